Context: an optimization exercise on an open-source flow, tuned for small area and a short achievable clock period. The choices shown serve that exercise and are no tape-out recipe.
Where RTL was checked, it was by simulation tests only, not by an equivalence proof against the original.
The runs stand in the order in which they began. Some may have run side by side, so a run need not build on the results above it, and the first need not be the original design.
Not every run is shown, and edits may drop behaviour that the tests do not exercise.
For runs 2 to 10, 16 to 19, 32 and 33, only the layout was checked, not whether the RTL still works.
The flow treats the clock pin as an ideal source, which a real chip does not have.
Power is estimated from default activity; no workload was simulated.

<file path="flow/run.sh">
#!/bin/bash
# synth_recipe.tcl (not shown) runs the flow's synth.tcl, then flattens the netlist and writes it again
# the make line also repeats each setting of config.mk as NAME=value (left out here)
make -C /OpenROAD-flow-scripts/flow DESIGN_CONFIG=/design/flow/config.mk WORK_HOME=/design/flow/orfs CLKGATE_MAP_FILE= SYNTH_SCRIPT=/design/flow/synth_recipe.tcl finish
</file>
<file path="flow/config.mk">
export PLATFORM = sky130hd
export DESIGN_NAME = ALU
export DESIGN_NICKNAME = ALU
export VERILOG_FILES = /design/flow/design.v
export SDC_FILE = /design/flow/constraint.sdc
export NUM_CORES = 4
export LEC_CHECK = 0
export CAP_MARGIN = 20
export CORE_MARGIN = 2
export CORE_UTILIZATION = 40
export SLEW_MARGIN = 20
</file>
<file path="flow/constraint.sdc">
create_clock -name core_clock -period 5.0 [get_ports {clk}]
set_input_delay 1.0000 -clock core_clock [delete_from_list [all_inputs] [get_ports {clk}]]
set_output_delay 1.0000 -clock core_clock [all_outputs]
set_load 0.01 [all_outputs]
</file>
<file path="flow/design.v">
module ALU(
    input [31:0] rs1,
    input [31:0] rs2,
    input clk,
    input [3:0] sel,
    output reg[31:0] out
);
    always @(posedge clk) begin
        case(sel)
            4'b0000: begin
                out = rs1+rs2;
            end
            4'b0001: begin
                out = rs1-rs2;
            end
            4'b0010: begin
                if($signed(rs1)<$signed(rs2)) begin
                    out = 1;
                end
                else begin
                    out = 0;
                end
            end    
            4'b0011: begin
                if(rs1<rs2) begin
                    out = 1;
                end
                else begin
                    out = 0;
                end
            end
            4'b0100: begin
                out = rs1 & rs2;
            end
            4'b0101: begin
                out = rs1 | rs2;
            end
            4'b0110: begin
               out = rs1 ^ rs2;
            end
            4'b0111: begin
                out = rs1<<rs2[4:0];
            end
            4'b1000: begin
                out = rs1>>rs2[4:0];
            end
            4'b1001: begin
                out = $signed(rs1)>>>rs2[4:0];
            end
        endcase
    end
endmodule
</file>
==> impl_results.md, run 1 <==
- DRC violations left: 0
- RSZ-0062 raised after global routing: no
- CP Buf/Inv Count: 3
- Critical path cell sequence: clkdlybuf4s50_1 -> inv_1 -> ha_1 -> inv_1 -> fa_1 -> nor2b_2 -> o21ai_1 -> a31oi_2 -> and3_4 -> o21ai_0 -> a21oi_1 -> a21oi_1 -> o211ai_1 -> o211a_1 -> a21o_1
- GRT Max-Usage Layer: met1
- Max-slew headroom: 0.3266
- Vias in the first global route: 10.19k
- Total power: a little under 2 mW
- Number of buffers created by CTS: 5
- Post-synth EDFFs: 32
- Yosys top cell by area: ha_1
- Detailed-route via count: roughly 11k
- Filler Cell Count: 2429
- Total Routing Usage GR: 0.3369
- Crit start category: input pin
- Clock Path Buffers: 2
- Syn nets: about 1.5k
- Final ANT Viol Nets: 0
- Hold Crit Class: input pin to flip-flop
- Critical Path RT: 5.06 ns
- Hold violation total from the final report: 0
- # port buffers: 100
- GRT overflow: 0
- Slowest CP cell: clkdlybuf4s50_1
- Die outline area: ~25000 µm²
- DP HPWL: 34140 µm
- Clock transition at path regs: approximately 0.070 ns
- Worst EP arrival: 4.53 ns
- Synth Warn #: 1
- Crit-path max cell delay: around 0.52 ns
- Final setup TNS: 0 ns
- Initial Util: 0.4069
- Static Leak: 4.661 nW
- First-pass GRT wire length: 62990 µm
- Critical-path maximum fanout: 5
- FFs w/ async S/R, synth: 0
- Tmin final: 4.469 ns
- CP Capture Type: flip-flop
- Avg WL per Cell: 24.76 µm
- Post-CTS Setup Repair Bufs: 0
- Mean Syn Cell Area: 7.122 µm²
- Period utilization: 0.8939
- Post-cts sizing count: 0
- Worst Max-Slew Pin Slew: between 1 and 1.5 ns
- Status: complete, no violations
- DR vias/cell: 6.518
- Die W: 158.5 µm
- CTS root buffer: clkbuf_16
- Largest register FFs: 32
- Post-CTS Hold Buffers: 0
- Post-Syn Area: 9550 µm²
- Final Slew Violations: 0
- Proportion of layout cells with a drive suffix above 1: 0.1133
- Count of cell types in the netlist: 97
- Maximum Capacitance Violations: 0
- Post-synthesis sequential area ratio: 0.1006
- VDD IR max: 0.0001236 V
- Placer Congestion: 1.063
- Yosys top cell area share: 0.1271
- Core Region: 23470 µm²
- DRT Pass-1 Iters: 6
- Met2 Use GR: 0.4894
- CP top delay family: compound AO/OA/AOI/OAI gates
- Ant. Diodes: 0
- # rows: 56
- I/O pins: 101
- Clock sinks: 32
- Cells after Synth: 1341
- H-Tree Depth: 2
- GR met1 Demand/Resource: 0.4904
- Hold Slack: roughly 1.4 ns
- Initial DRC count: 1515
- CTS tree: built
- Max Clk Rate: 223.7 MHz
- Largest net degree at the start of global routing: 87
- Initial antenna violation count: 0
- Synth Register Bits: 32
- Setup Viol. Count Final: 0
- Critical path class: input pin to flip-flop
- Synth-to-Final Area Change: 16.09%
- Die H: 158.5 µm
- Pwr per Cell Area: 175.0 nW/µm²
- Top cells by area, synth: ha_1, edfxtp_1, a21oi_1, nor2_1, o21ai_0
- Post-layout util: 0.4723
- Final wirelength: roughly 43000 µm
- Met3 Usage GRT: 0.06968
- Top FF cell, synth: edfxtp_1
- Final nets: 1579
## final timing paths
path               start  depth (start not counted)       to
setup / recovery  rs1[0]                         15  out[30]
hold / removal    rs2[3]                          4   out[3]
## through the flow
step / instance area (µm²) / setup WS [ns] / instances
3_5_place_dp: 10950 / 0.3532 / 1723
2_1_floorplan: 9550 / 0.3532 / 1341
3_3_place_gp: 10950 / 0.4513 / 1723
4_1_cts: 11090 / 0.6559 / 1731
5_1_grt: 11090 / 0.4061 / 1731
6_report: 11090 / 0.5305 / 1731
## cells in the final DEF (no fill, tap or decap), types with 9 or more instances in the layout
cell type	synthesis	routed
a211oi_1	21	21
a21o_1	19	19
a21oi_1	124	124
a221oi_1	23	23
a22oi_1	14	14
a31oi_1	13	13
buf_4	5	66
clkdlybuf4s50_1	0	96
edfxtp_1	32	32
ha_1	97	97
inv_1	93	93
mux2_2	15	15
mux2i_1	47	47
mux4_2	13	13
nand2_1	130	130
nand2b_1	18	18
nand3_1	19	19
nand4_1	10	10
nor2_1	139	139
nor3_1	29	29
nor4_1	12	12
o2111ai_1	11	11
o211ai_1	26	26
o21ai_0	98	97
o21bai_1	11	11
o221ai_1	18	18
o22ai_1	15	15
o31ai_1	10	9
or2_2	12	12
## tightest hold or removal path, cell delays in order
cell       delay, ns
buf_2           0.12
ha_1            0.25
nand2_1         0.07
o2111ai_1       0.13
## cell type report
type                       count  area (µm²)  share of cell area
timing repair buffer         169        1536              0.1386
clock buffer                   5       125.1             0.01129
multi-input combinational   1106        7687              0.6934
inverter                      97       364.1             0.03284
clock inverter                 3       13.76            0.001241
sequential                    32       960.9             0.08667
tap                          319       399.1             0.03600
## kinds of logic after synthesis
kind of cell	after synthesis	share of synthesized area
xor+xnor	3	0.002752
fa+ha+maj	99	0.1313
buf+inv	203	0.09773
compound gates	499	0.3575
mux	75	0.09760
flops	32	0.1006
simple gates	430	0.2125
## power breakdown
part	switching, mW	leakage, nW	internal, mW
Clock	0.134	0.0710	0.181
Sequential	0.0127	0.320	0.359
Combinational	0.759	4.27	0.494
Total	0.906	4.66	1.03
## cells in the mapped netlist (11+ instances only)
cell	n
clkbuf_1	51
o211ai_1	26
buf_1	16
o21ai_0	98
nor2_1	139
a22oi_1	14
a221oi_1	23
o2111ai_1	11
mux2i_1	47
nand2_1	130
nand3_1	19
nand2b_1	18
a21o_1	19
mux4_2	13
a21oi_1	124
nor3_1	29
mux2_2	15
or2_2	12
inv_1	93
a211oi_1	21
o221ai_1	18
nor4_1	12
ha_1	97
o21bai_1	11
edfxtp_1	32
a31oi_1	13
buf_2	18
o22ai_1	15
## per-layer routing
layer,vias up,wire length [µm]
met5,-,0
met4,0,1416
met3,87,5381
met2,738,17710
met1,5314,18350
li1,5144,-
==> run 2, diff against run 1 <==
==> flow/design.v (replaced) <==
module ALU(
    input [31:0] rs1,
    input [31:0] rs2,
    input clk,
    input [3:0] sel,
    output reg [31:0] out
);
    wire sub   = ~sel[3] & ~sel[2] & (sel[1] | sel[0]);    
    wire op_as = ~sel[3] & ~sel[2] & ~sel[1];              
    wire op_slt  = (sel == 4'd2);
    wire op_sltu = (sel == 4'd3);
    wire op_and = (sel == 4'd4);
    wire op_or  = (sel == 4'd5);
    wire op_xor = (sel == 4'd6);
    wire op_sll = (sel == 4'd7);
    wire op_srx = (sel == 4'd8) | (sel == 4'd9);
    wire op_sra = (sel == 4'd9);
    wire hold   = sel[3] & (sel[2] | sel[1]);               
    wire [31:0] b = rs2 ^ {32{sub}};
    wire [31:0] p = rs1 ^ b;
    wire [31:0] g = rs1 & b;
    wire g0c = g[0] | (p[0] & sub);
    wire G0_1 = g[1] | (p[1] & g0c);
    wire G0_3 = g[3] | (p[3] & g[2]);
    wire P0_3 = p[3] & p[2];
    wire G0_5 = g[5] | (p[5] & g[4]);
    wire P0_5 = p[5] & p[4];
    wire G0_7 = g[7] | (p[7] & g[6]);
    wire P0_7 = p[7] & p[6];
    wire G0_9 = g[9] | (p[9] & g[8]);
    wire P0_9 = p[9] & p[8];
    wire G0_11 = g[11] | (p[11] & g[10]);
    wire P0_11 = p[11] & p[10];
    wire G0_13 = g[13] | (p[13] & g[12]);
    wire P0_13 = p[13] & p[12];
    wire G0_15 = g[15] | (p[15] & g[14]);
    wire P0_15 = p[15] & p[14];
    wire G0_17 = g[17] | (p[17] & g[16]);
    wire P0_17 = p[17] & p[16];
    wire G0_19 = g[19] | (p[19] & g[18]);
    wire P0_19 = p[19] & p[18];
    wire G0_21 = g[21] | (p[21] & g[20]);
    wire P0_21 = p[21] & p[20];
    wire G0_23 = g[23] | (p[23] & g[22]);
    wire P0_23 = p[23] & p[22];
    wire G0_25 = g[25] | (p[25] & g[24]);
    wire P0_25 = p[25] & p[24];
    wire G0_27 = g[27] | (p[27] & g[26]);
    wire P0_27 = p[27] & p[26];
    wire G0_29 = g[29] | (p[29] & g[28]);
    wire P0_29 = p[29] & p[28];
    wire G0_31 = g[31] | (p[31] & g[30]);
    wire P0_31 = p[31] & p[30];
    wire G1_2 = g[2] | (p[2] & G0_1);
    wire G1_3 = G0_3 | (P0_3 & G0_1);
    wire G1_6 = g[6] | (p[6] & G0_5);
    wire P1_6 = p[6] & P0_5;
    wire G1_7 = G0_7 | (P0_7 & G0_5);
    wire P1_7 = P0_7 & P0_5;
    wire G1_10 = g[10] | (p[10] & G0_9);
    wire P1_10 = p[10] & P0_9;
    wire G1_11 = G0_11 | (P0_11 & G0_9);
    wire P1_11 = P0_11 & P0_9;
    wire G1_14 = g[14] | (p[14] & G0_13);
    wire P1_14 = p[14] & P0_13;
    wire G1_15 = G0_15 | (P0_15 & G0_13);
    wire P1_15 = P0_15 & P0_13;
    wire G1_18 = g[18] | (p[18] & G0_17);
    wire P1_18 = p[18] & P0_17;
    wire G1_19 = G0_19 | (P0_19 & G0_17);
    wire P1_19 = P0_19 & P0_17;
    wire G1_22 = g[22] | (p[22] & G0_21);
    wire P1_22 = p[22] & P0_21;
    wire G1_23 = G0_23 | (P0_23 & G0_21);
    wire P1_23 = P0_23 & P0_21;
    wire G1_26 = g[26] | (p[26] & G0_25);
    wire P1_26 = p[26] & P0_25;
    wire G1_27 = G0_27 | (P0_27 & G0_25);
    wire P1_27 = P0_27 & P0_25;
    wire G1_30 = g[30] | (p[30] & G0_29);
    wire P1_30 = p[30] & P0_29;
    wire G1_31 = G0_31 | (P0_31 & G0_29);
    wire P1_31 = P0_31 & P0_29;
    wire G2_4 = g[4] | (p[4] & G1_3);
    wire G2_5 = G0_5 | (P0_5 & G1_3);
    wire G2_6 = G1_6 | (P1_6 & G1_3);
    wire G2_7 = G1_7 | (P1_7 & G1_3);
    wire G2_12 = g[12] | (p[12] & G1_11);
    wire P2_12 = p[12] & P1_11;
    wire G2_13 = G0_13 | (P0_13 & G1_11);
    wire P2_13 = P0_13 & P1_11;
    wire G2_14 = G1_14 | (P1_14 & G1_11);
    wire P2_14 = P1_14 & P1_11;
    wire G2_15 = G1_15 | (P1_15 & G1_11);
    wire P2_15 = P1_15 & P1_11;
    wire G2_20 = g[20] | (p[20] & G1_19);
    wire P2_20 = p[20] & P1_19;
    wire G2_21 = G0_21 | (P0_21 & G1_19);
    wire P2_21 = P0_21 & P1_19;
    wire G2_22 = G1_22 | (P1_22 & G1_19);
    wire P2_22 = P1_22 & P1_19;
    wire G2_23 = G1_23 | (P1_23 & G1_19);
    wire P2_23 = P1_23 & P1_19;
    wire G2_28 = g[28] | (p[28] & G1_27);
    wire P2_28 = p[28] & P1_27;
    wire G2_29 = G0_29 | (P0_29 & G1_27);
    wire P2_29 = P0_29 & P1_27;
    wire G2_30 = G1_30 | (P1_30 & G1_27);
    wire P2_30 = P1_30 & P1_27;
    wire G2_31 = G1_31 | (P1_31 & G1_27);
    wire P2_31 = P1_31 & P1_27;
    wire G3_8 = g[8] | (p[8] & G2_7);
    wire G3_9 = G0_9 | (P0_9 & G2_7);
    wire G3_10 = G1_10 | (P1_10 & G2_7);
    wire G3_11 = G1_11 | (P1_11 & G2_7);
    wire G3_12 = G2_12 | (P2_12 & G2_7);
    wire G3_13 = G2_13 | (P2_13 & G2_7);
    wire G3_14 = G2_14 | (P2_14 & G2_7);
    wire G3_15 = G2_15 | (P2_15 & G2_7);
    wire G3_24 = g[24] | (p[24] & G2_23);
    wire P3_24 = p[24] & P2_23;
    wire G3_25 = G0_25 | (P0_25 & G2_23);
    wire P3_25 = P0_25 & P2_23;
    wire G3_26 = G1_26 | (P1_26 & G2_23);
    wire P3_26 = P1_26 & P2_23;
    wire G3_27 = G1_27 | (P1_27 & G2_23);
    wire P3_27 = P1_27 & P2_23;
    wire G3_28 = G2_28 | (P2_28 & G2_23);
    wire P3_28 = P2_28 & P2_23;
    wire G3_29 = G2_29 | (P2_29 & G2_23);
    wire P3_29 = P2_29 & P2_23;
    wire G3_30 = G2_30 | (P2_30 & G2_23);
    wire P3_30 = P2_30 & P2_23;
    wire G3_31 = G2_31 | (P2_31 & G2_23);
    wire P3_31 = P2_31 & P2_23;
    wire G4_16 = g[16] | (p[16] & G3_15);
    wire G4_17 = G0_17 | (P0_17 & G3_15);
    wire G4_18 = G1_18 | (P1_18 & G3_15);
    wire G4_19 = G1_19 | (P1_19 & G3_15);
    wire G4_20 = G2_20 | (P2_20 & G3_15);
    wire G4_21 = G2_21 | (P2_21 & G3_15);
    wire G4_22 = G2_22 | (P2_22 & G3_15);
    wire G4_23 = G2_23 | (P2_23 & G3_15);
    wire G4_24 = G3_24 | (P3_24 & G3_15);
    wire G4_25 = G3_25 | (P3_25 & G3_15);
    wire G4_26 = G3_26 | (P3_26 & G3_15);
    wire G4_27 = G3_27 | (P3_27 & G3_15);
    wire G4_28 = G3_28 | (P3_28 & G3_15);
    wire G4_29 = G3_29 | (P3_29 & G3_15);
    wire G4_30 = G3_30 | (P3_30 & G3_15);
    wire G4_31 = G3_31 | (P3_31 & G3_15);
    wire [32:0] c;
    assign c[0] = sub;
    assign c[1] = g0c;
    assign c[2] = G0_1;
    assign c[3] = G1_2;
    assign c[4] = G1_3;
    assign c[5] = G2_4;
    assign c[6] = G2_5;
    assign c[7] = G2_6;
    assign c[8] = G2_7;
    assign c[9] = G3_8;
    assign c[10] = G3_9;
    assign c[11] = G3_10;
    assign c[12] = G3_11;
    assign c[13] = G3_12;
    assign c[14] = G3_13;
    assign c[15] = G3_14;
    assign c[16] = G3_15;
    assign c[17] = G4_16;
    assign c[18] = G4_17;
    assign c[19] = G4_18;
    assign c[20] = G4_19;
    assign c[21] = G4_20;
    assign c[22] = G4_21;
    assign c[23] = G4_22;
    assign c[24] = G4_23;
    assign c[25] = G4_24;
    assign c[26] = G4_25;
    assign c[27] = G4_26;
    assign c[28] = G4_27;
    assign c[29] = G4_28;
    assign c[30] = G4_29;
    assign c[31] = G4_30;
    assign c[32] = G4_31;
    wire [31:0] sum = p ^ c[31:0];
    wire cout = c[32];
    wire ltu = ~cout;
    wire lt  = (rs1[31] ^ rs2[31]) ? rs1[31] : sum[31];
    wire [31:0] x;
    genvar k;
    generate for (k = 0; k < 32; k = k + 1) begin : rev
        assign x[k] = op_sll ? rs1[31-k] : rs1[k];
    end endgenerate
    wire fill = op_sra & rs1[31];
    wire [31:0] s1 = rs2[0] ? {fill, x[31:1]} : x;
    wire [31:0] s2 = rs2[1] ? {{2{fill}}, s1[31:2]} : s1;
    wire [31:0] s3 = rs2[2] ? {{4{fill}}, s2[31:4]} : s2;
    wire [31:0] s4 = rs2[3] ? {{8{fill}}, s3[31:8]} : s3;
    wire [31:0] sh = rs2[4] ? {{16{fill}}, s4[31:16]} : s4;
    wire [31:0] shl;
    generate for (k = 0; k < 32; k = k + 1) begin : rev2
        assign shl[k] = sh[31-k];
    end endgenerate
    wire [31:0] nxt = ({32{op_as}} & sum) | ({32{op_and | op_or}} & g) | ({32{op_or | op_xor}} & p)
                    | ({32{op_srx}} & sh) | ({32{op_sll}} & shl)
                    | {31'd0, (op_slt & lt) | (op_sltu & ltu)};
    always @(posedge clk)
        if (!hold) out <= nxt;
endmodule
==> flow/flow/run.sh (new file) <==
#!/bin/bash
# Standard layout, with plain buf_1 cells as the port buffers instead of the
# resizer's default choice.
set -euo pipefail
export BUFFER_PORTS_ARGS="-buffer_cell sky130_fd_sc_hd__buf_1"
bash standard.sh finish > make_finish.log 2>&1
==> flow/standard.sh (new file) <==
#!/bin/bash
# synth_recipe.tcl (not shown) runs the flow's synth.tcl, then flattens the netlist and writes it again
# the make line also repeats each setting of config.mk as NAME=value (left out here)
make -C /OpenROAD-flow-scripts/flow DESIGN_CONFIG=/design/flow/config.mk WORK_HOME=/design/flow/orfs CLKGATE_MAP_FILE= SYNTH_SCRIPT=/design/flow/synth_recipe.tcl "${@:-finish}"
removed: flow/run.sh
==> impl_results.md, run 2 <==
- Status: complete, no violations
- DR vias/cell: 6.527
- RSZ-0062 raised after global routing: no
- Die outline area: roughly 15000 µm²
- Proportion of layout cells with a drive suffix above 1: 0.1314
- Hold Crit Class: input pin to flip-flop
- Slowest CP cell: fa_1
- Switching Fraction: 0.4012
- Met3 wire len: roughly 1800 µm
- DRC violations left: 0
- Maximum Capacitance Violations: 0
- DP HPWL: roughly 17000 µm
- Largest register FFs: 32
- Post-synthesis mux area share: 0.2729
- Yosys top cell by area: edfxtp_1
- Largest net degree at the start of global routing: 41
- Count of cell types in the netlist: 58
- Synth Register Bits: 32
- Largest family of logic cells by synthesized area: multiplexers
- Final nets: roughly 810
- H-Tree Depth: 2
- Syn nets: approximately 700
- Max Clk Rate: 232.4 MHz
- Top Metal Used: met4
- Critical-path maximum fanout: 22
- Final ANT Viol Nets: 0
- Final setup TNS: 0 ns
- Final non-filler cell total: 880
- Commonest cells after routing, fill and taps aside: buf_1, mux2i_1, o21ai_0, nand2_1, a21oi_1
- GRT overflow: 0
- VDD IR max: roughly 0.00011 V
- I/O pins: 101
- Synth Area in Compound Gates: 0.2357
- Critical Path RT: 5.03 ns
- Met2 Wirelength: 10050 µm
- Filler Cell Count: 1355
- Sw Pwr: slightly below 0.6 mW
- Initial DRC count: 655
- Die W: 123.0 µm
- Post-CTS Hold Buffers: 0
- Synth Warn #: 1
- Worst EP arrival: 4.33 ns
- Clock transition at path regs: ~0.060 ns
- Period utilization: 0.8605
- Ant. Diodes: 0
- First-pass GRT wire length: 32600 µm
- Final Slew Violations: 0
- Setup WS pre-CTS: 0.4493 ns
- Avg WL per Cell: 24.47 µm
- Post-synthesis sequential area ratio: 0.1697
- Post-CTS Setup Repair Bufs: 0
- Placer Congestion: 1.007
- Simple-gate share of the synthesized area: 0.1144
- Worst Max-Slew Pin Slew: a little under 1 ns
- Total power: 1.486 mW
- Gate power share: 0.515
- Xor/xnor share of the synthesized area: 0.07424
- DRT Pass-1 Iters: 6
- Yosys top cell area share: 0.1697
- Top FF cell, synth: edfxtp_1
- Cells after Synth: just over 600
- Post-synth EDFFs: 32
- CP top delay family: compound AO/OA/AOI/OAI gates
- Internal power: about 0.9 mW
- Post-Route M1 WL: 8608 µm
- Top-count cell post-synth: mux2i_1
- CP Buf/Inv Count: 2
- Synth cell count leaders: mux2i_1, o21ai_0, nand2_1
- Die H: 123.0 µm
- Critical path class: input pin to flip-flop
- Setup Viol. Count Final: 0
- Leading cell type in the layout, fill and taps excluded: buf_1
- Tmin final: about 4.3 ns
- Synthesized-area fraction occupied by adder cells: 0.08838
- # rows: 43
- Final wirelength: 21530 µm
- Total Routing Usage GR: 0.2881
- Pwr per Cell Area: 230.3 nW/µm²
- Setup ws final: 0.6974 ns
- Max-slew headroom: 0.3427
- Flop pwr share: 0.243
- Detailed-route via count: 5744
- Static Leak: approximately 2.5 nW
- Mean Syn Cell Area: 9.208 µm²
- Hold violation total from the final report: 0
- Critical path cell sequence: buf_1 -> o21a_2 -> buf_4 -> xor2_1 -> ha_1 -> o21ai_0 -> a211oi_1 -> a21o_1 -> a31oi_1 -> fa_1 -> a21o_1 -> a221o_1 -> a221o_1
- Initial antenna violation count: 1
- Crit start category: input pin
- Synth-to-Final Area Change: 13.90%
- Clock sinks: 32
- Number of buffers created by CTS: 5
- Top cells by area, synth: edfxtp_1, mux4_2, mux2i_1, ha_1, xor2_1
- Clock Power Share: 0.241
- Clock Path Buffers: 2
- Post-Syn Area: 5663 µm²
- # port buffers: 100
- CTS root buffer: clkbuf_16
- Post-cts sizing count: 0
- CP Capture Type: flip-flop
- Placed cell count: 871
- Initial Util: 0.4080
- FFs w/ async S/R, synth: 0
- Vias in the first global route: about 5.7k
- CTS tree: built
- Core Region: 13880 µm²
- Crit-path max cell delay: 0.44 ns
==> run 2: changes by cell type after synthesis, moves of 16 or more <==
cell and change:
o211ai_1 -16, inv_1 -81, nor3_1 -19, mux4_2 +27, nor2_1 -103, a221oi_1 -20
xor2_1 +32, ha_1 -65, clkbuf_1 -24, a21oi_1 -78, nand2_1 -82, o21ai_0 -49
==> run 2: metrics by stage <==
step	hold WS, ns	instance area [µm²]	utilization
floorplan	1.339	5663	-
global placement	1.442	6255	0.4506
detailed placement	1.437	6255	0.4506
CTS	1.331	6422	0.4627
global route	1.360	6450	0.4647
finish	1.324	6450	0.4647
==> run 2: power by group through the flow <==
stage | registers (mW) | clock network (mW) | logic (mW)
6_report | 0.362 | 0.359 | 0.765
5_1_grt | 0.366 | 0.371 | 0.832
2_1_floorplan | 0.391 | 0 | 0.487
3_3_place_gp | 0.367 | 0 | 0.735
4_1_cts | 0.363 | 0.362 | 0.750
3_5_place_dp | 0.368 | 0 | 0.746
==> run 2: path summary, 6_finish.rpt <==
check,startpoint,end,cells past startpoint
min,sel[3],out[0],3
max,sel[0],out[17],13
==> run 2: logic make-up after synthesis <==
group / count (synthesis)
AOI/OAI and AO/OA: 199
xor gates and xnor gates: 48
adders and majority gates: 37
buffers and inverters: 59
DFF: 32
muxes: 102
and+or+nand+nor: 138
==> run 2: per-layer routing <==
metal  up-vias  global-route usage
met2       326              0.4675
met5         -                   0
met4         0              0.1378
met3        55             0.05212
met1      2766              0.3713
li1       2597                   -
==> run 2: layout make-up <==
type / instances / area [µm²] / share of cell area
multi-input cells: 524 / 4477 / 0.6941
flip-flops and latches: 32 / 960.9 / 0.1490
repair buffers: 123 / 570.5 / 0.08846
well taps: 180 / 225.2 / 0.03492
clock buffers: 5 / 125.1 / 0.01940
inverters: 13 / 48.80 / 0.007565
clock inverters: 3 / 42.54 / 0.006596
==> run 2: tightest hold or removal path: cells and delay by family <==
kind            cells  cell delay [ns]
buf+inv             2             0.24
compound gates      1             0.19
==> run 3, diff against run 2 <==
==> flow/run.sh (new file) <==
#!/bin/bash
# synth_recipe.tcl (not shown) runs the flow's synth.tcl, then flattens the netlist and writes it again
# the make line also repeats each setting of config.mk as NAME=value (left out here)
make -C /OpenROAD-flow-scripts/flow DESIGN_CONFIG=/design/flow/config.mk WORK_HOME=/design/flow/orfs CLKGATE_MAP_FILE= SYNTH_SCRIPT=/design/flow/synth_recipe.tcl finish
removed: flow/flow/run.sh
removed: flow/standard.sh
==> impl_results.md, run 3 <==
- Setup Viol. Count Final: 0
- Post-cts sizing count: 0
- CTS tree: built
- Static Leak: 2.816 nW
- Avg WL per Cell: approximately 26 µm
- Placer Congestion: roughly 0.96
- Initial Util: 0.4080
- Synth-to-Final Area Change: 24.66%
- Hold Path Cell Cnt: 5
- CTS root buffer: clkbuf_16
- Die W: 123.0 µm
- Post-Syn Area: between 5000 and 6000 µm²
- CP Capture Type: flip-flop
- GRT overflow: 0
- Clock Path Buffers: 2
- Final ANT Viol Nets: 0
- DP HPWL: 17930 µm
- Cells after Synth: 615
- Worst min-delay path endpoint: out[1]
- Worst EP arrival: 4.76 ns
- # rows: 43
- Leading cell type in the layout, fill and taps excluded: clkdlybuf4s50_1
- Die outline area: 15130 µm²
- Critical-path maximum fanout: 16
- Synth Register Bits: 32
- Ant. Diodes: 0
- Mean Syn Cell Area: 9.208 µm²
- Post-synth EDFFs: 32
- Area of the multi-input gates: 4467 µm²
- FFs w/ async S/R, synth: 0
- Count of cell types in the netlist: 58
- HP Start: rs2[1]
- Hold Crit Class: input pin to flip-flop
- Die H: 123.0 µm
- Synth cell count leaders: mux2i_1, o21ai_0, nand2_1
- Initial DRC count: ~810
- Final Slew Violations: 0
- I/O pins: just over 100
- Yosys top cell area share: 0.1697
- RSZ-0062 raised after global routing: no
- Vias in the first global route: 5687
- Post-CTS Setup Repair Bufs: 0
- Largest net degree at the start of global routing: 42
- Hold Slack: 1.645 ns
- Critical Path RT: about 5 ns
- Detailed-route via count: about 6k
- DRT Pass-1 Iters: 8
- VDD IR max: 0.0001169 V
- Clock transition at path regs: about 0.05 ns
- FF+latch area: 960.9 µm²
- Number of buffers created by CTS: 5
- Tmin final: 4.763 ns
- Pwr per Cell Area: approximately 220 nW/µm²
- Synth Warn #: 1
- Period utilization: 0.9526
- DR vias/cell: roughly 6.7
- Crit start category: input pin
- # port buffers: 100
- Post-synthesis sequential area ratio: 0.1697
- Syn nets: between 700 and 800
- Final wirelength: 22760 µm
- Final nets: 813
- Top cells by area, synth: edfxtp_1, mux4_2, mux2i_1, ha_1, xor2_1
- Initial antenna violation count: 1
- Total power: 1.523 mW
- First-pass GRT wire length: about 34000 µm
- Max Clk Rate: between 200 and 250 MHz
- Filler Cell Count: 1334
- Proportion of layout cells with a drive suffix above 1: 0.1372
- Top FF cell, synth: edfxtp_1
- DRC violations left: 0
- Post-CTS Hold Buffers: 0
- Status: complete, no violations
- Commonest cells after routing, fill and taps aside: clkdlybuf4s50_1, mux2i_1, o21ai_0, nand2_1, a21oi_1
- Yosys top cell by area: edfxtp_1
- Maximum Capacitance Violations: 0
- Core Region: around 14000 µm²
- Clock sinks: 32
- Largest register FFs: 32
- Worst Max-Slew Pin Slew: 0.9826 ns
- Final setup TNS: 0 ns
- Top-count cell post-synth: mux2i_1
- Hold violation total from the final report: 0
- Total Routing Usage GR: 0.3030
- Critical path class: input pin to flip-flop
- Max-slew headroom: 0.3449
- H-Tree Depth: 2
run 3: changes by cell type in the layout (fill, tap and decap cells not counted), sizes merged:
cell / change
buf: -88
clkinvlp: -1
clkbuf: -1
clkdlybuf4s50: +98
bufinv: -1
run 3: per-layer routing:
layer / global-route usage / part of all wire / vias up
met3: 0.04751 / 0.085 / 55
met4: 0.1115 / 0.041 / 2
li1: - / - / 2609
met2: 0.5007 / 0.47 / 366
met1: 0.4009 / 0.41 / 2874
met5: 0 / 0.00057 / -
run 3: metrics by stage:
stage	instances	setup slack (ns)	util	instance area, µm²
6_report	887	0.2371	0.5086	7059
5_1_grt	887	0.00006750	0.5086	7059
4_1_cts	887	0.3037	0.5086	7059
3_5_place_dp	880	0.04621	0.4989	6925
3_3_place_gp	880	0.08493	0.4989	6925
2_1_floorplan	615	0.4662	-	5663
run 3: kinds of logic (layout without fill, tap and decap cells):
kind of cell             after synthesis  after routing  synth area share
AO/OA/AOI/OAI                        199            199            0.2358
XOR/XNOR                              48             48           0.07424
flip-flops                            32             32            0.1697
multiplexers                         102            102            0.2729
AND/OR/NAND/NOR                      138            138            0.1145
adder cells (fa/ha/maj)               37             37           0.08838
buffers and inverters                 59            151           0.04463
run 3: final cells by class:
| type | instances | area share |
|---|---|---|
| timing repair buffer | 131 | 0.1733 |
| inverter | 13 | 0.006912 |
| clock inverter | 1 | 0.0007090 |
| clock buffer | 6 | 0.01826 |
| sequential | 32 | 0.1361 |
| tap | 180 | 0.03190 |
| multi-input combinational | 524 | 0.6328 |
run 3: how the worst max path moves through the flow:
stage | start | to | slack [ns] | cells after the start
3_5_place_dp | sel[3] | out[8] | 0.05 | 12
5_1_grt | sel[3] | out[8] | 0.00007 | 12
4_1_cts | sel[3] | out[8] | 0.30 | 12
3_3_place_gp | sel[3] | out[17] | 0.08 | 13
2_1_floorplan | sel[2] | out[17] | 0.47 | 15
6_report | sel[3] | out[8] | 0.24 | 12
run 3: worst max-delay path, cell delays in order:
cell             delay (ns)
clkdlybuf4s50_1        0.42
nor2_1                 0.19
o21a_2                 0.53
xor2_1                 0.21
fa_1                   0.49
a211oi_1               0.33
o21ai_0                0.22
nor3_1                 0.28
nor2_1                 0.12
fa_1                   0.48
a222oi_1               0.33
o211ai_1               0.15
run 3: where the power goes:
part	total (mW)	switching (mW)	internal [mW]
sequential	0.364	0.0133	0.350
combinational	0.868	0.473	0.395
clock	0.292	0.111	0.181
total	1.52	0.597	0.926
==> run 4, diff against run 3 <==
==> flow/flow/run.sh (new file) <==
#!/bin/bash
# Standard layout, with plain buf_1 cells as the port buffers instead of the
# resizer's default choice.
set -euo pipefail
export BUFFER_PORTS_ARGS="-buffer_cell sky130_fd_sc_hd__buf_1"
bash standard.sh finish > make_finish.log 2>&1
==> flow/standard.sh (new file) <==
#!/bin/bash
# synth_recipe.tcl (not shown) runs the flow's synth.tcl, then flattens the netlist and writes it again
# the make line also repeats each setting of config.mk as NAME=value (left out here)
make -C /OpenROAD-flow-scripts/flow DESIGN_CONFIG=/design/flow/config.mk WORK_HOME=/design/flow/orfs CLKGATE_MAP_FILE= SYNTH_SCRIPT=/design/flow/synth_recipe.tcl "${@:-finish}"
--- a/flow/config.mk
+++ b/flow/config.mk
@@ -10,2 +10,3 @@
 export CORE_UTILIZATION = 40
+export SETUP_SLACK_MARGIN = 1.5
 export SLEW_MARGIN = 20
removed: flow/run.sh
==> impl_results.md, run 4 <==
- Setup WS pre-CTS: 0.3522 ns
- Slowest CP cell: fa_2
- Final ANT Viol Nets: 0
- DR vias/cell: 6.469
- Hold Crit Class: input pin to flip-flop
- Die W: 123.0 µm
- Cells after Synth: 615
- Core Region: approximately 14000 µm²
- Period utilization: 0.7734
- Maximum Capacitance Violations: 0
- Top-count cell post-synth: mux2i_1
- Leading cell type in the layout, fill and taps excluded: buf_1
- Critical path cell sequence: buf_6 -> o21a_4 -> buf_6 -> xor2_4 -> fa_2 -> a211oi_4 -> o211ai_1 -> buf_4 -> nand3_1 -> nand2_2 -> a21oi_4 -> buf_12 -> o211ai_1 -> xor2_1 -> a221o_1
- Hold Slack: roughly 1.4 ns
- Critical-path maximum fanout: 7
- Initial Util: 0.4080
- FFs w/ async S/R, synth: 0
- Yosys top cell area share: 0.1697
- Final nets: roughly 870
- Final Slew Violations: 0
- RSZ-0062 raised after global routing: yes
- Crit start category: input pin
- DP HPWL: approximately 16000 µm
- CP Capture Type: flip-flop
- Pwr per Cell Area: 216.6 nW/µm²
- CTS tree: built
- Die outline area: ~15000 µm²
- Syn nets: 721
- HP Start: rs1[15]
- Commonest cells after routing, fill and taps aside: buf_1, buf_4, mux2i_1
- Critical path class: input pin to flip-flop
- CP Buf/Inv Count: 4
- Max-slew headroom: 0.3099
- Largest net degree at the start of global routing: between 40 and 50
- First-pass GRT wire length: between 30000 and 40000 µm
- Status: complete, no violations
- Initial DRC count: 869
- Setup ws final: 1.133 ns
- Vias in the first global route: 5502
- Post-Syn Area: around 5700 µm²
- VDD IR max: 0.0001258 V
- Worst Max-Slew Pin Slew: just over 1 ns
- Clock transition at path regs: 0.06 ns
- Synth-to-Final Area Change: 34.56%
- Hold violation total from the final report: 0
- Post-synth EDFFs: 32
- Yosys top cell by area: edfxtp_1
- Ant. Diodes: 0
- Placer Congestion: around 0.9
- Final wirelength: between 20000 and 25000 µm
- Initial antenna violation count: 0
- Post-layout util: 0.5489
- Synth cell count leaders: mux2i_1, o21ai_0, nand2_1
- Crit path from: sel[1]
- Avg WL per Cell: around 24 µm
- Final setup TNS: 0 ns
- Worst min-delay path endpoint: out[15]
- Count of cell types in the netlist: 58
- Post-synthesis sequential area ratio: 0.1697
- # port buffers: 100
- Die H: 123.0 µm
- GRT overflow: 0
- DRT Pass-1 Iters: 6
- Largest register FFs: 32
- Hold Path Cell Cnt: 4
- Max Clk Rate: 258.6 MHz
- # rows: 43
- Setup Viol. Count Final: 0
- Top FF cell, synth: edfxtp_1
- Synth Warn #: 1
- CP top delay family: compound AO/OA/AOI/OAI gates
- Clock sinks: 32
- Synth Register Bits: 32
- I/O pins: 101
- Crit-path max cell delay: around 0.45 ns
- H-Tree Depth: 2
- Tmin final: 3.867 ns
- Static Leak: 2.976 nW
- Clock Path Buffers: 2
- Number of buffers created by CTS: 5
- Proportion of layout cells with a drive suffix above 1: 0.3009
- Worst EP arrival: 3.90 ns
- Detailed-route via count: between 6k and 7k
- DRC violations left: 0
- Mean Syn Cell Area: slightly above 9 µm²
- Top cells by area, synth: edfxtp_1, mux4_2, mux2i_1, ha_1, xor2_1
- Total Routing Usage GR: 0.2911
- CTS root buffer: clkbuf_16
- Critical Path RT: 5.04 ns
[run 4: cell counts after synthesis]
No cell type changed its count.
[run 4: power breakdown]
group          internal, mW  switching [mW]
sequential            0.350          0.0127
clock                 0.181           0.120
combinational         0.441           0.545
[run 4: per-stage QoR]
stage                     cell area (µm²)  power, mW  instances
after floorplan                      5874     0.9085        615
after global placement               6351      1.118        868
after detailed placement             6351      1.128        868
after CTS                            7107      1.540        915
after global routing                 7620      1.721        941
final                                7620      1.651        941
[run 4: cells by family after synthesis]
logic type,count (synthesis),synth area share
AO/OA/AOI/OAI,199,0.2358
AND/OR/NAND/NOR,138,0.1145
multiplexers,102,0.2729
buffers and inverters,59,0.04463
XOR/XNOR,48,0.07424
adder cells (fa/ha/maj),37,0.08838
flip-flops,32,0.1697
[run 4: layout make-up]
| type | instances | area (µm²) |
|---|---|---|
| clock buffers | 5 | 125.1 |
| clock inverters | 3 | 13.76 |
| fillers | 1257 | 6261 |
| inverters | 13 | 75.07 |
| multi-input cells | 524 | 4974 |
| flip-flops and latches | 32 | 960.9 |
| well taps | 180 | 225.2 |
| repair buffers | 184 | 1246 |
[run 4: layer usage]
| layer | vias up | GRT usage | part of all wire | wire length, µm |
|---|---|---|---|---|
| li1 | 2722 | - | - | - |
| met1 | 2963 | 0.4350 | 0.42 | 9601 |
| met2 | 357 | 0.4261 | 0.45 | 10250 |
| met3 | 45 | 0.04290 | 0.10 | 2291 |
| met4 | 0 | 0.1044 | 0.030 | 684 |
| met5 | - | 0 | 0 | 0 |
[run 4: repair_timing]
action                                  4_1_cts  5_1_grt
pin swaps                                    38       40
hold buffers                                  0        0
hold endpoints to repair                      0        0
gates resized for setup                      66       50
buffers inserted                             37       25
gates cloned                                  2        1
endpoints found under the setup margin       32       30
[run 4: worst min-delay path: cells and delay by family]
kind	cells	cell delay [ns]
compound gates	2	0.19
buf+inv	1	0.16
fa+ha+maj	1	0.20
[run 4: how the worst max path moves through the flow]
stage,endpoint,slack [ns],depth (start not counted)
floorplan,out[17],1.02,14
global placement,out[16],0.45,14
detailed placement,out[16],0.35,14
CTS,out[16],1.18,15
global route,out[8],1.02,14
finish,out[31],1.13,15
==> run 5, diff against run 4 <==
--- a/flow/config.mk
+++ b/flow/config.mk
@@ -10,3 +10,3 @@
 export CORE_UTILIZATION = 40
-export SETUP_SLACK_MARGIN = 1.5
+export SETUP_SLACK_MARGIN = 2.2
 export SLEW_MARGIN = 20
==> impl_results.md, run 5 <==
- Die H: 123.0 µm
- Post-synthesis sequential area ratio: 0.1697
- Number of buffers created by CTS: 5
- Avg WL per Cell: 24.24 µm
- Max-slew headroom: 0.2486
- Slowest CP cell: fa_2
- Detailed-route via count: 6119
- Final nets: 862
- Clock sinks: 32
- RSZ-0062 raised after global routing: yes
- CTS tree: built
- Post-Syn Area: 5663 µm²
- Maximum Capacitance Violations: 0
- Yosys top cell area share: 0.1697
- Count of cell types in the netlist: 58
- Yosys top cell by area: edfxtp_1
- H-Tree Depth: 2
- I/O pins: 101
- CP Buf/Inv Count: 4
- Hold Crit Class: input pin to flip-flop
- First-pass GRT wire length: 33490 µm
- Synth-to-Final Area Change: 35.00%
- CTS root buffer: clkbuf_16
- Crit-path max cell delay: around 0.4 ns
- Critical-path maximum fanout: 5
- Static Leak: around 3.0 nW
- Worst Max-Slew Pin Slew: 1.126 ns
- Commonest cells after routing, fill and taps aside: buf_1, buf_4, nand2_1, mux2i_1, mux4_2
- VDD IR max: 0.0001139 V
- FFs w/ async S/R, synth: 0
- Synth cell count leaders: mux2i_1, o21ai_0, nand2_1
- Setup WS pre-CTS: approximately 0.38 ns
- CP top delay family: compound AO/OA/AOI/OAI gates
- Crit path from: sel[1]
- DP HPWL: 16320 µm
- Critical path class: input pin to flip-flop
- Final Slew Violations: 0
- Status: complete, no violations
- Cells after Synth: 615
- Top FF cell, synth: edfxtp_1
- Die W: ~120 µm
- Syn nets: 721
- Initial Util: 0.4080
- Ant. Diodes: 0
- Largest net degree at the start of global routing: 42
- # rows: 43
- GRT overflow: 0
- Largest register FFs: 32
- Core Region: 13880 µm²
- Total Routing Usage GR: 0.2967
- Placed cell count: approximately 870
- Vias in the first global route: 5715
- Critical Path RT: about 5 ns
- Period utilization: 0.7795
- Synth Warn #: 1
- Mean Syn Cell Area: 9.208 µm²
- Pwr per Cell Area: around 210 nW/µm²
- Synth Register Bits: 32
- DRC violations left: 0
- Levels on crit path: 14
- Hold violation total from the final report: 0
- Setup ws final: 1.103 ns
- Top cells by area, synth: edfxtp_1, mux4_2, mux2i_1, ha_1, xor2_1
- Critical path cell sequence: buf_2 -> o21a_4 -> buf_6 -> xor2_4 -> fa_2 -> a211oi_2 -> o211ai_1 -> a21o_1 -> buf_4 -> buf_6 -> a21oi_4 -> xnor2_1 -> a222oi_1 -> o221ai_1
- Post-synth EDFFs: 32
- Filler Cell Count: 1241
- Crit start category: input pin
- Die outline area: ~15000 µm²
- Proportion of layout cells with a drive suffix above 1: 0.3042
- Clock transition at path regs: 0.06 ns
- Final setup TNS: 0 ns
- Top-count cell post-synth: mux2i_1
- Final ANT Viol Nets: 0
- Tmin final: 3.898 ns
- Final wirelength: roughly 23000 µm
- Clock Path Buffers: 2
- Worst EP arrival: just under 4 ns
- CP most frequent cell: buf_6
- DRT Pass-1 Iters: 8
- DR vias/cell: 6.537
- Initial DRC count: roughly 790
- Placer Congestion: 1.007
- Initial antenna violation count: 0
- Hold Slack: 1.301 ns
- Setup Viol. Count Final: 0
- # port buffers: 100
- CP Capture Type: flip-flop
- Max Clk Rate: 256.6 MHz
- Leading cell type in the layout, fill and taps excluded: buf_1
- Final non-filler cell total: approximately 940
- End of the critical path: out[13]
[run 5: stage by stage]
step,utilization,instance area [µm²],power [mW]
floorplan,-,5891,0.9109
global placement,0.4579,6356,1.118
detailed placement,0.4579,6356,1.128
CTS,0.5202,7221,1.523
global route,0.5507,7645,1.705
finish,0.5507,7645,1.626
[run 5: kinds of logic (layout without fill, tap and decap cells)]
logic type	Yosys count	in the layout	synth area share
adders and majority gates	37	37	0.08838
buffers and inverters	59	199	0.04463
muxes	102	102	0.2729
DFF	32	32	0.1697
and+or+nand+nor	138	138	0.1145
AOI/OAI and AO/OA	199	200	0.2358
xor gates and xnor gates	48	48	0.07424
[run 5: where the power goes]
part / leakage, nW / internal, mW / switching, mW
Clock: 0.0648 / 0.178 / 0.109
Sequential: 0.324 / 0.350 / 0.0128
Combinational: 2.58 / 0.431 / 0.545
Total: 2.97 / 0.960 / 0.667
[run 5: final cells by class]
type                       count  area (µm²)  area share
timing repair buffer         179        1177      0.1540
inverter                      13       75.07    0.009820
sequential                    32       960.9      0.1257
clock inverter                 2       7.507   0.0009820
multi-input combinational    525        5074      0.6637
tap                          180       225.2     0.02946
clock buffer                   5       125.1     0.01637
[run 5: worst min path at each step]
stage | from | endpoint | slack, ns | cells after the start
2_1_floorplan | sel[3] | out[5] | 1.33 | 2
3_3_place_gp | out[26] | out[26] | 1.44 | 1
3_5_place_dp | out[9] | out[9] | 1.44 | 1
4_1_cts | sel[2] | out[0] | 1.25 | 4
5_1_grt | sel[3] | out[0] | 1.30 | 4
6_report | sel[3] | out[0] | 1.30 | 4
[run 5: layer usage]
layer / vias up / GRT usage / wire length [µm]
met1: 2964 / 0.4209 / 9407
li1: 2711 / - / -
met3: 52 / 0.05858 / 2447
met4: 0 / 0.1001 / 711
met2: 392 / 0.4527 / 10130
met5: - / 0 / 0
[run 5: worst min-delay path, delay by kind of cell]
family / cells / cell delay, ns
AO/OA/AOI/OAI: 1 / 0.14
buffers and inverters: 1 / 0.08
AND/OR/NAND/NOR: 2 / 0.18
[run 5: repair_timing]
item,CTS,global route
setup endpoints to repair,32,32
pin swaps,40,35
hold buffers,0,0
cloned,3,0
gates resized for setup,82,54
buffers inserted,44,13
==> run 6, diff against run 5 <==
--- a/flow/design.v
+++ b/flow/design.v
@@ -1 +1,13 @@
+module alu_aoi22(input a1, input a2, input b1, input b2, output y);
+    assign y = ~((a1 & a2) | (b1 & b2));
+endmodule
+module alu_aoi222(input a1, input a2, input b1, input b2, input c1, input c2, output y);
+    assign y = ~((a1 & a2) | (b1 & b2) | (c1 & c2));
+endmodule
+module alu_nand2(input a, input b, output y);
+    assign y = ~(a & b);
+endmodule
+module alu_nand3(input a, input b, input c, output y);
+    assign y = ~(a & b & c);
+endmodule
 module ALU(
@@ -8,12 +20,15 @@
     wire sub   = ~sel[3] & ~sel[2] & (sel[1] | sel[0]);    
-    wire op_as = ~sel[3] & ~sel[2] & ~sel[1];              
-    wire op_slt  = (sel == 4'd2);
-    wire op_sltu = (sel == 4'd3);
-    wire op_and = (sel == 4'd4);
-    wire op_or  = (sel == 4'd5);
-    wire op_xor = (sel == 4'd6);
-    wire op_sll = (sel == 4'd7);
-    wire op_srx = (sel == 4'd8) | (sel == 4'd9);
-    wire op_sra = (sel == 4'd9);
-    wire hold   = sel[3] & (sel[2] | sel[1]);               
+    wire m_s   = ~sel[3] & ~sel[2] & ~sel[1];              
+    wire m_c   = ~sel[3] & ~sel[2] &  sel[1];              
+    wire m_g   = (sel == 4'd4) | (sel == 4'd5);            
+    wire m_p   = (sel == 4'd5) | (sel == 4'd6);            
+    wire m_l   = (sel == 4'd7);                            
+    wire m_r   = (sel == 4'd8) | (sel == 4'd9);            
+    wire m_h   = sel[3] & (sel[2] | sel[1]);               
+    wire fill  = (sel == 4'd9) & rs1[31];
+    wire fill_n = ~fill;
+    wire rev   = m_l;
+    wire rev_n = ~m_l;
+    wire [4:0] sa   = rs2[4:0];
+    wire [4:0] sa_n = ~rs2[4:0];
     wire [31:0] b = rs2 ^ {32{sub}};
@@ -187,24 +202,32 @@
     wire cout = c[32];
-    wire ltu = ~cout;
-    wire lt  = (rs1[31] ^ rs2[31]) ? rs1[31] : sum[31];
-    wire [31:0] x;
-    genvar k;
-    generate for (k = 0; k < 32; k = k + 1) begin : rev
-        assign x[k] = op_sll ? rs1[31-k] : rs1[k];
+    wire lt = (sel[0] | (rs1[31] == rs2[31])) ? ~cout : rs1[31];
+    wire [31:0] x_n, s1, s2_n, s3, s4_n, sh;
+    genvar i;
+    generate for (i = 0; i < 32; i = i + 1) begin : shf
+        alu_aoi22 u_rev (.a1(rev), .a2(rs1[31-i]), .b1(rev_n), .b2(rs1[i]), .y(x_n[i]));
+        alu_aoi22 u_s1 (.a1(sa[0]), .a2(i + 1 < 32 ? x_n[(i + 1) % 32] : fill_n),
+                        .b1(sa_n[0]), .b2(x_n[i]), .y(s1[i]));
+        alu_aoi22 u_s2 (.a1(sa[1]), .a2(i + 2 < 32 ? s1[(i + 2) % 32] : fill),
+                        .b1(sa_n[1]), .b2(s1[i]), .y(s2_n[i]));
+        alu_aoi22 u_s3 (.a1(sa[2]), .a2(i + 4 < 32 ? s2_n[(i + 4) % 32] : fill_n),
+                        .b1(sa_n[2]), .b2(s2_n[i]), .y(s3[i]));
+        alu_aoi22 u_s4 (.a1(sa[3]), .a2(i + 8 < 32 ? s3[(i + 8) % 32] : fill),
+                        .b1(sa_n[3]), .b2(s3[i]), .y(s4_n[i]));
+        alu_aoi22 u_s5 (.a1(sa[4]), .a2(i + 16 < 32 ? s4_n[(i + 16) % 32] : fill_n),
+                        .b1(sa_n[4]), .b2(s4_n[i]), .y(sh[i]));
     end endgenerate
-    wire fill = op_sra & rs1[31];
-    wire [31:0] s1 = rs2[0] ? {fill, x[31:1]} : x;
-    wire [31:0] s2 = rs2[1] ? {{2{fill}}, s1[31:2]} : s1;
-    wire [31:0] s3 = rs2[2] ? {{4{fill}}, s2[31:4]} : s2;
-    wire [31:0] s4 = rs2[3] ? {{8{fill}}, s3[31:8]} : s3;
-    wire [31:0] sh = rs2[4] ? {{16{fill}}, s4[31:16]} : s4;
-    wire [31:0] shl;
-    generate for (k = 0; k < 32; k = k + 1) begin : rev2
-        assign shl[k] = sh[31-k];
+    wire [31:0] ra_n, rb_n, nxt;
+    wire lt_n;
+    alu_nand2 u_lt (.a(m_c), .b(lt), .y(lt_n));
+    generate for (i = 0; i < 32; i = i + 1) begin : res
+        alu_aoi222 u_a (.a1(m_s), .a2(sum[i]), .b1(m_r), .b2(sh[i]), .c1(m_l), .c2(sh[31-i]), .y(ra_n[i]));
+        alu_aoi222 u_b (.a1(m_g), .a2(g[i]), .b1(m_p), .b2(p[i]), .c1(m_h), .c2(out[i]), .y(rb_n[i]));
+        if (i == 0) begin : b0
+            alu_nand3 u_o (.a(ra_n[i]), .b(rb_n[i]), .c(lt_n), .y(nxt[i]));
+        end else begin : bn
+            alu_nand2 u_o (.a(ra_n[i]), .b(rb_n[i]), .y(nxt[i]));
+        end
     end endgenerate
-    wire [31:0] nxt = ({32{op_as}} & sum) | ({32{op_and | op_or}} & g) | ({32{op_or | op_xor}} & p)
-                    | ({32{op_srx}} & sh) | ({32{op_sll}} & shl)
-                    | {31'd0, (op_slt & lt) | (op_sltu & ltu)};
     always @(posedge clk)
-        if (!hold) out <= nxt;
-endmodule
+        out <= nxt;
+endmodule
==> flow/flow/run.sh (replaced) <==
#!/bin/bash
# Standard layout with two changes: plain buf_1 cells as the port buffers, and
# every synthesized cell swapped for its smallest size before placement (the
# resizer sizes up again where needed).
set -euo pipefail
export BUFFER_PORTS_ARGS="-buffer_cell sky130_fd_sc_hd__buf_1"
export POST_FLOORPLAN_TCL="$PWD/flow/downsize.tcl"
bash standard.sh finish > make_finish.log 2>&1
==> flow/flow/downsize.tcl (new file) <==
# Swap every cell for the smallest cell of the same function (the same name
# without its drive-strength suffix); the resizer's repair steps that follow
# size up again where slew, capacitance or timing need it.
set dont_use [split $::env(DONT_USE_CELLS)]
set smallest [dict create]
foreach lc [get_lib_cells sky130_fd_sc_hd__*] {
  set n [get_name $lc]
  if {[lsearch -exact $dont_use $n] >= 0} { continue }
  if {![regexp {^(.+)_([0-9]+)$} $n -> fam drv]} { continue }
  set a [get_property $lc area]
  if {![dict exists $smallest $fam] || $a < [lindex [dict get $smallest $fam] 1]} {
    dict set smallest $fam [list $n $a]
  }
}
set count 0
foreach inst [get_cells *] {
  set lc [get_lib_cells -of_objects $inst]
  set n [get_name $lc]
  if {![regexp {^(.+)_([0-9]+)$} $n -> fam drv]} { continue }
  if {![dict exists $smallest $fam]} { continue }
  lassign [dict get $smallest $fam] best a
  if {$best ne $n && $a < [get_property $lc area]} {
    replace_cell $inst $best
    incr count
  }
}
puts "downsize.tcl: replaced $count cells"
--- a/flow/config.mk
+++ b/flow/config.mk
@@ -10,3 +10,3 @@
 export CORE_UTILIZATION = 40
-export SETUP_SLACK_MARGIN = 2.2
 export SLEW_MARGIN = 20
+export SYNTH_HIERARCHICAL = 1
==> impl_results.md, run 6 <==
- Detailed-route via count: 6143
- Post-synthesis sequential area ratio: 0.1104
- Number of buffers created by CTS: 5
- CP top delay family: compound AO/OA/AOI/OAI gates
- Final non-filler cell total: roughly 890
- End of the critical path: out[28]
- Ant. Diodes: 0
- Worst Max-Slew Pin Slew: 0.9022 ns
- GR met1 Demand/Resource: 0.3312
- Maximum Capacitance Violations: 0
- Clock transition at path regs: 0.05 ns
- Post-synth EDFFs: 0
- Yosys top cell by area: a22oi_2
- Commonest cells after routing, fill and taps aside: a22oi_1, buf_1, a222oi_1
- Max Clk Rate: 209.7 MHz
- Simple-gate share of the synthesized area: 0.08238
- Hold Slack: between 0.4 and 0.5 ns
- Setup WS pre-CTS: -0.2505 ns
- Initial DRC count: 1043
- Vias in the first global route: 5816
- Synth-to-Final Area Change: -1.380%
- Clock sinks: 32
- Synth Warn #: 7
- Post-synthesis mux area share: 0.003451
- Placed cell count: 882
- Crit-path max cell delay: 0.58 ns
- Crit start category: input pin
- Top-count cell post-synth: a22oi_2
- CP Buf/Inv Count: 4
- DRT Pass-1 Iters: 11
- Critical path cell sequence: buf_1 -> nor2_1 -> nor3_2 -> buf_12 -> buf_4 -> xor2_1 -> ha_1 -> a21oi_1 -> o21ai_1 -> a211oi_1 -> buf_4 -> a21oi_1 -> a21oi_1 -> xnor2_1 -> a222oi_1 -> nand2_1
- Hold Crit Class: flip-flop to flip-flop
- CP Capture Type: flip-flop
- H-Tree Depth: 2
- Setup ws final: 0.2318 ns
- Top FF cell, synth: dfxtp_1
- CP most frequent cell: a21oi_1
- Largest family of logic cells by synthesized area: compound AO/OA/AOI/OAI gates
- Core Region: about 14000 µm²
- Hold violation total from the final report: 0
- GRT overflow: 0
- Synth Area in Compound Gates: 0.6181
- Die outline area: 15480 µm²
- Die H: between 100 and 150 µm
- R2r startpoint: out[0]
- Reg2reg end: out[0]
- Max-slew headroom: 0.3971
- Period utilization: 0.9536
- Largest net degree at the start of global routing: 34
- I/O pins: 101
- Placed instance area: 5582 µm²
- Critical-path maximum fanout: 16
- Syn nets: 679
- Filler Cell Count: 1481
- # port buffers: 100
- Post-Syn Area: 5802 µm²
- Synthesized-area fraction occupied by adder cells: 0.08626
- Synth Register Bits: 32
- Mean Syn Cell Area: between 10 and 15 µm²
- Final wirelength: slightly above 20000 µm
- Proportion of layout cells with a drive suffix above 1: 0.06099
- Placer Congestion: 0.9153
- Status: complete, no violations
- FFs w/ async S/R, synth: 0
- DR vias/cell: 6.910
- Met2 Use GR: 0.4034
- Total Routing Usage GR: 0.2521
- Final nets: 811
- Area of the multi-input gates: around 4000 µm²
- Leading cell type in the layout, fill and taps excluded: a22oi_1
- Initial Util: 0.4038
- Worst EP arrival: 4.94 ns
- Critical path class: input pin to flip-flop
- Count of cell types in the netlist: 54
- Clock Path Buffers: 2
- Tmin final: 4.768 ns
- CTS tree: built
- Critical Path RT: 5.17 ns
- Final setup TNS: 0 ns
- Crit path from: sel[0]
- Die W: roughly 120 µm
- Slowest CP cell: a211oi_1
- CTS root buffer: clkbuf_16
- Setup Skew: 0 ns
- VDD IR max: 0.0001281 V
- Cells after Synth: 573
- Largest register FFs: 32
- Clock insertion delay at the later pin of the skew report: about 0.29 ns
- Static Leak: around 2.4 nW
- Final Slew Violations: 0
- Met3 Usage GRT: 0.04253
- Yosys top cell area share: 0.4141
- Synth cell count leaders: a22oi_2, a222oi_1, nand2_1
- GRT Max-Usage Layer: met2
- FF+latch area: 640.6 µm²
- Final ANT Viol Nets: 0
- # rows: 44
- DP HPWL: 15620 µm
- Setup Viol. Count Final: 0
- First-pass GRT wire length: 31640 µm
- Worst reg2reg path depth: 2
- Xor/xnor share of the synthesized area: 0.08001
- RSZ-0062 raised after global routing: no
- Pwr per Cell Area: 252.5 nW/µm²
- Initial antenna violation count: 0
- Avg WL per Cell: roughly 23 µm
- Top cells by area, synth: a22oi_2, a222oi_1, dfxtp_1, ha_1, xor2_1
- Reg2Reg Setup Slack: 4.14 ns
- DRC violations left: 0
- Levels on crit path: 16
- Final instance area: 5722 µm²
run 6: cell count changes after synthesis, moves of 25 or more:
cell,previous run,this run
a21oi_1,46,18
a222oi_1,13,64
a22oi_2,0,192
clkbuf_1,27,1
dfxtp_1,0,32
edfxtp_1,32,0
mux2i_1,55,2
mux4_2,40,0
nor2_1,36,11
o21ai_0,49,1
run 6: layout make-up:
class / instances / share of cell area
clock buffers: 6 / 0.02252
multi-input cells: 512 / 0.7015
repair buffers: 129 / 0.1058
clock inverters: 1 / 0.0008747
inverters: 25 / 0.01706
flip-flops and latches: 32 / 0.1120
well taps: 184 / 0.04024
run 6: cells by family (layout without fill, tap and decap cells):
group,count (synthesis),count (layout)
xor gates and xnor gates,53,53
adders and majority gates,37,37
and+or+nand+nor,99,99
AOI/OAI and AO/OA,321,321
DFF,32,32
muxes,2,2
buffers and inverters,29,161
run 6: worst min-delay path by stage:
| stage | from | to | slack, ns | cells past startpoint |
|---|---|---|---|---|
| final | out[28] | out[28] | 0.49 | 2 |
| after global routing | out[22] | out[22] | 0.51 | 2 |
| after CTS | out[28] | out[28] | 0.48 | 2 |
| after detailed placement | out[28] | out[28] | 0.47 | 2 |
| after global placement | out[19] | out[19] | 0.47 | 2 |
| after floorplan | out[1] | out[1] | 0.53 | 2 |
run 6: tightest hold or removal path, stage by stage (launching register included):
cell	delay, ns
dfxtp_1	0.32
a222oi_1	0.08
nand2_1	0.06
run 6: routing by layer:
metal	share of wire	vias to the layer above
met1	0.41	2929
met4	0.043	0
met5	0	-
met2	0.46	374
li1	-	2789
met3	0.094	51
run 6: per-module statistics from Yosys, one instance, submodules excluded:
module / area [µm²] / copies in the design / flip-flops and latches / cells
ALU: 2634 / 1 / 32 / 284
alu_aoi222: 10.01 / 64 / 0 / 1
alu_nand2: 3.754 / 32 / 0 / 1
alu_nand3: 5.005 / 1 / 0 / 1
alu_aoi22: 12.51 / 192 / 0 / 1
run 6: power by group:
| group | internal [mW] | switching, mW | leakage (nW) | total [mW] |
|---|---|---|---|---|
| sequential | 0.309 | 0.0299 | 0.268 | 0.339 |
| combinational | 0.312 | 0.486 | 2.03 | 0.798 |
| clock | 0.181 | 0.127 | 0.0667 | 0.308 |
run 6: through the flow:
step	total power, mW	utilization
after floorplan	0.9752	-
after global placement	1.107	0.3885
after detailed placement	1.119	0.3885
after CTS	1.433	0.3978
after global routing	1.536	0.3982
final	1.445	0.3982
run 6: repair_timing:
| item | CTS | global route |
|---|---|---|
| setup endpoints to repair | 0 | 1 |
| hold buffers | 0 | 0 |
| endpoints found under the hold margin | 0 | 0 |
| resized for setup | 0 | 1 |
| setup buffers | 0 | 0 |
==> run 7, diff against run 6 <==
--- a/flow/flow/run.sh
+++ b/flow/flow/run.sh
@@ -6,3 +6,2 @@
 export BUFFER_PORTS_ARGS="-buffer_cell sky130_fd_sc_hd__buf_1"
-export POST_FLOORPLAN_TCL="$PWD/flow/downsize.tcl"
 bash standard.sh finish > make_finish.log 2>&1
removed: flow/flow/downsize.tcl
==> impl_results.md, run 7 <==
- Status: complete, no violations
- Detailed-route via count: 6100
- Placer Congestion: 0.9090
- Max Clk Rate: between 200 and 250 MHz
- RSZ-0062 raised after global routing: no
- # port buffers: 100
- Maximum Capacitance Violations: 0
- Final non-filler cell total: between 800 and 900
- Critical path class: input pin to flip-flop
- Critical Path RT: 5.17 ns
- DRC violations left: 0
- Cells after Synth: 573
- CP Buf/Inv Count: 4
- Post-CTS Hold Buffers: 0
- Worst min-delay path endpoint: out[30]
- I/O pins: approximately 100
- DP HPWL: 15930 µm
- Syn nets: just under 700
- Clock Path Buffers: 2
- Die H: 124.4 µm
- Top cells by area, synth: a22oi_2, a222oi_1, dfxtp_1, ha_1, xor2_1
- Post-CTS Setup Repair Bufs: 0
- CTS tree: built
- Post-synth EDFFs: 0
- Pwr per Cell Area: 232.8 nW/µm²
- Core Region: 14370 µm²
- CTS root buffer: clkbuf_16
- Avg WL per Cell: 23.50 µm
- Post-Syn Area: 5802 µm²
- Placed cell count: 884
- Largest net degree at the start of global routing: 37
- Top FF cell, synth: dfxtp_1
- Initial antenna violation count: 0
- Worst Max-Slew Pin Slew: about 0.95 ns
- Initial DRC count: 785
- HP Start: out[30]
- Worst reg2reg path depth: 2
- Yosys top cell area share: 0.4141
- Setup Skew: 0 ns
- Reg2reg end: out[24]
- Final ANT Viol Nets: 0
- Count of cell types in the netlist: 54
- CP Capture Type: flip-flop
- GRT overflow: 0
- CP top delay family: compound AO/OA/AOI/OAI gates
- Crit start category: input pin
- Total Routing Usage GR: 0.2654
- Largest register FFs: 32
- Period utilization: 0.9158
- Clock insertion delay at the later pin of the skew report: roughly 0.29 ns
- Crit-path max cell delay: 0.64 ns
- Die outline area: 15480 µm²
- Commonest cells after routing, fill and taps aside: a22oi_2, buf_1, a222oi_1
- Max-slew headroom: 0.3675
- Tmin final: 4.579 ns
- Yosys top cell by area: a22oi_2
- Worst EP arrival: 4.75 ns
- Proportion of layout cells with a drive suffix above 1: 0.3635
- Reg2Reg Setup Slack: roughly 4 ns
- Static Leak: 2.449 nW
- Post-cts sizing count: 0
- Hold violation total from the final report: 0
- Die W: 124.4 µm
- Hold Crit Class: flip-flop to flip-flop
- Initial Util: 0.4038
- R2r startpoint: out[24]
- H-Tree Depth: 2
- Final nets: 813
- Top-count cell post-synth: a22oi_2
- Critical-path maximum fanout: 19
- Final wirelength: 20940 µm
- Setup Viol. Count Final: 0
- DR vias/cell: 6.846
- Final setup TNS: 0 ns
- Synth cell count leaders: a22oi_2, a222oi_1, nand2_1
- Clock sinks: 32
- Synth Warn #: 7
- FFs w/ async S/R, synth: 0
- Hold Path Cell Cnt: 2
- Synth-to-Final Area Change: 17.51%
- Ant. Diodes: 0
- Slowest CP cell: a2111o_2
- DRT Pass-1 Iters: 6
- Number of buffers created by CTS: 5
- Mean Syn Cell Area: around 10 µm²
- First-pass GRT wire length: 33480 µm
- Synth Register Bits: 32
- Final Slew Violations: 0
- Post-synthesis sequential area ratio: 0.1104
- Vias in the first global route: about 5.9k
- # rows: 44
- Hold Slack: 0.4845 ns
- Leading cell type in the layout, fill and taps excluded: a22oi_2
- Critical path cell sequence: buf_1 -> nor2_1 -> nor3_2 -> buf_12 -> xnor2_1 -> inv_1 -> fa_1 -> nor2b_1 -> o2111ai_1 -> a2111o_2 -> and2_1 -> fa_1 -> inv_1 -> a222oi_1 -> nand2_1
- VDD IR max: roughly 0.00012 V
- Clock transition at path regs: 0.06 ns
==> run 7: layout make-up <==
class	count	area, µm²
clock buffers	5	125.1
flip-flops and latches	32	640.6
repair buffers	131	626.9
inverters	25	97.59
clock inverters	2	12.51
well taps	184	230.2
fillers	1394	7551
multi-input cells	512	5085
==> run 7: logic make-up (layout without fill, tap and decap cells) <==
logic type	Yosys count	count (layout)	share of synthesized area
AOI/OAI and AO/OA	321	321	0.6181
muxes	2	2	0.003451
buffers and inverters	29	163	0.01941
DFF	32	32	0.1104
xor gates and xnor gates	53	53	0.08001
adders and majority gates	37	37	0.08626
and+or+nand+nor	99	99	0.08238
==> run 7: per-stage QoR <==
step	util	setup slack, ns	power [mW]	cell area (µm²)
after floorplan	-	0.09850	0.9752	5816
after global placement	0.4649	0.3199	1.248	6680
after detailed placement	0.4649	0.1785	1.261	6680
after CTS	0.4745	0.4727	1.586	6818
after global routing	0.4745	0.2087	1.684	6818
final	0.4745	0.4211	1.587	6818
==> run 7: how the worst max path moves through the flow <==
stage,start,endpoint,cells after the start
after floorplan,sel[1],out[28],10
after global placement,sel[0],out[16],15
after detailed placement,sel[0],out[16],15
after CTS,sel[0],out[16],15
after global routing,sel[0],out[16],15
final,sel[0],out[16],15
==> run 7: power by group <==
part	internal [mW]	switching [mW]
sequential	0.309	0.0281
clock	0.181	0.136
combinational	0.375	0.558
==> run 7: routing by layer <==
| layer | up-vias | GRT usage | wire length, µm |
|---|---|---|---|
| li1 | 2789 | - | - |
| met1 | 3043 | 0.3718 | 9408 |
| met2 | 242 | 0.4327 | 9792 |
| met3 | 26 | 0.03823 | 1375 |
| met4 | 0 | 0.05816 | 359 |
| met5 | - | 0 | 0 |
==> run 7: Yosys stat by module (local to each module, per instance) <==
module      cells inside  flip-flops and latches  cell area, µm²  copies in the design
alu_aoi222             1                       0           10.01                    64
alu_nand3              1                       0           5.005                     1
alu_nand2              1                       0           3.754                    32
alu_aoi22              1                       0           12.51                   192
ALU                  284                      32            2634                     1
==> run 7: worst reg2reg max path, stage by stage, from the launching register on <==
cell      delay (ns)
dfxtp_1         0.32
a222oi_1        0.36
nand2_1         0.11
==> run 8, diff against run 7 <==
==> flow/design.v (replaced) <==
module alu_inv(input a, output y);
    assign y = ~a;
endmodule
module alu_nand2(input a, input b, output y);
    assign y = ~(a & b);
endmodule
module alu_nor2(input a, input b, output y);
    assign y = ~(a | b);
endmodule
module alu_and2(input a, input b, output y);
    assign y = a & b;
endmodule
module alu_xor2(input a, input b, output y);
    assign y = a ^ b;
endmodule
module alu_xnor2(input a, input b, output y);
    assign y = ~(a ^ b);
endmodule
module alu_aoi21(input a1, input a2, input b1, output y);
    assign y = ~((a1 & a2) | b1);
endmodule
module alu_oai21(input a1, input a2, input b1, output y);
    assign y = ~((a1 | a2) & b1);
endmodule
module alu_aoi22(input a1, input a2, input b1, input b2, output y);
    assign y = ~((a1 & a2) | (b1 & b2));
endmodule
module alu_aoi222(input a1, input a2, input b1, input b2, input c1, input c2, output y);
    assign y = ~((a1 & a2) | (b1 & b2) | (c1 & c2));
endmodule
module alu_nand3(input a, input b, input c, output y);
    assign y = ~(a & b & c);
endmodule
module alu_maj3(input a, input b, input c, output y);
    assign y = (a & b) | (c & (a | b));
endmodule
module ALU(
    input [31:0] rs1,
    input [31:0] rs2,
    input clk,
    input [3:0] sel,
    output reg [31:0] out
);
    wire sub    = ~sel[3] & ~sel[2] & (sel[1] | sel[0]);   
    wire m_s    = ~sel[3] & ~sel[2] & ~sel[1];             
    wire m_c    = ~sel[3] & ~sel[2] &  sel[1];             
    wire m_g    = (sel == 4'd4) | (sel == 4'd5);           
    wire m_p    = (sel == 4'd5) | (sel == 4'd6);           
    wire m_l    = (sel == 4'd7);                           
    wire m_r    = (sel == 4'd8) | (sel == 4'd9);           
    wire m_h    = sel[3] & (sel[2] | sel[1]);              
    wire fill   = (sel == 4'd9) & rs1[31];                 
    wire fill_n = ~fill;
    wire rev    = m_l;
    wire rev_n  = ~m_l;
    wire [4:0] sa   = rs2[4:0];
    wire [4:0] sa_n = ~rs2[4:0];
    wire bx0;
    wire p0;
    wire g0c;
    wire g0;
    wire bx1;
    wire p1;
    wire g1;
    wire bx2;
    wire p2;
    wire g2;
    wire bx3;
    wire p3;
    wire g3;
    wire bx4;
    wire p4;
    wire g4;
    wire bx5;
    wire p5;
    wire g5;
    wire bx6;
    wire p6;
    wire g6;
    wire bx7;
    wire p7;
    wire g7;
    wire bx8;
    wire p8;
    wire g8;
    wire bx9;
    wire p9;
    wire g9;
    wire bx10;
    wire p10;
    wire g10;
    wire bx11;
    wire p11;
    wire g11;
    wire bx12;
    wire p12;
    wire g12;
    wire bx13;
    wire p13;
    wire g13;
    wire bx14;
    wire p14;
    wire g14;
    wire bx15;
    wire p15;
    wire g15;
    wire bx16;
    wire p16;
    wire g16;
    wire bx17;
    wire p17;
    wire g17;
    wire bx18;
    wire p18;
    wire g18;
    wire bx19;
    wire p19;
    wire g19;
    wire bx20;
    wire p20;
    wire g20;
    wire bx21;
    wire p21;
    wire g21;
    wire bx22;
    wire p22;
    wire g22;
    wire bx23;
    wire p23;
    wire g23;
    wire bx24;
    wire p24;
    wire g24;
    wire bx25;
    wire p25;
    wire g25;
    wire bx26;
    wire p26;
    wire g26;
    wire bx27;
    wire p27;
    wire g27;
    wire bx28;
    wire p28;
    wire g28;
    wire bx29;
    wire p29;
    wire g29;
    wire bx30;
    wire p30;
    wire g30;
    wire bx31;
    wire p31;
    wire g31;
    wire G0_1;
    wire G0_2;
    wire P0_2;
    wire G0_3;
    wire P0_3;
    wire G0_4;
    wire P0_4;
    wire G0_5;
    wire P0_5;
    wire G0_6;
    wire P0_6;
    wire G0_7;
    wire P0_7;
    wire G0_8;
    wire P0_8;
    wire G0_9;
    wire P0_9;
    wire G0_10;
    wire P0_10;
    wire G0_11;
    wire P0_11;
    wire G0_12;
    wire P0_12;
    wire G0_13;
    wire P0_13;
    wire G0_14;
    wire P0_14;
    wire G0_15;
    wire P0_15;
    wire G0_16;
    wire P0_16;
    wire G0_17;
    wire P0_17;
    wire G0_18;
    wire P0_18;
    wire G0_19;
    wire P0_19;
    wire G0_20;
    wire P0_20;
    wire G0_21;
    wire P0_21;
    wire G0_22;
    wire P0_22;
    wire G0_23;
    wire P0_23;
    wire G0_24;
    wire P0_24;
    wire G0_25;
    wire P0_25;
    wire G0_26;
    wire P0_26;
    wire G0_27;
    wire P0_27;
    wire G0_28;
    wire P0_28;
    wire G0_29;
    wire P0_29;
    wire G0_30;
    wire P0_30;
    wire G0_31;
    wire P0_31;
    wire g0c_i;
    wire G1_2;
    wire G1_3;
    wire G1_4;
    wire P1_4;
    wire G1_5;
    wire P1_5;
    wire G1_6;
    wire P1_6;
    wire G1_7;
    wire P1_7;
    wire G1_8;
    wire P1_8;
    wire G1_9;
    wire P1_9;
    wire G1_10;
    wire P1_10;
    wire G1_11;
    wire P1_11;
    wire G1_12;
    wire P1_12;
    wire G1_13;
    wire P1_13;
    wire G1_14;
    wire P1_14;
    wire G1_15;
    wire P1_15;
    wire G1_16;
    wire P1_16;
    wire G1_17;
    wire P1_17;
    wire G1_18;
    wire P1_18;
    wire G1_19;
    wire P1_19;
    wire G1_20;
    wire P1_20;
    wire G1_21;
    wire P1_21;
    wire G1_22;
    wire P1_22;
    wire G1_23;
    wire P1_23;
    wire G1_24;
    wire P1_24;
    wire G1_25;
    wire P1_25;
    wire G1_26;
    wire P1_26;
    wire G1_27;
    wire P1_27;
    wire G1_28;
    wire P1_28;
    wire G1_29;
    wire P1_29;
    wire G1_30;
    wire P1_30;
    wire G1_31;
    wire P1_31;
    wire G2_4;
    wire G0_1_i;
    wire G2_5;
    wire G2_6;
    wire G2_7;
    wire G2_8;
    wire P2_8;
    wire G2_9;
    wire P2_9;
    wire G2_10;
    wire P2_10;
    wire G2_11;
    wire P2_11;
    wire G2_12;
    wire P2_12;
    wire G2_13;
    wire P2_13;
    wire G2_14;
    wire P2_14;
    wire G2_15;
    wire P2_15;
    wire G2_16;
    wire P2_16;
    wire G2_17;
    wire P2_17;
    wire G2_18;
    wire P2_18;
    wire G2_19;
    wire P2_19;
    wire G2_20;
    wire P2_20;
    wire G2_21;
    wire P2_21;
    wire G2_22;
    wire P2_22;
    wire G2_23;
    wire P2_23;
    wire G2_24;
    wire P2_24;
    wire G2_25;
    wire P2_25;
    wire G2_26;
    wire P2_26;
    wire G2_27;
    wire P2_27;
    wire G2_28;
    wire P2_28;
    wire G2_29;
    wire P2_29;
    wire G2_30;
    wire P2_30;
    wire G2_31;
    wire P2_31;
    wire G3_8;
    wire G3_9;
    wire G1_2_i;
    wire G3_10;
    wire G1_3_i;
    wire G3_11;
    wire G3_12;
    wire G3_13;
    wire G3_14;
    wire G3_15;
    wire G3_16;
    wire P3_16;
    wire G3_17;
    wire P3_17;
    wire G3_18;
    wire P3_18;
    wire G3_19;
    wire P3_19;
    wire G3_20;
    wire P3_20;
    wire G3_21;
    wire P3_21;
    wire G3_22;
    wire P3_22;
    wire G3_23;
    wire P3_23;
    wire G3_24;
    wire P3_24;
    wire G3_25;
    wire P3_25;
    wire G3_26;
    wire P3_26;
    wire G3_27;
    wire P3_27;
    wire G3_28;
    wire P3_28;
    wire G3_29;
    wire P3_29;
    wire G3_30;
    wire P3_30;
    wire G3_31;
    wire P3_31;
    wire G4_16;
    wire G4_17;
    wire G4_18;
    wire G4_19;
    wire G2_4_i;
    wire G4_20;
    wire G2_5_i;
    wire G4_21;
    wire G2_6_i;
    wire G4_22;
    wire G2_7_i;
    wire G4_23;
    wire G4_24;
    wire G4_25;
    wire G4_26;
    wire G4_27;
    wire G4_28;
    wire G4_29;
    wire G4_30;
    wire G4_31;
    wire s0;
    wire s1;
    wire s2;
    wire s3;
    wire s4;
    wire s5;
    wire s6;
    wire s7;
    wire s8;
    wire s9;
    wire s10;
    wire s11;
    wire s12;
    wire s13;
    wire s14;
    wire s15;
    wire s16;
    wire s17;
    wire s18;
    wire s19;
    wire s20;
    wire s21;
    wire s22;
    wire s23;
    wire s24;
    wire s25;
    wire s26;
    wire s27;
    wire s28;
    wire s29;
    wire s30;
    wire s31;
    wire x0;
    wire x1;
    wire x2;
    wire x3;
    wire x4;
    wire x5;
    wire x6;
    wire x7;
    wire x8;
    wire x9;
    wire x10;
    wire x11;
    wire x12;
    wire x13;
    wire x14;
    wire x15;
    wire x16;
    wire x17;
    wire x18;
    wire x19;
    wire x20;
    wire x21;
    wire x22;
    wire x23;
    wire x24;
    wire x25;
    wire x26;
    wire x27;
    wire x28;
    wire x29;
    wire x30;
    wire x31;
    wire sh0_0;
    wire sh0_1;
    wire sh0_2;
    wire sh0_3;
    wire sh0_4;
    wire sh0_5;
    wire sh0_6;
    wire sh0_7;
    wire sh0_8;
    wire sh0_9;
    wire sh0_10;
    wire sh0_11;
    wire sh0_12;
    wire sh0_13;
    wire sh0_14;
    wire sh0_15;
    wire sh0_16;
    wire sh0_17;
    wire sh0_18;
    wire sh0_19;
    wire sh0_20;
    wire sh0_21;
    wire sh0_22;
    wire sh0_23;
    wire sh0_24;
    wire sh0_25;
    wire sh0_26;
    wire sh0_27;
    wire sh0_28;
    wire sh0_29;
    wire sh0_30;
    wire sh0_31;
    wire sh1_0;
    wire sh1_1;
    wire sh1_2;
    wire sh1_3;
    wire sh1_4;
    wire sh1_5;
    wire sh1_6;
    wire sh1_7;
    wire sh1_8;
    wire sh1_9;
    wire sh1_10;
    wire sh1_11;
    wire sh1_12;
    wire sh1_13;
    wire sh1_14;
    wire sh1_15;
    wire sh1_16;
    wire sh1_17;
    wire sh1_18;
    wire sh1_19;
    wire sh1_20;
    wire sh1_21;
    wire sh1_22;
    wire sh1_23;
    wire sh1_24;
    wire sh1_25;
    wire sh1_26;
    wire sh1_27;
    wire sh1_28;
    wire sh1_29;
    wire sh1_30;
    wire sh1_31;
    wire sh2_0;
    wire sh2_1;
    wire sh2_2;
    wire sh2_3;
    wire sh2_4;
    wire sh2_5;
    wire sh2_6;
    wire sh2_7;
    wire sh2_8;
    wire sh2_9;
    wire sh2_10;
    wire sh2_11;
    wire sh2_12;
    wire sh2_13;
    wire sh2_14;
    wire sh2_15;
    wire sh2_16;
    wire sh2_17;
    wire sh2_18;
    wire sh2_19;
    wire sh2_20;
    wire sh2_21;
    wire sh2_22;
    wire sh2_23;
    wire sh2_24;
    wire sh2_25;
    wire sh2_26;
    wire sh2_27;
    wire sh2_28;
    wire sh2_29;
    wire sh2_30;
    wire sh2_31;
    wire sh3_0;
    wire sh3_1;
    wire sh3_2;
    wire sh3_3;
    wire sh3_4;
    wire sh3_5;
    wire sh3_6;
    wire sh3_7;
    wire sh3_8;
    wire sh3_9;
    wire sh3_10;
    wire sh3_11;
    wire sh3_12;
    wire sh3_13;
    wire sh3_14;
    wire sh3_15;
    wire sh3_16;
    wire sh3_17;
    wire sh3_18;
    wire sh3_19;
    wire sh3_20;
    wire sh3_21;
    wire sh3_22;
    wire sh3_23;
    wire sh3_24;
    wire sh3_25;
    wire sh3_26;
    wire sh3_27;
    wire sh3_28;
    wire sh3_29;
    wire sh3_30;
    wire sh3_31;
    wire sh4_0;
    wire sh4_1;
    wire sh4_2;
    wire sh4_3;
    wire sh4_4;
    wire sh4_5;
    wire sh4_6;
    wire sh4_7;
    wire sh4_8;
    wire sh4_9;
    wire sh4_10;
    wire sh4_11;
    wire sh4_12;
    wire sh4_13;
    wire sh4_14;
    wire sh4_15;
    wire sh4_16;
    wire sh4_17;
    wire sh4_18;
    wire sh4_19;
    wire sh4_20;
    wire sh4_21;
    wire sh4_22;
    wire sh4_23;
    wire sh4_24;
    wire sh4_25;
    wire sh4_26;
    wire sh4_27;
    wire sh4_28;
    wire sh4_29;
    wire sh4_30;
    wire sh4_31;
    wire ra0;
    wire rb0;
    wire n0;
    wire ra1;
    wire rb1;
    wire n1;
    wire ra2;
    wire rb2;
    wire n2;
    wire ra3;
    wire rb3;
    wire n3;
    wire ra4;
    wire rb4;
    wire n4;
    wire ra5;
    wire rb5;
    wire n5;
    wire ra6;
    wire rb6;
    wire n6;
    wire ra7;
    wire rb7;
    wire n7;
    wire ra8;
    wire rb8;
    wire n8;
    wire ra9;
    wire rb9;
    wire n9;
    wire ra10;
    wire rb10;
    wire n10;
    wire ra11;
    wire rb11;
    wire n11;
    wire ra12;
    wire rb12;
    wire n12;
    wire ra13;
    wire rb13;
    wire n13;
    wire ra14;
    wire rb14;
    wire n14;
    wire ra15;
    wire rb15;
    wire n15;
    wire ra16;
    wire rb16;
    wire n16;
    wire ra17;
    wire rb17;
    wire n17;
    wire ra18;
    wire rb18;
    wire n18;
    wire ra19;
    wire rb19;
    wire n19;
    wire ra20;
    wire rb20;
    wire n20;
    wire ra21;
    wire rb21;
    wire n21;
    wire ra22;
    wire rb22;
    wire n22;
    wire ra23;
    wire rb23;
    wire n23;
    wire ra24;
    wire rb24;
    wire n24;
    wire ra25;
    wire rb25;
    wire n25;
    wire ra26;
    wire rb26;
    wire n26;
    wire ra27;
    wire rb27;
    wire n27;
    wire ra28;
    wire rb28;
    wire n28;
    wire ra29;
    wire rb29;
    wire n29;
    wire ra30;
    wire rb30;
    wire n30;
    wire ra31;
    wire rb31;
    wire n31;
    alu_xor2 u1 (.a(rs2[0]), .b(sub), .y(bx0));
    alu_xor2 u2 (.a(rs1[0]), .b(bx0), .y(p0));
    alu_maj3 u3 (.a(rs1[0]), .b(bx0), .c(sub), .y(g0c));
    alu_and2 u4 (.a(rs1[0]), .b(bx0), .y(g0));
    alu_xor2 u5 (.a(rs2[1]), .b(sub), .y(bx1));
    alu_xor2 u6 (.a(rs1[1]), .b(bx1), .y(p1));
    alu_and2 u7 (.a(rs1[1]), .b(bx1), .y(g1));
    alu_xor2 u8 (.a(rs2[2]), .b(sub), .y(bx2));
    alu_xor2 u9 (.a(rs1[2]), .b(bx2), .y(p2));
    alu_and2 u10 (.a(rs1[2]), .b(bx2), .y(g2));
    alu_xor2 u11 (.a(rs2[3]), .b(sub), .y(bx3));
    alu_xor2 u12 (.a(rs1[3]), .b(bx3), .y(p3));
    alu_and2 u13 (.a(rs1[3]), .b(bx3), .y(g3));
    alu_xor2 u14 (.a(rs2[4]), .b(sub), .y(bx4));
    alu_xor2 u15 (.a(rs1[4]), .b(bx4), .y(p4));
    alu_and2 u16 (.a(rs1[4]), .b(bx4), .y(g4));
    alu_xor2 u17 (.a(rs2[5]), .b(sub), .y(bx5));
    alu_xor2 u18 (.a(rs1[5]), .b(bx5), .y(p5));
    alu_and2 u19 (.a(rs1[5]), .b(bx5), .y(g5));
    alu_xor2 u20 (.a(rs2[6]), .b(sub), .y(bx6));
    alu_xor2 u21 (.a(rs1[6]), .b(bx6), .y(p6));
    alu_and2 u22 (.a(rs1[6]), .b(bx6), .y(g6));
    alu_xor2 u23 (.a(rs2[7]), .b(sub), .y(bx7));
    alu_xor2 u24 (.a(rs1[7]), .b(bx7), .y(p7));
    alu_and2 u25 (.a(rs1[7]), .b(bx7), .y(g7));
    alu_xor2 u26 (.a(rs2[8]), .b(sub), .y(bx8));
    alu_xor2 u27 (.a(rs1[8]), .b(bx8), .y(p8));
    alu_and2 u28 (.a(rs1[8]), .b(bx8), .y(g8));
    alu_xor2 u29 (.a(rs2[9]), .b(sub), .y(bx9));
    alu_xor2 u30 (.a(rs1[9]), .b(bx9), .y(p9));
    alu_and2 u31 (.a(rs1[9]), .b(bx9), .y(g9));
    alu_xor2 u32 (.a(rs2[10]), .b(sub), .y(bx10));
    alu_xor2 u33 (.a(rs1[10]), .b(bx10), .y(p10));
    alu_and2 u34 (.a(rs1[10]), .b(bx10), .y(g10));
    alu_xor2 u35 (.a(rs2[11]), .b(sub), .y(bx11));
    alu_xor2 u36 (.a(rs1[11]), .b(bx11), .y(p11));
    alu_and2 u37 (.a(rs1[11]), .b(bx11), .y(g11));
    alu_xor2 u38 (.a(rs2[12]), .b(sub), .y(bx12));
    alu_xor2 u39 (.a(rs1[12]), .b(bx12), .y(p12));
    alu_and2 u40 (.a(rs1[12]), .b(bx12), .y(g12));
    alu_xor2 u41 (.a(rs2[13]), .b(sub), .y(bx13));
    alu_xor2 u42 (.a(rs1[13]), .b(bx13), .y(p13));
    alu_and2 u43 (.a(rs1[13]), .b(bx13), .y(g13));
    alu_xor2 u44 (.a(rs2[14]), .b(sub), .y(bx14));
    alu_xor2 u45 (.a(rs1[14]), .b(bx14), .y(p14));
    alu_and2 u46 (.a(rs1[14]), .b(bx14), .y(g14));
    alu_xor2 u47 (.a(rs2[15]), .b(sub), .y(bx15));
    alu_xor2 u48 (.a(rs1[15]), .b(bx15), .y(p15));
    alu_and2 u49 (.a(rs1[15]), .b(bx15), .y(g15));
    alu_xor2 u50 (.a(rs2[16]), .b(sub), .y(bx16));
    alu_xor2 u51 (.a(rs1[16]), .b(bx16), .y(p16));
    alu_and2 u52 (.a(rs1[16]), .b(bx16), .y(g16));
    alu_xor2 u53 (.a(rs2[17]), .b(sub), .y(bx17));
    alu_xor2 u54 (.a(rs1[17]), .b(bx17), .y(p17));
    alu_and2 u55 (.a(rs1[17]), .b(bx17), .y(g17));
    alu_xor2 u56 (.a(rs2[18]), .b(sub), .y(bx18));
    alu_xor2 u57 (.a(rs1[18]), .b(bx18), .y(p18));
    alu_and2 u58 (.a(rs1[18]), .b(bx18), .y(g18));
    alu_xor2 u59 (.a(rs2[19]), .b(sub), .y(bx19));
    alu_xor2 u60 (.a(rs1[19]), .b(bx19), .y(p19));
    alu_and2 u61 (.a(rs1[19]), .b(bx19), .y(g19));
    alu_xor2 u62 (.a(rs2[20]), .b(sub), .y(bx20));
    alu_xor2 u63 (.a(rs1[20]), .b(bx20), .y(p20));
    alu_and2 u64 (.a(rs1[20]), .b(bx20), .y(g20));
    alu_xor2 u65 (.a(rs2[21]), .b(sub), .y(bx21));
    alu_xor2 u66 (.a(rs1[21]), .b(bx21), .y(p21));
    alu_and2 u67 (.a(rs1[21]), .b(bx21), .y(g21));
    alu_xor2 u68 (.a(rs2[22]), .b(sub), .y(bx22));
    alu_xor2 u69 (.a(rs1[22]), .b(bx22), .y(p22));
    alu_and2 u70 (.a(rs1[22]), .b(bx22), .y(g22));
    alu_xor2 u71 (.a(rs2[23]), .b(sub), .y(bx23));
    alu_xor2 u72 (.a(rs1[23]), .b(bx23), .y(p23));
    alu_and2 u73 (.a(rs1[23]), .b(bx23), .y(g23));
    alu_xor2 u74 (.a(rs2[24]), .b(sub), .y(bx24));
    alu_xor2 u75 (.a(rs1[24]), .b(bx24), .y(p24));
    alu_and2 u76 (.a(rs1[24]), .b(bx24), .y(g24));
    alu_xor2 u77 (.a(rs2[25]), .b(sub), .y(bx25));
    alu_xor2 u78 (.a(rs1[25]), .b(bx25), .y(p25));
    alu_and2 u79 (.a(rs1[25]), .b(bx25), .y(g25));
    alu_xor2 u80 (.a(rs2[26]), .b(sub), .y(bx26));
    alu_xor2 u81 (.a(rs1[26]), .b(bx26), .y(p26));
    alu_and2 u82 (.a(rs1[26]), .b(bx26), .y(g26));
    alu_xor2 u83 (.a(rs2[27]), .b(sub), .y(bx27));
    alu_xor2 u84 (.a(rs1[27]), .b(bx27), .y(p27));
    alu_and2 u85 (.a(rs1[27]), .b(bx27), .y(g27));
    alu_xor2 u86 (.a(rs2[28]), .b(sub), .y(bx28));
    alu_xor2 u87 (.a(rs1[28]), .b(bx28), .y(p28));
    alu_and2 u88 (.a(rs1[28]), .b(bx28), .y(g28));
    alu_xor2 u89 (.a(rs2[29]), .b(sub), .y(bx29));
    alu_xor2 u90 (.a(rs1[29]), .b(bx29), .y(p29));
    alu_and2 u91 (.a(rs1[29]), .b(bx29), .y(g29));
    alu_xor2 u92 (.a(rs2[30]), .b(sub), .y(bx30));
    alu_xor2 u93 (.a(rs1[30]), .b(bx30), .y(p30));
    alu_and2 u94 (.a(rs1[30]), .b(bx30), .y(g30));
    alu_xor2 u95 (.a(rs2[31]), .b(sub), .y(bx31));
    alu_xor2 u96 (.a(rs1[31]), .b(bx31), .y(p31));
    alu_and2 u97 (.a(rs1[31]), .b(bx31), .y(g31));
    alu_aoi21 u98 (.a1(p1), .a2(g0c), .b1(g1), .y(G0_1));
    alu_aoi21 u99 (.a1(p2), .a2(g1), .b1(g2), .y(G0_2));
    alu_nand2 u100 (.a(p2), .b(p1), .y(P0_2));
    alu_aoi21 u101 (.a1(p3), .a2(g2), .b1(g3), .y(G0_3));
    alu_nand2 u102 (.a(p3), .b(p2), .y(P0_3));
    alu_aoi21 u103 (.a1(p4), .a2(g3), .b1(g4), .y(G0_4));
    alu_nand2 u104 (.a(p4), .b(p3), .y(P0_4));
    alu_aoi21 u105 (.a1(p5), .a2(g4), .b1(g5), .y(G0_5));
    alu_nand2 u106 (.a(p5), .b(p4), .y(P0_5));
    alu_aoi21 u107 (.a1(p6), .a2(g5), .b1(g6), .y(G0_6));
    alu_nand2 u108 (.a(p6), .b(p5), .y(P0_6));
    alu_aoi21 u109 (.a1(p7), .a2(g6), .b1(g7), .y(G0_7));
    alu_nand2 u110 (.a(p7), .b(p6), .y(P0_7));
    alu_aoi21 u111 (.a1(p8), .a2(g7), .b1(g8), .y(G0_8));
    alu_nand2 u112 (.a(p8), .b(p7), .y(P0_8));
    alu_aoi21 u113 (.a1(p9), .a2(g8), .b1(g9), .y(G0_9));
    alu_nand2 u114 (.a(p9), .b(p8), .y(P0_9));
    alu_aoi21 u115 (.a1(p10), .a2(g9), .b1(g10), .y(G0_10));
    alu_nand2 u116 (.a(p10), .b(p9), .y(P0_10));
    alu_aoi21 u117 (.a1(p11), .a2(g10), .b1(g11), .y(G0_11));
    alu_nand2 u118 (.a(p11), .b(p10), .y(P0_11));
    alu_aoi21 u119 (.a1(p12), .a2(g11), .b1(g12), .y(G0_12));
    alu_nand2 u120 (.a(p12), .b(p11), .y(P0_12));
    alu_aoi21 u121 (.a1(p13), .a2(g12), .b1(g13), .y(G0_13));
    alu_nand2 u122 (.a(p13), .b(p12), .y(P0_13));
    alu_aoi21 u123 (.a1(p14), .a2(g13), .b1(g14), .y(G0_14));
    alu_nand2 u124 (.a(p14), .b(p13), .y(P0_14));
    alu_aoi21 u125 (.a1(p15), .a2(g14), .b1(g15), .y(G0_15));
    alu_nand2 u126 (.a(p15), .b(p14), .y(P0_15));
    alu_aoi21 u127 (.a1(p16), .a2(g15), .b1(g16), .y(G0_16));
    alu_nand2 u128 (.a(p16), .b(p15), .y(P0_16));
    alu_aoi21 u129 (.a1(p17), .a2(g16), .b1(g17), .y(G0_17));
    alu_nand2 u130 (.a(p17), .b(p16), .y(P0_17));
    alu_aoi21 u131 (.a1(p18), .a2(g17), .b1(g18), .y(G0_18));
    alu_nand2 u132 (.a(p18), .b(p17), .y(P0_18));
    alu_aoi21 u133 (.a1(p19), .a2(g18), .b1(g19), .y(G0_19));
    alu_nand2 u134 (.a(p19), .b(p18), .y(P0_19));
    alu_aoi21 u135 (.a1(p20), .a2(g19), .b1(g20), .y(G0_20));
    alu_nand2 u136 (.a(p20), .b(p19), .y(P0_20));
    alu_aoi21 u137 (.a1(p21), .a2(g20), .b1(g21), .y(G0_21));
    alu_nand2 u138 (.a(p21), .b(p20), .y(P0_21));
    alu_aoi21 u139 (.a1(p22), .a2(g21), .b1(g22), .y(G0_22));
    alu_nand2 u140 (.a(p22), .b(p21), .y(P0_22));
    alu_aoi21 u141 (.a1(p23), .a2(g22), .b1(g23), .y(G0_23));
    alu_nand2 u142 (.a(p23), .b(p22), .y(P0_23));
    alu_aoi21 u143 (.a1(p24), .a2(g23), .b1(g24), .y(G0_24));
    alu_nand2 u144 (.a(p24), .b(p23), .y(P0_24));
    alu_aoi21 u145 (.a1(p25), .a2(g24), .b1(g25), .y(G0_25));
    alu_nand2 u146 (.a(p25), .b(p24), .y(P0_25));
    alu_aoi21 u147 (.a1(p26), .a2(g25), .b1(g26), .y(G0_26));
    alu_nand2 u148 (.a(p26), .b(p25), .y(P0_26));
    alu_aoi21 u149 (.a1(p27), .a2(g26), .b1(g27), .y(G0_27));
    alu_nand2 u150 (.a(p27), .b(p26), .y(P0_27));
    alu_aoi21 u151 (.a1(p28), .a2(g27), .b1(g28), .y(G0_28));
    alu_nand2 u152 (.a(p28), .b(p27), .y(P0_28));
    alu_aoi21 u153 (.a1(p29), .a2(g28), .b1(g29), .y(G0_29));
    alu_nand2 u154 (.a(p29), .b(p28), .y(P0_29));
    alu_aoi21 u155 (.a1(p30), .a2(g29), .b1(g30), .y(G0_30));
    alu_nand2 u156 (.a(p30), .b(p29), .y(P0_30));
    alu_aoi21 u157 (.a1(p31), .a2(g30), .b1(g31), .y(G0_31));
    alu_nand2 u158 (.a(p31), .b(p30), .y(P0_31));
    alu_inv u159 (.a(g0c), .y(g0c_i));
    alu_oai21 u160 (.a1(P0_2), .a2(g0c_i), .b1(G0_2), .y(G1_2));
    alu_oai21 u161 (.a1(P0_3), .a2(G0_1), .b1(G0_3), .y(G1_3));
    alu_oai21 u162 (.a1(P0_4), .a2(G0_2), .b1(G0_4), .y(G1_4));
    alu_nor2 u163 (.a(P0_4), .b(P0_2), .y(P1_4));
    alu_oai21 u164 (.a1(P0_5), .a2(G0_3), .b1(G0_5), .y(G1_5));
    alu_nor2 u165 (.a(P0_5), .b(P0_3), .y(P1_5));
    alu_oai21 u166 (.a1(P0_6), .a2(G0_4), .b1(G0_6), .y(G1_6));
    alu_nor2 u167 (.a(P0_6), .b(P0_4), .y(P1_6));
    alu_oai21 u168 (.a1(P0_7), .a2(G0_5), .b1(G0_7), .y(G1_7));
    alu_nor2 u169 (.a(P0_7), .b(P0_5), .y(P1_7));
    alu_oai21 u170 (.a1(P0_8), .a2(G0_6), .b1(G0_8), .y(G1_8));
    alu_nor2 u171 (.a(P0_8), .b(P0_6), .y(P1_8));
    alu_oai21 u172 (.a1(P0_9), .a2(G0_7), .b1(G0_9), .y(G1_9));
    alu_nor2 u173 (.a(P0_9), .b(P0_7), .y(P1_9));
    alu_oai21 u174 (.a1(P0_10), .a2(G0_8), .b1(G0_10), .y(G1_10));
    alu_nor2 u175 (.a(P0_10), .b(P0_8), .y(P1_10));
    alu_oai21 u176 (.a1(P0_11), .a2(G0_9), .b1(G0_11), .y(G1_11));
    alu_nor2 u177 (.a(P0_11), .b(P0_9), .y(P1_11));
    alu_oai21 u178 (.a1(P0_12), .a2(G0_10), .b1(G0_12), .y(G1_12));
    alu_nor2 u179 (.a(P0_12), .b(P0_10), .y(P1_12));
    alu_oai21 u180 (.a1(P0_13), .a2(G0_11), .b1(G0_13), .y(G1_13));
    alu_nor2 u181 (.a(P0_13), .b(P0_11), .y(P1_13));
    alu_oai21 u182 (.a1(P0_14), .a2(G0_12), .b1(G0_14), .y(G1_14));
    alu_nor2 u183 (.a(P0_14), .b(P0_12), .y(P1_14));
    alu_oai21 u184 (.a1(P0_15), .a2(G0_13), .b1(G0_15), .y(G1_15));
    alu_nor2 u185 (.a(P0_15), .b(P0_13), .y(P1_15));
    alu_oai21 u186 (.a1(P0_16), .a2(G0_14), .b1(G0_16), .y(G1_16));
    alu_nor2 u187 (.a(P0_16), .b(P0_14), .y(P1_16));
    alu_oai21 u188 (.a1(P0_17), .a2(G0_15), .b1(G0_17), .y(G1_17));
    alu_nor2 u189 (.a(P0_17), .b(P0_15), .y(P1_17));
    alu_oai21 u190 (.a1(P0_18), .a2(G0_16), .b1(G0_18), .y(G1_18));
    alu_nor2 u191 (.a(P0_18), .b(P0_16), .y(P1_18));
    alu_oai21 u192 (.a1(P0_19), .a2(G0_17), .b1(G0_19), .y(G1_19));
    alu_nor2 u193 (.a(P0_19), .b(P0_17), .y(P1_19));
    alu_oai21 u194 (.a1(P0_20), .a2(G0_18), .b1(G0_20), .y(G1_20));
    alu_nor2 u195 (.a(P0_20), .b(P0_18), .y(P1_20));
    alu_oai21 u196 (.a1(P0_21), .a2(G0_19), .b1(G0_21), .y(G1_21));
    alu_nor2 u197 (.a(P0_21), .b(P0_19), .y(P1_21));
    alu_oai21 u198 (.a1(P0_22), .a2(G0_20), .b1(G0_22), .y(G1_22));
    alu_nor2 u199 (.a(P0_22), .b(P0_20), .y(P1_22));
    alu_oai21 u200 (.a1(P0_23), .a2(G0_21), .b1(G0_23), .y(G1_23));
    alu_nor2 u201 (.a(P0_23), .b(P0_21), .y(P1_23));
    alu_oai21 u202 (.a1(P0_24), .a2(G0_22), .b1(G0_24), .y(G1_24));
    alu_nor2 u203 (.a(P0_24), .b(P0_22), .y(P1_24));
    alu_oai21 u204 (.a1(P0_25), .a2(G0_23), .b1(G0_25), .y(G1_25));
    alu_nor2 u205 (.a(P0_25), .b(P0_23), .y(P1_25));
    alu_oai21 u206 (.a1(P0_26), .a2(G0_24), .b1(G0_26), .y(G1_26));
    alu_nor2 u207 (.a(P0_26), .b(P0_24), .y(P1_26));
    alu_oai21 u208 (.a1(P0_27), .a2(G0_25), .b1(G0_27), .y(G1_27));
    alu_nor2 u209 (.a(P0_27), .b(P0_25), .y(P1_27));
    alu_oai21 u210 (.a1(P0_28), .a2(G0_26), .b1(G0_28), .y(G1_28));
    alu_nor2 u211 (.a(P0_28), .b(P0_26), .y(P1_28));
    alu_oai21 u212 (.a1(P0_29), .a2(G0_27), .b1(G0_29), .y(G1_29));
    alu_nor2 u213 (.a(P0_29), .b(P0_27), .y(P1_29));
    alu_oai21 u214 (.a1(P0_30), .a2(G0_28), .b1(G0_30), .y(G1_30));
    alu_nor2 u215 (.a(P0_30), .b(P0_28), .y(P1_30));
    alu_oai21 u216 (.a1(P0_31), .a2(G0_29), .b1(G0_31), .y(G1_31));
    alu_nor2 u217 (.a(P0_31), .b(P0_29), .y(P1_31));
    alu_aoi21 u218 (.a1(P1_4), .a2(g0c), .b1(G1_4), .y(G2_4));
    alu_inv u219 (.a(G0_1), .y(G0_1_i));
    alu_aoi21 u220 (.a1(P1_5), .a2(G0_1_i), .b1(G1_5), .y(G2_5));
    alu_aoi21 u221 (.a1(P1_6), .a2(G1_2), .b1(G1_6), .y(G2_6));
    alu_aoi21 u222 (.a1(P1_7), .a2(G1_3), .b1(G1_7), .y(G2_7));
    alu_aoi21 u223 (.a1(P1_8), .a2(G1_4), .b1(G1_8), .y(G2_8));
    alu_nand2 u224 (.a(P1_8), .b(P1_4), .y(P2_8));
    alu_aoi21 u225 (.a1(P1_9), .a2(G1_5), .b1(G1_9), .y(G2_9));
    alu_nand2 u226 (.a(P1_9), .b(P1_5), .y(P2_9));
    alu_aoi21 u227 (.a1(P1_10), .a2(G1_6), .b1(G1_10), .y(G2_10));
    alu_nand2 u228 (.a(P1_10), .b(P1_6), .y(P2_10));
    alu_aoi21 u229 (.a1(P1_11), .a2(G1_7), .b1(G1_11), .y(G2_11));
    alu_nand2 u230 (.a(P1_11), .b(P1_7), .y(P2_11));
    alu_aoi21 u231 (.a1(P1_12), .a2(G1_8), .b1(G1_12), .y(G2_12));
    alu_nand2 u232 (.a(P1_12), .b(P1_8), .y(P2_12));
    alu_aoi21 u233 (.a1(P1_13), .a2(G1_9), .b1(G1_13), .y(G2_13));
    alu_nand2 u234 (.a(P1_13), .b(P1_9), .y(P2_13));
    alu_aoi21 u235 (.a1(P1_14), .a2(G1_10), .b1(G1_14), .y(G2_14));
    alu_nand2 u236 (.a(P1_14), .b(P1_10), .y(P2_14));
    alu_aoi21 u237 (.a1(P1_15), .a2(G1_11), .b1(G1_15), .y(G2_15));
    alu_nand2 u238 (.a(P1_15), .b(P1_11), .y(P2_15));
    alu_aoi21 u239 (.a1(P1_16), .a2(G1_12), .b1(G1_16), .y(G2_16));
    alu_nand2 u240 (.a(P1_16), .b(P1_12), .y(P2_16));
    alu_aoi21 u241 (.a1(P1_17), .a2(G1_13), .b1(G1_17), .y(G2_17));
    alu_nand2 u242 (.a(P1_17), .b(P1_13), .y(P2_17));
    alu_aoi21 u243 (.a1(P1_18), .a2(G1_14), .b1(G1_18), .y(G2_18));
    alu_nand2 u244 (.a(P1_18), .b(P1_14), .y(P2_18));
    alu_aoi21 u245 (.a1(P1_19), .a2(G1_15), .b1(G1_19), .y(G2_19));
    alu_nand2 u246 (.a(P1_19), .b(P1_15), .y(P2_19));
    alu_aoi21 u247 (.a1(P1_20), .a2(G1_16), .b1(G1_20), .y(G2_20));
    alu_nand2 u248 (.a(P1_20), .b(P1_16), .y(P2_20));
    alu_aoi21 u249 (.a1(P1_21), .a2(G1_17), .b1(G1_21), .y(G2_21));
    alu_nand2 u250 (.a(P1_21), .b(P1_17), .y(P2_21));
    alu_aoi21 u251 (.a1(P1_22), .a2(G1_18), .b1(G1_22), .y(G2_22));
    alu_nand2 u252 (.a(P1_22), .b(P1_18), .y(P2_22));
    alu_aoi21 u253 (.a1(P1_23), .a2(G1_19), .b1(G1_23), .y(G2_23));
    alu_nand2 u254 (.a(P1_23), .b(P1_19), .y(P2_23));
    alu_aoi21 u255 (.a1(P1_24), .a2(G1_20), .b1(G1_24), .y(G2_24));
    alu_nand2 u256 (.a(P1_24), .b(P1_20), .y(P2_24));
    alu_aoi21 u257 (.a1(P1_25), .a2(G1_21), .b1(G1_25), .y(G2_25));
    alu_nand2 u258 (.a(P1_25), .b(P1_21), .y(P2_25));
    alu_aoi21 u259 (.a1(P1_26), .a2(G1_22), .b1(G1_26), .y(G2_26));
    alu_nand2 u260 (.a(P1_26), .b(P1_22), .y(P2_26));
    alu_aoi21 u261 (.a1(P1_27), .a2(G1_23), .b1(G1_27), .y(G2_27));
    alu_nand2 u262 (.a(P1_27), .b(P1_23), .y(P2_27));
    alu_aoi21 u263 (.a1(P1_28), .a2(G1_24), .b1(G1_28), .y(G2_28));
    alu_nand2 u264 (.a(P1_28), .b(P1_24), .y(P2_28));
    alu_aoi21 u265 (.a1(P1_29), .a2(G1_25), .b1(G1_29), .y(G2_29));
    alu_nand2 u266 (.a(P1_29), .b(P1_25), .y(P2_29));
    alu_aoi21 u267 (.a1(P1_30), .a2(G1_26), .b1(G1_30), .y(G2_30));
    alu_nand2 u268 (.a(P1_30), .b(P1_26), .y(P2_30));
    alu_aoi21 u269 (.a1(P1_31), .a2(G1_27), .b1(G1_31), .y(G2_31));
    alu_nand2 u270 (.a(P1_31), .b(P1_27), .y(P2_31));
    alu_oai21 u271 (.a1(P2_8), .a2(g0c_i), .b1(G2_8), .y(G3_8));
    alu_oai21 u272 (.a1(P2_9), .a2(G0_1), .b1(G2_9), .y(G3_9));
    alu_inv u273 (.a(G1_2), .y(G1_2_i));
    alu_oai21 u274 (.a1(P2_10), .a2(G1_2_i), .b1(G2_10), .y(G3_10));
    alu_inv u275 (.a(G1_3), .y(G1_3_i));
    alu_oai21 u276 (.a1(P2_11), .a2(G1_3_i), .b1(G2_11), .y(G3_11));
    alu_oai21 u277 (.a1(P2_12), .a2(G2_4), .b1(G2_12), .y(G3_12));
    alu_oai21 u278 (.a1(P2_13), .a2(G2_5), .b1(G2_13), .y(G3_13));
    alu_oai21 u279 (.a1(P2_14), .a2(G2_6), .b1(G2_14), .y(G3_14));
    alu_oai21 u280 (.a1(P2_15), .a2(G2_7), .b1(G2_15), .y(G3_15));
    alu_oai21 u281 (.a1(P2_16), .a2(G2_8), .b1(G2_16), .y(G3_16));
    alu_nor2 u282 (.a(P2_16), .b(P2_8), .y(P3_16));
    alu_oai21 u283 (.a1(P2_17), .a2(G2_9), .b1(G2_17), .y(G3_17));
    alu_nor2 u284 (.a(P2_17), .b(P2_9), .y(P3_17));
    alu_oai21 u285 (.a1(P2_18), .a2(G2_10), .b1(G2_18), .y(G3_18));
    alu_nor2 u286 (.a(P2_18), .b(P2_10), .y(P3_18));
    alu_oai21 u287 (.a1(P2_19), .a2(G2_11), .b1(G2_19), .y(G3_19));
    alu_nor2 u288 (.a(P2_19), .b(P2_11), .y(P3_19));
    alu_oai21 u289 (.a1(P2_20), .a2(G2_12), .b1(G2_20), .y(G3_20));
    alu_nor2 u290 (.a(P2_20), .b(P2_12), .y(P3_20));
    alu_oai21 u291 (.a1(P2_21), .a2(G2_13), .b1(G2_21), .y(G3_21));
    alu_nor2 u292 (.a(P2_21), .b(P2_13), .y(P3_21));
    alu_oai21 u293 (.a1(P2_22), .a2(G2_14), .b1(G2_22), .y(G3_22));
    alu_nor2 u294 (.a(P2_22), .b(P2_14), .y(P3_22));
    alu_oai21 u295 (.a1(P2_23), .a2(G2_15), .b1(G2_23), .y(G3_23));
    alu_nor2 u296 (.a(P2_23), .b(P2_15), .y(P3_23));
    alu_oai21 u297 (.a1(P2_24), .a2(G2_16), .b1(G2_24), .y(G3_24));
    alu_nor2 u298 (.a(P2_24), .b(P2_16), .y(P3_24));
    alu_oai21 u299 (.a1(P2_25), .a2(G2_17), .b1(G2_25), .y(G3_25));
    alu_nor2 u300 (.a(P2_25), .b(P2_17), .y(P3_25));
    alu_oai21 u301 (.a1(P2_26), .a2(G2_18), .b1(G2_26), .y(G3_26));
    alu_nor2 u302 (.a(P2_26), .b(P2_18), .y(P3_26));
    alu_oai21 u303 (.a1(P2_27), .a2(G2_19), .b1(G2_27), .y(G3_27));
    alu_nor2 u304 (.a(P2_27), .b(P2_19), .y(P3_27));
    alu_oai21 u305 (.a1(P2_28), .a2(G2_20), .b1(G2_28), .y(G3_28));
    alu_nor2 u306 (.a(P2_28), .b(P2_20), .y(P3_28));
    alu_oai21 u307 (.a1(P2_29), .a2(G2_21), .b1(G2_29), .y(G3_29));
    alu_nor2 u308 (.a(P2_29), .b(P2_21), .y(P3_29));
    alu_oai21 u309 (.a1(P2_30), .a2(G2_22), .b1(G2_30), .y(G3_30));
    alu_nor2 u310 (.a(P2_30), .b(P2_22), .y(P3_30));
    alu_oai21 u311 (.a1(P2_31), .a2(G2_23), .b1(G2_31), .y(G3_31));
    alu_nor2 u312 (.a(P2_31), .b(P2_23), .y(P3_31));
    alu_aoi21 u313 (.a1(P3_16), .a2(g0c), .b1(G3_16), .y(G4_16));
    alu_aoi21 u314 (.a1(P3_17), .a2(G0_1_i), .b1(G3_17), .y(G4_17));
    alu_aoi21 u315 (.a1(P3_18), .a2(G1_2), .b1(G3_18), .y(G4_18));
    alu_aoi21 u316 (.a1(P3_19), .a2(G1_3), .b1(G3_19), .y(G4_19));
    alu_inv u317 (.a(G2_4), .y(G2_4_i));
    alu_aoi21 u318 (.a1(P3_20), .a2(G2_4_i), .b1(G3_20), .y(G4_20));
    alu_inv u319 (.a(G2_5), .y(G2_5_i));
    alu_aoi21 u320 (.a1(P3_21), .a2(G2_5_i), .b1(G3_21), .y(G4_21));
    alu_inv u321 (.a(G2_6), .y(G2_6_i));
    alu_aoi21 u322 (.a1(P3_22), .a2(G2_6_i), .b1(G3_22), .y(G4_22));
    alu_inv u323 (.a(G2_7), .y(G2_7_i));
    alu_aoi21 u324 (.a1(P3_23), .a2(G2_7_i), .b1(G3_23), .y(G4_23));
    alu_aoi21 u325 (.a1(P3_24), .a2(G3_8), .b1(G3_24), .y(G4_24));
    alu_aoi21 u326 (.a1(P3_25), .a2(G3_9), .b1(G3_25), .y(G4_25));
    alu_aoi21 u327 (.a1(P3_26), .a2(G3_10), .b1(G3_26), .y(G4_26));
    alu_aoi21 u328 (.a1(P3_27), .a2(G3_11), .b1(G3_27), .y(G4_27));
    alu_aoi21 u329 (.a1(P3_28), .a2(G3_12), .b1(G3_28), .y(G4_28));
    alu_aoi21 u330 (.a1(P3_29), .a2(G3_13), .b1(G3_29), .y(G4_29));
    alu_aoi21 u331 (.a1(P3_30), .a2(G3_14), .b1(G3_30), .y(G4_30));
    alu_aoi21 u332 (.a1(P3_31), .a2(G3_15), .b1(G3_31), .y(G4_31));
    alu_xor2 u333 (.a(p0), .b(sub), .y(s0));
    alu_xor2 u334 (.a(p1), .b(g0c), .y(s1));
    alu_xor2 u335 (.a(p2), .b(G0_1_i), .y(s2));
    alu_xor2 u336 (.a(p3), .b(G1_2), .y(s3));
    alu_xor2 u337 (.a(p4), .b(G1_3), .y(s4));
    alu_xor2 u338 (.a(p5), .b(G2_4_i), .y(s5));
    alu_xor2 u339 (.a(p6), .b(G2_5_i), .y(s6));
    alu_xor2 u340 (.a(p7), .b(G2_6_i), .y(s7));
    alu_xor2 u341 (.a(p8), .b(G2_7_i), .y(s8));
    alu_xor2 u342 (.a(p9), .b(G3_8), .y(s9));
    alu_xor2 u343 (.a(p10), .b(G3_9), .y(s10));
    alu_xor2 u344 (.a(p11), .b(G3_10), .y(s11));
    alu_xor2 u345 (.a(p12), .b(G3_11), .y(s12));
    alu_xor2 u346 (.a(p13), .b(G3_12), .y(s13));
    alu_xor2 u347 (.a(p14), .b(G3_13), .y(s14));
    alu_xor2 u348 (.a(p15), .b(G3_14), .y(s15));
    alu_xor2 u349 (.a(p16), .b(G3_15), .y(s16));
    alu_xnor2 u350 (.a(p17), .b(G4_16), .y(s17));
    alu_xnor2 u351 (.a(p18), .b(G4_17), .y(s18));
    alu_xnor2 u352 (.a(p19), .b(G4_18), .y(s19));
    alu_xnor2 u353 (.a(p20), .b(G4_19), .y(s20));
    alu_xnor2 u354 (.a(p21), .b(G4_20), .y(s21));
    alu_xnor2 u355 (.a(p22), .b(G4_21), .y(s22));
    alu_xnor2 u356 (.a(p23), .b(G4_22), .y(s23));
    alu_xnor2 u357 (.a(p24), .b(G4_23), .y(s24));
    alu_xnor2 u358 (.a(p25), .b(G4_24), .y(s25));
    alu_xnor2 u359 (.a(p26), .b(G4_25), .y(s26));
    alu_xnor2 u360 (.a(p27), .b(G4_26), .y(s27));
    alu_xnor2 u361 (.a(p28), .b(G4_27), .y(s28));
    alu_xnor2 u362 (.a(p29), .b(G4_28), .y(s29));
    alu_xnor2 u363 (.a(p30), .b(G4_29), .y(s30));
    alu_xnor2 u364 (.a(p31), .b(G4_30), .y(s31));
    alu_aoi22 u365 (.a1(rev), .a2(rs1[31]), .b1(rev_n), .b2(rs1[0]), .y(x0));
    alu_aoi22 u366 (.a1(rev), .a2(rs1[30]), .b1(rev_n), .b2(rs1[1]), .y(x1));
    alu_aoi22 u367 (.a1(rev), .a2(rs1[29]), .b1(rev_n), .b2(rs1[2]), .y(x2));
    alu_aoi22 u368 (.a1(rev), .a2(rs1[28]), .b1(rev_n), .b2(rs1[3]), .y(x3));
    alu_aoi22 u369 (.a1(rev), .a2(rs1[27]), .b1(rev_n), .b2(rs1[4]), .y(x4));
    alu_aoi22 u370 (.a1(rev), .a2(rs1[26]), .b1(rev_n), .b2(rs1[5]), .y(x5));
    alu_aoi22 u371 (.a1(rev), .a2(rs1[25]), .b1(rev_n), .b2(rs1[6]), .y(x6));
    alu_aoi22 u372 (.a1(rev), .a2(rs1[24]), .b1(rev_n), .b2(rs1[7]), .y(x7));
    alu_aoi22 u373 (.a1(rev), .a2(rs1[23]), .b1(rev_n), .b2(rs1[8]), .y(x8));
    alu_aoi22 u374 (.a1(rev), .a2(rs1[22]), .b1(rev_n), .b2(rs1[9]), .y(x9));
    alu_aoi22 u375 (.a1(rev), .a2(rs1[21]), .b1(rev_n), .b2(rs1[10]), .y(x10));
    alu_aoi22 u376 (.a1(rev), .a2(rs1[20]), .b1(rev_n), .b2(rs1[11]), .y(x11));
    alu_aoi22 u377 (.a1(rev), .a2(rs1[19]), .b1(rev_n), .b2(rs1[12]), .y(x12));
    alu_aoi22 u378 (.a1(rev), .a2(rs1[18]), .b1(rev_n), .b2(rs1[13]), .y(x13));
    alu_aoi22 u379 (.a1(rev), .a2(rs1[17]), .b1(rev_n), .b2(rs1[14]), .y(x14));
    alu_aoi22 u380 (.a1(rev), .a2(rs1[16]), .b1(rev_n), .b2(rs1[15]), .y(x15));
    alu_aoi22 u381 (.a1(rev), .a2(rs1[15]), .b1(rev_n), .b2(rs1[16]), .y(x16));
    alu_aoi22 u382 (.a1(rev), .a2(rs1[14]), .b1(rev_n), .b2(rs1[17]), .y(x17));
    alu_aoi22 u383 (.a1(rev), .a2(rs1[13]), .b1(rev_n), .b2(rs1[18]), .y(x18));
    alu_aoi22 u384 (.a1(rev), .a2(rs1[12]), .b1(rev_n), .b2(rs1[19]), .y(x19));
    alu_aoi22 u385 (.a1(rev), .a2(rs1[11]), .b1(rev_n), .b2(rs1[20]), .y(x20));
    alu_aoi22 u386 (.a1(rev), .a2(rs1[10]), .b1(rev_n), .b2(rs1[21]), .y(x21));
    alu_aoi22 u387 (.a1(rev), .a2(rs1[9]), .b1(rev_n), .b2(rs1[22]), .y(x22));
    alu_aoi22 u388 (.a1(rev), .a2(rs1[8]), .b1(rev_n), .b2(rs1[23]), .y(x23));
    alu_aoi22 u389 (.a1(rev), .a2(rs1[7]), .b1(rev_n), .b2(rs1[24]), .y(x24));
    alu_aoi22 u390 (.a1(rev), .a2(rs1[6]), .b1(rev_n), .b2(rs1[25]), .y(x25));
    alu_aoi22 u391 (.a1(rev), .a2(rs1[5]), .b1(rev_n), .b2(rs1[26]), .y(x26));
    alu_aoi22 u392 (.a1(rev), .a2(rs1[4]), .b1(rev_n), .b2(rs1[27]), .y(x27));
    alu_aoi22 u393 (.a1(rev), .a2(rs1[3]), .b1(rev_n), .b2(rs1[28]), .y(x28));
    alu_aoi22 u394 (.a1(rev), .a2(rs1[2]), .b1(rev_n), .b2(rs1[29]), .y(x29));
    alu_aoi22 u395 (.a1(rev), .a2(rs1[1]), .b1(rev_n), .b2(rs1[30]), .y(x30));
    alu_aoi22 u396 (.a1(rev), .a2(rs1[0]), .b1(rev_n), .b2(rs1[31]), .y(x31));
    alu_aoi22 u397 (.a1(sa[0]), .a2(x1), .b1(sa_n[0]), .b2(x0), .y(sh0_0));
    alu_aoi22 u398 (.a1(sa[0]), .a2(x2), .b1(sa_n[0]), .b2(x1), .y(sh0_1));
    alu_aoi22 u399 (.a1(sa[0]), .a2(x3), .b1(sa_n[0]), .b2(x2), .y(sh0_2));
    alu_aoi22 u400 (.a1(sa[0]), .a2(x4), .b1(sa_n[0]), .b2(x3), .y(sh0_3));
    alu_aoi22 u401 (.a1(sa[0]), .a2(x5), .b1(sa_n[0]), .b2(x4), .y(sh0_4));
    alu_aoi22 u402 (.a1(sa[0]), .a2(x6), .b1(sa_n[0]), .b2(x5), .y(sh0_5));
    alu_aoi22 u403 (.a1(sa[0]), .a2(x7), .b1(sa_n[0]), .b2(x6), .y(sh0_6));
    alu_aoi22 u404 (.a1(sa[0]), .a2(x8), .b1(sa_n[0]), .b2(x7), .y(sh0_7));
    alu_aoi22 u405 (.a1(sa[0]), .a2(x9), .b1(sa_n[0]), .b2(x8), .y(sh0_8));
    alu_aoi22 u406 (.a1(sa[0]), .a2(x10), .b1(sa_n[0]), .b2(x9), .y(sh0_9));
    alu_aoi22 u407 (.a1(sa[0]), .a2(x11), .b1(sa_n[0]), .b2(x10), .y(sh0_10));
    alu_aoi22 u408 (.a1(sa[0]), .a2(x12), .b1(sa_n[0]), .b2(x11), .y(sh0_11));
    alu_aoi22 u409 (.a1(sa[0]), .a2(x13), .b1(sa_n[0]), .b2(x12), .y(sh0_12));
    alu_aoi22 u410 (.a1(sa[0]), .a2(x14), .b1(sa_n[0]), .b2(x13), .y(sh0_13));
    alu_aoi22 u411 (.a1(sa[0]), .a2(x15), .b1(sa_n[0]), .b2(x14), .y(sh0_14));
    alu_aoi22 u412 (.a1(sa[0]), .a2(x16), .b1(sa_n[0]), .b2(x15), .y(sh0_15));
    alu_aoi22 u413 (.a1(sa[0]), .a2(x17), .b1(sa_n[0]), .b2(x16), .y(sh0_16));
    alu_aoi22 u414 (.a1(sa[0]), .a2(x18), .b1(sa_n[0]), .b2(x17), .y(sh0_17));
    alu_aoi22 u415 (.a1(sa[0]), .a2(x19), .b1(sa_n[0]), .b2(x18), .y(sh0_18));
    alu_aoi22 u416 (.a1(sa[0]), .a2(x20), .b1(sa_n[0]), .b2(x19), .y(sh0_19));
    alu_aoi22 u417 (.a1(sa[0]), .a2(x21), .b1(sa_n[0]), .b2(x20), .y(sh0_20));
    alu_aoi22 u418 (.a1(sa[0]), .a2(x22), .b1(sa_n[0]), .b2(x21), .y(sh0_21));
    alu_aoi22 u419 (.a1(sa[0]), .a2(x23), .b1(sa_n[0]), .b2(x22), .y(sh0_22));
    alu_aoi22 u420 (.a1(sa[0]), .a2(x24), .b1(sa_n[0]), .b2(x23), .y(sh0_23));
    alu_aoi22 u421 (.a1(sa[0]), .a2(x25), .b1(sa_n[0]), .b2(x24), .y(sh0_24));
    alu_aoi22 u422 (.a1(sa[0]), .a2(x26), .b1(sa_n[0]), .b2(x25), .y(sh0_25));
    alu_aoi22 u423 (.a1(sa[0]), .a2(x27), .b1(sa_n[0]), .b2(x26), .y(sh0_26));
    alu_aoi22 u424 (.a1(sa[0]), .a2(x28), .b1(sa_n[0]), .b2(x27), .y(sh0_27));
    alu_aoi22 u425 (.a1(sa[0]), .a2(x29), .b1(sa_n[0]), .b2(x28), .y(sh0_28));
    alu_aoi22 u426 (.a1(sa[0]), .a2(x30), .b1(sa_n[0]), .b2(x29), .y(sh0_29));
    alu_aoi22 u427 (.a1(sa[0]), .a2(x31), .b1(sa_n[0]), .b2(x30), .y(sh0_30));
    alu_aoi22 u428 (.a1(sa[0]), .a2(fill_n), .b1(sa_n[0]), .b2(x31), .y(sh0_31));
    alu_aoi22 u429 (.a1(sa[1]), .a2(sh0_2), .b1(sa_n[1]), .b2(sh0_0), .y(sh1_0));
    alu_aoi22 u430 (.a1(sa[1]), .a2(sh0_3), .b1(sa_n[1]), .b2(sh0_1), .y(sh1_1));
    alu_aoi22 u431 (.a1(sa[1]), .a2(sh0_4), .b1(sa_n[1]), .b2(sh0_2), .y(sh1_2));
    alu_aoi22 u432 (.a1(sa[1]), .a2(sh0_5), .b1(sa_n[1]), .b2(sh0_3), .y(sh1_3));
    alu_aoi22 u433 (.a1(sa[1]), .a2(sh0_6), .b1(sa_n[1]), .b2(sh0_4), .y(sh1_4));
    alu_aoi22 u434 (.a1(sa[1]), .a2(sh0_7), .b1(sa_n[1]), .b2(sh0_5), .y(sh1_5));
    alu_aoi22 u435 (.a1(sa[1]), .a2(sh0_8), .b1(sa_n[1]), .b2(sh0_6), .y(sh1_6));
    alu_aoi22 u436 (.a1(sa[1]), .a2(sh0_9), .b1(sa_n[1]), .b2(sh0_7), .y(sh1_7));
    alu_aoi22 u437 (.a1(sa[1]), .a2(sh0_10), .b1(sa_n[1]), .b2(sh0_8), .y(sh1_8));
    alu_aoi22 u438 (.a1(sa[1]), .a2(sh0_11), .b1(sa_n[1]), .b2(sh0_9), .y(sh1_9));
    alu_aoi22 u439 (.a1(sa[1]), .a2(sh0_12), .b1(sa_n[1]), .b2(sh0_10), .y(sh1_10));
    alu_aoi22 u440 (.a1(sa[1]), .a2(sh0_13), .b1(sa_n[1]), .b2(sh0_11), .y(sh1_11));
    alu_aoi22 u441 (.a1(sa[1]), .a2(sh0_14), .b1(sa_n[1]), .b2(sh0_12), .y(sh1_12));
    alu_aoi22 u442 (.a1(sa[1]), .a2(sh0_15), .b1(sa_n[1]), .b2(sh0_13), .y(sh1_13));
    alu_aoi22 u443 (.a1(sa[1]), .a2(sh0_16), .b1(sa_n[1]), .b2(sh0_14), .y(sh1_14));
    alu_aoi22 u444 (.a1(sa[1]), .a2(sh0_17), .b1(sa_n[1]), .b2(sh0_15), .y(sh1_15));
    alu_aoi22 u445 (.a1(sa[1]), .a2(sh0_18), .b1(sa_n[1]), .b2(sh0_16), .y(sh1_16));
    alu_aoi22 u446 (.a1(sa[1]), .a2(sh0_19), .b1(sa_n[1]), .b2(sh0_17), .y(sh1_17));
    alu_aoi22 u447 (.a1(sa[1]), .a2(sh0_20), .b1(sa_n[1]), .b2(sh0_18), .y(sh1_18));
    alu_aoi22 u448 (.a1(sa[1]), .a2(sh0_21), .b1(sa_n[1]), .b2(sh0_19), .y(sh1_19));
    alu_aoi22 u449 (.a1(sa[1]), .a2(sh0_22), .b1(sa_n[1]), .b2(sh0_20), .y(sh1_20));
    alu_aoi22 u450 (.a1(sa[1]), .a2(sh0_23), .b1(sa_n[1]), .b2(sh0_21), .y(sh1_21));
    alu_aoi22 u451 (.a1(sa[1]), .a2(sh0_24), .b1(sa_n[1]), .b2(sh0_22), .y(sh1_22));
    alu_aoi22 u452 (.a1(sa[1]), .a2(sh0_25), .b1(sa_n[1]), .b2(sh0_23), .y(sh1_23));
    alu_aoi22 u453 (.a1(sa[1]), .a2(sh0_26), .b1(sa_n[1]), .b2(sh0_24), .y(sh1_24));
    alu_aoi22 u454 (.a1(sa[1]), .a2(sh0_27), .b1(sa_n[1]), .b2(sh0_25), .y(sh1_25));
    alu_aoi22 u455 (.a1(sa[1]), .a2(sh0_28), .b1(sa_n[1]), .b2(sh0_26), .y(sh1_26));
    alu_aoi22 u456 (.a1(sa[1]), .a2(sh0_29), .b1(sa_n[1]), .b2(sh0_27), .y(sh1_27));
    alu_aoi22 u457 (.a1(sa[1]), .a2(sh0_30), .b1(sa_n[1]), .b2(sh0_28), .y(sh1_28));
    alu_aoi22 u458 (.a1(sa[1]), .a2(sh0_31), .b1(sa_n[1]), .b2(sh0_29), .y(sh1_29));
    alu_aoi22 u459 (.a1(sa[1]), .a2(fill), .b1(sa_n[1]), .b2(sh0_30), .y(sh1_30));
    alu_aoi22 u460 (.a1(sa[1]), .a2(fill), .b1(sa_n[1]), .b2(sh0_31), .y(sh1_31));
    alu_aoi22 u461 (.a1(sa[2]), .a2(sh1_4), .b1(sa_n[2]), .b2(sh1_0), .y(sh2_0));
    alu_aoi22 u462 (.a1(sa[2]), .a2(sh1_5), .b1(sa_n[2]), .b2(sh1_1), .y(sh2_1));
    alu_aoi22 u463 (.a1(sa[2]), .a2(sh1_6), .b1(sa_n[2]), .b2(sh1_2), .y(sh2_2));
    alu_aoi22 u464 (.a1(sa[2]), .a2(sh1_7), .b1(sa_n[2]), .b2(sh1_3), .y(sh2_3));
    alu_aoi22 u465 (.a1(sa[2]), .a2(sh1_8), .b1(sa_n[2]), .b2(sh1_4), .y(sh2_4));
    alu_aoi22 u466 (.a1(sa[2]), .a2(sh1_9), .b1(sa_n[2]), .b2(sh1_5), .y(sh2_5));
    alu_aoi22 u467 (.a1(sa[2]), .a2(sh1_10), .b1(sa_n[2]), .b2(sh1_6), .y(sh2_6));
    alu_aoi22 u468 (.a1(sa[2]), .a2(sh1_11), .b1(sa_n[2]), .b2(sh1_7), .y(sh2_7));
    alu_aoi22 u469 (.a1(sa[2]), .a2(sh1_12), .b1(sa_n[2]), .b2(sh1_8), .y(sh2_8));
    alu_aoi22 u470 (.a1(sa[2]), .a2(sh1_13), .b1(sa_n[2]), .b2(sh1_9), .y(sh2_9));
    alu_aoi22 u471 (.a1(sa[2]), .a2(sh1_14), .b1(sa_n[2]), .b2(sh1_10), .y(sh2_10));
    alu_aoi22 u472 (.a1(sa[2]), .a2(sh1_15), .b1(sa_n[2]), .b2(sh1_11), .y(sh2_11));
    alu_aoi22 u473 (.a1(sa[2]), .a2(sh1_16), .b1(sa_n[2]), .b2(sh1_12), .y(sh2_12));
    alu_aoi22 u474 (.a1(sa[2]), .a2(sh1_17), .b1(sa_n[2]), .b2(sh1_13), .y(sh2_13));
    alu_aoi22 u475 (.a1(sa[2]), .a2(sh1_18), .b1(sa_n[2]), .b2(sh1_14), .y(sh2_14));
    alu_aoi22 u476 (.a1(sa[2]), .a2(sh1_19), .b1(sa_n[2]), .b2(sh1_15), .y(sh2_15));
    alu_aoi22 u477 (.a1(sa[2]), .a2(sh1_20), .b1(sa_n[2]), .b2(sh1_16), .y(sh2_16));
    alu_aoi22 u478 (.a1(sa[2]), .a2(sh1_21), .b1(sa_n[2]), .b2(sh1_17), .y(sh2_17));
    alu_aoi22 u479 (.a1(sa[2]), .a2(sh1_22), .b1(sa_n[2]), .b2(sh1_18), .y(sh2_18));
    alu_aoi22 u480 (.a1(sa[2]), .a2(sh1_23), .b1(sa_n[2]), .b2(sh1_19), .y(sh2_19));
    alu_aoi22 u481 (.a1(sa[2]), .a2(sh1_24), .b1(sa_n[2]), .b2(sh1_20), .y(sh2_20));
    alu_aoi22 u482 (.a1(sa[2]), .a2(sh1_25), .b1(sa_n[2]), .b2(sh1_21), .y(sh2_21));
    alu_aoi22 u483 (.a1(sa[2]), .a2(sh1_26), .b1(sa_n[2]), .b2(sh1_22), .y(sh2_22));
    alu_aoi22 u484 (.a1(sa[2]), .a2(sh1_27), .b1(sa_n[2]), .b2(sh1_23), .y(sh2_23));
    alu_aoi22 u485 (.a1(sa[2]), .a2(sh1_28), .b1(sa_n[2]), .b2(sh1_24), .y(sh2_24));
    alu_aoi22 u486 (.a1(sa[2]), .a2(sh1_29), .b1(sa_n[2]), .b2(sh1_25), .y(sh2_25));
    alu_aoi22 u487 (.a1(sa[2]), .a2(sh1_30), .b1(sa_n[2]), .b2(sh1_26), .y(sh2_26));
    alu_aoi22 u488 (.a1(sa[2]), .a2(sh1_31), .b1(sa_n[2]), .b2(sh1_27), .y(sh2_27));
    alu_aoi22 u489 (.a1(sa[2]), .a2(fill_n), .b1(sa_n[2]), .b2(sh1_28), .y(sh2_28));
    alu_aoi22 u490 (.a1(sa[2]), .a2(fill_n), .b1(sa_n[2]), .b2(sh1_29), .y(sh2_29));
    alu_aoi22 u491 (.a1(sa[2]), .a2(fill_n), .b1(sa_n[2]), .b2(sh1_30), .y(sh2_30));
    alu_aoi22 u492 (.a1(sa[2]), .a2(fill_n), .b1(sa_n[2]), .b2(sh1_31), .y(sh2_31));
    alu_aoi22 u493 (.a1(sa[3]), .a2(sh2_8), .b1(sa_n[3]), .b2(sh2_0), .y(sh3_0));
    alu_aoi22 u494 (.a1(sa[3]), .a2(sh2_9), .b1(sa_n[3]), .b2(sh2_1), .y(sh3_1));
    alu_aoi22 u495 (.a1(sa[3]), .a2(sh2_10), .b1(sa_n[3]), .b2(sh2_2), .y(sh3_2));
    alu_aoi22 u496 (.a1(sa[3]), .a2(sh2_11), .b1(sa_n[3]), .b2(sh2_3), .y(sh3_3));
    alu_aoi22 u497 (.a1(sa[3]), .a2(sh2_12), .b1(sa_n[3]), .b2(sh2_4), .y(sh3_4));
    alu_aoi22 u498 (.a1(sa[3]), .a2(sh2_13), .b1(sa_n[3]), .b2(sh2_5), .y(sh3_5));
    alu_aoi22 u499 (.a1(sa[3]), .a2(sh2_14), .b1(sa_n[3]), .b2(sh2_6), .y(sh3_6));
    alu_aoi22 u500 (.a1(sa[3]), .a2(sh2_15), .b1(sa_n[3]), .b2(sh2_7), .y(sh3_7));
    alu_aoi22 u501 (.a1(sa[3]), .a2(sh2_16), .b1(sa_n[3]), .b2(sh2_8), .y(sh3_8));
    alu_aoi22 u502 (.a1(sa[3]), .a2(sh2_17), .b1(sa_n[3]), .b2(sh2_9), .y(sh3_9));
    alu_aoi22 u503 (.a1(sa[3]), .a2(sh2_18), .b1(sa_n[3]), .b2(sh2_10), .y(sh3_10));
    alu_aoi22 u504 (.a1(sa[3]), .a2(sh2_19), .b1(sa_n[3]), .b2(sh2_11), .y(sh3_11));
    alu_aoi22 u505 (.a1(sa[3]), .a2(sh2_20), .b1(sa_n[3]), .b2(sh2_12), .y(sh3_12));
    alu_aoi22 u506 (.a1(sa[3]), .a2(sh2_21), .b1(sa_n[3]), .b2(sh2_13), .y(sh3_13));
    alu_aoi22 u507 (.a1(sa[3]), .a2(sh2_22), .b1(sa_n[3]), .b2(sh2_14), .y(sh3_14));
    alu_aoi22 u508 (.a1(sa[3]), .a2(sh2_23), .b1(sa_n[3]), .b2(sh2_15), .y(sh3_15));
    alu_aoi22 u509 (.a1(sa[3]), .a2(sh2_24), .b1(sa_n[3]), .b2(sh2_16), .y(sh3_16));
    alu_aoi22 u510 (.a1(sa[3]), .a2(sh2_25), .b1(sa_n[3]), .b2(sh2_17), .y(sh3_17));
    alu_aoi22 u511 (.a1(sa[3]), .a2(sh2_26), .b1(sa_n[3]), .b2(sh2_18), .y(sh3_18));
    alu_aoi22 u512 (.a1(sa[3]), .a2(sh2_27), .b1(sa_n[3]), .b2(sh2_19), .y(sh3_19));
    alu_aoi22 u513 (.a1(sa[3]), .a2(sh2_28), .b1(sa_n[3]), .b2(sh2_20), .y(sh3_20));
    alu_aoi22 u514 (.a1(sa[3]), .a2(sh2_29), .b1(sa_n[3]), .b2(sh2_21), .y(sh3_21));
    alu_aoi22 u515 (.a1(sa[3]), .a2(sh2_30), .b1(sa_n[3]), .b2(sh2_22), .y(sh3_22));
    alu_aoi22 u516 (.a1(sa[3]), .a2(sh2_31), .b1(sa_n[3]), .b2(sh2_23), .y(sh3_23));
    alu_aoi22 u517 (.a1(sa[3]), .a2(fill), .b1(sa_n[3]), .b2(sh2_24), .y(sh3_24));
    alu_aoi22 u518 (.a1(sa[3]), .a2(fill), .b1(sa_n[3]), .b2(sh2_25), .y(sh3_25));
    alu_aoi22 u519 (.a1(sa[3]), .a2(fill), .b1(sa_n[3]), .b2(sh2_26), .y(sh3_26));
    alu_aoi22 u520 (.a1(sa[3]), .a2(fill), .b1(sa_n[3]), .b2(sh2_27), .y(sh3_27));
    alu_aoi22 u521 (.a1(sa[3]), .a2(fill), .b1(sa_n[3]), .b2(sh2_28), .y(sh3_28));
    alu_aoi22 u522 (.a1(sa[3]), .a2(fill), .b1(sa_n[3]), .b2(sh2_29), .y(sh3_29));
    alu_aoi22 u523 (.a1(sa[3]), .a2(fill), .b1(sa_n[3]), .b2(sh2_30), .y(sh3_30));
    alu_aoi22 u524 (.a1(sa[3]), .a2(fill), .b1(sa_n[3]), .b2(sh2_31), .y(sh3_31));
    alu_aoi22 u525 (.a1(sa[4]), .a2(sh3_16), .b1(sa_n[4]), .b2(sh3_0), .y(sh4_0));
    alu_aoi22 u526 (.a1(sa[4]), .a2(sh3_17), .b1(sa_n[4]), .b2(sh3_1), .y(sh4_1));
    alu_aoi22 u527 (.a1(sa[4]), .a2(sh3_18), .b1(sa_n[4]), .b2(sh3_2), .y(sh4_2));
    alu_aoi22 u528 (.a1(sa[4]), .a2(sh3_19), .b1(sa_n[4]), .b2(sh3_3), .y(sh4_3));
    alu_aoi22 u529 (.a1(sa[4]), .a2(sh3_20), .b1(sa_n[4]), .b2(sh3_4), .y(sh4_4));
    alu_aoi22 u530 (.a1(sa[4]), .a2(sh3_21), .b1(sa_n[4]), .b2(sh3_5), .y(sh4_5));
    alu_aoi22 u531 (.a1(sa[4]), .a2(sh3_22), .b1(sa_n[4]), .b2(sh3_6), .y(sh4_6));
    alu_aoi22 u532 (.a1(sa[4]), .a2(sh3_23), .b1(sa_n[4]), .b2(sh3_7), .y(sh4_7));
    alu_aoi22 u533 (.a1(sa[4]), .a2(sh3_24), .b1(sa_n[4]), .b2(sh3_8), .y(sh4_8));
    alu_aoi22 u534 (.a1(sa[4]), .a2(sh3_25), .b1(sa_n[4]), .b2(sh3_9), .y(sh4_9));
    alu_aoi22 u535 (.a1(sa[4]), .a2(sh3_26), .b1(sa_n[4]), .b2(sh3_10), .y(sh4_10));
    alu_aoi22 u536 (.a1(sa[4]), .a2(sh3_27), .b1(sa_n[4]), .b2(sh3_11), .y(sh4_11));
    alu_aoi22 u537 (.a1(sa[4]), .a2(sh3_28), .b1(sa_n[4]), .b2(sh3_12), .y(sh4_12));
    alu_aoi22 u538 (.a1(sa[4]), .a2(sh3_29), .b1(sa_n[4]), .b2(sh3_13), .y(sh4_13));
    alu_aoi22 u539 (.a1(sa[4]), .a2(sh3_30), .b1(sa_n[4]), .b2(sh3_14), .y(sh4_14));
    alu_aoi22 u540 (.a1(sa[4]), .a2(sh3_31), .b1(sa_n[4]), .b2(sh3_15), .y(sh4_15));
    alu_aoi22 u541 (.a1(sa[4]), .a2(fill_n), .b1(sa_n[4]), .b2(sh3_16), .y(sh4_16));
    alu_aoi22 u542 (.a1(sa[4]), .a2(fill_n), .b1(sa_n[4]), .b2(sh3_17), .y(sh4_17));
    alu_aoi22 u543 (.a1(sa[4]), .a2(fill_n), .b1(sa_n[4]), .b2(sh3_18), .y(sh4_18));
    alu_aoi22 u544 (.a1(sa[4]), .a2(fill_n), .b1(sa_n[4]), .b2(sh3_19), .y(sh4_19));
    alu_aoi22 u545 (.a1(sa[4]), .a2(fill_n), .b1(sa_n[4]), .b2(sh3_20), .y(sh4_20));
    alu_aoi22 u546 (.a1(sa[4]), .a2(fill_n), .b1(sa_n[4]), .b2(sh3_21), .y(sh4_21));
    alu_aoi22 u547 (.a1(sa[4]), .a2(fill_n), .b1(sa_n[4]), .b2(sh3_22), .y(sh4_22));
    alu_aoi22 u548 (.a1(sa[4]), .a2(fill_n), .b1(sa_n[4]), .b2(sh3_23), .y(sh4_23));
    alu_aoi22 u549 (.a1(sa[4]), .a2(fill_n), .b1(sa_n[4]), .b2(sh3_24), .y(sh4_24));
    alu_aoi22 u550 (.a1(sa[4]), .a2(fill_n), .b1(sa_n[4]), .b2(sh3_25), .y(sh4_25));
    alu_aoi22 u551 (.a1(sa[4]), .a2(fill_n), .b1(sa_n[4]), .b2(sh3_26), .y(sh4_26));
    alu_aoi22 u552 (.a1(sa[4]), .a2(fill_n), .b1(sa_n[4]), .b2(sh3_27), .y(sh4_27));
    alu_aoi22 u553 (.a1(sa[4]), .a2(fill_n), .b1(sa_n[4]), .b2(sh3_28), .y(sh4_28));
    alu_aoi22 u554 (.a1(sa[4]), .a2(fill_n), .b1(sa_n[4]), .b2(sh3_29), .y(sh4_29));
    alu_aoi22 u555 (.a1(sa[4]), .a2(fill_n), .b1(sa_n[4]), .b2(sh3_30), .y(sh4_30));
    alu_aoi22 u556 (.a1(sa[4]), .a2(fill_n), .b1(sa_n[4]), .b2(sh3_31), .y(sh4_31));
    alu_aoi222 u557 (.a1(m_s), .a2(s0), .b1(m_r), .b2(sh4_0), .c1(m_l), .c2(sh4_31), .y(ra0));
    alu_aoi222 u558 (.a1(m_g), .a2(g0), .b1(m_p), .b2(p0), .c1(m_h), .c2(out[0]), .y(rb0));
    alu_nand3 u559 (.a(ra0), .b(rb0), .c(lt_n), .y(n0));
    alu_aoi222 u560 (.a1(m_s), .a2(s1), .b1(m_r), .b2(sh4_1), .c1(m_l), .c2(sh4_30), .y(ra1));
    alu_aoi222 u561 (.a1(m_g), .a2(g1), .b1(m_p), .b2(p1), .c1(m_h), .c2(out[1]), .y(rb1));
    alu_nand2 u562 (.a(ra1), .b(rb1), .y(n1));
    alu_aoi222 u563 (.a1(m_s), .a2(s2), .b1(m_r), .b2(sh4_2), .c1(m_l), .c2(sh4_29), .y(ra2));
    alu_aoi222 u564 (.a1(m_g), .a2(g2), .b1(m_p), .b2(p2), .c1(m_h), .c2(out[2]), .y(rb2));
    alu_nand2 u565 (.a(ra2), .b(rb2), .y(n2));
    alu_aoi222 u566 (.a1(m_s), .a2(s3), .b1(m_r), .b2(sh4_3), .c1(m_l), .c2(sh4_28), .y(ra3));
    alu_aoi222 u567 (.a1(m_g), .a2(g3), .b1(m_p), .b2(p3), .c1(m_h), .c2(out[3]), .y(rb3));
    alu_nand2 u568 (.a(ra3), .b(rb3), .y(n3));
    alu_aoi222 u569 (.a1(m_s), .a2(s4), .b1(m_r), .b2(sh4_4), .c1(m_l), .c2(sh4_27), .y(ra4));
    alu_aoi222 u570 (.a1(m_g), .a2(g4), .b1(m_p), .b2(p4), .c1(m_h), .c2(out[4]), .y(rb4));
    alu_nand2 u571 (.a(ra4), .b(rb4), .y(n4));
    alu_aoi222 u572 (.a1(m_s), .a2(s5), .b1(m_r), .b2(sh4_5), .c1(m_l), .c2(sh4_26), .y(ra5));
    alu_aoi222 u573 (.a1(m_g), .a2(g5), .b1(m_p), .b2(p5), .c1(m_h), .c2(out[5]), .y(rb5));
    alu_nand2 u574 (.a(ra5), .b(rb5), .y(n5));
    alu_aoi222 u575 (.a1(m_s), .a2(s6), .b1(m_r), .b2(sh4_6), .c1(m_l), .c2(sh4_25), .y(ra6));
    alu_aoi222 u576 (.a1(m_g), .a2(g6), .b1(m_p), .b2(p6), .c1(m_h), .c2(out[6]), .y(rb6));
    alu_nand2 u577 (.a(ra6), .b(rb6), .y(n6));
    alu_aoi222 u578 (.a1(m_s), .a2(s7), .b1(m_r), .b2(sh4_7), .c1(m_l), .c2(sh4_24), .y(ra7));
    alu_aoi222 u579 (.a1(m_g), .a2(g7), .b1(m_p), .b2(p7), .c1(m_h), .c2(out[7]), .y(rb7));
    alu_nand2 u580 (.a(ra7), .b(rb7), .y(n7));
    alu_aoi222 u581 (.a1(m_s), .a2(s8), .b1(m_r), .b2(sh4_8), .c1(m_l), .c2(sh4_23), .y(ra8));
    alu_aoi222 u582 (.a1(m_g), .a2(g8), .b1(m_p), .b2(p8), .c1(m_h), .c2(out[8]), .y(rb8));
    alu_nand2 u583 (.a(ra8), .b(rb8), .y(n8));
    alu_aoi222 u584 (.a1(m_s), .a2(s9), .b1(m_r), .b2(sh4_9), .c1(m_l), .c2(sh4_22), .y(ra9));
    alu_aoi222 u585 (.a1(m_g), .a2(g9), .b1(m_p), .b2(p9), .c1(m_h), .c2(out[9]), .y(rb9));
    alu_nand2 u586 (.a(ra9), .b(rb9), .y(n9));
    alu_aoi222 u587 (.a1(m_s), .a2(s10), .b1(m_r), .b2(sh4_10), .c1(m_l), .c2(sh4_21), .y(ra10));
    alu_aoi222 u588 (.a1(m_g), .a2(g10), .b1(m_p), .b2(p10), .c1(m_h), .c2(out[10]), .y(rb10));
    alu_nand2 u589 (.a(ra10), .b(rb10), .y(n10));
    alu_aoi222 u590 (.a1(m_s), .a2(s11), .b1(m_r), .b2(sh4_11), .c1(m_l), .c2(sh4_20), .y(ra11));
    alu_aoi222 u591 (.a1(m_g), .a2(g11), .b1(m_p), .b2(p11), .c1(m_h), .c2(out[11]), .y(rb11));
    alu_nand2 u592 (.a(ra11), .b(rb11), .y(n11));
    alu_aoi222 u593 (.a1(m_s), .a2(s12), .b1(m_r), .b2(sh4_12), .c1(m_l), .c2(sh4_19), .y(ra12));
    alu_aoi222 u594 (.a1(m_g), .a2(g12), .b1(m_p), .b2(p12), .c1(m_h), .c2(out[12]), .y(rb12));
    alu_nand2 u595 (.a(ra12), .b(rb12), .y(n12));
    alu_aoi222 u596 (.a1(m_s), .a2(s13), .b1(m_r), .b2(sh4_13), .c1(m_l), .c2(sh4_18), .y(ra13));
    alu_aoi222 u597 (.a1(m_g), .a2(g13), .b1(m_p), .b2(p13), .c1(m_h), .c2(out[13]), .y(rb13));
    alu_nand2 u598 (.a(ra13), .b(rb13), .y(n13));
    alu_aoi222 u599 (.a1(m_s), .a2(s14), .b1(m_r), .b2(sh4_14), .c1(m_l), .c2(sh4_17), .y(ra14));
    alu_aoi222 u600 (.a1(m_g), .a2(g14), .b1(m_p), .b2(p14), .c1(m_h), .c2(out[14]), .y(rb14));
    alu_nand2 u601 (.a(ra14), .b(rb14), .y(n14));
    alu_aoi222 u602 (.a1(m_s), .a2(s15), .b1(m_r), .b2(sh4_15), .c1(m_l), .c2(sh4_16), .y(ra15));
    alu_aoi222 u603 (.a1(m_g), .a2(g15), .b1(m_p), .b2(p15), .c1(m_h), .c2(out[15]), .y(rb15));
    alu_nand2 u604 (.a(ra15), .b(rb15), .y(n15));
    alu_aoi222 u605 (.a1(m_s), .a2(s16), .b1(m_r), .b2(sh4_16), .c1(m_l), .c2(sh4_15), .y(ra16));
    alu_aoi222 u606 (.a1(m_g), .a2(g16), .b1(m_p), .b2(p16), .c1(m_h), .c2(out[16]), .y(rb16));
    alu_nand2 u607 (.a(ra16), .b(rb16), .y(n16));
    alu_aoi222 u608 (.a1(m_s), .a2(s17), .b1(m_r), .b2(sh4_17), .c1(m_l), .c2(sh4_14), .y(ra17));
    alu_aoi222 u609 (.a1(m_g), .a2(g17), .b1(m_p), .b2(p17), .c1(m_h), .c2(out[17]), .y(rb17));
    alu_nand2 u610 (.a(ra17), .b(rb17), .y(n17));
    alu_aoi222 u611 (.a1(m_s), .a2(s18), .b1(m_r), .b2(sh4_18), .c1(m_l), .c2(sh4_13), .y(ra18));
    alu_aoi222 u612 (.a1(m_g), .a2(g18), .b1(m_p), .b2(p18), .c1(m_h), .c2(out[18]), .y(rb18));
    alu_nand2 u613 (.a(ra18), .b(rb18), .y(n18));
    alu_aoi222 u614 (.a1(m_s), .a2(s19), .b1(m_r), .b2(sh4_19), .c1(m_l), .c2(sh4_12), .y(ra19));
    alu_aoi222 u615 (.a1(m_g), .a2(g19), .b1(m_p), .b2(p19), .c1(m_h), .c2(out[19]), .y(rb19));
    alu_nand2 u616 (.a(ra19), .b(rb19), .y(n19));
    alu_aoi222 u617 (.a1(m_s), .a2(s20), .b1(m_r), .b2(sh4_20), .c1(m_l), .c2(sh4_11), .y(ra20));
    alu_aoi222 u618 (.a1(m_g), .a2(g20), .b1(m_p), .b2(p20), .c1(m_h), .c2(out[20]), .y(rb20));
    alu_nand2 u619 (.a(ra20), .b(rb20), .y(n20));
    alu_aoi222 u620 (.a1(m_s), .a2(s21), .b1(m_r), .b2(sh4_21), .c1(m_l), .c2(sh4_10), .y(ra21));
    alu_aoi222 u621 (.a1(m_g), .a2(g21), .b1(m_p), .b2(p21), .c1(m_h), .c2(out[21]), .y(rb21));
    alu_nand2 u622 (.a(ra21), .b(rb21), .y(n21));
    alu_aoi222 u623 (.a1(m_s), .a2(s22), .b1(m_r), .b2(sh4_22), .c1(m_l), .c2(sh4_9), .y(ra22));
    alu_aoi222 u624 (.a1(m_g), .a2(g22), .b1(m_p), .b2(p22), .c1(m_h), .c2(out[22]), .y(rb22));
    alu_nand2 u625 (.a(ra22), .b(rb22), .y(n22));
    alu_aoi222 u626 (.a1(m_s), .a2(s23), .b1(m_r), .b2(sh4_23), .c1(m_l), .c2(sh4_8), .y(ra23));
    alu_aoi222 u627 (.a1(m_g), .a2(g23), .b1(m_p), .b2(p23), .c1(m_h), .c2(out[23]), .y(rb23));
    alu_nand2 u628 (.a(ra23), .b(rb23), .y(n23));
    alu_aoi222 u629 (.a1(m_s), .a2(s24), .b1(m_r), .b2(sh4_24), .c1(m_l), .c2(sh4_7), .y(ra24));
    alu_aoi222 u630 (.a1(m_g), .a2(g24), .b1(m_p), .b2(p24), .c1(m_h), .c2(out[24]), .y(rb24));
    alu_nand2 u631 (.a(ra24), .b(rb24), .y(n24));
    alu_aoi222 u632 (.a1(m_s), .a2(s25), .b1(m_r), .b2(sh4_25), .c1(m_l), .c2(sh4_6), .y(ra25));
    alu_aoi222 u633 (.a1(m_g), .a2(g25), .b1(m_p), .b2(p25), .c1(m_h), .c2(out[25]), .y(rb25));
    alu_nand2 u634 (.a(ra25), .b(rb25), .y(n25));
    alu_aoi222 u635 (.a1(m_s), .a2(s26), .b1(m_r), .b2(sh4_26), .c1(m_l), .c2(sh4_5), .y(ra26));
    alu_aoi222 u636 (.a1(m_g), .a2(g26), .b1(m_p), .b2(p26), .c1(m_h), .c2(out[26]), .y(rb26));
    alu_nand2 u637 (.a(ra26), .b(rb26), .y(n26));
    alu_aoi222 u638 (.a1(m_s), .a2(s27), .b1(m_r), .b2(sh4_27), .c1(m_l), .c2(sh4_4), .y(ra27));
    alu_aoi222 u639 (.a1(m_g), .a2(g27), .b1(m_p), .b2(p27), .c1(m_h), .c2(out[27]), .y(rb27));
    alu_nand2 u640 (.a(ra27), .b(rb27), .y(n27));
    alu_aoi222 u641 (.a1(m_s), .a2(s28), .b1(m_r), .b2(sh4_28), .c1(m_l), .c2(sh4_3), .y(ra28));
    alu_aoi222 u642 (.a1(m_g), .a2(g28), .b1(m_p), .b2(p28), .c1(m_h), .c2(out[28]), .y(rb28));
    alu_nand2 u643 (.a(ra28), .b(rb28), .y(n28));
    alu_aoi222 u644 (.a1(m_s), .a2(s29), .b1(m_r), .b2(sh4_29), .c1(m_l), .c2(sh4_2), .y(ra29));
    alu_aoi222 u645 (.a1(m_g), .a2(g29), .b1(m_p), .b2(p29), .c1(m_h), .c2(out[29]), .y(rb29));
    alu_nand2 u646 (.a(ra29), .b(rb29), .y(n29));
    alu_aoi222 u647 (.a1(m_s), .a2(s30), .b1(m_r), .b2(sh4_30), .c1(m_l), .c2(sh4_1), .y(ra30));
    alu_aoi222 u648 (.a1(m_g), .a2(g30), .b1(m_p), .b2(p30), .c1(m_h), .c2(out[30]), .y(rb30));
    alu_nand2 u649 (.a(ra30), .b(rb30), .y(n30));
    alu_aoi222 u650 (.a1(m_s), .a2(s31), .b1(m_r), .b2(sh4_31), .c1(m_l), .c2(sh4_0), .y(ra31));
    alu_aoi222 u651 (.a1(m_g), .a2(g31), .b1(m_p), .b2(p31), .c1(m_h), .c2(out[31]), .y(rb31));
    alu_nand2 u652 (.a(ra31), .b(rb31), .y(n31));
    wire cout = ~G4_31;
    wire lt   = (sel[0] | (rs1[31] == rs2[31])) ? ~cout : rs1[31];
    wire lt_n = ~(m_c & lt);
    always @(posedge clk)
        out <= {n31, n30, n29, n28, n27, n26, n25, n24, n23, n22, n21, n20, n19, n18, n17, n16, n15, n14, n13, n12, n11, n10, n9, n8, n7, n6, n5, n4, n3, n2, n1, n0};
endmodule
--- a/flow/flow/run.sh
+++ b/flow/flow/run.sh
@@ -6,2 +6,3 @@
 export BUFFER_PORTS_ARGS="-buffer_cell sky130_fd_sc_hd__buf_1"
+export POST_FLOORPLAN_TCL="$PWD/flow/downsize.tcl"
 bash standard.sh finish > make_finish.log 2>&1
==> flow/flow/downsize.tcl (new file) <==
# Swap every cell for the smallest cell of the same function (the same name
# without its drive-strength suffix); the resizer's repair steps that follow
# size up again where slew, capacitance or timing need it.
set dont_use [split $::env(DONT_USE_CELLS)]
set smallest [dict create]
foreach lc [get_lib_cells sky130_fd_sc_hd__*] {
  set n [get_name $lc]
  if {[lsearch -exact $dont_use $n] >= 0} { continue }
  if {![regexp {^(.+)_([0-9]+)$} $n -> fam drv]} { continue }
  set a [get_property $lc area]
  if {![dict exists $smallest $fam] || $a < [lindex [dict get $smallest $fam] 1]} {
    dict set smallest $fam [list $n $a]
  }
}
set count 0
foreach inst [get_cells *] {
  set lc [get_lib_cells -of_objects $inst]
  set n [get_name $lc]
  if {![regexp {^(.+)_([0-9]+)$} $n -> fam drv]} { continue }
  if {![dict exists $smallest $fam]} { continue }
  lassign [dict get $smallest $fam] best a
  if {$best ne $n && $a < [get_property $lc area]} {
    replace_cell $inst $best
    incr count
  }
}
puts "downsize.tcl: replaced $count cells"
==> impl_results.md, run 8 <==
- Status: complete, no violations
- Static Leak: 2.316 nW
- Largest register FFs: 32
- Die W: ~130 µm
- GRT overflow: 0
- Final instance area: between 6000 and 7000 µm²
- Max-slew headroom: 0.3698
- CP Capture Type: flip-flop
- Top FF cell, synth: dfxtp_1
- Proportion of layout cells with a drive suffix above 1: 0.03933
- # port buffers: 100
- Maximum Capacitance Violations: 0
- Pwr per Cell Area: between 200 and 300 nW/µm²
- Final ANT Viol Nets: 0
- VDD IR max: 0.0001358 V
- DR vias/cell: 6.666
- Ant. Diodes: 0
- Total power: 1.592 mW
- Xor/xnor share of the synthesized area: 0.1341
- Top Metal Used: met4
- DRC violations left: 0
- CTS root buffer: clkbuf_16
- Crit start category: input pin
- Cells after Synth: between 700 and 800
- Number of buffers created by CTS: 5
- Post-CTS Hold Buffers: 0
- Die outline area: approximately 17000 µm²
- Largest family of logic cells by synthesized area: compound AO/OA/AOI/OAI gates
- Largest net degree at the start of global routing: 35
- Final setup TNS: 0 ns
- Tmin final: roughly 4.6 ns
- Final nets: 907
- Placer Congestion: 1.099
- I/O pins: 101
- Post-Syn Area: 6334 µm²
- Top cells by area, synth: a22oi_2, xor2_1, a21oi_2, a222oi_1, dfxtp_1
- DP HPWL: 18960 µm
- Final wirelength: around 24000 µm
- Worst EP arrival: 4.80 ns
- Slowest CP cell: o21a_2
- Filler Cell Count: 1730
- Clock sinks: 32
- Mean Syn Cell Area: between 8 and 9 µm²
- DRT Pass-1 Iters: 8
- Synth-to-Final Area Change: -4.603%
- Placed instance area: around 6000 µm²
- Post-synthesis mux area share: 0
- Vias in the first global route: 6268
- Met2 Wirelength: approximately 11000 µm
- # rows: 45
- Post-Route M1 WL: 10170 µm
- Leading cell type in the layout, fill and taps excluded: a22oi_1
- Clock insertion delay at the later pin of the skew report: 0.29 ns
- Crit-path max cell delay: between 0.5 and 0.6 ns
- Max Clk Rate: around 220 MHz
- Top-count cell post-synth: a22oi_2
- Die H: 129.8 µm
- Met3 wire len: 2391 µm
- Setup Viol. Count Final: 0
- Critical path class: input pin to flip-flop
- Hold Slack: 0.4850 ns
- Initial antenna violation count: 0
- Detailed-route via count: 6999
- Count of cell types in the netlist: 24
- Core Region: roughly 15000 µm²
- Hold Crit Class: flip-flop to flip-flop
- Critical path cell sequence: buf_1 -> nor2_1 -> o21a_2 -> buf_4 -> xor2_1 -> xor2_1 -> nand2_1 -> o21ai_1 -> a21oi_1 -> o21ai_1 -> a21oi_1 -> xnor2_1 -> a222oi_1 -> nand2_1
- Yosys top cell area share: 0.3793
- Yosys top cell by area: a22oi_2
- Post-synthesis sequential area ratio: 0.1011
- Critical Path RT: 5.17 ns
- CTS tree: built
- Worst Max-Slew Pin Slew: 0.9431 ns
- Synth cell count leaders: a22oi_2, nand2_1, xor2_1
- H-Tree Depth: 2
- Critical-path maximum fanout: 19
- Syn nets: 778
- Setup Skew: 0 ns
- Simple-gate share of the synthesized area: 0.1223
- Final Slew Violations: 0
- Initial Util: 0.4136
- First-pass GRT wire length: 35890 µm
- Period utilization: 0.9260
- Post-CTS Setup Repair Bufs: 0
- Synth Area in Compound Gates: 0.6306
- FFs w/ async S/R, synth: 0
- Synth Warn #: 7
- Commonest cells after routing, fill and taps aside: a22oi_1, buf_1, nand2_1
- Total Routing Usage GR: 0.2787
- Clock transition at path regs: 0.06 ns
- Synth Register Bits: 32
- Initial DRC count: around 1.2k
- Clock Path Buffers: 2
- Avg WL per Cell: roughly 23 µm
- RSZ-0062 raised after global routing: no
- Hold violation total from the final report: 0
- Post-synth EDFFs: 0
- Synthesized-area fraction occupied by adder cells: 0.001778
- Post-cts sizing count: 0
run 8: area by class of cell:
type	count	area, µm²	area share
inverter	14	52.55	0.008697
multi-input combinational	662	4390	0.7267
clock buffer	8	146.4	0.02423
sequential	32	640.6	0.1060
tap	211	264.0	0.04369
timing repair buffer	123	548.0	0.09070
run 8: path summary, 6_finish.rpt:
kind / from / to / slack [ns] / depth (start not counted)
worst max-delay path: sel[2] / out[31] / 0.37 / 14
worst min-delay path: out[19] / out[19] / 0.48 / 2
worst max register to register: out[6] / out[6] / 4.14 / 2
worst min register to register: out[19] / out[19] / 0.48 / 2
run 8: modules after synthesis (local to each module, per instance), excerpt:
module | cells inside | times used | cell area (µm²) | flops+latches
alu_and2 | 1 | 32 | 6.256 | 0
alu_oai21 | 1 | 54 | 5.005 | 0
ALU | 57 | 1 | 792.0 | 32
alu_xor2 | 1 | 81 | 8.758 | 0
alu_aoi21 | 1 | 75 | 8.758 | 0
alu_xnor2 | 1 | 15 | 8.758 | 0
alu_inv | 1 | 8 | 3.754 | 0
alu_nand3 | 1 | 1 | 5.005 | 0
alu_aoi22 | 1 | 192 | 12.51 | 0
run 8: cells by family (layout without fill, tap and decap cells):
group / after synthesis / in the layout
AND/OR/NAND/NOR: 176 / 176
adder cells (fa/ha/maj): 1 / 1
AO/OA/AOI/OAI: 388 / 388
XOR/XNOR: 97 / 97
flip-flops: 32 / 32
buffers and inverters: 15 / 145
run 8: report_power, final:
| group | leakage [nW] | switching (mW) | total [mW] | internal, mW |
|---|---|---|---|---|
| Combinational | 1.98 | 0.606 | 0.916 | 0.310 |
| Clock | 0.0712 | 0.133 | 0.333 | 0.199 |
| Sequential | 0.268 | 0.0339 | 0.344 | 0.310 |
run 8: layer usage:
metal	GRT usage	up-vias
met2	0.4342	422
met3	0.05863	69
met5	0	-
met4	0.1214	0
met1	0.3718	3332
li1	-	3176
run 8: critical path, delay by kind of cell:
| family | cells | cell delay (ns) |
|---|---|---|
| AOI/OAI and AO/OA | 6 | 2.20 |
| xor gates and xnor gates | 3 | 0.81 |
| buffers and inverters | 2 | 0.37 |
| and+or+nand+nor | 3 | 0.40 |
run 8: stage by stage:
step	std cells	setup slack, ns	utilization
after global routing	1050	0.1768	0.3945
after floorplan	709	0.1183	-
after CTS	1050	0.4824	0.3945
after detailed placement	1042	0.1898	0.3850
final	1050	0.3699	0.3945
after global placement	1042	0.1670	0.3850
==> run 9: too many edits to list; what changed since run 8 <==
flow/design.v: 1367 -> 1282 lines; modules unchanged: 12
  alu_nand4: new, 3 lines
  ALU: edited, 1331 -> 1243 lines, shown in part
==> module alu_nand4 as of run 9 <==
module alu_nand4(input a, input b, input c, input d, output y);
    assign y = ~(a & b & c & d);
endmodule
==> module ALU, changes in run 9, first 106 of 1425 lines <==
@@ -119,69 +119,37 @@
     wire G0_1;
-    wire G0_2;
-    wire P0_2;
     wire G0_3;
     wire P0_3;
-    wire G0_4;
-    wire P0_4;
     wire G0_5;
     wire P0_5;
-    wire G0_6;
-    wire P0_6;
     wire G0_7;
     wire P0_7;
-    wire G0_8;
-    wire P0_8;
     wire G0_9;
     wire P0_9;
-    wire G0_10;
-    wire P0_10;
     wire G0_11;
     wire P0_11;
-    wire G0_12;
-    wire P0_12;
     wire G0_13;
     wire P0_13;
-    wire G0_14;
-    wire P0_14;
     wire G0_15;
     wire P0_15;
-    wire G0_16;
-    wire P0_16;
     wire G0_17;
     wire P0_17;
-    wire G0_18;
-    wire P0_18;
     wire G0_19;
     wire P0_19;
-    wire G0_20;
-    wire P0_20;
     wire G0_21;
     wire P0_21;
-    wire G0_22;
-    wire P0_22;
     wire G0_23;
     wire P0_23;
-    wire G0_24;
-    wire P0_24;
     wire G0_25;
     wire P0_25;
-    wire G0_26;
-    wire P0_26;
     wire G0_27;
     wire P0_27;
-    wire G0_28;
-    wire P0_28;
     wire G0_29;
     wire P0_29;
-    wire G0_30;
-    wire P0_30;
     wire G0_31;
     wire P0_31;
-    wire g0c_i;
+    wire G0_1_i;
     wire G1_2;
     wire G1_3;
-    wire G1_4;
-    wire P1_4;
-    wire G1_5;
-    wire P1_5;
+    wire g6_i;
+    wire p6_i;
     wire G1_6;
@@ -190,6 +158,4 @@
     wire P1_7;
-    wire G1_8;
-    wire P1_8;
-    wire G1_9;
-    wire P1_9;
+    wire g10_i;
+    wire p10_i;
     wire G1_10;
@@ -198,6 +164,4 @@
     wire P1_11;
-    wire G1_12;
-    wire P1_12;
-    wire G1_13;
-    wire P1_13;
+    wire g14_i;
+    wire p14_i;
     wire G1_14;
@@ -206,6 +170,4 @@
     wire P1_15;
-    wire G1_16;
-    wire P1_16;
-    wire G1_17;
-    wire P1_17;
+    wire g18_i;
+    wire p18_i;
     wire G1_18;
@@ -214,6 +176,4 @@
     wire P1_19;
-    wire G1_20;
-    wire P1_20;
-    wire G1_21;
-    wire P1_21;
--- a/flow/config.mk
+++ b/flow/config.mk
@@ -10,2 +10,3 @@
 export CORE_UTILIZATION = 40
+export SETUP_SLACK_MARGIN = 1.2
 export SLEW_MARGIN = 20
==> impl_results.md, run 9 <==
- Placer Congestion: roughly 0.95
- Status: complete, no violations
- Critical path cell sequence: buf_1 -> nor2b_1 -> nand3_4 -> buf_6 -> a22oi_1 -> a22oi_1 -> a22oi_1 -> a22oi_1 -> a22oi_1 -> a22oi_1 -> a22oi_1 -> nand3_1
- CP Capture Type: flip-flop
- Slowest CP cell: a22oi_1
- Proportion of layout cells with a drive suffix above 1: 0.1014
- Largest net degree at the start of global routing: 35
- Hold violation total from the final report: 0
- Filler Cell Count: 1623
- Clock insertion delay at the later pin of the skew report: 0.30 ns
- Final nets: 877
- DP HPWL: roughly 14000 µm
- H-Tree Depth: 2
- Period utilization: 0.7375
- Commonest cells after routing, fill and taps aside: a22oi_1, buf_1, xor2_1
- DRT Pass-1 Iters: 9
- Final non-filler cell total: roughly 1000
- Static Leak: 2.372 nW
- Top-count cell post-synth: a22oi_2
- Cells after Synth: 665
- Final wirelength: roughly 19000 µm
- # rows: 45
- Leading cell type in the layout, fill and taps excluded: a22oi_1
- Setup Skew: 0 ns
- CP Buf/Inv Count: 2
- Setup WS pre-CTS: 0.6564 ns
- CTS root buffer: clkbuf_16
- Critical-path maximum fanout: 32
- Synth cell count leaders: a22oi_2, xor2_1, nand2_1
- I/O pins: 101
- Critical Path RT: between 5 and 6 ns
- Hold Slack: about 0.5 ns
- Initial DRC count: roughly 1.0k
- Mean Syn Cell Area: 9.201 µm²
- Crit-path max cell delay: 0.38 ns
- GRT overflow: 0
- CP most frequent cell: a22oi_1
- Final Slew Violations: 0
- Ant. Diodes: 0
- FF+latch area: ~640 µm²
- RSZ-0062 raised after global routing: yes
- Post-Syn Area: 6118 µm²
- Top FF cell, synth: dfxtp_1
- Setup ws final: 1.312 ns
- Final ANT Viol Nets: 0
- Max-slew headroom: 0.3616
- Syn nets: 734
- Post-synthesis sequential area ratio: 0.1047
- Critical path class: input pin to flip-flop
- Post-synth EDFFs: 0
- Vias in the first global route: around 5.4k
- Placed cell count: 970
- Area of the multi-input gates: around 4200 µm²
- Max Clk Rate: 271.2 MHz
- Worst EP arrival: 3.86 ns
- CP top delay family: compound AO/OA/AOI/OAI gates
- Worst Max-Slew Pin Slew: 0.9565 ns
- Synth Register Bits: 32
- Tmin final: 3.688 ns
- VDD IR max: 0.0001346 V
- Clock transition at path regs: 0.06 ns
- Setup Viol. Count Final: 0
- Number of buffers created by CTS: 5
- Pwr per Cell Area: ~250 nW/µm²
- Crit start category: input pin
- Post-CTS Hold Buffers: 0
- Synth-to-Final Area Change: -0.8997%
- DR vias/cell: 6.375
- Synth Warn #: 7
- Top cells by area, synth: a22oi_2, xor2_1, dfxtp_1, a21oi_2, a222oi_1
- Initial Util: 0.4055
- Largest register FFs: 32
- Maximum Capacitance Violations: 0
- FFs w/ async S/R, synth: 0
- Yosys top cell area share: 0.4581
- First-pass GRT wire length: 28940 µm
- Count of cell types in the netlist: 25
- Clock Path Buffers: 2
- Total Routing Usage GR: 0.2216
- DRC violations left: 0
- Die H: between 100 and 150 µm
- Post-layout util: 0.4018
- Avg WL per Cell: 19.50 µm
- Detailed-route via count: 6356
- Die W: 127.7 µm
- CTS tree: built
- Hold Crit Class: flip-flop to flip-flop
- # port buffers: 100
- Die outline area: 16300 µm²
- Yosys top cell by area: a22oi_2
- Core Region: 15090 µm²
- Final setup TNS: 0 ns
- Clock sinks: 32
- Initial antenna violation count: 0
[run 9: changes by cell type in the layout (fill, tap and decap cells not counted), sizes merged, moves of 4 or more]
cell / before / now
a22oi: 192 / 224
inv: 13 / 35
nor2: 48 / 26
buf: 123 / 131
a21oi: 75 / 46
nand3: 4 / 34
clkinvlp: 0 / 4
nand2: 85 / 59
a222oi: 64 / 32
o21ai: 54 / 34
[run 9: area by class of cell]
| cell class | instances | share of cell area |
|---|---|---|
| well taps | 188 | 0.03879 |
| flip-flops and latches | 32 | 0.1057 |
| repair inverters | 3 | 0.003302 |
| clock buffers | 6 | 0.02291 |
| inverters | 36 | 0.02291 |
| clock inverters | 2 | 0.001651 |
| repair buffers | 134 | 0.1110 |
| multi-input cells | 596 | 0.6938 |
[run 9: kinds of logic after synthesis]
| logic type | synth area share |
|---|---|
| buffers and inverters | 0.02393 |
| flip-flops | 0.1047 |
| adder cells (fa/ha/maj) | 0.001840 |
| XOR/XNOR | 0.1389 |
| AO/OA/AOI/OAI | 0.6080 |
| AND/OR/NAND/NOR | 0.1227 |
[run 9: per-stage QoR]
stage                     cell area, µm²  total power, mW
after floorplan                     6148            1.020
after global placement              5579            1.088
after detailed placement            5579            1.089
after CTS                           5746            1.431
after global routing                6063            1.594
final                               6063            1.496
[run 9: path summary, 6_finish.rpt]
path,from,to,slack (ns),cells after the start
min reg2reg,out[27],out[27],0.51,2
max,sel[2],out[14],1.31,12
max reg2reg,out[0],out[0],4.12,2
min,out[27],out[27],0.51,2
[run 9: timing repair]
action | 4_1_cts | 5_1_grt
cloned | 1 | 3
resized for setup | 3 | 37
endpoints found under the setup margin | 8 | 32
buffers inserted | 0 | 15
pin swaps | 0 | 3
[run 9: per-layer routing]
metal,vias up,routed length [µm],global-route usage
met5,-,0,0
met4,0,650,0.08274
met3,39,1903,0.04174
met2,345,8324,0.3322
met1,3012,8560,0.3149
li1,2960,-,-
[run 9: tightest hold or removal path, stage by stage (launching register included)]
cell      delay (ns)
dfxtp_1         0.33
a222oi_1        0.08
nand3_1         0.08
[run 9: per-module statistics from Yosys, one instance, submodules excluded, a selection]
module     times used  cell area, µm²  flip-flops and latches
ALU                 1           792.0                      32
alu_and2           32           6.256                       0
alu_aoi21          46           8.758                       0
alu_aoi22         224           12.51                       0
alu_maj3            1           11.26                       0
alu_nor2           22           3.754                       0
alu_xnor2          16           8.758                       0
[run 9: power breakdown]
group	switching (mW)	internal (mW)
registers	0.0297	0.310
logic	0.505	0.319
clock network	0.136	0.197
total	0.671	0.825
==> run 10, diff against run 9 <==
--- a/flow/config.mk
+++ b/flow/config.mk
@@ -10,3 +10,3 @@
 export CORE_UTILIZATION = 40
-export SETUP_SLACK_MARGIN = 1.2
+export SETUP_SLACK_MARGIN = 1.8
 export SLEW_MARGIN = 20
==> impl_results.md, run 10 <==
- Final nets: approximately 960
- Simple-gate share of the synthesized area: 0.1227
- Yosys top cell area share: 0.4581
- Final ANT Viol Nets: 0
- DRT Pass-1 Iters: 8
- Hold Slack: around 0.51 ns
- Post-synth EDFFs: 0
- Proportion of layout cells with a drive suffix above 1: 0.3811
- Clock sinks: 32
- Avg WL per Cell: between 20 and 25 µm
- Static Leak: 2.868 nW
- Die W: 127.7 µm
- Post-layout util: 0.5192
- Clock transition at path regs: ~0.06 ns
- Sw Pwr: approximately 0.8 mW
- Largest net degree at the start of global routing: 35
- Synth Register Bits: 32
- Max Clk Rate: 299.3 MHz
- Commonest cells after routing, fill and taps aside: a22oi_1, a22oi_2, buf_1
- Gate power share: 0.621
- Status: complete, no violations
- Final wirelength: around 23000 µm
- Post-Syn Area: 6118 µm²
- Detailed-route via count: a little under 7k
- First-pass GRT wire length: 32910 µm
- Worst EP arrival: 3.50 ns
- Xor/xnor share of the synthesized area: 0.1389
- Core Region: ~15000 µm²
- Switching Fraction: 0.4495
- Post-Route M1 WL: around 9300 µm
- CP Capture Type: flip-flop
- Worst Max-Slew Pin Slew: 1.160 ns
- Clock Path Buffers: 2
- Met3 wire len: 2241 µm
- Placed cell count: 970
- Synth Warn #: 7
- Period utilization: 0.6683
- Post-synthesis mux area share: 0
- Final setup TNS: 0 ns
- Initial Util: 0.4055
- Crit start category: input pin
- DRC violations left: 0
- Critical path class: input pin to flip-flop
- H-Tree Depth: 2
- Leading cell type in the layout, fill and taps excluded: a22oi_1
- # rows: 45
- Die H: 127.7 µm
- Final non-filler cell total: 1075
- Max-slew headroom: 0.2261
- Internal power: about 1 mW
- Top Metal Used: met4
- Pwr per Cell Area: between 200 and 250 nW/µm²
- Number of buffers created by CTS: 5
- Largest register FFs: 32
- Top-count cell post-synth: a22oi_2
- Yosys top cell by area: a22oi_2
- Met2 Wirelength: 10170 µm
- Total Routing Usage GR: 0.2539
- Cells after Synth: 665
- DR vias/cell: 6.478
- Final instance area: between 7000 and 8000 µm²
- Setup WS pre-CTS: about 0.66 ns
- Largest family of logic cells by synthesized area: compound AO/OA/AOI/OAI gates
- Final Slew Violations: 0
- Placed instance area: 5579 µm²
- Initial DRC count: 1050
- Total power: 1.776 mW
- Hold Crit Class: flip-flop to flip-flop
- CTS tree: built
- Die outline area: 16300 µm²
- Flop pwr share: 0.191
- GRT overflow: 0
- Synth cell count leaders: a22oi_2, xor2_1, nand2_1
- # port buffers: 100
- Initial antenna violation count: 0
- Reg2Reg Setup Slack: roughly 4.1 ns
- FFs w/ async S/R, synth: 0
- DP HPWL: 13920 µm
- Syn nets: between 700 and 800
- Maximum Capacitance Violations: 0
- RSZ-0062 raised after global routing: yes
- Hold violation total from the final report: 0
- Mean Syn Cell Area: 9.201 µm²
- Setup Viol. Count Final: 0
- Critical-path maximum fanout: 4
- Ant. Diodes: 0
- Setup ws final: 1.659 ns
- Count of cell types in the netlist: 25
- Synth-to-Final Area Change: 28.04%
- Post-synthesis sequential area ratio: 0.1047
- Critical Path RT: 5.16 ns
- Setup Skew: 0 ns
- Top cells by area, synth: a22oi_2, xor2_1, dfxtp_1, a21oi_2, a222oi_1
- Synth Area in Compound Gates: 0.6080
- Tmin final: 3.341 ns
- Clock insertion delay at the later pin of the skew report: 0.30 ns
- Placer Congestion: 0.9501
- CTS root buffer: clkbuf_16
- Post-CTS Hold Buffers: 0
- I/O pins: 101
- Synthesized-area fraction occupied by adder cells: 0.001840
- Top FF cell, synth: dfxtp_1
- Clock Power Share: 0.188
- Vias in the first global route: approximately 6.2k
- VDD IR max: 0.0001403 V
## run 10: per-module statistics from Yosys, one instance, submodules excluded, a selection
module / flops+latches / times used
alu_nand2: 0 / 59
alu_oai21: 0 / 34
ALU: 32 / 1
alu_xnor2: 0 / 16
alu_aoi21: 0 / 46
alu_and2: 0 / 32
alu_aoi22: 0 / 224
alu_inv: 0 / 30
alu_nand4: 0 / 1
alu_nand3: 0 / 31
alu_nor2: 0 / 22
## run 10: area by class of cell
cell class                 instances  area [µm²]
timing repair buffer             208        1391
sequential                        32       640.6
multi-input combinational        597        5215
tap                              188       235.2
inverter                          36       157.7
clock inverter                     2       10.01
timing repair inverter             6       45.04
clock buffer                       6       138.9
fill                            1412        7256
## run 10: repair_timing
item | in CTS | in global routing
cloned | 8 | 2
buffers inserted | 66 | 21
resized for setup | 137 | 131
pin swaps | 36 | 40
setup endpoints to repair | 32 | 32
## run 10: worst paths after layout
kind / from / end / cells after the start
setup reg to reg: out[0] / out[0] / 2
hold / removal: out[18] / out[18] / 2
setup / recovery: sel[2] / out[0] / 17
hold reg to reg: out[18] / out[18] / 2
## run 10: cell families after synthesis
kind of cell / Yosys count
AO/OA/AOI/OAI: 339
AND/OR/NAND/NOR: 159
XOR/XNOR: 97
buffers and inverters: 37
flip-flops: 32
adder cells (fa/ha/maj): 1
## run 10: power groups by stage
stage / clock network [mW] / registers (mW) / logic, mW
floorplan: 0 / 0.365 / 0.655
global placement: 0 / 0.344 / 0.744
detailed placement: 0 / 0.344 / 0.745
CTS: 0.340 / 0.338 / 0.956
global route: 0.349 / 0.344 / 1.18
finish: 0.334 / 0.339 / 1.10
## run 10: per-layer routing
metal,global-route usage,vias up
met3,0.05927,74
met1,0.3426,3335
li1,-,3093
met5,0,-
met2,0.3882,462
met4,0.1086,0
## run 10: worst max-delay path, stage by stage
cell,delay [ns]
buf_8,0.10
nor2_4,0.12
buf_6,0.11
o21a_4,0.25
xor2_4,0.20
maj3_2,0.25
a21oi_2,0.07
o21ai_2,0.22
a21oi_1,0.09
buf_4,0.16
o21ai_4,0.15
buf_6,0.16
a21oi_2,0.07
o21bai_1,0.15
a22o_1,0.18
nand3_1,0.08
nand4_1,0.11
==> run 11, diff against run 10 <==
--- a/flow/design.v
+++ b/flow/design.v
@@ -33,5 +33,2 @@
 endmodule
-module alu_nand4(input a, input b, input c, input d, output y);
-    assign y = ~(a & b & c & d);
-endmodule
 module alu_maj3(input a, input b, input c, output y);
@@ -540,3 +537,2 @@
     wire sh4_31;
-    wire rsum0;
     wire ra0;
@@ -544,3 +540,2 @@
     wire n0;
-    wire rsum1;
     wire ra1;
@@ -548,3 +543,2 @@
     wire n1;
-    wire rsum2;
     wire ra2;
@@ -552,3 +546,2 @@
     wire n2;
-    wire rsum3;
     wire ra3;
@@ -556,3 +549,2 @@
     wire n3;
-    wire rsum4;
     wire ra4;
@@ -560,3 +552,2 @@
     wire n4;
-    wire rsum5;
     wire ra5;
@@ -564,3 +555,2 @@
     wire n5;
-    wire rsum6;
     wire ra6;
@@ -568,3 +558,2 @@
     wire n6;
-    wire rsum7;
     wire ra7;
@@ -572,3 +561,2 @@
     wire n7;
-    wire rsum8;
     wire ra8;
@@ -576,3 +564,2 @@
     wire n8;
-    wire rsum9;
     wire ra9;
@@ -580,3 +567,2 @@
     wire n9;
-    wire rsum10;
     wire ra10;
@@ -584,3 +570,2 @@
     wire n10;
-    wire rsum11;
     wire ra11;
@@ -588,3 +573,2 @@
     wire n11;
-    wire rsum12;
     wire ra12;
@@ -592,3 +576,2 @@
     wire n12;
-    wire rsum13;
     wire ra13;
@@ -596,3 +579,2 @@
     wire n13;
-    wire rsum14;
     wire ra14;
@@ -600,3 +582,2 @@
     wire n14;
-    wire rsum15;
     wire ra15;
@@ -604,3 +585,2 @@
     wire n15;
-    wire rsum16;
     wire ra16;
@@ -608,3 +588,2 @@
     wire n16;
-    wire rsum17;
     wire ra17;
@@ -612,3 +591,2 @@
     wire n17;
-    wire rsum18;
     wire ra18;
@@ -616,3 +594,2 @@
     wire n18;
-    wire rsum19;
     wire ra19;
@@ -620,3 +597,2 @@
     wire n19;
-    wire rsum20;
     wire ra20;
@@ -624,3 +600,2 @@
     wire n20;
-    wire rsum21;
     wire ra21;
@@ -628,3 +603,2 @@
     wire n21;
-    wire rsum22;
     wire ra22;
@@ -632,3 +606,2 @@
     wire n22;
-    wire rsum23;
     wire ra23;
@@ -636,3 +609,2 @@
     wire n23;
-    wire rsum24;
     wire ra24;
@@ -640,3 +612,2 @@
     wire n24;
-    wire rsum25;
     wire ra25;
@@ -644,3 +615,2 @@
     wire n25;
-    wire rsum26;
     wire ra26;
@@ -648,3 +618,2 @@
     wire n26;
-    wire rsum27;
     wire ra27;
@@ -652,3 +621,2 @@
     wire n27;
-    wire rsum28;
     wire ra28;
@@ -656,3 +624,2 @@
     wire n28;
-    wire rsum29;
     wire ra29;
@@ -660,3 +627,2 @@
     wire n29;
-    wire rsum30;
     wire ra30;
@@ -664,3 +630,2 @@
     wire n30;
-    wire rsum31;
     wire ra31;
@@ -1148,130 +1113,98 @@
     alu_aoi22 u480 (.a1(sa[4]), .a2(fill_n), .b1(sa_n[4]), .b2(sh3_31), .y(sh4_31));
-    alu_nand2 u481 (.a(m_s), .b(s0), .y(rsum0));
-    alu_aoi22 u482 (.a1(m_r), .a2(sh4_0), .b1(m_l), .b2(sh4_31), .y(ra0));
-    alu_aoi222 u483 (.a1(m_g), .a2(g0), .b1(m_p), .b2(p0), .c1(m_h), .c2(out[0]), .y(rb0));
-    alu_nand4 u484 (.a(rsum0), .b(ra0), .c(rb0), .d(lt_n), .y(n0));
-    alu_nand2 u485 (.a(m_s), .b(s1), .y(rsum1));
-    alu_aoi22 u486 (.a1(m_r), .a2(sh4_1), .b1(m_l), .b2(sh4_30), .y(ra1));
-    alu_aoi222 u487 (.a1(m_g), .a2(g1), .b1(m_p), .b2(p1), .c1(m_h), .c2(out[1]), .y(rb1));
-    alu_nand3 u488 (.a(rsum1), .b(ra1), .c(rb1), .y(n1));
-    alu_nand2 u489 (.a(m_s), .b(s2), .y(rsum2));
-    alu_aoi22 u490 (.a1(m_r), .a2(sh4_2), .b1(m_l), .b2(sh4_29), .y(ra2));
-    alu_aoi222 u491 (.a1(m_g), .a2(g2), .b1(m_p), .b2(p2), .c1(m_h), .c2(out[2]), .y(rb2));
-    alu_nand3 u492 (.a(rsum2), .b(ra2), .c(rb2), .y(n2));
-    alu_nand2 u493 (.a(m_s), .b(s3), .y(rsum3));
-    alu_aoi22 u494 (.a1(m_r), .a2(sh4_3), .b1(m_l), .b2(sh4_28), .y(ra3));
-    alu_aoi222 u495 (.a1(m_g), .a2(g3), .b1(m_p), .b2(p3), .c1(m_h), .c2(out[3]), .y(rb3));
-    alu_nand3 u496 (.a(rsum3), .b(ra3), .c(rb3), .y(n3));
-    alu_nand2 u497 (.a(m_s), .b(s4), .y(rsum4));
-    alu_aoi22 u498 (.a1(m_r), .a2(sh4_4), .b1(m_l), .b2(sh4_27), .y(ra4));
-    alu_aoi222 u499 (.a1(m_g), .a2(g4), .b1(m_p), .b2(p4), .c1(m_h), .c2(out[4]), .y(rb4));
-    alu_nand3 u500 (.a(rsum4), .b(ra4), .c(rb4), .y(n4));
-    alu_nand2 u501 (.a(m_s), .b(s5), .y(rsum5));
-    alu_aoi22 u502 (.a1(m_r), .a2(sh4_5), .b1(m_l), .b2(sh4_26), .y(ra5));
-    alu_aoi222 u503 (.a1(m_g), .a2(g5), .b1(m_p), .b2(p5), .c1(m_h), .c2(out[5]), .y(rb5));
-    alu_nand3 u504 (.a(rsum5), .b(ra5), .c(rb5), .y(n5));
-    alu_nand2 u505 (.a(m_s), .b(s6), .y(rsum6));
-    alu_aoi22 u506 (.a1(m_r), .a2(sh4_6), .b1(m_l), .b2(sh4_25), .y(ra6));
-    alu_aoi222 u507 (.a1(m_g), .a2(g6), .b1(m_p), .b2(p6), .c1(m_h), .c2(out[6]), .y(rb6));
-    alu_nand3 u508 (.a(rsum6), .b(ra6), .c(rb6), .y(n6));
-    alu_nand2 u509 (.a(m_s), .b(s7), .y(rsum7));
-    alu_aoi22 u510 (.a1(m_r), .a2(sh4_7), .b1(m_l), .b2(sh4_24), .y(ra7));
-    alu_aoi222 u511 (.a1(m_g), .a2(g7), .b1(m_p), .b2(p7), .c1(m_h), .c2(out[7]), .y(rb7));
-    alu_nand3 u512 (.a(rsum7), .b(ra7), .c(rb7), .y(n7));
-    alu_nand2 u513 (.a(m_s), .b(s8), .y(rsum8));
-    alu_aoi22 u514 (.a1(m_r), .a2(sh4_8), .b1(m_l), .b2(sh4_23), .y(ra8));
-    alu_aoi222 u515 (.a1(m_g), .a2(g8), .b1(m_p), .b2(p8), .c1(m_h), .c2(out[8]), .y(rb8));
-    alu_nand3 u516 (.a(rsum8), .b(ra8), .c(rb8), .y(n8));
-    alu_nand2 u517 (.a(m_s), .b(s9), .y(rsum9));
-    alu_aoi22 u518 (.a1(m_r), .a2(sh4_9), .b1(m_l), .b2(sh4_22), .y(ra9));
-    alu_aoi222 u519 (.a1(m_g), .a2(g9), .b1(m_p), .b2(p9), .c1(m_h), .c2(out[9]), .y(rb9));
-    alu_nand3 u520 (.a(rsum9), .b(ra9), .c(rb9), .y(n9));
-    alu_nand2 u521 (.a(m_s), .b(s10), .y(rsum10));
-    alu_aoi22 u522 (.a1(m_r), .a2(sh4_10), .b1(m_l), .b2(sh4_21), .y(ra10));
-    alu_aoi222 u523 (.a1(m_g), .a2(g10), .b1(m_p), .b2(p10), .c1(m_h), .c2(out[10]), .y(rb10));
-    alu_nand3 u524 (.a(rsum10), .b(ra10), .c(rb10), .y(n10));
-    alu_nand2 u525 (.a(m_s), .b(s11), .y(rsum11));
-    alu_aoi22 u526 (.a1(m_r), .a2(sh4_11), .b1(m_l), .b2(sh4_20), .y(ra11));
-    alu_aoi222 u527 (.a1(m_g), .a2(g11), .b1(m_p), .b2(p11), .c1(m_h), .c2(out[11]), .y(rb11));
-    alu_nand3 u528 (.a(rsum11), .b(ra11), .c(rb11), .y(n11));
-    alu_nand2 u529 (.a(m_s), .b(s12), .y(rsum12));
-    alu_aoi22 u530 (.a1(m_r), .a2(sh4_12), .b1(m_l), .b2(sh4_19), .y(ra12));
-    alu_aoi222 u531 (.a1(m_g), .a2(g12), .b1(m_p), .b2(p12), .c1(m_h), .c2(out[12]), .y(rb12));
-    alu_nand3 u532 (.a(rsum12), .b(ra12), .c(rb12), .y(n12));
-    alu_nand2 u533 (.a(m_s), .b(s13), .y(rsum13));
-    alu_aoi22 u534 (.a1(m_r), .a2(sh4_13), .b1(m_l), .b2(sh4_18), .y(ra13));
-    alu_aoi222 u535 (.a1(m_g), .a2(g13), .b1(m_p), .b2(p13), .c1(m_h), .c2(out[13]), .y(rb13));
-    alu_nand3 u536 (.a(rsum13), .b(ra13), .c(rb13), .y(n13));
-    alu_nand2 u537 (.a(m_s), .b(s14), .y(rsum14));
-    alu_aoi22 u538 (.a1(m_r), .a2(sh4_14), .b1(m_l), .b2(sh4_17), .y(ra14));
-    alu_aoi222 u539 (.a1(m_g), .a2(g14), .b1(m_p), .b2(p14), .c1(m_h), .c2(out[14]), .y(rb14));
-    alu_nand3 u540 (.a(rsum14), .b(ra14), .c(rb14), .y(n14));
-    alu_nand2 u541 (.a(m_s), .b(s15), .y(rsum15));
-    alu_aoi22 u542 (.a1(m_r), .a2(sh4_15), .b1(m_l), .b2(sh4_16), .y(ra15));
-    alu_aoi222 u543 (.a1(m_g), .a2(g15), .b1(m_p), .b2(p15), .c1(m_h), .c2(out[15]), .y(rb15));
-    alu_nand3 u544 (.a(rsum15), .b(ra15), .c(rb15), .y(n15));
-    alu_nand2 u545 (.a(m_s), .b(s16), .y(rsum16));
-    alu_aoi22 u546 (.a1(m_r), .a2(sh4_16), .b1(m_l), .b2(sh4_15), .y(ra16));
-    alu_aoi222 u547 (.a1(m_g), .a2(g16), .b1(m_p), .b2(p16), .c1(m_h), .c2(out[16]), .y(rb16));
-    alu_nand3 u548 (.a(rsum16), .b(ra16), .c(rb16), .y(n16));
-    alu_nand2 u549 (.a(m_s), .b(s17), .y(rsum17));
-    alu_aoi22 u550 (.a1(m_r), .a2(sh4_17), .b1(m_l), .b2(sh4_14), .y(ra17));
-    alu_aoi222 u551 (.a1(m_g), .a2(g17), .b1(m_p), .b2(p17), .c1(m_h), .c2(out[17]), .y(rb17));
-    alu_nand3 u552 (.a(rsum17), .b(ra17), .c(rb17), .y(n17));
-    alu_nand2 u553 (.a(m_s), .b(s18), .y(rsum18));
-    alu_aoi22 u554 (.a1(m_r), .a2(sh4_18), .b1(m_l), .b2(sh4_13), .y(ra18));
-    alu_aoi222 u555 (.a1(m_g), .a2(g18), .b1(m_p), .b2(p18), .c1(m_h), .c2(out[18]), .y(rb18));
-    alu_nand3 u556 (.a(rsum18), .b(ra18), .c(rb18), .y(n18));
-    alu_nand2 u557 (.a(m_s), .b(s19), .y(rsum19));
-    alu_aoi22 u558 (.a1(m_r), .a2(sh4_19), .b1(m_l), .b2(sh4_12), .y(ra19));
-    alu_aoi222 u559 (.a1(m_g), .a2(g19), .b1(m_p), .b2(p19), .c1(m_h), .c2(out[19]), .y(rb19));
-    alu_nand3 u560 (.a(rsum19), .b(ra19), .c(rb19), .y(n19));
-    alu_nand2 u561 (.a(m_s), .b(s20), .y(rsum20));
-    alu_aoi22 u562 (.a1(m_r), .a2(sh4_20), .b1(m_l), .b2(sh4_11), .y(ra20));
-    alu_aoi222 u563 (.a1(m_g), .a2(g20), .b1(m_p), .b2(p20), .c1(m_h), .c2(out[20]), .y(rb20));
-    alu_nand3 u564 (.a(rsum20), .b(ra20), .c(rb20), .y(n20));
-    alu_nand2 u565 (.a(m_s), .b(s21), .y(rsum21));
-    alu_aoi22 u566 (.a1(m_r), .a2(sh4_21), .b1(m_l), .b2(sh4_10), .y(ra21));
-    alu_aoi222 u567 (.a1(m_g), .a2(g21), .b1(m_p), .b2(p21), .c1(m_h), .c2(out[21]), .y(rb21));
-    alu_nand3 u568 (.a(rsum21), .b(ra21), .c(rb21), .y(n21));
-    alu_nand2 u569 (.a(m_s), .b(s22), .y(rsum22));
-    alu_aoi22 u570 (.a1(m_r), .a2(sh4_22), .b1(m_l), .b2(sh4_9), .y(ra22));
-    alu_aoi222 u571 (.a1(m_g), .a2(g22), .b1(m_p), .b2(p22), .c1(m_h), .c2(out[22]), .y(rb22));
-    alu_nand3 u572 (.a(rsum22), .b(ra22), .c(rb22), .y(n22));
-    alu_nand2 u573 (.a(m_s), .b(s23), .y(rsum23));
-    alu_aoi22 u574 (.a1(m_r), .a2(sh4_23), .b1(m_l), .b2(sh4_8), .y(ra23));
-    alu_aoi222 u575 (.a1(m_g), .a2(g23), .b1(m_p), .b2(p23), .c1(m_h), .c2(out[23]), .y(rb23));
-    alu_nand3 u576 (.a(rsum23), .b(ra23), .c(rb23), .y(n23));
-    alu_nand2 u577 (.a(m_s), .b(s24), .y(rsum24));
-    alu_aoi22 u578 (.a1(m_r), .a2(sh4_24), .b1(m_l), .b2(sh4_7), .y(ra24));
-    alu_aoi222 u579 (.a1(m_g), .a2(g24), .b1(m_p), .b2(p24), .c1(m_h), .c2(out[24]), .y(rb24));
-    alu_nand3 u580 (.a(rsum24), .b(ra24), .c(rb24), .y(n24));
-    alu_nand2 u581 (.a(m_s), .b(s25), .y(rsum25));
-    alu_aoi22 u582 (.a1(m_r), .a2(sh4_25), .b1(m_l), .b2(sh4_6), .y(ra25));
-    alu_aoi222 u583 (.a1(m_g), .a2(g25), .b1(m_p), .b2(p25), .c1(m_h), .c2(out[25]), .y(rb25));
-    alu_nand3 u584 (.a(rsum25), .b(ra25), .c(rb25), .y(n25));
-    alu_nand2 u585 (.a(m_s), .b(s26), .y(rsum26));
-    alu_aoi22 u586 (.a1(m_r), .a2(sh4_26), .b1(m_l), .b2(sh4_5), .y(ra26));
-    alu_aoi222 u587 (.a1(m_g), .a2(g26), .b1(m_p), .b2(p26), .c1(m_h), .c2(out[26]), .y(rb26));
-    alu_nand3 u588 (.a(rsum26), .b(ra26), .c(rb26), .y(n26));
-    alu_nand2 u589 (.a(m_s), .b(s27), .y(rsum27));
-    alu_aoi22 u590 (.a1(m_r), .a2(sh4_27), .b1(m_l), .b2(sh4_4), .y(ra27));
-    alu_aoi222 u591 (.a1(m_g), .a2(g27), .b1(m_p), .b2(p27), .c1(m_h), .c2(out[27]), .y(rb27));
-    alu_nand3 u592 (.a(rsum27), .b(ra27), .c(rb27), .y(n27));
-    alu_nand2 u593 (.a(m_s), .b(s28), .y(rsum28));
-    alu_aoi22 u594 (.a1(m_r), .a2(sh4_28), .b1(m_l), .b2(sh4_3), .y(ra28));
-    alu_aoi222 u595 (.a1(m_g), .a2(g28), .b1(m_p), .b2(p28), .c1(m_h), .c2(out[28]), .y(rb28));
-    alu_nand3 u596 (.a(rsum28), .b(ra28), .c(rb28), .y(n28));
-    alu_nand2 u597 (.a(m_s), .b(s29), .y(rsum29));
-    alu_aoi22 u598 (.a1(m_r), .a2(sh4_29), .b1(m_l), .b2(sh4_2), .y(ra29));
-    alu_aoi222 u599 (.a1(m_g), .a2(g29), .b1(m_p), .b2(p29), .c1(m_h), .c2(out[29]), .y(rb29));
-    alu_nand3 u600 (.a(rsum29), .b(ra29), .c(rb29), .y(n29));
-    alu_nand2 u601 (.a(m_s), .b(s30), .y(rsum30));
-    alu_aoi22 u602 (.a1(m_r), .a2(sh4_30), .b1(m_l), .b2(sh4_1), .y(ra30));
-    alu_aoi222 u603 (.a1(m_g), .a2(g30), .b1(m_p), .b2(p30), .c1(m_h), .c2(out[30]), .y(rb30));
-    alu_nand3 u604 (.a(rsum30), .b(ra30), .c(rb30), .y(n30));
-    alu_nand2 u605 (.a(m_s), .b(s31), .y(rsum31));
-    alu_aoi22 u606 (.a1(m_r), .a2(sh4_31), .b1(m_l), .b2(sh4_0), .y(ra31));
-    alu_aoi222 u607 (.a1(m_g), .a2(g31), .b1(m_p), .b2(p31), .c1(m_h), .c2(out[31]), .y(rb31));
-    alu_nand3 u608 (.a(rsum31), .b(ra31), .c(rb31), .y(n31));
+    alu_aoi222 u481 (.a1(m_s), .a2(s0), .b1(m_r), .b2(sh4_0), .c1(m_l), .c2(sh4_31), .y(ra0));
+    alu_aoi222 u482 (.a1(m_g), .a2(g0), .b1(m_p), .b2(p0), .c1(m_h), .c2(out[0]), .y(rb0));
+    alu_nand3 u483 (.a(ra0), .b(rb0), .c(lt_n), .y(n0));
+    alu_aoi222 u484 (.a1(m_s), .a2(s1), .b1(m_r), .b2(sh4_1), .c1(m_l), .c2(sh4_30), .y(ra1));
+    alu_aoi222 u485 (.a1(m_g), .a2(g1), .b1(m_p), .b2(p1), .c1(m_h), .c2(out[1]), .y(rb1));
+    alu_nand2 u486 (.a(ra1), .b(rb1), .y(n1));
+    alu_aoi222 u487 (.a1(m_s), .a2(s2), .b1(m_r), .b2(sh4_2), .c1(m_l), .c2(sh4_29), .y(ra2));
+    alu_aoi222 u488 (.a1(m_g), .a2(g2), .b1(m_p), .b2(p2), .c1(m_h), .c2(out[2]), .y(rb2));
+    alu_nand2 u489 (.a(ra2), .b(rb2), .y(n2));
+    alu_aoi222 u490 (.a1(m_s), .a2(s3), .b1(m_r), .b2(sh4_3), .c1(m_l), .c2(sh4_28), .y(ra3));
+    alu_aoi222 u491 (.a1(m_g), .a2(g3), .b1(m_p), .b2(p3), .c1(m_h), .c2(out[3]), .y(rb3));
+    alu_nand2 u492 (.a(ra3), .b(rb3), .y(n3));
+    alu_aoi222 u493 (.a1(m_s), .a2(s4), .b1(m_r), .b2(sh4_4), .c1(m_l), .c2(sh4_27), .y(ra4));
+    alu_aoi222 u494 (.a1(m_g), .a2(g4), .b1(m_p), .b2(p4), .c1(m_h), .c2(out[4]), .y(rb4));
+    alu_nand2 u495 (.a(ra4), .b(rb4), .y(n4));
+    alu_aoi222 u496 (.a1(m_s), .a2(s5), .b1(m_r), .b2(sh4_5), .c1(m_l), .c2(sh4_26), .y(ra5));
+    alu_aoi222 u497 (.a1(m_g), .a2(g5), .b1(m_p), .b2(p5), .c1(m_h), .c2(out[5]), .y(rb5));
+    alu_nand2 u498 (.a(ra5), .b(rb5), .y(n5));
+    alu_aoi222 u499 (.a1(m_s), .a2(s6), .b1(m_r), .b2(sh4_6), .c1(m_l), .c2(sh4_25), .y(ra6));
+    alu_aoi222 u500 (.a1(m_g), .a2(g6), .b1(m_p), .b2(p6), .c1(m_h), .c2(out[6]), .y(rb6));
+    alu_nand2 u501 (.a(ra6), .b(rb6), .y(n6));
+    alu_aoi222 u502 (.a1(m_s), .a2(s7), .b1(m_r), .b2(sh4_7), .c1(m_l), .c2(sh4_24), .y(ra7));
+    alu_aoi222 u503 (.a1(m_g), .a2(g7), .b1(m_p), .b2(p7), .c1(m_h), .c2(out[7]), .y(rb7));
+    alu_nand2 u504 (.a(ra7), .b(rb7), .y(n7));
+    alu_aoi222 u505 (.a1(m_s), .a2(s8), .b1(m_r), .b2(sh4_8), .c1(m_l), .c2(sh4_23), .y(ra8));
+    alu_aoi222 u506 (.a1(m_g), .a2(g8), .b1(m_p), .b2(p8), .c1(m_h), .c2(out[8]), .y(rb8));
+    alu_nand2 u507 (.a(ra8), .b(rb8), .y(n8));
+    alu_aoi222 u508 (.a1(m_s), .a2(s9), .b1(m_r), .b2(sh4_9), .c1(m_l), .c2(sh4_22), .y(ra9));
+    alu_aoi222 u509 (.a1(m_g), .a2(g9), .b1(m_p), .b2(p9), .c1(m_h), .c2(out[9]), .y(rb9));
+    alu_nand2 u510 (.a(ra9), .b(rb9), .y(n9));
+    alu_aoi222 u511 (.a1(m_s), .a2(s10), .b1(m_r), .b2(sh4_10), .c1(m_l), .c2(sh4_21), .y(ra10));
+    alu_aoi222 u512 (.a1(m_g), .a2(g10), .b1(m_p), .b2(p10), .c1(m_h), .c2(out[10]), .y(rb10));
+    alu_nand2 u513 (.a(ra10), .b(rb10), .y(n10));
+    alu_aoi222 u514 (.a1(m_s), .a2(s11), .b1(m_r), .b2(sh4_11), .c1(m_l), .c2(sh4_20), .y(ra11));
+    alu_aoi222 u515 (.a1(m_g), .a2(g11), .b1(m_p), .b2(p11), .c1(m_h), .c2(out[11]), .y(rb11));
+    alu_nand2 u516 (.a(ra11), .b(rb11), .y(n11));
+    alu_aoi222 u517 (.a1(m_s), .a2(s12), .b1(m_r), .b2(sh4_12), .c1(m_l), .c2(sh4_19), .y(ra12));
+    alu_aoi222 u518 (.a1(m_g), .a2(g12), .b1(m_p), .b2(p12), .c1(m_h), .c2(out[12]), .y(rb12));
+    alu_nand2 u519 (.a(ra12), .b(rb12), .y(n12));
+    alu_aoi222 u520 (.a1(m_s), .a2(s13), .b1(m_r), .b2(sh4_13), .c1(m_l), .c2(sh4_18), .y(ra13));
+    alu_aoi222 u521 (.a1(m_g), .a2(g13), .b1(m_p), .b2(p13), .c1(m_h), .c2(out[13]), .y(rb13));
+    alu_nand2 u522 (.a(ra13), .b(rb13), .y(n13));
+    alu_aoi222 u523 (.a1(m_s), .a2(s14), .b1(m_r), .b2(sh4_14), .c1(m_l), .c2(sh4_17), .y(ra14));
+    alu_aoi222 u524 (.a1(m_g), .a2(g14), .b1(m_p), .b2(p14), .c1(m_h), .c2(out[14]), .y(rb14));
+    alu_nand2 u525 (.a(ra14), .b(rb14), .y(n14));
+    alu_aoi222 u526 (.a1(m_s), .a2(s15), .b1(m_r), .b2(sh4_15), .c1(m_l), .c2(sh4_16), .y(ra15));
+    alu_aoi222 u527 (.a1(m_g), .a2(g15), .b1(m_p), .b2(p15), .c1(m_h), .c2(out[15]), .y(rb15));
+    alu_nand2 u528 (.a(ra15), .b(rb15), .y(n15));
+    alu_aoi222 u529 (.a1(m_s), .a2(s16), .b1(m_r), .b2(sh4_16), .c1(m_l), .c2(sh4_15), .y(ra16));
+    alu_aoi222 u530 (.a1(m_g), .a2(g16), .b1(m_p), .b2(p16), .c1(m_h), .c2(out[16]), .y(rb16));
+    alu_nand2 u531 (.a(ra16), .b(rb16), .y(n16));
+    alu_aoi222 u532 (.a1(m_s), .a2(s17), .b1(m_r), .b2(sh4_17), .c1(m_l), .c2(sh4_14), .y(ra17));
+    alu_aoi222 u533 (.a1(m_g), .a2(g17), .b1(m_p), .b2(p17), .c1(m_h), .c2(out[17]), .y(rb17));
+    alu_nand2 u534 (.a(ra17), .b(rb17), .y(n17));
+    alu_aoi222 u535 (.a1(m_s), .a2(s18), .b1(m_r), .b2(sh4_18), .c1(m_l), .c2(sh4_13), .y(ra18));
+    alu_aoi222 u536 (.a1(m_g), .a2(g18), .b1(m_p), .b2(p18), .c1(m_h), .c2(out[18]), .y(rb18));
+    alu_nand2 u537 (.a(ra18), .b(rb18), .y(n18));
+    alu_aoi222 u538 (.a1(m_s), .a2(s19), .b1(m_r), .b2(sh4_19), .c1(m_l), .c2(sh4_12), .y(ra19));
+    alu_aoi222 u539 (.a1(m_g), .a2(g19), .b1(m_p), .b2(p19), .c1(m_h), .c2(out[19]), .y(rb19));
+    alu_nand2 u540 (.a(ra19), .b(rb19), .y(n19));
+    alu_aoi222 u541 (.a1(m_s), .a2(s20), .b1(m_r), .b2(sh4_20), .c1(m_l), .c2(sh4_11), .y(ra20));
+    alu_aoi222 u542 (.a1(m_g), .a2(g20), .b1(m_p), .b2(p20), .c1(m_h), .c2(out[20]), .y(rb20));
+    alu_nand2 u543 (.a(ra20), .b(rb20), .y(n20));
+    alu_aoi222 u544 (.a1(m_s), .a2(s21), .b1(m_r), .b2(sh4_21), .c1(m_l), .c2(sh4_10), .y(ra21));
+    alu_aoi222 u545 (.a1(m_g), .a2(g21), .b1(m_p), .b2(p21), .c1(m_h), .c2(out[21]), .y(rb21));
+    alu_nand2 u546 (.a(ra21), .b(rb21), .y(n21));
+    alu_aoi222 u547 (.a1(m_s), .a2(s22), .b1(m_r), .b2(sh4_22), .c1(m_l), .c2(sh4_9), .y(ra22));
+    alu_aoi222 u548 (.a1(m_g), .a2(g22), .b1(m_p), .b2(p22), .c1(m_h), .c2(out[22]), .y(rb22));
+    alu_nand2 u549 (.a(ra22), .b(rb22), .y(n22));
+    alu_aoi222 u550 (.a1(m_s), .a2(s23), .b1(m_r), .b2(sh4_23), .c1(m_l), .c2(sh4_8), .y(ra23));
+    alu_aoi222 u551 (.a1(m_g), .a2(g23), .b1(m_p), .b2(p23), .c1(m_h), .c2(out[23]), .y(rb23));
+    alu_nand2 u552 (.a(ra23), .b(rb23), .y(n23));
+    alu_aoi222 u553 (.a1(m_s), .a2(s24), .b1(m_r), .b2(sh4_24), .c1(m_l), .c2(sh4_7), .y(ra24));
+    alu_aoi222 u554 (.a1(m_g), .a2(g24), .b1(m_p), .b2(p24), .c1(m_h), .c2(out[24]), .y(rb24));
+    alu_nand2 u555 (.a(ra24), .b(rb24), .y(n24));
+    alu_aoi222 u556 (.a1(m_s), .a2(s25), .b1(m_r), .b2(sh4_25), .c1(m_l), .c2(sh4_6), .y(ra25));
+    alu_aoi222 u557 (.a1(m_g), .a2(g25), .b1(m_p), .b2(p25), .c1(m_h), .c2(out[25]), .y(rb25));
+    alu_nand2 u558 (.a(ra25), .b(rb25), .y(n25));
+    alu_aoi222 u559 (.a1(m_s), .a2(s26), .b1(m_r), .b2(sh4_26), .c1(m_l), .c2(sh4_5), .y(ra26));
+    alu_aoi222 u560 (.a1(m_g), .a2(g26), .b1(m_p), .b2(p26), .c1(m_h), .c2(out[26]), .y(rb26));
+    alu_nand2 u561 (.a(ra26), .b(rb26), .y(n26));
+    alu_aoi222 u562 (.a1(m_s), .a2(s27), .b1(m_r), .b2(sh4_27), .c1(m_l), .c2(sh4_4), .y(ra27));
+    alu_aoi222 u563 (.a1(m_g), .a2(g27), .b1(m_p), .b2(p27), .c1(m_h), .c2(out[27]), .y(rb27));
+    alu_nand2 u564 (.a(ra27), .b(rb27), .y(n27));
+    alu_aoi222 u565 (.a1(m_s), .a2(s28), .b1(m_r), .b2(sh4_28), .c1(m_l), .c2(sh4_3), .y(ra28));
+    alu_aoi222 u566 (.a1(m_g), .a2(g28), .b1(m_p), .b2(p28), .c1(m_h), .c2(out[28]), .y(rb28));
+    alu_nand2 u567 (.a(ra28), .b(rb28), .y(n28));
+    alu_aoi222 u568 (.a1(m_s), .a2(s29), .b1(m_r), .b2(sh4_29), .c1(m_l), .c2(sh4_2), .y(ra29));
+    alu_aoi222 u569 (.a1(m_g), .a2(g29), .b1(m_p), .b2(p29), .c1(m_h), .c2(out[29]), .y(rb29));
+    alu_nand2 u570 (.a(ra29), .b(rb29), .y(n29));
+    alu_aoi222 u571 (.a1(m_s), .a2(s30), .b1(m_r), .b2(sh4_30), .c1(m_l), .c2(sh4_1), .y(ra30));
+    alu_aoi222 u572 (.a1(m_g), .a2(g30), .b1(m_p), .b2(p30), .c1(m_h), .c2(out[30]), .y(rb30));
+    alu_nand2 u573 (.a(ra30), .b(rb30), .y(n30));
+    alu_aoi222 u574 (.a1(m_s), .a2(s31), .b1(m_r), .b2(sh4_31), .c1(m_l), .c2(sh4_0), .y(ra31));
+    alu_aoi222 u575 (.a1(m_g), .a2(g31), .b1(m_p), .b2(p31), .c1(m_h), .c2(out[31]), .y(rb31));
+    alu_nand2 u576 (.a(ra31), .b(rb31), .y(n31));
     wire cout = ~G4_31;
--- a/flow/config.mk
+++ b/flow/config.mk
@@ -10,3 +10,2 @@
 export CORE_UTILIZATION = 40
-export SETUP_SLACK_MARGIN = 1.8
 export SLEW_MARGIN = 20
==> impl_results.md, run 11 <==
- Crit start category: input pin
- Clock sinks: 32
- Crit-path max cell delay: between 0.4 and 0.5 ns
- Hold Slack: 0.4797 ns
- I/O pins: slightly above 100
- Critical Path RT: ~5.2 ns
- Status: complete, no violations
- Hold Crit Class: flip-flop to flip-flop
- VDD IR max: 0.0001178 V
- Placed cell count: 938
- Total power: 1.513 mW
- Pwr per Cell Area: ~270 nW/µm²
- Core Region: between 10000 and 15000 µm²
- DP HPWL: 13720 µm
- Worst EP arrival: 4.36 ns
- Hold violation total from the final report: 0
- Internal power: between 0.8 and 0.9 mW
- H-Tree Depth: 2
- Tmin final: 4.193 ns
- Max Clk Rate: between 200 and 250 MHz
- Reg2Reg Setup Slack: 4.15 ns
- Hold Path Cell Cnt: 2
- Final nets: 830
- DR vias/cell: around 6.4
- Vias in the first global route: 5458
- First-pass GRT wire length: 29410 µm
- Clock insertion delay at the later pin of the skew report: 0.28 ns
- Commonest cells after routing, fill and taps aside: a22oi_1, buf_1, xor2_1
- Critical-path maximum fanout: 12
- Post-CTS Setup Repair Bufs: 0
- Post-cts sizing count: 0
- Worst reg2reg path depth: 2
- CTS tree: built
- Post-synthesis sequential area ratio: 0.1090
- Setup Viol. Count Final: 0
- Post-Syn Area: 5878 µm²
- Max-slew headroom: 0.3219
- Switching Fraction: 0.4295
- Syn nets: 702
- Leading cell type in the layout, fill and taps excluded: a22oi_1
- Detailed-route via count: 6093
- Top cells by area, synth: a22oi_2, xor2_1, a222oi_1, dfxtp_1, a21oi_2
- Flop pwr share: 0.225
- Count of cell types in the netlist: 24
- Clock transition at path regs: 0.06 ns
- Top-count cell post-synth: a22oi_2
- Yosys top cell by area: a22oi_2
- DRT Pass-1 Iters: 9
- # rows: 44
- Avg WL per Cell: 20.03 µm
- Initial DRC count: around 1.1k
- Die H: 125.2 µm
- # port buffers: 100
- Synth-to-Final Area Change: -3.108%
- Period utilization: 0.8387
- CP Capture Type: flip-flop
- DRC violations left: 0
- Critical path cell sequence: buf_1 -> o21a_2 -> xor2_1 -> xor2_1 -> nand2_1 -> o21ai_1 -> a21oi_1 -> buf_4 -> o21ai_1 -> buf_4 -> a21oi_1 -> xnor2_1 -> a222oi_1 -> nand2_1
- Number of buffers created by CTS: 5
- Total Routing Usage GR: 0.2284
- Post-CTS Hold Buffers: 0
- Initial antenna violation count: 0
- Clock Power Share: 0.261
- FFs w/ async S/R, synth: 0
- Clock Path Buffers: 2
- RSZ-0062 raised after global routing: no
- Post-layout util: 0.3949
- Final non-filler cell total: 946
- Slowest CP cell: o21ai_1
- CTS root buffer: clkbuf_16
- Synth cell count leaders: a22oi_2, xor2_1, a222oi_1
- Sw Pwr: 0.6500 mW
- Die W: 125.2 µm
- Post-synth EDFFs: 0
- GRT overflow: 0
- Static Leak: 2.318 nW
- Final setup TNS: 0 ns
- Largest register FFs: 32
- Final Slew Violations: 0
- Initial Util: 0.4075
- Final wirelength: 18940 µm
- Placer Congestion: 0.9667
- Gate power share: 0.515
- Yosys top cell area share: 0.4087
- Largest net degree at the start of global routing: ~40
- Synth Warn #: 7
- Filler Cell Count: 1567
- Critical path class: input pin to flip-flop
- Cells after Synth: 633
- Top FF cell, synth: dfxtp_1
- Proportion of layout cells with a drive suffix above 1: 0.04593
- Setup Skew: 0 ns
- Synth Register Bits: 32
- Final ANT Viol Nets: 0
- Die outline area: 15680 µm²
- Maximum Capacitance Violations: 0
- Worst Max-Slew Pin Slew: 1.016 ns
- Mean Syn Cell Area: 9.286 µm²
- Ant. Diodes: 0
-- run 11: power groups by stage --
stage	clock network, mW	logic [mW]	registers, mW
6_report	0.394	0.779	0.340
3_3_place_gp	0	0.764	0.346
3_5_place_dp	0	0.763	0.345
4_1_cts	0.406	0.768	0.340
5_1_grt	0.414	0.859	0.347
2_1_floorplan	0	0.635	0.365
-- run 11: worst paths after layout --
kind	from	end
worst max-delay path	sel[1]	out[25]
worst min-delay path	out[3]	out[3]
worst max register to register	out[20]	out[20]
worst min register to register	out[3]	out[3]
-- run 11: cells by family (layout without fill, tap and decap cells) --
group | after synthesis | count (layout) | share of synthesized area
buffers and inverters | 37 | 166 | 0.02490
xor gates and xnor gates | 97 | 97 | 0.1445
DFF | 32 | 32 | 0.1090
adders and majority gates | 1 | 1 | 0.001916
AOI/OAI and AO/OA | 339 | 339 | 0.6192
and+or+nand+nor | 127 | 127 | 0.1005
-- run 11: through the flow --
stage | instance area [µm²] | setup WS [ns]
global route | 5695 | 0.4716
detailed placement | 5513 | 0.5492
CTS | 5695 | 0.8481
finish | 5695 | 0.8066
floorplan | 5884 | 0.1183
global placement | 5513 | 0.6137
-- run 11: metal layers --
metal	global-route usage	share of wire
met5	0	0
met4	0.07516	0.026
met3	0.02182	0.079
met2	0.3501	0.45
met1	0.3354	0.45
-- run 11: cell type report --
| class | instances | area [µm²] | share of cell area |
|---|---|---|---|
| Clock buffer | 7 | 152.6 | 0.02680 |
| Clock inverter | 1 | 30.03 | 0.005272 |
| Inverter | 36 | 135.1 | 0.02373 |
| Multi-Input combinational cell | 564 | 3966 | 0.6964 |
| Sequential cell | 32 | 640.6 | 0.1125 |
| Tap cell | 184 | 230.2 | 0.04042 |
| Timing Repair Buffer | 122 | 540.5 | 0.09490 |
-- run 11: worst max-delay path, delay by kind of cell --
family / cells / cell delay (ns)
AOI/OAI and AO/OA: 6 / 1.62
xor gates and xnor gates: 3 / 0.76
buffers and inverters: 3 / 0.76
and+or+nand+nor: 2 / 0.19
-- run 11: Yosys stat by module, one instance, submodules excluded, excerpt --
module | cells inside | times used | area, µm² | flops+latches
alu_and2 | 1 | 32 | 6.256 | 0
alu_nand2 | 1 | 58 | 3.754 | 0
alu_aoi222 | 1 | 64 | 10.01 | 0
alu_inv | 1 | 30 | 3.754 | 0
alu_aoi22 | 1 | 192 | 12.51 | 0
alu_maj3 | 1 | 1 | 11.26 | 0
alu_aoi21 | 1 | 46 | 8.758 | 0
==> run 12: too many edits to list; what changed since run 11 <==
flow/design.v: 1215 -> 1303 lines; modules unchanged: 12
  alu_nand4: new, 3 lines
  alu_and2b: new, 3 lines
  alu_a21o: new, 3 lines
  alu_mux2i: new, 3 lines
  alu_subdec: new, 3 lines
  ALU: edited, 1179 -> 1252 lines, shown in part
==> module alu_nand4 as of run 12 <==
module alu_nand4(input a, input b, input c, input d, output y);
    assign y = ~(a & b & c & d);
endmodule
==> module alu_and2b as of run 12 <==
module alu_and2b(input an, input b, output y);
    assign y = ~an & b;
endmodule
==> module alu_a21o as of run 12 <==
module alu_a21o(input a1, input a2, input b1, output y);
    assign y = (a1 & a2) | b1;
endmodule
==> module alu_mux2i as of run 12 <==
module alu_mux2i(input a0, input a1, input s, output y);
    assign y = ~(s ? a1 : a0);
endmodule
==> module alu_subdec as of run 12 <==
module alu_subdec(input s2, input s1, input s0, output y);
    assign y = ~s2 & (s1 | s0);
endmodule
==> module ALU, changes in run 12, first 98 of 1480 lines <==
@@ -7,3 +7,2 @@
 );
-    wire sub    = ~sel[3] & ~sel[2] & (sel[1] | sel[0]);   
     wire m_s    = ~sel[3] & ~sel[2] & ~sel[1];             
@@ -15,105 +14,109 @@
     wire m_h    = sel[3] & (sel[2] | sel[1]);              
-    wire fill   = (sel == 4'd9) & rs1[31];                 
+    wire fill   = sel[3] & sel[0] & rs1[31];               
     wire fill_n = ~fill;
-    wire rev    = m_l;
-    wire rev_n  = ~m_l;
+    wire rev    = ~sel[3];
+    wire rev_n  = sel[3];
     wire [4:0] sa   = rs2[4:0];
     wire [4:0] sa_n = ~rs2[4:0];
-    wire bx0;
+    wire sub_0;
+    wire sub_1;
+    wire sub_2;
+    wire sub_3;
+    wire xo0;
     wire p0;
-    wire g0c;
     wire g0;
-    wire bx1;
+    wire xo1;
     wire p1;
     wire g1;
-    wire bx2;
+    wire xo2;
     wire p2;
     wire g2;
-    wire bx3;
+    wire xo3;
     wire p3;
     wire g3;
-    wire bx4;
+    wire xo4;
     wire p4;
     wire g4;
-    wire bx5;
+    wire xo5;
     wire p5;
     wire g5;
-    wire bx6;
+    wire xo6;
     wire p6;
     wire g6;
-    wire bx7;
+    wire xo7;
     wire p7;
     wire g7;
-    wire bx8;
+    wire xo8;
     wire p8;
     wire g8;
-    wire bx9;
+    wire xo9;
     wire p9;
     wire g9;
-    wire bx10;
+    wire xo10;
     wire p10;
     wire g10;
-    wire bx11;
+    wire xo11;
     wire p11;
     wire g11;
-    wire bx12;
+    wire xo12;
     wire p12;
     wire g12;
-    wire bx13;
+    wire xo13;
     wire p13;
     wire g13;
-    wire bx14;
+    wire xo14;
     wire p14;
     wire g14;
-    wire bx15;
+    wire xo15;
     wire p15;
     wire g15;
-    wire bx16;
+    wire xo16;
     wire p16;
     wire g16;
-    wire bx17;
+    wire xo17;
     wire p17;
     wire g17;
-    wire bx18;
+    wire xo18;
     wire p18;
     wire g18;
-    wire bx19;
+    wire xo19;
--- a/flow/config.mk
+++ b/flow/config.mk
@@ -10,2 +10,3 @@
 export CORE_UTILIZATION = 40
+export SETUP_SLACK_MARGIN = 1.8
 export SLEW_MARGIN = 20
==> impl_results.md, run 12 <==
- Status: complete, no violations
- Worst Max-Slew Pin Slew: around 1.1 ns
- Gate power share: 0.611
- Critical Path RT: 5.16 ns
- Top-count cell post-synth: a22oi_2
- Synth Register Bits: 32
- Post-Syn Area: 6365 µm²
- Clock transition at path regs: approximately 0.06 ns
- Crit start category: input pin
- Hold violation total from the final report: 0
- Final nets: ~900
- VDD IR max: 0.0001261 V
- Core Region: 15710 µm²
- Pwr per Cell Area: 245.6 nW/µm²
- Setup ws final: 1.880 ns
- Die outline area: ~17000 µm²
- Synth-to-Final Area Change: 10.93%
- # rows: 46
- Top FF cell, synth: dfxtp_1
- Worst EP arrival: 3.28 ns
- Number of buffers created by CTS: 5
- Yosys top cell by area: a22oi_2
- Total Routing Usage GR: 0.2197
- Reg2Reg Setup Slack: 4.09 ns
- Initial DRC count: 781
- Initial Util: 0.4051
- Hold Path Cell Cnt: 2
- Largest register FFs: 32
- Final ANT Viol Nets: 0
- Post-synthesis sequential area ratio: 0.1006
- Largest net degree at the start of global routing: 35
- H-Tree Depth: 2
- Commonest cells after routing, fill and taps aside: a22oi_1, buf_1, nand2_1, a22oi_2, xor2_1
- Mean Syn Cell Area: 9.543 µm²
- RSZ-0062 raised after global routing: yes
- # port buffers: 100
- GRT overflow: 0
- Ant. Diodes: 0
- Count of cell types in the netlist: 21
- DRT Pass-1 Iters: 11
- Post-layout util: 0.4494
- CP Capture Type: flip-flop
- Max-slew headroom: 0.2915
- Synth cell count leaders: a22oi_2, xor2_1, nand2_1
- FFs w/ async S/R, synth: 0
- Critical-path maximum fanout: 10
- Worst reg2reg path depth: 2
- CTS root buffer: clkbuf_16
- Sw Pwr: 0.8020 mW
- R2r startpoint: out[16]
- Top cells by area, synth: a22oi_2, xor2_1, dfxtp_1, nor2b_4, a21oi_2
- Die H: 130.1 µm
- Tmin final: about 3.1 ns
- Avg WL per Cell: 18.98 µm
- Final setup TNS: 0 ns
- Switching Fraction: 0.4624
- DR vias/cell: 6.098
- Filler Cell Count: about 1.6k
- Vias in the first global route: 5478
- Reg2reg end: out[16]
- FF+latch area: roughly 640 µm²
- Die W: 130.1 µm
- Final wirelength: 19850 µm
- Placer Congestion: 0.9617
- HP Start: out[18]
- Largest family of logic cells by synthesized area: compound AO/OA/AOI/OAI gates
- Syn nets: roughly 740
- Internal power: 0.9323 mW
- Synth Warn #: 7
- Initial antenna violation count: 0
- Clock insertion delay at the later pin of the skew report: 0.28 ns
- Total power: 1.734 mW
- Synth Area in Compound Gates: 0.5890
- Area of the multi-input gates: around 5000 µm²
- Max Clk Rate: 320.5 MHz
- CTS tree: built
- First-pass GRT wire length: 29470 µm
- Flop pwr share: 0.200
- Static Leak: 2.507 nW
- Setup WS pre-CTS: 0.8369 ns
- Period utilization: 0.6240
- I/O pins: 101
- Cells after Synth: ~670
- Leading cell type in the layout, fill and taps excluded: a22oi_1
- Hold Crit Class: flip-flop to flip-flop
- Post-synth EDFFs: 0
- Simple-gate share of the synthesized area: 0.1535
- Yosys top cell area share: 0.4403
- Clock Power Share: 0.189
- Hold Slack: 0.5123 ns
- DRC violations left: 0
- Setup Viol. Count Final: 0
- Xor/xnor share of the synthesized area: 0.1335
- Critical path class: input pin to flip-flop
- Final Slew Violations: 0
- Clock sinks: 32
- Setup Skew: 0 ns
- Worst min-delay path endpoint: out[18]
- Synthesized-area fraction occupied by adder cells: 0
- Post-synthesis mux area share: 0.001573
- Maximum Capacitance Violations: 0
- Clock Path Buffers: 2
- Detailed-route via count: 6378
- DP HPWL: 13990 µm
- Proportion of layout cells with a drive suffix above 1: 0.2482
## run 12: changes by cell type after synthesis, sizes merged, moves of 2 or more
cell / change
a222oi: -32
a22oi: +32
and2: -33
nand2: +2
nand3: +28
nor2: +2
nor2b: +31
o21ba: +4
## run 12: repair_timing
item | in CTS | in global routing
hold endpoints to repair | 0 | 0
pin swaps | 1 | 20
buffers inserted | 8 | 26
endpoints found under the setup margin | 32 | 32
gates resized for setup | 72 | 111
cloned | 3 | 1
hold buffers | 0 | 0
## run 12: metal layers
metal  global-route usage  up-vias  share of wire
met5                    0        -              0
met2               0.3625      295           0.48
met4              0.06705        0          0.023
li1                     -     2992              -
met1               0.2965     3063           0.42
met3              0.03239       28          0.072
## run 12: final cells by class
class	count	area share
clock inverters	2	0.001418
well taps	216	0.03828
repair buffers	152	0.1216
multi-input cells	599	0.7035
flip-flops and latches	32	0.09073
clock buffers	6	0.01967
inverters	37	0.02268
repair inverters	2	0.002127
## run 12: kinds of logic (layout without fill, tap and decap cells)
| logic type | after synthesis | count (layout) |
|---|---|---|
| simple gates | 158 | 158 |
| xor+xnor | 97 | 97 |
| flops | 32 | 32 |
| buf+inv | 37 | 199 |
| mux | 1 | 1 |
| compound gates | 342 | 343 |
## run 12: how the worst max path moves through the flow
stage	end	from	slack [ns]	cells past startpoint
CTS	out[0]	sel[1]	1.77	13
floorplan	out[24]	sel[2]	1.74	11
global placement	out[22]	sel[0]	0.81	14
detailed placement	out[18]	sel[0]	0.84	14
finish	out[0]	sel[1]	1.88	14
global route	out[23]	sel[2]	1.75	17
## run 12: power groups by stage
stage | registers [mW] | logic [mW] | clock network [mW]
2_1_floorplan | 0.374 | 0.828 | 0
3_3_place_gp | 0.353 | 0.834 | 0
3_5_place_dp | 0.352 | 0.834 | 0
4_1_cts | 0.347 | 0.916 | 0.337
5_1_grt | 0.353 | 1.15 | 0.345
6_report | 0.347 | 1.06 | 0.328
## run 12: worst max-delay path: stages
cell and delay [ns]:
buf_1 0.10, buf_4 0.18, o21ba_4 0.25, buf_4 0.16, buf_4 0.13, xor2_2 0.26, nor2b_1 0.11, a21oi_1 0.14
o21ai_1 0.16, a21oi_4 0.24, o21ai_1 0.12, a21oi_2 0.13, mux2i_1 0.19, nand4_1 0.10
## run 12: modules after synthesis, one instance, submodules excluded, a selection
module | cell area (µm²) | times used | cells
alu_aoi22 | 12.51 | 224 | 1
alu_xor2 | 8.758 | 80 | 1
alu_inv | 3.754 | 30 | 1
alu_aoi222 | 10.01 | 32 | 1
ALU | 752.0 | 1 | 54
alu_xnor2 | 8.758 | 16 | 1
## run 12: stage by stage
stage                     area (µm²)  cells
final                           7061   1046
after global routing            7061   1046
after floorplan                 6665    667
after CTS                       6286   1019
after detailed placement        5637   1000
after global placement          5637   1000
==> run 13, diff against run 12 <==
--- a/flow/config.mk
+++ b/flow/config.mk
@@ -10,3 +10,3 @@
 export CORE_UTILIZATION = 40
-export SETUP_SLACK_MARGIN = 1.8
+export SETUP_SLACK_MARGIN = 1.3
 export SLEW_MARGIN = 20
==> impl_results.md, run 13 <==
- Status: complete, no violations
- Clock sinks: 32
- HP Start: out[23]
- Hold Path Cell Cnt: 2
- # rows: 46
- Avg WL per Cell: 18.84 µm
- Setup Skew: 0 ns
- Setup Viol. Count Final: 0
- Crit-path max cell delay: 0.36 ns
- Proportion of layout cells with a drive suffix above 1: 0.07098
- Commonest cells after routing, fill and taps aside: a22oi_1, buf_1, xor2_1
- First-pass GRT wire length: 28950 µm
- Clock transition at path regs: 0.06 ns
- Worst Max-Slew Pin Slew: 0.9397 ns
- Cells after Synth: ~670
- Yosys top cell by area: a22oi_2
- Critical Path RT: 5.14 ns
- Die W: 130.1 µm
- Number of buffers created by CTS: 5
- CTS root buffer: clkbuf_16
- Post-synthesis sequential area ratio: 0.1006
- Maximum Capacitance Violations: 0
- Clock Path Buffers: 2
- Synth-to-Final Area Change: -5.956%
- Hold violation total from the final report: 0
- Static Leak: 2.270 nW
- Leading cell type in the layout, fill and taps excluded: a22oi_1
- FF+latch area: 640.6 µm²
- Setup WS pre-CTS: 0.8196 ns
- FFs w/ async S/R, synth: 0
- Placer Congestion: between 0.9 and 1
- CP most frequent cell: a22oi_1
- Pwr per Cell Area: about 270 nW/µm²
- Worst EP arrival: 3.73 ns
- Final ANT Viol Nets: 0
- R2r startpoint: out[0]
- Worst reg2reg path depth: 2
- Area of the multi-input gates: 4151 µm²
- Top-count cell post-synth: a22oi_2
- Initial DRC count: 1269
- Die outline area: approximately 17000 µm²
- Count of cell types in the netlist: 21
- H-Tree Depth: 2
- Initial antenna violation count: 0
- Tmin final: between 3 and 4 ns
- Slowest CP cell: buf_4
- CP Capture Type: flip-flop
- # port buffers: 100
- RSZ-0062 raised after global routing: yes
- CP Buf/Inv Count: 4
- Synth Register Bits: 32
- Largest register FFs: 32
- Initial Util: 0.4051
- Core Region: 15710 µm²
- CP top delay family: compound AO/OA/AOI/OAI gates
- Reg2Reg Setup Slack: 4.01 ns
- Mean Syn Cell Area: 9.543 µm²
- Synth Warn #: 7
- Top FF cell, synth: dfxtp_1
- Final Slew Violations: 0
- Critical-path maximum fanout: 38
- CTS tree: built
- DR vias/cell: ~6
- Top cells by area, synth: a22oi_2, xor2_1, dfxtp_1, nor2b_4, a21oi_2
- Total Routing Usage GR: 0.2163
- Worst min-delay path endpoint: out[23]
- DRC violations left: 0
- Final wirelength: a little under 20000 µm
- Die H: 130.1 µm
- Critical path class: input pin to flip-flop
- GRT overflow: 0
- Syn nets: between 700 and 800
- Max-slew headroom: 0.3728
- I/O pins: 101
- Yosys top cell area share: 0.4403
- Clock insertion delay at the later pin of the skew report: 0.28 ns
- Detailed-route via count: between 6k and 7k
- Final setup TNS: 0 ns
- Period utilization: 0.7178
- Critical path cell sequence: buf_1 -> buf_4 -> clkinvlp_4 -> buf_4 -> a22oi_1 -> a22oi_1 -> a22oi_1 -> a22oi_1 -> a22oi_1 -> a22oi_1 -> a22oi_1 -> nand3_1
- Post-Syn Area: 6365 µm²
- Filler Cell Count: 1643
- Largest net degree at the start of global routing: 39
- Final nets: 871
- Crit start category: input pin
- DP HPWL: about 14000 µm
- VDD IR max: roughly 0.00013 V
- Hold Crit Class: flip-flop to flip-flop
- Post-synth EDFFs: 0
- DRT Pass-1 Iters: 9
- Ant. Diodes: 0
- Reg2reg end: out[0]
- Vias in the first global route: 5267
- Max Clk Rate: 278.6 MHz
- Hold Slack: 0.5120 ns
- Synth cell count leaders: a22oi_2, xor2_1, nand2_1
- Setup ws final: 1.411 ns
==> run 13: cell counts after synthesis <==
Identical to the previous run, type by type.
==> run 13: where the power goes <==
part           switching [mW]  leakage [nW]  total (mW)  internal, mW
combinational           0.550          1.91       0.881         0.331
sequential             0.0368         0.268       0.351         0.314
clock                   0.125        0.0901       0.387         0.263
==> run 13: layer usage <==
layer,part of all wire,vias up,track usage
li1,-,2953,-
met1,0.41,2944,0.2957
met2,0.49,292,0.3625
met3,0.076,26,0.01845
met4,0.021,0,0.06452
met5,0,-,0
==> run 13: worst max path at each step <==
stage / to / from / depth (start not counted)
after floorplan: out[24] / sel[2] / 11
after global placement: out[0] / sel[2] / 12
after detailed placement: out[0] / sel[2] / 12
after CTS: out[0] / sel[2] / 12
after global routing: out[30] / sel[3] / 12
final: out[30] / sel[3] / 12
==> run 13: tightest hold or removal path, stage by stage, from the launching register on <==
cell and delay [ns]:
dfxtp_1 0.32, a222oi_1 0.08, nand3_1 0.08
==> run 13: layout make-up <==
class / instances / share of cell area
multi-input cells: 598 / 0.6936
flip-flops and latches: 32 / 0.1070
repair buffers: 127 / 0.09866
well taps: 216 / 0.04515
clock buffers: 7 / 0.02550
inverters: 37 / 0.02383
clock inverters: 1 / 0.005017
repair inverters: 1 / 0.001254
==> run 13: cell families after synthesis <==
| family | synth area share |
|---|---|
| compound gates | 0.5890 |
| xor+xnor | 0.1335 |
| buf+inv | 0.02182 |
| flops | 0.1006 |
| mux | 0.001573 |
| simple gates | 0.1535 |
==> run 13: through the flow <==
step	instances	instance area (µm²)	total power, mW	utilization
3_5_place_dp	1001	5625	1.196	0.3580
2_1_floorplan	667	6402	1.165	-
5_1_grt	1019	5986	1.726	0.3810
6_report	1019	5986	1.620	0.3810
4_1_cts	1010	5834	1.591	0.3713
3_3_place_gp	1001	5625	1.195	0.3580
==> run 13: timing repair <==
item                                    in CTS  in global routing
gates cloned                                 1                  0
setup buffers                                0                  9
pin swaps                                    0                  1
hold buffers                                 0                  0
endpoints found under the setup margin      15                 30
gates resized for setup                      5                 12
==> run 13: per-module statistics from Yosys, one instance, submodules excluded, excerpt <==
module     cell area, µm²  flops+latches  copies in the design  cells inside
alu_inv             3.754              0                    30             1
alu_nand2           3.754              0                    59             1
alu_nor2            3.754              0                    22             1
alu_nand3           5.005              0                    31             1
alu_aoi21           8.758              0                    46             1
alu_a21o            7.507              0                     1             1
alu_oai21           5.005              0                    34             1
alu_xor2            8.758              0                    80             1
alu_and2b           13.76              0                    32             1
==> run 14, diff against run 13 <==
--- a/flow/config.mk
+++ b/flow/config.mk
@@ -10,3 +10,3 @@
 export CORE_UTILIZATION = 40
-export SETUP_SLACK_MARGIN = 1.3
+export SETUP_SLACK_MARGIN = 1.65
 export SLEW_MARGIN = 20
==> impl_results.md, run 14 <==
- Detailed-route via count: approximately 6.2k
- Hold Slack: 0.5189 ns
- Largest register FFs: 32
- DRT Pass-1 Iters: 9
- Number of buffers created by CTS: 5
- Post-synth EDFFs: 0
- CP top delay family: compound AO/OA/AOI/OAI gates
- Initial DRC count: 1152
- Post-Syn Area: 6365 µm²
- GRT Max-Usage Layer: met2
- H-Tree Depth: 2
- Ant. Diodes: 0
- Final nets: between 800 and 900
- Filler Cell Count: roughly 1.6k
- Top FF cell, synth: dfxtp_1
- DR vias/cell: slightly above 6
- Vias in the first global route: 5364
- Met3 Usage GRT: 0.02296
- Met2 Use GR: 0.3511
- Tmin final: 3.306 ns
- Hold Crit Class: flip-flop to flip-flop
- Final Slew Violations: 0
- Worst reg2reg path depth: 2
- Final wirelength: ~19000 µm
- Period utilization: 0.6612
- Placed instance area: 5632 µm²
- CTS root buffer: clkbuf_16
- First-pass GRT wire length: 29030 µm
- Placed cell count: 1001
- Setup Viol. Count Final: 0
- Synth cell count leaders: a22oi_2, xor2_1, nand2_1
- DP HPWL: 14160 µm
- Die W: 130.1 µm
- Yosys top cell area share: 0.4403
- Clock sinks: 32
- Commonest cells after routing, fill and taps aside: a22oi_1, buf_1, xor2_1
- RSZ-0062 raised after global routing: yes
- Initial antenna violation count: 0
- Max Clk Rate: ~300 MHz
- Yosys top cell by area: a22oi_2
- Slowest CP cell: a22oi_1
- Proportion of layout cells with a drive suffix above 1: 0.1372
- CP Capture Type: flip-flop
- Leading cell type in the layout, fill and taps excluded: a22oi_1
- Critical-path maximum fanout: 34
- # rows: 46
- Setup Skew: 0 ns
- Critical path cell sequence: clkbuf_4 -> clkinvlp_2 -> buf_4 -> a22oi_1 -> a22oi_1 -> a22oi_1 -> a22oi_1 -> a22oi_1 -> a22oi_1 -> a22oi_1 -> nand3_1
- I/O pins: between 100 and 150
- GR met1 Demand/Resource: 0.2934
- FFs w/ async S/R, synth: 0
- Clock transition at path regs: 0.06 ns
- Placer Congestion: 0.9369
- Final non-filler cell total: 1025
- Static Leak: ~2.4 nW
- Final setup TNS: 0 ns
- Top cells by area, synth: a22oi_2, xor2_1, dfxtp_1, nor2b_4, a21oi_2
- Total Routing Usage GR: 0.2163
- Crit start category: input pin
- CP Buf/Inv Count: 3
- Crit path from: sel[3]
- Worst Max-Slew Pin Slew: 1.056 ns
- R2r startpoint: out[0]
- Core Region: roughly 16000 µm²
- Post-synthesis sequential area ratio: 0.1006
- Worst EP arrival: 3.46 ns
- Avg WL per Cell: ~19 µm
- Cells after Synth: between 600 and 700
- Die outline area: 16940 µm²
- Critical path class: input pin to flip-flop
- Clock insertion delay at the later pin of the skew report: 0.28 ns
- Levels on crit path: 11
- Final instance area: 6429 µm²
- Status: complete, no violations
- GRT overflow: 0
- Maximum Capacitance Violations: 0
- Hold violation total from the final report: 0
- Initial Util: 0.4051
- Reg2reg end: out[0]
- Synth Warn #: 7
- Mean Syn Cell Area: 9.543 µm²
- CP most frequent cell: a22oi_1
- VDD IR max: 0.0001059 V
- Clock Path Buffers: 2
- DRC violations left: 0
- Reg2Reg Setup Slack: just over 4 ns
- CTS tree: built
- Synth Register Bits: 32
- Critical Path RT: 5.15 ns
- End of the critical path: out[10]
- Die H: about 130 µm
- Pwr per Cell Area: 264.4 nW/µm²
- Count of cell types in the netlist: 21
- Syn nets: 736
- Max-slew headroom: 0.2955
- Top-count cell post-synth: a22oi_2
- Crit-path max cell delay: 0.33 ns
- # port buffers: 100
- Final ANT Viol Nets: 0
- Synth-to-Final Area Change: 1.003%
- Largest net degree at the start of global routing: 35
[run 14: cell types whose count changed in the layout (fill, tap and decap cells not counted), moves of 4 or more]
cell,previous run,this run
xor2_4,0,10
a21oi_1,44,40
a22oi_1,224,207
xor2_1,73,61
a21oi_2,2,6
buf_1,100,95
a22oi_2,0,17
[run 14: modules after synthesis (local to each module, per instance), a selection]
module,cells,flops+latches
alu_mux2i,1,0
alu_inv,1,0
alu_nand2,1,0
alu_and2b,1,0
alu_nor2,1,0
alu_xnor2,1,0
alu_nand3,1,0
alu_aoi21,1,0
alu_a21o,1,0
[run 14: worst register-to-register path: cells and delay by family (launching register included)]
| kind | cells | cell delay, ns |
|---|---|---|
| AND/OR/NAND/NOR | 1 | 0.13 |
| flip-flops | 1 | 0.34 |
| AO/OA/AOI/OAI | 1 | 0.36 |
[run 14: through the flow]
| step | setup WS [ns] | power, mW | utilization |
|---|---|---|---|
| 2_1_floorplan | 1.653 | 1.177 | - |
| 3_3_place_gp | 0.6855 | 1.195 | 0.3584 |
| 3_5_place_dp | 0.5655 | 1.196 | 0.3584 |
| 4_1_cts | 1.648 | 1.610 | 0.3802 |
| 5_1_grt | 1.606 | 1.812 | 0.4091 |
| 6_report | 1.694 | 1.700 | 0.4091 |
[run 14: kinds of logic (layout without fill, tap and decap cells)]
group,Yosys count,count (layout),share of synthesized area
multiplexers,1,1,0.001573
XOR/XNOR,97,97,0.1335
flip-flops,32,32,0.1006
buffers and inverters,37,179,0.02182
AO/OA/AOI/OAI,342,342,0.5890
AND/OR/NAND/NOR,158,158,0.1535
[run 14: area by class of cell]
type | count | area [µm²] | share of cell area
timing repair inverter | 2 | 15.01 | 0.002336
multi-input combinational | 598 | 4518 | 0.7028
clock inverter | 1 | 30.03 | 0.004671
clock buffer | 7 | 152.6 | 0.02374
sequential | 32 | 640.6 | 0.09965
timing repair buffer | 132 | 654.4 | 0.1018
tap | 216 | 270.3 | 0.04204
inverter | 37 | 147.6 | 0.02297
[run 14: metal layers]
metal	wire length, µm	up-vias
li1	-	2954
met1	7658	2907
met2	9163	324
met3	1652	51
met4	694	0
met5	0	-
[run 14: worst min-delay path by stage]
stage             from  slack [ns]       to  depth (start not counted)
2_1_floorplan  out[11]        0.56  out[11]                          2
3_3_place_gp    out[2]        0.51   out[2]                          2
3_5_place_dp   out[15]        0.50  out[15]                          2
4_1_cts         out[2]        0.52   out[2]                          2
5_1_grt        out[23]        0.54  out[23]                          2
6_report       out[20]        0.52  out[20]                          2
[run 14: repair_timing]
item / CTS / global route
hold buffers: 0 / 0
pin swaps: 1 / 5
gates cloned: 1 / 1
endpoints found under the setup margin: 32 / 32
gates resized for setup: 30 / 56
setup buffers: 0 / 14
[run 14: power by group]
group	switching, mW	total (mW)	internal [mW]
Sequential	0.0366	0.351	0.314
Clock	0.126	0.389	0.263
Combinational	0.590	0.960	0.370
==> run 15, diff against run 14 <==
--- a/flow/config.mk
+++ b/flow/config.mk
@@ -10,3 +10,3 @@
 export CORE_UTILIZATION = 40
-export SETUP_SLACK_MARGIN = 1.65
+export SETUP_SLACK_MARGIN = 1.5
 export SLEW_MARGIN = 20
==> impl_results.md, run 15 <==
- DP HPWL: 13850 µm
- End of the critical path: out[22]
- Yosys top cell area share: 0.4403
- Top FF cell, synth: dfxtp_1
- Total power: 1.583 mW
- Total Routing Usage GR: 0.2160
- Initial antenna violation count: 0
- DRC violations left: 0
- Syn nets: 736
- Final nets: 864
- Die outline area: 16940 µm²
- Cells after Synth: 667
- Core Region: 15710 µm²
- Filler Cell Count: 1689
- Largest net degree at the start of global routing: 37
- Clock insertion delay at the later pin of the skew report: 0.30 ns
- CP Capture Type: flip-flop
- Maximum Capacitance Violations: 0
- Mean Syn Cell Area: between 9 and 10 µm²
- Worst EP arrival: 3.56 ns
- Detailed-route via count: roughly 6.2k
- Period utilization: 0.6649
- Clock Path Buffers: 2
- Final non-filler cell total: 1012
- Reg2Reg Setup Slack: about 4.1 ns
- Die H: roughly 130 µm
- Number of buffers created by CTS: 5
- Synth Register Bits: 32
- Avg WL per Cell: 19.06 µm
- VDD IR max: roughly 0.00014 V
- Status: complete, no violations
- First-pass GRT wire length: about 29000 µm
- Final instance area: 6077 µm²
- Critical-path maximum fanout: 9
- Synth cell count leaders: a22oi_2, xor2_1, nand2_1
- Placed instance area: between 5000 and 6000 µm²
- Pwr per Cell Area: 260.5 nW/µm²
- Post-Syn Area: 6365 µm²
- Crit start category: input pin
- Initial DRC count: 1068
- RSZ-0062 raised after global routing: no
- Reg2reg end: out[0]
- Placed cell count: 997
- Max-slew headroom: 0.3745
- Final Slew Violations: 0
- Post-CTS Hold Buffers: 0
- Placer Congestion: 0.9320
- Vias in the first global route: 5360
- Proportion of layout cells with a drive suffix above 1: 0.08417
- Setup Viol. Count Final: 0
- Clock sinks: 32
- Setup Skew: 0 ns
- Synth-to-Final Area Change: -4.521%
- # port buffers: 100
- Worst reg2reg path depth: 2
- CTS root buffer: clkbuf_16
- Static Leak: 2.251 nW
- Top cells by area, synth: a22oi_2, xor2_1, dfxtp_1, nor2b_4, a21oi_2
- FFs w/ async S/R, synth: 0
- Clock transition at path regs: 0.05 ns
- Ant. Diodes: 0
- Worst Max-Slew Pin Slew: 0.9360 ns
- Leading cell type in the layout, fill and taps excluded: a22oi_1
- Final setup TNS: 0 ns
- Synth Warn #: 7
- H-Tree Depth: 2
- DRT Pass-1 Iters: 10
- R2r startpoint: out[0]
- # rows: 46
- Max Clk Rate: 300.8 MHz
- Die W: 130.1 µm
- Post-synth EDFFs: 0
- Largest register FFs: 32
- Tmin final: 3.324 ns
- Hold Crit Class: flip-flop to flip-flop
- Critical Path RT: 5.23 ns
- CTS tree: built
- Post-synthesis sequential area ratio: 0.1006
- Top-count cell post-synth: a22oi_2
- Count of cell types in the netlist: 21
- Final wirelength: 19280 µm
- Final ANT Viol Nets: 0
- Critical path class: input pin to flip-flop
- GRT overflow: 0
- Initial Util: 0.4051
- I/O pins: around 100
- Commonest cells after routing, fill and taps aside: a22oi_1, buf_1, xor2_1
- Crit path from: sel[0]
- DR vias/cell: 6.123
- Yosys top cell by area: a22oi_2
- Hold violation total from the final report: 0
run 15: logic make-up (layout without fill, tap and decap cells):
logic type,after synthesis,count (layout),synth area share
DFF,32,32,0.1006
muxes,1,1,0.001573
xor gates and xnor gates,97,97,0.1335
and+or+nand+nor,158,158,0.1535
AOI/OAI and AO/OA,342,342,0.5890
buffers and inverters,37,166,0.02182
run 15: repair_timing:
action                     in CTS  in global routing
cloned                          0                  2
setup endpoints to repair      25                 32
pin swaps                       0                  1
buffers inserted                0                  5
resized for setup              21                 32
run 15: power breakdown:
part	leakage [nW]	switching, mW	internal, mW
clock network	0.0712	0.130	0.199
registers	0.268	0.0334	0.314
logic	1.91	0.566	0.341
run 15: worst min path at each step:
stage | from | endpoint | depth (start not counted)
after global routing | out[14] | out[14] | 2
after detailed placement | out[7] | out[7] | 2
after CTS | out[7] | out[7] | 2
final | out[16] | out[16] | 2
after global placement | out[28] | out[28] | 2
after floorplan | out[11] | out[11] | 2
run 15: per-stage QoR:
step / worst slack (ns) / util / hold WS [ns]
floorplan: 1.515 / - / 0.5557
global placement: 0.6603 / 0.3567 / 0.5009
detailed placement: 0.5851 / 0.3567 / 0.5024
CTS: 1.504 / 0.3724 / 0.5174
global route: 1.502 / 0.3868 / 0.5402
finish: 1.676 / 0.3868 / 0.5097
run 15: per-module statistics from Yosys, one instance, submodules excluded, a selection:
| module | flops+latches | copies in the design | area, µm² | cells |
|---|---|---|---|---|
| ALU | 32 | 1 | 752.0 | 54 |
| alu_subdec | 0 | 4 | 10.01 | 1 |
| alu_aoi222 | 0 | 32 | 10.01 | 1 |
| alu_xor2 | 0 | 80 | 8.758 | 1 |
| alu_aoi21 | 0 | 46 | 8.758 | 1 |
| alu_a21o | 0 | 1 | 7.507 | 1 |
| alu_nand4 | 0 | 1 | 6.256 | 1 |
| alu_nand3 | 0 | 31 | 5.005 | 1 |
| alu_nand2 | 0 | 59 | 3.754 | 1 |
| alu_inv | 0 | 30 | 3.754 | 1 |
| alu_nor2 | 0 | 22 | 3.754 | 1 |
run 15: critical path, stage by stage:
cell,delay [ns]
buf_2,0.17
o21ba_4,0.27
buf_12,0.17
xor2_4,0.21
nor2b_2,0.21
a21oi_4,0.06
o21ai_4,0.22
a21oi_1,0.12
buf_4,0.18
o21ai_1,0.15
buf_4,0.19
inv_1,0.11
o21ai_1,0.17
xor2_1,0.17
nand2_1,0.06
nand3_1,0.08
run 15: area by class of cell:
class | count | area, µm² | area share
Tap cell | 216 | 270.3 | 0.04447
Multi-Input combinational cell | 598 | 4314 | 0.7099
Timing Repair inverter | 2 | 15.01 | 0.002471
Timing Repair Buffer | 119 | 544.3 | 0.08956
Sequential cell | 32 | 640.6 | 0.1054
Inverter | 37 | 146.4 | 0.02409
Clock buffer | 8 | 146.4 | 0.02409
run 15: layer usage:
layer	vias to the layer above	share of wire	GRT usage
met1	2930	0.44	0.2980
met2	315	0.45	0.3428
met4	0	0.026	0.06894
met3	33	0.083	0.03690
met5	-	0	0
li1	2918	-	-
## Run 16: large edit since run 15, in outline
flow/design.v: 1303 -> 1343 lines; modules unchanged: 17
  ALU: edited, 1252 -> 1292 lines, shown in part
==> module ALU, changes in run 16, first 51 of 1267 lines <==
@@ -24,2 +24,6 @@
     wire sub_3;
+    wire sub_4;
+    wire sub_5;
+    wire sub_6;
+    wire sub_7;
     wire xo0;
@@ -633,2 +637,18 @@
     wire n31;
+    wire G1_3_d1;
+    wire G1_11_d1;
+    wire P1_11_d1;
+    wire G1_19_d1;
+    wire P1_19_d1;
+    wire G1_27_d1;
+    wire P1_27_d1;
+    wire G2_7_d1;
+    wire G2_23_d1;
+    wire G2_23_d2;
+    wire P2_23_d1;
+    wire P2_23_d2;
+    wire G3_15_d1;
+    wire G3_15_d2;
+    wire G3_15_d3;
+    wire G3_15_i_d1;
     alu_subdec u1 (.s2(sel[2]), .s1(sel[1]), .s0(sel[0]), .y(sub_0));
@@ -637,611 +657,631 @@
     alu_subdec u4 (.s2(sel[2]), .s1(sel[1]), .s0(sel[0]), .y(sub_3));
-    alu_xor2 u5 (.a(rs1[0]), .b(rs2[0]), .y(xo0));
-    alu_xor2 u6 (.a(xo0), .b(sub_0), .y(p0));
-    alu_and2b u7 (.an(p0), .b(rs1[0]), .y(g0));
-    alu_xor2 u8 (.a(rs1[1]), .b(rs2[1]), .y(xo1));
-    alu_xor2 u9 (.a(xo1), .b(sub_0), .y(p1));
-    alu_and2b u10 (.an(p1), .b(rs1[1]), .y(g1));
-    alu_xor2 u11 (.a(rs1[2]), .b(rs2[2]), .y(xo2));
-    alu_xor2 u12 (.a(xo2), .b(sub_0), .y(p2));
-    alu_and2b u13 (.an(p2), .b(rs1[2]), .y(g2));
-    alu_xor2 u14 (.a(rs1[3]), .b(rs2[3]), .y(xo3));
-    alu_xor2 u15 (.a(xo3), .b(sub_0), .y(p3));
-    alu_and2b u16 (.an(p3), .b(rs1[3]), .y(g3));
-    alu_xor2 u17 (.a(rs1[4]), .b(rs2[4]), .y(xo4));
-    alu_xor2 u18 (.a(xo4), .b(sub_0), .y(p4));
-    alu_and2b u19 (.an(p4), .b(rs1[4]), .y(g4));
-    alu_xor2 u20 (.a(rs1[5]), .b(rs2[5]), .y(xo5));
-    alu_xor2 u21 (.a(xo5), .b(sub_0), .y(p5));
-    alu_and2b u22 (.an(p5), .b(rs1[5]), .y(g5));
-    alu_xor2 u23 (.a(rs1[6]), .b(rs2[6]), .y(xo6));
-    alu_xor2 u24 (.a(xo6), .b(sub_0), .y(p6));
-    alu_and2b u25 (.an(p6), .b(rs1[6]), .y(g6));
-    alu_xor2 u26 (.a(rs1[7]), .b(rs2[7]), .y(xo7));
-    alu_xor2 u27 (.a(xo7), .b(sub_0), .y(p7));
--- a/flow/config.mk
+++ b/flow/config.mk
@@ -9,3 +9,4 @@
 export CORE_MARGIN = 2
-export CORE_UTILIZATION = 40
+export CORE_UTILIZATION = 65
+export PLACE_DENSITY = 0.8
 export SETUP_SLACK_MARGIN = 1.5
==> impl_results.md, run 16 <==
- Switching Fraction: 0.4925
- Proportion of layout cells with a drive suffix above 1: 0.08589
- Post-synthesis sequential area ratio: 0.09873
- Setup Skew: 0 ns
- Top cells by area, synth: a22oi_2, xor2_1, dfxtp_1, nor2b_4, a21oi_2
- Maximum Capacitance Violations: 0
- Die outline area: 10800 µm²
- Die H: 103.9 µm
- Initial Util: 0.6669
- Crit start category: input pin
- Final ANT Viol Nets: 0
- Synth cell count leaders: a22oi_2, xor2_1, nand2_1
- Yosys top cell by area: a22oi_2
- Avg WL per Cell: 20.59 µm
- Post-layout util: 0.6132
- End of the critical path: out[8]
- Worst Max-Slew Pin Slew: 0.9517 ns
- Post-synth EDFFs: 0
- Max-slew headroom: 0.3648
- FFs w/ async S/R, synth: 0
- Critical Path RT: ~5.2 ns
- Post-Syn Area: 6489 µm²
- Final wirelength: slightly below 20000 µm
- Synth Warn #: 7
- Top-count cell post-synth: a22oi_2
- Ant. Diodes: 0
- Mean Syn Cell Area: 9.445 µm²
- Static Leak: 2.258 nW
- Placer Congestion: 1.009
- Yosys top cell area share: 0.4319
- Final non-filler cell total: roughly 950
- Critical path cell sequence: buf_1 -> inv_1 -> a22oi_1 -> a22oi_1 -> a22oi_1 -> a22oi_1 -> a22oi_1 -> a22oi_1 -> nand3_1
- Sw Pwr: 0.7377 mW
- CP most frequent cell: a22oi_1
- Commonest cells after routing, fill and taps aside: a22oi_1, buf_1, xor2_1
- Worst reg2reg path depth: 2
- Number of buffers created by CTS: 5
- Syn nets: approximately 760
- Gate power share: 0.619
- Clock Path Buffers: 2
- Internal power: 0.7601 mW
- Filler Cell Count: 935
- # rows: 36
- Count of cell types in the netlist: 21
- Worst EP arrival: ~3.6 ns
- Tmin final: 3.456 ns
- Clock insertion delay at the later pin of the skew report: 0.29 ns
- Total Routing Usage GR: 0.3341
- Reg2reg end: out[11]
- # port buffers: 100
- Post-CTS Hold Buffers: 0
- H-Tree Depth: 2
- R2r startpoint: out[11]
- Final Slew Violations: 0
- Setup Viol. Count Final: 0
- First-pass GRT wire length: between 20000 and 30000 µm
- Final setup TNS: 0 ns
- Flop pwr share: 0.230
- Critical path class: input pin to flip-flop
- Max Clk Rate: a little under 300 MHz
- DP HPWL: 14150 µm
- Slowest CP cell: inv_1
- Hold Slack: 0.5236 ns
- Area of the multi-input gates: 4375 µm²
- Final nets: 883
- CP Capture Type: flip-flop
- Pwr per Cell Area: 251.1 nW/µm²
- RSZ-0062 raised after global routing: no
- Clock transition at path regs: 0.08 ns
- FF+latch area: 640.6 µm²
- Critical-path maximum fanout: 32
- DRT Pass-1 Iters: 9
- I/O pins: just over 100
- Clock sinks: 32
- Cells after Synth: roughly 690
- Synth-to-Final Area Change: -8.060%
- GRT overflow: 0
- Hold violation total from the final report: 0
- Crit-path max cell delay: about 0.71 ns
- Leading cell type in the layout, fill and taps excluded: a22oi_1
- CTS root buffer: clkbuf_8
- Die W: 103.9 µm
- CTS tree: built
- Reg2Reg Setup Slack: 4.08 ns
- Detailed-route via count: 6598
- DR vias/cell: just under 7
- Status: complete, no violations
- Hold Crit Class: flip-flop to flip-flop
- Vias in the first global route: 5787
- Largest register FFs: 32
- Clock Power Share: 0.151
- Crit path from: rs2[0]
- VDD IR max: 0.0001583 V
- Period utilization: 0.6913
- Initial antenna violation count: 0
- DRC violations left: 0
- Placed cell count: 933
- Synth Register Bits: 32
- Largest net degree at the start of global routing: 37
- Top FF cell, synth: dfxtp_1
- Core Region: 9729 µm²
- Initial DRC count: 1136
==> run 16: repair_timing <==
action / 4_1_cts / 5_1_grt
resized for setup: 7 / 38
pin swaps: 0 / 1
endpoints found under the hold margin: 0 / 0
gates cloned: 0 / 2
setup endpoints to repair: 25 / 32
setup buffers: 0 / 4
==> run 16: worst max-delay path, delay by kind of cell <==
family	cells	cell delay [ns]
AOI/OAI and AO/OA	6	1.61
and+or+nand+nor	1	0.13
buffers and inverters	2	0.86
==> run 16: cell type report <==
| class | count | area share |
|---|---|---|
| multi-input cells | 617 | 0.7334 |
| flip-flops and latches | 32 | 0.1074 |
| clock buffers | 6 | 0.01384 |
| inverters | 38 | 0.02517 |
| well taps | 133 | 0.02789 |
| clock inverters | 2 | 0.001678 |
| repair inverters | 2 | 0.002517 |
| repair buffers | 118 | 0.08809 |
==> run 16: power by group through the flow <==
stage | sequential [mW] | combinational (mW) | clock, mW
2_1_floorplan | 0.374 | 0.807 | 0
3_3_place_gp | 0.347 | 0.839 | 0
4_1_cts | 0.345 | 0.864 | 0.229
3_5_place_dp | 0.351 | 0.856 | 0
6_report | 0.345 | 0.927 | 0.226
5_1_grt | 0.352 | 1.01 | 0.241
==> run 16: cell families after synthesis <==
kind of cell              synth area share
buffers and inverters              0.02198
and+or+nand+nor                     0.1535
xor gates and xnor gates            0.1309
DFF                                0.09873
AOI/OAI and AO/OA                   0.5933
muxes                             0.001543
==> run 16: per-stage QoR <==
stage               setup slack, ns  total power, mW  area, µm²
finish                        1.544            1.498       5966
floorplan                     1.528            1.181       6500
CTS                           1.508            1.437       5708
global route                  1.450            1.601       5966
detailed placement           0.7822            1.207       5597
global placement             0.8730            1.186       5597
==> run 16: routing by layer <==
| metal | routed length, µm | up-vias | track usage |
|---|---|---|---|
| met4 | 424 | 0 | 0.1042 |
| li1 | - | 3005 | - |
| met2 | 9224 | 472 | 0.5367 |
| met5 | 0 | - | 0 |
| met3 | 2169 | 44 | 0.07957 |
| met1 | 7699 | 3077 | 0.4426 |
==> run 16: worst min-delay path by stage <==
stage	start	end	cells past startpoint
after floorplan	out[11]	out[11]	2
after global placement	out[25]	out[25]	2
after detailed placement	out[25]	out[25]	2
after CTS	out[22]	out[22]	2
after global routing	out[25]	out[25]	2
final	out[25]	out[25]	2
==> run 16: per-module statistics from Yosys, one instance, submodules excluded, excerpt <==
module      times used  flip-flops and latches  cell area, µm²  cells
alu_aoi22          224                       0           12.51      1
alu_subdec           8                       0           10.01      1
alu_nand4            1                       0           6.256      1
alu_inv             31                       0           3.754      1
alu_nor2            25                       0           3.754      1
alu_a21o             1                       0           7.507      1
alu_aoi21           49                       0           8.758      1
alu_nand2           61                       0           3.754      1
alu_nand3           31                       0           5.005      1
alu_xor2            80                       0           8.758      1
alu_aoi222          32                       0           10.01      1
alu_mux2i            1                       0           10.01      1
alu_and2b           32                       0           13.76      1
==> run 17, diff against run 16 <==
--- a/flow/config.mk
+++ b/flow/config.mk
@@ -9,4 +9,4 @@
 export CORE_MARGIN = 2
-export CORE_UTILIZATION = 65
-export PLACE_DENSITY = 0.8
+export CORE_UTILIZATION = 55
+export PLACE_DENSITY = 0.7
 export SETUP_SLACK_MARGIN = 1.5
==> impl_results.md, run 17 <==
- CP most frequent cell: a22oi_1
- CP top delay family: compound AO/OA/AOI/OAI gates
- Mean Syn Cell Area: 9.445 µm²
- Largest net degree at the start of global routing: 39
- Top cells by area, synth: a22oi_2, xor2_1, dfxtp_1, nor2b_4, a21oi_2
- Crit-path max cell delay: 0.38 ns
- Detailed-route via count: 6399
- Number of buffers created by CTS: 5
- DP HPWL: 13710 µm
- Total power: between 1.5 and 2 mW
- Sw Pwr: around 0.74 mW
- Crit start category: input pin
- Internal power: 0.8493 mW
- Post-Syn Area: 6489 µm²
- Slowest CP cell: a22oi_1
- CP Buf/Inv Count: 4
- Clock insertion delay at the later pin of the skew report: around 0.29 ns
- Die H: 112.6 µm
- Max-slew headroom: 0.3675
- Clock transition at path regs: 0.06 ns
- I/O pins: 101
- Post-synth EDFFs: 0
- Final wirelength: 18890 µm
- Synth-to-Final Area Change: -7.231%
- Synth Warn #: 7
- Critical path class: input pin to flip-flop
- Final Slew Violations: 0
- Worst Max-Slew Pin Slew: 0.9476 ns
- Leading cell type in the layout, fill and taps excluded: a22oi_1
- Pwr per Cell Area: 263.8 nW/µm²
- Post-synthesis sequential area ratio: 0.09873
- FFs w/ async S/R, synth: 0
- Clock Power Share: 0.206
- Setup Skew: 0 ns
- Switching Fraction: 0.4652
- Initial DRC count: 1037
- Synth cell count leaders: a22oi_2, xor2_1, nand2_1
- DRT Pass-1 Iters: 8
- Die W: 112.6 µm
- Static Leak: approximately 2.3 nW
- DR vias/cell: 6.687
- Core Region: ~11000 µm²
- Hold Crit Class: flip-flop to flip-flop
- Top FF cell, synth: dfxtp_1
- Gate power share: 0.575
- CTS tree: built
- Placed cell count: 945
- Count of cell types in the netlist: 21
- Yosys top cell by area: a22oi_2
- VDD IR max: roughly 0.00011 V
- RSZ-0062 raised after global routing: yes
- First-pass GRT wire length: 28870 µm
- Ant. Diodes: 0
- Tmin final: roughly 3.4 ns
- Vias in the first global route: 5442
- Initial Util: 0.5658
- Initial antenna violation count: 0
- Clock Path Buffers: 2
- Critical-path maximum fanout: 38
- Hold violation total from the final report: 0
- Status: complete, no violations
- GRT overflow: 0
- Max Clk Rate: 294.3 MHz
- Largest register FFs: 32
- Die outline area: 12680 µm²
- Clock sinks: 32
- CTS root buffer: clkbuf_16
- Yosys top cell area share: 0.4319
- # rows: 39
- Worst EP arrival: 3.56 ns
- Top-count cell post-synth: a22oi_2
- Critical Path RT: ~5.2 ns
- Placer Congestion: 0.9850
- DRC violations left: 0
- Total Routing Usage GR: 0.2806
- Maximum Capacitance Violations: 0
- Final nets: a little under 900
- Cells after Synth: 687
- Post-layout util: 0.5249
- Final non-filler cell total: approximately 960
- Setup Viol. Count Final: 0
- # port buffers: 100
- Final setup TNS: 0 ns
- Post-CTS Hold Buffers: 0
- Proportion of layout cells with a drive suffix above 1: 0.08600
- Syn nets: 756
- Commonest cells after routing, fill and taps aside: a22oi_1, buf_1, xor2_1
- Critical path cell sequence: buf_1 -> clkbuf_8 -> clkinvlp_4 -> buf_4 -> a22oi_1 -> a22oi_1 -> a22oi_1 -> a22oi_1 -> a22oi_1 -> a22oi_1 -> a22oi_1 -> nand3_1
- CP Capture Type: flip-flop
- Synth Register Bits: 32
- Flop pwr share: 0.218
- Avg WL per Cell: approximately 20 µm
- H-Tree Depth: 2
- Final ANT Viol Nets: 0
- Period utilization: 0.6796
run 17: power groups by stage:
stage / registers [mW] / logic [mW] / clock network [mW]
after floorplan: 0.374 / 0.807 / 0
after global placement: 0.352 / 0.848 / 0
after detailed placement: 0.352 / 0.852 / 0
after CTS: 0.347 / 0.865 / 0.337
after global routing: 0.352 / 0.999 / 0.345
final: 0.347 / 0.914 / 0.328
run 17: layout make-up:
cell class | count | area (µm²)
fillers | 1153 | 5448
clock buffers | 8 | 146.4
well taps | 143 | 178.9
repair buffers | 118 | 530.5
inverters | 38 | 150.1
multi-input cells | 617 | 4365
repair inverters | 1 | 7.507
flip-flops and latches | 32 | 640.6
run 17: modules after synthesis, one instance, submodules excluded, a selection:
module | flops+latches | cell area (µm²) | times used
alu_xor2 | 0 | 8.758 | 80
alu_nor2 | 0 | 3.754 | 25
alu_nand4 | 0 | 6.256 | 1
alu_nand2 | 0 | 3.754 | 61
ALU | 32 | 752.0 | 1
alu_aoi22 | 0 | 12.51 | 224
alu_aoi222 | 0 | 10.01 | 32
alu_and2b | 0 | 13.76 | 32
alu_nand3 | 0 | 5.005 | 31
alu_xnor2 | 0 | 8.758 | 16
alu_mux2i | 0 | 10.01 | 1
run 17: stage by stage:
| stage | instance area (µm²) | hold WS, ns | worst slack, ns |
|---|---|---|---|
| after floorplan | 6500 | 0.5557 | 1.528 |
| after global placement | 5624 | 0.5035 | 0.9897 |
| after detailed placement | 5624 | 0.5048 | 0.9597 |
| after CTS | 5833 | 0.5200 | 1.531 |
| after global routing | 6020 | 0.5422 | 1.443 |
| final | 6020 | 0.5167 | 1.602 |
run 17: worst paths after layout:
kind | cells after the start | to | slack (ns) | from
setup reg to reg | 2 | out[8] | 4.12 | out[8]
setup / recovery | 12 | out[7] | 1.60 | sel[3]
hold / removal | 2 | out[21] | 0.52 | out[21]
hold reg to reg | 2 | out[21] | 0.52 | out[21]
run 17: metal layers:
layer	vias to the layer above	global-route usage	routed length, µm
met4	0	0.07967	405
li1	3005	-	-
met5	-	0	0
met2	356	0.4495	8859
met1	3006	0.3948	8086
met3	32	0.03672	1540
run 17: what timing repair did:
action                                  in CTS  in global routing
cloned                                       1                  0
resized for setup                           15                 31
endpoints found under the setup margin      30                 31
buffers inserted                             1                  2
pin swaps                                    0                  1
run 17: logic make-up after synthesis:
logic type | Yosys count | synth area share
buf+inv | 38 | 0.02198
xor+xnor | 97 | 0.1309
flops | 32 | 0.09873
mux | 1 | 0.001543
simple gates | 163 | 0.1535
compound gates | 356 | 0.5933
run 17: worst register-to-register path, cell delays in order (launching register included):
cell      delay (ns)
dfxtp_1         0.31
a222oi_1        0.31
nand3_1         0.12
==> run 18, diff against run 17 <==
--- a/flow/config.mk
+++ b/flow/config.mk
@@ -9,4 +9,3 @@
 export CORE_MARGIN = 2
-export CORE_UTILIZATION = 55
-export PLACE_DENSITY = 0.7
+export CORE_UTILIZATION = 40
 export SETUP_SLACK_MARGIN = 1.5
==> impl_results.md, run 18 <==
- Status: complete, no violations
- Placed cell count: 1019
- Crit-path max cell delay: ~0.42 ns
- Final ANT Viol Nets: 0
- Vias in the first global route: 5593
- Setup ws final: 1.615 ns
- R2r startpoint: out[12]
- Hold Path Cell Cnt: 2
- Synth-to-Final Area Change: -4.358%
- CP Buf/Inv Count: 4
- HP Start: out[14]
- Core Region: 15890 µm²
- Final nets: just under 900
- Syn nets: 756
- Post-Syn Area: 6489 µm²
- Die outline area: 17260 µm²
- Final setup TNS: 0 ns
- Critical-path maximum fanout: 36
- Placer Congestion: approximately 0.94
- Area of the multi-input gates: 4402 µm²
- Simple-gate share of the synthesized area: 0.1535
- Static Leak: 2.306 nW
- DP HPWL: ~15000 µm
- Reg2Reg Setup Slack: 4.09 ns
- Pwr per Cell Area: 270.0 nW/µm²
- Clock sinks: 32
- Largest net degree at the start of global routing: 37
- CTS tree: built
- H-Tree Depth: 2
- FFs w/ async S/R, synth: 0
- DRT Pass-1 Iters: 8
- Count of cell types in the netlist: 21
- Top cells by area, synth: a22oi_2, xor2_1, dfxtp_1, nor2b_4, a21oi_2
- Setup WS pre-CTS: 0.7179 ns
- Worst reg2reg path depth: 2
- Clock Path Buffers: 2
- # port buffers: 100
- Mean Syn Cell Area: 9.445 µm²
- Crit start category: input pin
- Final Slew Violations: 0
- Critical path cell sequence: clkbuf_2 -> buf_6 -> nand3_1 -> buf_4 -> inv_1 -> a22oi_1 -> a22oi_1 -> a22oi_1 -> a22oi_1 -> a22oi_1 -> nand3_1
- Clock transition at path regs: 0.06 ns
- Xor/xnor share of the synthesized area: 0.1309
- Maximum Capacitance Violations: 0
- First-pass GRT wire length: 30710 µm
- Ant. Diodes: 0
- Synth cell count leaders: a22oi_2, xor2_1, nand2_1
- Setup Skew: 0 ns
- Filler Cell Count: ~1.8k
- Top FF cell, synth: dfxtp_1
- Avg WL per Cell: roughly 19 µm
- CTS root buffer: clkbuf_16
- Period utilization: 0.6769
- Yosys top cell area share: 0.4319
- Hold Crit Class: flip-flop to flip-flop
- RSZ-0062 raised after global routing: yes
- Initial Util: 0.4085
- Final wirelength: 19760 µm
- Reg2reg end: out[12]
- Max-slew headroom: 0.3833
- Yosys top cell by area: a22oi_2
- CP Capture Type: flip-flop
- Top-count cell post-synth: a22oi_2
- Final non-filler cell total: 1034
- FF+latch area: 640.6 µm²
- CP top delay family: compound AO/OA/AOI/OAI gates
- Proportion of layout cells with a drive suffix above 1: 0.09535
- Worst Max-Slew Pin Slew: 0.9240 ns
- Cells after Synth: roughly 690
- Initial antenna violation count: 0
- Worst EP arrival: 3.55 ns
- Post-synthesis mux area share: 0.001543
- Largest family of logic cells by synthesized area: compound AO/OA/AOI/OAI gates
- Post-CTS Hold Buffers: 0
- Slowest CP cell: a22oi_1
- Number of buffers created by CTS: 5
- Initial DRC count: around 1.2k
- Post-layout util: 0.3907
- Synthesized-area fraction occupied by adder cells: 0
- Detailed-route via count: 6339
- VDD IR max: 0.0001108 V
- Max Clk Rate: 295.5 MHz
- Hold Slack: slightly above 0.5 ns
- Hold violation total from the final report: 0
- Largest register FFs: 32
- Clock insertion delay at the later pin of the skew report: 0.30 ns
- Critical path class: input pin to flip-flop
- Die W: about 130 µm
- Worst min-delay path endpoint: out[14]
- Setup Viol. Count Final: 0
- I/O pins: 101
- Synth Warn #: 7
- Leading cell type in the layout, fill and taps excluded: a22oi_1
- Synth Area in Compound Gates: 0.5933
- Tmin final: 3.385 ns
- GRT overflow: 0
- CP most frequent cell: a22oi_1
- Critical Path RT: 5.17 ns
- DR vias/cell: just over 6
- # rows: 46
- Synth Register Bits: 32
- Post-synth EDFFs: 0
- Die H: 131.4 µm
- Post-synthesis sequential area ratio: 0.09873
- Total Routing Usage GR: 0.2191
- DRC violations left: 0
- Commonest cells after routing, fill and taps aside: a22oi_1, buf_1, xor2_1
## run 18: kinds of logic after synthesis
logic type | after synthesis
buffers and inverters | 38
AO/OA/AOI/OAI | 356
AND/OR/NAND/NOR | 163
XOR/XNOR | 97
flip-flops | 32
multiplexers | 1
## run 18: worst max path at each step
stage                     slack (ns)  startpoint       to  depth (start not counted)
final                           1.62      sel[3]   out[3]                         11
after global placement          0.80      sel[0]   out[0]                         14
after floorplan                 1.53      sel[3]   out[0]                          9
after global routing            1.47      sel[0]  out[27]                         13
after CTS                       1.51      sel[3]   out[3]                         10
after detailed placement        0.72      sel[1]   out[0]                         13
## run 18: Yosys stat by module, one instance, submodules excluded, excerpt
module      area, µm²  copies in the design  flip-flops and latches
ALU             752.0                     1                      32
alu_a21o        7.507                     1                       0
alu_aoi22       12.51                   224                       0
alu_aoi222      10.01                    32                       0
alu_inv         3.754                    31                       0
alu_mux2i       10.01                     1                       0
alu_nand2       3.754                    61                       0
alu_nand4       6.256                     1                       0
alu_nor2        3.754                    25                       0
alu_oai21       5.005                    41                       0
alu_xnor2       8.758                    16                       0
alu_xor2        8.758                    80                       0
## run 18: final cells by class
class | instances | share of cell area
clock buffers | 7 | 0.02460
clock inverters | 1 | 0.004839
inverters | 38 | 0.02480
multi-input cells | 617 | 0.7093
flip-flops and latches | 32 | 0.1032
well taps | 216 | 0.04355
repair buffers | 121 | 0.08730
repair inverters | 2 | 0.002419
## run 18: worst reg2reg max path: cells and delay by family (launching register included)
kind / cells / cell delay (ns)
AO/OA/AOI/OAI: 1 / 0.34
flip-flops: 1 / 0.32
AND/OR/NAND/NOR: 1 / 0.12
## run 18: routing by layer
metal | routed length (µm) | GRT usage | vias up | part of all wire
met5 | 0 | 0 | - | 0
met2 | 8868 | 0.3462 | 334 | 0.45
li1 | - | - | 3008 | -
met4 | 566 | 0.06582 | 0 | 0.029
met1 | 8480 | 0.3030 | 2953 | 0.43
met3 | 1841 | 0.04012 | 44 | 0.093
## run 18: stage by stage
stage                     power, mW  instance area [µm²]
after detailed placement      1.211                 5723
after floorplan               1.181                 6500
after global routing          1.794                 6206
after CTS                     1.625                 5932
after global placement        1.214                 5723
final                         1.676                 6206
## run 18: timing repair
action / in CTS / in global routing
setup endpoints to repair: 25 / 32
resized for setup: 9 / 40
gates cloned: 0 / 2
pin swaps: 0 / 1
buffers inserted: 0 / 5
## run 18: report_power, final
part | switching, mW | leakage [nW] | internal, mW | total (mW)
registers | 0.0314 | 0.268 | 0.314 | 0.345
clock network | 0.142 | 0.0901 | 0.263 | 0.405
logic | 0.584 | 1.95 | 0.342 | 0.926
total | 0.757 | 2.31 | 0.919 | 1.68
--- run 19: outline of the changes from run 18 ---
flow/design.v: 1343 -> 1350 lines; modules unchanged: 17
  alu_nor2b: new, 3 lines
  ALU: edited, 1292 -> 1296 lines, shown in part
==> module alu_nor2b as of run 19 <==
module alu_nor2b(input a, input bn, output y);
    assign y = ~(a | ~bn);
endmodule
==> module ALU as of run 19, first 94 of 1296 lines <==
module ALU(
    input [31:0] rs1,
    input [31:0] rs2,
    input clk,
    input [3:0] sel,
    output reg [31:0] out
);
    wire m_s    = ~sel[3] & ~sel[2] & ~sel[1];             
    wire m_c    = ~sel[3] & ~sel[2] &  sel[1];             
    wire m_g    = (sel == 4'd4) | (sel == 4'd5);           
    wire m_p    = (sel == 4'd5) | (sel == 4'd6);           
    wire m_l    = (sel == 4'd7);                           
    wire m_r    = (sel == 4'd8) | (sel == 4'd9);           
    wire m_h    = sel[3] & (sel[2] | sel[1]);              
    wire fill   = sel[3] & sel[0] & rs1[31];               
    wire fill_n = ~fill;
    wire rev    = ~sel[3];
    wire rev_n  = sel[3];
    wire [4:0] sa   = rs2[4:0];
    wire [4:0] sa_n = ~rs2[4:0];
    wire sub_0;
    wire sub_1;
    wire sub_2;
    wire sub_3;
    wire sub_4;
    wire sub_5;
    wire sub_6;
    wire sub_7;
    wire xo0;
    wire p0;
    wire g0;
    wire xo1;
    wire p1;
    wire g1;
    wire xo2;
    wire p2;
    wire g2;
    wire xo3;
    wire p3;
    wire g3;
    wire xo4;
    wire p4;
    wire g4;
    wire xo5;
    wire p5;
    wire g5;
    wire xo6;
    wire p6;
    wire g6;
    wire xo7;
    wire p7;
    wire g7;
    wire xo8;
    wire p8;
    wire g8;
    wire xo9;
    wire p9;
    wire g9;
    wire xo10;
    wire p10;
    wire g10;
    wire xo11;
    wire p11;
    wire g11;
    wire xo12;
    wire p12;
    wire g12;
    wire xo13;
    wire p13;
    wire g13;
    wire xo14;
    wire p14;
    wire g14;
    wire xo15;
    wire p15;
    wire g15;
    wire xo16;
    wire p16;
    wire g16;
    wire xo17;
    wire p17;
    wire g17;
    wire xo18;
    wire p18;
    wire g18;
    wire xo19;
    wire p19;
    wire g19;
    wire xo20;
    wire p20;
    wire g20;
    wire xo21;
    wire p21;
    wire g21;
==> impl_results.md, run 19 <==
- FFs w/ async S/R, synth: 0
- Reg2reg end: out[9]
- # port buffers: 100
- Number of buffers created by CTS: 5
- GR met1 Demand/Resource: 0.3097
- DRC violations left: 0
- Post-CTS Hold Buffers: 0
- Commonest cells after routing, fill and taps aside: a22oi_1, buf_1, nand2_1, xor2_1, a21oi_1
- Count of cell types in the netlist: 20
- Maximum Capacitance Violations: 0
- CP most frequent cell: a22oi_1
- Pwr per Cell Area: ~260 nW/µm²
- Yosys top cell area share: 0.4306
- Final Slew Violations: 0
- Reg2Reg Setup Slack: 4.11 ns
- CTS root buffer: clkbuf_16
- Syn nets: 758
- Hold Path Cell Cnt: 2
- Leading cell type in the layout, fill and taps excluded: a22oi_1
- Worst EP arrival: 3.55 ns
- GRT Max-Usage Layer: met2
- Die H: 131.6 µm
- Placer Congestion: 0.9216
- Die outline area: 17310 µm²
- Largest register FFs: 32
- Final ANT Viol Nets: 0
- Total Routing Usage GR: 0.2202
- Synth Register Bits: 32
- Setup Viol. Count Final: 0
- # rows: 46
- Met3 Usage GRT: 0.03125
- R2r startpoint: out[9]
- Initial DRC count: 1098
- Post-synthesis sequential area ratio: 0.09842
- Detailed-route via count: 6393
- Max-slew headroom: 0.3684
- Die W: 131.6 µm
- Post-Syn Area: approximately 6500 µm²
- Static Leak: 2.307 nW
- Period utilization: 0.6778
- Avg WL per Cell: 19.44 µm
- Critical-path maximum fanout: 32
- Clock insertion delay at the later pin of the skew report: 0.29 ns
- Post-synth EDFFs: 0
- CTS tree: built
- Critical path cell sequence: buf_1 -> inv_1 -> a22oi_1 -> a22oi_1 -> a22oi_1 -> a22oi_1 -> a22oi_1 -> a22oi_1 -> nand3_1
- I/O pins: approximately 100
- H-Tree Depth: 2
- Critical path class: input pin to flip-flop
- Met2 Use GR: 0.3438
- Clock transition at path regs: roughly 0.060 ns
- GRT overflow: 0
- Status: complete, no violations
- Initial Util: 0.4097
- Worst min-delay path endpoint: out[17]
- Hold Crit Class: flip-flop to flip-flop
- CP Capture Type: flip-flop
- Slowest CP cell: inv_1
- HP Start: out[17]
- Clock sinks: 32
- Crit path from: rs2[0]
- Largest net degree at the start of global routing: 37
- Initial antenna violation count: 0
- Tmin final: 3.389 ns
- Critical Path RT: 5.16 ns
- VDD IR max: around 0.00013 V
- Top FF cell, synth: dfxtp_1
- First-pass GRT wire length: between 30000 and 40000 µm
- Final nets: 887
- Crit-path max cell delay: just under 0.7 ns
- Clock Path Buffers: 2
- Worst Max-Slew Pin Slew: 0.9451 ns
- DP HPWL: 15080 µm
- Final wirelength: 20120 µm
- Final instance area: 6245 µm²
- Mean Syn Cell Area: 9.447 µm²
- Yosys top cell by area: a22oi_2
- Placed instance area: 5739 µm²
- Synth cell count leaders: a22oi_2, xor2_1, nand2_1
- DR vias/cell: 6.177
- Cells after Synth: 689
- DRT Pass-1 Iters: 8
- Worst reg2reg path depth: 2
- Crit start category: input pin
- Ant. Diodes: 0
- Proportion of layout cells with a drive suffix above 1: 0.08669
- Top-count cell post-synth: a22oi_2
- Final setup TNS: 0 ns
- Core Region: 15890 µm²
- Setup Skew: 0 ns
- Max Clk Rate: 295.1 MHz
- RSZ-0062 raised after global routing: yes
- Synth Warn #: 7
- Synth-to-Final Area Change: -4.056%
- Top cells by area, synth: a22oi_2, xor2_1, dfxtp_1, nor2b_4, a21oi_2
- Hold violation total from the final report: 0
- Vias in the first global route: 5618
==> run 19: changes by cell type in the layout (fill, tap and decap cells not counted), sizes merged <==
cell / previous run / this run
a21o: 1 / 0
nand2: 62 / 63
mux2i: 1 / 2
clkinv: 0 / 1
clkinvlp: 5 / 3
nor2b: 32 / 33
clkbuf: 8 / 6
inv: 35 / 37
==> run 19: per-module statistics from Yosys (local to each module, per instance), a selection <==
module | cell area [µm²] | copies in the design | cells | flip-flops and latches
ALU | 752.0 | 1 | 54 | 32
alu_aoi22 | 12.51 | 224 | 1 | 0
alu_subdec | 10.01 | 8 | 1 | 0
alu_aoi222 | 10.01 | 32 | 1 | 0
alu_aoi21 | 8.758 | 49 | 1 | 0
alu_xnor2 | 8.758 | 16 | 1 | 0
alu_nand4 | 6.256 | 1 | 1 | 0
alu_nand3 | 5.005 | 31 | 1 | 0
alu_oai21 | 5.005 | 41 | 1 | 0
alu_nand2 | 3.754 | 62 | 1 | 0
alu_inv | 3.754 | 31 | 1 | 0
==> run 19: layout make-up <==
type	instances	area [µm²]
fill	1772	9641
multi-input combinational	619	4463
tap	216	270.3
clock buffer	5	125.1
timing repair inverter	1	7.507
clock inverter	3	42.54
inverter	38	146.4
sequential	32	640.6
timing repair buffer	121	549.3
==> run 19: power breakdown <==
group,total (mW),internal (mW),switching (mW)
sequential,0.346,0.314,0.0323
combinational,0.931,0.343,0.588
clock,0.377,0.235,0.142
==> run 19: critical path, delay by kind of cell <==
| family | cells | cell delay (ns) |
|---|---|---|
| buffers and inverters | 2 | 0.77 |
| AND/OR/NAND/NOR | 1 | 0.12 |
| AO/OA/AOI/OAI | 6 | 1.64 |
==> run 19: stage by stage <==
step	utilization	hold WS (ns)	instances	power, mW	setup WS (ns)
floorplan	-	0.5557	689	1.179	1.528
global placement	0.3609	0.4945	1020	1.215	1.022
detailed placement	0.3613	0.4984	1020	1.213	1.004
CTS	0.3752	0.5140	1028	1.606	1.488
global route	0.3931	0.5456	1035	1.773	1.484
finish	0.3931	0.5210	1035	1.653	1.611
==> run 19: logic make-up (layout without fill, tap and decap cells) <==
logic type,Yosys count,count (layout),share of synthesized area
AND/OR/NAND/NOR,165,165,0.1557
flip-flops,32,32,0.09842
multiplexers,2,2,0.003076
XOR/XNOR,97,97,0.1305
AO/OA/AOI/OAI,355,355,0.5904
buffers and inverters,38,168,0.02192
==> run 19: worst max-delay path by stage <==
| stage | end | depth (start not counted) |
|---|---|---|
| CTS | out[0] | 13 |
| detailed placement | out[29] | 13 |
| floorplan | out[0] | 9 |
| global route | out[22] | 15 |
| global placement | out[18] | 14 |
| finish | out[9] | 9 |
==> run 19: timing repair <==
item,4_1_cts,5_1_grt
buffers inserted,0,6
cloned,0,1
pin swaps,0,1
resized for setup,10,40
setup endpoints to repair,19,32
==> run 19: layer usage <==
metal | up-vias | routed length (µm)
li1 | 3012 | -
met3 | 34 | 1185
met4 | 0 | 573
met2 | 284 | 9118
met1 | 3063 | 9242
met5 | - | 0
==> run 20, diff against run 19 <==
==> flow/design.v: back to that of run 12 <==
==> flow/flow/run.sh (replaced) <==
#!/bin/bash
# Standard layout with three changes: plain buf_1 cells as the port buffers;
# every synthesized cell swapped for its smallest size before placement (the
# resizer sizes up again where needed); and after clock tree synthesis, cells
# the timing repair sized up are sized down again wherever the worst setup
# slack stays at the repair's target (SETUP_SLACK_MARGIN).
set -euo pipefail
export BUFFER_PORTS_ARGS="-buffer_cell sky130_fd_sc_hd__buf_1"
export POST_FLOORPLAN_TCL="$PWD/flow/downsize.tcl"
export POST_CTS_TCL="$PWD/flow/recover.tcl"
bash standard.sh finish > make_finish.log 2>&1
==> flow/flow/recover.tcl (new file) <==
# Area recovery: swap cells for smaller sizes of the same function wherever
# the worst setup slack stays at or above the target.
set ar_period $::env(FLOW_PERIOD_NS)
proc ar_wns {} {
  estimate_parasitics -placement
  return [expr {[sta::worst_slack_cmd max] * 1e9}]
}
proc ar_run {target {product 0}} {
  set fam [dict create]
  foreach lc [get_lib_cells sky130_fd_sc_hd__*] {
    if {[get_property $lc dont_use]} { continue }
    set n [get_name $lc]
    if {![regexp {^(.+)_([0-9]+)$} $n -> f d]} { continue }
    dict lappend fam $f [list $n [get_property $lc area]]
  }
  set wns [ar_wns]
  if {$wns < $target} { set target $wns }
  set a0 [expr {[rsz::design_area] * 1e12}]
  set tried 0
  set kept 0
  set best [expr {$a0 * ($::ar_period - $wns)}]
  foreach inst [get_cells *] {
    set name [get_full_name $inst]
    if {[string match clkbuf_* $name] || [string match clkload* $name]} { continue }
    set lc [get_lib_cells -of_objects $inst]
    if {$lc eq "" || $lc eq "NULL"} { continue }
    set cur [get_name $lc]
    if {![regexp {^(.+)_([0-9]+)$} $cur -> f d]} { continue }
    if {![dict exists $fam $f]} { continue }
    set area [get_property $lc area]
    set smaller {}
    foreach x [dict get $fam $f] { if {[lindex $x 1] < $area} { lappend smaller $x } }
    set smaller [lsort -real -decreasing -index 1 $smaller]
    foreach x $smaller {
      incr tried
      replace_cell $inst [lindex $x 0]
      set w [ar_wns]
      if {$product} {
        set s [expr {[rsz::design_area] * 1e12 * ($::ar_period - $w)}]
        set ok [expr {$s < $best}]
      } else {
        set ok [expr {$w >= $target}]
      }
      if {$ok} {
        if {$product} { set best $s }
        set cur [lindex $x 0]
        incr kept
      } else {
        replace_cell $inst $cur
        break
      }
    }
  }
  set w [ar_wns]
  puts [format "recover.tcl: %d tried, %d kept; area %.1f -> %.1f, wns %.3f (target %.3f)" \
          $tried $kept $a0 [expr {[rsz::design_area] * 1e12}] $w $target]
}
ar_run $::env(SETUP_SLACK_MARGIN)
==> impl_results.md, run 20 <==
- Top FF cell, synth: dfxtp_1
- Count of cell types in the netlist: 21
- Top-count cell post-synth: a22oi_2
- I/O pins: just over 100
- Die H: 130.1 µm
- Post-synthesis sequential area ratio: 0.1006
- Synth cell count leaders: a22oi_2, xor2_1, nand2_1
- Synth Register Bits: 32
- Post-synth EDFFs: 0
- Die W: 130.1 µm
- Err: Error: cts.tcl, 90 can't read "::ar_period": no such variable
- Status: aborted with a tool error
- Stage reached: clock tree synthesis
- Yosys top cell area share: 0.4403
- Post-Syn Area: 6365 µm²
- Cells after Synth: 667
- Mean Syn Cell Area: 9.543 µm²
- # port buffers: 100
- Yosys top cell by area: a22oi_2
- Synth Warn #: 7
- Syn nets: 736
- Initial Util: 0.4051
- Top cells by area, synth: a22oi_2, xor2_1, dfxtp_1, nor2b_4, a21oi_2
- Setup WS pre-CTS: 0.5851 ns
- Placer Congestion: roughly 0.93
- FFs w/ async S/R, synth: 0
- Clock sinks: 32
- # rows: 46
- DP HPWL: 13850 µm
==> run 20: kinds of logic after synthesis <==
logic type | synth area share
AO/OA/AOI/OAI | 0.5890
XOR/XNOR | 0.1335
buffers and inverters | 0.02182
multiplexers | 0.001573
flip-flops | 0.1006
AND/OR/NAND/NOR | 0.1535
==> run 20: power groups by stage <==
stage / clock, mW / combinational [mW] / sequential [mW]
detailed placement: 0 / 0.836 / 0.352
global placement: 0 / 0.834 / 0.352
floorplan: 0 / 0.798 / 0.374
==> run 20: per-stage QoR <==
stage / std cells / util / cell area (µm²)
global placement: 997 / 0.3567 / 5605
floorplan: 667 / - / 6457
detailed placement: 997 / 0.3567 / 5605
==> run 20: Yosys stat by module, one instance, submodules excluded, excerpt <==
module,copies in the design,flip-flops and latches,cells inside
ALU,1,32,54
alu_and2b,32,0,1
alu_aoi21,46,0,1
alu_aoi222,32,0,1
alu_inv,30,0,1
alu_nand2,59,0,1
alu_nand3,31,0,1
alu_nand4,1,0,1
alu_oai21,34,0,1
alu_xor2,80,0,1
==> run 20: worst min path at each step <==
stage | slack, ns | cells after the start | to
after floorplan | 0.56 | 2 | out[11]
after global placement | 0.50 | 2 | out[28]
after detailed placement | 0.50 | 2 | out[7]
==> run 21, diff against run 20 <==
--- a/flow/config.mk
+++ b/flow/config.mk
@@ -10,3 +10,3 @@
 export CORE_UTILIZATION = 40
-export SETUP_SLACK_MARGIN = 1.5
+export SETUP_SLACK_MARGIN = 1.6
 export SLEW_MARGIN = 20
==> impl_results.md, run 21 <==
- Clock sinks: 32
- Top FF cell, synth: dfxtp_1
- Setup WS pre-CTS: 0.6646 ns
- Post-synthesis sequential area ratio: 0.1006
- # port buffers: 100
- # rows: 46
- Synth Register Bits: 32
- Placer Congestion: 0.9385
- Mean Syn Cell Area: ~9.5 µm²
- Post-Syn Area: around 6400 µm²
- Syn nets: 736
- Top cells by area, synth: a22oi_2, xor2_1, dfxtp_1, nor2b_4, a21oi_2
- Count of cell types in the netlist: 21
- FFs w/ async S/R, synth: 0
- Yosys top cell area share: 0.4403
- Die H: around 130 µm
- I/O pins: 101
- Synth cell count leaders: a22oi_2, xor2_1, nand2_1
- Top-count cell post-synth: a22oi_2
- Stage reached: clock tree synthesis
- Synth Warn #: 7
- Post-synth EDFFs: 0
- Yosys top cell by area: a22oi_2
- Die W: roughly 130 µm
- DP HPWL: 14230 µm
- Cells after Synth: 667
- Status: aborted with a tool error
- Err: Error: cts.tcl, 90 can't read "::ar_period": no such variable
- Initial Util: 0.4051
run 21: cell counts after synthesis:
No cell type changed its count.
run 21: worst min path at each step:
stage	startpoint	to	slack [ns]	cells past startpoint
after floorplan	out[11]	out[11]	0.56	2
after global placement	out[8]	out[8]	0.51	2
after detailed placement	out[20]	out[20]	0.50	2
run 21: stage by stage:
step / instances / area (µm²)
3_3_place_gp: 1001 / 5627
2_1_floorplan: 667 / 6501
3_5_place_dp: 1001 / 5627
run 21: power by group through the flow:
stage	Combinational (mW)	Sequential, mW	Clock [mW]
after floorplan	0.803	0.374	0
after global placement	0.835	0.357	0
after detailed placement	0.836	0.355	0
run 21: modules after synthesis, one instance, submodules excluded, a selection:
module     cells  flip-flops and latches
alu_aoi21      1                       0
ALU           54                      32
alu_oai21      1                       0
alu_a21o       1                       0
alu_nand2      1                       0
alu_nand3      1                       0
alu_nor2       1                       0
alu_xor2       1                       0
run 21: kinds of logic after synthesis:
group	Yosys count	synth area share
AOI/OAI and AO/OA	342	0.5890
xor gates and xnor gates	97	0.1335
buffers and inverters	37	0.02182
DFF	32	0.1006
muxes	1	0.001573
and+or+nand+nor	158	0.1535
==> run 22, diff against run 21 <==
--- a/flow/flow/recover.tcl
+++ b/flow/flow/recover.tcl
@@ -2,3 +2,3 @@
 # the worst setup slack stays at or above the target.
-set ar_period $::env(FLOW_PERIOD_NS)
+set ::ar_period $::env(FLOW_PERIOD_NS)
 proc ar_wns {} {
==> impl_results.md, run 22 <==
- Worst Max-Slew Pin Slew: 1.069 ns
- FFs w/ async S/R, synth: 0
- Synth Warn #: 7
- Post-synthesis sequential area ratio: 0.1006
- Sw Pwr: 0.7649 mW
- Synth cell count leaders: a22oi_2, xor2_1, nand2_1
- Synth Register Bits: 32
- Critical Path RT: 5.16 ns
- Hold Path Cell Cnt: 2
- Crit start category: input pin
- Die W: 130.1 µm
- CP Capture Type: flip-flop
- DR vias/cell: 6.182
- Clock insertion delay at the later pin of the skew report: 0.28 ns
- DRC violations left: 0
- Reg2Reg Setup Slack: about 4 ns
- Crit-path max cell delay: ~0.33 ns
- Post-Syn Area: roughly 6400 µm²
- Clock Power Share: 0.227
- Hold violation total from the final report: 0
- Leading cell type in the layout, fill and taps excluded: a22oi_1
- RSZ-0062 raised after global routing: yes
- Commonest cells after routing, fill and taps aside: a22oi_1, buf_1, nand2_1
- Tmin final: 3.293 ns
- Yosys top cell by area: a22oi_2
- Initial DRC count: about 1.1k
- Critical path cell sequence: clkbuf_2 -> buf_12 -> clkinvlp_2 -> buf_6 -> a22oi_1 -> a22oi_1 -> a22oi_1 -> a22oi_1 -> a22oi_1 -> a22oi_1 -> a22oi_1 -> nand3_1
- Cells after Synth: 667
- Top-count cell post-synth: a22oi_2
- Mean Syn Cell Area: around 9.5 µm²
- Worst EP arrival: 3.45 ns
- DRT Pass-1 Iters: 9
- Critical-path maximum fanout: 34
- Ant. Diodes: 0
- Largest net degree at the start of global routing: 38
- Die H: 130.1 µm
- Final ANT Viol Nets: 0
- Final nets: between 800 and 900
- Static Leak: approximately 2.4 nW
- I/O pins: 101
- Largest register FFs: 32
- Maximum Capacitance Violations: 0
- Count of cell types in the netlist: 21
- Detailed-route via count: 6361
- Critical path class: input pin to flip-flop
- Setup Skew: 0 ns
- Gate power share: 0.570
- Status: complete, no violations
- Vias in the first global route: 5280
- Post-synth EDFFs: 0
- R2r startpoint: out[0]
- Avg WL per Cell: 19.18 µm
- Initial antenna violation count: 0
- Core Region: 15710 µm²
- Final setup TNS: 0 ns
- Switching Fraction: 0.4443
- Period utilization: 0.6585
- Worst reg2reg path depth: 2
- VDD IR max: 0.0001220 V
- Initial Util: 0.4051
- Syn nets: 736
- Flop pwr share: 0.203
- Setup WS pre-CTS: 0.6646 ns
- Final Slew Violations: 0
- Setup ws final: around 1.7 ns
- GRT overflow: 0
- # rows: 46
- Top FF cell, synth: dfxtp_1
- First-pass GRT wire length: ~28000 µm
- Final wirelength: 19730 µm
- Max-slew headroom: 0.2815
- Slowest CP cell: a22oi_1
- Max Clk Rate: 303.7 MHz
- CP most frequent cell: a22oi_1
- Setup Viol. Count Final: 0
- Hold Crit Class: flip-flop to flip-flop
- Clock transition at path regs: 0.06 ns
- Clock sinks: 32
- Placer Congestion: between 0.9 and 1
- HP Start: out[18]
- Die outline area: ~17000 µm²
- Top cells by area, synth: a22oi_2, xor2_1, dfxtp_1, nor2b_4, a21oi_2
- Total Routing Usage GR: 0.2114
- Worst min-delay path endpoint: out[18]
- Internal power: about 0.96 mW
- CTS tree: built
- DP HPWL: 14230 µm
- Yosys top cell area share: 0.4403
- Pwr per Cell Area: 262.2 nW/µm²
- Reg2reg end: out[0]
- Proportion of layout cells with a drive suffix above 1: 0.1722
- # port buffers: 100
- Synth-to-Final Area Change: 3.165%
## run 22: per-layer routing
metal | share of wire | up-vias | GRT usage | routed length, µm
li1 | - | 2966 | - | -
met1 | 0.41 | 3052 | 0.2851 | 8107
met2 | 0.48 | 295 | 0.3579 | 9460
met3 | 0.073 | 48 | 0.02173 | 1442
met4 | 0.037 | 0 | 0.06072 | 722
met5 | 0 | - | 0 | 0
## run 22: modules after synthesis, one instance, submodules excluded, excerpt
module / area, µm² / copies in the design
alu_aoi22: 12.51 / 224
alu_mux2i: 10.01 / 1
alu_subdec: 10.01 / 4
alu_aoi21: 8.758 / 46
alu_xnor2: 8.758 / 16
alu_oai21: 5.005 / 34
alu_nand3: 5.005 / 31
alu_nand2: 3.754 / 59
## run 22: final cells by class
type                       count  area, µm²
inverter                      37      151.4
clock buffer                   7      152.6
sequential                    32      640.6
multi-input combinational    598       4614
timing repair buffer         135      684.4
timing repair inverter         3      22.52
tap                          216      270.3
fill                        1608       9146
clock inverter                 1      30.03
## run 22: worst max-delay path: cells and delay by family
| family | cells | cell delay, ns |
|---|---|---|
| simple gates | 1 | 0.11 |
| compound gates | 7 | 1.65 |
| buf+inv | 4 | 0.67 |
## run 22: logic make-up after synthesis
| logic type | count (synthesis) | synth area share |
|---|---|---|
| flops | 32 | 0.1006 |
| buf+inv | 37 | 0.02182 |
| compound gates | 342 | 0.5890 |
| mux | 1 | 0.001573 |
| simple gates | 158 | 0.1535 |
| xor+xnor | 97 | 0.1335 |
## run 22: worst max-delay path by stage
stage                start  endpoint  slack (ns)
floorplan           sel[0]    out[2]        1.61
global placement    sel[0]    out[0]        0.77
detailed placement  sel[0]   out[18]        0.66
global route        sel[1]   out[17]        1.54
finish              sel[3]    out[4]        1.71
## run 22: stage by stage
stage	std cells	instance area, µm²	hold slack, ns	total power [mW]	util
2_1_floorplan	667	6501	0.5557	1.177	-
3_3_place_gp	1001	5627	0.5058	1.192	0.3581
3_5_place_dp	1001	5627	0.5015	1.191	0.3581
5_1_grt	1029	6566	0.5305	1.819	0.4179
6_report	1029	6566	0.5118	1.722	0.4179
## run 22: power groups by stage
stage,clock (mW),sequential (mW),combinational (mW)
after global routing,0.402,0.355,1.06
after detailed placement,0,0.355,0.836
after global placement,0,0.357,0.835
final,0.390,0.350,0.981
after floorplan,0,0.374,0.803
==> run 23, diff against run 22 <==
--- a/flow/config.mk
+++ b/flow/config.mk
@@ -10,3 +10,3 @@
 export CORE_UTILIZATION = 40
-export SETUP_SLACK_MARGIN = 1.6
+export SETUP_SLACK_MARGIN = 1.5
 export SLEW_MARGIN = 20
==> impl_results.md, run 23 <==
- CTS tree: built
- Worst EP arrival: 3.57 ns
- Synth cell count leaders: a22oi_2, xor2_1, nand2_1
- Static Leak: 2.267 nW
- Die outline area: roughly 17000 µm²
- First-pass GRT wire length: 28530 µm
- I/O pins: between 100 and 150
- Largest register FFs: 32
- Cells after Synth: 667
- Clock transition at path regs: 0.05 ns
- Synth-to-Final Area Change: -3.479%
- Hold violation total from the final report: 0
- Hold Crit Class: flip-flop to flip-flop
- DR vias/cell: 6.093
- Worst Max-Slew Pin Slew: 0.9093 ns
- Filler Cell Count: 1682
- Initial Util: 0.4051
- Final nets: 870
- Clock sinks: 32
- Post-Syn Area: around 6400 µm²
- Total power: 1.592 mW
- Crit-path max cell delay: 0.27 ns
- Die W: 130.1 µm
- DP HPWL: between 10000 and 15000 µm
- Max-slew headroom: 0.3931
- Critical path class: input pin to flip-flop
- GR met1 Demand/Resource: 0.2979
- Die H: 130.1 µm
- Period utilization: 0.6673
- Levels on crit path: 16
- Leading cell type in the layout, fill and taps excluded: a22oi_1
- Critical path cell sequence: buf_2 -> o21ba_4 -> buf_12 -> xor2_4 -> nor2b_2 -> a21oi_4 -> o21ai_4 -> a21oi_1 -> buf_4 -> o21ai_1 -> buf_4 -> inv_1 -> o21ai_1 -> xor2_1 -> nand2_1 -> nand3_1
- Post-synth EDFFs: 0
- R2r startpoint: out[5]
- Synth Warn #: 7
- Critical Path RT: 5.23 ns
- Initial DRC count: around 1.1k
- Pwr per Cell Area: 259.1 nW/µm²
- Max Clk Rate: 299.7 MHz
- Syn nets: 736
- Final ANT Viol Nets: 0
- Total Routing Usage GR: 0.2160
- Crit start category: input pin
- Commonest cells after routing, fill and taps aside: a22oi_1, buf_1, xor2_1
- Status: complete, no violations
- Initial antenna violation count: 0
- DRC violations left: 0
- Crit path from: sel[0]
- Setup Skew: 0 ns
- CP top delay family: compound AO/OA/AOI/OAI gates
- Met3 Usage GRT: 0.03690
- FFs w/ async S/R, synth: 0
- Synth Register Bits: 32
- Tmin final: between 3 and 4 ns
- GRT Max-Usage Layer: met2
- Ant. Diodes: 0
- Vias in the first global route: 5369
- Final setup TNS: 0 ns
- Avg WL per Cell: 19.05 µm
- VDD IR max: 0.0001388 V
- End of the critical path: out[22]
- Reg2Reg Setup Slack: 4.12 ns
- Met2 Use GR: 0.3431
- Largest net degree at the start of global routing: 37
- Yosys top cell by area: a22oi_2
- Maximum Capacitance Violations: 0
- Proportion of layout cells with a drive suffix above 1: 0.08978
- Final wirelength: 19390 µm
- Reg2reg end: out[5]
- Mean Syn Cell Area: ~9.5 µm²
- Final Slew Violations: 0
- CP Capture Type: flip-flop
- Top FF cell, synth: dfxtp_1
- Post-synthesis sequential area ratio: 0.1006
- Detailed-route via count: a little over 6k
- Worst reg2reg path depth: 2
- RSZ-0062 raised after global routing: no
- Clock insertion delay at the later pin of the skew report: roughly 0.3 ns
- Top cells by area, synth: a22oi_2, xor2_1, dfxtp_1, nor2b_4, a21oi_2
- Core Region: 15710 µm²
- Count of cell types in the netlist: 21
- Top-count cell post-synth: a22oi_2
- CP Buf/Inv Count: 5
- Setup Viol. Count Final: 0
- DRT Pass-1 Iters: 11
- # rows: 46
- Yosys top cell area share: 0.4403
- Placer Congestion: 0.9320
- GRT overflow: 0
- Critical-path maximum fanout: 9
- Slowest CP cell: o21ba_4
- # port buffers: 100
==> run 23: cell counts after synthesis <==
No cell type changed its count.
==> run 23: cell families (layout without fill, tap and decap cells) <==
| kind of cell | count (synthesis) | after routing | share of synthesized area |
|---|---|---|---|
| buf+inv | 37 | 172 | 0.02182 |
| flops | 32 | 32 | 0.1006 |
| mux | 1 | 1 | 0.001573 |
| simple gates | 158 | 158 | 0.1535 |
| compound gates | 342 | 342 | 0.5890 |
| xor+xnor | 97 | 97 | 0.1335 |
==> run 23: final cells by class <==
type | instances | area, µm² | area share
clock buffers | 8 | 146.4 | 0.02383
inverters | 37 | 153.9 | 0.02505
multi-input cells | 598 | 4309 | 0.7014
flip-flops and latches | 32 | 640.6 | 0.1043
well taps | 216 | 270.3 | 0.04399
repair buffers | 124 | 600.6 | 0.09776
repair inverters | 3 | 22.52 | 0.003666
==> run 23: worst min-delay path, stage by stage, from the launching register on <==
cell and delay (ns):
dfxtp_1 0.32, a222oi_1 0.08, nand3_1 0.08
==> run 23: per-module statistics from Yosys, one instance, submodules excluded, a selection <==
module,cells,flip-flops and latches,times used
alu_aoi21,1,0,46
alu_oai21,1,0,34
alu_a21o,1,0,1
alu_nor2,1,0,22
alu_mux2i,1,0,1
alu_aoi22,1,0,224
alu_xnor2,1,0,16
ALU,54,32,1
alu_and2b,1,0,32
alu_nand4,1,0,1
alu_subdec,1,0,4
alu_nand2,1,0,59
==> run 23: worst min-delay path by stage <==
stage	from	to	slack [ns]	cells after the start
6_report	out[16]	out[16]	0.51	2
3_5_place_dp	out[7]	out[7]	0.50	2
2_1_floorplan	out[11]	out[11]	0.56	2
3_3_place_gp	out[28]	out[28]	0.50	2
5_1_grt	out[14]	out[14]	0.54	2
==> run 23: layer usage <==
| metal | vias to the layer above | routed length, µm |
|---|---|---|
| met1 | 2902 | 8541 |
| met3 | 42 | 1612 |
| met4 | 0 | 558 |
| li1 | 2938 | - |
| met2 | 321 | 8678 |
| met5 | - | 0 |
==> run 23: power breakdown <==
part | internal (mW) | switching, mW | total (mW) | leakage, nW
clock network | 0.199 | 0.132 | 0.332 | 0.0712
logic | 0.344 | 0.569 | 0.913 | 1.93
registers | 0.314 | 0.0336 | 0.348 | 0.268
==> run 23: stage by stage <==
step | area (µm²) | setup WS [ns] | utilization | hold WS (ns) | instances
floorplan | 6457 | 1.515 | - | 0.5557 | 667
global placement | 5605 | 0.6603 | 0.3567 | 0.5009 | 997
detailed placement | 5605 | 0.5851 | 0.3567 | 0.5024 | 997
global route | 6143 | 1.486 | 0.3910 | 0.5395 | 1018
finish | 6143 | 1.664 | 0.3910 | 0.5134 | 1018
==> run 24, diff against run 23 <==
==> flow/flow/run.sh (replaced) <==
#!/bin/bash
# Standard layout with two changes: plain buf_1 cells as the port buffers, and
# every synthesized cell swapped for its smallest size before placement (the
# resizer sizes up again where needed).
set -euo pipefail
export BUFFER_PORTS_ARGS="-buffer_cell sky130_fd_sc_hd__buf_1"
export POST_FLOORPLAN_TCL="$PWD/flow/downsize.tcl"
bash standard.sh finish > make_finish.log 2>&1
--- a/flow/config.mk
+++ b/flow/config.mk
@@ -10,2 +10,3 @@
 export CORE_UTILIZATION = 40
+export CTS_BUF_LIST = sky130_fd_sc_hd__clkbuf_4 sky130_fd_sc_hd__clkbuf_8
 export SETUP_SLACK_MARGIN = 1.5
removed: flow/flow/recover.tcl
==> impl_results.md, run 24 <==
- Status: complete, no violations
- Pwr per Cell Area: roughly 250 nW/µm²
- CP most frequent cell: a22oi_1
- Worst reg2reg path depth: 2
- Synth-to-Final Area Change: -4.934%
- Setup Skew: 0 ns
- Total Routing Usage GR: 0.2149
- Max Clk Rate: roughly 290 MHz
- Final nets: 864
- VDD IR max: 0.00009306 V
- CTS tree: built
- Synth Warn #: 7
- Final ANT Viol Nets: 0
- Hold Crit Class: flip-flop to flip-flop
- Synth cell count leaders: a22oi_2, xor2_1, nand2_1
- Cells after Synth: between 600 and 700
- DP HPWL: 13850 µm
- Number of buffers created by CTS: 5
- Xor/xnor share of the synthesized area: 0.1335
- Syn nets: approximately 740
- Static Leak: 2.237 nW
- Die W: 130.1 µm
- Critical path cell sequence: buf_1 -> clkinvlp_4 -> a22oi_1 -> a22oi_1 -> a22oi_1 -> a22oi_1 -> a22oi_1 -> a22oi_1 -> a22oi_1 -> nand3_1
- Clock Path Buffers: 2
- Initial antenna violation count: 0
- Tmin final: approximately 3.5 ns
- DRT Pass-1 Iters: 10
- Vias in the first global route: around 5.3k
- Post-synth EDFFs: 0
- Post-Syn Area: 6365 µm²
- DR vias/cell: 6.082
- Maximum Capacitance Violations: 0
- Top-count cell post-synth: a22oi_2
- Critical path class: input pin to flip-flop
- Ant. Diodes: 0
- Synth Area in Compound Gates: 0.5890
- Largest net degree at the start of global routing: 37
- Post-synthesis sequential area ratio: 0.1006
- Post-synthesis mux area share: 0.001573
- I/O pins: 101
- GRT overflow: 0
- Critical Path RT: 5.19 ns
- First-pass GRT wire length: 28390 µm
- Reg2Reg Setup Slack: 4.11 ns
- Core Region: 15710 µm²
- CP Capture Type: flip-flop
- Die H: 130.1 µm
- Crit start category: input pin
- Simple-gate share of the synthesized area: 0.1535
- CTS root buffer: clkbuf_8
- Initial DRC count: 998
- Slowest CP cell: clkinvlp_4
- Leading cell type in the layout, fill and taps excluded: a22oi_1
- Post-layout util: 0.3851
- Initial Util: 0.4051
- # rows: 46
- Synth Register Bits: 32
- # port buffers: 100
- Proportion of layout cells with a drive suffix above 1: 0.08794
- Switching Fraction: 0.4808
- Worst Max-Slew Pin Slew: 0.9296 ns
- Mean Syn Cell Area: 9.543 µm²
- Clock sinks: 32
- CP Buf/Inv Count: 2
- CP top delay family: compound AO/OA/AOI/OAI gates
- Die outline area: roughly 17000 µm²
- Crit-path max cell delay: 0.43 ns
- Hold violation total from the final report: 0
- Largest register FFs: 32
- Commonest cells after routing, fill and taps aside: a22oi_1, buf_1, xor2_1
- Worst EP arrival: 3.65 ns
- Synthesized-area fraction occupied by adder cells: 0
- Flop pwr share: 0.231
- Placed cell count: approximately 1000
- Levels on crit path: 10
- Final Slew Violations: 0
- Clock insertion delay at the later pin of the skew report: 0.32 ns
- Yosys top cell area share: 0.4403
- RSZ-0062 raised after global routing: no
- Post-CTS Hold Buffers: 0
- Final non-filler cell total: 1012
- Gate power share: 0.607
- Avg WL per Cell: 19.06 µm
- H-Tree Depth: 2
- Top FF cell, synth: dfxtp_1
- Clock Power Share: 0.162
- Final setup TNS: 0 ns
- Critical-path maximum fanout: 16
- Clock transition at path regs: roughly 0.070 ns
- Final wirelength: 19290 µm
- Max-slew headroom: 0.3788
- Internal power: 0.7791 mW
- Detailed-route via count: 6155
- Count of cell types in the netlist: 21
- Placer Congestion: 0.9320
- DRC violations left: 0
- Period utilization: 0.6919
- Sw Pwr: 0.7213 mW
- Setup Viol. Count Final: 0
- Yosys top cell by area: a22oi_2
- FFs w/ async S/R, synth: 0
- Hold Path Cell Cnt: 2
- Largest family of logic cells by synthesized area: compound AO/OA/AOI/OAI gates
- Top cells by area, synth: a22oi_2, xor2_1, dfxtp_1, nor2b_4, a21oi_2
==> run 24: power by group through the flow <==
stage	Combinational (mW)	Clock, mW	Sequential (mW)
global route	0.997	0.258	0.352
detailed placement	0.836	0	0.352
finish	0.911	0.243	0.347
global placement	0.834	0	0.352
CTS	0.852	0.255	0.347
floorplan	0.798	0	0.374
==> run 24: layer usage <==
layer	track usage	vias to the layer above	wire length, µm	part of all wire
met5	0	-	0	0
met2	0.3412	293	8764	0.45
met3	0.03116	27	1432	0.074
met4	0.07084	0	375	0.019
met1	0.2988	2908	8716	0.45
li1	-	2927	-	-
==> run 24: per-module statistics from Yosys (local to each module, per instance), a selection <==
module | cells inside | cell area, µm² | copies in the design
alu_nand4 | 1 | 6.256 | 1
alu_nor2 | 1 | 3.754 | 22
alu_aoi222 | 1 | 10.01 | 32
alu_inv | 1 | 3.754 | 30
alu_mux2i | 1 | 10.01 | 1
alu_nand3 | 1 | 5.005 | 31
alu_aoi21 | 1 | 8.758 | 46
alu_and2b | 1 | 13.76 | 32
ALU | 54 | 752.0 | 1
alu_nand2 | 1 | 3.754 | 59
alu_oai21 | 1 | 5.005 | 34
==> run 24: cells by family after synthesis <==
kind of cell,count (synthesis)
AO/OA/AOI/OAI,342
AND/OR/NAND/NOR,158
multiplexers,1
XOR/XNOR,97
flip-flops,32
buffers and inverters,37
==> run 24: worst min-delay path: stages, from the launching register on <==
cell and delay, ns:
dfxtp_1 0.33, a222oi_1 0.08, nand3_1 0.08
==> run 24: area by class of cell <==
class | count | area [µm²]
fillers | 1690 | 9662
multi-input cells | 598 | 4340
flip-flops and latches | 32 | 640.6
repair buffers | 119 | 540.5
well taps | 216 | 270.3
inverters | 37 | 146.4
clock buffers | 8 | 97.59
repair inverters | 2 | 15.01
==> run 24: path summary, 6_finish.rpt <==
| kind | start | to |
|---|---|---|
| worst max register to register | out[0] | out[0] |
| worst max-delay path | sel[3] | out[6] |
| worst min register to register | out[16] | out[16] |
| worst min-delay path | out[16] | out[16] |
==> run 24: timing repair <==
| item | in CTS | in global routing |
|---|---|---|
| setup buffers | 0 | 5 |
| gates cloned | 0 | 2 |
| pin swaps | 0 | 1 |
| resized for setup | 18 | 37 |
| endpoints found under the setup margin | 22 | 32 |
==> run 24: metrics by stage <==
step | setup WS, ns | area [µm²] | hold WS (ns) | power, mW
4_1_cts | 1.502 | 5788 | 0.5224 | 1.454
5_1_grt | 1.497 | 6051 | 0.5449 | 1.606
6_report | 1.540 | 6051 | 0.5158 | 1.500
3_3_place_gp | 0.6603 | 5605 | 0.5009 | 1.186
3_5_place_dp | 0.5851 | 5605 | 0.5024 | 1.188
2_1_floorplan | 1.515 | 6457 | 0.5557 | 1.172
==> run 25, diff against run 24 <==
--- a/flow/config.mk
+++ b/flow/config.mk
@@ -10,3 +10,3 @@
 export CORE_UTILIZATION = 40
-export CTS_BUF_LIST = sky130_fd_sc_hd__clkbuf_4 sky130_fd_sc_hd__clkbuf_8
+export GPL_TIMING_DRIVEN = 1
 export SETUP_SLACK_MARGIN = 1.5
==> impl_results.md, run 25 <==
- Crit start category: input pin
- Number of buffers created by CTS: 5
- Placed cell count: 997
- Top-count cell post-synth: a22oi_2
- Critical Path RT: 5.23 ns
- Max Clk Rate: 300.8 MHz
- Clock Path Buffers: 2
- Final setup TNS: 0 ns
- GRT overflow: 0
- Top cells by area, synth: a22oi_2, xor2_1, dfxtp_1, nor2b_4, a21oi_2
- Slowest CP cell: o21ba_4
- Die W: 130.1 µm
- DR vias/cell: 6.123
- Flop pwr share: 0.219
- DRT Pass-1 Iters: 10
- Count of cell types in the netlist: 21
- Commonest cells after routing, fill and taps aside: a22oi_1, buf_1, xor2_1
- Worst EP arrival: 3.56 ns
- # rows: 46
- Critical path class: input pin to flip-flop
- Initial DRC count: between 1k and 1.5k
- Post-Syn Area: 6365 µm²
- Total Routing Usage GR: 0.2160
- Initial Util: 0.4051
- CP top delay family: compound AO/OA/AOI/OAI gates
- Vias in the first global route: between 5k and 6k
- Setup ws final: 1.676 ns
- Final Slew Violations: 0
- Final wirelength: 19280 µm
- Static Leak: 2.251 nW
- Setup Viol. Count Final: 0
- Yosys top cell area share: 0.4403
- Internal power: 0.8536 mW
- Final nets: roughly 860
- Syn nets: about 740
- Die H: approximately 130 µm
- Ant. Diodes: 0
- CP Capture Type: flip-flop
- Largest register FFs: 32
- Switching Fraction: 0.4608
- Detailed-route via count: 6196
- Clock Power Share: 0.208
- FFs w/ async S/R, synth: 0
- Core Region: 15710 µm²
- Hold Crit Class: flip-flop to flip-flop
- Post-layout util: 0.3868
- Die outline area: between 15000 and 20000 µm²
- Total power: roughly 1.6 mW
- Maximum Capacitance Violations: 0
- Initial antenna violation count: 0
- Top FF cell, synth: dfxtp_1
- Critical-path maximum fanout: 9
- Setup WS pre-CTS: 0.5851 ns
- Cells after Synth: 667
- Synth Register Bits: 32
- Sw Pwr: 0.7294 mW
- Pwr per Cell Area: between 200 and 300 nW/µm²
- Status: complete, no violations
- Placed instance area: 5605 µm²
- Synth Warn #: 7
- Filler Cell Count: 1689
- Avg WL per Cell: 19.06 µm
- CTS root buffer: clkbuf_16
- Clock insertion delay at the later pin of the skew report: approximately 0.30 ns
- CTS tree: built
- Crit-path max cell delay: about 0.27 ns
- Post-synthesis sequential area ratio: 0.1006
- Synth-to-Final Area Change: -4.521%
- Hold violation total from the final report: 0
- Max-slew headroom: 0.3745
- Final ANT Viol Nets: 0
- Setup Skew: 0 ns
- VDD IR max: 0.0001369 V
- Placer Congestion: 0.9320
- First-pass GRT wire length: ~29000 µm
- Worst Max-Slew Pin Slew: 0.9360 ns
- Mean Syn Cell Area: 9.543 µm²
- Period utilization: 0.6649
- Proportion of layout cells with a drive suffix above 1: 0.08417
- DRC violations left: 0
- Final instance area: 6077 µm²
- Hold Slack: 0.5097 ns
- Largest net degree at the start of global routing: 37
- H-Tree Depth: 2
- Tmin final: 3.324 ns
- # port buffers: 100
- Gate power share: 0.573
- I/O pins: 101
- CP Buf/Inv Count: 5
- RSZ-0062 raised after global routing: no
- Synth cell count leaders: a22oi_2, xor2_1, nand2_1
- Clock sinks: 32
- Clock transition at path regs: 0.05 ns
- Critical path cell sequence: buf_2 -> o21ba_4 -> buf_12 -> xor2_4 -> nor2b_2 -> a21oi_4 -> o21ai_4 -> a21oi_1 -> buf_4 -> o21ai_1 -> buf_4 -> inv_1 -> o21ai_1 -> xor2_1 -> nand2_1 -> nand3_1
- Leading cell type in the layout, fill and taps excluded: a22oi_1
- Post-synth EDFFs: 0
- Yosys top cell by area: a22oi_2
- Final non-filler cell total: 1012
- DP HPWL: between 10000 and 15000 µm
## run 25: timing repair
item                                   4_1_cts  5_1_grt
gates resized for setup                     21       32
hold buffers                                 0        0
endpoints found under the hold margin        0        0
setup buffers                                0        5
pin swaps                                    0        1
gates cloned                                 0        2
setup endpoints to repair                   25       32
## run 25: cells by family (layout without fill, tap and decap cells)
kind of cell / after synthesis / in the layout / share of synthesized area
AOI/OAI and AO/OA: 342 / 342 / 0.5890
and+or+nand+nor: 158 / 158 / 0.1535
xor gates and xnor gates: 97 / 97 / 0.1335
buffers and inverters: 37 / 166 / 0.02182
DFF: 32 / 32 / 0.1006
muxes: 1 / 1 / 0.001573
## run 25: worst min-delay path, stage by stage, from the launching register on
cell	delay [ns]
dfxtp_1	0.32
a222oi_1	0.08
nand3_1	0.08
## run 25: worst paths after layout
path	from	endpoint	slack, ns	cells past startpoint
max	sel[0]	out[22]	1.68	16
min	out[16]	out[16]	0.51	2
max reg2reg	out[0]	out[0]	4.14	2
min reg2reg	out[16]	out[16]	0.51	2
## run 25: power by group through the flow
stage                     Sequential (mW)  Combinational, mW  Clock (mW)
after global routing                0.353              0.993       0.346
after CTS                           0.347              0.856       0.337
after floorplan                     0.374              0.798           0
final                               0.347              0.907       0.329
after global placement              0.352              0.834           0
after detailed placement            0.352              0.836           0
## run 25: layout make-up
type	count	area [µm²]	area share
clock buffers	8	146.4	0.02409
flip-flops and latches	32	640.6	0.1054
inverters	37	146.4	0.02409
well taps	216	270.3	0.04447
repair buffers	119	544.3	0.08956
repair inverters	2	15.01	0.002471
multi-input cells	598	4314	0.7099
## run 25: modules after synthesis, one instance, submodules excluded
module      cells inside  flops+latches  copies in the design  area [µm²]
alu_inv                1              0                    30       3.754
alu_xnor2              1              0                    16       8.758
alu_oai21              1              0                    34       5.005
alu_subdec             1              0                     4       10.01
alu_aoi22              1              0                   224       12.51
alu_nand3              1              0                    31       5.005
alu_nand4              1              0                     1       6.256
alu_nand2              1              0                    59       3.754
alu_aoi222             1              0                    32       10.01
alu_mux2i              1              0                     1       10.01
alu_a21o               1              0                     1       7.507
alu_nor2               1              0                    22       3.754
alu_aoi21              1              0                    46       8.758
alu_xor2               1              0                    80       8.758
ALU                   54             32                     1       752.0
alu_and2b              1              0                    32       13.76
## run 25: metal layers
metal,up-vias,wire length (µm),global-route usage
li1,2918,-,-
met5,-,0,0
met3,33,1600,0.03690
met4,0,499,0.06894
met1,2930,8504,0.2980
met2,315,8679,0.3428
==> run 26, diff against run 25 <==
--- a/flow/config.mk
+++ b/flow/config.mk
@@ -10,4 +10,3 @@
 export CORE_UTILIZATION = 40
-export GPL_TIMING_DRIVEN = 1
-export SETUP_SLACK_MARGIN = 1.5
+export SETUP_SLACK_MARGIN = 1.4
 export SLEW_MARGIN = 20
==> impl_results.md, run 26 <==
- GRT overflow: 0
- RSZ-0062 raised after global routing: yes
- Proportion of layout cells with a drive suffix above 1: 0.07615
- GR met1 Demand/Resource: 0.2778
- Final Slew Violations: 0
- I/O pins: slightly above 100
- Mean Syn Cell Area: 9.543 µm²
- Crit start category: input pin
- Max Clk Rate: 288.2 MHz
- Final ANT Viol Nets: 0
- Ant. Diodes: 0
- Clock insertion delay at the later pin of the skew report: 0.28 ns
- Met2 Use GR: 0.3431
- R2r startpoint: out[0]
- Critical path class: input pin to flip-flop
- Synth-to-Final Area Change: -5.937%
- Max-slew headroom: 0.3733
- Hold Path Cell Cnt: 2
- Final non-filler cell total: 1017
- Clock sinks: 32
- Sw Pwr: between 0.7 and 0.8 mW
- Synth cell count leaders: a22oi_2, xor2_1, nand2_1
- Post-CTS Hold Buffers: 0
- Internal power: approximately 0.83 mW
- Final wirelength: 19010 µm
- DRT Pass-1 Iters: 9
- Count of cell types in the netlist: 21
- Initial Util: 0.4051
- Placed instance area: 5595 µm²
- Placed cell count: 997
- Syn nets: between 700 and 800
- Initial DRC count: ~1.2k
- Setup Viol. Count Final: 0
- Commonest cells after routing, fill and taps aside: a22oi_1, buf_1, xor2_1
- Post-layout util: 0.3810
- # port buffers: 100
- Worst min-delay path endpoint: out[25]
- Top FF cell, synth: dfxtp_1
- GRT Max-Usage Layer: met2
- Top cells by area, synth: a22oi_2, xor2_1, dfxtp_1, nor2b_4, a21oi_2
- First-pass GRT wire length: 27390 µm
- Clock Path Buffers: 2
- Gate power share: 0.579
- CTS tree: built
- Period utilization: 0.6940
- Switching Fraction: 0.4622
- Synth Register Bits: 32
- DP HPWL: 14060 µm
- Core Region: 15710 µm²
- Met3 Usage GRT: 0.01763
- Hold violation total from the final report: 0
- Reg2reg end: out[0]
- Clock transition at path regs: 0.06 ns
- Status: complete, no violations
- Worst reg2reg path depth: 2
- Flop pwr share: 0.225
- Vias in the first global route: between 5k and 6k
- Number of buffers created by CTS: 5
- CP Capture Type: flip-flop
- Die H: roughly 130 µm
- Yosys top cell area share: 0.4403
- Reg2Reg Setup Slack: 4.02 ns
- Setup WS pre-CTS: 0.7716 ns
- Leading cell type in the layout, fill and taps excluded: a22oi_1
- Setup ws final: ~1.5 ns
- CTS root buffer: clkbuf_16
- Detailed-route via count: 6153
- Largest net degree at the start of global routing: 37
- Post-synthesis sequential area ratio: 0.1006
- DR vias/cell: 6.050
- Setup Skew: 0 ns
- Total power: 1.550 mW
- Critical-path maximum fanout: 32
- H-Tree Depth: 2
- Pwr per Cell Area: 258.9 nW/µm²
- HP Start: out[25]
- Post-synth EDFFs: 0
- Top-count cell post-synth: a22oi_2
- VDD IR max: 0.0001261 V
- Worst EP arrival: about 3.6 ns
- Clock Power Share: 0.197
- Hold Crit Class: flip-flop to flip-flop
- Avg WL per Cell: 18.70 µm
- DRC violations left: 0
- Total Routing Usage GR: 0.2051
- Final setup TNS: 0 ns
- Initial antenna violation count: 0
- Final instance area: roughly 6000 µm²
- Die W: roughly 130 µm
- Post-Syn Area: roughly 6400 µm²
- Die outline area: 16940 µm²
- Placer Congestion: 0.9505
- FFs w/ async S/R, synth: 0
- Hold Slack: 0.5110 ns
- Tmin final: 3.470 ns
- # rows: 46
- Largest register FFs: 32
- Cells after Synth: 667
- Yosys top cell by area: a22oi_2
- Final nets: 870
- Synth Warn #: 7
- Static Leak: 2.253 nW
- Maximum Capacitance Violations: 0
- Critical Path RT: 5.15 ns
- Worst Max-Slew Pin Slew: between 0.9 and 1 ns
[run 26: cell count changes in the layout (fill, tap and decap cells not counted), moves of 2 or more]
cell	delta
o21ai_2	+2
nor2_2	+2
buf_1	+4
buf_4	+4
clkinvlp_4	-2
nor2b_1	+2
nor2_4	-2
xor2_1	+5
clkbuf_2	-2
xor2_4	-5
o21ba_2	+2
a21oi_1	+2
nor2b_2	-2
[run 26: critical path: stages]
cell and delay (ns):
buf_1 0.17, inv_1 0.71, a22oi_1 0.23, a22oi_1 0.32, a22oi_1 0.18, a22oi_1 0.29, a22oi_1 0.19, a22oi_1 0.37
nand3_1 0.13
[run 26: timing repair]
action,4_1_cts,5_1_grt
hold endpoints to repair,0,0
setup buffers,0,10
cloned,0,3
resized for setup,8,22
pin swaps,0,1
endpoints found under the setup margin,21,31
[run 26: per-module statistics from Yosys (local to each module, per instance), excerpt]
module / flops+latches / cells / area [µm²]
ALU: 32 / 54 / 752.0
alu_subdec: 0 / 1 / 10.01
alu_xnor2: 0 / 1 / 8.758
alu_aoi21: 0 / 1 / 8.758
alu_xor2: 0 / 1 / 8.758
alu_nand2: 0 / 1 / 3.754
[run 26: final cells by class]
class                      instances  area, µm²
fill                            1655       9726
multi-input combinational        599       4203
sequential                        32      640.6
timing repair buffer             125      589.3
tap                              216      270.3
inverter                          37      142.6
clock buffer                       6      128.9
timing repair inverter             1      7.507
clock inverter                     1      5.005
[run 26: kinds of logic (layout without fill, tap and decap cells)]
family | after synthesis | count (layout) | share of synthesized area
AND/OR/NAND/NOR | 158 | 158 | 0.1535
XOR/XNOR | 97 | 97 | 0.1335
buffers and inverters | 37 | 170 | 0.02182
multiplexers | 1 | 1 | 0.001573
flip-flops | 32 | 32 | 0.1006
AO/OA/AOI/OAI | 342 | 343 | 0.5890
[run 26: routing by layer]
metal | wire (µm) | vias to the layer above
li1 | - | 2950
met1 | 7981 | 2869
met2 | 8937 | 288
met3 | 1399 | 46
met4 | 696 | 0
met5 | 0 | -
[run 26: worst max-delay path by stage]
stage,cells past startpoint,slack [ns],endpoint,start
2_1_floorplan,11,1.42,out[24],sel[2]
4_1_cts,16,1.40,out[23],sel[2]
5_1_grt,11,1.39,out[5],sel[3]
3_5_place_dp,15,0.77,out[24],sel[0]
6_report,9,1.53,out[5],rs2[0]
3_3_place_gp,11,0.86,out[0],sel[0]
[run 26: power groups by stage]
stage	clock (mW)	combinational [mW]	sequential (mW)
finish	0.305	0.897	0.348
global route	0.318	0.981	0.353
CTS	0.309	0.839	0.348
detailed placement	0	0.832	0.353
global placement	0	0.832	0.355
floorplan	0	0.793	0.374
## Run 27: large edit since run 26, in outline
flow/design.v: 1303 -> 1319 lines; modules unchanged: 16
  alu_nor2b: new, 3 lines
  ALU: edited, 1252 -> 1268 lines, shown in part
  removed: alu_subdec
==> module alu_nor2b as of run 27 <==
module alu_nor2b(input a, input bn, output y);
    assign y = ~(a | ~bn);
endmodule
==> module ALU, changes in run 27, first 46 of 1254 lines <==
@@ -20,2 +20,4 @@
     wire [4:0] sa_n = ~rs2[4:0];
+    wire sub_t0;
+    wire sub_t1;
     wire sub_0;
@@ -24,2 +26,6 @@
     wire sub_3;
+    wire sub_4;
+    wire sub_5;
+    wire sub_6;
+    wire sub_7;
     wire xo0;
@@ -120,2 +126,4 @@
     wire g31;
+    wire g0a_n;
+    wire g0s_n;
     wire g0c;
@@ -633,615 +641,623 @@
     wire n31;
-    alu_subdec u1 (.s2(sel[2]), .s1(sel[1]), .s0(sel[0]), .y(sub_0));
-    alu_subdec u2 (.s2(sel[2]), .s1(sel[1]), .s0(sel[0]), .y(sub_1));
-    alu_subdec u3 (.s2(sel[2]), .s1(sel[1]), .s0(sel[0]), .y(sub_2));
-    alu_subdec u4 (.s2(sel[2]), .s1(sel[1]), .s0(sel[0]), .y(sub_3));
-    alu_xor2 u5 (.a(rs1[0]), .b(rs2[0]), .y(xo0));
-    alu_xor2 u6 (.a(xo0), .b(sub_0), .y(p0));
-    alu_and2b u7 (.an(p0), .b(rs1[0]), .y(g0));
-    alu_xor2 u8 (.a(rs1[1]), .b(rs2[1]), .y(xo1));
-    alu_xor2 u9 (.a(xo1), .b(sub_0), .y(p1));
-    alu_and2b u10 (.an(p1), .b(rs1[1]), .y(g1));
-    alu_xor2 u11 (.a(rs1[2]), .b(rs2[2]), .y(xo2));
-    alu_xor2 u12 (.a(xo2), .b(sub_0), .y(p2));
-    alu_and2b u13 (.an(p2), .b(rs1[2]), .y(g2));
-    alu_xor2 u14 (.a(rs1[3]), .b(rs2[3]), .y(xo3));
-    alu_xor2 u15 (.a(xo3), .b(sub_0), .y(p3));
-    alu_and2b u16 (.an(p3), .b(rs1[3]), .y(g3));
-    alu_xor2 u17 (.a(rs1[4]), .b(rs2[4]), .y(xo4));
-    alu_xor2 u18 (.a(xo4), .b(sub_0), .y(p4));
-    alu_and2b u19 (.an(p4), .b(rs1[4]), .y(g4));
-    alu_xor2 u20 (.a(rs1[5]), .b(rs2[5]), .y(xo5));
-    alu_xor2 u21 (.a(xo5), .b(sub_0), .y(p5));
-    alu_and2b u22 (.an(p5), .b(rs1[5]), .y(g5));
-    alu_xor2 u23 (.a(rs1[6]), .b(rs2[6]), .y(xo6));
-    alu_xor2 u24 (.a(xo6), .b(sub_0), .y(p6));
-    alu_and2b u25 (.an(p6), .b(rs1[6]), .y(g6));
-    alu_xor2 u26 (.a(rs1[7]), .b(rs2[7]), .y(xo7));
-    alu_xor2 u27 (.a(xo7), .b(sub_0), .y(p7));
--- a/flow/config.mk
+++ b/flow/config.mk
@@ -10,3 +10,3 @@
 export CORE_UTILIZATION = 40
-export SETUP_SLACK_MARGIN = 1.4
+export SETUP_SLACK_MARGIN = 1.7
 export SLEW_MARGIN = 20
==> impl_results.md, run 27 <==
- Critical path class: input pin to flip-flop
- Cells after Synth: 675
- H-Tree Depth: 2
- Clock transition at path regs: 0.06 ns
- Die outline area: 16980 µm²
- Area of the multi-input gates: 4825 µm²
- Critical Path RT: 5.23 ns
- Final wirelength: 20620 µm
- Synth Register Bits: 32
- DR vias/cell: between 6 and 7
- First-pass GRT wire length: 30030 µm
- GRT overflow: 0
- DRC violations left: 0
- CP Capture Type: flip-flop
- Initial DRC count: 1136
- Post-Syn Area: 6382 µm²
- Setup WS pre-CTS: 0.7126 ns
- Commonest cells after routing, fill and taps aside: a22oi_1, buf_1, a22oi_2
- Clock Path Buffers: 2
- CTS tree: built
- Proportion of layout cells with a drive suffix above 1: 0.2374
- Setup ws final: 1.683 ns
- Synth-to-Final Area Change: 8.214%
- I/O pins: 101
- Vias in the first global route: 5418
- Die W: approximately 130 µm
- Hold Crit Class: flip-flop to flip-flop
- Final ANT Viol Nets: 0
- Clock sinks: 32
- Total Routing Usage GR: 0.2249
- Tmin final: 3.317 ns
- Filler Cell Count: 1585
- Hold violation total from the final report: 0
- Top FF cell, synth: dfxtp_1
- Maximum Capacitance Violations: 0
- Post-CTS Hold Buffers: 0
- Period utilization: 0.6633
- Worst EP arrival: about 3.5 ns
- Setup Skew: 0 ns
- CP most frequent cell: a22oi_1
- Core Region: 15710 µm²
- Setup Viol. Count Final: 0
- Post-synth EDFFs: 0
- Largest register FFs: 32
- Avg WL per Cell: 19.64 µm
- # rows: 46
- Initial antenna violation count: 0
- Yosys top cell by area: a22oi_2
- Post-synthesis sequential area ratio: 0.1004
- Leading cell type in the layout, fill and taps excluded: a22oi_1
- Crit start category: input pin
- Initial Util: 0.4062
- DP HPWL: between 10000 and 15000 µm
- Placed instance area: 5629 µm²
- Number of buffers created by CTS: 5
- Synth Warn #: 7
- CTS root buffer: clkbuf_16
- Placer Congestion: 0.9424
- Syn nets: ~740
- Max-slew headroom: 0.1851
- Worst Max-Slew Pin Slew: 1.221 ns
- Ant. Diodes: 0
- Top-count cell post-synth: a22oi_2
- Final setup TNS: 0 ns
- DRT Pass-1 Iters: 7
- Die H: 130.3 µm
- FF+latch area: roughly 640 µm²
- Status: complete, no violations
- Yosys top cell area share: 0.4391
- Final nets: 902
- Final instance area: just under 7000 µm²
- Largest net degree at the start of global routing: 38
- Critical path cell sequence: clkbuf_2 -> buf_12 -> clkinvlp_2 -> buf_6 -> a22oi_1 -> a22oi_1 -> a22oi_2 -> a22oi_1 -> a22oi_1 -> a22oi_1 -> a22oi_1 -> nand3_1
- Pwr per Cell Area: 254.1 nW/µm²
- Mean Syn Cell Area: 9.455 µm²
- Top cells by area, synth: a22oi_2, xor2_1, dfxtp_1, nor2b_4, a21oi_2
- RSZ-0062 raised after global routing: yes
- Static Leak: between 2 and 2.5 nW
- Hold Slack: 0.5100 ns
- Max Clk Rate: 301.5 MHz
- Crit-path max cell delay: 0.44 ns
- Detailed-route via count: 6448
- # port buffers: 100
- Synth cell count leaders: a22oi_2, xor2_1, nand2_1
- Count of cell types in the netlist: 19
- Final Slew Violations: 0
- VDD IR max: 0.0001449 V
- Slowest CP cell: a22oi_1
- Critical-path maximum fanout: 34
- Clock insertion delay at the later pin of the skew report: 0.28 ns
- FFs w/ async S/R, synth: 0
## run 27: timing repair
item | 4_1_cts | 5_1_grt
setup endpoints to repair | 30 | 32
setup buffers | 8 | 23
gates cloned | 1 | 2
pin swaps | 2 | 16
resized for setup | 49 | 115
## run 27: per-module statistics from Yosys (local to each module, per instance)
module	cells	times used	flops+latches	cell area, µm²
ALU	54	1	32	752.0
alu_and2b	1	32	0	13.76
alu_nor2b	1	1	0	13.76
alu_aoi22	1	224	0	12.51
alu_aoi222	1	32	0	10.01
alu_mux2i	1	2	0	10.01
alu_aoi21	1	46	0	8.758
alu_xnor2	1	16	0	8.758
alu_xor2	1	80	0	8.758
alu_nand4	1	1	0	6.256
alu_nand3	1	31	0	5.005
alu_oai21	1	34	0	5.005
alu_inv	1	30	0	3.754
alu_nand2	1	60	0	3.754
alu_nor2	1	32	0	3.754
## run 27: layer usage
layer	vias to the layer above	track usage	part of all wire
met1	3068	0.3290	0.43
met4	0	0.06641	0.031
met2	340	0.3446	0.45
met3	45	0.02747	0.084
met5	-	0	0
li1	2995	-	-
## run 27: logic make-up after synthesis
family,synth area share
AOI/OAI and AO/OA,0.5799
buffers and inverters,0.02176
and+or+nand+nor,0.1617
DFF,0.1004
xor gates and xnor gates,0.1331
muxes,0.003137
## run 27: critical path, delay by kind of cell
family / cells / cell delay [ns]
AOI/OAI and AO/OA: 7 / 1.75
buffers and inverters: 4 / 0.67
and+or+nand+nor: 1 / 0.10
## run 27: cell type report
class | count | share of cell area
sequential | 32 | 0.09275
timing repair inverter | 2 | 0.002174
tap | 216 | 0.03913
timing repair buffer | 149 | 0.1223
clock buffer | 6 | 0.01866
inverter | 37 | 0.02138
clock inverter | 2 | 0.005072
multi-input combinational | 606 | 0.6986
## run 27: power by group
group,internal (mW),leakage (nW),switching [mW]
Sequential,0.314,0.268,0.0365
Clock,0.235,0.0808,0.127
Combinational,0.410,2.12,0.633
## run 27: final timing paths
check,start,endpoint,slack [ns],cells past startpoint
setup reg to reg,out[0],out[0],4.02,2
setup / recovery,sel[3],out[5],1.68,12
hold reg to reg,out[23],out[23],0.51,2
hold / removal,out[23],out[23],0.51,2
## run 27: metrics by stage
step / utilization / total power [mW] / instances
after floorplan: - / 1.189 / 675
after global placement: 0.3583 / 1.198 / 1008
after detailed placement: 0.3583 / 1.194 / 1008
after CTS: 0.3878 / 1.614 / 1025
after global routing: 0.4396 / 1.865 / 1050
final: 0.4396 / 1.755 / 1050
==> run 28, diff against run 27 <==
--- a/flow/config.mk
+++ b/flow/config.mk
@@ -10,3 +10,3 @@
 export CORE_UTILIZATION = 40
-export SETUP_SLACK_MARGIN = 1.7
+export SETUP_SLACK_MARGIN = 1.6
 export SLEW_MARGIN = 20
==> impl_results.md, run 28 <==
- Status: complete, no violations
- Top-count cell post-synth: a22oi_2
- Filler Cell Count: about 1.7k
- Synth-to-Final Area Change: -0.6078%
- Worst Max-Slew Pin Slew: 1.050 ns
- Proportion of layout cells with a drive suffix above 1: 0.1299
- Final ANT Viol Nets: 0
- Yosys top cell area share: 0.4391
- Ant. Diodes: 0
- Initial DRC count: 1020
- CTS root buffer: clkbuf_16
- DR vias/cell: between 6 and 7
- Post-synthesis sequential area ratio: 0.1004
- Top FF cell, synth: dfxtp_1
- Largest register FFs: 32
- Synth Register Bits: 32
- Final wirelength: 20140 µm
- Clock sinks: 32
- Clock Path Buffers: 2
- Worst EP arrival: between 3 and 4 ns
- Final Slew Violations: 0
- Yosys top cell by area: a22oi_2
- Static Leak: ~2.3 nW
- Placer Congestion: 0.9593
- Final nets: slightly below 900
- Reg2reg end: out[16]
- DRT Pass-1 Iters: 9
- R2r startpoint: out[16]
- Leading cell type in the layout, fill and taps excluded: a22oi_1
- Hold violation total from the final report: 0
- CP Capture Type: flip-flop
- Top cells by area, synth: a22oi_2, xor2_1, dfxtp_1, nor2b_4, a21oi_2
- Setup Skew: 0 ns
- Core Region: 15710 µm²
- Post-layout util: 0.4037
- Max-slew headroom: 0.2989
- Pwr per Cell Area: 266.5 nW/µm²
- Critical Path RT: 5.15 ns
- Clock insertion delay at the later pin of the skew report: 0.28 ns
- Avg WL per Cell: around 20 µm
- I/O pins: 101
- Initial Util: 0.4062
- # port buffers: 100
- Tmin final: 3.350 ns
- Final setup TNS: 0 ns
- VDD IR max: 0.0001403 V
- Total power: 1.691 mW
- Crit path from: sel[3]
- Synth Warn #: 7
- DP HPWL: 14600 µm
- Synth cell count leaders: a22oi_2, xor2_1, nand2_1
- Die W: 130.3 µm
- Maximum Capacitance Violations: 0
- Total Routing Usage GR: 0.2186
- CTS tree: built
- RSZ-0062 raised after global routing: yes
- Reg2Reg Setup Slack: 4.10 ns
- Syn nets: 744
- DRC violations left: 0
- Detailed-route via count: 6365
- Worst reg2reg path depth: 2
- H-Tree Depth: 2
- Final instance area: 6344 µm²
- Setup Viol. Count Final: 0
- Period utilization: 0.6700
- Critical-path maximum fanout: 34
- Max Clk Rate: 298.5 MHz
- Critical path class: input pin to flip-flop
- Placed instance area: 5652 µm²
- Hold Crit Class: flip-flop to flip-flop
- Cells after Synth: slightly below 700
- GRT overflow: 0
- FFs w/ async S/R, synth: 0
- Initial antenna violation count: 0
- Count of cell types in the netlist: 19
- Die outline area: around 17000 µm²
- Crit start category: input pin
- Largest net degree at the start of global routing: 35
- Clock transition at path regs: about 0.06 ns
- End of the critical path: out[10]
- # rows: 46
- Number of buffers created by CTS: 5
- Commonest cells after routing, fill and taps aside: a22oi_1, buf_1, nand2_1
- First-pass GRT wire length: between 20000 and 30000 µm
- Mean Syn Cell Area: 9.455 µm²
- Vias in the first global route: 5327
- Post-CTS Hold Buffers: 0
- Die H: 130.3 µm
- Post-Syn Area: 6382 µm²
- Post-synth EDFFs: 0
==> run 28: cells by family (layout without fill, tap and decap cells) <==
logic type,Yosys count,count (layout),share of synthesized area
muxes,2,2,0.003137
DFF,32,32,0.1004
and+or+nand+nor,170,170,0.1617
AOI/OAI and AO/OA,337,337,0.5799
buffers and inverters,37,178,0.02176
xor gates and xnor gates,97,97,0.1331
==> run 28: per-stage QoR <==
step / setup slack (ns) / hold slack, ns / std cells
floorplan: 1.608 / 0.5557 / 675
global placement: 0.5853 / 0.4978 / 1011
detailed placement: 0.5811 / 0.5012 / 1011
CTS: 1.603 / 0.5167 / 1019
global route: 1.571 / 0.5365 / 1032
finish: 1.650 / 0.5155 / 1032
==> run 28: repair_timing <==
| action | 4_1_cts | 5_1_grt |
|---|---|---|
| cloned | 0 | 3 |
| hold endpoints to repair | 0 | 0 |
| endpoints found under the setup margin | 32 | 32 |
| buffers inserted | 0 | 10 |
| resized for setup | 22 | 62 |
| pin swaps | 0 | 4 |
==> run 28: worst max-delay path, stage by stage <==
cell and delay, ns:
clkbuf_4 0.24, clkinvlp_2 0.12, buf_4 0.25, a22oi_1 0.29, a22oi_1 0.17, a22oi_1 0.30, a22oi_1 0.15, a22oi_1 0.34
a22oi_1 0.19, a22oi_1 0.34, nand3_1 0.10
==> run 28: worst min-delay path by stage <==
stage | start | to | slack [ns] | depth (start not counted)
CTS | out[2] | out[2] | 0.52 | 2
floorplan | out[11] | out[11] | 0.56 | 2
global route | out[24] | out[24] | 0.54 | 2
global placement | out[26] | out[26] | 0.50 | 2
finish | out[2] | out[2] | 0.52 | 2
detailed placement | out[13] | out[13] | 0.50 | 2
==> run 28: area by class of cell <==
| type | count | area [µm²] | area share |
|---|---|---|---|
| sequential | 32 | 640.6 | 0.1010 |
| tap | 216 | 270.3 | 0.04260 |
| multi-input combinational | 606 | 4456 | 0.7024 |
| clock buffer | 7 | 152.6 | 0.02406 |
| timing repair buffer | 131 | 631.9 | 0.09961 |
| inverter | 37 | 147.6 | 0.02327 |
| timing repair inverter | 2 | 15.01 | 0.002367 |
| clock inverter | 1 | 30.03 | 0.004734 |
==> run 28: per-layer routing <==
layer / vias to the layer above / part of all wire / global-route usage / routed length (µm)
li1: 2970 / - / - / -
met1: 3029 / 0.44 / 0.3170 / 8816
met2: 326 / 0.46 / 0.3369 / 9165
met3: 40 / 0.084 / 0.03444 / 1694
met4: 0 / 0.023 / 0.05566 / 463
met5: - / 0 / 0 / 0
==> run 28: per-module statistics from Yosys, one instance, submodules excluded <==
| module | cells | flops+latches | area [µm²] |
|---|---|---|---|
| ALU | 54 | 32 | 752.0 |
| alu_and2b | 1 | 0 | 13.76 |
| alu_aoi21 | 1 | 0 | 8.758 |
| alu_aoi22 | 1 | 0 | 12.51 |
| alu_aoi222 | 1 | 0 | 10.01 |
| alu_inv | 1 | 0 | 3.754 |
| alu_mux2i | 1 | 0 | 10.01 |
| alu_nand2 | 1 | 0 | 3.754 |
| alu_nand3 | 1 | 0 | 5.005 |
| alu_nand4 | 1 | 0 | 6.256 |
| alu_nor2 | 1 | 0 | 3.754 |
| alu_nor2b | 1 | 0 | 13.76 |
| alu_oai21 | 1 | 0 | 5.005 |
| alu_xnor2 | 1 | 0 | 8.758 |
| alu_xor2 | 1 | 0 | 8.758 |
==> run 28: report_power, final <==
part           switching (mW)  total (mW)  internal (mW)
clock network           0.126       0.389          0.263
registers              0.0391       0.353          0.314
logic                   0.591       0.949          0.357
total                   0.756        1.69          0.934
==> run 29, diff against run 28 <==
--- a/flow/config.mk
+++ b/flow/config.mk
@@ -10,3 +10,3 @@
 export CORE_UTILIZATION = 40
-export SETUP_SLACK_MARGIN = 1.6
+export SETUP_SLACK_MARGIN = 1.5
 export SLEW_MARGIN = 20
==> impl_results.md, run 29 <==
- Syn nets: 744
- Clock sinks: 32
- Top FF cell, synth: dfxtp_1
- Avg WL per Cell: just under 20 µm
- Max Clk Rate: 301.8 MHz
- Post-synth EDFFs: 0
- Yosys top cell area share: 0.4391
- Proportion of layout cells with a drive suffix above 1: 0.09729
- Static Leak: between 2 and 2.5 nW
- # port buffers: 100
- DRT Pass-1 Iters: 7
- Die H: 130.3 µm
- Initial Util: 0.4062
- Synth-to-Final Area Change: -4.685%
- GRT overflow: 0
- Critical-path maximum fanout: 9
- First-pass GRT wire length: 29710 µm
- Yosys top cell by area: a22oi_2
- Placer Congestion: 0.9448
- Hold Crit Class: flip-flop to flip-flop
- FFs w/ async S/R, synth: 0
- Worst min-delay path endpoint: out[27]
- # rows: 46
- Worst EP arrival: between 3 and 4 ns
- CP Capture Type: flip-flop
- Hold Path Cell Cnt: 2
- Tmin final: 3.313 ns
- Leading cell type in the layout, fill and taps excluded: a22oi_1
- Filler Cell Count: ~1.7k
- H-Tree Depth: 2
- Die W: 130.3 µm
- Post-layout util: 0.3872
- Initial antenna violation count: 0
- Period utilization: 0.6627
- Max-slew headroom: 0.3635
- Count of cell types in the netlist: 19
- Setup Skew: 0 ns
- DP HPWL: around 15000 µm
- Largest net degree at the start of global routing: 37
- Maximum Capacitance Violations: 0
- Synth cell count leaders: a22oi_2, xor2_1, nand2_1
- Setup Viol. Count Final: 0
- Post-synthesis sequential area ratio: 0.1004
- Final nets: 880
- VDD IR max: 0.0001341 V
- Clock transition at path regs: around 0.050 ns
- Top cells by area, synth: a22oi_2, xor2_1, dfxtp_1, nor2b_4, a21oi_2
- Hold violation total from the final report: 0
- Synth Warn #: 7
- Vias in the first global route: approximately 5.3k
- Final ANT Viol Nets: 0
- Post-Syn Area: 6382 µm²
- RSZ-0062 raised after global routing: no
- I/O pins: 101
- Mean Syn Cell Area: between 9 and 10 µm²
- Final wirelength: 20110 µm
- DRC violations left: 0
- Final setup TNS: 0 ns
- Top-count cell post-synth: a22oi_2
- Clock insertion delay at the later pin of the skew report: 0.28 ns
- Reg2Reg Setup Slack: 3.99 ns
- Largest register FFs: 32
- Number of buffers created by CTS: 5
- Final Slew Violations: 0
- Worst Max-Slew Pin Slew: 0.9537 ns
- Critical Path RT: approximately 5.2 ns
- Synth Register Bits: 32
- CTS root buffer: clkbuf_16
- Crit start category: input pin
- Detailed-route via count: around 6.3k
- Critical path class: input pin to flip-flop
- HP Start: out[27]
- Worst reg2reg path depth: 2
- Total Routing Usage GR: 0.2237
- CTS tree: built
- FF+latch area: about 640 µm²
- Status: complete, no violations
- Area of the multi-input gates: 4272 µm²
- DR vias/cell: 6.149
- Initial DRC count: 1142
- Reg2reg end: out[0]
- Cells after Synth: 675
- Clock Path Buffers: 2
- Die outline area: 16980 µm²
- Ant. Diodes: 0
- R2r startpoint: out[0]
- Core Region: between 15000 and 20000 µm²
- Pwr per Cell Area: 259.7 nW/µm²
- Commonest cells after routing, fill and taps aside: a22oi_1, buf_1, xor2_1
[run 29: how the worst max path moves through the flow]
stage | start | depth (start not counted) | endpoint | slack [ns]
2_1_floorplan | sel[0] | 12 | out[24] | 1.50
3_3_place_gp | sel[1] | 14 | out[0] | 0.63
3_5_place_dp | sel[1] | 14 | out[0] | 0.53
4_1_cts | sel[2] | 13 | out[0] | 1.50
5_1_grt | sel[1] | 14 | out[28] | 1.45
6_report | sel[1] | 15 | out[0] | 1.69
[run 29: routing by layer]
metal / up-vias / track usage / share of wire
met1: 2975 / 0.3220 / 0.44
met2: 356 / 0.3477 / 0.45
met4: 0 / 0.06578 / 0.018
met3: 27 / 0.02911 / 0.089
met5: - / 0 / 0
li1: 2963 / - / -
[run 29: what timing repair did]
item / CTS / global route
hold buffers: 0 / 0
cloned: 0 / 3
buffers inserted: 1 / 8
setup endpoints to repair: 25 / 31
pin swaps: 1 / 2
gates resized for setup: 24 / 26
[run 29: per-stage QoR]
stage	setup WS [ns]	cell area, µm²	instances	power, mW	hold WS [ns]
2_1_floorplan	1.500	6490	675	1.171	0.5557
3_3_place_gp	0.6303	5633	1008	1.196	0.5044
3_5_place_dp	0.5340	5633	1008	1.198	0.4951
4_1_cts	1.503	5898	1017	1.543	0.5101
5_1_grt	1.455	6083	1028	1.690	0.5461
6_report	1.687	6083	1028	1.580	0.5086
[run 29: kinds of logic after synthesis]
logic type / Yosys count / share of synthesized area
muxes: 2 / 0.003137
AOI/OAI and AO/OA: 337 / 0.5799
and+or+nand+nor: 170 / 0.1617
DFF: 32 / 0.1004
buffers and inverters: 37 / 0.02176
xor gates and xnor gates: 97 / 0.1331
[run 29: per-module statistics from Yosys (local to each module, per instance), a selection]
module | flip-flops and latches | cell area (µm²) | cells | times used
ALU | 32 | 752.0 | 54 | 1
alu_and2b | 0 | 13.76 | 1 | 32
alu_aoi21 | 0 | 8.758 | 1 | 46
alu_aoi22 | 0 | 12.51 | 1 | 224
alu_mux2i | 0 | 10.01 | 1 | 2
alu_nand2 | 0 | 3.754 | 1 | 60
alu_nor2 | 0 | 3.754 | 1 | 32
alu_nor2b | 0 | 13.76 | 1 | 1
alu_oai21 | 0 | 5.005 | 1 | 34
alu_xnor2 | 0 | 8.758 | 1 | 16
alu_xor2 | 0 | 8.758 | 1 | 80
[run 29: worst max-delay path: stages]
cell     delay [ns]
buf_2          0.19
nor2_4         0.23
nor2_4         0.08
buf_4          0.16
xor2_2         0.26
nor2b_1        0.11
a21oi_1        0.13
o21ai_1        0.08
buf_4          0.17
a21oi_2        0.24
o21ai_2        0.14
buf_4          0.20
a21oi_1        0.17
mux2i_1        0.20
nand4_1        0.10
[run 29: where the power goes]
group	total, mW	switching, mW	internal [mW]
Combinational	0.904	0.570	0.334
Clock	0.324	0.128	0.197
Sequential	0.351	0.0375	0.314
[run 29: cell type report]
cell class,instances,area share
sequential,32,0.1053
tap,216,0.04443
timing repair inverter,3,0.003702
multi-input combinational,606,0.7022
clock buffer,6,0.02283
inverter,37,0.02468
timing repair buffer,126,0.09523
clock inverter,2,0.001645
==> run 30, diff against run 29 <==
--- a/flow/flow/downsize.tcl
+++ b/flow/flow/downsize.tcl
@@ -2,3 +2,4 @@
 # without its drive-strength suffix); the resizer's repair steps that follow
-# size up again where slew, capacitance or timing need it.
+# size up again where slew, capacitance or timing need it. The adder's carry
+# tree (its AOI21 and OAI21 cells) keeps the sizes synthesis gave it.
 set dont_use [split $::env(DONT_USE_CELLS)]
@@ -20,2 +21,3 @@
   if {![dict exists $smallest $fam]} { continue }
+  if {$fam in {sky130_fd_sc_hd__a21oi sky130_fd_sc_hd__o21ai}} { continue }
   lassign [dict get $smallest $fam] best a
==> impl_results.md, run 30 <==
- Status: complete, no violations
- Post-CTS Hold Buffers: 0
- Yosys top cell by area: a22oi_2
- Crit path from: sel[3]
- Post-Route M1 WL: 8188 µm
- Static Leak: 2.274 nW
- Synth Warn #: 7
- Total power: 1.631 mW
- Count of cell types in the netlist: 19
- Pwr per Cell Area: 258.3 nW/µm²
- Synthesized-area fraction occupied by adder cells: 0
- Top FF cell, synth: dfxtp_1
- I/O pins: 101
- Cells after Synth: roughly 680
- Xor/xnor share of the synthesized area: 0.1331
- Critical-path maximum fanout: 38
- Ant. Diodes: 0
- Commonest cells after routing, fill and taps aside: a22oi_1, buf_1, nand2_1
- Leading cell type in the layout, fill and taps excluded: a22oi_1
- Clock Path Buffers: 2
- Syn nets: roughly 740
- CP Capture Type: flip-flop
- Synth cell count leaders: a22oi_2, xor2_1, nand2_1
- Maximum Capacitance Violations: 0
- Initial DRC count: roughly 1.2k
- Met3 wire len: 1540 µm
- Worst reg2reg path depth: 2
- RSZ-0062 raised after global routing: yes
- Avg WL per Cell: approximately 19 µm
- Filler Cell Count: around 1.7k
- # port buffers: 100
- Setup ws final: approximately 1.6 ns
- R2r startpoint: out[13]
- DP HPWL: 14480 µm
- First-pass GRT wire length: 29610 µm
- DR vias/cell: approximately 6.1
- Final wirelength: between 15000 and 20000 µm
- Post-synth EDFFs: 0
- Proportion of layout cells with a drive suffix above 1: 0.1592
- Post-synthesis mux area share: 0.003137
- Hold violation total from the final report: 0
- Post-Syn Area: 6382 µm²
- Setup Skew: 0 ns
- Final Slew Violations: 0
- Die H: 130.3 µm
- VDD IR max: 0.0001205 V
- Mean Syn Cell Area: between 9 and 10 µm²
- Hold Slack: approximately 0.52 ns
- Final ANT Viol Nets: 0
- Setup WS pre-CTS: 0.3737 ns
- # rows: 46
- Vias in the first global route: 5458
- Max-slew headroom: 0.3551
- Largest register FFs: 32
- Max Clk Rate: slightly below 300 MHz
- CTS root buffer: clkbuf_16
- Placer Congestion: 0.8939
- Worst Max-Slew Pin Slew: 0.9663 ns
- Period utilization: 0.6798
- Synth Register Bits: 32
- Tmin final: about 3.4 ns
- H-Tree Depth: 2
- Post-layout util: 0.4019
- Top-count cell post-synth: a22oi_2
- Top Metal Used: met4
- CTS tree: built
- Hold Crit Class: flip-flop to flip-flop
- Simple-gate share of the synthesized area: 0.1617
- Detailed-route via count: between 6k and 7k
- Clock transition at path regs: 0.05 ns
- HP Start: out[30]
- Die W: roughly 130 µm
- Critical Path RT: slightly above 5 ns
- Met2 Wirelength: between 9000 and 10000 µm
- Total Routing Usage GR: 0.2230
- Initial Util: 0.4062
- Setup Viol. Count Final: 0
- Critical path class: input pin to flip-flop
- GRT overflow: 0
- DRC violations left: 0
- Initial antenna violation count: 0
- Clock sinks: 32
- Top cells by area, synth: a22oi_2, xor2_1, dfxtp_1, nor2b_4, a21oi_2
- Hold Path Cell Cnt: 2
- Core Region: 15710 µm²
- Final nets: roughly 870
- Crit start category: input pin
- Largest net degree at the start of global routing: 39
- Synth-to-Final Area Change: -1.059%
- Die outline area: 16980 µm²
- FFs w/ async S/R, synth: 0
- Post-synthesis sequential area ratio: 0.1004
- Synth Area in Compound Gates: 0.5799
- Number of buffers created by CTS: 5
- Final setup TNS: 0 ns
- Yosys top cell area share: 0.4391
- Clock insertion delay at the later pin of the skew report: 0.28 ns
- Worst EP arrival: 3.55 ns
- Largest family of logic cells by synthesized area: compound AO/OA/AOI/OAI gates
- DRT Pass-1 Iters: 11
-- run 30: cell counts after synthesis --
Identical to the previous run, type by type.
-- run 30: final timing paths --
| path | slack, ns | endpoint |
|---|---|---|
| max | 1.60 | out[5] |
| min reg2reg | 0.52 | out[30] |
| min | 0.52 | out[30] |
| max reg2reg | 4.12 | out[13] |
-- run 30: Yosys stat by module, one instance, submodules excluded --
module / cells / cell area, µm² / flops+latches / copies in the design
alu_aoi21: 1 / 8.758 / 0 / 46
alu_nand3: 1 / 5.005 / 0 / 31
alu_inv: 1 / 3.754 / 0 / 30
alu_nand2: 1 / 3.754 / 0 / 60
alu_nor2: 1 / 3.754 / 0 / 32
ALU: 54 / 752.0 / 32 / 1
alu_aoi22: 1 / 12.51 / 0 / 224
alu_nand4: 1 / 6.256 / 0 / 1
alu_xnor2: 1 / 8.758 / 0 / 16
alu_mux2i: 1 / 10.01 / 0 / 2
alu_oai21: 1 / 5.005 / 0 / 34
alu_aoi222: 1 / 10.01 / 0 / 32
alu_xor2: 1 / 8.758 / 0 / 80
alu_nor2b: 1 / 13.76 / 0 / 1
alu_and2b: 1 / 13.76 / 0 / 32
-- run 30: critical path: stages --
cell and delay (ns):
buf_1 0.11, buf_8 0.25, clkinvlp_4 0.11, buf_4 0.20, a22oi_1 0.32, a22oi_1 0.17
a22oi_1 0.25, a22oi_1 0.14, a22oi_1 0.28, a22oi_1 0.20, a22oi_1 0.39, nand3_1 0.11
-- run 30: where the power goes --
part	switching (mW)	total (mW)	leakage, nW	internal (mW)
clock network	0.126	0.323	0.0766	0.197
logic	0.608	0.961	1.93	0.353
registers	0.0335	0.347	0.268	0.314
total	0.767	1.63	2.27	0.864
-- run 30: metal layers --
metal / up-vias / GRT usage
met5: - / 0
met1: 2953 / 0.2962
met4: 0 / 0.07843
met2: 319 / 0.3656
li1: 2945 / -
met3: 39 / 0.03690
-- run 30: logic make-up after synthesis --
kind of cell | after synthesis
flops | 32
compound gates | 337
simple gates | 170
mux | 2
buf+inv | 37
xor+xnor | 97
-- run 30: stage by stage --
stage                     area [µm²]  cells
after CTS                       6132   1017
after global routing            6315   1020
after detailed placement        5794   1005
after floorplan                 6490    675
after global placement          5794   1005
final                           6315   1020
-- run 30: final cells by class --
cell class | count | area (µm²) | share of cell area
clock buffers | 6 | 138.9 | 0.02199
clock inverters | 2 | 10.01 | 0.001585
inverters | 37 | 146.4 | 0.02318
multi-input cells | 606 | 4552 | 0.7208
flip-flops and latches | 32 | 640.6 | 0.1014
well taps | 216 | 270.3 | 0.04280
repair buffers | 119 | 541.8 | 0.08579
repair inverters | 2 | 15.01 | 0.002378
-- run 30: repair_timing --
item,in CTS,in global routing
endpoints found under the setup margin,32,32
setup buffers,3,2
cloned,1,1
resized for setup,31,29
pin swaps,1,0
==> run 31, diff against run 30 <==
--- a/flow/flow/downsize.tcl
+++ b/flow/flow/downsize.tcl
@@ -2,4 +2,3 @@
 # without its drive-strength suffix); the resizer's repair steps that follow
-# size up again where slew, capacitance or timing need it. The adder's carry
-# tree (its AOI21 and OAI21 cells) keeps the sizes synthesis gave it.
+# size up again where slew, capacitance or timing need it.
 set dont_use [split $::env(DONT_USE_CELLS)]
@@ -21,3 +20,2 @@
   if {![dict exists $smallest $fam]} { continue }
-  if {$fam in {sky130_fd_sc_hd__a21oi sky130_fd_sc_hd__o21ai}} { continue }
   lassign [dict get $smallest $fam] best a
--- a/flow/config.mk
+++ b/flow/config.mk
@@ -7,3 +7,3 @@
 export LEC_CHECK = 0
-export CAP_MARGIN = 20
+export CAP_MARGIN = 0
 export CORE_MARGIN = 2
@@ -11,3 +11,3 @@
 export SETUP_SLACK_MARGIN = 1.5
-export SLEW_MARGIN = 20
+export SLEW_MARGIN = 0
 export SYNTH_HIERARCHICAL = 1
==> impl_results.md, run 31 <==
- Pwr per Cell Area: 259.8 nW/µm²
- Tmin final: approximately 3.3 ns
- Static Leak: between 2 and 2.5 nW
- Post-Syn Area: around 6400 µm²
- Largest net degree at the start of global routing: 37
- Maximum Capacitance Violations: 0
- Top cells by area, synth: a22oi_2, xor2_1, dfxtp_1, nor2b_4, a21oi_2
- GRT overflow: 0
- Vias in the first global route: 5328
- DRC violations left: 0
- CTS root buffer: clkbuf_16
- Yosys top cell area share: 0.4391
- Yosys top cell by area: a22oi_2
- First-pass GRT wire length: 29710 µm
- Critical-path maximum fanout: 9
- RSZ-0062 raised after global routing: no
- Clock insertion delay at the later pin of the skew report: 0.28 ns
- Top Metal Used: met4
- Die H: 130.3 µm
- Largest register FFs: 32
- Worst EP arrival: 3.47 ns
- Final Slew Violations: 0
- Number of buffers created by CTS: 5
- Worst Max-Slew Pin Slew: 1.167 ns
- Cells after Synth: 675
- Post-synth EDFFs: 0
- Met3 wire len: between 1500 and 2000 µm
- Syn nets: between 700 and 800
- Period utilization: 0.6634
- FFs w/ async S/R, synth: 0
- Critical Path RT: 5.16 ns
- Max-slew headroom: 0.2209
- Top-count cell post-synth: a22oi_2
- Synth Warn #: 7
- DP HPWL: between 10000 and 15000 µm
- Core Region: 15710 µm²
- Hold Crit Class: flip-flop to flip-flop
- Die outline area: 16980 µm²
- Commonest cells after routing, fill and taps aside: a22oi_1, buf_1, xor2_1
- Proportion of layout cells with a drive suffix above 1: 0.09840
- Critical path class: input pin to flip-flop
- Synth Register Bits: 32
- Clock sinks: 32
- Setup Skew: 0 ns
- Initial DRC count: 1105
- Final wirelength: 20190 µm
- Avg WL per Cell: 19.62 µm
- Initial Util: 0.4062
- Ant. Diodes: 0
- Final nets: between 800 and 900
- I/O pins: around 100
- Initial antenna violation count: 0
- Synth-to-Final Area Change: -4.646%
- Max Clk Rate: 301.5 MHz
- FF+latch area: 640.6 µm²
- Post-synthesis sequential area ratio: 0.1004
- Top FF cell, synth: dfxtp_1
- VDD IR max: 0.0001352 V
- Hold Slack: about 0.5 ns
- Met2 Wirelength: about 9000 µm
- Synth cell count leaders: a22oi_2, xor2_1, nand2_1
- Final ANT Viol Nets: 0
- Clock Path Buffers: 2
- Hold violation total from the final report: 0
- DR vias/cell: just over 6
- Area of the multi-input gates: 4267 µm²
- Placer Congestion: 0.9448
- CTS tree: built
- Die W: 130.3 µm
- Count of cell types in the netlist: 19
- # port buffers: 100
- Detailed-route via count: 6327
- Post-Route M1 WL: 9019 µm
- # rows: 46
- Mean Syn Cell Area: 9.455 µm²
- Final setup TNS: 0 ns
- Filler Cell Count: 1698
- Leading cell type in the layout, fill and taps excluded: a22oi_1
- CP Capture Type: flip-flop
- Status: complete, no violations
- Total Routing Usage GR: 0.2237
- Clock transition at path regs: roughly 0.06 ns
- Setup Viol. Count Final: 0
- H-Tree Depth: 2
- DRT Pass-1 Iters: 10
- Crit start category: input pin
==> run 31: cell counts after synthesis <==
Identical to the previous run, type by type.
==> run 31: cell type report <==
type                            count  area share
Sequential cell                    32      0.1053
Inverter                           37     0.02467
Clock inverter                      2    0.001645
Tap cell                          216     0.04441
Timing Repair inverter              3    0.003701
Multi-Input combinational cell    606      0.7011
Timing Repair Buffer              127     0.09642
Clock buffer                        6     0.02282
==> run 31: logic make-up (layout without fill, tap and decap cells) <==
| logic type | after synthesis | after routing | share of synthesized area |
|---|---|---|---|
| flip-flops | 32 | 32 | 0.1004 |
| AND/OR/NAND/NOR | 170 | 170 | 0.1617 |
| XOR/XNOR | 97 | 97 | 0.1331 |
| buffers and inverters | 37 | 175 | 0.02176 |
| multiplexers | 2 | 2 | 0.003137 |
| AO/OA/AOI/OAI | 337 | 337 | 0.5799 |
==> run 31: power breakdown <==
part	switching [mW]	leakage [nW]	internal, mW	total (mW)
registers	0.0379	0.268	0.314	0.352
logic	0.571	1.93	0.334	0.905
clock network	0.128	0.0766	0.197	0.324
==> run 31: worst paths after layout <==
path            from      end  slack (ns)  cells past startpoint
max           sel[0]   out[0]        1.68                     15
min          out[27]  out[27]        0.51                      2
max reg2reg   out[0]   out[0]        4.05                      2
min reg2reg  out[27]  out[27]        0.51                      2
==> run 31: through the flow <==
stage | std cells | setup WS [ns] | instance area, µm² | total power, mW | utilization
floorplan | 675 | 1.500 | 6490 | 1.171 | -
global placement | 1008 | 0.6303 | 5633 | 1.196 | 0.3585
detailed placement | 1008 | 0.5340 | 5633 | 1.198 | 0.3585
CTS | 1017 | 1.503 | 5898 | 1.543 | 0.3754
global route | 1029 | 1.455 | 6086 | 1.691 | 0.3873
finish | 1029 | 1.683 | 6086 | 1.581 | 0.3873
==> run 31: repair_timing <==
action                     in CTS  in global routing
cloned                          0                  3
setup endpoints to repair      25                 31
hold buffers                    0                  0
setup buffers                   1                  9
pin swaps                       1                  2
gates resized for setup        24                 26
==> run 31: critical path, cell delays in order <==
cell and delay (ns):
buf_2 0.17, nor2_4 0.25, nor2_4 0.08, buf_4 0.16
xor2_2 0.26, nor2b_1 0.12, a21oi_1 0.13, o21ai_1 0.08
buf_4 0.17, a21oi_2 0.23, o21ai_2 0.14, buf_4 0.20
a21oi_1 0.17, mux2i_1 0.20, nand4_1 0.10
==> run 31: per-module statistics from Yosys (local to each module, per instance), excerpt <==
module     copies in the design  flip-flops and latches  area [µm²]
alu_and2b                    32                       0       13.76
alu_nor2b                     1                       0       13.76
alu_xnor2                    16                       0       8.758
alu_inv                      30                       0       3.754
alu_nor2                     32                       0       3.754
alu_nand2                    60                       0       3.754
==> run 31: per-layer routing <==
| layer | vias up | global-route usage |
|---|---|---|
| li1 | 2965 | - |
| met1 | 2983 | 0.3220 |
| met2 | 351 | 0.3477 |
| met3 | 28 | 0.02911 |
| met4 | 0 | 0.06578 |
| met5 | - | 0 |
==> run 32, diff against run 31 <==
--- a/flow/design.v
+++ b/flow/design.v
@@ -692,2 +692,18 @@
     wire n31;
+    wire G1_3_d1;
+    wire G1_11_d1;
+    wire P1_11_d1;
+    wire G1_19_d1;
+    wire P1_19_d1;
+    wire G1_27_d1;
+    wire P1_27_d1;
+    wire G2_7_d1;
+    wire G2_23_d1;
+    wire G2_23_d2;
+    wire P2_23_d1;
+    wire P2_23_d2;
+    wire G3_15_d1;
+    wire G3_15_d2;
+    wire G3_15_d3;
+    wire G3_15_i_d1;
     alu_nor2 u1 (.a(sel[1]), .b(sel[0]), .y(sub_t0));
@@ -881,3 +897,3 @@
     alu_aoi21 u189 (.a1(P1_6), .a2(G1_3), .b1(G1_6), .y(G2_6));
-    alu_aoi21 u190 (.a1(P1_7), .a2(G1_3), .b1(G1_7), .y(G2_7));
+    alu_aoi21 u190 (.a1(P1_7), .a2(G1_3_d1), .b1(G1_7), .y(G2_7));
     alu_aoi21 u191 (.a1(p12), .a2(G1_11), .b1(g12), .y(G2_12));
@@ -890,4 +906,4 @@
     alu_nand2 u198 (.a(P1_14), .b(P1_11), .y(P2_14));
-    alu_aoi21 u199 (.a1(P1_15), .a2(G1_11), .b1(G1_15), .y(G2_15));
-    alu_nand2 u200 (.a(P1_15), .b(P1_11), .y(P2_15));
+    alu_aoi21 u199 (.a1(P1_15), .a2(G1_11_d1), .b1(G1_15), .y(G2_15));
+    alu_nand2 u200 (.a(P1_15), .b(P1_11_d1), .y(P2_15));
     alu_aoi21 u201 (.a1(p20), .a2(G1_19), .b1(g20), .y(G2_20));
@@ -900,4 +916,4 @@
     alu_nand2 u208 (.a(P1_22), .b(P1_19), .y(P2_22));
-    alu_aoi21 u209 (.a1(P1_23), .a2(G1_19), .b1(G1_23), .y(G2_23));
-    alu_nand2 u210 (.a(P1_23), .b(P1_19), .y(P2_23));
+    alu_aoi21 u209 (.a1(P1_23), .a2(G1_19_d1), .b1(G1_23), .y(G2_23));
+    alu_nand2 u210 (.a(P1_23), .b(P1_19_d1), .y(P2_23));
     alu_aoi21 u211 (.a1(p28), .a2(G1_27), .b1(g28), .y(G2_28));
@@ -910,4 +926,4 @@
     alu_nand2 u218 (.a(P1_30), .b(P1_27), .y(P2_30));
-    alu_aoi21 u219 (.a1(P1_31), .a2(G1_27), .b1(G1_31), .y(G2_31));
-    alu_nand2 u220 (.a(P1_31), .b(P1_27), .y(P2_31));
+    alu_aoi21 u219 (.a1(P1_31), .a2(G1_27_d1), .b1(G1_31), .y(G2_31));
+    alu_nand2 u220 (.a(P1_31), .b(P1_27_d1), .y(P2_31));
     alu_inv u221 (.a(G2_7), .y(G2_7_i));
@@ -916,7 +932,7 @@
     alu_aoi21 u224 (.a1(P1_10), .a2(G2_7_i), .b1(G1_10), .y(G3_10));
-    alu_aoi21 u225 (.a1(P1_11), .a2(G2_7_i), .b1(G1_11), .y(G3_11));
+    alu_aoi21 u225 (.a1(P1_11_d1), .a2(G2_7_i), .b1(G1_11_d1), .y(G3_11));
     alu_oai21 u226 (.a1(P2_12), .a2(G2_7), .b1(G2_12), .y(G3_12));
-    alu_oai21 u227 (.a1(P2_13), .a2(G2_7), .b1(G2_13), .y(G3_13));
-    alu_oai21 u228 (.a1(P2_14), .a2(G2_7), .b1(G2_14), .y(G3_14));
-    alu_oai21 u229 (.a1(P2_15), .a2(G2_7), .b1(G2_15), .y(G3_15));
+    alu_oai21 u227 (.a1(P2_13), .a2(G2_7_d1), .b1(G2_13), .y(G3_13));
+    alu_oai21 u228 (.a1(P2_14), .a2(G2_7_d1), .b1(G2_14), .y(G3_14));
+    alu_oai21 u229 (.a1(P2_15), .a2(G2_7_d1), .b1(G2_15), .y(G3_15));
     alu_inv u230 (.a(g24), .y(g24_i));
@@ -931,14 +947,14 @@
     alu_nor2 u239 (.a(P1_26_i), .b(P2_23), .y(P3_26));
-    alu_inv u240 (.a(G1_27), .y(G1_27_i));
-    alu_inv u241 (.a(P1_27), .y(P1_27_i));
-    alu_oai21 u242 (.a1(P1_27_i), .a2(G2_23), .b1(G1_27_i), .y(G3_27));
-    alu_nor2 u243 (.a(P1_27_i), .b(P2_23), .y(P3_27));
-    alu_oai21 u244 (.a1(P2_28), .a2(G2_23), .b1(G2_28), .y(G3_28));
-    alu_nor2 u245 (.a(P2_28), .b(P2_23), .y(P3_28));
-    alu_oai21 u246 (.a1(P2_29), .a2(G2_23), .b1(G2_29), .y(G3_29));
-    alu_nor2 u247 (.a(P2_29), .b(P2_23), .y(P3_29));
-    alu_oai21 u248 (.a1(P2_30), .a2(G2_23), .b1(G2_30), .y(G3_30));
-    alu_nor2 u249 (.a(P2_30), .b(P2_23), .y(P3_30));
-    alu_oai21 u250 (.a1(P2_31), .a2(G2_23), .b1(G2_31), .y(G3_31));
-    alu_nor2 u251 (.a(P2_31), .b(P2_23), .y(P3_31));
+    alu_inv u240 (.a(G1_27_d1), .y(G1_27_i));
+    alu_inv u241 (.a(P1_27_d1), .y(P1_27_i));
+    alu_oai21 u242 (.a1(P1_27_i), .a2(G2_23_d1), .b1(G1_27_i), .y(G3_27));
+    alu_nor2 u243 (.a(P1_27_i), .b(P2_23_d1), .y(P3_27));
+    alu_oai21 u244 (.a1(P2_28), .a2(G2_23_d1), .b1(G2_28), .y(G3_28));
+    alu_nor2 u245 (.a(P2_28), .b(P2_23_d1), .y(P3_28));
+    alu_oai21 u246 (.a1(P2_29), .a2(G2_23_d1), .b1(G2_29), .y(G3_29));
+    alu_nor2 u247 (.a(P2_29), .b(P2_23_d1), .y(P3_29));
+    alu_oai21 u248 (.a1(P2_30), .a2(G2_23_d2), .b1(G2_30), .y(G3_30));
+    alu_nor2 u249 (.a(P2_30), .b(P2_23_d2), .y(P3_30));
+    alu_oai21 u250 (.a1(P2_31), .a2(G2_23_d2), .b1(G2_31), .y(G3_31));
+    alu_nor2 u251 (.a(P2_31), .b(P2_23_d2), .y(P3_31));
     alu_aoi21 u252 (.a1(p16), .a2(G3_15), .b1(g16), .y(G4_16));
@@ -947,15 +963,15 @@
     alu_aoi21 u255 (.a1(P1_18), .a2(G3_15), .b1(G1_18), .y(G4_18));
-    alu_aoi21 u256 (.a1(P1_19), .a2(G3_15), .b1(G1_19), .y(G4_19));
+    alu_aoi21 u256 (.a1(P1_19_d1), .a2(G3_15), .b1(G1_19_d1), .y(G4_19));
     alu_oai21 u257 (.a1(P2_20), .a2(G3_15_i), .b1(G2_20), .y(G4_20));
     alu_oai21 u258 (.a1(P2_21), .a2(G3_15_i), .b1(G2_21), .y(G4_21));
-    alu_oai21 u259 (.a1(P2_22), .a2(G3_15_i), .b1(G2_22), .y(G4_22));
-    alu_oai21 u260 (.a1(P2_23), .a2(G3_15_i), .b1(G2_23), .y(G4_23));
-    alu_aoi21 u261 (.a1(P3_24), .a2(G3_15), .b1(G3_24), .y(G4_24));
-    alu_aoi21 u262 (.a1(P3_25), .a2(G3_15), .b1(G3_25), .y(G4_25));
-    alu_aoi21 u263 (.a1(P3_26), .a2(G3_15), .b1(G3_26), .y(G4_26));
-    alu_aoi21 u264 (.a1(P3_27), .a2(G3_15), .b1(G3_27), .y(G4_27));
-    alu_aoi21 u265 (.a1(P3_28), .a2(G3_15), .b1(G3_28), .y(G4_28));
-    alu_aoi21 u266 (.a1(P3_29), .a2(G3_15), .b1(G3_29), .y(G4_29));
-    alu_aoi21 u267 (.a1(P3_30), .a2(G3_15), .b1(G3_30), .y(G4_30));
-    alu_aoi21 u268 (.a1(P3_31), .a2(G3_15), .b1(G3_31), .y(G4_31));
+    alu_oai21 u259 (.a1(P2_22), .a2(G3_15_i_d1), .b1(G2_22), .y(G4_22));
+    alu_oai21 u260 (.a1(P2_23_d2), .a2(G3_15_i_d1), .b1(G2_23_d2), .y(G4_23));
+    alu_aoi21 u261 (.a1(P3_24), .a2(G3_15_d1), .b1(G3_24), .y(G4_24));
+    alu_aoi21 u262 (.a1(P3_25), .a2(G3_15_d1), .b1(G3_25), .y(G4_25));
+    alu_aoi21 u263 (.a1(P3_26), .a2(G3_15_d1), .b1(G3_26), .y(G4_26));
+    alu_aoi21 u264 (.a1(P3_27), .a2(G3_15_d1), .b1(G3_27), .y(G4_27));
+    alu_aoi21 u265 (.a1(P3_28), .a2(G3_15_d2), .b1(G3_28), .y(G4_28));
+    alu_aoi21 u266 (.a1(P3_29), .a2(G3_15_d2), .b1(G3_29), .y(G4_29));
+    alu_aoi21 u267 (.a1(P3_30), .a2(G3_15_d2), .b1(G3_30), .y(G4_30));
+    alu_aoi21 u268 (.a1(P3_31), .a2(G3_15_d2), .b1(G3_31), .y(G4_31));
     alu_xor2 u269 (.a(p0), .b(sub_0), .y(s0));
@@ -964,3 +980,3 @@
     alu_xnor2 u272 (.a(p3), .b(G1_2), .y(s3));
-    alu_xor2 u273 (.a(p4), .b(G1_3), .y(s4));
+    alu_xor2 u273 (.a(p4), .b(G1_3_d1), .y(s4));
     alu_xnor2 u274 (.a(p5), .b(G2_4), .y(s5));
@@ -976,3 +992,3 @@
     alu_xor2 u284 (.a(p15), .b(G3_14), .y(s15));
-    alu_xor2 u285 (.a(p16), .b(G3_15), .y(s16));
+    alu_xor2 u285 (.a(p16), .b(G3_15_d3), .y(s16));
     alu_xnor2 u286 (.a(p17), .b(G4_16), .y(s17));
@@ -1313,2 +1329,18 @@
     alu_nand3 u621 (.a(rsum31), .b(ra31), .c(rb31), .y(n31));
+    alu_oai21 u622 (.a1(P0_3), .a2(G0_1), .b1(G0_3), .y(G1_3_d1));
+    alu_oai21 u623 (.a1(P0_11), .a2(G0_9), .b1(G0_11), .y(G1_11_d1));
+    alu_nor2 u624 (.a(P0_11), .b(P0_9), .y(P1_11_d1));
+    alu_oai21 u625 (.a1(P0_19), .a2(G0_17), .b1(G0_19), .y(G1_19_d1));
+    alu_nor2 u626 (.a(P0_19), .b(P0_17), .y(P1_19_d1));
+    alu_oai21 u627 (.a1(P0_27), .a2(G0_25), .b1(G0_27), .y(G1_27_d1));
+    alu_nor2 u628 (.a(P0_27), .b(P0_25), .y(P1_27_d1));
+    alu_aoi21 u629 (.a1(P1_7), .a2(G1_3_d1), .b1(G1_7), .y(G2_7_d1));
+    alu_aoi21 u630 (.a1(P1_23), .a2(G1_19_d1), .b1(G1_23), .y(G2_23_d1));
+    alu_aoi21 u631 (.a1(P1_23), .a2(G1_19_d1), .b1(G1_23), .y(G2_23_d2));
+    alu_nand2 u632 (.a(P1_23), .b(P1_19_d1), .y(P2_23_d1));
+    alu_nand2 u633 (.a(P1_23), .b(P1_19_d1), .y(P2_23_d2));
+    alu_oai21 u634 (.a1(P2_15), .a2(G2_7_d1), .b1(G2_15), .y(G3_15_d1));
+    alu_oai21 u635 (.a1(P2_15), .a2(G2_7_d1), .b1(G2_15), .y(G3_15_d2));
+    alu_oai21 u636 (.a1(P2_15), .a2(G2_7_d1), .b1(G2_15), .y(G3_15_d3));
+    alu_inv u637 (.a(G3_15), .y(G3_15_i_d1));
     wire u  = sel[0] | (rs1[31] == rs2[31]);
==> impl_results.md, run 32 <==
- Synth-to-Final Area Change: -6.308%
- Top FF cell, synth: dfxtp_1
- Max Clk Rate: about 300 MHz
- Synth Warn #: 7
- Clock sinks: 32
- Setup Skew: 0 ns
- # rows: 46
- Hold Crit Class: flip-flop to flip-flop
- Worst reg2reg path depth: 2
- Reg2Reg Setup Slack: 4.07 ns
- Final wirelength: 19520 µm
- Initial Util: 0.4085
- Critical-path maximum fanout: 17
- Status: complete, no violations
- Core Region: 15830 µm²
- Commonest cells after routing, fill and taps aside: a22oi_1, buf_1, xor2_1
- Cells after Synth: 691
- Die outline area: 17200 µm²
- HP Start: out[23]
- Final ANT Viol Nets: 0
- Worst EP arrival: 3.52 ns
- DR vias/cell: 6.115
- CTS root buffer: clkbuf_16
- CP Capture Type: flip-flop
- Proportion of layout cells with a drive suffix above 1: 0.08303
- Initial DRC count: 1093
- Hold Slack: 0.5110 ns
- Post-Syn Area: 6466 µm²
- CP most frequent cell: a22oi_1
- Avg WL per Cell: between 15 and 20 µm
- Post-synth EDFFs: 0
- Critical Path RT: around 5 ns
- Worst min-delay path endpoint: out[23]
- Crit-path max cell delay: 0.32 ns
- Area of the multi-input gates: 4320 µm²
- Clock insertion delay at the later pin of the skew report: 0.28 ns
- Top cells by area, synth: a22oi_2, xor2_1, dfxtp_1, nor2b_4, a21oi_2
- Yosys top cell by area: a22oi_2
- Placer Congestion: about 0.97
- Die W: approximately 130 µm
- FF+latch area: 640.6 µm²
- Count of cell types in the netlist: 19
- Final setup TNS: 0 ns
- FFs w/ async S/R, synth: 0
- Reg2reg end: out[0]
- Vias in the first global route: 5504
- Crit start category: input pin
- Largest net degree at the start of global routing: 37
- Worst Max-Slew Pin Slew: 1.169 ns
- Synth Register Bits: 32
- Mean Syn Cell Area: around 9.4 µm²
- Number of buffers created by CTS: 5
- R2r startpoint: out[0]
- Critical path class: input pin to flip-flop
- CTS tree: built
- Hold violation total from the final report: 0
- DRC violations left: 0
- Yosys top cell area share: 0.4334
- # port buffers: 100
- Synth cell count leaders: a22oi_2, xor2_1, nand2_1
- I/O pins: just over 100
- Critical path cell sequence: buf_1 -> clkinvlp_4 -> buf_4 -> a22oi_1 -> a22oi_1 -> a22oi_1 -> a22oi_1 -> a22oi_1 -> a22oi_1 -> a22oi_1 -> nand3_1
- Slowest CP cell: a22oi_1
- Final Slew Violations: 0
- DP HPWL: 14800 µm
- Syn nets: between 700 and 800
- Hold Path Cell Cnt: 2
- Tmin final: approximately 3.4 ns
- Largest register FFs: 32
- Leading cell type in the layout, fill and taps excluded: a22oi_1
- Setup Viol. Count Final: 0
- Period utilization: 0.6750
- RSZ-0062 raised after global routing: yes
- H-Tree Depth: 2
- Die H: between 100 and 150 µm
- GRT overflow: 0
- DRT Pass-1 Iters: 9
- Pwr per Cell Area: 256.5 nW/µm²
- Initial antenna violation count: 0
- Clock transition at path regs: 0.05 ns
- Total Routing Usage GR: 0.2117
- Max-slew headroom: 0.2200
- Post-synthesis sequential area ratio: 0.09907
- Top-count cell post-synth: a22oi_2
- Filler Cell Count: between 1.5k and 2k
- Static Leak: 2.244 nW
- Clock Path Buffers: 2
- Maximum Capacitance Violations: 0
- VDD IR max: 0.0001336 V
- Final nets: 888
- First-pass GRT wire length: 29890 µm
- Detailed-route via count: 6335
run 32: cell count changes after synthesis:
cell     before  now
a21oi_2      46   49
o21ai_1      34   41
nor2_1       38   41
inv_1        37   38
nand2_1      61   63
run 32: logic make-up (layout without fill, tap and decap cells):
kind of cell,after synthesis,after routing,share of synthesized area
AOI/OAI and AO/OA,347,347,0.5819
and+or+nand+nor,175,175,0.1625
xor gates and xnor gates,97,97,0.1314
buffers and inverters,38,166,0.02206
DFF,32,32,0.09907
muxes,2,2,0.003096
other,0,1,0
run 32: power breakdown:
| group | internal (mW) | switching (mW) | leakage (nW) |
|---|---|---|---|
| sequential | 0.314 | 0.0335 | 0.268 |
| combinational | 0.330 | 0.571 | 1.91 |
| clock | 0.181 | 0.125 | 0.0667 |
| total | 0.825 | 0.729 | 2.24 |
run 32: worst max-delay path by stage:
| stage | start | end | slack, ns | depth (start not counted) |
|---|---|---|---|---|
| after floorplan | sel[0] | out[18] | 1.52 | 12 |
| after global placement | sel[1] | out[29] | 0.90 | 13 |
| after detailed placement | sel[1] | out[29] | 0.86 | 13 |
| after CTS | sel[0] | out[0] | 1.50 | 12 |
| after global routing | rs2[1] | out[21] | 1.48 | 14 |
| final | sel[3] | out[1] | 1.63 | 11 |
run 32: metal layers:
layer  up-vias  global-route usage  part of all wire
met1      3016              0.2913              0.44
met3        27             0.02431             0.064
met2       273              0.3547              0.47
li1       3019                   -                 -
met4         0             0.04891             0.022
met5         -                   0                 0
run 32: cell type report:
class / instances / share of cell area
Antenna cell: 1 / 0.0004131
Clock buffer: 6 / 0.02127
Clock inverter: 1 / 0.0008261
Inverter: 38 / 0.02478
Multi-Input combinational cell: 621 / 0.7131
Sequential cell: 32 / 0.1057
Tap cell: 216 / 0.04461
Timing Repair Buffer: 119 / 0.08674
Timing Repair inverter: 2 / 0.002478
run 32: worst max-delay path: cells and delay by family:
family / cells / cell delay (ns)
AO/OA/AOI/OAI: 7 / 1.74
buffers and inverters: 3 / 0.65
AND/OR/NAND/NOR: 1 / 0.13
run 32: through the flow:
step / instances / setup slack [ns] / util / instance area, µm² / total power [mW]
4_1_cts: 1030 / 1.502 / 0.3718 / 5884 / 1.521
3_5_place_dp: 1023 / 0.8555 / 0.3597 / 5693 / 1.208
6_report: 1036 / 1.625 / 0.3828 / 6058 / 1.554
3_3_place_gp: 1023 / 0.8975 / 0.3597 / 5693 / 1.208
2_1_floorplan: 691 / 1.520 / - / 6477 / 1.177
5_1_grt: 1035 / 1.481 / 0.3826 / 6056 / 1.665
run 32: what timing repair did:
item | in CTS | in global routing
resized for setup | 13 | 30
gates cloned | 0 | 2
setup endpoints to repair | 22 | 32
pin swaps | 0 | 0
buffers inserted | 0 | 3
hold buffers | 0 | 0
run 32: Yosys stat by module, one instance, submodules excluded:
module | cells inside | flip-flops and latches | copies in the design
ALU | 54 | 32 | 1
alu_and2b | 1 | 0 | 32
alu_aoi21 | 1 | 0 | 49
alu_aoi22 | 1 | 0 | 224
alu_aoi222 | 1 | 0 | 32
alu_inv | 1 | 0 | 31
alu_mux2i | 1 | 0 | 2
alu_nand2 | 1 | 0 | 62
alu_nand3 | 1 | 0 | 31
alu_nand4 | 1 | 0 | 1
alu_nor2 | 1 | 0 | 35
alu_nor2b | 1 | 0 | 1
alu_oai21 | 1 | 0 | 41
alu_xnor2 | 1 | 0 | 16
alu_xor2 | 1 | 0 | 80
==> run 33, diff against run 32 <==
--- a/flow/config.mk
+++ b/flow/config.mk
@@ -10,3 +10,3 @@
 export CORE_UTILIZATION = 40
-export SETUP_SLACK_MARGIN = 1.5
+export SETUP_SLACK_MARGIN = 1.6
 export SLEW_MARGIN = 0
==> impl_results.md, run 33 <==
- Status: complete, no violations
- Pwr per Cell Area: 253.8 nW/µm²
- Synth Warn #: 7
- Switching Fraction: 0.4717
- Clock Power Share: 0.192
- Final nets: 896
- Critical path cell sequence: clkbuf_4 -> nor2_4 -> buf_4 -> nor2_4 -> buf_12 -> xor2_2 -> nor2b_1 -> a21oi_1 -> o21ai_2 -> a21oi_1 -> buf_4 -> o21ai_2 -> a21oi_1 -> mux2i_1 -> nand4_1
- Synth Register Bits: 32
- Count of cell types in the netlist: 19
- Setup Skew: 0 ns
- Avg WL per Cell: 19.22 µm
- Setup Viol. Count Final: 0
- Internal power: 0.8437 mW
- RSZ-0062 raised after global routing: yes
- VDD IR max: between 0.0001 and 0.00015 V
- CP Capture Type: flip-flop
- First-pass GRT wire length: 30300 µm
- Ant. Diodes: 0
- Hold Crit Class: flip-flop to flip-flop
- Die outline area: 17200 µm²
- Simple-gate share of the synthesized area: 0.1625
- Core Region: 15830 µm²
- H-Tree Depth: 2
- Post-synth EDFFs: 0
- Synth cell count leaders: a22oi_2, xor2_1, nand2_1
- Max-slew headroom: 0.2273
- Final wirelength: 20050 µm
- Yosys top cell area share: 0.4334
- Tmin final: 3.346 ns
- Placer Congestion: 0.9455
- Syn nets: 760
- DRC violations left: 0
- GRT overflow: 0
- # rows: 46
- Leading cell type in the layout, fill and taps excluded: a22oi_1
- Yosys top cell by area: a22oi_2
- Maximum Capacitance Violations: 0
- Top Metal Used: met4
- Final instance area: 6291 µm²
- DRT Pass-1 Iters: 10
- Flop pwr share: 0.218
- Slowest CP cell: a21oi_1
- Xor/xnor share of the synthesized area: 0.1314
- Post-synthesis mux area share: 0.003096
- Detailed-route via count: approximately 6.4k
- Initial Util: 0.4085
- Mean Syn Cell Area: 9.358 µm²
- Post-synthesis sequential area ratio: 0.09907
- Synthesized-area fraction occupied by adder cells: 0
- Static Leak: around 2.3 nW
- CP most frequent cell: a21oi_1
- Total power: 1.597 mW
- Gate power share: 0.590
- Total Routing Usage GR: 0.2167
- Cells after Synth: 691
- Clock transition at path regs: 0.06 ns
- FFs w/ async S/R, synth: 0
- Initial DRC count: ~1.1k
- Critical Path RT: 5.16 ns
- # port buffers: 100
- Clock insertion delay at the later pin of the skew report: between 0.2 and 0.3 ns
- Met2 Wirelength: 9546 µm
- Top cells by area, synth: a22oi_2, xor2_1, dfxtp_1, nor2b_4, a21oi_2
- DP HPWL: 14970 µm
- Commonest cells after routing, fill and taps aside: a22oi_1, buf_1, nand2_1
- Post-Route M1 WL: 8747 µm
- Final Slew Violations: 0
- Clock Path Buffers: 2
- Crit-path max cell delay: 0.27 ns
- Critical path class: input pin to flip-flop
- Critical-path maximum fanout: 9
- Hold violation total from the final report: 0
- Clock sinks: 32
- Period utilization: 0.6693
- Proportion of layout cells with a drive suffix above 1: 0.1040
- Top FF cell, synth: dfxtp_1
- Worst Max-Slew Pin Slew: 1.158 ns
- Initial antenna violation count: 0
- Placed instance area: between 5000 and 6000 µm²
- Final ANT Viol Nets: 0
- Max Clk Rate: 298.8 MHz
- Largest net degree at the start of global routing: 37
- Crit start category: input pin
- CTS root buffer: clkbuf_16
- Die H: 131.1 µm
- Hold Slack: 0.5161 ns
- Die W: 131.1 µm
- Worst EP arrival: around 3.5 ns
- CTS tree: built
- Synth Area in Compound Gates: 0.5818
- Number of buffers created by CTS: 5
- Vias in the first global route: 5490
- Sw Pwr: 0.7532 mW
- CP top delay family: compound AO/OA/AOI/OAI gates
- CP Buf/Inv Count: 4
- DR vias/cell: 6.149
- Met3 wire len: ~1400 µm
- Final setup TNS: 0 ns
- Largest register FFs: 32
- Top-count cell post-synth: a22oi_2
- Largest family of logic cells by synthesized area: compound AO/OA/AOI/OAI gates
- Synth-to-Final Area Change: -2.709%
- Post-Syn Area: about 6500 µm²
- I/O pins: 101
run 33: cell counts after synthesis:
No cell type changed its count.
run 33: worst register-to-register path, stage by stage (launching register included):
cell      delay (ns)
dfxtp_1         0.33
a222oi_1        0.34
nand4_1         0.13
run 33: metal layers:
| layer | up-vias | global-route usage |
|---|---|---|
| met2 | 299 | 0.3541 |
| li1 | 3025 | - |
| met1 | 3061 | 0.3037 |
| met4 | 0 | 0.05193 |
| met3 | 28 | 0.02623 |
| met5 | - | 0 |
run 33: cell type report:
| class | count | area, µm² |
|---|---|---|
| multi-input combinational | 621 | 4463 |
| clock buffer | 6 | 128.9 |
| sequential | 32 | 640.6 |
| inverter | 38 | 147.6 |
| fill | 1670 | 9537 |
| timing repair buffer | 128 | 628.1 |
| clock inverter | 1 | 5.005 |
| tap | 216 | 270.3 |
| timing repair inverter | 1 | 7.507 |
run 33: timing repair:
| item | in CTS | in global routing |
|---|---|---|
| buffers inserted | 0 | 10 |
| pin swaps | 0 | 5 |
| setup endpoints to repair | 27 | 32 |
| hold buffers | 0 | 0 |
| resized for setup | 25 | 37 |
| endpoints found under the hold margin | 0 | 0 |
| cloned | 0 | 1 |
run 33: logic make-up after synthesis:
kind of cell,Yosys count
and+or+nand+nor,175
muxes,2
buffers and inverters,38
AOI/OAI and AO/OA,347
DFF,32
xor gates and xnor gates,97
run 33: path summary, 6_finish.rpt:
kind / slack (ns) / startpoint / to / cells past startpoint
hold reg to reg: 0.52 / out[25] / out[25] / 2
hold / removal: 0.52 / out[25] / out[25] / 2
setup / recovery: 1.65 / sel[1] / out[0] / 15
setup reg to reg: 4.09 / out[0] / out[0] / 2
run 33: metrics by stage:
stage / setup WS (ns) / std cells / utilization
floorplan: 1.608 / 691 / -
CTS: 1.598 / 1032 / 0.3764
detailed placement: 0.8460 / 1025 / 0.3607
finish: 1.654 / 1043 / 0.3975
global route: 1.547 / 1043 / 0.3975
global placement: 0.8521 / 1025 / 0.3607
run 33: modules after synthesis (local to each module, per instance), excerpt:
| module | copies in the design | flip-flops and latches | cells inside |
|---|---|---|---|
| ALU | 1 | 32 | 54 |
| alu_nand4 | 1 | 0 | 1 |
| alu_nor2b | 1 | 0 | 1 |
| alu_aoi21 | 49 | 0 | 1 |
| alu_inv | 31 | 0 | 1 |
| alu_xnor2 | 16 | 0 | 1 |
| alu_aoi22 | 224 | 0 | 1 |
| alu_nand3 | 31 | 0 | 1 |
| alu_mux2i | 2 | 0 | 1 |
| alu_nand2 | 62 | 0 | 1 |
| alu_xor2 | 80 | 0 | 1 |
| alu_and2b | 32 | 0 | 1 |
| alu_aoi222 | 32 | 0 | 1 |
| alu_oai21 | 41 | 0 | 1 |
run 33: power groups by stage:
stage	combinational (mW)	sequential, mW	clock (mW)
after floorplan	0.805	0.373	0
after global routing	1.03	0.354	0.326
after detailed placement	0.860	0.352	0
final	0.943	0.348	0.307
after CTS	0.879	0.347	0.315
after global placement	0.857	0.354	0
==> run 34, diff against run 33 <==
==> flow/design.v: back to that of run 27 <==
--- a/flow/config.mk
+++ b/flow/config.mk
@@ -10,3 +10,3 @@
 export CORE_UTILIZATION = 40
-export SETUP_SLACK_MARGIN = 1.6
+export SETUP_SLACK_MARGIN = 1.55
 export SLEW_MARGIN = 0
==> impl_results.md, run 34 <==
- Status: complete, no violations
- FFs w/ async S/R, synth: 0
- Critical path class: input pin to flip-flop
- Placer Congestion: slightly below 1
- Clock insertion delay at the later pin of the skew report: ~0.28 ns
- Setup Viol. Count Final: 0
- RSZ-0062 raised after global routing: yes
- Ant. Diodes: 0
- Slowest CP cell: a22oi_1
- Post-Syn Area: 6382 µm²
- DP HPWL: 14530 µm
- CP Capture Type: flip-flop
- Commonest cells after routing, fill and taps aside: a22oi_1, buf_1, xor2_1
- Maximum Capacitance Violations: 0
- Critical Path RT: 5.16 ns
- Static Leak: around 2.3 nW
- Critical-path maximum fanout: 22
- Largest net degree at the start of global routing: 34
- Total power: 1.666 mW
- Initial DRC count: between 1k and 1.5k
- I/O pins: 101
- Crit start category: input pin
- CP most frequent cell: a22oi_1
- HP Start: out[22]
- Count of cell types in the netlist: 19
- Crit path from: sel[3]
- Top FF cell, synth: dfxtp_1
- Post-synthesis sequential area ratio: 0.1004
- DRC violations left: 0
- DR vias/cell: 6.118
- # port buffers: 100
- Vias in the first global route: between 5k and 6k
- GRT overflow: 0
- CTS root buffer: clkbuf_16
- Tmin final: 3.370 ns
- First-pass GRT wire length: 29620 µm
- Die W: between 100 and 150 µm
- Worst EP arrival: 3.53 ns
- Filler Cell Count: 1636
- Setup Skew: 0 ns
- Cells after Synth: 675
- Top-count cell post-synth: a22oi_2
- Max-slew headroom: 0.1999
- Final wirelength: ~20000 µm
- Pwr per Cell Area: 265.8 nW/µm²
- Clock Path Buffers: 2
- Yosys top cell area share: 0.4391
- Initial Util: 0.4062
- R2r startpoint: out[0]
- Proportion of layout cells with a drive suffix above 1: 0.1115
- Final nets: 884
- Clock transition at path regs: 0.06 ns
- Number of buffers created by CTS: 5
- Final Slew Violations: 0
- Final ANT Viol Nets: 0
- VDD IR max: 0.0001268 V
- Hold violation total from the final report: 0
- Largest register FFs: 32
- Top cells by area, synth: a22oi_2, xor2_1, dfxtp_1, nor2b_4, a21oi_2
- CP top delay family: compound AO/OA/AOI/OAI gates
- Mean Syn Cell Area: 9.455 µm²
- Final setup TNS: 0 ns
- Crit-path max cell delay: approximately 0.36 ns
- Synth Register Bits: 32
- Core Region: 15710 µm²
- Total Routing Usage GR: 0.2222
- Max Clk Rate: 296.7 MHz
- H-Tree Depth: 2
- Clock sinks: 32
- Hold Crit Class: flip-flop to flip-flop
- Detailed-route via count: 6314
- Post-synth EDFFs: 0
- Die H: 130.3 µm
- DRT Pass-1 Iters: 10
- Leading cell type in the layout, fill and taps excluded: a22oi_1
- Synth Warn #: 7
- Yosys top cell by area: a22oi_2
- Worst Max-Slew Pin Slew: 1.199 ns
- Avg WL per Cell: 19.40 µm
- Initial antenna violation count: 0
- Die outline area: 16980 µm²
- Synth cell count leaders: a22oi_2, xor2_1, nand2_1
- Period utilization: 0.6740
- CP Buf/Inv Count: 4
- Syn nets: about 740
- # rows: 46
- Post-CTS Hold Buffers: 0
- CTS tree: built
- Synth-to-Final Area Change: -1.804%
- Critical path cell sequence: buf_1 -> buf_6 -> clkinvlp_4 -> buf_4 -> a22oi_1 -> a22oi_1 -> a22oi_1 -> a22oi_1 -> a22oi_1 -> a22oi_1 -> a22oi_1 -> nand3_1
-- run 34: per-module statistics from Yosys, one instance, submodules excluded, excerpt --
module / cells inside / cell area, µm²
ALU: 54 / 752.0
alu_nor2b: 1 / 13.76
alu_aoi22: 1 / 12.51
alu_aoi222: 1 / 10.01
alu_mux2i: 1 / 10.01
alu_xor2: 1 / 8.758
alu_nand3: 1 / 5.005
alu_nor2: 1 / 3.754
alu_nand2: 1 / 3.754
-- run 34: repair_timing --
item / CTS / global route
resized for setup: 19 / 44
endpoints found under the setup margin: 32 / 32
cloned: 1 / 2
pin swaps: 0 / 2
buffers inserted: 2 / 11
-- run 34: logic make-up (layout without fill, tap and decap cells) --
| family | count (synthesis) | in the layout | synth area share |
|---|---|---|---|
| buffers and inverters | 37 | 178 | 0.02176 |
| AO/OA/AOI/OAI | 337 | 337 | 0.5799 |
| XOR/XNOR | 97 | 97 | 0.1331 |
| flip-flops | 32 | 32 | 0.1004 |
| multiplexers | 2 | 2 | 0.003137 |
| AND/OR/NAND/NOR | 170 | 170 | 0.1617 |
-- run 34: final cells by class --
class                      count  area (µm²)  area share
clock buffer                   7       152.6     0.02436
timing repair inverter         3       22.52    0.003594
tap                          216       270.3     0.04312
sequential                    32       640.6      0.1022
clock inverter                 1       30.03    0.004791
multi-input combinational    606        4374      0.6979
timing repair buffer         130       626.9      0.1000
inverter                      37       150.1     0.02396
-- run 34: power breakdown --
| part | internal [mW] | leakage, nW | total, mW | switching, mW |
|---|---|---|---|---|
| Clock | 0.263 | 0.0901 | 0.389 | 0.127 |
| Combinational | 0.347 | 1.95 | 0.925 | 0.579 |
| Sequential | 0.314 | 0.268 | 0.351 | 0.0371 |
-- run 34: per-stage QoR --
step	std cells	hold WS, ns	setup WS, ns	util	instance area (µm²)
floorplan	675	0.5557	1.528	-	6499
CTS	1019	0.5214	1.551	0.3766	5917
global placement	1008	0.5003	0.5847	0.3585	5633
detailed placement	1008	0.5024	0.5988	0.3585	5633
global route	1032	0.5343	1.501	0.3989	6267
finish	1032	0.5191	1.630	0.3989	6267
-- run 34: worst min-delay path: cells and delay by family (launching register included) --
kind,cells,cell delay (ns)
flops,1,0.33
compound gates,1,0.08
simple gates,1,0.08
-- run 34: path summary, 6_finish.rpt --
kind	cells past startpoint	slack, ns	end
worst max register to register	2	4.12	out[0]
worst min-delay path	2	0.52	out[22]
worst max-delay path	12	1.63	out[30]
worst min register to register	2	0.52	out[22]
-- run 34: routing by layer --
layer  global-route usage  vias up  share of wire
met5                    0        -              0
met4              0.06515        0          0.028
met3              0.02952       40          0.088
met2               0.3382      345           0.44
met1               0.3256     2957           0.45
li1                     -     2972              -

afterwards: timing with drivers on the ports:
The results above use ideal ports. As a check the final layouts listed here were re-extracted and re-timed, cells and wires unchanged. Step 1 assumes that a clkbuf_16 drives the clock port and a buf_2 every other input. Step 2, shift: input delay + t, output delay - t, t = (earliest + latest rising clock arrival at the registers) / 2. This alone moves slack from input paths to output paths. a / b / c = ideal ports / drivers / drivers and shift; a / b = the first two.
run	shift t [ns]	slack for setup (ns)	worst setup path after step 2
run 1	0.337	0.531 / 0.550 / 0.213	input to register
run 2	0.320	0.697 / 0.713 / 0.394	input to register
run 3	0.312	0.237 / 0.253 / -0.060	input to register
run 4	0.324	1.133 / 1.132 / 0.809	input to register
run 5	0.317	1.103 / 1.084 / 0.767	input to register
run 6	0.328	0.232 / 0.248 / -0.080	input to register
run 7	0.331	0.421 / 0.437 / 0.106	input to register
run 8	0.323	0.370 / 0.387 / 0.064	input to register
run 9	0.339	1.312 / 1.332 / 0.993	input to register
run 10	0.341	1.659 / 1.661 / 1.320	input to register
run 11	0.327	0.807 / 0.825 / 0.498	input to register
run 12	0.327	1.880 / 1.894 / 1.568	input to register
run 13	0.322	1.411 / 1.426 / 1.104	input to register
run 14	0.317	1.694 / 1.698 / 1.382	input to register
run 15	0.338	1.676 / 1.696 / 1.358	input to register
run 16	0.327	1.544 / 1.556 / 1.230	input to register
run 17	0.326	1.602 / 1.619 / 1.294	input to register
run 18	0.339	1.615 / 1.637 / 1.299	input to register
run 19	0.333	1.611 / 1.630 / 1.298	input to register
run 22	0.320	1.707 / 1.713 / 1.394	input to register
run 23	0.340	1.664 / 1.683 / 1.343	input to register
run 24	0.359	1.540 / 1.551 / 1.192	input to register
run 25	0.338	1.676 / 1.696 / 1.358	input to register
run 26	0.316	1.530 / 1.544 / 1.228	input to register
run 27	0.322	1.683 / 1.697 / 1.376	input to register
run 28	0.320	1.650 / 1.661 / 1.341	input to register
run 29	0.329	1.687 / 1.711 / 1.383	input to register
run 30	0.323	1.601 / 1.615 / 1.292	input to register
run 31	0.327	1.683 / 1.703 / 1.376	input to register
run 32	0.319	1.625 / 1.642 / 1.323	input to register
run 33	0.328	1.654 / 1.664 / 1.336	input to register
run 34	0.324	1.630 / 1.636 / 1.313	input to register
With both steps, setup timing fails in run 3 and run 6, where it was met with ideal ports. For run 24, which loses most, drivers alone change the setup slack by +0.011 ns; drivers and shift together by -0.348 ns.
